Source: an optimization exercise on an open RTL-to-GDS flow (aim: small area). Production flows keep margins and buffers that such runs may drop. Function was checked by simulation only, so behaviour that the tests miss may differ from the original. Runs are listed by start time; runs that overlapped did not see each other's results, and the first one shown may already differ from the original design. Not every run is shown, and edits may drop behaviour that the tests do not exercise.

==> flow/design.v <==
module Fifo_Datapath (
    input  logic        clk,
    input  logic        rst,
    input  logic        wc_en,       
    input  logic        rc_en,       
    input  logic [31:0] Data_in,
    output logic [31:0] Data_out,
    output logic        full,
    output logic        fifo_empty
);
    logic [3:0] w_addr;
    logic [3:0] r_addr;
    logic [31:0] Memory [15:0];
    logic [4:0] count;  
    always_ff @(posedge clk or posedge rst) begin
        if (rst)
            w_addr <= 0;
        else if (wc_en && !full)
            w_addr <= w_addr + 1;
    end
    always_ff @(posedge clk or posedge rst) begin
        if (rst) 
            r_addr <= 0;
        else if (rc_en && !fifo_empty)
            r_addr <= r_addr + 1;
    end
    always_ff @(posedge clk) begin
        if (wc_en && !full)
            Memory[w_addr] <= Data_in;
    end
    always_comb begin
        Data_out = (rst || fifo_empty)? 0: Memory[r_addr];
    end
    always_ff @(posedge clk or posedge rst) begin
        if (rst)
            count <= 0;
        else begin
            case ({wc_en && !full, rc_en && !fifo_empty})
                2'b10: count <= count + 1;  
                2'b01: count <= count - 1;  
                default: count <= count;    
            endcase
        end
    end
    assign full       = (count == 15);
    assign fifo_empty = (count == 0);
endmodule
module channel_ctrl(
    input  logic       clk,
    input  logic       rst,
    input  logic       channel_en,
    input  logic       readyIn,
    input  logic       fifo_full,
    input  logic       fifo_empty,
    input  logic       bsz,
    input  logic       tslb,
    input  logic       tsz,
    input  logic [1:0] M_HResp,
    output logic       irq,
    output logic [1:0] HTrans,
    output logic       write,
    output logic       b_sel, d_sel, t_sel, s_sel, h_sel,
    output logic       d_en, s_en, ts_en, burst_en, count_en, sz_en,
    output logic       rd_en, wr_en,
    output logic       trigger
);
    typedef enum logic [2:0] {
        DISABLED      = 3'b000,
        ENABLED       = 3'b001,
        READ_WAIT     = 3'b010,
        HOLD_READ     = 3'b011,
        WRITE_WAIT    = 3'b100,
        HOLD_WRITE    = 3'b101
    } state_t;
    localparam IDLE     = 2'b00;
    localparam BUSY     = 2'b01;
    localparam NON_SEQ  = 2'b10;
    localparam SEQ      = 2'b11;
    state_t current_state, next_state;
    always_ff @(posedge clk or posedge rst) begin
        if (rst)
            current_state <= DISABLED;
        else
            current_state <= next_state;
    end
    always_comb begin
        case (current_state)
            DISABLED: begin
                next_state = (channel_en) ? ENABLED : DISABLED;
            end
            ENABLED: begin
                next_state = tsz ? DISABLED : READ_WAIT;
            end
            READ_WAIT: begin
                if (!readyIn)
                    next_state = READ_WAIT;
                else if (!channel_en && readyIn) 
                    next_state = HOLD_READ;
                else if (channel_en && readyIn && !bsz && !M_HResp)
                    next_state = READ_WAIT;
                else if (channel_en && readyIn && bsz && (M_HResp == 0))
                    next_state = WRITE_WAIT;
                else
                    next_state = READ_WAIT;
            end
            HOLD_READ: begin
                if (channel_en && bsz) begin
                    next_state = WRITE_WAIT;
                end else if (channel_en && !bsz) begin
                    next_state = READ_WAIT;
                end else begin
                    next_state = HOLD_READ;
                end
            end
            WRITE_WAIT: begin
                if (!readyIn)
                    next_state = WRITE_WAIT;
                else if (channel_en && tsz && bsz)
                    next_state = DISABLED;
                else if (!channel_en && readyIn)
                    next_state = HOLD_WRITE; 
                else if (channel_en && readyIn && !bsz && (M_HResp == 0))
                    next_state = WRITE_WAIT; 
                else if (channel_en && readyIn && bsz && (M_HResp == 0))
                    next_state = READ_WAIT;
                else
                    next_state = WRITE_WAIT;
            end
            HOLD_WRITE: begin
                if (channel_en && !bsz) begin
                    next_state = WRITE_WAIT;
                end else if (channel_en && bsz) begin
                    if (tsz)
                        next_state = DISABLED;
                    else 
                        next_state = READ_WAIT;
                end else begin
                    next_state = HOLD_WRITE;
                end
            end
            default: next_state = current_state;
        endcase
    end
    always_comb begin
        irq       = 0;
        b_sel     = 0;
        d_sel     = 0;
        t_sel     = 0;
        s_sel     = 0;
        h_sel     = 0;
        d_en      = 0;
        s_en      = 0;
        ts_en     = 0;
        burst_en  = 0;
        count_en  = 0;
        sz_en     = 0;
        rd_en     = 0;
        wr_en     = 0;
        trigger   = 0;
        write     = 0;
        HTrans    = IDLE;
        case (current_state)
            DISABLED: begin
                if (channel_en) begin
                    t_sel     = 1;
                    d_sel     = 1;
                    s_sel     = 1;
                    burst_en  = 1;
                    s_en      = 1;
                    d_en      = 1;
                    sz_en     = 1;
                    ts_en     = 1;
                    HTrans    = IDLE;
                end
            end
            ENABLED: begin
                if (tsz) begin
                    irq = 1;
                end else if (channel_en) begin
                    write = 0;
                    count_en  = 1;
                    s_en = 1;
                    HTrans    = NON_SEQ;
                end
            end
            READ_WAIT: begin
                if (!readyIn && bsz) begin
                    write     = 0;
                    HTrans    = BUSY;
                    h_sel = 1;
                end else if (!readyIn && !bsz) begin
                    write = 0;
                    HTrans = BUSY;
                end else if (!channel_en && readyIn) begin
                    wr_en = 1;
                    HTrans = IDLE;
                end else if (channel_en && readyIn && (M_HResp == 0) && !bsz)  begin
                    write     = 0;
                    wr_en     = 1;
                    count_en  = 1;
                    s_en      = 1;
                    HTrans    = SEQ;
                end else if (channel_en && bsz && (M_HResp == 0) && readyIn)  begin
                    wr_en = 1;
                    ts_en = 1;
                    count_en = 1;
                    write    = 1;
                    h_sel    = 1;
                    d_en     = 1;
                    HTrans    = NON_SEQ;
                end
            end
            HOLD_READ: begin
                if (channel_en && !bsz) begin
                    count_en = 1;
                    s_en     = 1;
                    HTrans   = SEQ;
                end else if (channel_en && bsz) begin
                    ts_en = 1;
                    write = 1;
                    h_sel = 1;
                    d_en = 1;
                    count_en = 1;
                    HTrans = NON_SEQ;
                end else
                    HTrans = IDLE;
            end
            WRITE_WAIT: begin
                if (!readyIn && bsz) begin
                    write     = 1;
                    HTrans    = BUSY;
                    h_sel = 0;
                    trigger = 1;
                end else if (!readyIn && !bsz) begin
                    h_sel = 1;
                    trigger = 1;
                    HTrans = BUSY;
                    write = 1;
                end else if (!channel_en && readyIn) begin
                    rd_en = 1;
                    trigger = 1;
                    HTrans = IDLE;
                end else if (channel_en && tsz && bsz) begin
                    irq = 1;
                    rd_en = 1;
                    trigger = 1;
                    HTrans = IDLE;
                end else if (channel_en && readyIn && (M_HResp == 0) && !bsz) begin
                    h_sel = 1;
                    write = 1;
                    trigger = 1;
                    rd_en = 1;
                    d_en      =  1;
                    count_en  = 1;
                    HTrans    = SEQ;
                end
                else if (channel_en && readyIn && (M_HResp == 0) && !tslb && bsz) begin
                    h_sel = 0;
                    write = 0;
                    count_en  = 1;
                    s_en = 1;
                    trigger = 1;
                    rd_en = 1;
                    HTrans    = NON_SEQ;
                end else if (channel_en && readyIn && (M_HResp == 0) && tslb && bsz) begin
                    burst_en = 1;
                    b_sel = 1;
                    write = 0;
                    count_en  = 1;
                    s_en = 1;
                    h_sel = 0;
                    trigger = 1;
                    rd_en = 1;
                    HTrans    = NON_SEQ;
                end
            end
            HOLD_WRITE: begin
                if (channel_en && !bsz) begin
                    h_sel = 1;
                    write = 1;
                    d_en = 1;
                    count_en = 1;
                    HTrans = SEQ;
                end else if (channel_en && bsz) begin
                    if (tsz) begin
                        irq = 1;
                        HTrans = IDLE;
                    end else if (tslb) begin
                        burst_en = 1;
                        b_sel   = 1;
                        count_en = 1;
                        s_en = 1;
                        HTrans = NON_SEQ;
                    end else if (!tslb) begin
                        count_en = 1;
                        s_en = 1;
                        HTrans = NON_SEQ;
                    end
            end
        end
        endcase
    end
endmodule
module Dmac_Channel_Datapath (
    input  logic        clk,
    input  logic        rst,
    input  logic        s_sel,
    input  logic        d_sel,
    input  logic        b_sel,
    input  logic        t_sel,
    input  logic        s_en,
    input  logic        d_en,
    input  logic        ts_en,
    input  logic        sz_en,
    input  logic        burst_en,
    input  logic        count_en,
    input  logic        h_sel,
    input  logic        wr_en,
    input  logic        rd_en,
    input  logic        trigger,
    input  logic [31:0] S_Address,
    input  logic [31:0] D_Address,
    input  logic [31:0] T_Size,
    input  logic [31:0] B_Size,
    input  logic [31:0] R_Data,
    input  logic [1:0]  HSize,
    output logic        bs0,
    output logic        tslb,
    output logic        ts0,
    output logic        fifo_full,
    output logic        fifo_empty,
    output logic [31:0] MAddress,
    output logic [31:0] MWData,
    output logic [3:0]  MWStrb
);
    logic [31:0] Src_Addr, Dst_Addr, Transfer_Size, Burst_Size;
    logic [31:0] Incr_Src_Addr;
    logic [31:0] Incr_Dst_Addr;
    logic [31:0] Dec_Transfer_Size;
    always_comb begin
        Incr_Src_Addr      = Src_Addr + 32'd4;
        Incr_Dst_Addr      = Dst_Addr + 32'd4;
        Dec_Transfer_Size  = Transfer_Size - Burst_Size;
    end
    always_ff @(posedge clk or posedge rst) begin
        if (rst) begin
            Src_Addr <= 32'b0;
        end
        else if (s_en)
            Src_Addr <= s_sel ? S_Address : Incr_Src_Addr;
    end
    always_ff @(posedge clk or posedge rst) begin
        if (rst) begin
            Dst_Addr <= 32'b0;
        end
        else if (d_en)
            Dst_Addr <= d_sel ? D_Address : Incr_Dst_Addr;
    end
    always_ff @(posedge clk or posedge rst) begin
        if (rst) begin
            Transfer_Size <= 32'b0;
        end
        else if (ts_en)
            Transfer_Size <= t_sel ? T_Size : Dec_Transfer_Size;
    end
    always_ff @(posedge clk or posedge rst) begin
        if (rst) begin
            Burst_Size <= 32'b0;
        end
        else if (burst_en)
            Burst_Size <= (B_Size == 0)? 1: (b_sel ? 1 : B_Size);
    end
    assign tslb = (Transfer_Size < B_Size);
    logic [31:0] Decrement_Counter;
    logic [31:0] Decremented_Value;
    always_comb begin
        Decremented_Value = Decrement_Counter - 1;
    end
    always_ff @(posedge clk or posedge rst) begin
        if (rst)
            Decrement_Counter <= 32'b0;
        else if (count_en)
            Decrement_Counter <= (Decrement_Counter == 0) ? ((tslb) ? 0: Burst_Size-1)  : Decremented_Value;
    end
    assign MAddress = h_sel ? (Dst_Addr) : (Src_Addr);
    logic [31:0] fifo_out;
    Fifo_Datapath fifo_inst (
        .clk        (clk),
        .rst        (rst),
        .wc_en      (wr_en),
        .rc_en      (rd_en),
        .Data_in    (R_Data),
        .Data_out   (fifo_out),
        .full       (fifo_full),
        .fifo_empty (fifo_empty)
    );
    logic [1:0] HSize_Reg;
    always_ff @(posedge clk or posedge rst) begin
        if (rst) begin
            HSize_Reg <= 0;
        end
        else if (sz_en) begin
            HSize_Reg <= HSize;
        end
    end
    always_comb begin
        if (trigger) begin
            MWData = fifo_out;  
            case (HSize)
                2'b00: begin   
                    case (Src_Addr[1:0])
                        2'b00: MWStrb = 4'b0001;
                        2'b01: MWStrb = 4'b0010;
                        2'b10: MWStrb = 4'b0100;
                        2'b11: MWStrb = 4'b1000;
                        default: MWStrb = 4'b0000;
                    endcase
                end
                2'b01: begin   
                    case (Src_Addr[1:0])
                        2'b00: MWStrb = 4'b0011;  
                        2'b10: MWStrb = 4'b1100;
                        default: MWStrb = 4'b0000;
                    endcase
                end
                2'b10: MWStrb = 4'b1111;   
                default: MWStrb = 4'b0000;
            endcase
        end else begin
            MWData  = 32'b0;
            MWStrb  = 4'b0000;
        end
    end
    assign bs0 = (Decrement_Counter == 0);
    assign ts0 = (Transfer_Size == 0);
endmodule
module Dmac_Channel (
    input  logic        clk,
    input  logic        rst,
    input  logic        channel_en,
    input  logic        readyIn,
    input  logic [1:0]  M_HResp,
    input  logic [31:0] S_Address,
    input  logic [31:0] D_Address,
    input  logic [31:0] T_Size,
    input  logic [31:0] B_Size,
    input  logic [31:0] R_Data,
    input  logic [1:0]  HSize,
    output logic        irq,
    output logic        write,
    output logic [1:0]  HTrans,
    output logic [31:0] MAddress,
    output logic [31:0] MWData,
    output logic  [3:0] MWStrb
);
    logic s_sel, d_sel, b_sel, t_sel;
    logic s_en, d_en, ts_en, burst_en, count_en, sz_en;
    logic h_sel, rd_en, wr_en;
    logic fifo_full, fifo_empty;
    logic trigger;
    logic bs0, tslb, ts0;
    Dmac_Channel_Datapath datapath_inst (
        .clk         (clk),
        .rst         (rst),
        .s_sel       (s_sel),
        .d_sel       (d_sel),
        .b_sel       (b_sel),
        .t_sel       (t_sel),
        .s_en        (s_en),
        .d_en        (d_en),
        .ts_en       (ts_en),
        .sz_en       (sz_en),
        .burst_en    (burst_en),
        .count_en    (count_en),
        .h_sel       (h_sel),
        .wr_en       (wr_en),
        .rd_en       (rd_en),
        .trigger     (trigger),
        .S_Address   (S_Address),
        .D_Address   (D_Address),
        .T_Size      (T_Size),
        .B_Size      (B_Size),
        .R_Data      (R_Data),
        .HSize       (HSize),
        .bs0         (bs0),
        .tslb        (tslb),
        .ts0         (ts0),
        .fifo_full   (fifo_full),
        .fifo_empty  (fifo_empty),
        .MAddress    (MAddress),
        .MWData      (MWData),
        .MWStrb      (MWStrb)
    );
    channel_ctrl controller_inst (
        .clk         (clk),
        .rst         (rst),
        .channel_en  (channel_en),
        .readyIn     (readyIn),
        .fifo_full   (fifo_full),
        .fifo_empty  (fifo_empty),
        .bsz         (bs0),
        .tslb        (tslb),
        .tsz         (ts0),
        .M_HResp     (M_HResp),
        .irq         (irq),
        .HTrans      (HTrans),
        .write       (write),
        .b_sel       (b_sel),
        .d_sel       (d_sel),
        .t_sel       (t_sel),
        .s_sel       (s_sel),
        .h_sel       (h_sel),
        .d_en        (d_en),
        .s_en        (s_en),
        .ts_en       (ts_en),
        .sz_en       (sz_en),
        .burst_en    (burst_en),
        .count_en    (count_en),
        .rd_en       (rd_en),
        .wr_en       (wr_en),
        .trigger     (trigger)
    );
endmodule
module Dmac_Main_Ctrl(
    input  logic clk,
    input  logic rst,
    input  logic [1:0] DmacReq,
    input  logic con_new_sel,
    input  logic irq,
    input  logic Bus_Grant,
    input  logic C_config,
    output logic con_sel,
    output logic Bus_Req,
    output logic HReadyOut,
    output logic [1:0] S_HResp,
    output logic Interrupt,
    output logic con_en,
    output logic Channel_en_1, Channel_en_2,
    output logic hold,
    output logic [1:0] ReqAck
);
    typedef enum logic [1:0] {
        IDLE     = 2'b00,
        MSB_REQ  = 2'b01,
        LSB_REQ  = 2'b10,
        WAIT     = 2'b11
    } state_t;
    state_t current_state, next_state;
    always_ff @(posedge clk or posedge rst) begin
        if (rst)
            current_state <= IDLE;
        else
            current_state <= next_state;
    end
    always_comb begin
        hold         = 0;
        Bus_Req      = 0;
        Interrupt    = 0;
        con_en       = 0;
        con_sel      = 0;
        HReadyOut    = 0;
        ReqAck       = 2'b00;
        S_HResp      = 2'b00;
        next_state   = current_state;   
        case (current_state)
            IDLE: begin
                if (DmacReq[1] == 1'b1) begin
                    hold     = 1;
                    Bus_Req  = 1;
                    next_state = MSB_REQ;
                end else if (DmacReq == 2'b01) begin
                    hold     = 1;
                    Bus_Req  = 1;
                    next_state = LSB_REQ;
                end
            end
            MSB_REQ: begin
                if (!irq && ({C_config, Bus_Grant} == 2'b11)) begin
                    con_en       = 0;
                    con_sel      = 0;
                    ReqAck       = 2'b10;
                    next_state   = WAIT;
                end else if (irq && ({C_config, Bus_Grant} == 2'b11)) begin
                    Interrupt  = 1;
                    con_sel = 1;
                    next_state = IDLE;
                end else
                    Bus_Req = 1;
            end
            LSB_REQ: begin
                if (!irq && ({C_config, Bus_Grant} == 2'b11)) begin
                    con_en       = 1;
                    con_sel      = 1;
                    ReqAck       = 2'b01;
                    next_state   = WAIT;
                end else if (irq && ({C_config, Bus_Grant} == 2'b11)) begin
                    Interrupt  = 1;
                    con_sel = 1;
                    next_state = IDLE;
                end else
                    Bus_Req = 1;
            end
            WAIT: begin
                if (({Bus_Grant, con_new_sel} == 2'b00)) begin
                    next_state = MSB_REQ;
                    Bus_Req    = 1;
                end else if (({Bus_Grant, con_new_sel} == 2'b01)) begin
                    next_state = LSB_REQ;
                    Bus_Req    = 1;
                    con_sel    = 1;
                end else
                 if (!irq && !con_new_sel) begin
                    con_sel    = 0;
                    con_en     = 1;
                    next_state = WAIT;
                end else if (!irq && con_new_sel) begin
                    con_sel    = 1;
                    con_en     = 1;
                    next_state = WAIT;
                end else if (irq && ({Bus_Grant, con_new_sel} == 2'b10)) begin
                    Interrupt  = 1;
                    con_sel = con_new_sel;
                    next_state = IDLE;
                end else if (irq && ({Bus_Grant, con_new_sel} == 2'b11)) begin
                    Interrupt  = 1;
                    con_sel = con_new_sel;
                    next_state = IDLE;
                end
            end
        endcase
    end
    always_comb begin
        Channel_en_1 = 0;
        Channel_en_2 = 0;
        case (current_state)
            MSB_REQ: Channel_en_1 = C_config && Bus_Grant;
            LSB_REQ: Channel_en_2 = C_config && Bus_Grant;
            WAIT: begin
                Channel_en_1 = Bus_Grant && !con_new_sel;
                Channel_en_2 = Bus_Grant && con_new_sel;
            end
            default: ;
        endcase
    end
endmodule
module Dmac_Main_Datapath(
    input logic clk,
    input logic rst,
    input logic write,
    input logic HSel,
    input logic [1:0] STrans,  
    input logic channel_en_1,
    input logic channel_en_2,
    input logic [31:0] HWData,
    input logic [31:0] HAddr,
    input logic [31:0] MRData,
    input logic HReady,
    input logic [1:0] M_HResp,
    input logic con_en,
    input logic con_sel,
    output logic C_config,
    output logic irq,
    output logic con_new_sel,
    output logic [31:0] MAddress,
    output logic [31:0] MWData,
    output logic [3:0] MBurst_Size,
    output logic MWrite,
    output logic [3:0] MWStrb,
    output logic [1:0] MTrans
);
logic dmac_selected;
logic [3:0] decoded_address;
logic [31:0] Size_Reg, SAddr_Reg, DAddr_Reg, Ctrl_Reg;
logic [31:0] latched_address;
logic latched_write, latched_sel;
logic [1:0] latched_STrans;
assign  dmac_selected = latched_write && latched_STrans[1] && latched_sel;
assign decoded_address = latched_address[5:2];
assign C_config = Ctrl_Reg[16];
always_ff @( posedge clk ) begin
    if (rst) begin
        latched_address <= 32'b0;
        latched_write <= 0;
        latched_STrans <= 2'b0;
        latched_sel <= 0;
    end else begin
        latched_address <= HAddr;
        latched_STrans <= STrans;
        latched_sel <= HSel;
        latched_write <= write;
    end
end
always_ff @(posedge clk or posedge rst) begin
    if (rst) begin
        Size_Reg <= 32'b0;
        SAddr_Reg <= 32'b0;
        DAddr_Reg <= 32'b0;
        Ctrl_Reg <= 32'b0;
    end
    else if (irq)
        Ctrl_Reg <= 32'b0;
    else if (dmac_selected) begin
        case (decoded_address)
            4'b0000: Size_Reg <=  HWData;
            4'b0001: SAddr_Reg <= HWData;
            4'b0010: DAddr_Reg <= HWData;
            4'b0011: Ctrl_Reg <=  HWData;
            default: ;
        endcase
    end
end
logic irq_1;
logic write_1;
logic [1:0]  MTrans_1;
logic [31:0] MAddress_1;
logic [31:0] MWData_1;
logic [3:0] MWStrb_1;
Dmac_Channel channel_1 (
    .clk(clk),
    .rst(rst),
    .channel_en(channel_en_1),
    .readyIn(HReady),
    .M_HResp(M_HResp),
    .S_Address(SAddr_Reg),
    .D_Address(DAddr_Reg),
    .T_Size(Size_Reg),
    .B_Size({{28{1'b0}}, {Ctrl_Reg[3:0]}}),
    .R_Data(MRData),
    .HSize(Ctrl_Reg[5:4]),
    .irq(irq_1),
    .write(write_1),
    .HTrans(MTrans_1),
    .MAddress(MAddress_1),
    .MWData(MWData_1),
    .MWStrb(MWStrb_1)
);
logic irq_2;
logic write_2;
logic [1:0]  MTrans_2;
logic [31:0] MAddress_2;
logic [31:0] MWData_2;
logic [3:0] MWStrb_2;
Dmac_Channel channel_2 (
    .clk(clk),
    .rst(rst),
    .channel_en(channel_en_2),
    .readyIn(HReady),
    .M_HResp(M_HResp),
    .S_Address(SAddr_Reg),
    .D_Address(DAddr_Reg),
    .T_Size(Size_Reg),
    .B_Size({{28{1'b0}}, {Ctrl_Reg[3:0]}}) ,
    .R_Data(MRData),
    .HSize(Ctrl_Reg[5:4]),
    .irq(irq_2),
    .write(write_2),
    .HTrans(MTrans_2),
    .MAddress(MAddress_2),
    .MWData(MWData_2),
    .MWStrb(MWStrb_2)
);
assign MAddress = con_sel? MAddress_2 : MAddress_1;
assign MWData = con_sel? MWData_2 : MWData_1;
assign MTrans = con_sel? MTrans_2 : MTrans_1;
assign MBurst_Size = Ctrl_Reg[3:0];
assign MWrite = con_sel? write_2 : write_1;
assign irq = irq_1 || irq_2; 
assign MWStrb = con_sel? MWStrb_2 : MWStrb_1;
always_ff @(posedge clk or posedge rst) begin
    if (rst) begin
        con_new_sel <= 0;
    end
    else if (con_en) begin
        con_new_sel <= con_sel;
    end
end
endmodule
module Dmac_Top (
    input  logic        clk,
    input  logic        rst,
    input  logic        write,
    input  logic        HSel,
    input  logic [1:0]  STrans,
    input  logic [31:0] HWData,
    input  logic [31:0] HAddr,
    input  logic [31:0] MRData,
    input  logic        HReady,
    input  logic [1:0]  M_HResp,
    output logic HReadyOut,
    output logic [1:0] S_HResp,
    input  logic [1:0]  DmacReq,      
    input  logic        Bus_Grant,   
    output logic [31:0] MAddress,
    output logic [31:0] MWData,
    output logic [3:0]  MBurst_Size,
    output logic        MWrite,
    output logic [1:0]  MTrans,
    output logic [3:0]  MWStrb,
    output logic        Bus_Req,
    output logic        Interrupt,
    output logic [1:0]  ReqAck
);
    logic con_sel, con_en, irq, con_new_sel, C_config;
    logic hold;
    logic channel_en_1, channel_en_2;
    Dmac_Main_Datapath datapath_inst (
        .clk            (clk),
        .rst            (rst),
        .write          (write),
        .HSel           (HSel),
        .STrans         (STrans),
        .channel_en_1   (channel_en_1),
        .channel_en_2   (channel_en_2),
        .HWData         (HWData),
        .HAddr          (HAddr),
        .MRData         (MRData),
        .HReady         (HReady),
        .M_HResp          (M_HResp),
        .con_en         (con_en),
        .con_sel        (con_sel),
        .C_config       (C_config),
        .irq            (irq),
        .con_new_sel    (con_new_sel),
        .MAddress       (MAddress),
        .MWData         (MWData),
        .MBurst_Size    (MBurst_Size),
        .MWrite         (MWrite),
        .MTrans         (MTrans),
        .MWStrb         (MWStrb)
    );
    Dmac_Main_Ctrl controller_inst (
        .clk            (clk),
        .rst            (rst),
        .DmacReq        (DmacReq),
        .con_new_sel    (con_new_sel),
        .irq            (irq),
        .Bus_Grant      (Bus_Grant),
        .C_config       (C_config),
        .con_sel        (con_sel),
        .HReadyOut      (HReadyOut),
        .S_HResp          (S_HResp),
        .Bus_Req        (Bus_Req),
        .Interrupt      (Interrupt),
        .con_en         (con_en),
        .Channel_en_1   (channel_en_1),
        .Channel_en_2   (channel_en_2),
        .hold           (hold),
        .ReqAck         (ReqAck)
    );
endmodule
==> flow/run.sh <==
#!/bin/bash
# synth_recipe.tcl (not shown) runs the flow's synth.tcl, then flattens the netlist and writes it again
# the make line also repeats each setting of config.mk as NAME=value (left out here)
make -C /OpenROAD-flow-scripts/flow DESIGN_CONFIG=/design/flow/config.mk WORK_HOME=/design/flow/orfs CLKGATE_MAP_FILE= SYNTH_SCRIPT=/design/flow/synth_recipe.tcl finish
==> flow/config.mk <==
export PLATFORM = sky130hd
export DESIGN_NAME = Dmac_Top
export DESIGN_NICKNAME = Dmac_Top
export VERILOG_FILES = /design/flow/design.v
export SDC_FILE = /design/flow/constraint.sdc
export NUM_CORES = 4
export LEC_CHECK = 0
export CAP_MARGIN = 20
export CORE_MARGIN = 2
export CORE_UTILIZATION = 40
export PLACE_DENSITY = 0.6
export SLEW_MARGIN = 20
==> flow/constraint.sdc <==
create_clock -name core_clock -period 10.0 [get_ports {clk}]
set_input_delay 2.0000 -clock core_clock [delete_from_list [all_inputs] [get_ports {clk}]]
set_output_delay 2.0000 -clock core_clock [all_outputs]
set_load 0.01 [all_outputs]
==> results of run 1 <==
-- cell families after synthesis --
kind of cell / after synthesis / share of synthesized area [%]
AO/OA/AOI/OAI: 871 / 8.15
multiplexers: 532 / 13.4
XOR/XNOR: 137 / 1.93
adder cells (fa/ha/maj): 54 / 1.12
AND/OR/NAND/NOR: 1001 / 7.65
flip-flops: 1433 / 65.7
buffers and inverters: 311 / 2.04
other: 1 / 0.00602
-- worst max-delay path: stages --
cell	delay, ns
clkdlybuf4s50_1	0.94
a21oi_1	0.19
nor3_1	0.21
a31o_1	0.15
a32o_1	0.63
a21o_4	0.70
buf_4	0.42
a211oi_1	0.11
a31o_1	0.30
clkdlybuf4s50_1	0.57
-- layout make-up --
type	count	area, um2
inverter	62	236
antenna	2	5.00
fill	13400	82800
clock buffer	204	4240
sequential	1433	41000
multi-input combinational	2598	20400
clock inverter	75	891
timing repair buffer	248	2250
tap	2044	2560
-- cells in the final DEF (no fill, tap or decap), types with 24 or more instances in the layout --
cell             instances
a211oi_1                34
a21oi_1                241
a221oi_1                32
a22oi_1                 35
a31o_1                  33
and3_1                  44
buf_4                   87
clkbuf_1                34
clkbuf_16              157
clkdlybuf4s50_1        145
dfrtp_1                395
edfxtp_1              1024
ha_1                    48
inv_1                   61
mux2_2                 166
mux2i_1                140
mux4_2                 224
nand2_1                332
nand2b_1                24
nand3_1                 75
nand4_1                 33
nor2_1                 214
nor2_4                  24
nor3_1                  73
nor4_1                  44
o21ai_0                340
o21ai_1                 35
o22ai_1                 25
xnor2_1                 48
xor2_1                  89
-- through the flow --
step	hold WS, ns	std cells	utilization (%)
2_1_floorplan	0.442	4342	-
6_report	0.475	6666	46.3
3_5_place_dp	0.463	6384	43.0
3_3_place_gp	0.456	6384	43.0
5_1_grt	0.521	6665	46.3
4_1_cts	0.477	6663	46.4
-- flip-flops by register name (all words and copies together) (netlist names), 5 cells and up --
| register | cells |
|---|---|
| datapath_inst.channel_1.datapath_inst.Transfer_Size | 32 |
| datapath_inst.channel_2.datapath_inst.Decrement_Counter | 32 |
| datapath_inst.channel_1.datapath_inst.fifo_inst.count | 5 |
| datapath_inst.channel_2.datapath_inst.fifo_inst.count | 5 |
| datapath_inst.channel_2.datapath_inst.Src_Addr | 32 |
| datapath_inst.channel_2.datapath_inst.fifo_inst.Memory | 512 |
| datapath_inst.channel_1.datapath_inst.fifo_inst.Memory | 512 |
| datapath_inst.Size_Reg | 32 |
| datapath_inst.channel_2.datapath_inst.Transfer_Size | 32 |
| datapath_inst.Ctrl_Reg | 7 |
| datapath_inst.channel_1.datapath_inst.Src_Addr | 32 |
| datapath_inst.SAddr_Reg | 32 |
| datapath_inst.channel_2.datapath_inst.Dst_Addr | 32 |
| datapath_inst.DAddr_Reg | 32 |
| datapath_inst.channel_1.datapath_inst.Dst_Addr | 32 |
| datapath_inst.channel_1.datapath_inst.Decrement_Counter | 32 |
-- path summary, 6_finish.rpt --
| check | from | depth (start not counted) | end | slack, ns |
|---|---|---|---|---|
| worst max-delay path | HReady | 10 | MWData[16] | 1.71 |
| worst min-delay path | flip-flop | 2 | flip-flop | 0.47 |
| worst max register to register | flip-flop | 17 | flip-flop | 4.91 |
| worst min register to register | flip-flop | 2 | flip-flop | 0.47 |
| max in group asynchronous | rst | 4 | datapath_inst.DAddr_Reg[10]$_DFFE_PP0P_ | 5.78 |
| min in group asynchronous | rst | 2 | asynchronous set/reset pin | 2.28 |
-- layer usage --
layer / up-vias / track usage (%)
met1: 19400 / 28.5
met5: - / 0
met3: 227 / 3.26
li1: 17000 / -
met2: 1179 / 33.3
met4: 4 / 5.55
==> report_table.html, run 1 <==
<table>
<tr><th>Metric</th><th>Value</th></tr>
<tr><th colspan="2">Outcome</th></tr>
<tr><td>Status</td><td>finished clean</td></tr>
<tr><th colspan="2">Setup path</th></tr>
<tr><td>Startpoint types</td><td>input port</td></tr>
<tr><td>Worst endpoint data arrival time</td><td>approximately 6.3 ns</td></tr>
<tr><td>Kind of capture point of the worst setup path</td><td>primary output</td></tr>
<tr><td>Required time of the critical path</td><td>around 8 ns</td></tr>
<tr><td>Startpoint-to-endpoint class of the critical path</td><td>input port to primary output</td></tr>
<tr><td>Largest fanout of any net on the critical path</td><td>49</td></tr>
<tr><th colspan="2">Drt</th></tr>
<tr><td>Uppermost signal routing layer after detailed routing</td><td>met5</td></tr>
<tr><td>Routed wl met3</td><td>9340 um</td></tr>
<tr><td>WL/cell</td><td>between 20 and 25 um</td></tr>
<tr><td>Routed metal-1 wirelength</td><td>just over 70,000 um</td></tr>
<tr><td>Met2 routed wirelength</td><td>between 70,000 and 80,000 um</td></tr>
<tr><td>Number of design rule violations left after detail routing</td><td>0</td></tr>
<tr><td>DRT Pass-1 Iters</td><td>6</td></tr>
<tr><td>Detailed Route WL</td><td>about 160,000 um</td></tr>
<tr><td>Vias</td><td>about 38k</td></tr>
<tr><td>Remaining antenna violation count</td><td>0</td></tr>
<tr><td>Initial detailed-routing violation count</td><td>approximately 3.3k</td></tr>
<tr><td>Via-to-Cell Ratio</td><td>roughly 5.7</td></tr>
<tr><th colspan="2">Synthesis</th></tr>
<tr><td>Commonest cells post-synth</td><td>edfxtp_1, dfrtp_1, o21ai_0, nand2_1, a21oi_1</td></tr>
<tr><td>Number of flops mapped to enable cells by yosys</td><td>a little over 1k</td></tr>
<tr><td>Post-synthesis async set-or-reset flop share</td><td>28.1%</td></tr>
<tr><td>Seq/Total Area, Yosys</td><td>65.7%</td></tr>
<tr><td>Most area-hungry cell type in the Yosys netlist</td><td>edfxtp_1</td></tr>
<tr><td>Most frequent cell after synthesis</td><td>edfxtp_1</td></tr>
<tr><td>Synthesis Warnings</td><td>5</td></tr>
<tr><td>Cell types occupying the most area after synthesis</td><td>edfxtp_1, dfrtp_1, mux4_2</td></tr>
<tr><td>Portion of synthesized cell area occupied by the leading cell type</td><td>about half</td></tr>
<tr><td>Mean instance size in the synthesized netlist</td><td>between 10 and 15 um2</td></tr>
<tr><td>Synthesis-stage register bit count</td><td>1,433</td></tr>
<tr><td>Post-Synthesis Cells</td><td>about 4.3k</td></tr>
<tr><td>Most used flip-flop cell after synthesis</td><td>edfxtp_1</td></tr>
<tr><td>Count of different cell masters after synthesis</td><td>between 70 and 80</td></tr>
<tr><td>Mapped cell area</td><td>~0.062 mm2</td></tr>
<tr><th colspan="2">STA</th></tr>
<tr><td>Min Tclk post-route</td><td>just over 8 ns</td></tr>
<tr><td>Peak Freq</td><td>0.121 GHz</td></tr>
<tr><td>Fin worst setup slack</td><td>roughly 1.7 ns</td></tr>
<tr><td>Number of slew-limit violations in the final report</td><td>0</td></tr>
<tr><td>Count of endpoints failing setup in the final report</td><td>0</td></tr>
<tr><td>Final Hold Vio Count</td><td>0</td></tr>
<tr><td>Largest clock skew in the final design</td><td>just under 0.07 ns</td></tr>
<tr><td>Slew @ Worst Pin</td><td>roughly 1.2 ns</td></tr>
<tr><td>Post-route fraction of the period consumed by the critical path</td><td>between 80 and 90%</td></tr>
<tr><td>Setup Total Neg Slack</td><td>0 ns</td></tr>
<tr><td>Max transition margin</td><td>22.7%</td></tr>
<tr><td>RSZ-0062 raised after global routing</td><td>false</td></tr>
<tr><th colspan="2">Die</th></tr>
<tr><td>Row count</td><td>144</td></tr>
<tr><td>DIE AREA</td><td>between 0.15 and 0.2 mm2</td></tr>
<tr><td>Effective utilization at floorplan</td><td>between 40 and 50%</td></tr>
<tr><td>Number of primary I/O pins</td><td>between 150 and 200</td></tr>
<tr><td>Die width</td><td>approximately 400 um</td></tr>
<tr><td>Area of the placeable core</td><td>around 0.15 mm2</td></tr>
<tr><td>DIE HEIGHT</td><td>between 300 and 400 um</td></tr>
<tr><th colspan="2">Global routing</th></tr>
<tr><td>Remaining Overflow, GRT</td><td>0</td></tr>
<tr><td>Number of antenna violations at the first check in global routing</td><td>12</td></tr>
<tr><td>Pin count of the biggest net entering global routing</td><td>between 150 and 200</td></tr>
<tr><td>Vias in the first global route</td><td>37.5k</td></tr>
<tr><td>Total GRT Usage</td><td>20.4%</td></tr>
<tr><td>First-pass GRT wire length</td><td>244,000 um</td></tr>
<tr><th colspan="2">Clocking</th></tr>
<tr><td>Total setup buffers inserted after CTS</td><td>0</td></tr>
<tr><td>Clock Path Buffers</td><td>3</td></tr>
<tr><td>Number of gates resized after cts</td><td>0</td></tr>
<tr><td>Clock-pin slew reported for the worst setup and hold paths after clock tree synthesis</td><td>0.06 ns</td></tr>
<tr><td>Num CTS Buffers</td><td>155</td></tr>
<tr><td>Worst-Skew Late Latency</td><td>0.81 ns</td></tr>
<tr><td>H-tree level count</td><td>4</td></tr>
<tr><td>CTS tree</td><td>done</td></tr>
<tr><td>Cell at the root of the clock tree</td><td>clkbuf_16</td></tr>
<tr><td>Clk sinks</td><td>between 1k and 1.5k</td></tr>
<tr><td>Number of buffers inserted for hold repair after clock tree synthesis</td><td>0</td></tr>
<tr><th colspan="2">Placed design</th></tr>
<tr><td>Final weighted congestion in routability-driven placement</td><td>between 0.8 and 0.9</td></tr>
<tr><td>Setup WS pre-CTS</td><td>approximately 1.7 ns</td></tr>
<tr><td>Placed cell area</td><td>0.0665 mm2</td></tr>
<tr><td>Number of port buffers</td><td>157</td></tr>
<tr><td>HPWL after DPL</td><td>99,000 um</td></tr>
<tr><th colspan="2">Flow run</th></tr>
<tr><td>Max-capacitance violation count</td><td>0</td></tr>
<tr><th colspan="2">Finish</th></tr>
<tr><td>Final instance area</td><td>approximately 0.07 mm2</td></tr>
<tr><td>Syn-to-layout area delta</td><td>14.9%</td></tr>
<tr><td>Share of cells above drive strength 1</td><td>around 17%</td></tr>
<tr><td># nets final</td><td>about 4.7k</td></tr>
<tr><th colspan="2">Min path</th></tr>
<tr><td>Worst min-delay path category</td><td>flip-flop to flip-flop</td></tr>
</table>
Power of run 1 is not shown: the default activity estimate is doubtful for this run.
==> run 2, diff against run 1 <==
--- a/flow/design.v
+++ b/flow/design.v
@@ -1,49 +1,42 @@
 module Fifo_Datapath (
     input  logic        clk,
     input  logic        rst,
-    input  logic        wc_en,       
-    input  logic        rc_en,       
+    input  logic        wc_en,
+    input  logic        rc_en,
+    input  logic        rd_show,
     input  logic [31:0] Data_in,
     output logic [31:0] Data_out,
     output logic        full,
     output logic        fifo_empty
 );
-    logic [3:0] w_addr;
-    logic [3:0] r_addr;
-    logic [31:0] Memory [15:0];
-    logic [4:0] count;  
-    always_ff @(posedge clk or posedge rst) begin
-        if (rst)
-            w_addr <= 0;
-        else if (wc_en && !full)
-            w_addr <= w_addr + 1;
-    end
-    always_ff @(posedge clk or posedge rst) begin
-        if (rst) 
-            r_addr <= 0;
-        else if (rc_en && !fifo_empty)
-            r_addr <= r_addr + 1;
-    end
+    localparam int DEPTH = 15;
+    logic [31:0] Memory [DEPTH-1:0];
+    logic [3:0]  count;
+    logic        wr_ok, rd_ok;
+    assign full       = (count == 4'd15);
+    assign fifo_empty = (count == 4'd0);
+    assign wr_ok      = wc_en && !full;
+    assign rd_ok      = rc_en && !fifo_empty;
     always_ff @(posedge clk) begin
-        if (wc_en && !full)
-            Memory[w_addr] <= Data_in;
-    end
-    always_comb begin
-        Data_out = (rst || fifo_empty)? 0: Memory[r_addr];
+        if (wr_ok) begin
+            Memory[0] <= Data_in;
+            for (int i = 1; i < DEPTH; i++)
+                Memory[i] <= Memory[i-1];
+        end
     end
     always_ff @(posedge clk or posedge rst) begin
         if (rst)
-            count <= 0;
-        else begin
-            case ({wc_en && !full, rc_en && !fifo_empty})
-                2'b10: count <= count + 1;  
-                2'b01: count <= count - 1;  
-                default: count <= count;    
-            endcase
-        end
+            count <= 4'd0;
+        else if (wr_ok != rd_ok)
+            count <= wr_ok ? count + 4'd1 : count - 4'd1;
+    end
+    logic [3:0] sel;
+    assign sel = rd_show ? count : 4'd0;
+    always_comb begin
+        Data_out = 32'b0;
+        for (int i = 0; i < DEPTH; i++)
+            Data_out = Data_out | (Memory[i] & {32{sel == 4'(i + 1)}});
     end
-    assign full       = (count == 15);
-    assign fifo_empty = (count == 0);
 endmodule
 module channel_ctrl(
     input  logic       clk,
@@ -311,17 +304,17 @@
     input  logic        s_en,
     input  logic        d_en,
     input  logic        ts_en,
-    input  logic        sz_en,
     input  logic        burst_en,
     input  logic        count_en,
     input  logic        h_sel,
     input  logic        wr_en,
     input  logic        rd_en,
     input  logic        trigger,
+    input  logic        out_en,
     input  logic [31:0] S_Address,
     input  logic [31:0] D_Address,
     input  logic [31:0] T_Size,
-    input  logic [31:0] B_Size,
+    input  logic [3:0]  B_Size,
     input  logic [31:0] R_Data,
     input  logic [1:0]  HSize,
     output logic        bs0,
@@ -333,117 +326,74 @@
     output logic [31:0] MWData,
     output logic [3:0]  MWStrb
 );
-    logic [31:0] Src_Addr, Dst_Addr, Transfer_Size, Burst_Size;
-    logic [31:0] Incr_Src_Addr;
-    logic [31:0] Incr_Dst_Addr;
-    logic [31:0] Dec_Transfer_Size;
-    always_comb begin
-        Incr_Src_Addr      = Src_Addr + 32'd4;
-        Incr_Dst_Addr      = Dst_Addr + 32'd4;
-        Dec_Transfer_Size  = Transfer_Size - Burst_Size;
-    end
+    logic [31:0] Src_Addr, Dst_Addr, Transfer_Size;
+    logic [3:0]  Burst_Size;
+    logic [31:2] Incr_Addr;
+    assign Incr_Addr = MAddress[31:2] + 30'd1;
     always_ff @(posedge clk or posedge rst) begin
-        if (rst) begin
+        if (rst)
             Src_Addr <= 32'b0;
-        end
         else if (s_en)
-            Src_Addr <= s_sel ? S_Address : Incr_Src_Addr;
+            Src_Addr <= s_sel ? S_Address : {Incr_Addr, Src_Addr[1:0]};
     end
-    always_ff @(posedge clk or posedge rst) begin
-        if (rst) begin
-            Dst_Addr <= 32'b0;
-        end
-        else if (d_en)
-            Dst_Addr <= d_sel ? D_Address : Incr_Dst_Addr;
-    end
-    always_ff @(posedge clk or posedge rst) begin
-        if (rst) begin
-            Transfer_Size <= 32'b0;
-        end
-        else if (ts_en)
-            Transfer_Size <= t_sel ? T_Size : Dec_Transfer_Size;
+    always_ff @(posedge clk) begin
+        if (d_en)
+            Dst_Addr <= d_sel ? D_Address : {Incr_Addr, Dst_Addr[1:0]};
     end
-    always_ff @(posedge clk or posedge rst) begin
-        if (rst) begin
-            Burst_Size <= 32'b0;
-        end
-        else if (burst_en)
-            Burst_Size <= (B_Size == 0)? 1: (b_sel ? 1 : B_Size);
+    always_ff @(posedge clk) begin
+        if (ts_en)
+            Transfer_Size <= t_sel ? T_Size : Transfer_Size - {28'b0, Burst_Size};
     end
-    assign tslb = (Transfer_Size < B_Size);
-    logic [31:0] Decrement_Counter;
-    logic [31:0] Decremented_Value;
-    always_comb begin
-        Decremented_Value = Decrement_Counter - 1;
+    always_ff @(posedge clk) begin
+        if (burst_en)
+            Burst_Size <= (B_Size == 4'd0 || b_sel) ? 4'd1 : B_Size;
     end
+    assign tslb = (Transfer_Size[31:4] == 28'b0) && (Transfer_Size[3:0] < B_Size);
+    assign ts0  = (Transfer_Size == 32'b0);
+    logic [3:0] Decrement_Counter;
     always_ff @(posedge clk or posedge rst) begin
         if (rst)
-            Decrement_Counter <= 32'b0;
+            Decrement_Counter <= 4'b0;
         else if (count_en)
-            Decrement_Counter <= (Decrement_Counter == 0) ? ((tslb) ? 0: Burst_Size-1)  : Decremented_Value;
+            Decrement_Counter <= bs0 ? (tslb ? 4'd0 : Burst_Size - 4'd1) : Decrement_Counter - 4'd1;
     end
-    assign MAddress = h_sel ? (Dst_Addr) : (Src_Addr);
-    logic [31:0] fifo_out;
+    assign bs0 = (Decrement_Counter == 4'd0);
+    assign MAddress = h_sel ? Dst_Addr : Src_Addr;
     Fifo_Datapath fifo_inst (
         .clk        (clk),
         .rst        (rst),
         .wc_en      (wr_en),
         .rc_en      (rd_en),
+        .rd_show    (trigger && out_en),
         .Data_in    (R_Data),
-        .Data_out   (fifo_out),
+        .Data_out   (MWData),
         .full       (fifo_full),
         .fifo_empty (fifo_empty)
     );
-    logic [1:0] HSize_Reg;
-    always_ff @(posedge clk or posedge rst) begin
-        if (rst) begin
-            HSize_Reg <= 0;
-        end
-        else if (sz_en) begin
-            HSize_Reg <= HSize;
-        end
-    end
     always_comb begin
+        MWStrb = 4'b0000;
         if (trigger) begin
-            MWData = fifo_out;  
             case (HSize)
-                2'b00: begin   
-                    case (Src_Addr[1:0])
-                        2'b00: MWStrb = 4'b0001;
-                        2'b01: MWStrb = 4'b0010;
-                        2'b10: MWStrb = 4'b0100;
-                        2'b11: MWStrb = 4'b1000;
-                        default: MWStrb = 4'b0000;
-                    endcase
-                end
-                2'b01: begin   
-                    case (Src_Addr[1:0])
-                        2'b00: MWStrb = 4'b0011;  
-                        2'b10: MWStrb = 4'b1100;
-                        default: MWStrb = 4'b0000;
-                    endcase
-                end
-                2'b10: MWStrb = 4'b1111;   
+                2'b00: MWStrb = 4'b0001 << Src_Addr[1:0];                    
+                2'b01: MWStrb = (Src_Addr[1:0] == 2'b00) ? 4'b0011 :         
+                                (Src_Addr[1:0] == 2'b10) ? 4'b1100 : 4'b0000;
+                2'b10: MWStrb = 4'b1111;                                     
                 default: MWStrb = 4'b0000;
             endcase
-        end else begin
-            MWData  = 32'b0;
-            MWStrb  = 4'b0000;
         end
     end
-    assign bs0 = (Decrement_Counter == 0);
-    assign ts0 = (Transfer_Size == 0);
 endmodule
 module Dmac_Channel (
     input  logic        clk,
     input  logic        rst,
     input  logic        channel_en,
+    input  logic        out_en,
     input  logic        readyIn,
     input  logic [1:0]  M_HResp,
     input  logic [31:0] S_Address,
     input  logic [31:0] D_Address,
     input  logic [31:0] T_Size,
-    input  logic [31:0] B_Size,
+    input  logic [3:0]  B_Size,
     input  logic [31:0] R_Data,
     input  logic [1:0]  HSize,
     output logic        irq,
@@ -469,13 +419,13 @@
         .s_en        (s_en),
         .d_en        (d_en),
         .ts_en       (ts_en),
-        .sz_en       (sz_en),
         .burst_en    (burst_en),
         .count_en    (count_en),
         .h_sel       (h_sel),
         .wr_en       (wr_en),
         .rd_en       (rd_en),
         .trigger     (trigger),
+        .out_en      (out_en),
         .S_Address   (S_Address),
         .D_Address   (D_Address),
         .T_Size      (T_Size),
@@ -513,7 +463,6 @@
         .d_en        (d_en),
         .s_en        (s_en),
         .ts_en       (ts_en),
-        .sz_en       (sz_en),
         .burst_en    (burst_en),
         .count_en    (count_en),
         .rd_en       (rd_en),
@@ -670,22 +619,23 @@
 );
 logic dmac_selected;
 logic [3:0] decoded_address;
-logic [31:0] Size_Reg, SAddr_Reg, DAddr_Reg, Ctrl_Reg;
-logic [31:0] latched_address;
+logic [31:0] Size_Reg, SAddr_Reg, DAddr_Reg;
+logic [31:0] Ctrl_Reg;  
+logic [5:2] latched_address;
 logic latched_write, latched_sel;
-logic [1:0] latched_STrans;
-assign  dmac_selected = latched_write && latched_STrans[1] && latched_sel;
+logic latched_STrans;
+assign  dmac_selected = latched_write && latched_STrans && latched_sel;
 assign decoded_address = latched_address[5:2];
 assign C_config = Ctrl_Reg[16];
 always_ff @( posedge clk ) begin
     if (rst) begin
-        latched_address <= 32'b0;
+        latched_address <= 4'b0;
         latched_write <= 0;
-        latched_STrans <= 2'b0;
+        latched_STrans <= 1'b0;
         latched_sel <= 0;
     end else begin
-        latched_address <= HAddr;
-        latched_STrans <= STrans;
+        latched_address <= HAddr[5:2];
+        latched_STrans <= STrans[1];
         latched_sel <= HSel;
         latched_write <= write;
     end
@@ -719,12 +669,13 @@
     .clk(clk),
     .rst(rst),
     .channel_en(channel_en_1),
+    .out_en(!con_sel),
     .readyIn(HReady),
     .M_HResp(M_HResp),
     .S_Address(SAddr_Reg),
     .D_Address(DAddr_Reg),
     .T_Size(Size_Reg),
-    .B_Size({{28{1'b0}}, {Ctrl_Reg[3:0]}}),
+    .B_Size(Ctrl_Reg[3:0]),
     .R_Data(MRData),
     .HSize(Ctrl_Reg[5:4]),
     .irq(irq_1),
@@ -744,12 +695,13 @@
     .clk(clk),
     .rst(rst),
     .channel_en(channel_en_2),
+    .out_en(con_sel),
     .readyIn(HReady),
     .M_HResp(M_HResp),
     .S_Address(SAddr_Reg),
     .D_Address(DAddr_Reg),
     .T_Size(Size_Reg),
-    .B_Size({{28{1'b0}}, {Ctrl_Reg[3:0]}}) ,
+    .B_Size(Ctrl_Reg[3:0]) ,
     .R_Data(MRData),
     .HSize(Ctrl_Reg[5:4]),
     .irq(irq_2),
@@ -760,7 +712,7 @@
     .MWStrb(MWStrb_2)
 );
 assign MAddress = con_sel? MAddress_2 : MAddress_1;
-assign MWData = con_sel? MWData_2 : MWData_1;
+assign MWData = MWData_1 | MWData_2;  
 assign MTrans = con_sel? MTrans_2 : MTrans_1;
 assign MBurst_Size = Ctrl_Reg[3:0];
 assign MWrite = con_sel? write_2 : write_1;
==> run 2 against run 1 <==
Critical path type unchanged. Cell area decreased by 12%. Via count decreased by 4.1%. Critical endpoint is now MWData[5]. Die area decreased by 13%. Largest cell class unchanged. Clock skew decreased by 0.031 ns. Global-route usage increased by 3.5 points. Sequential share of layout area increased by 2.7 points.
==> report_table.html, run 2 <==
<table>
<tr><th>Metric</th><th>Value</th></tr>
<tr><th colspan="2">Outcome</th></tr>
<tr><td>Status</td><td>finished clean</td></tr>
<tr><th colspan="2">Synthesis</th></tr>
<tr><td>Most used flip-flop cell after synthesis</td><td>edfxtp_1</td></tr>
<tr><td>Cell types occupying the most area after synthesis</td><td>edfxtp_1, dfrtp_1, a22oi_1</td></tr>
<tr><td>Commonest cells post-synth</td><td>edfxtp_1, nand2_1, a22oi_1, o21ai_0, dfrtp_1</td></tr>
<tr><td>Mapped cell area</td><td>0.0543 mm2 (-13%)</td></tr>
<tr><td>Post-synthesis async set-or-reset flop share</td><td>14.8% (-13 points)</td></tr>
<tr><td>Seq/Total Area, Yosys</td><td>69.7% (+4.0 points)</td></tr>
<tr><td>Synthesis-stage register bit count</td><td>1,295 (-9.6%)</td></tr>
<tr><td>Number of flops mapped to enable cells by yosys</td><td>1,096 (+7.0%)</td></tr>
<tr><td>Post-Synthesis Cells</td><td>3,824 (-12%)</td></tr>
<tr><td>Most area-hungry cell type in the Yosys netlist</td><td>edfxtp_1</td></tr>
<tr><td>Most frequent cell after synthesis</td><td>edfxtp_1</td></tr>
<tr><td>Portion of synthesized cell area occupied by the leading cell type</td><td>60.6% (+11 points)</td></tr>
<tr><td>Mean instance size in the synthesized netlist</td><td>14.2 um2 (-1.0%)</td></tr>
<tr><td>Count of different cell masters after synthesis</td><td>94 (+24%)</td></tr>
<tr><td>Synthesis Warnings</td><td>6 (+1)</td></tr>
<tr><th colspan="2">Placed design</th></tr>
<tr><td>Number of port buffers</td><td>157 (unchanged)</td></tr>
<tr><td>Placed cell area</td><td>0.0587 mm2 (-12%)</td></tr>
<tr><td>Final weighted congestion in routability-driven placement</td><td>0.882 (+3.9%)</td></tr>
<tr><td>Placed cell count</td><td>5,687 (-11%)</td></tr>
<tr><td>HPWL after DPL</td><td>108,000 um (+9.4%)</td></tr>
<tr><th colspan="2">Setup path</th></tr>
<tr><td>Sequence of cells on the critical path</td><td>clkdlybuf4s50_1 &gt; a31oi_1 &gt; or4_1 &gt; o31a_2 &gt; o211ai_4 &gt; buf_4 &gt; buf_4 &gt; a21oi_1 &gt; a21oi_1 &gt; nand4_1 &gt; or3_1 &gt; clkdlybuf4s50_1</td></tr>
<tr><td>Startpoint types</td><td>input port</td></tr>
<tr><td>Number of gates on the worst path with buffers counted</td><td>12 (+2)</td></tr>
<tr><td>Worst Path Buf+Inv</td><td>4 (+1)</td></tr>
<tr><td>Delay contributed by the slowest stage of the critical path</td><td>0.69 ns (-0.25 ns)</td></tr>
<tr><td>Crit-path leading delay family</td><td>buffers and inverters</td></tr>
<tr><td>Depth of the most critical reg-to-reg path</td><td>16 (-1)</td></tr>
<tr><td>Max stage delay cell, worst path</td><td>clkdlybuf4s50_1</td></tr>
<tr><td>Required time of the critical path</td><td>8.00 ns (about the same)</td></tr>
<tr><td>Startpoint-to-endpoint class of the critical path</td><td>input port to primary output</td></tr>
<tr><td>Kind of capture point of the worst setup path</td><td>primary output</td></tr>
<tr><td>Worst endpoint data arrival time</td><td>6.94 ns (+0.65 ns)</td></tr>
<tr><td>Register-to-register setup slack</td><td>4.09 ns (-0.82 ns)</td></tr>
<tr><td>Largest fanout of any net on the critical path</td><td>24 (-51%)</td></tr>
<tr><th colspan="2">Drt</th></tr>
<tr><td>Vias</td><td>36.3k (-4.1%)</td></tr>
<tr><td>Detailed Route WL</td><td>169,000 um (+3.4%)</td></tr>
<tr><td>WL/cell</td><td>28.5 um (+16%)</td></tr>
<tr><td>Initial detailed-routing violation count</td><td>5,045 (+52%)</td></tr>
<tr><td>Via-to-Cell Ratio</td><td>6.12 (+7.8%)</td></tr>
<tr><td>DRT Pass-1 Iters</td><td>6 (unchanged)</td></tr>
<tr><td>Remaining antenna violation count</td><td>0 (unchanged)</td></tr>
<tr><td>Number of design rule violations left after detail routing</td><td>0 (unchanged)</td></tr>
<tr><th colspan="2">Global routing</th></tr>
<tr><td>Pin count of the biggest net entering global routing</td><td>182 (-1.1%)</td></tr>
<tr><td>Most Used Layer, Global Route</td><td>met2</td></tr>
<tr><td>Vias in the first global route</td><td>34.5k (-8.1%)</td></tr>
<tr><td>Met2 track utilization from global routing</td><td>35.9% (+2.6 points)</td></tr>
<tr><td>Grt met3 use</td><td>4.90% (+1.6 points)</td></tr>
<tr><td>Remaining Overflow, GRT</td><td>0 (unchanged)</td></tr>
<tr><td>Met1 track demand over resource</td><td>34.5% (+6.0 points)</td></tr>
<tr><td>Number of antenna violations at the first check in global routing</td><td>6 (-6)</td></tr>
<tr><td>First-pass GRT wire length</td><td>242,000 um (-0.81%)</td></tr>
<tr><td>Total GRT Usage</td><td>23.9% (+3.5 points)</td></tr>
<tr><th colspan="2">STA</th></tr>
<tr><td>Number of slew-limit violations in the final report</td><td>0 (unchanged)</td></tr>
<tr><td>Post-route fraction of the period consumed by the critical path</td><td>89.4% (+6.5 points)</td></tr>
<tr><td>Largest clock skew in the final design</td><td>0.0368 ns (-0.0311 ns)</td></tr>
<tr><td>Count of endpoints failing setup in the final report</td><td>0 (unchanged)</td></tr>
<tr><td>Max transition margin</td><td>21.3% (-1.4 points)</td></tr>
<tr><td>Min Tclk post-route</td><td>8.94 ns (+0.648 ns)</td></tr>
<tr><td>RSZ-0062 raised after global routing</td><td>false</td></tr>
<tr><td>Slew @ Worst Pin</td><td>1.18 ns (+0.0216 ns)</td></tr>
<tr><td>Final Hold Vio Count</td><td>0 (unchanged)</td></tr>
<tr><td>Final hold slack</td><td>0.416 ns (-0.0587 ns)</td></tr>
<tr><td>Peak Freq</td><td>0.112 GHz (-7.3%)</td></tr>
<tr><th colspan="2">Clocking</th></tr>
<tr><td>Clk sinks</td><td>1,295 (-9.6%)</td></tr>
<tr><td>Number of buffers inserted for hold repair after clock tree synthesis</td><td>0 (unchanged)</td></tr>
<tr><td>Number of gates resized after cts</td><td>0 (unchanged)</td></tr>
<tr><td>Worst-Skew Late Latency</td><td>0.78 ns (-0.03 ns)</td></tr>
<tr><td>CTS tree</td><td>done</td></tr>
<tr><td>Clock-pin slew reported for the worst setup and hold paths after clock tree synthesis</td><td>0.06 ns (about the same)</td></tr>
<tr><td>Total setup buffers inserted after CTS</td><td>0 (unchanged)</td></tr>
<tr><td>Num CTS Buffers</td><td>141 (-9.0%)</td></tr>
<tr><td>H-tree level count</td><td>4 (unchanged)</td></tr>
<tr><td>Clock Path Buffers</td><td>3 (unchanged)</td></tr>
<tr><td>Cell at the root of the clock tree</td><td>clkbuf_16</td></tr>
<tr><th colspan="2">Die</th></tr>
<tr><td>Area of the placeable core</td><td>0.135 mm2 (-12%)</td></tr>
<tr><td>Row count</td><td>135 (-6.3%)</td></tr>
<tr><td>DIE AREA</td><td>0.139 mm2 (-13%)</td></tr>
<tr><td>Die width</td><td>373 um (-6.6%)</td></tr>
<tr><td>DIE HEIGHT</td><td>373 um (-6.6%)</td></tr>
<tr><td>Effective utilization at floorplan</td><td>40.2% (-0.15 points)</td></tr>
<tr><td>Number of primary I/O pins</td><td>190 (unchanged)</td></tr>
<tr><th colspan="2">Flow run</th></tr>
<tr><td>Max-capacitance violation count</td><td>0 (unchanged)</td></tr>
<tr><th colspan="2">Min path</th></tr>
<tr><td>Min-Delay Path Depth</td><td>0 (-2)</td></tr>
<tr><td>Worst min-delay path category</td><td>flip-flop to flip-flop</td></tr>
<tr><th colspan="2">Finish</th></tr>
<tr><td>Final instance area</td><td>0.0632 mm2 (-12%)</td></tr>
<tr><td>Share of cells above drive strength 1</td><td>12.8% (-4.3 points)</td></tr>
<tr><td>Regs by FF count</td><td>datapath_inst.channel_1.datapath_inst.fifo_inst.Memory (480), datapath_inst.channel_2.datapath_inst.fifo_inst.Memory (480)</td></tr>
<tr><td>Most common library cell in the layout ignoring fill and taps</td><td>edfxtp_1</td></tr>
<tr><td>Number of standard cells in the final layout excluding fillers</td><td>5,931 (-11%)</td></tr>
<tr><td># nets final</td><td>4,190 (-10%)</td></tr>
<tr><td>Share of the core filled with cells</td><td>46.7% (+0.39 points)</td></tr>
<tr><td>Syn-to-layout area delta</td><td>16.2%</td></tr>
<tr><td>Leading cell types in the layout, fill and taps excluded</td><td>edfxtp_1, nand2_1, a22oi_1</td></tr>
</table>
## run 2: changes by cell type after synthesis, moves of 34 or more
cell      delta
dfrtp_1    -210
edfxtp_1    +72
nor3_1      -34
a22oi_1    +208
a221oi_1    +47
o21ai_0    -121
a22o_1      +69
mux2i_1     -47
a21oi_1    -133
mux2_2      -50
mux4_2     -224
nand3_1     +42
nor2_1      -54
## run 2: per-stage QoR
| step | setup TNS [ns] | setup slack (ns) |
|---|---|---|
| 6_report | 0 | 1.06 |
| 4_1_cts | 0 | 1.11 |
| 5_1_grt | 0 | 0.845 |
| 3_3_place_gp | 0 | 1.11 |
| 3_5_place_dp | 0 | 1.13 |
| 2_1_floorplan | -337.86 | -0.486 |
## run 2: kinds of logic after synthesis
kind of cell               Yosys count  share of synthesized area (%)
AOI/OAI and AO/OA                  954                           12.7
xor gates and xnor gates           131                           2.11
adders and majority gates           34                          0.834
buffers and inverters              262                           2.04
DFF                               1295                           69.7
muxes                              209                           4.12
other                                1                        0.00690
and+or+nand+nor                    938                           8.53
## run 2: layer usage
metal | routed length [um] | vias up
met5 | 12 | -
met4 | 5830 | 2
met3 | 17300 | 316
met2 | 75700 | 2006
met1 | 69900 | 18500
li1 | - | 15500
## run 2: worst paths after layout
| check | start | endpoint |
|---|---|---|
| min reg2reg | flip-flop | flip-flop |
| max | Bus_Grant | MWData[5] |
| max reg2reg | flip-flop | datapath_inst.channel_1.datapath_inst.Dst_Addr[24]$_DFFE_PP_ |
| min in group asynchronous | rst | asynchronous set/reset pin |
| max in group asynchronous | rst | asynchronous set/reset pin |
| min | flip-flop | flip-flop |
## run 2: layout make-up
cell class | instances | area [um2]
clock buffer | 181 | 3820
sequential | 1295 | 37900
inverter | 48 | 200
fill | 11800 | 72000
multi-input combinational | 2269 | 15700
tap | 1781 | 2230
clock inverter | 62 | 671
antenna | 1 | 2.50
timing repair buffer | 294 | 2710
## run 2: worst register-to-register path, cell delays in order (launching register included)
cell and delay, ns:
dfrtp_1 0.40, inv_1 0.07, ha_1 0.18, or3b_1 0.51, mux2i_1 0.40, a21o_2 0.66, buf_4 0.48, mux2_2 0.27
ha_1 0.38, nand3_1 0.26, or4_1 0.55, mux2i_1 0.43, nand2_1 0.25, nor2b_1 0.33, nor2b_1 0.22, xor2_1 0.19
o21ai_0 0.10
Power of run 2 is not shown: the default activity estimate is doubtful for this run.
==> run 3, diff against run 2 <==
--- a/flow/config.mk
+++ b/flow/config.mk
@@ -7,6 +7,7 @@
 export LEC_CHECK = 0
 export CAP_MARGIN = 20
 export CORE_MARGIN = 2
-export CORE_UTILIZATION = 40
-export PLACE_DENSITY = 0.6
+export CORE_UTILIZATION = 60
+export CTS_BUF_LIST = sky130_fd_sc_hd__clkbuf_4 sky130_fd_sc_hd__clkbuf_8
+export PLACE_DENSITY = 0.75
 export SLEW_MARGIN = 20
==> run 3 against run 2 <==
Highest routed layer is now met4. Critical path type unchanged. Still clean on timing, DRC and antenna. Cell count down 8.6%. Largest cell class unchanged. Via count rose by 2.9%. Critical path depth decreased by 1.
==> report_table.html, run 3 <==
<table>
<tr><th>Metric</th><th>Value</th></tr>
<tr><th colspan="2">Outcome</th></tr>
<tr><td>Status</td><td>finished clean</td></tr>
<tr><th colspan="2">STA</th></tr>
<tr><td>Largest clock skew in the final design</td><td>0.0640 ns (+0.0272 ns)</td></tr>
<tr><td>Setup Total Neg Slack</td><td>0 ns (unchanged)</td></tr>
<tr><td>Final Hold Vio Count</td><td>0 (unchanged)</td></tr>
<tr><td>Count of endpoints failing setup in the final report</td><td>0 (unchanged)</td></tr>
<tr><td>RSZ-0062 raised after global routing</td><td>false</td></tr>
<tr><td>Max transition margin</td><td>14.7% (-6.6 points)</td></tr>
<tr><td>Slew @ Worst Pin</td><td>1.28 ns (+0.0984 ns)</td></tr>
<tr><td>Post-route fraction of the period consumed by the critical path</td><td>92.7% (+3.3 points)</td></tr>
<tr><td>Peak Freq</td><td>0.108 GHz (-3.6%)</td></tr>
<tr><td>Min Tclk post-route</td><td>9.27 ns (+0.330 ns)</td></tr>
<tr><td>Number of slew-limit violations in the final report</td><td>0 (unchanged)</td></tr>
<tr><th colspan="2">Global routing</th></tr>
<tr><td>Remaining Overflow, GRT</td><td>0 (unchanged)</td></tr>
<tr><td>Grt met3 use</td><td>9.55% (+4.7 points)</td></tr>
<tr><td>Vias in the first global route</td><td>35.7k (+3.7%)</td></tr>
<tr><td>Total GRT Usage</td><td>34.1% (+10 points)</td></tr>
<tr><td>Met1 track demand over resource</td><td>50.4% (+16 points)</td></tr>
<tr><td>Pin count of the biggest net entering global routing</td><td>190 (+4.4%)</td></tr>
<tr><td>Most Used Layer, Global Route</td><td>met1</td></tr>
<tr><td>First-pass GRT wire length</td><td>233,000 um (-3.5%)</td></tr>
<tr><td>Met2 track utilization from global routing</td><td>48.2% (+12 points)</td></tr>
<tr><td>Number of antenna violations at the first check in global routing</td><td>1 (-5)</td></tr>
<tr><th colspan="2">Die</th></tr>
<tr><td>Die width</td><td>305 um (-18%)</td></tr>
<tr><td>Number of primary I/O pins</td><td>190 (unchanged)</td></tr>
<tr><td>DIE HEIGHT</td><td>305 um (-18%)</td></tr>
<tr><td>Row count</td><td>110 (-19%)</td></tr>
<tr><td>Effective utilization at floorplan</td><td>60.4% (+20 points)</td></tr>
<tr><td>DIE AREA</td><td>0.0930 mm2 (-33%)</td></tr>
<tr><td>Area of the placeable core</td><td>0.0899 mm2 (-33%)</td></tr>
<tr><th colspan="2">Clocking</th></tr>
<tr><td>H-tree level count</td><td>4 (unchanged)</td></tr>
<tr><td>Clock Path Buffers</td><td>3 (unchanged)</td></tr>
<tr><td>CTS tree</td><td>done</td></tr>
<tr><td>Clock-pin slew reported for the worst setup and hold paths after clock tree synthesis</td><td>0.06 ns (about the same)</td></tr>
<tr><td>Worst-Skew Late Latency</td><td>0.89 ns (+0.11 ns)</td></tr>
<tr><td>Number of gates resized after cts</td><td>0 (unchanged)</td></tr>
<tr><td>Number of buffers inserted for hold repair after clock tree synthesis</td><td>0 (unchanged)</td></tr>
<tr><td>Num CTS Buffers</td><td>200 (+42%)</td></tr>
<tr><td>Total setup buffers inserted after CTS</td><td>0 (unchanged)</td></tr>
<tr><td>Clk sinks</td><td>1,295 (unchanged)</td></tr>
<tr><td>Cell at the root of the clock tree</td><td>clkbuf_8</td></tr>
<tr><th colspan="2">Synthesis</th></tr>
<tr><td>Most area-hungry cell type in the Yosys netlist</td><td>edfxtp_1</td></tr>
<tr><td>Number of flops mapped to enable cells by yosys</td><td>1,096 (unchanged)</td></tr>
<tr><td>Count of different cell masters after synthesis</td><td>94 (unchanged)</td></tr>
<tr><td>Synthesis Warnings</td><td>6 (unchanged)</td></tr>
<tr><td>Most used flip-flop cell after synthesis</td><td>edfxtp_1</td></tr>
<tr><td>Mapped cell area</td><td>0.0543 mm2 (unchanged)</td></tr>
<tr><td>Post-synthesis async set-or-reset flop share</td><td>14.8% (unchanged)</td></tr>
<tr><td>Synthesis-stage register bit count</td><td>1,295 (unchanged)</td></tr>
<tr><td>Commonest cells post-synth</td><td>edfxtp_1, nand2_1, a22oi_1, o21ai_0, dfrtp_1</td></tr>
<tr><td>Most frequent cell after synthesis</td><td>edfxtp_1</td></tr>
<tr><td>Cell types occupying the most area after synthesis</td><td>edfxtp_1, dfrtp_1, a22oi_1</td></tr>
<tr><td>Seq/Total Area, Yosys</td><td>69.7% (unchanged)</td></tr>
<tr><td>Mean instance size in the synthesized netlist</td><td>14.2 um2 (unchanged)</td></tr>
<tr><td>Post-Synthesis Cells</td><td>3,824 (unchanged)</td></tr>
<tr><td>Portion of synthesized cell area occupied by the leading cell type</td><td>60.6% (unchanged)</td></tr>
<tr><th colspan="2">Setup path</th></tr>
<tr><td>Startpoint types</td><td>input port</td></tr>
<tr><td>Worst Path Buf+Inv</td><td>3 (-1)</td></tr>
<tr><td>Startpoint-to-endpoint class of the critical path</td><td>input port to primary output</td></tr>
<tr><td>Max stage delay cell, worst path</td><td>clkdlybuf4s50_1</td></tr>
<tr><td>Worst endpoint data arrival time</td><td>7.27 ns (+0.33 ns)</td></tr>
<tr><td>Required time of the critical path</td><td>8.00 ns (about the same)</td></tr>
<tr><td>Sequence of cells on the critical path</td><td>clkdlybuf4s50_1 &gt; a31oi_1 &gt; or4_1 &gt; o31a_2 &gt; o211a_2 &gt; and2_0 &gt; buf_4 &gt; a222oi_1 &gt; nand3_1 &gt; or3_1 &gt; clkdlybuf4s50_1</td></tr>
<tr><td>Most numerous cell on the critical path</td><td>clkdlybuf4s50_1</td></tr>
<tr><td>Largest fanout of any net on the critical path</td><td>16 (-33%)</td></tr>
<tr><td>Kind of capture point of the worst setup path</td><td>primary output</td></tr>
<tr><td>Delay contributed by the slowest stage of the critical path</td><td>0.82 ns (+0.13 ns)</td></tr>
<tr><td>Crit-path leading delay family</td><td>simple AND/OR/NAND/NOR gates</td></tr>
<tr><th colspan="2">Placed design</th></tr>
<tr><td>HPWL after DPL</td><td>100,000 um (-7.3%)</td></tr>
<tr><td>Number of port buffers</td><td>157 (unchanged)</td></tr>
<tr><td>Final weighted congestion in routability-driven placement</td><td>0.919 (+4.3%)</td></tr>
<tr><th colspan="2">Finish</th></tr>
<tr><td>Regs by FF count</td><td>datapath_inst.channel_1.datapath_inst.fifo_inst.Memory (480), datapath_inst.channel_2.datapath_inst.fifo_inst.Memory (480)</td></tr>
<tr><td>Most common library cell in the layout ignoring fill and taps</td><td>edfxtp_1</td></tr>
<tr><td>Share of cells above drive strength 1</td><td>15.0% (+2.2 points)</td></tr>
<tr><td># nets final</td><td>4,227 (+0.88%)</td></tr>
<tr><td>Syn-to-layout area delta</td><td>13.7%</td></tr>
<tr><td>Leading cell types in the layout, fill and taps excluded</td><td>edfxtp_1, nand2_1, a22oi_1</td></tr>
<tr><th colspan="2">Drt</th></tr>
<tr><td>Initial detailed-routing violation count</td><td>6,206 (+23%)</td></tr>
<tr><td>DRT Pass-1 Iters</td><td>8 (+2)</td></tr>
<tr><td>WL/cell</td><td>29.3 um (+3.0%)</td></tr>
<tr><td>Remaining antenna violation count</td><td>0 (unchanged)</td></tr>
<tr><td>Via-to-Cell Ratio</td><td>6.89 (+13%)</td></tr>
<tr><td>Detailed Route WL</td><td>159,000 um (-5.8%)</td></tr>
<tr><td>Vias</td><td>37.4k (+2.9%)</td></tr>
<tr><td>Number of design rule violations left after detail routing</td><td>0 (unchanged)</td></tr>
<tr><th colspan="2">Flow run</th></tr>
<tr><td>Max-capacitance violation count</td><td>0 (unchanged)</td></tr>
<tr><th colspan="2">Min path</th></tr>
<tr><td>Worst min-delay path category</td><td>flip-flop to flip-flop</td></tr>
</table>
[run 3: cell types whose count changed in the layout (fill, tap and decap cells not counted), sizes merged]
cell / change
bufinv: -5
clkinvlp: +1
clkbuf: +102
inv: +1
buf: -22
clkinv: +20
[run 3: cell families (layout without fill, tap and decap cells)]
group           after synthesis  in the layout  synth area share [%]
compound gates              954            954                  12.7
xor+xnor                    131            131                  2.11
fa+ha+maj                    34             34                 0.834
buf+inv                     262            682                  2.04
flops                      1295           1295                  69.7
mux                         209            209                  4.12
other cells                   1              4               0.00690
simple gates                938            938                  8.53
[run 3: final cells by class]
cell class,instances,area [um2]
Sequential cell,1295,37900
Fill cell,5999,28100
Multi-Input combinational cell,2269,15700
Clock buffer,283,3480
Timing Repair Buffer,272,2530
Tap cell,1176,1470
Clock inverter,79,531
Inverter,48,200
Antenna cell,1,2.50
[run 3: path summary, 6_finish.rpt]
kind                            from                                                            to  slack [ns]  cells past startpoint
hold / removal             flip-flop                                                     flip-flop        0.42                      0
setup / recovery           Bus_Grant                                                     MWData[8]        0.73                     11
hold reg to reg            flip-flop                                                     flip-flop        0.42                      0
max in group asynchronous        rst                        datapath_inst.SAddr_Reg[0]$_DFFE_PP0P_        6.53                      3
setup reg to reg           flip-flop  datapath_inst.channel_1.datapath_inst.Dst_Addr[24]$_DFFE_PP_        4.48                     15
min in group asynchronous        rst                                    asynchronous set/reset pin        1.90                      2
[run 3: worst reg2reg max path: cells and delay by family (launching register included)]
family	cells	cell delay (ns)
xor gates and xnor gates	1	0.19
muxes	3	1.14
and+or+nand+nor	6	2.08
buffers and inverters	1	0.07
adders and majority gates	2	0.57
AOI/OAI and AO/OA	2	0.75
DFF	1	0.40
[run 3: per-layer routing]
metal | part of all wire (%) | wire (um)
met5 | 0 | 0
met2 | 43 | 68300
met1 | 39 | 61700
met4 | 3.6 | 5770
met3 | 15 | 23200
[run 3: per-stage QoR]
stage / cell area, um2 / instances / worst slack, ns / util (%) / hold slack (ns)
2_1_floorplan: 54400 / 3826 / -0.486 / - / 0.417
3_3_place_gp: 57700 / 5057 / 0.938 / 64.2 / 0.427
3_5_place_dp: 57700 / 5059 / 0.932 / 64.2 / 0.428
4_1_cts: 61700 / 5421 / 0.879 / 68.7 / 0.427
5_1_grt: 61800 / 5423 / 0.769 / 68.7 / 0.431
6_report: 61800 / 5423 / 0.735 / 68.7 / 0.420
Power of run 3 is not shown: the default activity estimate is doubtful for this run.
==> run 4, diff against run 3 <==
==> flow/flow/run.sh (new file) <==
#!/bin/bash
# Layout: the standard flow (standard synthesis unchanged), with the clock tree
# built from larger sink clusters and without dummy loads. Logs: standard.log here,
# and ORFS's per-step logs under orfs/logs.
set -euo pipefail
CTS="-sink_clustering_enable -repair_clock_nets -dont_use_dummy_load"
CTS="$CTS -buf_list {sky130_fd_sc_hd__clkbuf_8 sky130_fd_sc_hd__clkbuf_16}"
CTS="$CTS -sink_clustering_size 30 -sink_clustering_max_diameter 80"
bash standard.sh "CTS_ARGS=$CTS" finish > standard.log 2>&1
==> flow/standard.sh (new file) <==
#!/bin/bash
# synth_recipe.tcl (not shown) runs the flow's synth.tcl, then flattens the netlist and writes it again
# the make line also repeats each setting of config.mk as NAME=value (left out here)
make -C /OpenROAD-flow-scripts/flow DESIGN_CONFIG=/design/flow/config.mk WORK_HOME=/design/flow/orfs CLKGATE_MAP_FILE= SYNTH_SCRIPT=/design/flow/synth_recipe.tcl "${@:-finish}"
==> flow/config.mk (replaced) <==
export PLATFORM = sky130hd
export DESIGN_NAME = Dmac_Top
export DESIGN_NICKNAME = Dmac_Top
export VERILOG_FILES = /design/flow/design.v
export SDC_FILE = /design/flow/constraint.sdc
export NUM_CORES = 4
export LEC_CHECK = 0
export CAP_MARGIN = 10
export CORE_MARGIN = 2
export CORE_UTILIZATION = 60
export PLACE_DENSITY = 0.75
export SLEW_MARGIN = 10
removed: flow/run.sh
==> run 4 against run 3 <==
Count of clock-buffer cells in the layout decreased by 227. Fmax increased by 0.83%. Wire length decreased by 2.3%. Via count decreased by 3.3%. Area after synthesis unchanged. Non-clock buffer count decreased by 3. Largest cell class unchanged. Global-route usage decreased by 1.1 points.
==> report_table.html, run 4 <==
<table>
<tr><th>Metric</th><th>Value</th></tr>
<tr><th colspan="2">Outcome</th></tr>
<tr><td>Status</td><td>finished clean</td></tr>
<tr><th colspan="2">Clocking</th></tr>
<tr><td>Number of buffers inserted for hold repair after clock tree synthesis</td><td>0 (unchanged)</td></tr>
<tr><td>CTS tree</td><td>done</td></tr>
<tr><td>Clock Path Buffers</td><td>3 (unchanged)</td></tr>
<tr><td>Worst-Skew Late Latency</td><td>0.70 ns (-0.19 ns)</td></tr>
<tr><td>Num CTS Buffers</td><td>56 (-72%)</td></tr>
<tr><td>Clock-pin slew reported for the worst setup and hold paths after clock tree synthesis</td><td>0.11 ns (+0.05 ns)</td></tr>
<tr><td>Clk sinks</td><td>1,295 (unchanged)</td></tr>
<tr><td>Cell at the root of the clock tree</td><td>clkbuf_16</td></tr>
<tr><td>Total setup buffers inserted after CTS</td><td>0 (unchanged)</td></tr>
<tr><td>H-tree level count</td><td>2 (-2)</td></tr>
<tr><td>Number of gates resized after cts</td><td>0 (unchanged)</td></tr>
<tr><th colspan="2">Synthesis</th></tr>
<tr><td>Count of different cell masters after synthesis</td><td>94 (unchanged)</td></tr>
<tr><td>Most used flip-flop cell after synthesis</td><td>edfxtp_1</td></tr>
<tr><td>Cell types occupying the most area after synthesis</td><td>edfxtp_1, dfrtp_1, a22oi_1</td></tr>
<tr><td>Post-synthesis async set-or-reset flop share</td><td>14.8% (unchanged)</td></tr>
<tr><td>Portion of synthesized cell area occupied by the leading cell type</td><td>60.6% (unchanged)</td></tr>
<tr><td>Post-Synthesis Cells</td><td>3,824 (unchanged)</td></tr>
<tr><td>Number of flops mapped to enable cells by yosys</td><td>1,096 (unchanged)</td></tr>
<tr><td>Mean instance size in the synthesized netlist</td><td>14.2 um2 (unchanged)</td></tr>
<tr><td>Synthesis-stage register bit count</td><td>1,295 (unchanged)</td></tr>
<tr><td>Mapped cell area</td><td>0.0543 mm2 (unchanged)</td></tr>
<tr><td>Synthesis Warnings</td><td>6 (unchanged)</td></tr>
<tr><td>Most area-hungry cell type in the Yosys netlist</td><td>edfxtp_1</td></tr>
<tr><td>Most frequent cell after synthesis</td><td>edfxtp_1</td></tr>
<tr><td>Seq/Total Area, Yosys</td><td>69.7% (unchanged)</td></tr>
<tr><td>Commonest cells post-synth</td><td>edfxtp_1, nand2_1, a22oi_1, o21ai_0, dfrtp_1</td></tr>
<tr><th colspan="2">Setup path</th></tr>
<tr><td>Worst Path Buf+Inv</td><td>3 (unchanged)</td></tr>
<tr><td>Most numerous cell on the critical path</td><td>clkdlybuf4s50_1</td></tr>
<tr><td>Largest fanout of any net on the critical path</td><td>16 (unchanged)</td></tr>
<tr><td>Crit-path leading delay family</td><td>buffers and inverters</td></tr>
<tr><td>Delay contributed by the slowest stage of the critical path</td><td>0.80 ns (-0.02 ns)</td></tr>
<tr><td>Sequence of cells on the critical path</td><td>clkdlybuf4s50_1 &gt; a31oi_1 &gt; or4_1 &gt; o31a_2 &gt; o211a_2 &gt; and2_0 &gt; buf_4 &gt; a222oi_1 &gt; nand3_1 &gt; or3_1 &gt; clkdlybuf4s50_1</td></tr>
<tr><td>Worst endpoint data arrival time</td><td>7.19 ns (-0.08 ns)</td></tr>
<tr><td>Startpoint-to-endpoint class of the critical path</td><td>input port to primary output</td></tr>
<tr><td>Required time of the critical path</td><td>8.00 ns (about the same)</td></tr>
<tr><td>Startpoint types</td><td>input port</td></tr>
<tr><td>Kind of capture point of the worst setup path</td><td>primary output</td></tr>
<tr><td>Max stage delay cell, worst path</td><td>clkdlybuf4s50_1</td></tr>
<tr><th colspan="2">Die</th></tr>
<tr><td>DIE AREA</td><td>0.0930 mm2 (unchanged)</td></tr>
<tr><td>DIE HEIGHT</td><td>305 um (unchanged)</td></tr>
<tr><td>Effective utilization at floorplan</td><td>60.4% (unchanged)</td></tr>
<tr><td>Row count</td><td>110 (unchanged)</td></tr>
<tr><td>Number of primary I/O pins</td><td>190 (unchanged)</td></tr>
<tr><td>Area of the placeable core</td><td>0.0899 mm2 (unchanged)</td></tr>
<tr><td>Die width</td><td>305 um (unchanged)</td></tr>
<tr><th colspan="2">STA</th></tr>
<tr><td>Min Tclk post-route</td><td>9.19 ns (-0.0759 ns)</td></tr>
<tr><td>Max transition margin</td><td>16.9% (+2.2 points)</td></tr>
<tr><td>Peak Freq</td><td>0.109 GHz (+0.83%)</td></tr>
<tr><td>Count of endpoints failing setup in the final report</td><td>0 (unchanged)</td></tr>
<tr><td>Number of slew-limit violations in the final report</td><td>0 (unchanged)</td></tr>
<tr><td>Slew @ Worst Pin</td><td>1.25 ns (-0.0331 ns)</td></tr>
<tr><td>RSZ-0062 raised after global routing</td><td>false</td></tr>
<tr><td>Largest clock skew in the final design</td><td>0.113 ns (+0.0487 ns)</td></tr>
<tr><td>Post-route fraction of the period consumed by the critical path</td><td>91.9% (-0.76 points)</td></tr>
<tr><td>Final Hold Vio Count</td><td>0 (unchanged)</td></tr>
<tr><th colspan="2">Min path</th></tr>
<tr><td>Worst min-delay path category</td><td>flip-flop to flip-flop</td></tr>
<tr><th colspan="2">Placed design</th></tr>
<tr><td>Number of port buffers</td><td>157 (unchanged)</td></tr>
<tr><td>HPWL after DPL</td><td>100,000 um (-0.18%)</td></tr>
<tr><td>Final weighted congestion in routability-driven placement</td><td>0.919 (unchanged)</td></tr>
<tr><th colspan="2">Finish</th></tr>
<tr><td>Filler Cell Count</td><td>6,285 (+4.8%)</td></tr>
<tr><td>Share of the core filled with cells</td><td>65.7% (-3.0 points)</td></tr>
<tr><td>Leading cell types in the layout, fill and taps excluded</td><td>edfxtp_1, nand2_1, a22oi_1</td></tr>
<tr><td>Most common library cell in the layout ignoring fill and taps</td><td>edfxtp_1</td></tr>
<tr><td>Share of cells above drive strength 1</td><td>9.40% (-5.6 points)</td></tr>
<tr><td>Syn-to-layout area delta</td><td>8.76%</td></tr>
<tr><td>Regs by FF count</td><td>datapath_inst.channel_1.datapath_inst.fifo_inst.Memory (480), datapath_inst.channel_2.datapath_inst.fifo_inst.Memory (480)</td></tr>
<tr><td># nets final</td><td>4,080 (-3.5%)</td></tr>
<tr><td>Count of inserted antenna diode cells</td><td>0 (-1)</td></tr>
<tr><th colspan="2">Drt</th></tr>
<tr><td>Detailed Route WL</td><td>155,000 um (-2.3%)</td></tr>
<tr><td>DRT Pass-1 Iters</td><td>8 (unchanged)</td></tr>
<tr><td>Via-to-Cell Ratio</td><td>7.07 (+2.6%)</td></tr>
<tr><td>WL/cell</td><td>30.4 um (+3.6%)</td></tr>
<tr><td>Vias</td><td>36.1k (-3.3%)</td></tr>
<tr><td>Initial detailed-routing violation count</td><td>6,413 (+3.3%)</td></tr>
<tr><td>Remaining antenna violation count</td><td>0 (unchanged)</td></tr>
<tr><td>Number of design rule violations left after detail routing</td><td>0 (unchanged)</td></tr>
<tr><th colspan="2">Global routing</th></tr>
<tr><td>First-pass GRT wire length</td><td>227,000 um (-2.8%)</td></tr>
<tr><td>Remaining Overflow, GRT</td><td>0 (unchanged)</td></tr>
<tr><td>Pin count of the biggest net entering global routing</td><td>190 (unchanged)</td></tr>
<tr><td>Most Used Layer, Global Route</td><td>met1</td></tr>
<tr><td>Total GRT Usage</td><td>33.0% (-1.1 points)</td></tr>
<tr><td>Grt met3 use</td><td>7.55% (-2.0 points)</td></tr>
<tr><td>Met2 track utilization from global routing</td><td>47.2% (-0.99 points)</td></tr>
<tr><td>Met1 track demand over resource</td><td>50.4% (about the same)</td></tr>
<tr><td>Number of antenna violations at the first check in global routing</td><td>4 (+3)</td></tr>
<tr><td>Vias in the first global route</td><td>33.9k (-5.1%)</td></tr>
<tr><th colspan="2">Flow run</th></tr>
<tr><td>Max-capacitance violation count</td><td>0 (unchanged)</td></tr>
</table>
## run 4: cell types whose count changed in the layout (fill, tap and decap cells not counted), sizes merged, moves of 3 or more
cell / before / now
buf: 115 / 112
bufinv: 5 / 0
clkbuf: 283 / 56
clkinv: 66 / 1
clkinvlp: 5 / 2
inv: 51 / 45
## run 4: final cells by class
cell class                 count  area, um2  share of cell area [%]
clock buffer                  56       1400                    2.37
inverter                      48        200                   0.339
timing repair buffer         269       2470                    4.19
sequential                  1295      37900                    64.1
multi-input combinational   2269      15700                    26.5
tap                         1176       1470                    2.49
## run 4: path summary, 6_finish.rpt
path / startpoint / end / slack (ns) / cells after the start
max in group asynchronous: rst / datapath_inst.DAddr_Reg[1]$_DFFE_PP0P_ / 6.27 / 3
hold / removal: flip-flop / flip-flop / 0.38 / 0
min in group asynchronous: rst / datapath_inst.Size_Reg[23]$_DFFE_PP0P_ / 2.10 / 2
setup reg to reg: flip-flop / datapath_inst.channel_1.datapath_inst.Dst_Addr[24]$_DFFE_PP_ / 4.47 / 15
hold reg to reg: flip-flop / flip-flop / 0.38 / 0
setup / recovery: Bus_Grant / MWData[8] / 0.81 / 11
## run 4: through the flow
stage | TNS, ns | hold WS (ns) | instance area (um2) | worst slack, ns | cells
3_5_place_dp | 0 | 0.432 | 57700 | 0.935 | 5057
6_report | 0 | 0.380 | 59100 | 0.810 | 5113
5_1_grt | 0 | 0.407 | 59100 | 0.768 | 5113
3_3_place_gp | 0 | 0.427 | 57700 | 0.938 | 5057
2_1_floorplan | -337.86 | 0.417 | 54400 | -0.486 | 3826
4_1_cts | 0 | 0.389 | 59100 | 0.917 | 5113
## run 4: kinds of logic after synthesis
family | after synthesis | synth area share [%]
buffers and inverters | 262 | 2.04
AND/OR/NAND/NOR | 938 | 8.53
AO/OA/AOI/OAI | 954 | 12.7
adder cells (fa/ha/maj) | 34 | 0.834
other | 1 | 0.00690
multiplexers | 209 | 4.12
flip-flops | 1295 | 69.7
XOR/XNOR | 131 | 2.11
## run 4: layer usage
layer	routed length, um	part of all wire, %
met1	60800	39
met2	66400	43
met3	22400	14
met5	21	0.014
met4	5800	3.7
Power of run 4 is not shown: the default activity estimate is doubtful for this run.
==> run 5, diff against run 4 <==
==> flow/run.sh (new file) <==
#!/bin/bash
# synth_recipe.tcl (not shown) runs the flow's synth.tcl, then flattens the netlist and writes it again
# the make line also repeats each setting of config.mk as NAME=value (left out here)
make -C /OpenROAD-flow-scripts/flow DESIGN_CONFIG=/design/flow/config.mk WORK_HOME=/design/flow/orfs CLKGATE_MAP_FILE= SYNTH_SCRIPT=/design/flow/synth_recipe.tcl finish
--- a/flow/config.mk
+++ b/flow/config.mk
@@ -7,6 +7,9 @@
 export LEC_CHECK = 0
 export CAP_MARGIN = 10
 export CORE_MARGIN = 2
-export CORE_UTILIZATION = 60
-export PLACE_DENSITY = 0.75
+export CORE_UTILIZATION = 55
+export CTS_BUF_LIST = sky130_fd_sc_hd__clkbuf_8 sky130_fd_sc_hd__clkbuf_16
+export CTS_CLUSTER_DIAMETER = 80
+export CTS_CLUSTER_SIZE = 30
+export PLACE_DENSITY = 0.7
 export SLEW_MARGIN = 10
removed: flow/flow/run.sh
removed: flow/standard.sh
==> run 5 against run 4 <==
Synthesized cell count unchanged. Largest cell class unchanged. Wire length increased by 1.5%. Non-clock buffer count grew 8. Cell area grew 1.0%. Count of clock-buffer cells in the layout stayed put. Critical path type unchanged. Still clean. Core utilization fell by 4.9 points. Global-route usage is 2.5 points lower. Fmax up 5.4%.
==> report_table.html, run 5 <==
<table>
<tr><th>Metric</th><th>Value</th></tr>
<tr><th colspan="2">Finish</th></tr>
<tr><td>Share of cells above drive strength 1</td><td>10.1% (+0.72 points)</td></tr>
<tr><td># nets final</td><td>4,087 (+0.17%)</td></tr>
<tr><td>Regs by FF count</td><td>datapath_inst.channel_1.datapath_inst.fifo_inst.Memory (480), datapath_inst.channel_2.datapath_inst.fifo_inst.Memory (480)</td></tr>
<tr><td>Leading cell types in the layout, fill and taps excluded</td><td>edfxtp_1, nand2_1, a22oi_1</td></tr>
<tr><td>Most common library cell in the layout ignoring fill and taps</td><td>edfxtp_1</td></tr>
<tr><td>Syn-to-layout area delta</td><td>9.89%</td></tr>
<tr><th colspan="2">Synthesis</th></tr>
<tr><td>Most used flip-flop cell after synthesis</td><td>edfxtp_1</td></tr>
<tr><td>Mapped cell area</td><td>0.0543 mm2 (unchanged)</td></tr>
<tr><td>Synthesis Warnings</td><td>6 (unchanged)</td></tr>
<tr><td>Cell types occupying the most area after synthesis</td><td>edfxtp_1, dfrtp_1, a22oi_1</td></tr>
<tr><td>Most frequent cell after synthesis</td><td>edfxtp_1</td></tr>
<tr><td>Portion of synthesized cell area occupied by the leading cell type</td><td>60.6% (unchanged)</td></tr>
<tr><td>Commonest cells post-synth</td><td>edfxtp_1, nand2_1, a22oi_1, o21ai_0, dfrtp_1</td></tr>
<tr><td>Number of flops mapped to enable cells by yosys</td><td>1,096 (unchanged)</td></tr>
<tr><td>Most area-hungry cell type in the Yosys netlist</td><td>edfxtp_1</td></tr>
<tr><td>Post-Synthesis Cells</td><td>3,824 (unchanged)</td></tr>
<tr><td>Mean instance size in the synthesized netlist</td><td>14.2 um2 (unchanged)</td></tr>
<tr><td>Synthesis-stage register bit count</td><td>1,295 (unchanged)</td></tr>
<tr><td>Seq/Total Area, Yosys</td><td>69.7% (unchanged)</td></tr>
<tr><td>Post-synthesis async set-or-reset flop share</td><td>14.8% (unchanged)</td></tr>
<tr><td>Count of different cell masters after synthesis</td><td>94 (unchanged)</td></tr>
<tr><th colspan="2">Drt</th></tr>
<tr><td>Vias</td><td>35.7k (-1.2%)</td></tr>
<tr><td>Uppermost signal routing layer after detailed routing</td><td>met5</td></tr>
<tr><td>Detailed Route WL</td><td>158,000 um (+1.5%)</td></tr>
<tr><td>Via-to-Cell Ratio</td><td>6.78 (-4.1%)</td></tr>
<tr><td>Initial detailed-routing violation count</td><td>5,605 (-13%)</td></tr>
<tr><td>Number of design rule violations left after detail routing</td><td>0 (unchanged)</td></tr>
<tr><td>Met2 routed wirelength</td><td>67,900 um (+2.2%)</td></tr>
<tr><td>Routed metal-1 wirelength</td><td>64,000 um (+5.4%)</td></tr>
<tr><td>DRT Pass-1 Iters</td><td>8 (unchanged)</td></tr>
<tr><td>Remaining antenna violation count</td><td>0 (unchanged)</td></tr>
<tr><td>Routed wl met3</td><td>19,800 um (-12%)</td></tr>
<tr><td>WL/cell</td><td>29.9 um (-1.5%)</td></tr>
<tr><th colspan="2">Clocking</th></tr>
<tr><td>Clock Path Buffers</td><td>3 (unchanged)</td></tr>
<tr><td>Clk sinks</td><td>1,295 (unchanged)</td></tr>
<tr><td>Num CTS Buffers</td><td>55 (-1.8%)</td></tr>
<tr><td>Total setup buffers inserted after CTS</td><td>0 (unchanged)</td></tr>
<tr><td>Clock-pin slew reported for the worst setup and hold paths after clock tree synthesis</td><td>0.12 ns (about the same)</td></tr>
<tr><td>Number of gates resized after cts</td><td>0 (unchanged)</td></tr>
<tr><td>H-tree level count</td><td>2 (unchanged)</td></tr>
<tr><td>Worst-Skew Late Latency</td><td>0.75 ns (+0.05 ns)</td></tr>
<tr><td>Number of buffers inserted for hold repair after clock tree synthesis</td><td>0 (unchanged)</td></tr>
<tr><td>Cell at the root of the clock tree</td><td>clkbuf_16</td></tr>
<tr><td>CTS tree</td><td>done</td></tr>
<tr><th colspan="2">Setup path</th></tr>
<tr><td>Depth of the most critical reg-to-reg path</td><td>15 (unchanged)</td></tr>
<tr><td>Sequence of cells on the critical path</td><td>clkdlybuf4s50_1 &gt; buf_4 &gt; a31oi_1 &gt; or4_1 &gt; o31a_2 &gt; buf_4 &gt; o211a_2 &gt; and2_0 &gt; buf_4 &gt; a222oi_1 &gt; nand3_1 &gt; or3_1 &gt; clkdlybuf4s50_1</td></tr>
<tr><td>Largest fanout of any net on the critical path</td><td>23 (+7)</td></tr>
<tr><td>Worst endpoint data arrival time</td><td>6.72 ns (-0.47 ns)</td></tr>
<tr><td>Startpoint types</td><td>input port</td></tr>
<tr><td>End of the worst register-to-register path</td><td>datapath_inst.channel_1.datapath_inst.Dst_Addr[24]$_DFFE_PP_</td></tr>
<tr><td>Register-to-register setup slack</td><td>4.25 ns (-0.22 ns)</td></tr>
<tr><td>Startpoint-to-endpoint class of the critical path</td><td>input port to primary output</td></tr>
<tr><td>Kind of capture point of the worst setup path</td><td>primary output</td></tr>
<tr><td>Max stage delay cell, worst path</td><td>or4_1</td></tr>
<tr><td>Delay contributed by the slowest stage of the critical path</td><td>0.55 ns (-0.25 ns)</td></tr>
<tr><td>Required time of the critical path</td><td>8.00 ns (about the same)</td></tr>
<tr><td>Most numerous cell on the critical path</td><td>buf_4</td></tr>
<tr><th colspan="2">STA</th></tr>
<tr><td>RSZ-0062 raised after global routing</td><td>false</td></tr>
<tr><td>Peak Freq</td><td>0.115 GHz (+5.4%)</td></tr>
<tr><td>Post-route fraction of the period consumed by the critical path</td><td>87.2% (-4.7 points)</td></tr>
<tr><td>Final Hold Vio Count</td><td>0 (unchanged)</td></tr>
<tr><td>Max transition margin</td><td>9.56% (-7.3 points)</td></tr>
<tr><td>Min Tclk post-route</td><td>8.72 ns (-0.474 ns)</td></tr>
<tr><td>Count of endpoints failing setup in the final report</td><td>0 (unchanged)</td></tr>
<tr><td>Largest clock skew in the final design</td><td>0.0632 ns (-0.0495 ns)</td></tr>
<tr><td>Final hold slack</td><td>0.418 ns (+0.0382 ns)</td></tr>
<tr><td>Number of slew-limit violations in the final report</td><td>0 (unchanged)</td></tr>
<tr><td>Slew @ Worst Pin</td><td>1.36 ns (+0.110 ns)</td></tr>
<tr><td>Fin worst setup slack</td><td>1.28 ns (+0.474 ns)</td></tr>
<tr><th colspan="2">Placed design</th></tr>
<tr><td>Final weighted congestion in routability-driven placement</td><td>0.910 (-1.1%)</td></tr>
<tr><td>Setup WS pre-CTS</td><td>1.40 ns (+0.467 ns)</td></tr>
<tr><td>HPWL after DPL</td><td>101,000 um (+1.3%)</td></tr>
<tr><td>Number of port buffers</td><td>157 (unchanged)</td></tr>
<tr><th colspan="2">Die</th></tr>
<tr><td>DIE AREA</td><td>0.101 mm2 (+9.0%)</td></tr>
<tr><td>Effective utilization at floorplan</td><td>55.4% (-5.1 points)</td></tr>
<tr><td>DIE HEIGHT</td><td>318 um (+4.4%)</td></tr>
<tr><td>Number of primary I/O pins</td><td>190 (unchanged)</td></tr>
<tr><td>Row count</td><td>115 (+4.5%)</td></tr>
<tr><td>Area of the placeable core</td><td>0.0981 mm2 (+9.2%)</td></tr>
<tr><td>Die width</td><td>318 um (+4.4%)</td></tr>
<tr><th colspan="2">Min path</th></tr>
<tr><td>Worst min-delay path category</td><td>flip-flop to flip-flop</td></tr>
<tr><td>Min-Delay Path Depth</td><td>0 (unchanged)</td></tr>
<tr><th colspan="2">Flow run</th></tr>
<tr><td>Max-capacitance violation count</td><td>0 (unchanged)</td></tr>
<tr><th colspan="2">Global routing</th></tr>
<tr><td>Remaining Overflow, GRT</td><td>0 (unchanged)</td></tr>
<tr><td>Number of antenna violations at the first check in global routing</td><td>6 (+2)</td></tr>
<tr><td>Total GRT Usage</td><td>30.4% (-2.5 points)</td></tr>
<tr><td>First-pass GRT wire length</td><td>227,000 um (+0.30%)</td></tr>
<tr><td>Vias in the first global route</td><td>33.4k (-1.6%)</td></tr>
<tr><td>Pin count of the biggest net entering global routing</td><td>169 (-11%)</td></tr>
<tr><th colspan="2">Outcome</th></tr>
<tr><td>Status</td><td>finished clean</td></tr>
</table>
## run 5: cell counts after synthesis
No cell type changed its count.
## run 5: worst max-delay path: cells and delay by family
family | cells | cell delay, ns
AO/OA/AOI/OAI | 4 | 1.40
AND/OR/NAND/NOR | 4 | 1.47
buffers and inverters | 5 | 1.81
## run 5: final cells by class
type	count	area, um2
fillers	7418	38400
repair buffers	277	2530
inverters	48	200
clock buffers	56	1400
clock inverters	29	400
multi-input cells	2269	15700
flip-flops and latches	1295	37900
well taps	1287	1610
diodes	4	10.0
## run 5: stage by stage
| stage | area [um2] | TNS (ns) | util [%] | instances |
|---|---|---|---|---|
| after global placement | 57900 | 0 | 59.0 | 5176 |
| after detailed placement | 57900 | 0 | 59.0 | 5176 |
| final | 59700 | 0 | 60.8 | 5265 |
| after CTS | 59700 | 0 | 60.8 | 5261 |
| after floorplan | 54400 | -337.86 | - | 3826 |
| after global routing | 59700 | 0 | 60.8 | 5263 |
## run 5: per-layer routing
metal  vias to the layer above  GRT usage (%)
li1                      15200              -
met1                     17900           45.7
met2                      2273           43.9
met3                       305           6.94
met4                         4           10.3
met5                         -              0
## run 5: logic make-up (layout without fill, tap and decap cells)
family / Yosys count / in the layout / synth area share [%]
and+or+nand+nor: 938 / 938 / 8.53
DFF: 1295 / 1295 / 69.7
adders and majority gates: 34 / 34 / 0.834
muxes: 209 / 209 / 4.12
other: 1 / 7 / 0.00690
AOI/OAI and AO/OA: 954 / 954 / 12.7
buffers and inverters: 262 / 410 / 2.04
xor gates and xnor gates: 131 / 131 / 2.11
## run 5: how the worst max path moves through the flow
stage | cells after the start | slack (ns) | to | from
after global routing | 13 | 1.24 | MWData[8] | Bus_Grant
after CTS | 13 | 1.39 | MWData[8] | Bus_Grant
after detailed placement | 13 | 1.40 | MWData[8] | Bus_Grant
after global placement | 13 | 1.42 | MWData[4] | Bus_Grant
after floorplan | 5 | -0.49 | flip-flop | HReady
final | 13 | 1.28 | MWData[8] | Bus_Grant
Power of run 5 is not shown: the default activity estimate is doubtful for this run.
==> run 6, diff against run 5 <==
==> flow/flow/run.sh (new file) <==
#!/bin/bash
# Layout: the standard flow (standard synthesis unchanged) with three changes:
#  - the port buffers are buf_1 cells (every input and output port still gets one);
#  - the clock tree is built from clkbuf_8/clkbuf_16 over larger sink clusters;
#  - the clock tree gets no dummy loads.
# Logs: standard.log here, and ORFS's per-step logs under orfs/logs.
set -euo pipefail
CTS="-sink_clustering_enable -repair_clock_nets -dont_use_dummy_load"
CTS="$CTS -buf_list {sky130_fd_sc_hd__clkbuf_8 sky130_fd_sc_hd__clkbuf_16}"
CTS="$CTS -sink_clustering_size 24 -sink_clustering_max_diameter 60"
bash standard.sh "CTS_ARGS=$CTS" "BUFFER_PORTS_ARGS=-buffer_cell sky130_fd_sc_hd__buf_1" finish > standard.log 2>&1
==> flow/standard.sh (new file) <==
#!/bin/bash
# synth_recipe.tcl (not shown) runs the flow's synth.tcl, then flattens the netlist and writes it again
# the make line also repeats each setting of config.mk as NAME=value (left out here)
make -C /OpenROAD-flow-scripts/flow DESIGN_CONFIG=/design/flow/config.mk WORK_HOME=/design/flow/orfs CLKGATE_MAP_FILE= SYNTH_SCRIPT=/design/flow/synth_recipe.tcl "${@:-finish}"
==> flow/config.mk (replaced) <==
export PLATFORM = sky130hd
export DESIGN_NAME = Dmac_Top
export DESIGN_NICKNAME = Dmac_Top
export VERILOG_FILES = /design/flow/design.v
export SDC_FILE = /design/flow/constraint.sdc
export NUM_CORES = 4
export LEC_CHECK = 0
export CAP_MARGIN = 10
export CORE_MARGIN = 2
export CORE_UTILIZATION = 60
export PLACE_DENSITY = 0.75
export SLEW_MARGIN = 10
removed: flow/run.sh
==> run 6 against run 5 <==
Count of clock-buffer cells in the layout rose by 36. Global-route usage rose by 2.7 points. Flip-flop and latch count stayed put. Cell area shrank 1.3%. Critical endpoint is now MWData[24]. Worst setup slack improved by 0.089 ns. Non-clock buffer count is 17 lower. Register-to-register slack improved by 0.66 ns. Still clean. Sequential share of layout area increased by 0.81 points. Clock skew rose by 0.012 ns.
==> report_table.html, run 6 <==
<table>
<tr><th>Metric</th><th>Value</th></tr>
<tr><th colspan="2">Outcome</th></tr>
<tr><td>Status</td><td>finished clean</td></tr>
<tr><th colspan="2">Finish</th></tr>
<tr><td>Leading cell types in the layout, fill and taps excluded</td><td>edfxtp_1, nand2_1, a22oi_1</td></tr>
<tr><td>Syn-to-layout area delta</td><td>8.51%</td></tr>
<tr><td>Filler Cell Count</td><td>6,388 (-14%)</td></tr>
<tr><td>Share of cells above drive strength 1</td><td>10.0% (-0.075 points)</td></tr>
<tr><td># nets final</td><td>4,107 (+0.49%)</td></tr>
<tr><td>Most common library cell in the layout ignoring fill and taps</td><td>edfxtp_1</td></tr>
<tr><td>Regs by FF count</td><td>datapath_inst.channel_1.datapath_inst.fifo_inst.Memory (480), datapath_inst.channel_2.datapath_inst.fifo_inst.Memory (480)</td></tr>
<tr><th colspan="2">Clocking</th></tr>
<tr><td>Clock-pin slew reported for the worst setup and hold paths after clock tree synthesis</td><td>0.08 ns (-0.04 ns)</td></tr>
<tr><td>Num CTS Buffers</td><td>92 (+67%)</td></tr>
<tr><td>Total setup buffers inserted after CTS</td><td>0 (unchanged)</td></tr>
<tr><td>Clk sinks</td><td>1,295 (unchanged)</td></tr>
<tr><td>H-tree level count</td><td>3 (+1)</td></tr>
<tr><td>Worst-Skew Late Latency</td><td>0.71 ns (-0.04 ns)</td></tr>
<tr><td>Clock Path Buffers</td><td>3 (unchanged)</td></tr>
<tr><td>CTS tree</td><td>done</td></tr>
<tr><td>Cell at the root of the clock tree</td><td>clkbuf_16</td></tr>
<tr><td>Number of buffers inserted for hold repair after clock tree synthesis</td><td>0 (unchanged)</td></tr>
<tr><td>Number of gates resized after cts</td><td>0 (unchanged)</td></tr>
<tr><th colspan="2">Global routing</th></tr>
<tr><td>Pin count of the biggest net entering global routing</td><td>194 (+15%)</td></tr>
<tr><td>Vias in the first global route</td><td>34.3k (+2.8%)</td></tr>
<tr><td>Number of antenna violations at the first check in global routing</td><td>3 (-3)</td></tr>
<tr><td>Total GRT Usage</td><td>33.1% (+2.7 points)</td></tr>
<tr><td>Remaining Overflow, GRT</td><td>0 (unchanged)</td></tr>
<tr><td>First-pass GRT wire length</td><td>226,000 um (-0.43%)</td></tr>
<tr><th colspan="2">STA</th></tr>
<tr><td>Number of slew-limit violations in the final report</td><td>0 (unchanged)</td></tr>
<tr><td>Count of endpoints failing setup in the final report</td><td>0 (unchanged)</td></tr>
<tr><td>RSZ-0062 raised after global routing</td><td>false</td></tr>
<tr><td>Setup Total Neg Slack</td><td>0 ns (unchanged)</td></tr>
<tr><td>Slew @ Worst Pin</td><td>1.37 ns (+0.0132 ns)</td></tr>
<tr><td>Largest clock skew in the final design</td><td>0.0749 ns (+0.0117 ns)</td></tr>
<tr><td>Max transition margin</td><td>8.50% (-1.1 points)</td></tr>
<tr><td>Final Hold Vio Count</td><td>0 (unchanged)</td></tr>
<tr><td>Min Tclk post-route</td><td>8.63 ns (-0.0887 ns)</td></tr>
<tr><td>Peak Freq</td><td>0.116 GHz (+1.0%)</td></tr>
<tr><td>Post-route fraction of the period consumed by the critical path</td><td>86.3% (-0.89 points)</td></tr>
<tr><th colspan="2">Drt</th></tr>
<tr><td>WL/cell</td><td>30.4 um (+1.5%)</td></tr>
<tr><td>DRT Pass-1 Iters</td><td>8 (unchanged)</td></tr>
<tr><td>Remaining antenna violation count</td><td>0 (unchanged)</td></tr>
<tr><td>Initial detailed-routing violation count</td><td>6,278 (+12%)</td></tr>
<tr><td>Via-to-Cell Ratio</td><td>7.08 (+4.3%)</td></tr>
<tr><td>Number of design rule violations left after detail routing</td><td>0 (unchanged)</td></tr>
<tr><td>Vias</td><td>36.4k (+1.9%)</td></tr>
<tr><td>Detailed Route WL</td><td>156,000 um (-0.83%)</td></tr>
<tr><th colspan="2">Die</th></tr>
<tr><td>Effective utilization at floorplan</td><td>60.4% (+5.1 points)</td></tr>
<tr><td>Area of the placeable core</td><td>0.0899 mm2 (-8.4%)</td></tr>
<tr><td>Row count</td><td>110 (-4.3%)</td></tr>
<tr><td>Number of primary I/O pins</td><td>190 (unchanged)</td></tr>
<tr><td>Die width</td><td>305 um (-4.2%)</td></tr>
<tr><td>DIE HEIGHT</td><td>305 um (-4.2%)</td></tr>
<tr><td>DIE AREA</td><td>0.0930 mm2 (-8.2%)</td></tr>
<tr><th colspan="2">Setup path</th></tr>
<tr><td>Required time of the critical path</td><td>8.00 ns (about the same)</td></tr>
<tr><td>Delay contributed by the slowest stage of the critical path</td><td>0.69 ns (+0.14 ns)</td></tr>
<tr><td>Sequence of cells on the critical path</td><td>buf_1 &gt; a31oi_1 &gt; or4_1 &gt; o31a_2 &gt; o211a_2 &gt; buf_4 &gt; and2_1 &gt; a22oi_1 &gt; nand4_1 &gt; or3_1 &gt; buf_1</td></tr>
<tr><td>Largest fanout of any net on the critical path</td><td>27 (+17%)</td></tr>
<tr><td>Worst Path Buf+Inv</td><td>3 (-2)</td></tr>
<tr><td>Startpoint-to-endpoint class of the critical path</td><td>input port to primary output</td></tr>
<tr><td>Startpoint types</td><td>input port</td></tr>
<tr><td>Most numerous cell on the critical path</td><td>buf_1</td></tr>
<tr><td>Max stage delay cell, worst path</td><td>o31a_2</td></tr>
<tr><td>Kind of capture point of the worst setup path</td><td>primary output</td></tr>
<tr><td>Crit-path leading delay family</td><td>simple AND/OR/NAND/NOR gates</td></tr>
<tr><td>Worst endpoint data arrival time</td><td>6.63 ns (-0.09 ns)</td></tr>
<tr><th colspan="2">Synthesis</th></tr>
<tr><td>Cell types occupying the most area after synthesis</td><td>edfxtp_1, dfrtp_1, a22oi_1</td></tr>
<tr><td>Commonest cells post-synth</td><td>edfxtp_1, nand2_1, a22oi_1, o21ai_0, dfrtp_1</td></tr>
<tr><td>Mapped cell area</td><td>0.0543 mm2 (unchanged)</td></tr>
<tr><td>Synthesis Warnings</td><td>6 (unchanged)</td></tr>
<tr><td>Most area-hungry cell type in the Yosys netlist</td><td>edfxtp_1</td></tr>
<tr><td>Post-synthesis async set-or-reset flop share</td><td>14.8% (unchanged)</td></tr>
<tr><td>Portion of synthesized cell area occupied by the leading cell type</td><td>60.6% (unchanged)</td></tr>
<tr><td>Seq/Total Area, Yosys</td><td>69.7% (unchanged)</td></tr>
<tr><td>Number of flops mapped to enable cells by yosys</td><td>1,096 (unchanged)</td></tr>
<tr><td>Most frequent cell after synthesis</td><td>edfxtp_1</td></tr>
<tr><td>Count of different cell masters after synthesis</td><td>94 (unchanged)</td></tr>
<tr><td>Mean instance size in the synthesized netlist</td><td>14.2 um2 (unchanged)</td></tr>
<tr><td>Most used flip-flop cell after synthesis</td><td>edfxtp_1</td></tr>
<tr><td>Post-Synthesis Cells</td><td>3,824 (unchanged)</td></tr>
<tr><td>Synthesis-stage register bit count</td><td>1,295 (unchanged)</td></tr>
<tr><th colspan="2">Placed design</th></tr>
<tr><td>Final weighted congestion in routability-driven placement</td><td>0.914 (+0.48%)</td></tr>
<tr><td>HPWL after DPL</td><td>100,000 um (-1.4%)</td></tr>
<tr><td>Number of port buffers</td><td>157 (unchanged)</td></tr>
<tr><th colspan="2">Min path</th></tr>
<tr><td>Worst min-delay path category</td><td>flip-flop to flip-flop</td></tr>
<tr><th colspan="2">Flow run</th></tr>
<tr><td>Max-capacitance violation count</td><td>0 (unchanged)</td></tr>
</table>
run 6: cell counts after synthesis:
Identical to the previous run, type by type.
run 6: kinds of logic after synthesis:
group / share of synthesized area (%)
mux: 4.12
other cells: 0.00690
xor+xnor: 2.11
buf+inv: 2.04
simple gates: 8.53
compound gates: 12.7
fa+ha+maj: 0.834
flops: 69.7
run 6: through the flow:
| step | utilization [%] | worst slack [ns] | cell area, um2 | hold WS, ns | instances |
|---|---|---|---|---|---|
| 2_1_floorplan | - | -0.486 | 54400 | 0.417 | 3826 |
| 3_3_place_gp | 63.0 | 1.66 | 56600 | 0.424 | 5048 |
| 3_5_place_dp | 63.0 | 1.59 | 56600 | 0.431 | 5048 |
| 4_1_cts | 65.6 | 1.58 | 58900 | 0.408 | 5140 |
| 5_1_grt | 65.6 | 1.28 | 58900 | 0.417 | 5142 |
| 6_report | 65.6 | 1.37 | 58900 | 0.406 | 5144 |
run 6: final timing paths:
check | depth (start not counted) | slack [ns] | startpoint | endpoint
setup / recovery | 11 | 1.37 | Bus_Grant | MWData[24]
hold / removal | 0 | 0.41 | flip-flop | flip-flop
setup reg to reg | 15 | 4.91 | controller_inst.current_state[0]$_DFFE_PP0P_ | datapath_inst.channel_2.datapath_inst.Dst_Addr[26]$_DFFE_PP_
hold reg to reg | 0 | 0.41 | flip-flop | flip-flop
max in group asynchronous | 4 | 6.36 | rst | datapath_inst.Size_Reg[13]$_DFFE_PP0P_
min in group asynchronous | 2 | 1.55 | rst | datapath_inst.SAddr_Reg[24]$_DFFE_PP0P_
run 6: worst register-to-register path, stage by stage (launching register included):
cell and delay (ns):
dfrtp_1 0.41, inv_1 0.10, ha_1 0.25, a22o_1 0.26, a31oi_1 0.72, or2_2 0.23
buf_4 0.59, nand2_1 0.12, nand2_1 0.15, ha_1 0.53, inv_1 0.27, a21oi_1 0.50
nand2_1 0.21, nor2_1 0.16, xor2_1 0.21, o21ai_0 0.10
run 6: final cells by class:
| cell class | instances | area, um2 | area share (%) |
|---|---|---|---|
| inverter | 48 | 200 | 0.340 |
| timing repair buffer | 260 | 1410 | 2.40 |
| clock buffer | 92 | 2300 | 3.91 |
| antenna | 4 | 10.0 | 0.0170 |
| sequential | 1295 | 37900 | 64.2 |
| tap | 1176 | 1470 | 2.50 |
| multi-input combinational | 2269 | 15700 | 26.6 |
run 6: per-layer routing:
layer / track usage, % / wire length [um] / up-vias
met5: 0 / 0 / -
met4: 13.3 / 7190 / 0
met3: 8.82 / 22800 / 424
met2: 46.4 / 66000 / 2723
met1: 49.5 / 60400 / 18000
li1: - / - / 15200
Power of run 6 is not shown: the default activity estimate is doubtful for this run.
==> run 7, diff against run 6 <==
==> flow/flow/run.sh (replaced) <==
#!/bin/bash
# Layout: the standard flow with four changes:
#  - synthesis is the standard synthesis, except that ABC maps the logic with the
#    area-oriented script flow/abc_map.script (registers are mapped before ABC runs, so
#    they are the same as the standard synthesis's);
#  - the port buffers are buf_1 cells (every input and output port still gets one);
#  - the clock tree is built from clkbuf_8/clkbuf_16 over larger sink clusters;
#  - the clock tree gets no dummy loads.
# Logs: synth.log and standard.log here, and ORFS's per-step logs under orfs/logs.
set -euo pipefail
rm -rf scripts_abc
cp -r "$FLOW_HOME/scripts" scripts_abc
cp flow/abc_map.script scripts_abc/abc_speed.script
bash standard.sh "SCRIPTS_DIR=$PWD/scripts_abc" synth > synth.log 2>&1
CTS="-sink_clustering_enable -repair_clock_nets -dont_use_dummy_load"
CTS="$CTS -buf_list {sky130_fd_sc_hd__clkbuf_8 sky130_fd_sc_hd__clkbuf_16}"
CTS="$CTS -sink_clustering_size 24 -sink_clustering_max_diameter 60"
bash standard.sh "CTS_ARGS=$CTS" "BUFFER_PORTS_ARGS=-buffer_cell sky130_fd_sc_hd__buf_1" finish > standard.log 2>&1
==> flow/flow/abc_map.script (new file) <==
strash
dc2
dch -f
amap
strash
dc2
dch -f
amap
topo
==> run 7 against run 6 <==
Cell count decreased by 5.6%. Sequential share of layout area is 3.6 points higher. Cell area shrank 5.3%. Worst setup slack lost 0.77 ns. Count of clock-buffer cells in the layout fell by 9. Non-clock buffer count is 1 lower.
==> report_table.html, run 7 <==
<table>
<tr><th>Metric</th><th>Value</th></tr>
<tr><th colspan="2">Finish</th></tr>
<tr><td>Syn-to-layout area delta</td><td>10.5%</td></tr>
<tr><td>Filler Cell Count</td><td>5,710 (-11%)</td></tr>
<tr><td>Count of inserted antenna diode cells</td><td>0 (-4)</td></tr>
<tr><td>Regs by FF count</td><td>datapath_inst.channel_1.datapath_inst.fifo_inst.Memory (480), datapath_inst.channel_2.datapath_inst.fifo_inst.Memory (480)</td></tr>
<tr><td>Leading cell types in the layout, fill and taps excluded</td><td>edfxtp_1, clkinv_1, nand2_1</td></tr>
<tr><td>Share of cells above drive strength 1</td><td>6.57% (-3.5 points)</td></tr>
<tr><td># nets final</td><td>3,919 (-4.6%)</td></tr>
<tr><td>Most common library cell in the layout ignoring fill and taps</td><td>edfxtp_1</td></tr>
<tr><th colspan="2">STA</th></tr>
<tr><td>Post-route fraction of the period consumed by the critical path</td><td>93.9% (+7.7 points)</td></tr>
<tr><td>Setup Total Neg Slack</td><td>0 ns (unchanged)</td></tr>
<tr><td>Slew @ Worst Pin</td><td>1.19 ns (-0.175 ns)</td></tr>
<tr><td>RSZ-0062 raised after global routing</td><td>false</td></tr>
<tr><td>Count of endpoints failing setup in the final report</td><td>0 (unchanged)</td></tr>
<tr><td>Min Tclk post-route</td><td>9.39 ns (+0.767 ns)</td></tr>
<tr><td>Max transition margin</td><td>19.9% (+11 points)</td></tr>
<tr><td>Number of slew-limit violations in the final report</td><td>0 (unchanged)</td></tr>
<tr><td>Final Hold Vio Count</td><td>0 (unchanged)</td></tr>
<tr><td>Fin worst setup slack</td><td>0.606 ns (-0.767 ns)</td></tr>
<tr><td>Final hold slack</td><td>0.394 ns (-0.0124 ns)</td></tr>
<tr><td>Peak Freq</td><td>0.106 GHz (-8.2%)</td></tr>
<tr><td>Largest clock skew in the final design</td><td>0.0748 ns (-0.0000689 ns)</td></tr>
<tr><th colspan="2">Global routing</th></tr>
<tr><td>First-pass GRT wire length</td><td>200,000 um (-12%)</td></tr>
<tr><td>Pin count of the biggest net entering global routing</td><td>185 (-4.6%)</td></tr>
<tr><td>Vias in the first global route</td><td>32.1k (-6.4%)</td></tr>
<tr><td>Number of antenna violations at the first check in global routing</td><td>3 (unchanged)</td></tr>
<tr><td>Remaining Overflow, GRT</td><td>0 (unchanged)</td></tr>
<tr><td>Total GRT Usage</td><td>31.1% (-2.1 points)</td></tr>
<tr><th colspan="2">Setup path</th></tr>
<tr><td>Largest fanout of any net on the critical path</td><td>37 (+37%)</td></tr>
<tr><td>Worst setup startpoint</td><td>Bus_Grant</td></tr>
<tr><td>Startpoint types</td><td>input port</td></tr>
<tr><td>Kind of capture point of the worst setup path</td><td>primary output</td></tr>
<tr><td>Depth of the most critical reg-to-reg path</td><td>41 (+26)</td></tr>
<tr><td>Register-to-register setup slack</td><td>2.61 ns (-2.30 ns)</td></tr>
<tr><td>Worst endpoint data arrival time</td><td>7.39 ns (+0.76 ns)</td></tr>
<tr><td>Startpoint-to-endpoint class of the critical path</td><td>input port to primary output</td></tr>
<tr><td>Required time of the critical path</td><td>8.00 ns (about the same)</td></tr>
<tr><th colspan="2">Synthesis</th></tr>
<tr><td>Seq/Total Area, Yosys</td><td>75.0% (+5.3 points)</td></tr>
<tr><td>Count of different cell masters after synthesis</td><td>54 (-43%)</td></tr>
<tr><td>Commonest cells post-synth</td><td>edfxtp_1, clkinv_1, nand2_1, nor2_1, o22ai_1</td></tr>
<tr><td>Post-synthesis async set-or-reset flop share</td><td>14.8% (unchanged)</td></tr>
<tr><td>Most area-hungry cell type in the Yosys netlist</td><td>edfxtp_1</td></tr>
<tr><td>Cell types occupying the most area after synthesis</td><td>edfxtp_1, dfrtp_1, a222oi_1</td></tr>
<tr><td>Mapped cell area</td><td>0.0505 mm2 (-7.1%)</td></tr>
<tr><td>Synthesis Warnings</td><td>6 (unchanged)</td></tr>
<tr><td>Post-Synthesis Cells</td><td>3,439 (-10%)</td></tr>
<tr><td>Mean instance size in the synthesized netlist</td><td>14.7 um2 (+3.3%)</td></tr>
<tr><td>Synthesis-stage register bit count</td><td>1,295 (unchanged)</td></tr>
<tr><td>Portion of synthesized cell area occupied by the leading cell type</td><td>65.2% (+4.6 points)</td></tr>
<tr><td>Number of flops mapped to enable cells by yosys</td><td>1,096 (unchanged)</td></tr>
<tr><td>Most frequent cell after synthesis</td><td>edfxtp_1</td></tr>
<tr><td>Most used flip-flop cell after synthesis</td><td>edfxtp_1</td></tr>
<tr><th colspan="2">Die</th></tr>
<tr><td>Row count</td><td>106 (-3.6%)</td></tr>
<tr><td>Die width</td><td>294 um (-3.5%)</td></tr>
<tr><td>DIE AREA</td><td>0.0865 mm2 (-7.0%)</td></tr>
<tr><td>Effective utilization at floorplan</td><td>60.5% (+0.078 points)</td></tr>
<tr><td>DIE HEIGHT</td><td>294 um (-3.5%)</td></tr>
<tr><td>Area of the placeable core</td><td>0.0834 mm2 (-7.2%)</td></tr>
<tr><td>Number of primary I/O pins</td><td>190 (unchanged)</td></tr>
<tr><th colspan="2">Clocking</th></tr>
<tr><td>Number of gates resized after cts</td><td>0 (unchanged)</td></tr>
<tr><td>Num CTS Buffers</td><td>83 (-9.8%)</td></tr>
<tr><td>H-tree level count</td><td>3 (unchanged)</td></tr>
<tr><td>Clock-pin slew reported for the worst setup and hold paths after clock tree synthesis</td><td>0.09 ns (about the same)</td></tr>
<tr><td>Number of buffers inserted for hold repair after clock tree synthesis</td><td>0 (unchanged)</td></tr>
<tr><td>CTS tree</td><td>done</td></tr>
<tr><td>Cell at the root of the clock tree</td><td>clkbuf_16</td></tr>
<tr><td>Clock Path Buffers</td><td>3 (unchanged)</td></tr>
<tr><td>Worst-Skew Late Latency</td><td>0.68 ns (-0.03 ns)</td></tr>
<tr><td>Total setup buffers inserted after CTS</td><td>0 (unchanged)</td></tr>
<tr><td>Clk sinks</td><td>1,295 (unchanged)</td></tr>
<tr><th colspan="2">Drt</th></tr>
<tr><td>Via-to-Cell Ratio</td><td>6.88 (-2.8%)</td></tr>
<tr><td>Number of design rule violations left after detail routing</td><td>0 (unchanged)</td></tr>
<tr><td>Detailed Route WL</td><td>135,000 um (-14%)</td></tr>
<tr><td>Vias</td><td>33.4k (-8.2%)</td></tr>
<tr><td>DRT Pass-1 Iters</td><td>10 (+2)</td></tr>
<tr><td>Remaining antenna violation count</td><td>0 (unchanged)</td></tr>
<tr><td>Initial detailed-routing violation count</td><td>5,529 (-12%)</td></tr>
<tr><td>WL/cell</td><td>27.8 um (-8.6%)</td></tr>
<tr><th colspan="2">Min path</th></tr>
<tr><td>Min-Delay Path Depth</td><td>0 (unchanged)</td></tr>
<tr><td>Worst min-delay path category</td><td>flip-flop to flip-flop</td></tr>
<tr><th colspan="2">Placed design</th></tr>
<tr><td>Setup WS pre-CTS</td><td>0.737 ns (-0.849 ns)</td></tr>
<tr><td>HPWL after DPL</td><td>82,500 um (-17%)</td></tr>
<tr><td>Number of port buffers</td><td>157 (unchanged)</td></tr>
<tr><td>Final weighted congestion in routability-driven placement</td><td>0.890 (-2.6%)</td></tr>
<tr><th colspan="2">Flow run</th></tr>
<tr><td>Max-capacitance violation count</td><td>0 (unchanged)</td></tr>
<tr><th colspan="2">Outcome</th></tr>
<tr><td>Status</td><td>finished clean</td></tr>
</table>
==> run 7: area by class of cell <==
class / instances / area (um2) / area share (%)
clock buffer: 83 / 2080 / 3.72
inverter: 314 / 1220 / 2.18
multi-input combinational: 1825 / 11800 / 21.1
sequential: 1295 / 37900 / 67.8
tap: 1080 / 1350 / 2.42
timing repair buffer: 259 / 1530 / 2.74
==> run 7: metrics by stage <==
step                      utilization [%]  cells  cell area, um2
after floorplan                         -   3441           50600
after global placement               64.4   4773           53700
after detailed placement             64.4   4773           53700
after CTS                            66.9   4856           55800
after global routing                 66.9   4856           55800
final                                66.9   4856           55800
==> run 7: kinds of logic (layout without fill, tap and decap cells) <==
family	Yosys count	after routing	synth area share, %
flip-flops	1295	1295	75.0
buffers and inverters	321	656	2.44
AO/OA/AOI/OAI	1038	1038	15.0
XOR/XNOR	1	1	0.0173
AND/OR/NAND/NOR	750	750	6.70
other	1	3	0.00743
adder cells (fa/ha/maj)	33	33	0.877
==> run 7: worst max path at each step <==
stage / endpoint / cells after the start
detailed placement: MWData[24] / 24
CTS: MWData[24] / 24
global route: MWData[31] / 24
global placement: MWData[24] / 24
finish: MWData[24] / 24
floorplan: flip-flop / 16
==> run 7: critical path: stages <==
cell	delay (ns)
buf_1	0.23
clkinv_16	0.09
nor2b_4	0.05
nand2_2	0.09
o21ai_2	0.08
clkinv_2	0.13
nor2_1	0.13
clkinv_1	0.12
o21ai_0	0.11
a31oi_1	0.21
nor2_1	0.10
o21ai_4	0.19
buf_4	0.50
clkinv_1	0.24
nor3_1	0.66
nand3_1	0.45
nor2_4	0.81
buf_4	0.38
a22o_1	0.17
a21oi_1	0.04
nand4_1	0.12
nor3_1	0.05
nand4_1	0.22
buf_1	0.19
==> run 7: per-layer routing <==
layer | vias to the layer above | wire length [um] | global-route usage, % | share of wire, %
met5 | - | 28 | 0 | 0.021
met4 | 4 | 5550 | 12.0 | 4.1
met3 | 354 | 16000 | 5.97 | 12
met2 | 2249 | 63500 | 49.6 | 47
met1 | 16300 | 49800 | 42.7 | 37
li1 | 14500 | - | - | -
Power of run 7 is not shown: the default activity estimate is doubtful for this run.
==> run 8, diff against run 7 <==
==> flow/flow/run.sh (replaced) <==
#!/bin/bash
# Layout: the standard flow with four changes:
#  - synthesis is the standard synthesis, except that ABC maps the logic with the
#    area-oriented script flow/abc_map.script (registers are mapped before ABC runs, so
#    they are the same as the standard synthesis's);
#  - the port buffers are buf_1 cells (every input and output port still gets one);
#  - the clock tree is built from clkbuf_8 over sink clusters of at most 16;
#  - the clock tree gets no dummy loads.
# Logs: synth.log and standard.log here, and ORFS's per-step logs under orfs/logs.
set -euo pipefail
rm -rf scripts_abc
cp -r "$FLOW_HOME/scripts" scripts_abc
cp flow/abc_map.script scripts_abc/abc_speed.script
bash standard.sh "SCRIPTS_DIR=$PWD/scripts_abc" synth > synth.log 2>&1
CTS="-sink_clustering_enable -repair_clock_nets -dont_use_dummy_load"
CTS="$CTS -buf_list {sky130_fd_sc_hd__clkbuf_8}"
CTS="$CTS -sink_clustering_size 16 -sink_clustering_max_diameter 50"
bash standard.sh "CTS_ARGS=$CTS" "BUFFER_PORTS_ARGS=-buffer_cell sky130_fd_sc_hd__buf_1" finish > standard.log 2>&1
==> flow/flow/abc_map.script (replaced) <==
strash
dc2
dch -f
amap -F 3 -A 8
strash
dc2
dch -f
amap -F 3 -A 8
topo
--- a/flow/config.mk
+++ b/flow/config.mk
@@ -5,8 +5,8 @@
 export SDC_FILE = /design/flow/constraint.sdc
 export NUM_CORES = 4
 export LEC_CHECK = 0
-export CAP_MARGIN = 10
+export CAP_MARGIN = 0
 export CORE_MARGIN = 2
 export CORE_UTILIZATION = 60
 export PLACE_DENSITY = 0.75
-export SLEW_MARGIN = 10
+export SLEW_MARGIN = 0
==> run 8 against run 7 <==
Global-route usage is 0.16 points higher. Clock skew is 0.062 ns higher. Worst hold slack lost 0.025 ns. Critical endpoint is now MWData[30]. Sequential share of layout area grew 1.2 points. First-iteration DRC count increased by 10%. Area after synthesis is 0.50% lower. Core utilization is 1.0 points lower. Flip-flop and latch count unchanged. Critical path type unchanged. Still clean. Die area is 0.50% lower.
==> report_table.html, run 8 <==
<table>
<tr><th>Metric</th><th>Value</th></tr>
<tr><th colspan="2">Outcome</th></tr>
<tr><td>Status</td><td>finished clean</td></tr>
<tr><th colspan="2">Flow run</th></tr>
<tr><td>Max-capacitance violation count</td><td>0 (unchanged)</td></tr>
<tr><th colspan="2">Die</th></tr>
<tr><td>Row count</td><td>106 (unchanged)</td></tr>
<tr><td>Area of the placeable core</td><td>0.0833 mm2 (-0.16%)</td></tr>
<tr><td>DIE HEIGHT</td><td>293 um (-0.25%)</td></tr>
<tr><td>DIE AREA</td><td>0.0861 mm2 (-0.50%)</td></tr>
<tr><td>Number of primary I/O pins</td><td>190 (unchanged)</td></tr>
<tr><td>Effective utilization at floorplan</td><td>60.3% (-0.21 points)</td></tr>
<tr><td>Die width</td><td>293 um (-0.25%)</td></tr>
<tr><th colspan="2">Clocking</th></tr>
<tr><td>Worst-Skew Late Latency</td><td>0.80 ns (+0.12 ns)</td></tr>
<tr><td>Number of gates resized after cts</td><td>0 (unchanged)</td></tr>
<tr><td>Total setup buffers inserted after CTS</td><td>0 (unchanged)</td></tr>
<tr><td>Clock-pin slew reported for the worst setup and hold paths after clock tree synthesis</td><td>0.10 ns (about the same)</td></tr>
<tr><td>Cell at the root of the clock tree</td><td>clkbuf_8</td></tr>
<tr><td>Clock Path Buffers</td><td>3 (unchanged)</td></tr>
<tr><td>Num CTS Buffers</td><td>116 (+40%)</td></tr>
<tr><td>H-tree level count</td><td>3 (unchanged)</td></tr>
<tr><td>Clk sinks</td><td>1,295 (unchanged)</td></tr>
<tr><td>Number of buffers inserted for hold repair after clock tree synthesis</td><td>0 (unchanged)</td></tr>
<tr><td>CTS tree</td><td>done</td></tr>
<tr><th colspan="2">Setup path</th></tr>
<tr><td>Delay contributed by the slowest stage of the critical path</td><td>0.94 ns (+0.13 ns)</td></tr>
<tr><td>Number of gates on the worst path with buffers counted</td><td>24 (unchanged)</td></tr>
<tr><td>Startpoint-to-endpoint class of the critical path</td><td>input port to primary output</td></tr>
<tr><td>Max stage delay cell, worst path</td><td>nor2_4</td></tr>
<tr><td>Register-to-register setup slack</td><td>2.24 ns (-0.37 ns)</td></tr>
<tr><td>Worst endpoint data arrival time</td><td>7.42 ns (+0.03 ns)</td></tr>
<tr><td>Worst Path Buf+Inv</td><td>9 (+1)</td></tr>
<tr><td>Sequence of cells on the critical path</td><td>buf_1 &gt; clkinv_1 &gt; nor2_2 &gt; clkinv_2 &gt; o21ai_0 &gt; clkinv_2 &gt; nor2_1 &gt; clkinv_1 &gt; o21ai_0 &gt; o311a_1 &gt; nor2_1 &gt; nor2_1 &gt; o21ai_4 &gt; clkinv_1 &gt; o211ai_1 &gt; clkinv_1 &gt; nand3_1 &gt; nor2_4 &gt; buf_4 &gt; a221oi_1 &gt; nand4_1 &gt; nor3_1 &gt; nand2_1 &gt; buf_1</td></tr>
<tr><td>Most numerous cell on the critical path</td><td>clkinv_1</td></tr>
<tr><td>Largest fanout of any net on the critical path</td><td>18 (-51%)</td></tr>
<tr><td>Worst setup startpoint</td><td>Bus_Grant</td></tr>
<tr><td>Startpoint types</td><td>input port</td></tr>
<tr><td>Depth of the most critical reg-to-reg path</td><td>41 (unchanged)</td></tr>
<tr><td>Kind of capture point of the worst setup path</td><td>primary output</td></tr>
<tr><td>Required time of the critical path</td><td>8.00 ns (about the same)</td></tr>
<tr><td>Start of the worst register-to-register path</td><td>controller_inst.current_state[1]$_DFFE_PP0P_</td></tr>
<tr><td>Crit-path leading delay family</td><td>simple AND/OR/NAND/NOR gates</td></tr>
<tr><th colspan="2">STA</th></tr>
<tr><td>Min Tclk post-route</td><td>9.42 ns (+0.0253 ns)</td></tr>
<tr><td>Count of endpoints failing setup in the final report</td><td>0 (unchanged)</td></tr>
<tr><td>Number of slew-limit violations in the final report</td><td>0 (unchanged)</td></tr>
<tr><td>Final Hold Vio Count</td><td>0 (unchanged)</td></tr>
<tr><td>RSZ-0062 raised after global routing</td><td>false</td></tr>
<tr><td>Peak Freq</td><td>0.106 GHz (-0.27%)</td></tr>
<tr><td>Slew @ Worst Pin</td><td>1.20 ns (+0.00124 ns)</td></tr>
<tr><td>Largest clock skew in the final design</td><td>0.137 ns (+0.0619 ns)</td></tr>
<tr><td>Post-route fraction of the period consumed by the critical path</td><td>94.2% (+0.25 points)</td></tr>
<tr><td>Max transition margin</td><td>20.3% (+0.35 points)</td></tr>
<tr><td>Setup Total Neg Slack</td><td>0 ns (unchanged)</td></tr>
<tr><th colspan="2">Synthesis</th></tr>
<tr><td>Mapped cell area</td><td>0.0502 mm2 (-0.50%)</td></tr>
<tr><td>Count of different cell masters after synthesis</td><td>52 (-3.7%)</td></tr>
<tr><td>Most area-hungry cell type in the Yosys netlist</td><td>edfxtp_1</td></tr>
<tr><td>Number of flops mapped to enable cells by yosys</td><td>1,096 (unchanged)</td></tr>
<tr><td>Cell types occupying the most area after synthesis</td><td>edfxtp_1, dfrtp_1, a222oi_1</td></tr>
<tr><td>Post-Synthesis Cells</td><td>3,398 (-1.2%)</td></tr>
<tr><td>Synthesis-stage register bit count</td><td>1,295 (unchanged)</td></tr>
<tr><td>Portion of synthesized cell area occupied by the leading cell type</td><td>65.5% (+0.33 points)</td></tr>
<tr><td>Mean instance size in the synthesized netlist</td><td>14.8 um2 (+0.70%)</td></tr>
<tr><td>Synthesis Warnings</td><td>6 (unchanged)</td></tr>
<tr><td>Most used flip-flop cell after synthesis</td><td>edfxtp_1</td></tr>
<tr><td>Commonest cells post-synth</td><td>edfxtp_1, clkinv_1, nand2_1, nor2_1, o21ai_0</td></tr>
<tr><td>Post-synthesis async set-or-reset flop share</td><td>14.8% (unchanged)</td></tr>
<tr><td>Seq/Total Area, Yosys</td><td>75.4% (+0.38 points)</td></tr>
<tr><td>Most frequent cell after synthesis</td><td>edfxtp_1</td></tr>
<tr><th colspan="2">Drt</th></tr>
<tr><td>Remaining antenna violation count</td><td>0 (unchanged)</td></tr>
<tr><td>DRT Pass-1 Iters</td><td>9 (-1)</td></tr>
<tr><td>Initial detailed-routing violation count</td><td>6,100 (+10%)</td></tr>
<tr><td>Vias</td><td>33.6k (+0.58%)</td></tr>
<tr><td>Detailed Route WL</td><td>135,000 um (+0.14%)</td></tr>
<tr><td>Via-to-Cell Ratio</td><td>6.95 (+1.0%)</td></tr>
<tr><td>WL/cell</td><td>27.9 um (+0.60%)</td></tr>
<tr><td>Number of design rule violations left after detail routing</td><td>0 (unchanged)</td></tr>
<tr><th colspan="2">Global routing</th></tr>
<tr><td>Number of antenna violations at the first check in global routing</td><td>3 (unchanged)</td></tr>
<tr><td>Remaining Overflow, GRT</td><td>0 (unchanged)</td></tr>
<tr><td>First-pass GRT wire length</td><td>201,000 um (+0.51%)</td></tr>
<tr><td>Pin count of the biggest net entering global routing</td><td>190 (+2.7%)</td></tr>
<tr><td>Total GRT Usage</td><td>31.2% (+0.16 points)</td></tr>
<tr><td>Vias in the first global route</td><td>32.5k (+1.3%)</td></tr>
<tr><th colspan="2">Finish</th></tr>
<tr><td># nets final</td><td>3,894 (-0.64%)</td></tr>
<tr><td>Area of all sequential standard cells</td><td>0.0379 mm2 (unchanged)</td></tr>
<tr><td>Leading cell types in the layout, fill and taps excluded</td><td>edfxtp_1, clkinv_1, nand2_1</td></tr>
<tr><td>Share of cells above drive strength 1</td><td>6.82% (+0.26 points)</td></tr>
<tr><td>Filler Cell Count</td><td>5,857 (+2.6%)</td></tr>
<tr><td>Most common library cell in the layout ignoring fill and taps</td><td>edfxtp_1</td></tr>
<tr><td>Syn-to-layout area delta</td><td>9.20%</td></tr>
<tr><td>Multi-input logic area</td><td>0.0116 mm2 (-1.7%)</td></tr>
<tr><td>Regs by FF count</td><td>datapath_inst.channel_1.datapath_inst.fifo_inst.Memory (480), datapath_inst.channel_2.datapath_inst.fifo_inst.Memory (480)</td></tr>
<tr><td>Share of the core filled with cells</td><td>65.9% (-1.0 points)</td></tr>
<tr><th colspan="2">Placed design</th></tr>
<tr><td>HPWL after DPL</td><td>82,300 um (-0.22%)</td></tr>
<tr><td>Final weighted congestion in routability-driven placement</td><td>0.876 (-1.5%)</td></tr>
<tr><td>Number of port buffers</td><td>157 (unchanged)</td></tr>
<tr><th colspan="2">Min path</th></tr>
<tr><td>Min-Delay Path Depth</td><td>0 (unchanged)</td></tr>
<tr><td>Worst min-delay path category</td><td>flip-flop to flip-flop</td></tr>
</table>
[run 8: cell count changes after synthesis, moves of 21 or more]
cell and change:
a22o_1 -21, a22oi_1 +35, a222oi_1 +27, o21ai_0 +30
[run 8: worst reg2reg max path: cells and delay by family (launching register included)]
kind / cells / cell delay (ns)
buffers and inverters: 7 / 1.29
flip-flops: 1 / 0.40
AND/OR/NAND/NOR: 27 / 3.74
adder cells (fa/ha/maj): 2 / 0.44
AO/OA/AOI/OAI: 5 / 1.61
[run 8: final cells by class]
class                   count  area share (%)
diodes                      3          0.0137
clock buffers             116            2.91
inverters                 298            2.10
multi-input cells        1800            21.1
flip-flops and latches   1295            69.0
well taps                1080            2.46
repair buffers            242            2.42
[run 8: cells by family after synthesis]
logic type      Yosys count  synth area share (%)
simple gates            719                  6.42
compound gates         1045                  15.0
other cells               1               0.00746
flops                  1295                  75.4
buf+inv                 305                  2.33
fa+ha+maj                33                 0.882
[run 8: metal layers]
metal | track usage, % | wire length [um]
met2 | 47.2 | 60700
met4 | 10.9 | 5410
met1 | 45.2 | 50200
met5 | 0 | 13
met3 | 7.20 | 18700
[run 8: final timing paths]
check / endpoint
min in group asynchronous: datapath_inst.Ctrl_Reg[3]$_DFFE_PP0P_
max in group asynchronous: datapath_inst.Size_Reg[22]$_DFFE_PP0P_
worst max-delay path: MWData[30]
worst min-delay path: flip-flop
worst min register to register: flip-flop
worst max register to register: datapath_inst.channel_1.datapath_inst.Dst_Addr[30]$_DFFE_PP_
[run 8: through the flow]
stage | std cells | setup slack [ns] | area [um2] | hold slack [ns]
after global routing | 4832 | 0.206 | 54900 | 0.382
after global placement | 4715 | 0.827 | 53300 | 0.427
after detailed placement | 4715 | 0.630 | 53300 | 0.432
after floorplan | 3400 | -12.28 | 50300 | 0.421
final | 4834 | 0.581 | 54900 | 0.369
after CTS | 4831 | 0.621 | 54900 | 0.347
Power of run 8 is not shown: the default activity estimate is doubtful for this run.
==> run 9, diff against run 8 <==
--- a/flow/config.mk
+++ b/flow/config.mk
@@ -5,8 +5,8 @@
 export SDC_FILE = /design/flow/constraint.sdc
 export NUM_CORES = 4
 export LEC_CHECK = 0
-export CAP_MARGIN = 0
+export CAP_MARGIN = 10
 export CORE_MARGIN = 2
 export CORE_UTILIZATION = 60
 export PLACE_DENSITY = 0.75
-export SLEW_MARGIN = 0
+export SLEW_MARGIN = 10
==> run 9 against run 8 <==
Global-route usage did not move. Still clean. Area after synthesis stayed put. Sequential share of layout area is the same. Core utilization stayed put. Critical endpoint unchanged. Worst hold slack did not move.
==> report_table.html, run 9 <==
<table>
<tr><th>Metric</th><th>Value</th></tr>
<tr><th colspan="2">Synthesis</th></tr>
<tr><td>Most area-hungry cell type in the Yosys netlist</td><td>edfxtp_1</td></tr>
<tr><td>Commonest cells post-synth</td><td>edfxtp_1, clkinv_1, nand2_1, nor2_1, o21ai_0</td></tr>
<tr><td>Synthesis-stage register bit count</td><td>1,295 (unchanged)</td></tr>
<tr><td>Cell types occupying the most area after synthesis</td><td>edfxtp_1, dfrtp_1, a222oi_1</td></tr>
<tr><td>Fraction of the mapped netlist area in compound gates</td><td>15.0% (unchanged)</td></tr>
<tr><td>Count of different cell masters after synthesis</td><td>52 (unchanged)</td></tr>
<tr><td>Mapped cell area</td><td>0.0502 mm2 (unchanged)</td></tr>
<tr><td>Dominant combinational cell family by area after synthesis</td><td>compound AO/OA/AOI/OAI gates</td></tr>
<tr><td>Simple-gate portion of the synthesized area</td><td>6.42% (unchanged)</td></tr>
<tr><td>Synthesis Warnings</td><td>6 (unchanged)</td></tr>
<tr><td>Portion of synthesized cell area occupied by the leading cell type</td><td>65.5% (unchanged)</td></tr>
<tr><td>Mean instance size in the synthesized netlist</td><td>14.8 um2 (unchanged)</td></tr>
<tr><td>Post-Synthesis Cells</td><td>3,398 (unchanged)</td></tr>
<tr><td>Post-synthesis async set-or-reset flop share</td><td>14.8% (unchanged)</td></tr>
<tr><td>Post-synthesis share of cell area spent on full adders, half adders and majority gates</td><td>0.882% (unchanged)</td></tr>
<tr><td>Xor/xnor cell area share of the yosys netlist</td><td>0% (unchanged)</td></tr>
<tr><td>Proportion of synthesized area in mux cells</td><td>0% (unchanged)</td></tr>
<tr><td>Most frequent cell after synthesis</td><td>edfxtp_1</td></tr>
<tr><td>Number of flops mapped to enable cells by yosys</td><td>1,096 (unchanged)</td></tr>
<tr><td>Most used flip-flop cell after synthesis</td><td>edfxtp_1</td></tr>
<tr><td>Seq/Total Area, Yosys</td><td>75.4% (unchanged)</td></tr>
<tr><th colspan="2">Global routing</th></tr>
<tr><td>Total GRT Usage</td><td>31.2% (unchanged)</td></tr>
<tr><td>Number of antenna violations at the first check in global routing</td><td>3 (unchanged)</td></tr>
<tr><td>Remaining Overflow, GRT</td><td>0 (unchanged)</td></tr>
<tr><td>Vias in the first global route</td><td>32.5k (unchanged)</td></tr>
<tr><td>First-pass GRT wire length</td><td>201,000 um (unchanged)</td></tr>
<tr><td>Pin count of the biggest net entering global routing</td><td>190 (unchanged)</td></tr>
<tr><th colspan="2">Drt</th></tr>
<tr><td>Remaining antenna violation count</td><td>0 (unchanged)</td></tr>
<tr><td>Initial detailed-routing violation count</td><td>6,100 (unchanged)</td></tr>
<tr><td>Number of design rule violations left after detail routing</td><td>0 (unchanged)</td></tr>
<tr><td>DRT Pass-1 Iters</td><td>9 (unchanged)</td></tr>
<tr><td>Via-to-Cell Ratio</td><td>6.95 (unchanged)</td></tr>
<tr><td>WL/cell</td><td>27.9 um (unchanged)</td></tr>
<tr><td>Vias</td><td>33.6k (unchanged)</td></tr>
<tr><td>Detailed Route WL</td><td>135,000 um (unchanged)</td></tr>
<tr><th colspan="2">Clocking</th></tr>
<tr><td>H-tree level count</td><td>3 (unchanged)</td></tr>
<tr><td>Num CTS Buffers</td><td>116 (unchanged)</td></tr>
<tr><td>Number of gates resized after cts</td><td>0 (unchanged)</td></tr>
<tr><td>Clock-pin slew reported for the worst setup and hold paths after clock tree synthesis</td><td>0.10 ns (about the same)</td></tr>
<tr><td>Total setup buffers inserted after CTS</td><td>0 (unchanged)</td></tr>
<tr><td>Cell at the root of the clock tree</td><td>clkbuf_8</td></tr>
<tr><td>Clock Path Buffers</td><td>3 (unchanged)</td></tr>
<tr><td>CTS tree</td><td>done</td></tr>
<tr><td>Number of buffers inserted for hold repair after clock tree synthesis</td><td>0 (unchanged)</td></tr>
<tr><td>Clk sinks</td><td>1,295 (unchanged)</td></tr>
<tr><td>Worst-Skew Late Latency</td><td>0.80 ns (about the same)</td></tr>
<tr><th colspan="2">Setup path</th></tr>
<tr><td>End of the worst register-to-register path</td><td>datapath_inst.channel_1.datapath_inst.Dst_Addr[30]$_DFFE_PP_</td></tr>
<tr><td>Start of the worst register-to-register path</td><td>controller_inst.current_state[1]$_DFFE_PP0P_</td></tr>
<tr><td>Max stage delay cell, worst path</td><td>nor2_4</td></tr>
<tr><td>Required time of the critical path</td><td>8.00 ns (about the same)</td></tr>
<tr><td>Kind of capture point of the worst setup path</td><td>primary output</td></tr>
<tr><td>Startpoint types</td><td>input port</td></tr>
<tr><td>Sequence of cells on the critical path</td><td>buf_1 &gt; clkinv_1 &gt; nor2_2 &gt; clkinv_2 &gt; o21ai_0 &gt; clkinv_2 &gt; nor2_1 &gt; clkinv_1 &gt; o21ai_0 &gt; o311a_1 &gt; nor2_1 &gt; nor2_1 &gt; o21ai_4 &gt; clkinv_1 &gt; o211ai_1 &gt; clkinv_1 &gt; nand3_1 &gt; nor2_4 &gt; buf_4 &gt; a221oi_1 &gt; nand4_1 &gt; nor3_1 &gt; nand2_1 &gt; buf_1</td></tr>
<tr><td>Worst endpoint data arrival time</td><td>7.42 ns (about the same)</td></tr>
<tr><td>Register-to-register setup slack</td><td>2.24 ns (about the same)</td></tr>
<tr><td>Depth of the most critical reg-to-reg path</td><td>41 (unchanged)</td></tr>
<tr><td>Delay contributed by the slowest stage of the critical path</td><td>0.94 ns (about the same)</td></tr>
<tr><td>Most numerous cell on the critical path</td><td>clkinv_1</td></tr>
<tr><td>Largest fanout of any net on the critical path</td><td>18 (unchanged)</td></tr>
<tr><td>Worst Path Buf+Inv</td><td>9 (unchanged)</td></tr>
<tr><td>Worst setup startpoint</td><td>Bus_Grant</td></tr>
<tr><td>Startpoint-to-endpoint class of the critical path</td><td>input port to primary output</td></tr>
<tr><td>Crit-path leading delay family</td><td>simple AND/OR/NAND/NOR gates</td></tr>
<tr><th colspan="2">Min path</th></tr>
<tr><td>Min-Delay Path Depth</td><td>0 (unchanged)</td></tr>
<tr><td>Worst min-delay path category</td><td>flip-flop to flip-flop</td></tr>
<tr><th colspan="2">STA</th></tr>
<tr><td>Count of endpoints failing setup in the final report</td><td>0 (unchanged)</td></tr>
<tr><td>Max transition margin</td><td>20.3% (unchanged)</td></tr>
<tr><td>Largest clock skew in the final design</td><td>0.137 ns (unchanged)</td></tr>
<tr><td>Fin worst setup slack</td><td>0.581 ns (unchanged)</td></tr>
<tr><td>RSZ-0062 raised after global routing</td><td>false</td></tr>
<tr><td>Final Hold Vio Count</td><td>0 (unchanged)</td></tr>
<tr><td>Post-route fraction of the period consumed by the critical path</td><td>94.2% (unchanged)</td></tr>
<tr><td>Number of slew-limit violations in the final report</td><td>0 (unchanged)</td></tr>
<tr><td>Min Tclk post-route</td><td>9.42 ns (unchanged)</td></tr>
<tr><td>Slew @ Worst Pin</td><td>1.20 ns (unchanged)</td></tr>
<tr><td>Peak Freq</td><td>0.106 GHz (unchanged)</td></tr>
<tr><th colspan="2">Die</th></tr>
<tr><td>Number of primary I/O pins</td><td>190 (unchanged)</td></tr>
<tr><td>Row count</td><td>106 (unchanged)</td></tr>
<tr><td>DIE AREA</td><td>0.0861 mm2 (unchanged)</td></tr>
<tr><td>Area of the placeable core</td><td>0.0833 mm2 (unchanged)</td></tr>
<tr><td>Effective utilization at floorplan</td><td>60.3% (unchanged)</td></tr>
<tr><td>DIE HEIGHT</td><td>293 um (unchanged)</td></tr>
<tr><td>Die width</td><td>293 um (unchanged)</td></tr>
<tr><th colspan="2">Placed design</th></tr>
<tr><td>Placed cell count</td><td>4,715 (unchanged)</td></tr>
<tr><td>Setup WS pre-CTS</td><td>0.630 ns (unchanged)</td></tr>
<tr><td>Placed cell area</td><td>0.0533 mm2 (unchanged)</td></tr>
<tr><td>Number of port buffers</td><td>157 (unchanged)</td></tr>
<tr><td>HPWL after DPL</td><td>82,300 um (unchanged)</td></tr>
<tr><td>Final weighted congestion in routability-driven placement</td><td>0.876 (unchanged)</td></tr>
<tr><th colspan="2">Finish</th></tr>
<tr><td>Number of standard cells in the final layout excluding fillers</td><td>4,834 (unchanged)</td></tr>
<tr><td>Share of the core filled with cells</td><td>65.9% (unchanged)</td></tr>
<tr><td>Syn-to-layout area delta</td><td>9.20% (unchanged)</td></tr>
<tr><td>Final instance area</td><td>0.0549 mm2 (unchanged)</td></tr>
<tr><td># nets final</td><td>3,894 (unchanged)</td></tr>
<tr><td>Most common library cell in the layout ignoring fill and taps</td><td>edfxtp_1</td></tr>
<tr><td>Regs by FF count</td><td>datapath_inst.channel_1.datapath_inst.fifo_inst.Memory (480), datapath_inst.channel_2.datapath_inst.fifo_inst.Memory (480)</td></tr>
<tr><td>Share of cells above drive strength 1</td><td>6.82% (unchanged)</td></tr>
<tr><td>Leading cell types in the layout, fill and taps excluded</td><td>edfxtp_1, clkinv_1, nand2_1</td></tr>
<tr><th colspan="2">Outcome</th></tr>
<tr><td>Status</td><td>finished clean</td></tr>
<tr><th colspan="2">Flow run</th></tr>
<tr><td>Max-capacitance violation count</td><td>0 (unchanged)</td></tr>
</table>
run 9: cell counts after synthesis:
Identical to the previous run, type by type.
run 9: worst max path at each step:
stage	to	slack [ns]	cells after the start
after CTS	MWData[25]	0.62	23
after global routing	MWData[10]	0.21	24
final	MWData[30]	0.58	24
after global placement	MWData[8]	0.83	22
after floorplan	flip-flop	-12.28	15
after detailed placement	MWData[25]	0.63	23
run 9: area by class of cell:
type / count / area, um2
fillers: 5857 / 28400
inverters: 298 / 1150
repair buffers: 242 / 1330
diodes: 3 / 7.51
multi-input cells: 1800 / 11600
flip-flops and latches: 1295 / 37900
clock buffers: 116 / 1600
well taps: 1080 / 1350
run 9: cell families (layout without fill, tap and decap cells):
| kind of cell | Yosys count | after routing |
|---|---|---|
| other | 1 | 6 |
| AO/OA/AOI/OAI | 1045 | 1045 |
| buffers and inverters | 305 | 656 |
| flip-flops | 1295 | 1295 |
| AND/OR/NAND/NOR | 719 | 719 |
| adder cells (fa/ha/maj) | 33 | 33 |
run 9: routing by layer:
metal  vias up  wire [um]  GRT usage (%)  share of wire [%]
met5         -         13              0             0.0096
li1      14500          -              -                  -
met2      2517      60700           47.2                 45
met4         2       5410           10.9                4.0
met3       367      18700           7.20                 14
met1     16300      50200           45.2                 37
run 9: metrics by stage:
stage | hold slack (ns) | setup TNS, ns
5_1_grt | 0.382 | 0
6_report | 0.369 | 0
3_3_place_gp | 0.427 | 0
4_1_cts | 0.347 | 0
3_5_place_dp | 0.432 | 0
2_1_floorplan | 0.421 | -4111.46
Power of run 9 is not shown: the default activity estimate is doubtful for this run.
==> run 10, diff against run 9 <==
==> flow/config.mk (replaced) <==
export PLATFORM = sky130hd
export DESIGN_NAME = Dmac_Top
export DESIGN_NICKNAME = Dmac_Top
export VERILOG_FILES = /design/flow/design.v
export SDC_FILE = /design/flow/constraint.sdc
export NUM_CORES = 4
export LEC_CHECK = 0
export CAP_MARGIN = 20
export CORE_MARGIN = 2
export CORE_UTILIZATION = 65
export GPL_TIMING_DRIVEN = 0
export PLACE_DENSITY = 0.8
export SLEW_MARGIN = 20
==> run 10 against run 9 <==
Still clean. Flip-flop and latch count unchanged. First-iteration DRC count increased by 3.2%. Cell count increased by 1.0%. Die area decreased by 7.6%. Core utilization increased by 8.4 points. Sequential share of layout area decreased by 2.2 points. Wire length increased by 4.6%. Cell area increased by 3.2%. Non-clock buffer count increased by 105. Fmax decreased by 4.0%. Highest routed layer unchanged.
==> report_table.html, run 10 <==
<table>
<tr><th>Metric</th><th>Value</th></tr>
<tr><th colspan="2">Die</th></tr>
<tr><td>DIE HEIGHT</td><td>282 um (-3.9%)</td></tr>
<tr><td>Effective utilization at floorplan</td><td>65.9% (+5.6 points)</td></tr>
<tr><td>DIE AREA</td><td>0.0795 mm2 (-7.6%)</td></tr>
<tr><td>Number of primary I/O pins</td><td>190 (unchanged)</td></tr>
<tr><td>Row count</td><td>101 (-4.7%)</td></tr>
<tr><td>Die width</td><td>282 um (-3.9%)</td></tr>
<tr><td>Area of the placeable core</td><td>0.0762 mm2 (-8.5%)</td></tr>
<tr><th colspan="2">Min path</th></tr>
<tr><td>Min-Delay Path Depth</td><td>0 (unchanged)</td></tr>
<tr><td>Worst min-delay path category</td><td>flip-flop to flip-flop</td></tr>
<tr><th colspan="2">Finish</th></tr>
<tr><td>Syn-to-layout area delta</td><td>12.7%</td></tr>
<tr><td>Leading cell types in the layout, fill and taps excluded</td><td>edfxtp_1, clkinv_1, nand2_1</td></tr>
<tr><td>Regs by FF count</td><td>datapath_inst.channel_1.datapath_inst.fifo_inst.Memory (480), datapath_inst.channel_2.datapath_inst.fifo_inst.Memory (480)</td></tr>
<tr><td>Most common library cell in the layout ignoring fill and taps</td><td>edfxtp_1</td></tr>
<tr><td>Share of cells above drive strength 1</td><td>9.56% (+2.7 points)</td></tr>
<tr><td># nets final</td><td>3,992 (+2.5%)</td></tr>
<tr><th colspan="2">Synthesis</th></tr>
<tr><td>Mapped cell area</td><td>0.0502 mm2 (unchanged)</td></tr>
<tr><td>Post-synthesis async set-or-reset flop share</td><td>14.8% (unchanged)</td></tr>
<tr><td>Count of different cell masters after synthesis</td><td>52 (unchanged)</td></tr>
<tr><td>Cell types occupying the most area after synthesis</td><td>edfxtp_1, dfrtp_1, a222oi_1</td></tr>
<tr><td>Proportion of synthesized area in mux cells</td><td>0% (unchanged)</td></tr>
<tr><td>Synthesis-stage register bit count</td><td>1,295 (unchanged)</td></tr>
<tr><td>Fraction of the mapped netlist area in compound gates</td><td>15.0% (unchanged)</td></tr>
<tr><td>Most frequent cell after synthesis</td><td>edfxtp_1</td></tr>
<tr><td>Xor/xnor cell area share of the yosys netlist</td><td>0% (unchanged)</td></tr>
<tr><td>Most area-hungry cell type in the Yosys netlist</td><td>edfxtp_1</td></tr>
<tr><td>Post-Synthesis Cells</td><td>3,398 (unchanged)</td></tr>
<tr><td>Number of flops mapped to enable cells by yosys</td><td>1,096 (unchanged)</td></tr>
<tr><td>Dominant combinational cell family by area after synthesis</td><td>compound AO/OA/AOI/OAI gates</td></tr>
<tr><td>Portion of synthesized cell area occupied by the leading cell type</td><td>65.5% (unchanged)</td></tr>
<tr><td>Mean instance size in the synthesized netlist</td><td>14.8 um2 (unchanged)</td></tr>
<tr><td>Seq/Total Area, Yosys</td><td>75.4% (unchanged)</td></tr>
<tr><td>Simple-gate portion of the synthesized area</td><td>6.42% (unchanged)</td></tr>
<tr><td>Post-synthesis share of cell area spent on full adders, half adders and majority gates</td><td>0.882% (unchanged)</td></tr>
<tr><td>Commonest cells post-synth</td><td>edfxtp_1, clkinv_1, nand2_1, nor2_1, o21ai_0</td></tr>
<tr><td>Synthesis Warnings</td><td>6 (unchanged)</td></tr>
<tr><td>Most used flip-flop cell after synthesis</td><td>edfxtp_1</td></tr>
<tr><th colspan="2">STA</th></tr>
<tr><td>Number of slew-limit violations in the final report</td><td>0 (unchanged)</td></tr>
<tr><td>Post-route fraction of the period consumed by the critical path</td><td>98.1% (+3.9 points)</td></tr>
<tr><td>Final hold slack</td><td>0.409 ns (+0.0398 ns)</td></tr>
<tr><td>Count of endpoints failing setup in the final report</td><td>0 (unchanged)</td></tr>
<tr><td>Peak Freq</td><td>0.102 GHz (-4.0%)</td></tr>
<tr><td>Min Tclk post-route</td><td>9.81 ns (+0.388 ns)</td></tr>
<tr><td>Largest clock skew in the final design</td><td>0.119 ns (-0.0179 ns)</td></tr>
<tr><td>Slew @ Worst Pin</td><td>1.02 ns (-0.174 ns)</td></tr>
<tr><td>RSZ-0062 raised after global routing</td><td>false</td></tr>
<tr><td>Final Hold Vio Count</td><td>0 (unchanged)</td></tr>
<tr><td>Max transition margin</td><td>31.5% (+11 points)</td></tr>
<tr><th colspan="2">Clocking</th></tr>
<tr><td>H-tree level count</td><td>3 (unchanged)</td></tr>
<tr><td>Clk sinks</td><td>1,295 (unchanged)</td></tr>
<tr><td>Clock-pin slew reported for the worst setup and hold paths after clock tree synthesis</td><td>0.09 ns (about the same)</td></tr>
<tr><td>Cell at the root of the clock tree</td><td>clkbuf_8</td></tr>
<tr><td>Clock Path Buffers</td><td>3 (unchanged)</td></tr>
<tr><td>Num CTS Buffers</td><td>109 (-6.0%)</td></tr>
<tr><td>Worst-Skew Late Latency</td><td>0.81 ns (about the same)</td></tr>
<tr><td>Number of buffers inserted for hold repair after clock tree synthesis</td><td>0 (unchanged)</td></tr>
<tr><td>CTS tree</td><td>done</td></tr>
<tr><th colspan="2">Setup path</th></tr>
<tr><td>Worst endpoint data arrival time</td><td>7.81 ns (+0.39 ns)</td></tr>
<tr><td>Depth of the most critical reg-to-reg path</td><td>41 (unchanged)</td></tr>
<tr><td>Most numerous cell on the critical path</td><td>nor2_1</td></tr>
<tr><td>Kind of capture point of the worst setup path</td><td>primary output</td></tr>
<tr><td>Delay contributed by the slowest stage of the critical path</td><td>0.44 ns (-0.50 ns)</td></tr>
<tr><td>Register-to-register setup slack</td><td>1.60 ns (-0.64 ns)</td></tr>
<tr><td>End of the worst register-to-register path</td><td>datapath_inst.channel_2.datapath_inst.Dst_Addr[31]$_DFFE_PP_</td></tr>
<tr><td>Max stage delay cell, worst path</td><td>o21ai_4</td></tr>
<tr><td>Startpoint types</td><td>input port</td></tr>
<tr><td>Required time of the critical path</td><td>8.00 ns (about the same)</td></tr>
<tr><td>Largest fanout of any net on the critical path</td><td>34 (+16)</td></tr>
<tr><td>Startpoint-to-endpoint class of the critical path</td><td>input port to primary output</td></tr>
<tr><th colspan="2">Drt</th></tr>
<tr><td>Vias</td><td>35.2k (+4.8%)</td></tr>
<tr><td>Detailed Route WL</td><td>141,000 um (+4.6%)</td></tr>
<tr><td>WL/cell</td><td>28.9 um (+3.5%)</td></tr>
<tr><td>Number of design rule violations left after detail routing</td><td>0 (unchanged)</td></tr>
<tr><td>Via-to-Cell Ratio</td><td>7.21 (+3.7%)</td></tr>
<tr><td>Remaining antenna violation count</td><td>0 (unchanged)</td></tr>
<tr><td>Initial detailed-routing violation count</td><td>6,297 (+3.2%)</td></tr>
<tr><td>DRT Pass-1 Iters</td><td>7 (-2)</td></tr>
<tr><th colspan="2">Global routing</th></tr>
<tr><td>Total GRT Usage</td><td>35.4% (+4.1 points)</td></tr>
<tr><td>Vias in the first global route</td><td>33.9k (+4.4%)</td></tr>
<tr><td>Remaining Overflow, GRT</td><td>0 (unchanged)</td></tr>
<tr><td>First-pass GRT wire length</td><td>208,000 um (+3.4%)</td></tr>
<tr><td>Pin count of the biggest net entering global routing</td><td>127 (-33%)</td></tr>
<tr><td>Number of antenna violations at the first check in global routing</td><td>4 (+1)</td></tr>
<tr><th colspan="2">Flow run</th></tr>
<tr><td>Max-capacitance violation count</td><td>0 (unchanged)</td></tr>
<tr><th colspan="2">Placed design</th></tr>
<tr><td>Final weighted congestion in routability-driven placement</td><td>0.851 (-2.9%)</td></tr>
<tr><td>HPWL after DPL</td><td>93,300 um (+13%)</td></tr>
<tr><td>Number of port buffers</td><td>157 (unchanged)</td></tr>
<tr><th colspan="2">Outcome</th></tr>
<tr><td>Status</td><td>finished clean</td></tr>
</table>
[run 10: cell types whose count changed in the layout (fill, tap and decap cells not counted), sizes merged]
cell	change
clkbuf	-7
diode	+2
clkinv	+2
buf	+105
inv	-2
[run 10: layout make-up]
cell class,count,area [um2]
sequential,1295,37900
fill,4381,19600
multi-input combinational,1800,11600
timing repair buffer,340,3150
clock buffer,109,1500
tap,1030,1290
inverter,298,1170
buffer,7,52.6
antenna,5,12.5
[run 10: what timing repair did]
| item | in CTS | in global routing |
|---|---|---|
| setup endpoints to repair | 2 | 30 |
| pin swaps | 0 | 1 |
| buffers inserted | 0 | 3 |
| hold endpoints to repair | 0 | 0 |
| resized for setup | 2 | 5 |
[run 10: worst max path at each step]
stage,start,endpoint,slack [ns],cells after the start
detailed placement,Bus_Grant,MWData[27],-0.11,25
finish,Bus_Grant,MWData[23],0.19,27
global route,Bus_Grant,MWData[27],0.006,25
CTS,Bus_Grant,MWData[8],0.006,25
global placement,M_HResp[1],flip-flop,-20.37,12
floorplan,Bus_Grant,flip-flop,-12.28,15
[run 10: cells by family after synthesis]
kind of cell | after synthesis
simple gates | 719
buf+inv | 305
other cells | 1
compound gates | 1045
flops | 1295
fa+ha+maj | 33
[run 10: layer usage]
layer  vias up  wire (um)  global-route usage (%)
met2      3092      63100                    53.4
li1      14600          -                       -
met4         4       7140                    15.5
met1     16900      49700                    49.8
met5         -         30                       0
met3       565      21300                    8.59
[run 10: critical path: cells and delay by family]
kind	cells	cell delay (ns)
and+or+nand+nor	11	2.06
buffers and inverters	9	1.88
AOI/OAI and AO/OA	7	1.81
[run 10: through the flow]
stage	TNS, ns	util (%)	instances	setup slack (ns)	cell area [um2]
2_1_floorplan	-4111.46	-	3400	-12.28	50300
3_5_place_dp	-0.215	72.3	4767	-0.113	55100
6_report	0	74.3	4884	0.193	56600
4_1_cts	0	74.2	4876	0.00636	56600
3_3_place_gp	-	68.5	4587	-20.37	52200
5_1_grt	0	74.3	4882	0.00552	56600
Power of run 10 is not shown: the default activity estimate is doubtful for this run.
==> run 11, diff against run 10 <==
==> flow/flow/run.sh (replaced) <==
#!/bin/bash
# Layout: the standard flow with four changes:
#  - synthesis is the standard synthesis, except that ABC maps the logic with the
#    area-oriented script flow/abc_map.script (registers are mapped before ABC runs, so
#    they are the same as the standard synthesis's);
#  - the port buffers are buf_1 cells (every input and output port still gets one);
#  - the clock tree is built from clkbuf_4 over sink clusters of at most 10;
#  - the clock tree gets no dummy loads.
# Logs: synth.log and standard.log here, and ORFS's per-step logs under orfs/logs.
set -euo pipefail
rm -rf scripts_abc
cp -r "$FLOW_HOME/scripts" scripts_abc
cp flow/abc_map.script scripts_abc/abc_speed.script
bash standard.sh "SCRIPTS_DIR=$PWD/scripts_abc" synth > synth.log 2>&1
CTS="-sink_clustering_enable -repair_clock_nets -dont_use_dummy_load"
CTS="$CTS -buf_list {sky130_fd_sc_hd__clkbuf_4}"
CTS="$CTS -sink_clustering_size 10 -sink_clustering_max_diameter 40"
bash standard.sh "CTS_ARGS=$CTS" "BUFFER_PORTS_ARGS=-buffer_cell sky130_fd_sc_hd__buf_1" finish > standard.log 2>&1
==> flow/config.mk (replaced) <==
export PLATFORM = sky130hd
export DESIGN_NAME = Dmac_Top
export DESIGN_NICKNAME = Dmac_Top
export VERILOG_FILES = /design/flow/design.v
export SDC_FILE = /design/flow/constraint.sdc
export NUM_CORES = 4
export LEC_CHECK = 0
export CAP_MARGIN = 10
export CORE_MARGIN = 2
export CORE_UTILIZATION = 60
export PLACE_DENSITY = 0.75
export SLEW_MARGIN = 10
==> run 11 against run 10 <==
Via count fell by 3.6%. Fmax rose by 2.9%. Critical path depth fell by 4. Wire length fell by 3.7%. Sequential share of layout area rose by 2.6 points. Synthesized cell count did not move. Highest routed layer unchanged. Global-route usage fell by 3.8 points. Non-clock buffer count fell by 105. Worst setup slack improved by 0.28 ns. Register-to-register slack improved by 0.84 ns. Cell count did not move. Die area rose by 8.2%.
==> report_table.html, run 11 <==
<table>
<tr><th>Metric</th><th>Value</th></tr>
<tr><th colspan="2">Setup path</th></tr>
<tr><td>Startpoint-to-endpoint class of the critical path</td><td>input port to primary output</td></tr>
<tr><td>Largest fanout of any net on the critical path</td><td>19 (-44%)</td></tr>
<tr><td>Startpoint types</td><td>input port</td></tr>
<tr><td>Required time of the critical path</td><td>8.00 ns (about the same)</td></tr>
<tr><td>Delay contributed by the slowest stage of the critical path</td><td>0.96 ns (+0.52 ns)</td></tr>
<tr><td>Crit-path leading delay family</td><td>simple AND/OR/NAND/NOR gates</td></tr>
<tr><td>Max stage delay cell, worst path</td><td>nor2_4</td></tr>
<tr><td>Worst Path Buf+Inv</td><td>9 (unchanged)</td></tr>
<tr><td>Worst endpoint data arrival time</td><td>7.53 ns (-0.28 ns)</td></tr>
<tr><td>Kind of capture point of the worst setup path</td><td>primary output</td></tr>
<tr><td>Most numerous cell on the critical path</td><td>clkinv_1</td></tr>
<tr><td>Sequence of cells on the critical path</td><td>buf_1 &gt; clkinv_1 &gt; nor2_2 &gt; clkinv_2 &gt; o21ai_0 &gt; clkinv_2 &gt; nor2_1 &gt; clkinv_1 &gt; o21ai_0 &gt; o311a_1 &gt; nor2_1 &gt; nor2_1 &gt; o21ai_4 &gt; clkinv_1 &gt; o211ai_1 &gt; clkinv_1 &gt; nand3_1 &gt; nor2_4 &gt; buf_4 &gt; a221oi_1 &gt; nand4_1 &gt; or4_1 &gt; buf_1</td></tr>
<tr><th colspan="2">Die</th></tr>
<tr><td>Die width</td><td>293 um (+4.0%)</td></tr>
<tr><td>DIE AREA</td><td>0.0861 mm2 (+8.2%)</td></tr>
<tr><td>DIE HEIGHT</td><td>293 um (+4.0%)</td></tr>
<tr><td>Effective utilization at floorplan</td><td>60.3% (-5.6 points)</td></tr>
<tr><td>Row count</td><td>106 (+5.0%)</td></tr>
<tr><td>Area of the placeable core</td><td>0.0833 mm2 (+9.3%)</td></tr>
<tr><td>Number of primary I/O pins</td><td>190 (unchanged)</td></tr>
<tr><th colspan="2">Synthesis</th></tr>
<tr><td>Cell types occupying the most area after synthesis</td><td>edfxtp_1, dfrtp_1, a222oi_1</td></tr>
<tr><td>Mapped cell area</td><td>0.0502 mm2 (unchanged)</td></tr>
<tr><td>Proportion of synthesized area in mux cells</td><td>0% (unchanged)</td></tr>
<tr><td>Post-Synthesis Cells</td><td>3,398 (unchanged)</td></tr>
<tr><td>Simple-gate portion of the synthesized area</td><td>6.42% (unchanged)</td></tr>
<tr><td>Xor/xnor cell area share of the yosys netlist</td><td>0% (unchanged)</td></tr>
<tr><td>Number of flops mapped to enable cells by yosys</td><td>1,096 (unchanged)</td></tr>
<tr><td>Most used flip-flop cell after synthesis</td><td>edfxtp_1</td></tr>
<tr><td>Most area-hungry cell type in the Yosys netlist</td><td>edfxtp_1</td></tr>
<tr><td>Portion of synthesized cell area occupied by the leading cell type</td><td>65.5% (unchanged)</td></tr>
<tr><td>Post-synthesis share of cell area spent on full adders, half adders and majority gates</td><td>0.882% (unchanged)</td></tr>
<tr><td>Synthesis Warnings</td><td>6 (unchanged)</td></tr>
<tr><td>Commonest cells post-synth</td><td>edfxtp_1, clkinv_1, nand2_1, nor2_1, o21ai_0</td></tr>
<tr><td>Mean instance size in the synthesized netlist</td><td>14.8 um2 (unchanged)</td></tr>
<tr><td>Post-synthesis async set-or-reset flop share</td><td>14.8% (unchanged)</td></tr>
<tr><td>Synthesis-stage register bit count</td><td>1,295 (unchanged)</td></tr>
<tr><td>Dominant combinational cell family by area after synthesis</td><td>compound AO/OA/AOI/OAI gates</td></tr>
<tr><td>Fraction of the mapped netlist area in compound gates</td><td>15.0% (unchanged)</td></tr>
<tr><td>Most frequent cell after synthesis</td><td>edfxtp_1</td></tr>
<tr><td>Seq/Total Area, Yosys</td><td>75.4% (unchanged)</td></tr>
<tr><td>Count of different cell masters after synthesis</td><td>52 (unchanged)</td></tr>
<tr><th colspan="2">STA</th></tr>
<tr><td>Setup Total Neg Slack</td><td>0 ns (unchanged)</td></tr>
<tr><td>Max transition margin</td><td>19.3% (-12 points)</td></tr>
<tr><td>Min Tclk post-route</td><td>9.53 ns (-0.279 ns)</td></tr>
<tr><td>Peak Freq</td><td>0.105 GHz (+2.9%)</td></tr>
<tr><td>Number of slew-limit violations in the final report</td><td>0 (unchanged)</td></tr>
<tr><td>Count of endpoints failing setup in the final report</td><td>0 (unchanged)</td></tr>
<tr><td>Slew @ Worst Pin</td><td>1.21 ns (+0.188 ns)</td></tr>
<tr><td>Final Hold Vio Count</td><td>0 (unchanged)</td></tr>
<tr><td>Post-route fraction of the period consumed by the critical path</td><td>95.3% (-2.8 points)</td></tr>
<tr><td>RSZ-0062 raised after global routing</td><td>false</td></tr>
<tr><td>Largest clock skew in the final design</td><td>0.201 ns (+0.0820 ns)</td></tr>
<tr><th colspan="2">Drt</th></tr>
<tr><td>DRT Pass-1 Iters</td><td>10 (+3)</td></tr>
<tr><td>Initial detailed-routing violation count</td><td>5,667 (-10%)</td></tr>
<tr><td>Vias</td><td>34.0k (-3.6%)</td></tr>
<tr><td>WL/cell</td><td>27.8 um (-3.7%)</td></tr>
<tr><td>Via-to-Cell Ratio</td><td>6.95 (-3.6%)</td></tr>
<tr><td>Detailed Route WL</td><td>136,000 um (-3.7%)</td></tr>
<tr><td>Number of design rule violations left after detail routing</td><td>0 (unchanged)</td></tr>
<tr><td>Remaining antenna violation count</td><td>0 (unchanged)</td></tr>
<tr><th colspan="2">Global routing</th></tr>
<tr><td>Total GRT Usage</td><td>31.6% (-3.8 points)</td></tr>
<tr><td>Remaining Overflow, GRT</td><td>0 (unchanged)</td></tr>
<tr><td>Met2 track utilization from global routing</td><td>47.0% (-6.4 points)</td></tr>
<tr><td>Vias in the first global route</td><td>32.9k (-3.1%)</td></tr>
<tr><td>Met1 track demand over resource</td><td>44.5% (-5.3 points)</td></tr>
<tr><td>Grt met3 use</td><td>8.97% (+0.38 points)</td></tr>
<tr><td>Most Used Layer, Global Route</td><td>met2</td></tr>
<tr><td>First-pass GRT wire length</td><td>201,000 um (-3.1%)</td></tr>
<tr><td>Pin count of the biggest net entering global routing</td><td>190 (+50%)</td></tr>
<tr><td>Number of antenna violations at the first check in global routing</td><td>4 (unchanged)</td></tr>
<tr><th colspan="2">Finish</th></tr>
<tr><td>Most common library cell in the layout ignoring fill and taps</td><td>edfxtp_1</td></tr>
<tr><td># nets final</td><td>3,945 (-1.2%)</td></tr>
<tr><td>Leading cell types in the layout, fill and taps excluded</td><td>edfxtp_1, clkinv_1, nand2_1</td></tr>
<tr><td>Regs by FF count</td><td>datapath_inst.channel_1.datapath_inst.fifo_inst.Memory (480), datapath_inst.channel_2.datapath_inst.fifo_inst.Memory (480)</td></tr>
<tr><td>Share of cells above drive strength 1</td><td>8.07% (-1.5 points)</td></tr>
<tr><td>Syn-to-layout area delta</td><td>8.51%</td></tr>
<tr><td>Area of all sequential standard cells</td><td>0.0379 mm2 (unchanged)</td></tr>
<tr><td>Filler Cell Count</td><td>5,940 (+36%)</td></tr>
<tr><td>Multi-input logic area</td><td>0.0116 mm2 (-0.26%)</td></tr>
<tr><th colspan="2">Outcome</th></tr>
<tr><td>Status</td><td>finished clean</td></tr>
<tr><th colspan="2">Clocking</th></tr>
<tr><td>H-tree level count</td><td>4 (+1)</td></tr>
<tr><td>Number of buffers inserted for hold repair after clock tree synthesis</td><td>0 (unchanged)</td></tr>
<tr><td>CTS tree</td><td>done</td></tr>
<tr><td>Clk sinks</td><td>1,295 (unchanged)</td></tr>
<tr><td>Clock Path Buffers</td><td>3 (unchanged)</td></tr>
<tr><td>Cell at the root of the clock tree</td><td>clkbuf_4</td></tr>
<tr><td>Worst-Skew Late Latency</td><td>1.12 ns (+0.31 ns)</td></tr>
<tr><td>Total setup buffers inserted after CTS</td><td>0 (unchanged)</td></tr>
<tr><td>Num CTS Buffers</td><td>167 (+53%)</td></tr>
<tr><td>Number of gates resized after cts</td><td>0 (-2)</td></tr>
<tr><td>Clock-pin slew reported for the worst setup and hold paths after clock tree synthesis</td><td>0.09 ns (about the same)</td></tr>
<tr><th colspan="2">Placed design</th></tr>
<tr><td>Final weighted congestion in routability-driven placement</td><td>0.876 (+2.9%)</td></tr>
<tr><td>Number of port buffers</td><td>157 (unchanged)</td></tr>
<tr><td>HPWL after DPL</td><td>82,300 um (-12%)</td></tr>
<tr><th colspan="2">Min path</th></tr>
<tr><td>Worst min-delay path category</td><td>flip-flop to flip-flop</td></tr>
<tr><th colspan="2">Flow run</th></tr>
<tr><td>Max-capacitance violation count</td><td>0 (unchanged)</td></tr>
</table>
==> run 11: path summary, 6_finish.rpt <==
kind                                                                                      to  slack, ns                                    startpoint  depth (start not counted)
worst max-delay path                                                              MWData[25]       0.47                                     Bus_Grant                         23
min in group asynchronous                             datapath_inst.DAddr_Reg[1]$_DFFE_PP0P_       1.31                                           rst                          2
worst max register to register  datapath_inst.channel_1.datapath_inst.Dst_Addr[30]$_DFFE_PP_       2.44  controller_inst.current_state[1]$_DFFE_PP0P_                         41
worst min register to register                                                     flip-flop       0.37                                     flip-flop                          0
worst min-delay path                                                               flip-flop       0.37                                     flip-flop                          0
max in group asynchronous                             datapath_inst.Size_Reg[20]$_DFFE_PP0P_       7.10                                           rst                          3
==> run 11: layer usage <==
layer / part of all wire (%) / vias to the layer above
met5: 0.0059 / -
met4: 4.0 / 2
met3: 15 / 367
met2: 45 / 2625
met1: 37 / 16300
li1: - / 14700
==> run 11: worst reg2reg max path: cells and delay by family, from the launching register on <==
family / cells / cell delay [ns]
simple gates: 27 / 3.74
compound gates: 5 / 1.55
flops: 1 / 0.39
fa+ha+maj: 2 / 0.44
buf+inv: 7 / 1.28
==> run 11: cell families (layout without fill, tap and decap cells) <==
logic type	count (synthesis)	in the layout
AOI/OAI and AO/OA	1045	1045
adders and majority gates	33	33
buffers and inverters	305	707
DFF	1295	1295
other	1	5
and+or+nand+nor	719	719
==> run 11: through the flow <==
step	hold WS, ns	instances	utilization (%)	worst slack (ns)	area, um2
global placement	0.427	4715	63.9	0.827	53300
detailed placement	0.432	4715	63.9	0.630	53300
CTS	0.362	4882	65.4	0.623	54500
global route	0.373	4883	65.4	0.202	54500
finish	0.374	4884	65.5	0.471	54500
floorplan	0.421	3400	-	-12.28	50300
==> run 11: layout make-up <==
class | count | share of cell area (%)
Timing Repair Buffer | 242 | 2.44
Clock buffer | 167 | 2.30
Sequential cell | 1295 | 69.4
Tap cell | 1080 | 2.48
Inverter | 298 | 2.12
Multi-Input combinational cell | 1800 | 21.2
Antenna cell | 2 | 0.00918
Power of run 11 is not shown: the default activity estimate is doubtful for this run.
==> run 12, diff against run 11 <==
==> flow/config.mk (replaced) <==
export PLATFORM = sky130hd
export DESIGN_NAME = Dmac_Top
export DESIGN_NICKNAME = Dmac_Top
export VERILOG_FILES = /design/flow/design.v
export SDC_FILE = /design/flow/constraint.sdc
export NUM_CORES = 4
export LEC_CHECK = 0
export CAP_MARGIN = 20
export CORE_MARGIN = 2
export CORE_UTILIZATION = 70
export PLACE_DENSITY = 0.85
export SLEW_MARGIN = 20
==> run 12 against run 11 <==
Still clean on timing, DRC and antenna. Clock skew down 0.041 ns. Die area down 14%. Count of clock-buffer cells in the layout down 5. Flip-flop and latch count unchanged. Worst setup slack better by 0.019 ns. Global-route usage up 5.5 points. Non-clock buffer count down 6. Via count up 2.4%. Synthesized cell count unchanged. Cell count down 2.9%. Critical endpoint is now MWData[31].
==> report_table.html, run 12 <==
<table>
<tr><th>Metric</th><th>Value</th></tr>
<tr><th colspan="2">Synthesis</th></tr>
<tr><td>Synthesis-stage register bit count</td><td>1,295 (unchanged)</td></tr>
<tr><td>Count of different cell masters after synthesis</td><td>52 (unchanged)</td></tr>
<tr><td>Most used flip-flop cell after synthesis</td><td>edfxtp_1</td></tr>
<tr><td>Post-synthesis async set-or-reset flop share</td><td>14.8% (unchanged)</td></tr>
<tr><td>Mean instance size in the synthesized netlist</td><td>14.8 um2 (unchanged)</td></tr>
<tr><td>Number of flops mapped to enable cells by yosys</td><td>1,096 (unchanged)</td></tr>
<tr><td>Synthesis Warnings</td><td>6 (unchanged)</td></tr>
<tr><td>Mapped cell area</td><td>0.0502 mm2 (unchanged)</td></tr>
<tr><td>Post-Synthesis Cells</td><td>3,398 (unchanged)</td></tr>
<tr><td>Commonest cells post-synth</td><td>edfxtp_1, clkinv_1, nand2_1, nor2_1, o21ai_0</td></tr>
<tr><td>Portion of synthesized cell area occupied by the leading cell type</td><td>65.5% (unchanged)</td></tr>
<tr><td>Most frequent cell after synthesis</td><td>edfxtp_1</td></tr>
<tr><td>Seq/Total Area, Yosys</td><td>75.4% (unchanged)</td></tr>
<tr><td>Cell types occupying the most area after synthesis</td><td>edfxtp_1, dfrtp_1, a222oi_1</td></tr>
<tr><td>Most area-hungry cell type in the Yosys netlist</td><td>edfxtp_1</td></tr>
<tr><th colspan="2">STA</th></tr>
<tr><td>Final hold slack</td><td>0.363 ns (-0.0105 ns)</td></tr>
<tr><td>Number of slew-limit violations in the final report</td><td>0 (unchanged)</td></tr>
<tr><td>Post-route fraction of the period consumed by the critical path</td><td>95.1% (-0.19 points)</td></tr>
<tr><td>Largest clock skew in the final design</td><td>0.160 ns (-0.0412 ns)</td></tr>
<tr><td>Max transition margin</td><td>21.6% (+2.3 points)</td></tr>
<tr><td>Fin worst setup slack</td><td>0.490 ns (+0.0186 ns)</td></tr>
<tr><td>Setup Total Neg Slack</td><td>0 ns (unchanged)</td></tr>
<tr><td>Slew @ Worst Pin</td><td>1.17 ns (-0.0369 ns)</td></tr>
<tr><td>Peak Freq</td><td>0.105 GHz (+0.20%)</td></tr>
<tr><td>RSZ-0062 raised after global routing</td><td>false</td></tr>
<tr><td>Min Tclk post-route</td><td>9.51 ns (-0.0186 ns)</td></tr>
<tr><td>Count of endpoints failing setup in the final report</td><td>0 (unchanged)</td></tr>
<tr><td>Final Hold Vio Count</td><td>0 (unchanged)</td></tr>
<tr><th colspan="2">Global routing</th></tr>
<tr><td>Vias in the first global route</td><td>34.3k (+4.2%)</td></tr>
<tr><td>Pin count of the biggest net entering global routing</td><td>180 (-5.3%)</td></tr>
<tr><td>Number of antenna violations at the first check in global routing</td><td>8 (+4)</td></tr>
<tr><td>Remaining Overflow, GRT</td><td>0 (unchanged)</td></tr>
<tr><td>Total GRT Usage</td><td>37.1% (+5.5 points)</td></tr>
<tr><td>First-pass GRT wire length</td><td>204,000 um (+1.5%)</td></tr>
<tr><th colspan="2">Die</th></tr>
<tr><td>Number of primary I/O pins</td><td>190 (unchanged)</td></tr>
<tr><td>Area of the placeable core</td><td>0.0712 mm2 (-14%)</td></tr>
<tr><td>DIE HEIGHT</td><td>272 um (-7.3%)</td></tr>
<tr><td>DIE AREA</td><td>0.0739 mm2 (-14%)</td></tr>
<tr><td>Row count</td><td>98 (-7.5%)</td></tr>
<tr><td>Effective utilization at floorplan</td><td>70.5% (+10 points)</td></tr>
<tr><td>Die width</td><td>272 um (-7.3%)</td></tr>
<tr><th colspan="2">Finish</th></tr>
<tr><td>Regs by FF count</td><td>datapath_inst.channel_1.datapath_inst.fifo_inst.Memory (480), datapath_inst.channel_2.datapath_inst.fifo_inst.Memory (480)</td></tr>
<tr><td>Most common library cell in the layout ignoring fill and taps</td><td>edfxtp_1</td></tr>
<tr><td>Leading cell types in the layout, fill and taps excluded</td><td>edfxtp_1, clkinv_1, nand2_1</td></tr>
<tr><td>Syn-to-layout area delta</td><td>8.11%</td></tr>
<tr><td># nets final</td><td>3,934 (-0.28%)</td></tr>
<tr><td>Multi-input logic area</td><td>0.0116 mm2 (about the same)</td></tr>
<tr><td>Share of cells above drive strength 1</td><td>7.81% (-0.27 points)</td></tr>
<tr><td>Area of all sequential standard cells</td><td>0.0379 mm2 (unchanged)</td></tr>
<tr><td>Number of standard cells in the final layout excluding fillers</td><td>4,744 (-2.9%)</td></tr>
<tr><td>Filler Cell Count</td><td>4,049 (-32%)</td></tr>
<tr><th colspan="2">Clocking</th></tr>
<tr><td>Clock-pin slew reported for the worst setup and hold paths after clock tree synthesis</td><td>0.10 ns (about the same)</td></tr>
<tr><td>Clk sinks</td><td>1,295 (unchanged)</td></tr>
<tr><td>CTS tree</td><td>done</td></tr>
<tr><td>Clock Path Buffers</td><td>3 (unchanged)</td></tr>
<tr><td>Num CTS Buffers</td><td>162 (-3.0%)</td></tr>
<tr><td>Cell at the root of the clock tree</td><td>clkbuf_4</td></tr>
<tr><td>H-tree level count</td><td>4 (unchanged)</td></tr>
<tr><td>Number of buffers inserted for hold repair after clock tree synthesis</td><td>0 (unchanged)</td></tr>
<tr><td>Number of gates resized after cts</td><td>0 (unchanged)</td></tr>
<tr><td>Worst-Skew Late Latency</td><td>1.07 ns (-0.05 ns)</td></tr>
<tr><td>Total setup buffers inserted after CTS</td><td>0 (unchanged)</td></tr>
<tr><th colspan="2">Placed design</th></tr>
<tr><td>Placed cell count</td><td>4,578 (-2.9%)</td></tr>
<tr><td>Setup WS pre-CTS</td><td>0.684 ns (+0.0540 ns)</td></tr>
<tr><td>Final weighted congestion in routability-driven placement</td><td>0.895 (+2.1%)</td></tr>
<tr><td>HPWL after DPL</td><td>82,800 um (+0.60%)</td></tr>
<tr><td>Number of port buffers</td><td>157 (unchanged)</td></tr>
<tr><th colspan="2">Drt</th></tr>
<tr><td>Number of design rule violations left after detail routing</td><td>0 (unchanged)</td></tr>
<tr><td>Initial detailed-routing violation count</td><td>6,967 (+23%)</td></tr>
<tr><td>Remaining antenna violation count</td><td>0 (unchanged)</td></tr>
<tr><td>DRT Pass-1 Iters</td><td>27 (+17)</td></tr>
<tr><td>Vias</td><td>34.8k (+2.4%)</td></tr>
<tr><td>Detailed Route WL</td><td>137,000 um (+1.1%)</td></tr>
<tr><td>Via-to-Cell Ratio</td><td>7.33 (+5.4%)</td></tr>
<tr><td>WL/cell</td><td>29.0 um (+4.1%)</td></tr>
<tr><th colspan="2">Min path</th></tr>
<tr><td>Min-Delay Path Depth</td><td>0 (unchanged)</td></tr>
<tr><td>Worst min-delay path category</td><td>flip-flop to flip-flop</td></tr>
<tr><th colspan="2">Setup path</th></tr>
<tr><td>Depth of the most critical reg-to-reg path</td><td>41 (unchanged)</td></tr>
<tr><td>Register-to-register setup slack</td><td>2.39 ns (-0.05 ns)</td></tr>
<tr><td>Startpoint-to-endpoint class of the critical path</td><td>input port to primary output</td></tr>
<tr><td>Kind of capture point of the worst setup path</td><td>primary output</td></tr>
<tr><td>Largest fanout of any net on the critical path</td><td>20 (+1)</td></tr>
<tr><td>Worst endpoint data arrival time</td><td>7.51 ns (-0.02 ns)</td></tr>
<tr><td>Required time of the critical path</td><td>8.00 ns (about the same)</td></tr>
<tr><td>End of the worst register-to-register path</td><td>datapath_inst.channel_1.datapath_inst.Dst_Addr[30]$_DFFE_PP_</td></tr>
<tr><td>Start of the worst register-to-register path</td><td>controller_inst.current_state[1]$_DFFE_PP0P_</td></tr>
<tr><td>Startpoint types</td><td>input port</td></tr>
<tr><th colspan="2">Flow run</th></tr>
<tr><td>Max-capacitance violation count</td><td>0 (unchanged)</td></tr>
<tr><th colspan="2">Outcome</th></tr>
<tr><td>Status</td><td>finished clean</td></tr>
</table>
run 12: cell counts after synthesis:
Identical to the previous run, type by type.
run 12: final cells by class:
type,instances,share of cell area [%]
Inverter,298,2.12
Multi-Input combinational cell,1800,21.3
Sequential cell,1295,69.7
Antenna cell,3,0.0138
Clock buffer,162,2.24
Tap cell,950,2.19
Timing Repair Buffer,236,2.44
run 12: how the worst max path moves through the flow:
stage	end	cells past startpoint	slack, ns	start
2_1_floorplan	flip-flop	15	-12.28	Bus_Grant
3_3_place_gp	MWData[8]	22	0.92	Bus_Grant
3_5_place_dp	MWData[31]	22	0.68	Bus_Grant
4_1_cts	MWData[31]	22	0.62	Bus_Grant
5_1_grt	MWData[31]	22	0.17	Bus_Grant
6_report	MWData[31]	22	0.49	Bus_Grant
run 12: metal layers:
layer  track usage (%)  share of wire, %  up-vias
met1              52.2                34    16500
met4              17.5               4.7        8
met2              54.8                45     3101
met5                 0             0.033        -
li1                  -                 -    14600
met3              10.3                16      581
run 12: critical path: stages:
cell and delay, ns:
buf_1 0.22, clkinv_1 0.20, nor2_2 0.20, clkinv_2 0.09, o21ai_0 0.54, clkinv_2 0.29, nor2_1 0.27, clkinv_1 0.15
o21ai_0 0.11, o311a_1 0.18, nor2_1 0.10, nor2_1 0.21, o21ai_4 0.12, o211ai_1 0.12, clkinv_1 0.22, nand3_1 0.41
nor2_4 0.28, a222oi_1 0.43, nand3_1 0.12, a2111oi_0 0.63, nand4_1 0.39, buf_1 0.22
run 12: cells by family (layout without fill, tap and decap cells):
family | after synthesis | in the layout | synth area share [%]
buffers and inverters | 305 | 696 | 2.33
and+or+nand+nor | 719 | 719 | 6.42
adders and majority gates | 33 | 33 | 0.882
DFF | 1295 | 1295 | 75.4
other | 1 | 6 | 0.00746
AOI/OAI and AO/OA | 1045 | 1045 | 15.0
run 12: stage by stage:
stage | utilization (%) | cell area, um2
2_1_floorplan | - | 50300
3_3_place_gp | 74.4 | 53000
3_5_place_dp | 74.5 | 53100
4_1_cts | 76.2 | 54300
5_1_grt | 76.2 | 54300
6_report | 76.2 | 54300
Power of run 12 is not shown: the default activity estimate is doubtful for this run.
==> run 13, diff against run 12 <==
--- a/flow/flow/run.sh
+++ b/flow/flow/run.sh
@@ -5,7 +5,8 @@
 #    they are the same as the standard synthesis's);
 #  - the port buffers are buf_1 cells (every input and output port still gets one);
 #  - the clock tree is built from clkbuf_4 over sink clusters of at most 10;
-#  - the clock tree gets no dummy loads.
+#  - the clock tree gets no dummy loads;
+#  - after global routing, gates off the critical paths are downsized (RECOVER_POWER).
 # Logs: synth.log and standard.log here, and ORFS's per-step logs under orfs/logs.
 set -euo pipefail
 rm -rf scripts_abc
@@ -15,4 +16,4 @@
 CTS="-sink_clustering_enable -repair_clock_nets -dont_use_dummy_load"
 CTS="$CTS -buf_list {sky130_fd_sc_hd__clkbuf_4}"
 CTS="$CTS -sink_clustering_size 10 -sink_clustering_max_diameter 40"
-bash standard.sh "CTS_ARGS=$CTS" "BUFFER_PORTS_ARGS=-buffer_cell sky130_fd_sc_hd__buf_1" finish > standard.log 2>&1
+bash standard.sh "CTS_ARGS=$CTS" "BUFFER_PORTS_ARGS=-buffer_cell sky130_fd_sc_hd__buf_1" RECOVER_POWER=100 finish > standard.log 2>&1
==> flow/config.mk (replaced) <==
export PLATFORM = sky130hd
export DESIGN_NAME = Dmac_Top
export DESIGN_NICKNAME = Dmac_Top
export VERILOG_FILES = /design/flow/design.v
export SDC_FILE = /design/flow/constraint.sdc
export NUM_CORES = 4
export LEC_CHECK = 0
export CAP_MARGIN = 10
export CORE_MARGIN = 2
export CORE_UTILIZATION = 60
export PLACE_DENSITY = 0.75
export SLEW_MARGIN = 10
==> run 13 against run 12 <==
Now fails the layout checks on max-capacitance violations, max-slew violations. Via count is 2.5% lower. Fmax decreased by 0.95%. Critical path depth grew 4. Area after synthesis did not move. First-iteration DRC count down 14%. Synthesized cell count unchanged. Core utilization fell by 11 points. Non-clock buffer count up 6. Worst hold slack better by 0.0017 ns. Critical endpoint is now MWData[14].
==> report_table.html, run 13 <==
<table>
<tr><th>Metric</th><th>Value</th></tr>
<tr><th colspan="2">Outcome</th></tr>
<tr><td>Status</td><td>complete, but fails checks</td></tr>
<tr><td>Reasons for failing layout checks</td><td>max-capacitance violations, max-slew violations</td></tr>
<tr><th colspan="2">STA</th></tr>
<tr><td>Final Hold Vio Count</td><td>0 (unchanged)</td></tr>
<tr><td>Min Tclk post-route</td><td>9.60 ns (+0.0910 ns)</td></tr>
<tr><td>Peak Freq</td><td>0.104 GHz (-0.95%)</td></tr>
<tr><td>RSZ-0062 raised after global routing</td><td>false</td></tr>
<tr><td>Max transition margin</td><td>-308% (-330 points)</td></tr>
<tr><td>Fin worst setup slack</td><td>0.399 ns (-0.0910 ns)</td></tr>
<tr><td>Slew @ Worst Pin</td><td>6.13 ns (+4.95 ns)</td></tr>
<tr><td>Largest clock skew in the final design</td><td>0.214 ns (+0.0547 ns)</td></tr>
<tr><td>Number of slew-limit violations in the final report</td><td>1,346 (+1,346)</td></tr>
<tr><td>Post-route fraction of the period consumed by the critical path</td><td>96.0% (+0.91 points)</td></tr>
<tr><td>Count of endpoints failing setup in the final report</td><td>0 (unchanged)</td></tr>
<tr><th colspan="2">Drt</th></tr>
<tr><td>Remaining antenna violation count</td><td>0 (unchanged)</td></tr>
<tr><td>WL/cell</td><td>27.8 um (-4.0%)</td></tr>
<tr><td>Initial detailed-routing violation count</td><td>6,018 (-14%)</td></tr>
<tr><td>DRT Pass-1 Iters</td><td>9 (-67%)</td></tr>
<tr><td>Vias</td><td>33.9k (-2.5%)</td></tr>
<tr><td>Detailed Route WL</td><td>136,000 um (-1.2%)</td></tr>
<tr><td>Number of design rule violations left after detail routing</td><td>0 (unchanged)</td></tr>
<tr><td>Via-to-Cell Ratio</td><td>6.94 (-5.3%)</td></tr>
<tr><th colspan="2">Setup path</th></tr>
<tr><td>Register-to-register setup slack</td><td>1.28 ns (-1.11 ns)</td></tr>
<tr><td>Depth of the most critical reg-to-reg path</td><td>10 (-76%)</td></tr>
<tr><td>Startpoint-to-endpoint class of the critical path</td><td>input port to primary output</td></tr>
<tr><td>Worst endpoint data arrival time</td><td>7.60 ns (+0.09 ns)</td></tr>
<tr><td>Largest fanout of any net on the critical path</td><td>17 (-15%)</td></tr>
<tr><td>Worst Path Buf+Inv</td><td>9 (+2)</td></tr>
<tr><td>Number of gates on the worst path with buffers counted</td><td>26 (+18%)</td></tr>
<tr><td>Required time of the critical path</td><td>8.00 ns (about the same)</td></tr>
<tr><td>Crit-path leading delay family</td><td>simple AND/OR/NAND/NOR gates</td></tr>
<tr><td>Delay contributed by the slowest stage of the critical path</td><td>0.83 ns (+0.20 ns)</td></tr>
<tr><td>Max stage delay cell, worst path</td><td>nor2_2</td></tr>
<tr><td>Start of the worst register-to-register path</td><td>datapath_inst.Ctrl_Reg[16]$_DFFE_PP0P_</td></tr>
<tr><td>Kind of capture point of the worst setup path</td><td>primary output</td></tr>
<tr><td>Startpoint types</td><td>input port</td></tr>
<tr><th colspan="2">Synthesis</th></tr>
<tr><td>Mapped cell area</td><td>0.0502 mm2 (unchanged)</td></tr>
<tr><td>Seq/Total Area, Yosys</td><td>75.4% (unchanged)</td></tr>
<tr><td>Count of different cell masters after synthesis</td><td>52 (unchanged)</td></tr>
<tr><td>Post-synthesis async set-or-reset flop share</td><td>14.8% (unchanged)</td></tr>
<tr><td>Cell types occupying the most area after synthesis</td><td>edfxtp_1, dfrtp_1, a222oi_1</td></tr>
<tr><td>Mean instance size in the synthesized netlist</td><td>14.8 um2 (unchanged)</td></tr>
<tr><td>Commonest cells post-synth</td><td>edfxtp_1, clkinv_1, nand2_1, nor2_1, o21ai_0</td></tr>
<tr><td>Synthesis-stage register bit count</td><td>1,295 (unchanged)</td></tr>
<tr><td>Number of flops mapped to enable cells by yosys</td><td>1,096 (unchanged)</td></tr>
<tr><td>Post-Synthesis Cells</td><td>3,398 (unchanged)</td></tr>
<tr><td>Portion of synthesized cell area occupied by the leading cell type</td><td>65.5% (unchanged)</td></tr>
<tr><td>Most frequent cell after synthesis</td><td>edfxtp_1</td></tr>
<tr><td>Most used flip-flop cell after synthesis</td><td>edfxtp_1</td></tr>
<tr><td>Most area-hungry cell type in the Yosys netlist</td><td>edfxtp_1</td></tr>
<tr><td>Synthesis Warnings</td><td>6 (unchanged)</td></tr>
<tr><th colspan="2">Finish</th></tr>
<tr><td>Regs by FF count</td><td>datapath_inst.channel_1.datapath_inst.fifo_inst.Memory (480), datapath_inst.channel_2.datapath_inst.fifo_inst.Memory (480)</td></tr>
<tr><td>Final instance area</td><td>0.0543 mm2 (about the same)</td></tr>
<tr><td># nets final</td><td>3,945 (+0.28%)</td></tr>
<tr><td>Syn-to-layout area delta</td><td>8.09% (about the same)</td></tr>
<tr><td>Area of all sequential standard cells</td><td>0.0379 mm2 (unchanged)</td></tr>
<tr><td>Multi-input logic area</td><td>0.0115 mm2 (-0.74%)</td></tr>
<tr><td>Leading cell types in the layout, fill and taps excluded</td><td>edfxtp_1, clkinv_1, nand2_1</td></tr>
<tr><td>Most common library cell in the layout ignoring fill and taps</td><td>edfxtp_1</td></tr>
<tr><td>Share of cells above drive strength 1</td><td>7.42% (-0.39 points)</td></tr>
<tr><td>Filler Cell Count</td><td>5,980 (+48%)</td></tr>
<tr><th colspan="2">Clocking</th></tr>
<tr><td>Clock Path Buffers</td><td>3 (unchanged)</td></tr>
<tr><td>Clock-pin slew reported for the worst setup and hold paths after clock tree synthesis</td><td>0.10 ns (about the same)</td></tr>
<tr><td>H-tree level count</td><td>4 (unchanged)</td></tr>
<tr><td>Worst-Skew Late Latency</td><td>1.13 ns (+0.06 ns)</td></tr>
<tr><td>CTS tree</td><td>done</td></tr>
<tr><td>Cell at the root of the clock tree</td><td>clkbuf_4</td></tr>
<tr><td>Num CTS Buffers</td><td>167 (+3.1%)</td></tr>
<tr><td>Number of buffers inserted for hold repair after clock tree synthesis</td><td>0 (unchanged)</td></tr>
<tr><td>Number of gates resized after cts</td><td>0 (unchanged)</td></tr>
<tr><td>Clk sinks</td><td>1,295 (unchanged)</td></tr>
<tr><td>Total setup buffers inserted after CTS</td><td>0 (unchanged)</td></tr>
<tr><th colspan="2">Global routing</th></tr>
<tr><td>First-pass GRT wire length</td><td>201,000 um (-1.5%)</td></tr>
<tr><td>Vias in the first global route</td><td>32.9k (-4.0%)</td></tr>
<tr><td>Number of antenna violations at the first check in global routing</td><td>4 (-4)</td></tr>
<tr><td>Total GRT Usage</td><td>31.6% (-5.5 points)</td></tr>
<tr><td>Pin count of the biggest net entering global routing</td><td>190 (+5.6%)</td></tr>
<tr><td>Remaining Overflow, GRT</td><td>0 (unchanged)</td></tr>
<tr><th colspan="2">Die</th></tr>
<tr><td>DIE AREA</td><td>0.0861 mm2 (+16%)</td></tr>
<tr><td>Effective utilization at floorplan</td><td>60.3% (-10 points)</td></tr>
<tr><td>DIE HEIGHT</td><td>293 um (+7.9%)</td></tr>
<tr><td>Area of the placeable core</td><td>0.0833 mm2 (+17%)</td></tr>
<tr><td>Row count</td><td>106 (+8.2%)</td></tr>
<tr><td>Number of primary I/O pins</td><td>190 (unchanged)</td></tr>
<tr><td>Die width</td><td>293 um (+7.9%)</td></tr>
<tr><th colspan="2">Placed design</th></tr>
<tr><td>Placed cell area</td><td>0.0533 mm2 (+0.37%)</td></tr>
<tr><td>Number of port buffers</td><td>157 (unchanged)</td></tr>
<tr><td>Setup WS pre-CTS</td><td>0.630 ns (-0.0540 ns)</td></tr>
<tr><td>HPWL after DPL</td><td>82,300 um (-0.60%)</td></tr>
<tr><td>Final weighted congestion in routability-driven placement</td><td>0.876 (-2.1%)</td></tr>
<tr><th colspan="2">Flow run</th></tr>
<tr><td>Max-capacitance violation count</td><td>17 (+17)</td></tr>
<tr><th colspan="2">Min path</th></tr>
<tr><td>Min-Delay Path Depth</td><td>0 (unchanged)</td></tr>
<tr><td>Worst min-delay path category</td><td>flip-flop to flip-flop</td></tr>
</table>
run 13: cell counts after synthesis:
No cell type changed its count.
run 13: how the worst max path moves through the flow:
| stage | slack (ns) | endpoint | from |
|---|---|---|---|
| global route | 0.10 | flip-flop | Bus_Grant |
| global placement | 0.83 | MWData[8] | Bus_Grant |
| CTS | 0.62 | MWData[25] | Bus_Grant |
| finish | 0.40 | MWData[14] | Bus_Grant |
| detailed placement | 0.63 | MWData[25] | Bus_Grant |
| floorplan | -12.28 | flip-flop | Bus_Grant |
run 13: area by class of cell:
| class | instances | area share [%] |
|---|---|---|
| sequential | 1295 | 69.7 |
| multi-input combinational | 1800 | 21.1 |
| tap | 1080 | 2.49 |
| clock buffer | 167 | 2.31 |
| timing repair buffer | 242 | 2.26 |
| inverter | 298 | 2.08 |
| antenna | 1 | 0.00461 |
run 13: through the flow:
step           hold WS, ns  util [%]   TNS, ns  instances
4_1_cts              0.362      65.4         0       4882
3_5_place_dp         0.432      63.9         0       4715
2_1_floorplan        0.421         -  -4111.46       3400
3_3_place_gp         0.427      63.9         0       4715
6_report             0.365      65.2         0       4883
5_1_grt              0.373      65.2         0       4883
run 13: kinds of logic (layout without fill, tap and decap cells):
kind of cell	Yosys count	in the layout	synth area share [%]
simple gates	719	719	6.42
other cells	1	4	0.00746
flops	1295	1295	75.4
fa+ha+maj	33	33	0.882
buf+inv	305	707	2.33
compound gates	1045	1045	15.0
run 13: per-layer routing:
metal / share of wire, % / track usage [%] / routed length (um) / vias to the layer above
met5: 0.0059 / 0 / 8 / -
met4: 3.9 / 12.9 / 5360 / 2
met3: 14 / 8.97 / 19500 / 379
met2: 45 / 47.0 / 61000 / 2605
met1: 37 / 44.5 / 49900 / 16300
li1: - / - / - / 14600
Power of run 13 is not shown: the default activity estimate is doubtful for this run.
==> run 14, diff against run 13 <==
==> flow/flow/run.sh (replaced) <==
#!/bin/bash
# Layout: the standard flow with four changes:
#  - synthesis is the standard synthesis, except that ABC maps the logic with the
#    area-oriented script flow/abc_map.script (registers are mapped before ABC runs, so
#    they are the same as the standard synthesis's);
#  - the port buffers are buf_1 cells (every input and output port still gets one);
#  - the clock tree is built from clkbuf_4/clkbuf_8 over sink clusters of at most 10;
#  - the clock tree gets no dummy loads.
# Logs: synth.log and standard.log here, and ORFS's per-step logs under orfs/logs.
set -euo pipefail
rm -rf scripts_abc
cp -r "$FLOW_HOME/scripts" scripts_abc
cp flow/abc_map.script scripts_abc/abc_speed.script
bash standard.sh "SCRIPTS_DIR=$PWD/scripts_abc" synth > synth.log 2>&1
CTS="-sink_clustering_enable -repair_clock_nets -dont_use_dummy_load"
CTS="$CTS -buf_list {sky130_fd_sc_hd__clkbuf_4 sky130_fd_sc_hd__clkbuf_8}"
CTS="$CTS -sink_clustering_size 10 -sink_clustering_max_diameter 40"
bash standard.sh "CTS_ARGS=$CTS" "BUFFER_PORTS_ARGS=-buffer_cell sky130_fd_sc_hd__buf_1" finish > standard.log 2>&1
==> run 14 against run 13 <==
The run now finishes clean. Global-route usage rose by 0.23 points. Critical endpoint is now MWData[25]. Non-clock buffer count unchanged. Area after synthesis did not move. Critical path depth shrank 3. Flip-flop and latch count stayed put.
==> report_table.html, run 14 <==
<table>
<tr><th>Metric</th><th>Value</th></tr>
<tr><th colspan="2">Die</th></tr>
<tr><td>Number of primary I/O pins</td><td>190 (unchanged)</td></tr>
<tr><td>Area of the placeable core</td><td>0.0833 mm2 (unchanged)</td></tr>
<tr><td>Effective utilization at floorplan</td><td>60.3% (unchanged)</td></tr>
<tr><td>Die width</td><td>293 um (unchanged)</td></tr>
<tr><td>DIE HEIGHT</td><td>293 um (unchanged)</td></tr>
<tr><td>Row count</td><td>106 (unchanged)</td></tr>
<tr><td>DIE AREA</td><td>0.0861 mm2 (unchanged)</td></tr>
<tr><th colspan="2">Min path</th></tr>
<tr><td>Min-Delay Path Depth</td><td>0 (unchanged)</td></tr>
<tr><td>Worst min-delay path category</td><td>flip-flop to flip-flop</td></tr>
<tr><th colspan="2">STA</th></tr>
<tr><td>Peak Freq</td><td>0.106 GHz (+1.6%)</td></tr>
<tr><td>RSZ-0062 raised after global routing</td><td>false</td></tr>
<tr><td>Slew @ Worst Pin</td><td>1.23 ns (-4.90 ns)</td></tr>
<tr><td>Number of slew-limit violations in the final report</td><td>0 (-100%)</td></tr>
<tr><td>Min Tclk post-route</td><td>9.45 ns (-0.149 ns)</td></tr>
<tr><td>Max transition margin</td><td>18.3% (+330 points)</td></tr>
<tr><td>Final Hold Vio Count</td><td>0 (unchanged)</td></tr>
<tr><td>Count of endpoints failing setup in the final report</td><td>0 (unchanged)</td></tr>
<tr><td>Post-route fraction of the period consumed by the critical path</td><td>94.5% (-1.5 points)</td></tr>
<tr><td>Largest clock skew in the final design</td><td>0.149 ns (-0.0657 ns)</td></tr>
<tr><th colspan="2">Synthesis</th></tr>
<tr><td>Synthesis Warnings</td><td>6 (unchanged)</td></tr>
<tr><td>Synthesis-stage register bit count</td><td>1,295 (unchanged)</td></tr>
<tr><td>Post-synthesis async set-or-reset flop share</td><td>14.8% (unchanged)</td></tr>
<tr><td>Commonest cells post-synth</td><td>edfxtp_1, clkinv_1, nand2_1, nor2_1, o21ai_0</td></tr>
<tr><td>Seq/Total Area, Yosys</td><td>75.4% (unchanged)</td></tr>
<tr><td>Count of different cell masters after synthesis</td><td>52 (unchanged)</td></tr>
<tr><td>Post-Synthesis Cells</td><td>3,398 (unchanged)</td></tr>
<tr><td>Number of flops mapped to enable cells by yosys</td><td>1,096 (unchanged)</td></tr>
<tr><td>Most frequent cell after synthesis</td><td>edfxtp_1</td></tr>
<tr><td>Most used flip-flop cell after synthesis</td><td>edfxtp_1</td></tr>
<tr><td>Most area-hungry cell type in the Yosys netlist</td><td>edfxtp_1</td></tr>
<tr><td>Mapped cell area</td><td>0.0502 mm2 (unchanged)</td></tr>
<tr><td>Mean instance size in the synthesized netlist</td><td>14.8 um2 (unchanged)</td></tr>
<tr><td>Portion of synthesized cell area occupied by the leading cell type</td><td>65.5% (unchanged)</td></tr>
<tr><td>Cell types occupying the most area after synthesis</td><td>edfxtp_1, dfrtp_1, a222oi_1</td></tr>
<tr><th colspan="2">Placed design</th></tr>
<tr><td>Number of port buffers</td><td>157 (unchanged)</td></tr>
<tr><td>Final weighted congestion in routability-driven placement</td><td>0.876 (unchanged)</td></tr>
<tr><td>Placed cell count</td><td>4,715 (unchanged)</td></tr>
<tr><td>HPWL after DPL</td><td>82,300 um (unchanged)</td></tr>
<tr><th colspan="2">Drt</th></tr>
<tr><td>Number of design rule violations left after detail routing</td><td>0 (unchanged)</td></tr>
<tr><td>WL/cell</td><td>28.1 um (+1.0%)</td></tr>
<tr><td>Vias</td><td>34.1k (+0.63%)</td></tr>
<tr><td>Remaining antenna violation count</td><td>0 (unchanged)</td></tr>
<tr><td>DRT Pass-1 Iters</td><td>9 (unchanged)</td></tr>
<tr><td>Via-to-Cell Ratio</td><td>6.98 (+0.59%)</td></tr>
<tr><td>Detailed Route WL</td><td>137,000 um (+1.1%)</td></tr>
<tr><td>Initial detailed-routing violation count</td><td>6,190 (+2.9%)</td></tr>
<tr><th colspan="2">Setup path</th></tr>
<tr><td>Depth of the most critical reg-to-reg path</td><td>41 (+31)</td></tr>
<tr><td>End of the worst register-to-register path</td><td>datapath_inst.channel_1.datapath_inst.Dst_Addr[30]$_DFFE_PP_</td></tr>
<tr><td>Startpoint-to-endpoint class of the critical path</td><td>input port to primary output</td></tr>
<tr><td>Largest fanout of any net on the critical path</td><td>18 (+1)</td></tr>
<tr><td>Required time of the critical path</td><td>8.00 ns (about the same)</td></tr>
<tr><td>Worst endpoint data arrival time</td><td>7.45 ns (-0.15 ns)</td></tr>
<tr><td>Start of the worst register-to-register path</td><td>controller_inst.current_state[1]$_DFFE_PP0P_</td></tr>
<tr><td>Startpoint types</td><td>input port</td></tr>
<tr><td>Register-to-register setup slack</td><td>2.34 ns (+1.06 ns)</td></tr>
<tr><td>Kind of capture point of the worst setup path</td><td>primary output</td></tr>
<tr><th colspan="2">Clocking</th></tr>
<tr><td>Num CTS Buffers</td><td>167 (unchanged)</td></tr>
<tr><td>Number of gates resized after cts</td><td>0 (unchanged)</td></tr>
<tr><td>Cell at the root of the clock tree</td><td>clkbuf_8</td></tr>
<tr><td>Worst-Skew Late Latency</td><td>0.87 ns (-0.26 ns)</td></tr>
<tr><td>Total setup buffers inserted after CTS</td><td>0 (unchanged)</td></tr>
<tr><td>H-tree level count</td><td>4 (unchanged)</td></tr>
<tr><td>CTS tree</td><td>done</td></tr>
<tr><td>Clock-pin slew reported for the worst setup and hold paths after clock tree synthesis</td><td>0.07 ns (-0.03 ns)</td></tr>
<tr><td>Number of buffers inserted for hold repair after clock tree synthesis</td><td>0 (unchanged)</td></tr>
<tr><td>Clk sinks</td><td>1,295 (unchanged)</td></tr>
<tr><td>Clock Path Buffers</td><td>3 (unchanged)</td></tr>
<tr><th colspan="2">Global routing</th></tr>
<tr><td>Total GRT Usage</td><td>31.8% (+0.23 points)</td></tr>
<tr><td>Remaining Overflow, GRT</td><td>0 (unchanged)</td></tr>
<tr><td>First-pass GRT wire length</td><td>203,000 um (+1.0%)</td></tr>
<tr><td>Vias in the first global route</td><td>33.1k (+0.61%)</td></tr>
<tr><td>Number of antenna violations at the first check in global routing</td><td>5 (+1)</td></tr>
<tr><td>Pin count of the biggest net entering global routing</td><td>190 (unchanged)</td></tr>
<tr><th colspan="2">Finish</th></tr>
<tr><td>Syn-to-layout area delta</td><td>10.6%</td></tr>
<tr><td>Regs by FF count</td><td>datapath_inst.channel_1.datapath_inst.fifo_inst.Memory (480), datapath_inst.channel_2.datapath_inst.fifo_inst.Memory (480)</td></tr>
<tr><td># nets final</td><td>3,945 (unchanged)</td></tr>
<tr><td>Share of cells above drive strength 1</td><td>8.07% (+0.66 points)</td></tr>
<tr><td>Leading cell types in the layout, fill and taps excluded</td><td>edfxtp_1, clkinv_1, nand2_1</td></tr>
<tr><td>Most common library cell in the layout ignoring fill and taps</td><td>edfxtp_1</td></tr>
<tr><td>Number of standard cells in the final layout excluding fillers</td><td>4,885 (+0.041%)</td></tr>
<tr><th colspan="2">Outcome</th></tr>
<tr><td>Status</td><td>finished clean</td></tr>
<tr><th colspan="2">Flow run</th></tr>
<tr><td>Max-capacitance violation count</td><td>0 (-17)</td></tr>
</table>
-- run 14: cell counts after synthesis --
No cell type changed its count.
-- run 14: kinds of logic after synthesis --
group	synth area share, %
adder cells (fa/ha/maj)	0.882
other	0.00746
flip-flops	75.4
buffers and inverters	2.33
AO/OA/AOI/OAI	15.0
AND/OR/NAND/NOR	6.42
-- run 14: critical path: stages --
cell      delay, ns
buf_1          0.21
clkinv_1       0.20
nor2_2         0.19
clkinv_2       0.09
o21ai_0        0.47
clkinv_2       0.27
nor2_1         0.23
clkinv_1       0.15
o21ai_0        0.10
o311a_1        0.19
nor2_1         0.09
nor2_1         0.19
o21ai_4        0.11
clkinv_1       0.08
o211ai_1       0.18
clkinv_1       0.27
nand3_1        0.36
nor2_4         0.97
buf_4          0.38
a221oi_1       0.14
nand4_1        0.11
or4_1          0.23
buf_1          0.19
-- run 14: layer usage --
metal  GRT usage, %  share of wire [%]  vias up
met2           47.6                 45     2646
met4           12.1                3.8        0
met5              0                  0        -
met3           8.07                 14      381
met1           45.6                 37    16500
li1               -                  -    14600
-- run 14: how the worst max path moves through the flow --
| stage | startpoint | end | depth (start not counted) |
|---|---|---|---|
| 4_1_cts | Bus_Grant | MWData[25] | 23 |
| 3_5_place_dp | Bus_Grant | MWData[25] | 23 |
| 6_report | Bus_Grant | MWData[25] | 23 |
| 3_3_place_gp | Bus_Grant | MWData[8] | 22 |
| 2_1_floorplan | Bus_Grant | flip-flop | 15 |
| 5_1_grt | Bus_Grant | MWData[10] | 24 |
-- run 14: metrics by stage --
step	setup WS [ns]	area (um2)	TNS, ns	util [%]	hold slack (ns)
after floorplan	-12.28	50300	-4111.46	-	0.421
after global placement	0.827	53300	0	63.9	0.427
after detailed placement	0.630	53300	0	63.9	0.432
after CTS	0.616	55600	0	66.7	0.382
after global routing	0.216	55600	0	66.7	0.384
final	0.548	55600	0	66.7	0.371
-- run 14: cell type report --
class	instances	area (um2)
Fill cell	5757	27700
Clock buffer	167	2300
Tap cell	1080	1350
Sequential cell	1295	37900
Multi-Input combinational cell	1800	11600
Inverter	298	1150
Timing Repair Buffer	242	1330
Antenna cell	3	7.51
Power of run 14 is not shown: the default activity estimate is doubtful for this run.
==> run 15, diff against run 14 <==
==> flow/flow/run.sh (replaced) <==
#!/bin/bash
# Layout: the standard flow with these changes:
#  - synthesis is the standard synthesis, except that ABC maps the logic with the
#    area-oriented script flow/abc_map.script and adders are left to ABC rather than
#    mapped to full/half-adder cells first (registers are mapped before ABC runs, so
#    they are the same as the standard synthesis's);
#  - the port buffers are buf_1 cells (every input and output port still gets one);
#  - the clock tree is built from clkbuf_4 over sink clusters of at most 10;
#  - the clock tree gets no dummy loads.
# Logs: synth.log and standard.log here, and ORFS's per-step logs under orfs/logs.
set -euo pipefail
rm -rf scripts_abc
cp -r "$FLOW_HOME/scripts" scripts_abc
cp flow/abc_map.script scripts_abc/abc_speed.script
bash standard.sh "SCRIPTS_DIR=$PWD/scripts_abc" "ADDER_MAP_FILE=" synth > synth.log 2>&1
CTS="-sink_clustering_enable -repair_clock_nets -dont_use_dummy_load"
CTS="$CTS -buf_list {sky130_fd_sc_hd__clkbuf_4}"
CTS="$CTS -sink_clustering_size 10 -sink_clustering_max_diameter 40"
bash standard.sh "CTS_ARGS=$CTS" "BUFFER_PORTS_ARGS=-buffer_cell sky130_fd_sc_hd__buf_1" finish > standard.log 2>&1
==> run 15 against run 14 <==
Worst hold slack got worse by 0.038 ns. Via count decreased by 0.44%. Synthesized cell count decreased by 2.5%. Count of clock-buffer cells in the layout did not move. Largest cell class unchanged.
==> report_table.html, run 15 <==
<table>
<tr><th>Metric</th><th>Value</th></tr>
<tr><th colspan="2">Outcome</th></tr>
<tr><td>Status</td><td>finished clean</td></tr>
<tr><th colspan="2">STA</th></tr>
<tr><td>Min Tclk post-route</td><td>9.30 ns (-0.149 ns)</td></tr>
<tr><td>Largest clock skew in the final design</td><td>0.178 ns (+0.0295 ns)</td></tr>
<tr><td>Final Hold Vio Count</td><td>0 (unchanged)</td></tr>
<tr><td>Count of endpoints failing setup in the final report</td><td>0 (unchanged)</td></tr>
<tr><td>Max transition margin</td><td>9.73% (-8.6 points)</td></tr>
<tr><td>Post-route fraction of the period consumed by the critical path</td><td>93.0% (-1.5 points)</td></tr>
<tr><td>Slew @ Worst Pin</td><td>1.35 ns (+0.121 ns)</td></tr>
<tr><td>Number of slew-limit violations in the final report</td><td>0 (unchanged)</td></tr>
<tr><td>Peak Freq</td><td>0.107 GHz (+1.6%)</td></tr>
<tr><th colspan="2">Die</th></tr>
<tr><td>DIE AREA</td><td>0.0854 mm2 (-0.78%)</td></tr>
<tr><td>Number of primary I/O pins</td><td>190 (unchanged)</td></tr>
<tr><td>DIE HEIGHT</td><td>292 um (-0.39%)</td></tr>
<tr><td>Die width</td><td>292 um (-0.39%)</td></tr>
<tr><td>Effective utilization at floorplan</td><td>60.7% (+0.39 points)</td></tr>
<tr><td>Area of the placeable core</td><td>0.0821 mm2 (-1.4%)</td></tr>
<tr><td>Row count</td><td>105 (-0.94%)</td></tr>
<tr><th colspan="2">Synthesis</th></tr>
<tr><td>Mapped cell area</td><td>0.0498 mm2 (-0.79%)</td></tr>
<tr><td>Post-Synthesis Cells</td><td>3,314 (-2.5%)</td></tr>
<tr><td>Most area-hungry cell type in the Yosys netlist</td><td>edfxtp_1</td></tr>
<tr><td>Portion of synthesized cell area occupied by the leading cell type</td><td>66.0% (+0.52 points)</td></tr>
<tr><td>Synthesis Warnings</td><td>6 (unchanged)</td></tr>
<tr><td>Number of flops mapped to enable cells by yosys</td><td>1,096 (unchanged)</td></tr>
<tr><td>Dominant combinational cell family by area after synthesis</td><td>compound AO/OA/AOI/OAI gates</td></tr>
<tr><td>Proportion of synthesized area in mux cells</td><td>0% (unchanged)</td></tr>
<tr><td>Most used flip-flop cell after synthesis</td><td>edfxtp_1</td></tr>
<tr><td>Post-synthesis share of cell area spent on full adders, half adders and majority gates</td><td>0% (-0.88 points)</td></tr>
<tr><td>Cell types occupying the most area after synthesis</td><td>edfxtp_1, dfrtp_1, a222oi_1</td></tr>
<tr><td>Synthesis-stage register bit count</td><td>1,295 (unchanged)</td></tr>
<tr><td>Count of different cell masters after synthesis</td><td>47 (-9.6%)</td></tr>
<tr><td>Mean instance size in the synthesized netlist</td><td>15.0 um2 (+1.7%)</td></tr>
<tr><td>Simple-gate portion of the synthesized area</td><td>6.36% (-0.062 points)</td></tr>
<tr><td>Seq/Total Area, Yosys</td><td>75.9% (+0.60 points)</td></tr>
<tr><td>Post-synthesis async set-or-reset flop share</td><td>14.8% (unchanged)</td></tr>
<tr><td>Most frequent cell after synthesis</td><td>edfxtp_1</td></tr>
<tr><td>Commonest cells post-synth</td><td>edfxtp_1, clkinv_1, a222oi_1, nor2_1, o22ai_1</td></tr>
<tr><td>Fraction of the mapped netlist area in compound gates</td><td>15.1% (+0.12 points)</td></tr>
<tr><td>Xor/xnor cell area share of the yosys netlist</td><td>0.0527% (+0.053 points)</td></tr>
<tr><th colspan="2">Placed design</th></tr>
<tr><td>Final weighted congestion in routability-driven placement</td><td>0.895 (+2.1%)</td></tr>
<tr><td>Placed cell count</td><td>4,722 (+0.15%)</td></tr>
<tr><td>Number of port buffers</td><td>157 (unchanged)</td></tr>
<tr><td>HPWL after DPL</td><td>81,300 um (-1.3%)</td></tr>
<tr><th colspan="2">Global routing</th></tr>
<tr><td>Pin count of the biggest net entering global routing</td><td>194 (+2.1%)</td></tr>
<tr><td>First-pass GRT wire length</td><td>201,000 um (-1.0%)</td></tr>
<tr><td>Met2 track utilization from global routing</td><td>47.3% (-0.32 points)</td></tr>
<tr><td>Total GRT Usage</td><td>31.6% (-0.25 points)</td></tr>
<tr><td>Vias in the first global route</td><td>32.7k (-1.2%)</td></tr>
<tr><td>Remaining Overflow, GRT</td><td>0 (unchanged)</td></tr>
<tr><td>Most Used Layer, Global Route</td><td>met2</td></tr>
<tr><td>Grt met3 use</td><td>7.36% (-0.71 points)</td></tr>
<tr><td>Met1 track demand over resource</td><td>45.7% (+0.12 points)</td></tr>
<tr><td>Number of antenna violations at the first check in global routing</td><td>5 (unchanged)</td></tr>
<tr><th colspan="2">Finish</th></tr>
<tr><td>Syn-to-layout area delta</td><td>10.6% (about the same)</td></tr>
<tr><td>Most common library cell in the layout ignoring fill and taps</td><td>edfxtp_1</td></tr>
<tr><td>Number of standard cells in the final layout excluding fillers</td><td>4,901 (+0.33%)</td></tr>
<tr><td># nets final</td><td>3,934 (-0.28%)</td></tr>
<tr><td>Share of cells above drive strength 1</td><td>12.8% (+4.7 points)</td></tr>
<tr><td>Regs by FF count</td><td>datapath_inst.channel_1.datapath_inst.fifo_inst.Memory (480), datapath_inst.channel_2.datapath_inst.fifo_inst.Memory (480)</td></tr>
<tr><td>Leading cell types in the layout, fill and taps excluded</td><td>edfxtp_1, clkinv_1, a222oi_1</td></tr>
<tr><th colspan="2">Setup path</th></tr>
<tr><td>Delay contributed by the slowest stage of the critical path</td><td>0.65 ns (-0.32 ns)</td></tr>
<tr><td>Max stage delay cell, worst path</td><td>or3_1</td></tr>
<tr><td>Sequence of cells on the critical path</td><td>nor4_1 &gt; nand3_1 &gt; or2_0 &gt; nand4b_1 &gt; nor3_1 &gt; o311a_1 &gt; a31oi_1 &gt; buf_4 &gt; nor2_1 &gt; nor3_2 &gt; clkinv_1 &gt; o211ai_1 &gt; or3_1 &gt; nor2_4 &gt; buf_4 &gt; a222oi_1 &gt; nand3_1 &gt; nor4_1 &gt; nand2_1 &gt; buf_1</td></tr>
<tr><td>Startpoint types</td><td>flip-flop</td></tr>
<tr><td>Worst Path Buf+Inv</td><td>4 (-5)</td></tr>
<tr><td>Worst endpoint data arrival time</td><td>7.30 ns (-0.15 ns)</td></tr>
<tr><td>Required time of the critical path</td><td>8.00 ns (about the same)</td></tr>
<tr><td>Startpoint-to-endpoint class of the critical path</td><td>flip-flop to primary output</td></tr>
<tr><td>Crit-path leading delay family</td><td>simple AND/OR/NAND/NOR gates</td></tr>
<tr><td>Largest fanout of any net on the critical path</td><td>20 (+2)</td></tr>
<tr><td>Kind of capture point of the worst setup path</td><td>primary output</td></tr>
<tr><th colspan="2">Clocking</th></tr>
<tr><td>H-tree level count</td><td>4 (unchanged)</td></tr>
<tr><td>CTS tree</td><td>done</td></tr>
<tr><td>Number of buffers inserted for hold repair after clock tree synthesis</td><td>0 (unchanged)</td></tr>
<tr><td>Clock-pin slew reported for the worst setup and hold paths after clock tree synthesis</td><td>0.11 ns (+0.04 ns)</td></tr>
<tr><td>Clk sinks</td><td>1,295 (unchanged)</td></tr>
<tr><td>Worst-Skew Late Latency</td><td>1.15 ns (+0.28 ns)</td></tr>
<tr><td>Cell at the root of the clock tree</td><td>clkbuf_4</td></tr>
<tr><td>Clock Path Buffers</td><td>3 (unchanged)</td></tr>
<tr><td>Num CTS Buffers</td><td>167 (unchanged)</td></tr>
<tr><th colspan="2">Drt</th></tr>
<tr><td>Detailed Route WL</td><td>136,000 um (-1.1%)</td></tr>
<tr><td>Initial detailed-routing violation count</td><td>5,917 (-4.4%)</td></tr>
<tr><td>Vias</td><td>34.0k (-0.44%)</td></tr>
<tr><td>Remaining antenna violation count</td><td>0 (unchanged)</td></tr>
<tr><td>Number of design rule violations left after detail routing</td><td>0 (unchanged)</td></tr>
<tr><td>Via-to-Cell Ratio</td><td>6.93 (-0.76%)</td></tr>
<tr><td>WL/cell</td><td>27.7 um (-1.5%)</td></tr>
<tr><td>DRT Pass-1 Iters</td><td>12 (+3)</td></tr>
<tr><th colspan="2">Min path</th></tr>
<tr><td>Worst min-delay path category</td><td>flip-flop to flip-flop</td></tr>
<tr><th colspan="2">Flow run</th></tr>
<tr><td>Max-capacitance violation count</td><td>0 (unchanged)</td></tr>
</table>
-- run 15: through the flow --
stage / setup slack [ns] / util (%) / TNS, ns / hold WS (ns) / instance area, um2
2_1_floorplan: -4.17 / - / -756.50 / 0.421 / 49900
3_3_place_gp: -1.24 / 65.3 / -15.38 / 0.426 / 53600
3_5_place_dp: -1.44 / 65.3 / -21.13 / 0.431 / 53600
4_1_cts: 0.00564 / 66.9 / 0 / 0.346 / 54900
5_1_grt: -0.197 / 67.2 / -0.569 / 0.360 / 55100
6_report: 0.696 / 67.2 / 0 / 0.333 / 55100
-- run 15: worst paths after layout --
| kind | from | endpoint | slack (ns) | depth (start not counted) |
|---|---|---|---|---|
| max reg2reg | flip-flop | flip-flop | 1.29 | 69 |
| max in group asynchronous | rst | datapath_inst.DAddr_Reg[28]$_DFFE_PP0P_ | 7.23 | 3 |
| min reg2reg | flip-flop | flip-flop | 0.33 | 0 |
| min | flip-flop | flip-flop | 0.33 | 0 |
| min in group asynchronous | rst | asynchronous set/reset pin | 1.29 | 2 |
| max | flip-flop | MWData[28] | 0.70 | 20 |
-- run 15: layout make-up --
class | count | area [um2]
clock buffers | 167 | 1250
well taps | 1070 | 1340
multi-input cells | 1696 | 11200
flip-flops and latches | 1295 | 37900
inverters | 318 | 1220
repair buffers | 348 | 2210
diodes | 7 | 17.5
fillers | 5637 | 27000
-- run 15: routing by layer --
| layer | wire (um) | vias to the layer above | part of all wire (%) |
|---|---|---|---|
| met5 | 83 | - | 0.061 |
| met4 | 4690 | 6 | 3.5 |
| met1 | 50000 | 16500 | 37 |
| met2 | 61400 | 2596 | 45 |
| li1 | - | 14600 | - |
| met3 | 19500 | 319 | 14 |
-- run 15: kinds of logic after synthesis --
group / Yosys count
AOI/OAI and AO/OA: 999
xor gates and xnor gates: 3
buffers and inverters: 325
DFF: 1295
other: 1
and+or+nand+nor: 691
-- run 15: timing repair --
item                                    CTS  global route
setup buffers                             0             4
gates resized for setup                  15            76
cloned                                    0             0
pin swaps                                 0            12
endpoints found under the setup margin    8            27
Power of run 15 is not shown: the default activity estimate is doubtful for this run.
==> run 16, diff against run 15 <==
--- a/flow/design.v
+++ b/flow/design.v
@@ -322,6 +322,7 @@
     output logic        ts0,
     output logic        fifo_full,
     output logic        fifo_empty,
+    output logic        started,
     output logic [31:0] MAddress,
     output logic [31:0] MWData,
     output logic [3:0]  MWStrb
@@ -332,8 +333,12 @@
     assign Incr_Addr = MAddress[31:2] + 30'd1;
     always_ff @(posedge clk or posedge rst) begin
         if (rst)
-            Src_Addr <= 32'b0;
-        else if (s_en)
+            started <= 1'b0;
+        else if (s_en && s_sel)
+            started <= 1'b1;
+    end
+    always_ff @(posedge clk) begin
+        if (s_en)
             Src_Addr <= s_sel ? S_Address : {Incr_Addr, Src_Addr[1:0]};
     end
     always_ff @(posedge clk) begin
@@ -399,6 +404,7 @@
     output logic        irq,
     output logic        write,
     output logic [1:0]  HTrans,
+    output logic        started,
     output logic [31:0] MAddress,
     output logic [31:0] MWData,
     output logic  [3:0] MWStrb
@@ -437,6 +443,7 @@
         .ts0         (ts0),
         .fifo_full   (fifo_full),
         .fifo_empty  (fifo_empty),
+        .started     (started),
         .MAddress    (MAddress),
         .MWData      (MWData),
         .MWStrb      (MWStrb)
@@ -660,6 +667,7 @@
     end
 end
 logic irq_1;
+logic started_1;
 logic write_1;
 logic [1:0]  MTrans_1;
 logic [31:0] MAddress_1;
@@ -679,6 +687,7 @@
     .R_Data(MRData),
     .HSize(Ctrl_Reg[5:4]),
     .irq(irq_1),
+    .started(started_1),
     .write(write_1),
     .HTrans(MTrans_1),
     .MAddress(MAddress_1),
@@ -686,6 +695,7 @@
     .MWStrb(MWStrb_1)
 );
 logic irq_2;
+logic started_2;
 logic write_2;
 logic [1:0]  MTrans_2;
 logic [31:0] MAddress_2;
@@ -705,13 +715,14 @@
     .R_Data(MRData),
     .HSize(Ctrl_Reg[5:4]),
     .irq(irq_2),
+    .started(started_2),
     .write(write_2),
     .HTrans(MTrans_2),
     .MAddress(MAddress_2),
     .MWData(MWData_2),
     .MWStrb(MWStrb_2)
 );
-assign MAddress = con_sel? MAddress_2 : MAddress_1;
+assign MAddress = (MAddress_1 & {32{!con_sel && started_1}}) | (MAddress_2 & {32{con_sel && started_2}});
 assign MWData = MWData_1 | MWData_2;  
 assign MTrans = con_sel? MTrans_2 : MTrans_1;
 assign MBurst_Size = Ctrl_Reg[3:0];
==> run 16 against run 15 <==
Still clean. Worst setup slack lost 0.24 ns. Worst hold slack improved by 0.047 ns. First-iteration DRC count is 6.2% lower. Cell area shrank 1.6%. Sequential share of layout area up 1.8 points. Non-clock buffer count decreased by 32. Via count down 2.1%. Clock skew down 0.0081 ns.
==> report_table.html, run 16 <==
<table>
<tr><th>Metric</th><th>Value</th></tr>
<tr><th colspan="2">Min path</th></tr>
<tr><td>Worst min-delay path category</td><td>flip-flop to flip-flop</td></tr>
<tr><td>Min-Delay Path Depth</td><td>0 (unchanged)</td></tr>
<tr><th colspan="2">Drt</th></tr>
<tr><td>Vias</td><td>33.3k (-2.1%)</td></tr>
<tr><td>DRT Pass-1 Iters</td><td>9 (-3)</td></tr>
<tr><td>Remaining antenna violation count</td><td>0 (unchanged)</td></tr>
<tr><td>Number of design rule violations left after detail routing</td><td>0 (unchanged)</td></tr>
<tr><td>Initial detailed-routing violation count</td><td>5,550 (-6.2%)</td></tr>
<tr><td>Detailed Route WL</td><td>133,000 um (-2.1%)</td></tr>
<tr><td>WL/cell</td><td>27.7 um (+0.16%)</td></tr>
<tr><td>Via-to-Cell Ratio</td><td>6.94 (about the same)</td></tr>
<tr><th colspan="2">Synthesis</th></tr>
<tr><td>Count of different cell masters after synthesis</td><td>47 (unchanged)</td></tr>
<tr><td>Portion of synthesized cell area occupied by the leading cell type</td><td>70.4% (+4.4 points)</td></tr>
<tr><td>Number of flops mapped to enable cells by yosys</td><td>1,160 (+5.8%)</td></tr>
<tr><td>Most frequent cell after synthesis</td><td>edfxtp_1</td></tr>
<tr><td>Most area-hungry cell type in the Yosys netlist</td><td>edfxtp_1</td></tr>
<tr><td>Most used flip-flop cell after synthesis</td><td>edfxtp_1</td></tr>
<tr><td>Mapped cell area</td><td>0.0494 mm2 (-0.80%)</td></tr>
<tr><td>Synthesis Warnings</td><td>6 (unchanged)</td></tr>
<tr><td>Seq/Total Area, Yosys</td><td>77.3% (+1.4 points)</td></tr>
<tr><td>Synthesis-stage register bit count</td><td>1,297 (+0.15%)</td></tr>
<tr><td>Mean instance size in the synthesized netlist</td><td>15.2 um2 (+1.3%)</td></tr>
<tr><td>Commonest cells post-synth</td><td>edfxtp_1, clkinv_1, o22ai_1, nand2_1, o21ai_0</td></tr>
<tr><td>Post-synthesis async set-or-reset flop share</td><td>10.0% (-4.8 points)</td></tr>
<tr><td>Cell types occupying the most area after synthesis</td><td>edfxtp_1, dfrtp_1, a222oi_1</td></tr>
<tr><td>Post-Synthesis Cells</td><td>3,245 (-2.1%)</td></tr>
<tr><th colspan="2">STA</th></tr>
<tr><td>Min Tclk post-route</td><td>9.55 ns (+0.244 ns)</td></tr>
<tr><td>Final Hold Vio Count</td><td>0 (unchanged)</td></tr>
<tr><td>Final hold slack</td><td>0.380 ns (+0.0470 ns)</td></tr>
<tr><td>Largest clock skew in the final design</td><td>0.170 ns (-0.00807 ns)</td></tr>
<tr><td>Count of endpoints failing setup in the final report</td><td>0 (unchanged)</td></tr>
<tr><td>Slew @ Worst Pin</td><td>1.22 ns (-0.122 ns)</td></tr>
<tr><td>Fin worst setup slack</td><td>0.453 ns (-0.244 ns)</td></tr>
<tr><td>Peak Freq</td><td>0.105 GHz (-2.6%)</td></tr>
<tr><td>Setup Total Neg Slack</td><td>0 ns (unchanged)</td></tr>
<tr><td>Post-route fraction of the period consumed by the critical path</td><td>95.5% (+2.4 points)</td></tr>
<tr><td>Number of slew-limit violations in the final report</td><td>0 (unchanged)</td></tr>
<tr><td>RSZ-0062 raised after global routing</td><td>false</td></tr>
<tr><td>Max transition margin</td><td>18.1% (+8.4 points)</td></tr>
<tr><th colspan="2">Setup path</th></tr>
<tr><td>Largest fanout of any net on the critical path</td><td>17 (-15%)</td></tr>
<tr><td>Worst endpoint data arrival time</td><td>7.55 ns (+0.25 ns)</td></tr>
<tr><td>Required time of the critical path</td><td>8.00 ns (about the same)</td></tr>
<tr><td>End of the worst register-to-register path</td><td>datapath_inst.channel_2.datapath_inst.Dst_Addr[31]$_DFFE_PP_</td></tr>
<tr><td>Startpoint-to-endpoint class of the critical path</td><td>flip-flop to primary output</td></tr>
<tr><td>Register-to-register setup slack</td><td>1.10 ns (-0.19 ns)</td></tr>
<tr><td>Startpoint types</td><td>flip-flop</td></tr>
<tr><td>Depth of the most critical reg-to-reg path</td><td>36 (-48%)</td></tr>
<tr><td>Kind of capture point of the worst setup path</td><td>primary output</td></tr>
<tr><td>Timing endpoint of the critical path</td><td>MWData[2]</td></tr>
<tr><th colspan="2">Global routing</th></tr>
<tr><td>Pin count of the biggest net entering global routing</td><td>193 (-0.52%)</td></tr>
<tr><td>Remaining Overflow, GRT</td><td>0 (unchanged)</td></tr>
<tr><td>First-pass GRT wire length</td><td>196,000 um (-2.5%)</td></tr>
<tr><td>Total GRT Usage</td><td>31.0% (-0.63 points)</td></tr>
<tr><td>Vias in the first global route</td><td>32.2k (-1.5%)</td></tr>
<tr><td>Number of antenna violations at the first check in global routing</td><td>6 (+1)</td></tr>
<tr><th colspan="2">Clocking</th></tr>
<tr><td>Clock-pin slew reported for the worst setup and hold paths after clock tree synthesis</td><td>0.11 ns (about the same)</td></tr>
<tr><td>Total setup buffers inserted after CTS</td><td>0 (unchanged)</td></tr>
<tr><td>Num CTS Buffers</td><td>165 (-1.2%)</td></tr>
<tr><td>Cell at the root of the clock tree</td><td>clkbuf_4</td></tr>
<tr><td>Clock Path Buffers</td><td>3 (unchanged)</td></tr>
<tr><td>CTS tree</td><td>done</td></tr>
<tr><td>Clk sinks</td><td>1,297 (+0.15%)</td></tr>
<tr><td>H-tree level count</td><td>4 (unchanged)</td></tr>
<tr><td>Worst-Skew Late Latency</td><td>1.05 ns (-0.10 ns)</td></tr>
<tr><th colspan="2">Finish</th></tr>
<tr><td># nets final</td><td>3,829 (-2.7%)</td></tr>
<tr><td>Share of cells above drive strength 1</td><td>10.2% (-2.5 points)</td></tr>
<tr><td>Number of standard cells in the final layout excluding fillers</td><td>4,793 (-2.2%)</td></tr>
<tr><td>Leading cell types in the layout, fill and taps excluded</td><td>edfxtp_1, clkinv_1, o22ai_1</td></tr>
<tr><td>Syn-to-layout area delta</td><td>9.70%</td></tr>
<tr><td>Regs by FF count</td><td>datapath_inst.channel_1.datapath_inst.fifo_inst.Memory (480), datapath_inst.channel_2.datapath_inst.fifo_inst.Memory (480)</td></tr>
<tr><td>Most common library cell in the layout ignoring fill and taps</td><td>edfxtp_1</td></tr>
<tr><th colspan="2">Outcome</th></tr>
<tr><td>Status</td><td>finished clean</td></tr>
<tr><th colspan="2">Placed design</th></tr>
<tr><td>Setup WS pre-CTS</td><td>-0.357 ns (+1.09 ns)</td></tr>
<tr><td>Placed cell count</td><td>4,624 (-2.1%)</td></tr>
<tr><td>HPWL after DPL</td><td>80,200 um (-1.3%)</td></tr>
<tr><td>Number of port buffers</td><td>157 (unchanged)</td></tr>
<tr><td>Final weighted congestion in routability-driven placement</td><td>0.931 (+4.1%)</td></tr>
<tr><th colspan="2">Die</th></tr>
<tr><td>DIE HEIGHT</td><td>291 um (-0.40%)</td></tr>
<tr><td>Number of primary I/O pins</td><td>190 (unchanged)</td></tr>
<tr><td>DIE AREA</td><td>0.0847 mm2 (-0.79%)</td></tr>
<tr><td>Row count</td><td>105 (unchanged)</td></tr>
<tr><td>Area of the placeable core</td><td>0.0818 mm2 (-0.32%)</td></tr>
<tr><td>Effective utilization at floorplan</td><td>60.4% (-0.29 points)</td></tr>
<tr><td>Die width</td><td>291 um (-0.40%)</td></tr>
<tr><th colspan="2">Flow run</th></tr>
<tr><td>Max-capacitance violation count</td><td>0 (unchanged)</td></tr>
</table>
run 16: cell types whose count changed after synthesis, moves of 20 or more:
cell	change
nand2_1	+36
edfxtp_1	+64
clkinv_1	-70
nand3_1	+45
or2_0	+38
nor2_1	-54
o22ai_1	+39
a222oi_1	-65
nor3_1	-20
o21ai_0	+69
o21bai_1	-56
a211oi_1	-54
dfrtp_1	-62
run 16: final cells by class:
type | count | area (um2)
Antenna cell | 4 | 10.0
Clock buffer | 165 | 1240
Fill cell | 5707 | 27600
Inverter | 248 | 966
Multi-Input combinational cell | 1693 | 10600
Sequential cell | 1297 | 38200
Tap cell | 1070 | 1340
Timing Repair Buffer | 316 | 1870
run 16: what timing repair did:
item,in CTS,in global routing
gates resized for setup,0,3
setup endpoints to repair,0,2
hold buffers,0,0
run 16: how the worst min path moves through the flow:
stage,start,end,slack (ns)
after global routing,flip-flop,flip-flop,0.38
after floorplan,flip-flop,flip-flop,0.42
final,flip-flop,flip-flop,0.38
after detailed placement,flip-flop,flip-flop,0.43
after global placement,flip-flop,flip-flop,0.43
after CTS,flip-flop,flip-flop,0.36
run 16: logic make-up (layout without fill, tap and decap cells):
group           Yosys count  in the layout  share of synthesized area [%]
flops                  1297           1297                           77.3
compound gates          933            933                           13.4
simple gates            757            757                           7.30
buf+inv                 257            729                           2.00
other cells               1              7                        0.00758
run 16: through the flow:
stage          instance area [um2]  util (%)
2_1_floorplan                49600         -
3_3_place_gp                 53000      64.7
3_5_place_dp                 53000      64.7
4_1_cts                      54200      66.3
5_1_grt                      54200      66.3
6_report                     54200      66.3
run 16: critical path, cell delays in order (launching register included):
cell and delay, ns:
edfxtp_1 0.45, or4_1 0.51, or3_1 0.41, or4_1 0.52, nor3_1 0.63, o31ai_1 0.19, a21oi_1 0.34, nor3_1 0.15
o21ai_0 0.17, nor2_1 0.05, buf_4 0.16, o211ai_1 0.08, buf_4 0.20, clkinv_1 0.23, nand3_1 0.43, nor2_4 0.28
buf_4 0.34, a222oi_1 0.30, nand2_1 0.09, a2111oi_0 0.54, nand4b_1 0.27, buf_1 0.19
run 16: routing by layer:
| metal | part of all wire (%) | vias up | track usage [%] |
|---|---|---|---|
| li1 | - | 14200 | - |
| met5 | 0.035 | - | 0 |
| met3 | 14 | 364 | 7.60 |
| met2 | 45 | 2471 | 46.7 |
| met4 | 3.7 | 8 | 11.5 |
| met1 | 37 | 16200 | 44.3 |
Power of run 16 is not shown: the default activity estimate is doubtful for this run.
==> run 17, diff against run 16 <==
--- a/flow/config.mk
+++ b/flow/config.mk
@@ -8,5 +8,6 @@
 export CAP_MARGIN = 10
 export CORE_MARGIN = 2
 export CORE_UTILIZATION = 60
+export GPL_TIMING_DRIVEN = 0
 export PLACE_DENSITY = 0.75
 export SLEW_MARGIN = 10
==> run 17 against run 16 <==
Still clean on timing, DRC and antenna. Global-route usage rose by 0.55 points. First-iteration DRC count increased by 2.2%. Clock skew shrank 0.012 ns. Count of clock-buffer cells in the layout fell by 5. Cell count did not move. Core utilization rose by 2.1 points. Worst hold slack got worse by 0.015 ns. Critical path type unchanged. Largest cell class unchanged.
==> report_table.html, run 17 <==
<table>
<tr><th>Metric</th><th>Value</th></tr>
<tr><th colspan="2">Outcome</th></tr>
<tr><td>Status</td><td>finished clean</td></tr>
<tr><th colspan="2">Synthesis</th></tr>
<tr><td>Most used flip-flop cell after synthesis</td><td>edfxtp_1</td></tr>
<tr><td>Portion of synthesized cell area occupied by the leading cell type</td><td>70.4% (unchanged)</td></tr>
<tr><td>Cell types occupying the most area after synthesis</td><td>edfxtp_1, dfrtp_1, a222oi_1</td></tr>
<tr><td>Number of flops mapped to enable cells by yosys</td><td>1,160 (unchanged)</td></tr>
<tr><td>Post-Synthesis Cells</td><td>3,245 (unchanged)</td></tr>
<tr><td>Seq/Total Area, Yosys</td><td>77.3% (unchanged)</td></tr>
<tr><td>Commonest cells post-synth</td><td>edfxtp_1, clkinv_1, o22ai_1, nand2_1, o21ai_0</td></tr>
<tr><td>Post-synthesis async set-or-reset flop share</td><td>10.0% (unchanged)</td></tr>
<tr><td>Count of different cell masters after synthesis</td><td>47 (unchanged)</td></tr>
<tr><td>Most area-hungry cell type in the Yosys netlist</td><td>edfxtp_1</td></tr>
<tr><td>Synthesis Warnings</td><td>6 (unchanged)</td></tr>
<tr><td>Mapped cell area</td><td>0.0494 mm2 (unchanged)</td></tr>
<tr><td>Most frequent cell after synthesis</td><td>edfxtp_1</td></tr>
<tr><td>Mean instance size in the synthesized netlist</td><td>15.2 um2 (unchanged)</td></tr>
<tr><td>Synthesis-stage register bit count</td><td>1,297 (unchanged)</td></tr>
<tr><th colspan="2">STA</th></tr>
<tr><td>Largest clock skew in the final design</td><td>0.158 ns (-0.0123 ns)</td></tr>
<tr><td>Min Tclk post-route</td><td>9.79 ns (+0.243 ns)</td></tr>
<tr><td>Setup Total Neg Slack</td><td>0 ns (unchanged)</td></tr>
<tr><td>Final Hold Vio Count</td><td>0 (unchanged)</td></tr>
<tr><td>Count of endpoints failing setup in the final report</td><td>0 (unchanged)</td></tr>
<tr><td>Post-route fraction of the period consumed by the critical path</td><td>97.9% (+2.4 points)</td></tr>
<tr><td>Number of slew-limit violations in the final report</td><td>0 (unchanged)</td></tr>
<tr><td>RSZ-0062 raised after global routing</td><td>true</td></tr>
<tr><td>Final hold slack</td><td>0.365 ns (-0.0150 ns)</td></tr>
<tr><td>Slew @ Worst Pin</td><td>1.19 ns (-0.0383 ns)</td></tr>
<tr><td>Peak Freq</td><td>0.102 GHz (-2.5%)</td></tr>
<tr><td>Max transition margin</td><td>20.4% (+2.3 points)</td></tr>
<tr><th colspan="2">Flow run</th></tr>
<tr><td>Max-capacitance violation count</td><td>0 (unchanged)</td></tr>
<tr><th colspan="2">Drt</th></tr>
<tr><td>Remaining antenna violation count</td><td>0 (unchanged)</td></tr>
<tr><td>Number of design rule violations left after detail routing</td><td>0 (unchanged)</td></tr>
<tr><td>DRT Pass-1 Iters</td><td>7 (-2)</td></tr>
<tr><td>Via-to-Cell Ratio</td><td>7.01 (+1.0%)</td></tr>
<tr><td>Detailed Route WL</td><td>135,000 um (+1.5%)</td></tr>
<tr><td>Initial detailed-routing violation count</td><td>5,673 (+2.2%)</td></tr>
<tr><td>Vias</td><td>33.6k (+1.0%)</td></tr>
<tr><td>WL/cell</td><td>28.1 um (+1.5%)</td></tr>
<tr><th colspan="2">Min path</th></tr>
<tr><td>Worst min-delay path category</td><td>flip-flop to flip-flop</td></tr>
<tr><th colspan="2">Clocking</th></tr>
<tr><td>Clock-pin slew reported for the worst setup and hold paths after clock tree synthesis</td><td>0.11 ns (about the same)</td></tr>
<tr><td>Worst-Skew Late Latency</td><td>1.10 ns (+0.05 ns)</td></tr>
<tr><td>CTS tree</td><td>done</td></tr>
<tr><td>Num CTS Buffers</td><td>160 (-3.0%)</td></tr>
<tr><td>H-tree level count</td><td>4 (unchanged)</td></tr>
<tr><td>Clock Path Buffers</td><td>3 (unchanged)</td></tr>
<tr><td>Number of buffers inserted for hold repair after clock tree synthesis</td><td>0 (unchanged)</td></tr>
<tr><td>Clk sinks</td><td>1,297 (unchanged)</td></tr>
<tr><td>Cell at the root of the clock tree</td><td>clkbuf_4</td></tr>
<tr><th colspan="2">Setup path</th></tr>
<tr><td>Largest fanout of any net on the critical path</td><td>6 (-11)</td></tr>
<tr><td>Startpoint-to-endpoint class of the critical path</td><td>flip-flop to primary output</td></tr>
<tr><td>Required time of the critical path</td><td>8.00 ns (about the same)</td></tr>
<tr><td>Most numerous cell on the critical path</td><td>clkinv_1</td></tr>
<tr><td>Max stage delay cell, worst path</td><td>nor4_2</td></tr>
<tr><td>Worst endpoint data arrival time</td><td>7.79 ns (+0.24 ns)</td></tr>
<tr><td>Startpoint types</td><td>flip-flop</td></tr>
<tr><td>Kind of capture point of the worst setup path</td><td>primary output</td></tr>
<tr><td>Register-to-register setup slack</td><td>0.53 ns (-0.57 ns)</td></tr>
<tr><td>Delay contributed by the slowest stage of the critical path</td><td>0.93 ns (+0.30 ns)</td></tr>
<tr><th colspan="2">Global routing</th></tr>
<tr><td>Remaining Overflow, GRT</td><td>0 (unchanged)</td></tr>
<tr><td>Pin count of the biggest net entering global routing</td><td>120 (-38%)</td></tr>
<tr><td>Most Used Layer, Global Route</td><td>met2</td></tr>
<tr><td>Vias in the first global route</td><td>32.3k (+0.35%)</td></tr>
<tr><td>Met1 track demand over resource</td><td>44.7% (+0.43 points)</td></tr>
<tr><td>Grt met3 use</td><td>7.43% (-0.18 points)</td></tr>
<tr><td>Total GRT Usage</td><td>31.5% (+0.55 points)</td></tr>
<tr><td>Met2 track utilization from global routing</td><td>47.4% (+0.68 points)</td></tr>
<tr><td>First-pass GRT wire length</td><td>199,000 um (+1.3%)</td></tr>
<tr><td>Number of antenna violations at the first check in global routing</td><td>5 (-1)</td></tr>
<tr><th colspan="2">Finish</th></tr>
<tr><td># nets final</td><td>3,825 (-0.10%)</td></tr>
<tr><td>Number of standard cells in the final layout excluding fillers</td><td>4,793 (unchanged)</td></tr>
<tr><td>Most common library cell in the layout ignoring fill and taps</td><td>edfxtp_1</td></tr>
<tr><td>Filler Cell Count</td><td>5,351 (-6.2%)</td></tr>
<tr><td>Regs by FF count</td><td>datapath_inst.channel_1.datapath_inst.fifo_inst.Memory (480), datapath_inst.channel_2.datapath_inst.fifo_inst.Memory (480)</td></tr>
<tr><td>Share of cells above drive strength 1</td><td>11.5% (+1.2 points)</td></tr>
<tr><td>Syn-to-layout area delta</td><td>13.1%</td></tr>
<tr><td>Leading cell types in the layout, fill and taps excluded</td><td>edfxtp_1, clkinv_1, o22ai_1</td></tr>
<tr><td>Final instance area</td><td>0.0559 mm2 (+3.1%)</td></tr>
<tr><th colspan="2">Die</th></tr>
<tr><td>DIE HEIGHT</td><td>291 um (unchanged)</td></tr>
<tr><td>Row count</td><td>105 (unchanged)</td></tr>
<tr><td>Number of primary I/O pins</td><td>190 (unchanged)</td></tr>
<tr><td>Area of the placeable core</td><td>0.0818 mm2 (unchanged)</td></tr>
<tr><td>Die width</td><td>291 um (unchanged)</td></tr>
<tr><td>Effective utilization at floorplan</td><td>60.4% (unchanged)</td></tr>
<tr><td>DIE AREA</td><td>0.0847 mm2 (unchanged)</td></tr>
<tr><th colspan="2">Placed design</th></tr>
<tr><td>Number of port buffers</td><td>157 (unchanged)</td></tr>
<tr><td>Final weighted congestion in routability-driven placement</td><td>0.863 (-7.3%)</td></tr>
<tr><td>HPWL after DPL</td><td>86,400 um (+7.7%)</td></tr>
<tr><td>Placed cell count</td><td>4,604 (-0.43%)</td></tr>
<tr><td>Placed cell area</td><td>0.0543 mm2 (+2.5%)</td></tr>
</table>
-- run 17: path summary, 6_finish.rpt --
path                                                                                 to      start  cells past startpoint
setup / recovery                                                             MWData[16]  flip-flop                     25
hold / removal                                                                flip-flop  flip-flop                      0
setup reg to reg           datapath_inst.channel_2.datapath_inst.Dst_Addr[31]$_DFFE_PP_  flip-flop                     37
hold reg to reg                                                               flip-flop  flip-flop                      0
max in group asynchronous                        datapath_inst.Size_Reg[14]$_DFFE_PP0P_        rst                      3
min in group asynchronous                        datapath_inst.Size_Reg[28]$_DFFE_PP0P_        rst                      2
-- run 17: through the flow --
stage / util [%] / setup slack, ns
floorplan: - / -1.16
CTS: 68.1 / 0.00364
finish: 68.3 / 0.210
global placement: 62.9 / -6.07
detailed placement: 66.3 / -2.98
global route: 68.3 / -0.210
-- run 17: metal layers --
metal,vias to the layer above,routed length [um]
met4,2,5920
met2,2609,61100
met3,435,18300
met5,-,13
li1,14200,-
met1,16300,49500
-- run 17: critical path, delay by kind of cell, from the launching register on --
kind | cells | cell delay (ns)
buf+inv | 9 | 1.69
compound gates | 5 | 1.27
simple gates | 11 | 3.35
flops | 1 | 0.47
-- run 17: what timing repair did --
action / CTS / global route
resized for setup: 42 / 55
setup buffers: 13 / 6
pin swaps: 3 / 9
cloned: 2 / 0
setup endpoints to repair: 64 / 50
-- run 17: final cells by class --
type / count / area (um2) / area share [%]
antenna: 8 / 20.0 / 0.0358
buffer: 9 / 60.1 / 0.107
clock buffer: 160 / 1200 / 2.15
inverter: 248 / 1020 / 1.82
multi-input combinational: 1693 / 10800 / 19.3
sequential: 1297 / 38200 / 68.4
tap: 1070 / 1340 / 2.39
timing repair buffer: 306 / 3240 / 5.79
timing repair inverter: 2 / 17.5 / 0.0313
-- run 17: cells by family (layout without fill, tap and decap cells) --
| family | after synthesis | in the layout | synth area share, % |
|---|---|---|---|
| DFF | 1297 | 1297 | 77.3 |
| AOI/OAI and AO/OA | 933 | 933 | 13.4 |
| and+or+nand+nor | 757 | 757 | 7.30 |
| buffers and inverters | 257 | 725 | 2.00 |
| other | 1 | 11 | 0.00758 |
Power of run 17 is not shown: the default activity estimate is doubtful for this run.
==> run 18, diff against run 17 <==
--- a/flow/design.v
+++ b/flow/design.v
@@ -337,17 +337,30 @@
         else if (s_en && s_sel)
             started <= 1'b1;
     end
+    logic ld_s, st_s, hd_s, ld_d, st_d, hd_d, ld_t, st_t, hd_t;
+    assign ld_s = s_en && s_sel;
+    assign st_s = s_en && !s_sel;
+    assign hd_s = !s_en;
+    assign ld_d = d_en && d_sel;
+    assign st_d = d_en && !d_sel;
+    assign hd_d = !d_en;
+    assign ld_t = ts_en && t_sel;
+    assign st_t = ts_en && !t_sel;
+    assign hd_t = !ts_en;
     always_ff @(posedge clk) begin
-        if (s_en)
-            Src_Addr <= s_sel ? S_Address : {Incr_Addr, Src_Addr[1:0]};
+        Src_Addr <= (S_Address & {32{ld_s}})
+                  | ({Incr_Addr, Src_Addr[1:0]} & {32{st_s}})
+                  | (Src_Addr & {32{hd_s}});
     end
     always_ff @(posedge clk) begin
-        if (d_en)
-            Dst_Addr <= d_sel ? D_Address : {Incr_Addr, Dst_Addr[1:0]};
+        Dst_Addr <= (D_Address & {32{ld_d}})
+                  | ({Incr_Addr, Dst_Addr[1:0]} & {32{st_d}})
+                  | (Dst_Addr & {32{hd_d}});
     end
     always_ff @(posedge clk) begin
-        if (ts_en)
-            Transfer_Size <= t_sel ? T_Size : Transfer_Size - {28'b0, Burst_Size};
+        Transfer_Size <= (T_Size & {32{ld_t}})
+                       | ((Transfer_Size - {28'b0, Burst_Size}) & {32{st_t}})
+                       | (Transfer_Size & {32{hd_t}});
     end
     always_ff @(posedge clk) begin
         if (burst_en)
--- a/flow/config.mk
+++ b/flow/config.mk
@@ -8,6 +8,5 @@
 export CAP_MARGIN = 10
 export CORE_MARGIN = 2
 export CORE_UTILIZATION = 60
-export GPL_TIMING_DRIVEN = 0
 export PLACE_DENSITY = 0.75
 export SLEW_MARGIN = 10
==> run 18 against run 17 <==
Via count is 1.1% higher. Flip-flop and latch count did not move. Fmax up 0.27%. Worst hold slack worse by 0.015 ns. Register-to-register slack better by 0.52 ns. Non-clock buffer count is 31 higher. Count of clock-buffer cells in the layout up 5. Critical endpoint is now MWData[7]. Largest cell class unchanged.
==> report_table.html, run 18 <==
<table>
<tr><th>Metric</th><th>Value</th></tr>
<tr><th colspan="2">Outcome</th></tr>
<tr><td>Status</td><td>finished clean</td></tr>
<tr><th colspan="2">Finish</th></tr>
<tr><td>Multi-input logic area</td><td>0.0113 mm2 (+4.4%)</td></tr>
<tr><td>Most common library cell in the layout ignoring fill and taps</td><td>edfxtp_1</td></tr>
<tr><td>Share of cells above drive strength 1</td><td>12.5% (+0.96 points)</td></tr>
<tr><td>Leading cell types in the layout, fill and taps excluded</td><td>edfxtp_1, clkinv_1, a222oi_1</td></tr>
<tr><td>Syn-to-layout area delta</td><td>11.1%</td></tr>
<tr><td>Regs by FF count</td><td>datapath_inst.channel_1.datapath_inst.fifo_inst.Memory (480), datapath_inst.channel_2.datapath_inst.fifo_inst.Memory (480)</td></tr>
<tr><td># nets final</td><td>3,972 (+3.8%)</td></tr>
<tr><td>Final instance area</td><td>0.0538 mm2 (-3.7%)</td></tr>
<tr><td>Filler Cell Count</td><td>5,580 (+4.3%)</td></tr>
<tr><td>Area of all sequential standard cells</td><td>0.0363 mm2 (-5.0%)</td></tr>
<tr><th colspan="2">Placed design</th></tr>
<tr><td>HPWL after DPL</td><td>79,400 um (-8.1%)</td></tr>
<tr><td>Number of port buffers</td><td>157 (unchanged)</td></tr>
<tr><td>Final weighted congestion in routability-driven placement</td><td>0.912 (+5.7%)</td></tr>
<tr><td>Setup WS pre-CTS</td><td>-0.847 ns (+2.13 ns)</td></tr>
<tr><td>Placed cell area</td><td>0.0523 mm2 (-3.6%)</td></tr>
<tr><th colspan="2">Min path</th></tr>
<tr><td>Worst min-delay path category</td><td>flip-flop to flip-flop</td></tr>
<tr><td>Min-Delay Path Depth</td><td>0 (unchanged)</td></tr>
<tr><th colspan="2">Synthesis</th></tr>
<tr><td>Most area-hungry cell type in the Yosys netlist</td><td>edfxtp_1</td></tr>
<tr><td>Mean instance size in the synthesized netlist</td><td>14.5 um2 (-5.1%)</td></tr>
<tr><td>Cell types occupying the most area after synthesis</td><td>edfxtp_1, dfxtp_1, a222oi_1</td></tr>
<tr><td>Most frequent cell after synthesis</td><td>edfxtp_1</td></tr>
<tr><td>Portion of synthesized cell area occupied by the leading cell type</td><td>60.0% (-10 points)</td></tr>
<tr><td>Seq/Total Area, Yosys</td><td>74.9% (-2.4 points)</td></tr>
<tr><td>Post-Synthesis Cells</td><td>3,354 (+3.4%)</td></tr>
<tr><td>Synthesis-stage register bit count</td><td>1,297 (unchanged)</td></tr>
<tr><td>Most used flip-flop cell after synthesis</td><td>edfxtp_1</td></tr>
<tr><td>Mapped cell area</td><td>0.0485 mm2 (-2.0%)</td></tr>
<tr><td>Post-synthesis async set-or-reset flop share</td><td>10.0% (unchanged)</td></tr>
<tr><td>Synthesis Warnings</td><td>6 (unchanged)</td></tr>
<tr><td>Commonest cells post-synth</td><td>edfxtp_1, clkinv_1, a222oi_1, nor2_1, dfxtp_1</td></tr>
<tr><td>Number of flops mapped to enable cells by yosys</td><td>968 (-17%)</td></tr>
<tr><td>Count of different cell masters after synthesis</td><td>50 (+6.4%)</td></tr>
<tr><th colspan="2">Drt</th></tr>
<tr><td>Routed metal-1 wirelength</td><td>48,600 um (-1.8%)</td></tr>
<tr><td>DRT Pass-1 Iters</td><td>13 (+6)</td></tr>
<tr><td>Vias</td><td>34.0k (+1.1%)</td></tr>
<tr><td>Via-to-Cell Ratio</td><td>6.89 (-1.7%)</td></tr>
<tr><td>Uppermost signal routing layer after detailed routing</td><td>met5</td></tr>
<tr><td>Detailed Route WL</td><td>133,000 um (-1.2%)</td></tr>
<tr><td>Met2 routed wirelength</td><td>60,600 um (-0.87%)</td></tr>
<tr><td>Initial detailed-routing violation count</td><td>6,142 (+8.3%)</td></tr>
<tr><td>Routed wl met3</td><td>19,100 um (+4.7%)</td></tr>
<tr><td>Number of design rule violations left after detail routing</td><td>0 (unchanged)</td></tr>
<tr><td>WL/cell</td><td>27.0 um (-3.9%)</td></tr>
<tr><td>Remaining antenna violation count</td><td>0 (unchanged)</td></tr>
<tr><th colspan="2">Die</th></tr>
<tr><td>Area of the placeable core</td><td>0.0803 mm2 (-1.9%)</td></tr>
<tr><td>Row count</td><td>104 (-0.95%)</td></tr>
<tr><td>Number of primary I/O pins</td><td>190 (unchanged)</td></tr>
<tr><td>DIE AREA</td><td>0.0831 mm2 (-1.9%)</td></tr>
<tr><td>Effective utilization at floorplan</td><td>60.4% (about the same)</td></tr>
<tr><td>Die width</td><td>288 um (-0.97%)</td></tr>
<tr><td>DIE HEIGHT</td><td>288 um (-0.97%)</td></tr>
<tr><th colspan="2">Setup path</th></tr>
<tr><td>Delay contributed by the slowest stage of the critical path</td><td>0.80 ns (-0.13 ns)</td></tr>
<tr><td>Worst endpoint data arrival time</td><td>7.76 ns (-0.03 ns)</td></tr>
<tr><td>End of the worst register-to-register path</td><td>datapath_inst.channel_1.datapath_inst.Dst_Addr[30]$_DFF_P_</td></tr>
<tr><td>Startpoint-to-endpoint class of the critical path</td><td>flip-flop to primary output</td></tr>
<tr><td>Most numerous cell on the critical path</td><td>nor3_1</td></tr>
<tr><td>Required time of the critical path</td><td>8.00 ns (about the same)</td></tr>
<tr><td>Max stage delay cell, worst path</td><td>nor2_4</td></tr>
<tr><td>Largest fanout of any net on the critical path</td><td>15 (+9)</td></tr>
<tr><td>Kind of capture point of the worst setup path</td><td>primary output</td></tr>
<tr><td>Worst Path Buf+Inv</td><td>5 (-4)</td></tr>
<tr><td>Register-to-register setup slack</td><td>1.05 ns (+0.52 ns)</td></tr>
<tr><td>Depth of the most critical reg-to-reg path</td><td>68 (+84%)</td></tr>
<tr><td>Sequence of cells on the critical path</td><td>or4_1 &gt; or3_1 &gt; nor2_1 &gt; nand2_1 &gt; nor3_1 &gt; clkinv_1 &gt; nor3_1 &gt; o21a_1 &gt; nor3_1 &gt; nor2_1 &gt; nor3_1 &gt; clkinv_1 &gt; o311ai_1 &gt; clkinv_1 &gt; nand3_1 &gt; nor2_4 &gt; buf_4 &gt; a222oi_1 &gt; nand3_1 &gt; nand3b_1 &gt; nand4bb_1 &gt; buf_1</td></tr>
<tr><td>Number of gates on the worst path with buffers counted</td><td>22 (-12%)</td></tr>
<tr><td>Startpoint types</td><td>flip-flop</td></tr>
<tr><td>Crit-path leading delay family</td><td>simple AND/OR/NAND/NOR gates</td></tr>
<tr><th colspan="2">STA</th></tr>
<tr><td>Number of slew-limit violations in the final report</td><td>0 (unchanged)</td></tr>
<tr><td>Max transition margin</td><td>20.8% (+0.37 points)</td></tr>
<tr><td>Final Hold Vio Count</td><td>0 (unchanged)</td></tr>
<tr><td>Min Tclk post-route</td><td>9.76 ns (-0.0260 ns)</td></tr>
<tr><td>Post-route fraction of the period consumed by the critical path</td><td>97.6% (-0.26 points)</td></tr>
<tr><td>Peak Freq</td><td>0.102 GHz (+0.27%)</td></tr>
<tr><td>Largest clock skew in the final design</td><td>0.170 ns (+0.0121 ns)</td></tr>
<tr><td>Fin worst setup slack</td><td>0.236 ns (+0.0260 ns)</td></tr>
<tr><td>Setup Total Neg Slack</td><td>0 ns (unchanged)</td></tr>
<tr><td>Count of endpoints failing setup in the final report</td><td>0 (unchanged)</td></tr>
<tr><td>Slew @ Worst Pin</td><td>1.18 ns (-0.00551 ns)</td></tr>
<tr><th colspan="2">Global routing</th></tr>
<tr><td>Number of antenna violations at the first check in global routing</td><td>6 (+1)</td></tr>
<tr><td>Remaining Overflow, GRT</td><td>0 (unchanged)</td></tr>
<tr><td>First-pass GRT wire length</td><td>195,000 um (-1.7%)</td></tr>
<tr><td>Vias in the first global route</td><td>32.2k (-0.48%)</td></tr>
<tr><td>Pin count of the biggest net entering global routing</td><td>216 (+80%)</td></tr>
<tr><td>Total GRT Usage</td><td>31.6% (+0.068 points)</td></tr>
<tr><th colspan="2">Clocking</th></tr>
<tr><td>H-tree level count</td><td>4 (unchanged)</td></tr>
<tr><td>CTS tree</td><td>done</td></tr>
<tr><td>Cell at the root of the clock tree</td><td>clkbuf_4</td></tr>
<tr><td>Clock Path Buffers</td><td>3 (unchanged)</td></tr>
<tr><td>Clk sinks</td><td>1,297 (unchanged)</td></tr>
<tr><td>Number of buffers inserted for hold repair after clock tree synthesis</td><td>0 (unchanged)</td></tr>
<tr><td>Num CTS Buffers</td><td>165 (+3.1%)</td></tr>
<tr><td>Clock-pin slew reported for the worst setup and hold paths after clock tree synthesis</td><td>0.10 ns (about the same)</td></tr>
<tr><td>Worst-Skew Late Latency</td><td>1.08 ns (-0.02 ns)</td></tr>
<tr><th colspan="2">Flow run</th></tr>
<tr><td>Max-capacitance violation count</td><td>0 (unchanged)</td></tr>
</table>
## run 18: metrics by stage
| stage | utilization (%) | hold slack (ns) | std cells |
|---|---|---|---|
| 6_report | 67.1 | 0.351 | 4928 |
| 4_1_cts | 66.7 | 0.377 | 4908 |
| 5_1_grt | 67.0 | 0.370 | 4926 |
| 3_5_place_dp | 65.2 | 0.431 | 4743 |
| 3_3_place_gp | 65.2 | 0.426 | 4743 |
| 2_1_floorplan | - | 0.421 | 3356 |
## run 18: area by class of cell
| class | count | area share (%) |
|---|---|---|
| antenna | 6 | 0.0279 |
| tap | 1060 | 2.46 |
| inverter | 374 | 2.70 |
| sequential | 1297 | 67.4 |
| clock buffer | 165 | 2.30 |
| multi-input combinational | 1680 | 20.9 |
| timing repair buffer | 346 | 4.13 |
## run 18: kinds of logic after synthesis
group                  count (synthesis)  synth area share [%]
AND/OR/NAND/NOR                      674                  6.40
AO/OA/AOI/OAI                       1000                  15.7
buffers and inverters                381                  3.00
other                                  1               0.00774
flip-flops                          1297                  74.9
XOR/XNOR                               1                0.0181
## run 18: repair_timing
action                                  CTS  global route
resized for setup                         0            49
setup buffers                             0            12
endpoints found under the setup margin    0            26
## run 18: worst max-delay path by stage
stage                     startpoint                                                         end  slack [ns]
after floorplan            Bus_Grant  datapath_inst.channel_2.datapath_inst.Src_Addr[30]$_DFF_P_       -0.01
after global placement     Bus_Grant  datapath_inst.channel_1.datapath_inst.Src_Addr[30]$_DFF_P_       -0.61
after detailed placement   Bus_Grant  datapath_inst.channel_1.datapath_inst.Dst_Addr[30]$_DFF_P_       -0.85
after CTS                  Bus_Grant  datapath_inst.channel_1.datapath_inst.Dst_Addr[30]$_DFF_P_        0.16
after global routing       Bus_Grant  datapath_inst.channel_1.datapath_inst.Dst_Addr[30]$_DFF_P_       -0.12
final                      flip-flop                                                   MWData[7]        0.24
## run 18: layer usage
layer  vias to the layer above  track usage (%)
met1                     16400             44.4
met3                       356             7.76
met2                      2549             48.1
met5                         -                0
met4                         6             12.3
li1                      14700                -
Power of run 18 is not shown: the default activity estimate is doubtful for this run.
==> run 19, diff against run 18 <==
--- a/flow/design.v
+++ b/flow/design.v
@@ -17,26 +17,28 @@
     assign fifo_empty = (count == 4'd0);
     assign wr_ok      = wc_en && !full;
     assign rd_ok      = rc_en && !fifo_empty;
-    always_ff @(posedge clk) begin
-        if (wr_ok) begin
-            Memory[0] <= Data_in;
-            for (int i = 1; i < DEPTH; i++)
-                Memory[i] <= Memory[i-1];
+    logic [3:0] wpos;
+    assign wpos = count - {3'b0, rd_ok};
+    logic [DEPTH-1:0] ld, sh, hd;
+    always_comb begin
+        for (int i = 0; i < DEPTH; i++) begin
+            ld[i] = wr_ok && (wpos == 4'(i));
+            sh[i] = rd_ok && !ld[i];
+            hd[i] = !rd_ok && !ld[i];
         end
     end
+    always_ff @(posedge clk) begin
+        for (int i = 0; i < DEPTH - 1; i++)
+            Memory[i] <= (Data_in & {32{ld[i]}}) | (Memory[i+1] & {32{sh[i]}}) | (Memory[i] & {32{hd[i]}});
+        Memory[DEPTH-1] <= (Data_in & {32{ld[DEPTH-1]}}) | (Memory[DEPTH-1] & {32{hd[DEPTH-1]}});
+    end
     always_ff @(posedge clk or posedge rst) begin
         if (rst)
             count <= 4'd0;
         else if (wr_ok != rd_ok)
             count <= wr_ok ? count + 4'd1 : count - 4'd1;
     end
-    logic [3:0] sel;
-    assign sel = rd_show ? count : 4'd0;
-    always_comb begin
-        Data_out = 32'b0;
-        for (int i = 0; i < DEPTH; i++)
-            Data_out = Data_out | (Memory[i] & {32{sel == 4'(i + 1)}});
-    end
+    assign Data_out = Memory[0] & {32{rd_show && !fifo_empty}};
 endmodule
 module channel_ctrl(
     input  logic       clk,
==> run 19 against run 18 <==
Cell count increased by 30%. Largest cell class unchanged. Via count increased by 26%. Worst setup slack better by 0.13 ns. Die area decreased by 0.51%. Global-route usage increased by 1.6 points. Worst hold slack improved by 0.078 ns. Register-to-register slack better by 0.21 ns. Sequential share of layout area shrank 17 points. Core utilization is 0.24 points higher. Highest routed layer is now met4.
==> report_table.html, run 19 <==
<table>
<tr><th>Metric</th><th>Value</th></tr>
<tr><th colspan="2">Synthesis</th></tr>
<tr><td>Post-synthesis async set-or-reset flop share</td><td>10.0% (unchanged)</td></tr>
<tr><td>Cell types occupying the most area after synthesis</td><td>dfxtp_1, a222oi_1, clkinv_1</td></tr>
<tr><td>Mapped cell area</td><td>0.0482 mm2 (-0.51%)</td></tr>
<tr><td>Post-Synthesis Cells</td><td>4,869 (+45%)</td></tr>
<tr><td>Most frequent cell after synthesis</td><td>clkinv_1</td></tr>
<tr><td>Count of different cell masters after synthesis</td><td>46 (-8.0%)</td></tr>
<tr><td>Most used flip-flop cell after synthesis</td><td>dfxtp_1</td></tr>
<tr><td>Synthesis Warnings</td><td>6 (unchanged)</td></tr>
<tr><td>Most area-hungry cell type in the Yosys netlist</td><td>dfxtp_1</td></tr>
<tr><td>Synthesis-stage register bit count</td><td>1,297 (unchanged)</td></tr>
<tr><td>Mean instance size in the synthesized netlist</td><td>9.90 um2 (-31%)</td></tr>
<tr><td>Seq/Total Area, Yosys</td><td>55.4% (-20 points)</td></tr>
<tr><td>Number of flops mapped to enable cells by yosys</td><td>8 (-99%)</td></tr>
<tr><td>Portion of synthesized cell area occupied by the leading cell type</td><td>48.1% (-12 points)</td></tr>
<tr><td>Commonest cells post-synth</td><td>clkinv_1, dfxtp_1, a222oi_1, o22ai_1, nor2_1</td></tr>
<tr><th colspan="2">Clocking</th></tr>
<tr><td>Num CTS Buffers</td><td>163 (-1.2%)</td></tr>
<tr><td>Worst-Skew Late Latency</td><td>1.07 ns (about the same)</td></tr>
<tr><td>Clock Path Buffers</td><td>3 (unchanged)</td></tr>
<tr><td>Cell at the root of the clock tree</td><td>clkbuf_4</td></tr>
<tr><td>CTS tree</td><td>done</td></tr>
<tr><td>H-tree level count</td><td>4 (unchanged)</td></tr>
<tr><td>Clk sinks</td><td>1,297 (unchanged)</td></tr>
<tr><td>Clock-pin slew reported for the worst setup and hold paths after clock tree synthesis</td><td>0.10 ns (about the same)</td></tr>
<tr><th colspan="2">Setup path</th></tr>
<tr><td>Most numerous cell on the critical path</td><td>clkinv_1</td></tr>
<tr><td>Kind of capture point of the worst setup path</td><td>primary output</td></tr>
<tr><td>Max stage delay cell, worst path</td><td>nor3_1</td></tr>
<tr><td>End of the worst register-to-register path</td><td>datapath_inst.channel_1.datapath_inst.Dst_Addr[31]$_DFF_P_</td></tr>
<tr><td>Timing endpoint of the critical path</td><td>MWData[4]</td></tr>
<tr><td>Startpoint types</td><td>flip-flop</td></tr>
<tr><td>Startpoint-to-endpoint class of the critical path</td><td>flip-flop to primary output</td></tr>
<tr><td>Worst endpoint data arrival time</td><td>7.64 ns (-0.12 ns)</td></tr>
<tr><td>Depth of the most critical reg-to-reg path</td><td>67 (-1.5%)</td></tr>
<tr><td>Worst Path Buf+Inv</td><td>8 (+3)</td></tr>
<tr><td>Crit-path leading delay family</td><td>simple AND/OR/NAND/NOR gates</td></tr>
<tr><td>Register-to-register setup slack</td><td>1.26 ns (+0.21 ns)</td></tr>
<tr><td>Sequence of cells on the critical path</td><td>or4_1 &gt; or2_0 &gt; or4_1 &gt; or3_1 &gt; nor3_1 &gt; nand3_1 &gt; nor2_4 &gt; clkinv_1 &gt; o221ai_1 &gt; buf_4 &gt; clkinv_1 &gt; o21ai_0 &gt; buf_4 &gt; clkinv_1 &gt; a211oi_1 &gt; clkinv_1 &gt; or2_1 &gt; buf_4 &gt; o22ai_1 &gt; buf_1</td></tr>
<tr><td>Largest fanout of any net on the critical path</td><td>32 (+17)</td></tr>
<tr><td>Number of gates on the worst path with buffers counted</td><td>20 (-9.1%)</td></tr>
<tr><td>Required time of the critical path</td><td>8.00 ns (about the same)</td></tr>
<tr><td>Delay contributed by the slowest stage of the critical path</td><td>0.91 ns (+0.11 ns)</td></tr>
<tr><th colspan="2">Drt</th></tr>
<tr><td>Number of design rule violations left after detail routing</td><td>0 (unchanged)</td></tr>
<tr><td>DRT Pass-1 Iters</td><td>15 (+2)</td></tr>
<tr><td>Via-to-Cell Ratio</td><td>6.67 (-3.2%)</td></tr>
<tr><td>Remaining antenna violation count</td><td>0 (unchanged)</td></tr>
<tr><td>WL/cell</td><td>21.8 um (-19%)</td></tr>
<tr><td>Vias</td><td>42.8k (+26%)</td></tr>
<tr><td>Initial detailed-routing violation count</td><td>8,612 (+40%)</td></tr>
<tr><td>Detailed Route WL</td><td>140,000 um (+5.0%)</td></tr>
<tr><th colspan="2">Finish</th></tr>
<tr><td>Syn-to-layout area delta</td><td>10.6%</td></tr>
<tr><td>Most common library cell in the layout ignoring fill and taps</td><td>clkinv_1</td></tr>
<tr><td># nets final</td><td>5,480 (+38%)</td></tr>
<tr><td>Multi-input logic area</td><td>0.0167 mm2 (+48%)</td></tr>
<tr><td>Number of standard cells in the final layout excluding fillers</td><td>6,421 (+30%)</td></tr>
<tr><td>Filler Cell Count</td><td>6,362 (+14%)</td></tr>
<tr><td>Share of cells above drive strength 1</td><td>10.1% (-2.3 points)</td></tr>
<tr><td>Regs by FF count</td><td>datapath_inst.channel_1.datapath_inst.fifo_inst.Memory (480), datapath_inst.channel_2.datapath_inst.fifo_inst.Memory (480)</td></tr>
<tr><td>Area of all sequential standard cells</td><td>0.0267 mm2 (-26%)</td></tr>
<tr><td>Leading cell types in the layout, fill and taps excluded</td><td>clkinv_1, dfxtp_1, a222oi_1</td></tr>
<tr><th colspan="2">Global routing</th></tr>
<tr><td>Vias in the first global route</td><td>38.7k (+20%)</td></tr>
<tr><td>Remaining Overflow, GRT</td><td>0 (unchanged)</td></tr>
<tr><td>First-pass GRT wire length</td><td>220,000 um (+13%)</td></tr>
<tr><td>Pin count of the biggest net entering global routing</td><td>233 (+7.9%)</td></tr>
<tr><td>Number of antenna violations at the first check in global routing</td><td>1 (-5)</td></tr>
<tr><td>Total GRT Usage</td><td>33.2% (+1.6 points)</td></tr>
<tr><th colspan="2">STA</th></tr>
<tr><td>Number of slew-limit violations in the final report</td><td>0 (unchanged)</td></tr>
<tr><td>Largest clock skew in the final design</td><td>0.131 ns (-0.0393 ns)</td></tr>
<tr><td>Max transition margin</td><td>16.1% (-4.7 points)</td></tr>
<tr><td>Count of endpoints failing setup in the final report</td><td>0 (unchanged)</td></tr>
<tr><td>Post-route fraction of the period consumed by the critical path</td><td>96.4% (-1.3 points)</td></tr>
<tr><td>Slew @ Worst Pin</td><td>1.26 ns (+0.0758 ns)</td></tr>
<tr><td>Peak Freq</td><td>0.104 GHz (+1.3%)</td></tr>
<tr><td>Final Hold Vio Count</td><td>0 (unchanged)</td></tr>
<tr><td>Min Tclk post-route</td><td>9.64 ns (-0.127 ns)</td></tr>
<tr><th colspan="2">Die</th></tr>
<tr><td>Die width</td><td>288 um (-0.25%)</td></tr>
<tr><td>DIE HEIGHT</td><td>288 um (-0.25%)</td></tr>
<tr><td>Area of the placeable core</td><td>0.0793 mm2 (-1.3%)</td></tr>
<tr><td>Row count</td><td>103 (-0.96%)</td></tr>
<tr><td>Number of primary I/O pins</td><td>190 (unchanged)</td></tr>
<tr><td>Effective utilization at floorplan</td><td>60.8% (+0.47 points)</td></tr>
<tr><td>DIE AREA</td><td>0.0827 mm2 (-0.51%)</td></tr>
<tr><th colspan="2">Outcome</th></tr>
<tr><td>Status</td><td>finished clean</td></tr>
<tr><th colspan="2">Flow run</th></tr>
<tr><td>Max-capacitance violation count</td><td>0 (unchanged)</td></tr>
<tr><th colspan="2">Placed design</th></tr>
<tr><td>HPWL after DPL</td><td>87,800 um (+11%)</td></tr>
<tr><td>Number of port buffers</td><td>157 (unchanged)</td></tr>
<tr><td>Final weighted congestion in routability-driven placement</td><td>0.900 (-1.2%)</td></tr>
<tr><td>Placed cell count</td><td>6,249 (+32%)</td></tr>
<tr><th colspan="2">Min path</th></tr>
<tr><td>Worst min-delay path category</td><td>flip-flop to flip-flop</td></tr>
</table>
run 19: cell types whose count changed in the layout (fill, tap and decap cells not counted), moves of 25 or more:
cell	change
clkinv_1	+1040
clkbuf_2	+32
buf_1	-32
nand3_1	-25
nand2_1	-79
a22oi_1	-107
edfxtp_1	-960
a222oi_1	+691
a221oi_1	-26
dfxtp_1	+960
nand4_1	-55
nor2_2	+52
o22ai_1	+107
run 19: cell families (layout without fill, tap and decap cells):
group	count (synthesis)	count (layout)	share of synthesized area, %
XOR/XNOR	2	2	0.0363
AND/OR/NAND/NOR	518	518	4.72
AO/OA/AOI/OAI	1624	1624	28.7
flip-flops	1297	1297	55.4
other	1	4	0.00778
buffers and inverters	1427	1926	11.2
run 19: stage by stage:
stage | cell area, um2 | TNS, ns | hold slack, ns | worst slack, ns | utilization, %
floorplan | 48400 | -8448.13 | 0.425 | -8.57 | -
global placement | 51800 | -12.18 | 0.435 | -1.01 | 65.4
detailed placement | 51800 | -18.10 | 0.443 | -1.27 | 65.4
CTS | 53100 | 0 | 0.397 | 0.00787 | 67.0
global route | 53300 | -0.441 | 0.423 | -0.182 | 67.3
finish | 53300 | 0 | 0.429 | 0.362 | 67.3
run 19: worst min path at each step:
stage	to	slack, ns	cells after the start
floorplan	datapath_inst.channel_2.datapath_inst.Dst_Addr[0]$_DFF_P_	0.43	2
global placement	flip-flop	0.44	2
detailed placement	flip-flop	0.44	2
CTS	flip-flop	0.40	2
global route	flip-flop	0.42	2
finish	flip-flop	0.43	2
run 19: per-layer routing:
layer / share of wire [%] / GRT usage, %
met1: 43 / 50.7
met2: 41 / 46.2
met3: 13 / 5.83
met4: 3.5 / 13.3
met5: 0 / 0
run 19: worst reg2reg max path, delay by kind of cell, from the launching register on:
family	cells	cell delay, ns
flip-flops	1	0.40
AO/OA/AOI/OAI	4	0.93
buffers and inverters	32	3.51
AND/OR/NAND/NOR	31	3.90
run 19: area by class of cell:
class	instances	area share, %
well taps	1050	2.46
inverters	1420	10.0
clock buffers	163	2.29
diodes	1	0.00469
flip-flops and latches	1297	50.0
multi-input cells	2147	31.3
repair buffers	343	3.89
run 19: timing repair:
item                       4_1_cts  5_1_grt
pin swaps                        0       16
gates cloned                     0        0
hold buffers                     0        0
gates resized for setup          6       79
setup endpoints to repair        4       28
setup buffers                    0        6
Power of run 19 is not shown: the default activity estimate is doubtful for this run.
==> run 20, diff against run 19 <==
--- a/flow/config.mk
+++ b/flow/config.mk
@@ -7,6 +7,6 @@
 export LEC_CHECK = 0
 export CAP_MARGIN = 10
 export CORE_MARGIN = 2
-export CORE_UTILIZATION = 60
-export PLACE_DENSITY = 0.75
+export CORE_UTILIZATION = 55
+export PLACE_DENSITY = 0.65
 export SLEW_MARGIN = 10
==> run 20 against run 19 <==
Core utilization is 5.7 points lower. Critical path depth is 1 lower. Still clean on timing, DRC and antenna. Via count is 1.5% lower. Largest cell class unchanged. Synthesized cell count stayed put. Worst setup slack better by 0.32 ns.
==> report_table.html, run 20 <==
<table>
<tr><th>Metric</th><th>Value</th></tr>
<tr><th colspan="2">Die</th></tr>
<tr><td>Number of primary I/O pins</td><td>190 (unchanged)</td></tr>
<tr><td>Area of the placeable core</td><td>0.0869 mm2 (+9.6%)</td></tr>
<tr><td>Effective utilization at floorplan</td><td>55.5% (-5.3 points)</td></tr>
<tr><td>DIE HEIGHT</td><td>300 um (+4.4%)</td></tr>
<tr><td>Row count</td><td>108 (+4.9%)</td></tr>
<tr><td>DIE AREA</td><td>0.0901 mm2 (+9.0%)</td></tr>
<tr><td>Die width</td><td>300 um (+4.4%)</td></tr>
<tr><th colspan="2">Synthesis</th></tr>
<tr><td>Cell types occupying the most area after synthesis</td><td>dfxtp_1, a222oi_1, clkinv_1</td></tr>
<tr><td>Post-Synthesis Cells</td><td>4,869 (unchanged)</td></tr>
<tr><td>Synthesis Warnings</td><td>6 (unchanged)</td></tr>
<tr><td>Commonest cells post-synth</td><td>clkinv_1, dfxtp_1, a222oi_1, o22ai_1, nor2_1</td></tr>
<tr><td>Portion of synthesized cell area occupied by the leading cell type</td><td>48.1% (unchanged)</td></tr>
<tr><td>Number of flops mapped to enable cells by yosys</td><td>8 (unchanged)</td></tr>
<tr><td>Post-synthesis share of cell area spent on full adders, half adders and majority gates</td><td>0% (unchanged)</td></tr>
<tr><td>Most area-hungry cell type in the Yosys netlist</td><td>dfxtp_1</td></tr>
<tr><td>Fraction of the mapped netlist area in compound gates</td><td>28.7% (unchanged)</td></tr>
<tr><td>Proportion of synthesized area in mux cells</td><td>0% (unchanged)</td></tr>
<tr><td>Post-synthesis async set-or-reset flop share</td><td>10.0% (unchanged)</td></tr>
<tr><td>Count of different cell masters after synthesis</td><td>46 (unchanged)</td></tr>
<tr><td>Dominant combinational cell family by area after synthesis</td><td>compound AO/OA/AOI/OAI gates</td></tr>
<tr><td>Mean instance size in the synthesized netlist</td><td>9.90 um2 (unchanged)</td></tr>
<tr><td>Synthesis-stage register bit count</td><td>1,297 (unchanged)</td></tr>
<tr><td>Seq/Total Area, Yosys</td><td>55.4% (unchanged)</td></tr>
<tr><td>Most used flip-flop cell after synthesis</td><td>dfxtp_1</td></tr>
<tr><td>Most frequent cell after synthesis</td><td>clkinv_1</td></tr>
<tr><td>Simple-gate portion of the synthesized area</td><td>4.72% (unchanged)</td></tr>
<tr><td>Mapped cell area</td><td>0.0482 mm2 (unchanged)</td></tr>
<tr><td>Xor/xnor cell area share of the yosys netlist</td><td>0.0363% (unchanged)</td></tr>
<tr><th colspan="2">Finish</th></tr>
<tr><td>Most common library cell in the layout ignoring fill and taps</td><td>clkinv_1</td></tr>
<tr><td>Filler Cell Count</td><td>7,493 (+18%)</td></tr>
<tr><td>Leading cell types in the layout, fill and taps excluded</td><td>clkinv_1, dfxtp_1, a222oi_1</td></tr>
<tr><td>Share of cells above drive strength 1</td><td>10.0% (-0.086 points)</td></tr>
<tr><td>Syn-to-layout area delta</td><td>11.0%</td></tr>
<tr><td>Share of the core filled with cells</td><td>61.6% (-5.7 points)</td></tr>
<tr><td>Regs by FF count</td><td>datapath_inst.channel_1.datapath_inst.fifo_inst.Memory (480), datapath_inst.channel_2.datapath_inst.fifo_inst.Memory (480)</td></tr>
<tr><td># nets final</td><td>5,476 (-0.073%)</td></tr>
<tr><th colspan="2">STA</th></tr>
<tr><td>Largest clock skew in the final design</td><td>0.127 ns (-0.00315 ns)</td></tr>
<tr><td>Min Tclk post-route</td><td>9.31 ns (-0.323 ns)</td></tr>
<tr><td>Number of slew-limit violations in the final report</td><td>0 (unchanged)</td></tr>
<tr><td>Post-route fraction of the period consumed by the critical path</td><td>93.1% (-3.2 points)</td></tr>
<tr><td>Count of endpoints failing setup in the final report</td><td>0 (unchanged)</td></tr>
<tr><td>Final Hold Vio Count</td><td>0 (unchanged)</td></tr>
<tr><td>Final hold slack</td><td>0.397 ns (-0.0329 ns)</td></tr>
<tr><td>Max transition margin</td><td>19.7% (+3.6 points)</td></tr>
<tr><td>Peak Freq</td><td>0.107 GHz (+3.5%)</td></tr>
<tr><td>Slew @ Worst Pin</td><td>1.20 ns (-0.0538 ns)</td></tr>
<tr><th colspan="2">Clocking</th></tr>
<tr><td>Worst-Skew Late Latency</td><td>1.14 ns (+0.07 ns)</td></tr>
<tr><td>Clk sinks</td><td>1,297 (unchanged)</td></tr>
<tr><td>Cell at the root of the clock tree</td><td>clkbuf_4</td></tr>
<tr><td>Num CTS Buffers</td><td>170 (+4.3%)</td></tr>
<tr><td>Number of buffers inserted for hold repair after clock tree synthesis</td><td>0 (unchanged)</td></tr>
<tr><td>CTS tree</td><td>done</td></tr>
<tr><td>Clock-pin slew reported for the worst setup and hold paths after clock tree synthesis</td><td>0.10 ns (about the same)</td></tr>
<tr><td>Clock Path Buffers</td><td>3 (unchanged)</td></tr>
<tr><td>H-tree level count</td><td>4 (unchanged)</td></tr>
<tr><th colspan="2">Setup path</th></tr>
<tr><td>Startpoint types</td><td>flip-flop</td></tr>
<tr><td>Required time of the critical path</td><td>8.00 ns (about the same)</td></tr>
<tr><td>End of the worst register-to-register path</td><td>datapath_inst.channel_1.datapath_inst.Dst_Addr[30]$_DFF_P_</td></tr>
<tr><td>Startpoint-to-endpoint class of the critical path</td><td>flip-flop to primary output</td></tr>
<tr><td>Worst endpoint data arrival time</td><td>7.31 ns (-0.33 ns)</td></tr>
<tr><td>Depth of the most critical reg-to-reg path</td><td>64 (-4.5%)</td></tr>
<tr><td>Kind of capture point of the worst setup path</td><td>primary output</td></tr>
<tr><td>Timing endpoint of the critical path</td><td>MWData[27]</td></tr>
<tr><td>Register-to-register setup slack</td><td>1.12 ns (-0.14 ns)</td></tr>
<tr><td>Largest fanout of any net on the critical path</td><td>17 (-47%)</td></tr>
<tr><th colspan="2">Outcome</th></tr>
<tr><td>Status</td><td>finished clean</td></tr>
<tr><th colspan="2">Drt</th></tr>
<tr><td>WL/cell</td><td>22.1 um (+1.6%)</td></tr>
<tr><td>Via-to-Cell Ratio</td><td>6.46 (-3.1%)</td></tr>
<tr><td>Detailed Route WL</td><td>144,000 um (+3.3%)</td></tr>
<tr><td>Initial detailed-routing violation count</td><td>7,521 (-13%)</td></tr>
<tr><td>Remaining antenna violation count</td><td>0 (unchanged)</td></tr>
<tr><td>DRT Pass-1 Iters</td><td>15 (unchanged)</td></tr>
<tr><td>Vias</td><td>42.2k (-1.5%)</td></tr>
<tr><td>Number of design rule violations left after detail routing</td><td>0 (unchanged)</td></tr>
<tr><th colspan="2">Placed design</th></tr>
<tr><td>Final weighted congestion in routability-driven placement</td><td>0.863 (-4.2%)</td></tr>
<tr><td>Number of port buffers</td><td>157 (unchanged)</td></tr>
<tr><td>HPWL after DPL</td><td>90,500 um (+3.1%)</td></tr>
<tr><th colspan="2">Global routing</th></tr>
<tr><td>Vias in the first global route</td><td>37.4k (-3.4%)</td></tr>
<tr><td>Total GRT Usage</td><td>31.2% (-2.0 points)</td></tr>
<tr><td>First-pass GRT wire length</td><td>223,000 um (+1.6%)</td></tr>
<tr><td>Number of antenna violations at the first check in global routing</td><td>2 (+1)</td></tr>
<tr><td>Remaining Overflow, GRT</td><td>0 (unchanged)</td></tr>
<tr><td>Pin count of the biggest net entering global routing</td><td>178 (-24%)</td></tr>
<tr><th colspan="2">Flow run</th></tr>
<tr><td>Max-capacitance violation count</td><td>0 (unchanged)</td></tr>
<tr><th colspan="2">Min path</th></tr>
<tr><td>Worst min-delay path category</td><td>flip-flop to flip-flop</td></tr>
</table>
run 20: how the worst min path moves through the flow:
stage	end	from	slack [ns]	cells past startpoint
finish	flip-flop	flip-flop	0.40	2
global route	flip-flop	flip-flop	0.43	2
CTS	flip-flop	flip-flop	0.39	2
detailed placement	flip-flop	flip-flop	0.44	2
global placement	flip-flop	flip-flop	0.44	2
floorplan	datapath_inst.channel_2.datapath_inst.Dst_Addr[0]$_DFF_P_	datapath_inst.channel_2.datapath_inst.Dst_Addr[0]$_DFF_P_	0.43	2
run 20: kinds of logic (layout without fill, tap and decap cells):
kind of cell | count (synthesis) | after routing
compound gates | 1624 | 1624
xor+xnor | 2 | 2
buf+inv | 1427 | 1922
flops | 1297 | 1297
other cells | 1 | 12
simple gates | 518 | 518
run 20: worst max-delay path, stage by stage (launching register included):
cell      delay (ns)
dfxtp_1         0.35
or4_1           0.52
or2_0           0.27
or4_1           0.51
or3_1           0.42
nor3_1          0.27
buf_4           0.21
nand3_1         0.21
nor2_4          0.21
clkinv_1        0.10
o221ai_1        0.33
clkinv_1        0.16
o21ai_0         0.35
clkinv_1        0.28
a211oi_1        0.52
clkinv_1        0.25
or2_2           0.57
buf_4           0.31
o22ai_1         0.18
buf_1           0.18
run 20: layer usage:
layer  vias to the layer above  part of all wire [%]  wire [um]  GRT usage, %
met5                         -                     0          0             0
met4                         0                   2.4       3420          9.50
met3                       220                    11      15500          5.33
met2                      2100                    41      58600          42.5
met1                     20100                    46      66800          49.6
li1                      19800                     -          -             -
run 20: timing repair:
item	in CTS	in global routing
cloned	0	1
pin swaps	1	16
resized for setup	6	82
endpoints found under the setup margin	4	32
setup buffers	0	5
endpoints found under the hold margin	0	0
run 20: area by class of cell:
type | count | area (um2) | area share [%]
Sequential cell | 1297 | 26700 | 49.9
Multi-Input combinational cell | 2147 | 16700 | 31.2
Inverter | 1420 | 5350 | 9.99
Timing Repair Buffer | 332 | 2030 | 3.79
Tap cell | 1155 | 1450 | 2.70
Clock buffer | 170 | 1280 | 2.38
Antenna cell | 9 | 22.5 | 0.0421
run 20: per-stage QoR:
step	TNS (ns)	worst slack (ns)	cell area, um2	std cells
2_1_floorplan	-8448.13	-8.57	48400	4871
3_3_place_gp	-14.82	-1.20	51900	6345
3_5_place_dp	-17.62	-1.28	51900	6345
4_1_cts	0	0.0355	53200	6515
5_1_grt	-0.00614	-0.00614	53500	6527
6_report	0	0.685	53500	6530
Power of run 20 is not shown: the default activity estimate is doubtful for this run.
==> run 21, diff against run 20 <==
--- a/flow/config.mk
+++ b/flow/config.mk
@@ -7,6 +7,6 @@
 export LEC_CHECK = 0
 export CAP_MARGIN = 10
 export CORE_MARGIN = 2
-export CORE_UTILIZATION = 55
-export PLACE_DENSITY = 0.65
+export CORE_UTILIZATION = 66
+export PLACE_DENSITY = 0.8
 export SLEW_MARGIN = 10
==> run 21 against run 20 <==
First-iteration DRC count grew 20%. Via count rose by 2.7%. Wire length fell by 3.4%. Non-clock buffer count is 7 higher. Register-to-register slack got worse by 0.08 ns. Cell count fell by 3.1%. Fmax fell by 0.27%. Die area shrank 16%. Flip-flop and latch count unchanged. Largest cell class unchanged.
==> report_table.html, run 21 <==
<table>
<tr><th>Metric</th><th>Value</th></tr>
<tr><th colspan="2">Outcome</th></tr>
<tr><td>Status</td><td>finished clean</td></tr>
<tr><th colspan="2">Finish</th></tr>
<tr><td>Syn-to-layout area delta</td><td>10.4%</td></tr>
<tr><td>Most common library cell in the layout ignoring fill and taps</td><td>clkinv_1</td></tr>
<tr><td># nets final</td><td>5,472 (-0.073%)</td></tr>
<tr><td>Filler Cell Count</td><td>5,515 (-26%)</td></tr>
<tr><td>Area of all sequential standard cells</td><td>0.0267 mm2 (unchanged)</td></tr>
<tr><td>Multi-input logic area</td><td>0.0167 mm2 (-0.21%)</td></tr>
<tr><td>Leading cell types in the layout, fill and taps excluded</td><td>clkinv_1, dfxtp_1, a222oi_1</td></tr>
<tr><td>Share of cells above drive strength 1</td><td>9.96% (-0.086 points)</td></tr>
<tr><td>Regs by FF count</td><td>datapath_inst.channel_1.datapath_inst.fifo_inst.Memory (480), datapath_inst.channel_2.datapath_inst.fifo_inst.Memory (480)</td></tr>
<tr><td>Number of standard cells in the final layout excluding fillers</td><td>6,328 (-3.1%)</td></tr>
<tr><th colspan="2">Synthesis</th></tr>
<tr><td>Mapped cell area</td><td>0.0482 mm2 (unchanged)</td></tr>
<tr><td>Synthesis Warnings</td><td>6 (unchanged)</td></tr>
<tr><td>Most area-hungry cell type in the Yosys netlist</td><td>dfxtp_1</td></tr>
<tr><td>Most frequent cell after synthesis</td><td>clkinv_1</td></tr>
<tr><td>Seq/Total Area, Yosys</td><td>55.4% (unchanged)</td></tr>
<tr><td>Count of different cell masters after synthesis</td><td>46 (unchanged)</td></tr>
<tr><td>Number of flops mapped to enable cells by yosys</td><td>8 (unchanged)</td></tr>
<tr><td>Post-Synthesis Cells</td><td>4,869 (unchanged)</td></tr>
<tr><td>Post-synthesis async set-or-reset flop share</td><td>10.0% (unchanged)</td></tr>
<tr><td>Commonest cells post-synth</td><td>clkinv_1, dfxtp_1, a222oi_1, o22ai_1, nor2_1</td></tr>
<tr><td>Portion of synthesized cell area occupied by the leading cell type</td><td>48.1% (unchanged)</td></tr>
<tr><td>Mean instance size in the synthesized netlist</td><td>9.90 um2 (unchanged)</td></tr>
<tr><td>Cell types occupying the most area after synthesis</td><td>dfxtp_1, a222oi_1, clkinv_1</td></tr>
<tr><td>Most used flip-flop cell after synthesis</td><td>dfxtp_1</td></tr>
<tr><td>Synthesis-stage register bit count</td><td>1,297 (unchanged)</td></tr>
<tr><th colspan="2">Setup path</th></tr>
<tr><td>Worst Path Buf+Inv</td><td>8 (+1)</td></tr>
<tr><td>Startpoint types</td><td>flip-flop</td></tr>
<tr><td>Max stage delay cell, worst path</td><td>a211oi_1</td></tr>
<tr><td>Most numerous cell on the critical path</td><td>clkinv_1</td></tr>
<tr><td>Kind of capture point of the worst setup path</td><td>primary output</td></tr>
<tr><td>Worst endpoint data arrival time</td><td>7.34 ns (+0.03 ns)</td></tr>
<tr><td>Required time of the critical path</td><td>8.00 ns (about the same)</td></tr>
<tr><td>Delay contributed by the slowest stage of the critical path</td><td>0.60 ns (+0.03 ns)</td></tr>
<tr><td>Startpoint-to-endpoint class of the critical path</td><td>flip-flop to primary output</td></tr>
<tr><td>Crit-path leading delay family</td><td>simple AND/OR/NAND/NOR gates</td></tr>
<tr><td>Largest fanout of any net on the critical path</td><td>32 (+15)</td></tr>
<tr><td>Sequence of cells on the critical path</td><td>or4_1 &gt; or2_0 &gt; or4_1 &gt; or3_1 &gt; nor3_2 &gt; nand3_1 &gt; nor2_4 &gt; clkinv_1 &gt; o221ai_1 &gt; buf_4 &gt; clkinv_1 &gt; o21ai_0 &gt; buf_4 &gt; clkinv_1 &gt; a211oi_1 &gt; clkinv_1 &gt; or2_1 &gt; buf_4 &gt; o22ai_1 &gt; buf_1</td></tr>
<tr><th colspan="2">Clocking</th></tr>
<tr><td>Num CTS Buffers</td><td>159 (-6.5%)</td></tr>
<tr><td>Number of buffers inserted for hold repair after clock tree synthesis</td><td>0 (unchanged)</td></tr>
<tr><td>Clock-pin slew reported for the worst setup and hold paths after clock tree synthesis</td><td>0.10 ns (about the same)</td></tr>
<tr><td>Clock Path Buffers</td><td>3 (unchanged)</td></tr>
<tr><td>Worst-Skew Late Latency</td><td>1.07 ns (-0.07 ns)</td></tr>
<tr><td>CTS tree</td><td>done</td></tr>
<tr><td>H-tree level count</td><td>4 (unchanged)</td></tr>
<tr><td>Cell at the root of the clock tree</td><td>clkbuf_4</td></tr>
<tr><td>Clk sinks</td><td>1,297 (unchanged)</td></tr>
<tr><th colspan="2">STA</th></tr>
<tr><td>Max transition margin</td><td>15.9% (-3.8 points)</td></tr>
<tr><td>Count of endpoints failing setup in the final report</td><td>0 (unchanged)</td></tr>
<tr><td>Slew @ Worst Pin</td><td>1.26 ns (+0.0590 ns)</td></tr>
<tr><td>Min Tclk post-route</td><td>9.34 ns (+0.0254 ns)</td></tr>
<tr><td>Post-route fraction of the period consumed by the critical path</td><td>93.4% (+0.25 points)</td></tr>
<tr><td>Largest clock skew in the final design</td><td>0.140 ns (+0.0122 ns)</td></tr>
<tr><td>Number of slew-limit violations in the final report</td><td>0 (unchanged)</td></tr>
<tr><td>Final Hold Vio Count</td><td>0 (unchanged)</td></tr>
<tr><td>Peak Freq</td><td>0.107 GHz (-0.27%)</td></tr>
<tr><th colspan="2">Drt</th></tr>
<tr><td>Vias</td><td>43.3k (+2.7%)</td></tr>
<tr><td>Number of design rule violations left after detail routing</td><td>0 (unchanged)</td></tr>
<tr><td>Initial detailed-routing violation count</td><td>8,997 (+20%)</td></tr>
<tr><td>Via-to-Cell Ratio</td><td>6.85 (+6.0%)</td></tr>
<tr><td>WL/cell</td><td>22.1 um (-0.29%)</td></tr>
<tr><td>Remaining antenna violation count</td><td>0 (unchanged)</td></tr>
<tr><td>Detailed Route WL</td><td>140,000 um (-3.4%)</td></tr>
<tr><td>DRT Pass-1 Iters</td><td>15 (unchanged)</td></tr>
<tr><th colspan="2">Placed design</th></tr>
<tr><td>Number of port buffers</td><td>157 (unchanged)</td></tr>
<tr><td>Final weighted congestion in routability-driven placement</td><td>0.904 (+4.8%)</td></tr>
<tr><td>Placed cell count</td><td>6,152 (-3.0%)</td></tr>
<tr><td>HPWL after DPL</td><td>88,100 um (-2.7%)</td></tr>
<tr><th colspan="2">Global routing</th></tr>
<tr><td>Number of antenna violations at the first check in global routing</td><td>3 (+1)</td></tr>
<tr><td>Remaining Overflow, GRT</td><td>0 (unchanged)</td></tr>
<tr><td>Vias in the first global route</td><td>39.1k (+4.5%)</td></tr>
<tr><td>Total GRT Usage</td><td>36.3% (+5.1 points)</td></tr>
<tr><td>Pin count of the biggest net entering global routing</td><td>230 (+29%)</td></tr>
<tr><td>First-pass GRT wire length</td><td>218,000 um (-2.2%)</td></tr>
<tr><th colspan="2">Die</th></tr>
<tr><td>Die width</td><td>274 um (-8.6%)</td></tr>
<tr><td>Effective utilization at floorplan</td><td>66.4% (+11 points)</td></tr>
<tr><td>Row count</td><td>99 (-8.3%)</td></tr>
<tr><td>Number of primary I/O pins</td><td>190 (unchanged)</td></tr>
<tr><td>Area of the placeable core</td><td>0.0726 mm2 (-16%)</td></tr>
<tr><td>DIE AREA</td><td>0.0752 mm2 (-16%)</td></tr>
<tr><td>DIE HEIGHT</td><td>274 um (-8.6%)</td></tr>
<tr><th colspan="2">Flow run</th></tr>
<tr><td>Max-capacitance violation count</td><td>0 (unchanged)</td></tr>
<tr><th colspan="2">Min path</th></tr>
<tr><td>Worst min-delay path category</td><td>flip-flop to flip-flop</td></tr>
</table>
## run 21: cell count changes in the layout (fill, tap and decap cells not counted), moves of 2 or more
| cell | previous run | this run |
|---|---|---|
| buf_12 | 5 | 3 |
| nor3_2 | 3 | 5 |
| diode_2 | 9 | 7 |
| nor2_4 | 20 | 13 |
| nor2_2 | 101 | 108 |
| clkbuf_4 | 170 | 159 |
| buf_8 | 0 | 3 |
| buf_4 | 168 | 175 |
## run 21: per-stage QoR
step / setup slack (ns) / setup TNS [ns] / cell area, um2 / utilization, % / hold WS (ns)
6_report: 0.660 / 0 / 53200 / 73.3 / 0.431
5_1_grt: -0.161 / -0.668 / 53200 / 73.3 / 0.441
4_1_cts: 0.0100 / 0 / 52900 / 72.9 / 0.417
3_5_place_dp: -1.33 / -19.24 / 51700 / 71.2 / 0.442
3_3_place_gp: -1.06 / -11.97 / 51700 / 71.2 / 0.435
2_1_floorplan: -8.57 / -8448.13 / 48400 / - / 0.425
## run 21: cell families (layout without fill, tap and decap cells)
logic type	count (synthesis)	count (layout)	share of synthesized area (%)
flops	1297	1297	55.4
other cells	1	10	0.00778
buf+inv	1427	1918	11.2
simple gates	518	518	4.72
compound gates	1624	1624	28.7
xor+xnor	2	2	0.0363
## run 21: path summary, 6_finish.rpt
check	start	cells after the start	to	slack, ns
worst max-delay path	flip-flop	20	MWData[22]	0.66
worst min-delay path	flip-flop	2	flip-flop	0.43
worst max register to register	flip-flop	67	datapath_inst.channel_1.datapath_inst.Dst_Addr[30]$_DFF_P_	1.04
worst min register to register	flip-flop	2	flip-flop	0.43
max in group asynchronous	rst	3	datapath_inst.SAddr_Reg[26]$_DFFE_PP0P_	7.33
min in group asynchronous	rst	2	asynchronous set/reset pin	1.27
## run 21: cell type report
cell class	instances	area share, %
Sequential cell	1297	50.2
Antenna cell	7	0.0329
Tap cell	959	2.25
Multi-Input combinational cell	2147	31.4
Clock buffer	159	2.24
Inverter	1420	10.1
Timing Repair Buffer	339	3.91
## run 21: per-layer routing
layer  track usage, %  share of wire [%]  vias to the layer above  wire length (um)
li1                 -                  -                    19800                 -
met1             54.9                 41                    20600             57600
met2             51.2                 42                     2696             58100
met3             6.08                 13                      319             18700
met4             14.9                3.8                        2              5240
met5                0              0.011                        -                15
## run 21: timing repair
| item | CTS | global route |
|---|---|---|
| pin swaps | 4 | 17 |
| cloned | 1 | 0 |
| gates resized for setup | 12 | 73 |
| setup buffers | 0 | 6 |
| setup endpoints to repair | 9 | 33 |
## run 21: worst reg2reg max path, delay by kind of cell (launching register included)
family / cells / cell delay [ns]
AND/OR/NAND/NOR: 31 / 4.05
buffers and inverters: 32 / 3.54
AO/OA/AOI/OAI: 4 / 0.92
flip-flops: 1 / 0.40
Power of run 21 is not shown: the default activity estimate is doubtful for this run.
==> run 22, diff against run 21 <==
--- a/flow/design.v
+++ b/flow/design.v
@@ -17,19 +17,16 @@
     assign fifo_empty = (count == 4'd0);
     assign wr_ok      = wc_en && !full;
     assign rd_ok      = rc_en && !fifo_empty;
-    logic [3:0] wpos;
-    assign wpos = count - {3'b0, rd_ok};
-    logic [DEPTH-1:0] ld, sh, hd;
+    logic [DEPTH-1:0] ld, hd;
     always_comb begin
         for (int i = 0; i < DEPTH; i++) begin
-            ld[i] = wr_ok && (wpos == 4'(i));
-            sh[i] = rd_ok && !ld[i];
+            ld[i] = wr_ok && (count == 4'(i));
             hd[i] = !rd_ok && !ld[i];
         end
     end
     always_ff @(posedge clk) begin
         for (int i = 0; i < DEPTH - 1; i++)
-            Memory[i] <= (Data_in & {32{ld[i]}}) | (Memory[i+1] & {32{sh[i]}}) | (Memory[i] & {32{hd[i]}});
+            Memory[i] <= (Data_in & {32{ld[i]}}) | (Memory[i+1] & {32{rd_ok}}) | (Memory[i] & {32{hd[i]}});
         Memory[DEPTH-1] <= (Data_in & {32{ld[DEPTH-1]}}) | (Memory[DEPTH-1] & {32{hd[DEPTH-1]}});
     end
     always_ff @(posedge clk or posedge rst) begin
--- a/flow/config.mk
+++ b/flow/config.mk
@@ -7,6 +7,6 @@
 export LEC_CHECK = 0
 export CAP_MARGIN = 10
 export CORE_MARGIN = 2
-export CORE_UTILIZATION = 66
-export PLACE_DENSITY = 0.8
+export CORE_UTILIZATION = 60
+export PLACE_DENSITY = 0.75
 export SLEW_MARGIN = 10
==> run 22 against run 21 <==
Sequential share of layout area rose by 0.30 points. Still clean on timing, DRC and antenna. Clock skew rose by 0.0031 ns. Largest cell class unchanged. Area after synthesis fell by 0.61%. Worst hold slack got worse by 0.024 ns. Wire length fell by 2.6%. Critical path depth rose by 53. Count of clock-buffer cells in the layout rose by 5. Cell area fell by 0.60%. Worst setup slack got worse by 0.00083 ns.
==> report_table.html, run 22 <==
<table>
<tr><th>Metric</th><th>Value</th></tr>
<tr><th colspan="2">Drt</th></tr>
<tr><td>Initial detailed-routing violation count</td><td>8,396 (-6.7%)</td></tr>
<tr><td>WL/cell</td><td>21.6 um (-2.1%)</td></tr>
<tr><td>Number of design rule violations left after detail routing</td><td>0 (unchanged)</td></tr>
<tr><td>Vias</td><td>42.0k (-3.1%)</td></tr>
<tr><td>Remaining antenna violation count</td><td>0 (unchanged)</td></tr>
<tr><td>DRT Pass-1 Iters</td><td>15 (unchanged)</td></tr>
<tr><td>Via-to-Cell Ratio</td><td>6.67 (-2.6%)</td></tr>
<tr><td>Detailed Route WL</td><td>136,000 um (-2.6%)</td></tr>
<tr><th colspan="2">Setup path</th></tr>
<tr><td>Startpoint types</td><td>input port</td></tr>
<tr><td>Required time of the critical path</td><td>10.93 ns (+2.93 ns)</td></tr>
<tr><td>Worst endpoint data arrival time</td><td>10.27 ns (+2.93 ns)</td></tr>
<tr><td>Startpoint-to-endpoint class of the critical path</td><td>input port to flip-flop</td></tr>
<tr><td>Kind of capture point of the worst setup path</td><td>flip-flop</td></tr>
<tr><td>Register-to-register setup slack</td><td>1.09 ns (+0.05 ns)</td></tr>
<tr><td>Largest fanout of any net on the critical path</td><td>7 (-78%)</td></tr>
<tr><td>End of the worst register-to-register path</td><td>datapath_inst.channel_2.datapath_inst.Src_Addr[31]$_DFF_P_</td></tr>
<tr><td>Delay contributed by the slowest stage of the critical path</td><td>0.38 ns (-0.22 ns)</td></tr>
<tr><td>Depth of the most critical reg-to-reg path</td><td>72 (+7.5%)</td></tr>
<tr><td>Most numerous cell on the critical path</td><td>nor2_2</td></tr>
<tr><td>Max stage delay cell, worst path</td><td>a222oi_1</td></tr>
<tr><th colspan="2">STA</th></tr>
<tr><td>Count of endpoints failing setup in the final report</td><td>0 (unchanged)</td></tr>
<tr><td>Min Tclk post-route</td><td>9.34 ns (+0.000828 ns)</td></tr>
<tr><td>Slew @ Worst Pin</td><td>1.21 ns (-0.0493 ns)</td></tr>
<tr><td>Max transition margin</td><td>18.4% (+2.5 points)</td></tr>
<tr><td>Post-route fraction of the period consumed by the critical path</td><td>93.4% (about the same)</td></tr>
<tr><td>Final Hold Vio Count</td><td>0 (unchanged)</td></tr>
<tr><td>Peak Freq</td><td>0.107 GHz (about the same)</td></tr>
<tr><td>Fin worst setup slack</td><td>0.659 ns (-0.000828 ns)</td></tr>
<tr><td>Largest clock skew in the final design</td><td>0.143 ns (+0.00313 ns)</td></tr>
<tr><td>Number of slew-limit violations in the final report</td><td>0 (unchanged)</td></tr>
<tr><th colspan="2">Clocking</th></tr>
<tr><td>CTS tree</td><td>done</td></tr>
<tr><td>Worst-Skew Late Latency</td><td>1.10 ns (+0.03 ns)</td></tr>
<tr><td>Clock Path Buffers</td><td>3 (unchanged)</td></tr>
<tr><td>Number of buffers inserted for hold repair after clock tree synthesis</td><td>0 (unchanged)</td></tr>
<tr><td>Cell at the root of the clock tree</td><td>clkbuf_4</td></tr>
<tr><td>Clock-pin slew reported for the worst setup and hold paths after clock tree synthesis</td><td>0.10 ns (about the same)</td></tr>
<tr><td>H-tree level count</td><td>4 (unchanged)</td></tr>
<tr><td>Num CTS Buffers</td><td>164 (+3.1%)</td></tr>
<tr><td>Clk sinks</td><td>1,297 (unchanged)</td></tr>
<tr><th colspan="2">Placed design</th></tr>
<tr><td>Placed cell count</td><td>6,123 (-0.47%)</td></tr>
<tr><td>Setup WS pre-CTS</td><td>-1.16 ns (+0.168 ns)</td></tr>
<tr><td>Number of port buffers</td><td>157 (unchanged)</td></tr>
<tr><td>Final weighted congestion in routability-driven placement</td><td>0.902 (-0.22%)</td></tr>
<tr><td>HPWL after DPL</td><td>84,900 um (-3.7%)</td></tr>
<tr><td>Placed cell area</td><td>0.0514 mm2 (-0.49%)</td></tr>
<tr><th colspan="2">Synthesis</th></tr>
<tr><td>Cell types occupying the most area after synthesis</td><td>dfxtp_1, a222oi_1, clkinv_1</td></tr>
<tr><td>Post-synthesis async set-or-reset flop share</td><td>10.0% (unchanged)</td></tr>
<tr><td>Commonest cells post-synth</td><td>clkinv_1, dfxtp_1, a222oi_1, nor2_1, o22ai_1</td></tr>
<tr><td>Mapped cell area</td><td>0.0479 mm2 (-0.61%)</td></tr>
<tr><td>Synthesis Warnings</td><td>6 (unchanged)</td></tr>
<tr><td>Synthesis-stage register bit count</td><td>1,297 (unchanged)</td></tr>
<tr><td>Most used flip-flop cell after synthesis</td><td>dfxtp_1</td></tr>
<tr><td>Post-Synthesis Cells</td><td>4,755 (-2.3%)</td></tr>
<tr><td>Seq/Total Area, Yosys</td><td>55.7% (+0.34 points)</td></tr>
<tr><td>Count of different cell masters after synthesis</td><td>47 (+2.2%)</td></tr>
<tr><td>Mean instance size in the synthesized netlist</td><td>10.1 um2 (+1.8%)</td></tr>
<tr><td>Portion of synthesized cell area occupied by the leading cell type</td><td>48.4% (+0.29 points)</td></tr>
<tr><td>Most frequent cell after synthesis</td><td>clkinv_1</td></tr>
<tr><td>Number of flops mapped to enable cells by yosys</td><td>8 (unchanged)</td></tr>
<tr><td>Most area-hungry cell type in the Yosys netlist</td><td>dfxtp_1</td></tr>
<tr><th colspan="2">Finish</th></tr>
<tr><td>Final instance area</td><td>0.0529 mm2 (-0.60%)</td></tr>
<tr><td>Most common library cell in the layout ignoring fill and taps</td><td>clkinv_1</td></tr>
<tr><td>Syn-to-layout area delta</td><td>10.4% (about the same)</td></tr>
<tr><td>Regs by FF count</td><td>datapath_inst.channel_1.datapath_inst.fifo_inst.Memory (480), datapath_inst.channel_2.datapath_inst.fifo_inst.Memory (480)</td></tr>
<tr><td>Filler Cell Count</td><td>6,328 (+15%)</td></tr>
<tr><td>Leading cell types in the layout, fill and taps excluded</td><td>clkinv_1, dfxtp_1, a222oi_1</td></tr>
<tr><td># nets final</td><td>5,352 (-2.2%)</td></tr>
<tr><td>Share of the core filled with cells</td><td>67.0% (-6.4 points)</td></tr>
<tr><td>Share of cells above drive strength 1</td><td>9.98% (+0.018 points)</td></tr>
<tr><td>Number of standard cells in the final layout excluding fillers</td><td>6,298 (-0.47%)</td></tr>
<tr><th colspan="2">Die</th></tr>
<tr><td>Row count</td><td>103 (+4.0%)</td></tr>
<tr><td>DIE AREA</td><td>0.0822 mm2 (+9.2%)</td></tr>
<tr><td>Area of the placeable core</td><td>0.0790 mm2 (+8.8%)</td></tr>
<tr><td>DIE HEIGHT</td><td>287 um (+4.5%)</td></tr>
<tr><td>Number of primary I/O pins</td><td>190 (unchanged)</td></tr>
<tr><td>Die width</td><td>287 um (+4.5%)</td></tr>
<tr><td>Effective utilization at floorplan</td><td>60.7% (-5.8 points)</td></tr>
<tr><th colspan="2">Min path</th></tr>
<tr><td>Min-Delay Path Depth</td><td>2 (unchanged)</td></tr>
<tr><td>Worst min-delay path category</td><td>flip-flop to flip-flop</td></tr>
<tr><th colspan="2">Global routing</th></tr>
<tr><td>Remaining Overflow, GRT</td><td>0 (unchanged)</td></tr>
<tr><td>Vias in the first global route</td><td>37.5k (-4.2%)</td></tr>
<tr><td>Number of antenna violations at the first check in global routing</td><td>2 (-1)</td></tr>
<tr><td>Total GRT Usage</td><td>32.3% (-4.0 points)</td></tr>
<tr><td>Pin count of the biggest net entering global routing</td><td>191 (-17%)</td></tr>
<tr><td>First-pass GRT wire length</td><td>215,000 um (-1.7%)</td></tr>
<tr><th colspan="2">Outcome</th></tr>
<tr><td>Status</td><td>finished clean</td></tr>
<tr><th colspan="2">Flow run</th></tr>
<tr><td>Max-capacitance violation count</td><td>0 (unchanged)</td></tr>
</table>
run 22: area by class of cell:
type | count | area, um2 | area share (%)
diodes | 6 | 15.0 | 0.0284
well taps | 1050 | 1310 | 2.48
inverters | 1310 | 4940 | 9.34
multi-input cells | 2143 | 16700 | 31.7
clock buffers | 164 | 1230 | 2.33
flip-flops and latches | 1297 | 26700 | 50.5
repair buffers | 328 | 1970 | 3.71
run 22: worst max-delay path, delay by kind of cell:
family,cells,cell delay [ns]
buf+inv,33,3.25
simple gates,35,4.21
compound gates,5,0.75
run 22: kinds of logic (layout without fill, tap and decap cells):
family,Yosys count,in the layout,synth area share [%]
and+or+nand+nor,511,511,4.61
DFF,1297,1297,55.7
buffers and inverters,1317,1802,10.4
other,1,9,0.00782
xor gates and xnor gates,1,1,0.0183
AOI/OAI and AO/OA,1628,1628,29.3
run 22: how the worst max path moves through the flow:
stage              start                                                    endpoint  slack (ns)  cells past startpoint
3_3_place_gp   Bus_Grant  datapath_inst.channel_2.datapath_inst.Dst_Addr[31]$_DFF_P_       -0.90                     73
4_1_cts        Bus_Grant  datapath_inst.channel_1.datapath_inst.Dst_Addr[31]$_DFF_P_       0.001                     74
2_1_floorplan  Bus_Grant                                                   flip-flop      -10.54                     10
3_5_place_dp   Bus_Grant  datapath_inst.channel_1.datapath_inst.Src_Addr[31]$_DFF_P_       -1.16                     73
5_1_grt        Bus_Grant  datapath_inst.channel_2.datapath_inst.Src_Addr[31]$_DFF_P_       -0.30                     73
6_report       Bus_Grant  datapath_inst.channel_2.datapath_inst.Src_Addr[31]$_DFF_P_        0.66                     73
run 22: per-layer routing:
| layer | routed length (um) | vias to the layer above | GRT usage [%] |
|---|---|---|---|
| met5 | 0 | - | 0 |
| met4 | 3960 | 0 | 10.9 |
| met3 | 16200 | 252 | 5.27 |
| met2 | 55100 | 2278 | 44.5 |
| met1 | 60700 | 20000 | 50.8 |
| li1 | - | 19500 | - |
run 22: what timing repair did:
item | in CTS | in global routing
setup endpoints to repair | 6 | 28
gates resized for setup | 4 | 73
pin swaps | 4 | 11
setup buffers | 1 | 2
gates cloned | 0 | 0
run 22: through the flow:
stage	hold slack, ns	TNS, ns
floorplan	0.425	-7925.91
global placement	0.436	-10.84
detailed placement	0.444	-16.58
CTS	0.427	0
global route	0.433	-1.15
finish	0.407	0
Power of run 22 is not shown: the default activity estimate is doubtful for this run.

## port drivers added, routing unchanged
Ports are ideal in the flow. The routed layouts listed here were re-timed in OpenROAD. Step 1: set_driving_cell puts a clkbuf_16 on clk and a buf_2 on each other input, an assumption about the parent block. Step 2 adds t to the input delays and takes it off the output delays; t is the mean of the earliest and latest rising clock arrival at the registers after step 1. Input paths then give back, and output paths get back, about the clock's delay inside the block. a / b / c = no drivers / after step 1 / after step 2; a / b = the first two.
| run | t (ns) | setup WS [ns] | slew at the worst register clock pin (ns) | cell pins on the clock port's net |
|---|---|---|---|---|
| run 1 | 0.846 | 1.713 / 1.629 / 1.629 | 0.06 / 0.06 | 1 |
| run 2 | 0.837 | 1.065 / 1.020 / 1.020 | 0.07 / 0.07 | 1 |
| run 3 | 0.925 | 0.735 / 0.702 / 0.702 | 0.07 / 0.07 | 1 |
| run 4 | 0.724 | 0.810 / 0.778 / 0.778 | 0.12 / 0.12 | 1 |
| run 5 | 0.795 | 1.285 / 1.258 / 1.258 | 0.12 / 0.12 | 1 |
| run 6 | 0.739 | 1.374 / 1.296 / 1.296 | 0.09 / 0.09 | 1 |
| run 7 | 0.704 | 0.606 / 0.585 / 0.585 | 0.09 / 0.09 | 1 |
| run 8 | 0.793 | 0.581 / 0.558 / 0.460 | 0.10 / 0.10 | 1 |
| run 9 | 0.793 | 0.581 / 0.558 / 0.460 | 0.10 / 0.10 | 1 |
| run 10 | 0.813 | 0.193 / 0.172 / -0.032 | 0.11 / 0.11 | 1 |
| run 11 | 1.079 | 0.471 / 0.448 / 0.448 | 0.11 / 0.11 | 1 |
| run 12 | 1.053 | 0.490 / 0.468 / 0.468 | 0.12 / 0.12 | 1 |
| run 13 | 1.085 | 0.399 / 0.375 / -0.467 | 0.12 / 0.12 | 1 |
| run 14 | 0.863 | 0.548 / 0.524 / 0.524 | 0.08 / 0.08 | 1 |
| run 15 | 1.127 | 0.696 / 0.634 / -0.262 | 0.11 / 0.11 | 1 |
| run 16 | 1.037 | 0.453 / 0.384 / -0.474 | 0.12 / 0.12 | 1 |
| run 17 | 1.085 | 0.210 / 0.143 / -0.815 | 0.12 / 0.12 | 1 |
| run 18 | 1.064 | 0.236 / 0.168 / -0.294 | 0.11 / 0.11 | 1 |
| run 19 | 1.067 | 0.362 / 0.298 / -0.228 | 0.11 / 0.11 | 1 |
| run 20 | 1.143 | 0.685 / 0.618 / -0.263 | 0.11 / 0.11 | 1 |
| run 21 | 1.067 | 0.660 / 0.596 / -0.273 | 0.11 / 0.11 | 1 |
| run 22 | 1.091 | 0.659 / 0.698 / -0.392 | 0.11 / 0.11 | 1 |
For run 22, which loses most, drivers alone change the setup slack by +0.039 ns; drivers and shift together by -1.051 ns.
